From an optimization exercise on the open Yosys and OpenROAD flow, aimed at small area and a short achievable clock period; shortcuts taken in it are not production practice. Where RTL was checked, it was by simulation tests only, not by an equivalence proof against the original. Runs are listed by start time; runs that overlapped did not see each other's results, and the first one shown may already differ from the original design. The series may have gaps, and a smaller design here may also do less where the tests do not look. Only the layout flow was run in runs 2 to 8, 11 to 13, 15, 16, 21, 23 to 26 and 35; the RTL was not checked for function there. Power figures rest on the tool's default switching activity, not on a simulated workload.

File: flow/design.v
module Shifter16_LR(out, shift, lr, in);
	input [15:0] shift;  
	input lr;  
	input [15:0] in;  
	output [15:0] out;  
	wire [15:0] ta;  
	wire [15:0] tb;  
	wire [15:0] tc;  
	wire [15:0] td;  
	assign ta = shift[0] ? (lr ? {in[14:0], 1'b0} : {1'b0, in[15:1]}) : in;  
	assign tb = shift[1] ? (lr ? {ta[13:0], 2'b0} : {2'b0, ta[15:2]}) : ta;  
	assign tc = shift[2] ? (lr ? {tb[11:0], 4'b0} : {4'b0, tb[15:4]}) : tb;  
	assign td = shift[3] ? (lr ? {tc[7:0], 8'b0} : {8'b0, tc[15:8]}) : tc;  
	assign out = td;
endmodule 
module ALU (result, cc, valA, valB, aluop);
	input [15:0] valA; 
	input [15:0] valB; 
	input [3:0] aluop; 
	wire sub; 
	output [3:0] cc;  
	output [15:0] result;  
	wire [15:0] and16b, or16b, not16b;
	wire [15:0] shift_out;
	wire [15:0] add_out, svalB;
	wire [15:0] result;
	wire [3:0] cc;
	wire shift_co, add_co; 
	wire shift_LR; 
	wire N, Z, C, V;  
	assign and16b = valA & valB; 
	assign or16b = valA | valB; 
	assign not16b = ~valB; 
	assign shift_LR = 
		(aluop == 3'b011) ? 1'b1 : 
		(aluop == 3'b100) ? 1'b0 : 1'b0; 
	Shifter16_LR myShifter(shift_out, valB, shift_LR, valA);
	assign sub = (aluop == 3'b010) ? 1'b1 : 1'b0;
	assign svalB = (aluop == 3'b010) ? ~valB : valB; 
	assign {add_co, add_out} = valA + svalB + sub;
	assign result =
		(aluop == 3'b001) ? add_out :
		(aluop == 3'b010) ? add_out :
		(aluop == 3'b011) ? shift_out :
		(aluop == 3'b100) ? shift_out :
		(aluop == 3'b101) ? and16b :
		(aluop == 3'b110) ? or16b :
		(aluop == 3'b111) ? not16b : 16'b0;
	assign N = result[15]; 
	assign Z = ~|result; 
	assign C = 
		(aluop == 3'b001) ? add_co :
		1'b0;
	assign V = 
		(aluop == 3'b011) ? valA[15] ^ shift_out[15] : 
		(aluop == 3'b001) ? 
			(~valA[15] & ~svalB[15] & add_out[15]) |   
			(valA[15] & svalB[15] & ~add_out[15]) :  
		1'b0;
	assign cc = {N, Z, C, V};
endmodule 
module Decoder_OP(instr, unary, imm, aluop, setcc, rD, rA, rB, immB, wben);
	input [15:0] instr;
	output unary;
	output imm;
	output [2:0] aluop;  
	output setcc;
	output [2:0] rD;
	output [2:0] rA;
	output [2:0] rB;
	output [4:0] immB;
	output wben;
	wire [3:0] opcode_i;
	reg unary;
	reg imm;
	reg [2:0] aluop;
	reg setcc;
	reg [2:0] rD;
	reg [2:0] rA;
	reg [2:0] rB;
	reg [4:0] immB;
	reg wben;
	assign opcode_i = {instr[15:12], instr[11]};  
	always @(opcode_i or instr)
		case (opcode_i)
			4'b0000: {unary, imm, aluop, setcc, rD, rA, rB, immB, wben} = 
				{1'b0, 1'b0, 3'b001, instr[11], instr[10:8], instr[7:5], instr[4:2], 5'b0, 1'b1};
			4'b0001: {unary, imm, aluop, setcc, rD, rA, rB, immB, wben} = 
				{1'b0, 1'b1, 3'b001, instr[11], instr[10:8], instr[7:5], 3'b0, instr[4:0], 1'b1};
			4'b0010: {unary, imm, aluop, setcc, rD, rA, rB, immB, wben} =
				{1'b1, 1'b0, 3'b001, instr[11], instr[10:8], instr[7:5], instr[4:2], 5'b0, 1'b1};
			4'b0011: {unary, imm, aluop, setcc, rD, rA, rB, immB, wben} =
				{1'b1, 1'b1, 3'b001, instr[11], instr[10:8], instr[7:5], 3'b0, instr[4:0], 1'b1};
			4'b0100: {unary, imm, aluop, setcc, rD, rA, rB, immB, wben} =
				{1'b0, 1'b0, 3'b010, instr[11], instr[10:8], instr[7:5], instr[4:2], 5'b0, 1'b1};
			4'b0101: {unary, imm, aluop, setcc, rD, rA, rB, immB, wben} =
				{1'b0, 1'b1, 3'b010, instr[11], instr[10:8], instr[7:5], 3'b0, instr[4:0], 1'b1};
			4'b0110: {unary, imm, aluop, setcc, rD, rA, rB, immB, wben} =
				{1'b0, 1'b0, 3'b011, instr[11], instr[10:8], instr[7:5], instr[4:2], 5'b0, 1'b1};
			4'b0111: {unary, imm, aluop, setcc, rD, rA, rB, immB, wben} =
				{1'b0, 1'b1, 3'b011, instr[11],instr[10:8], instr[7:5], 3'b0, instr[4:0], 1'b1};
			4'b1000: {unary, imm, aluop, setcc, rD, rA, rB, immB, wben} =
				{1'b0, 1'b0, 3'b100, instr[11], instr[10:8], instr[7:5], instr[4:2], 5'b0, 1'b1};
			4'b1001: {unary, imm, aluop, setcc, rD, rA, rB, immB, wben} =
				{1'b0, 1'b1, 3'b100, instr[11], instr[10:8], instr[7:5], 3'b0, instr[4:0], 1'b1};
			4'b1010: {unary, imm, aluop, setcc, rD, rA, rB, immB, wben} =
				{1'b0, 1'b0, 3'b101, instr[11], instr[10:8], instr[7:5], instr[4:2], 5'b0, 1'b1};
			4'b1011: {unary, imm, aluop, setcc, rD, rA, rB, immB, wben} =
				{1'b0, 1'b1, 3'b101, instr[11], instr[10:8], instr[7:5], 3'b0, instr[4:0], 1'b1};
			4'b1100: {unary, imm, aluop, setcc, rD, rA, rB, immB, wben} =
				{1'b0, 1'b0, 3'b110, instr[11], instr[10:8], instr[7:5], instr[4:2], 5'b0, 1'b1};
			4'b1101: {unary, imm, aluop, setcc, rD, rA, rB, immB, wben} =
				{1'b0, 1'b1, 3'b110, instr[11], instr[10:8], instr[7:5], 3'b0, instr[4:0], 1'b1};
			4'b1110: {unary, imm, aluop, setcc, rD, rA, rB, immB, wben} =
				{1'b0, 1'b0, 3'b111, instr[11], instr[10:8], instr[7:5], instr[4:2], 5'b0, 1'b1};
			default: {unary, imm, aluop, setcc, rD, rA, rB, immB, wben} =
				{1'b0, 1'b0, 3'b000, 1'b0, 3'b0, 3'b0, 3'b0, 5'b0, 1'b0};  
		endcase
endmodule 
module RegisterFile (clk, nRESET, write_en, write_addr, write_data, read_addrA,read_addrB, read_dataA,read_dataB, read_addrC, read_dataC);
	input clk,nRESET, write_en;
	input [3:0] write_addr, read_addrA, read_addrB, read_addrC;
	input [15:0] write_data;
	output [15:0] read_dataA, read_dataB, read_dataC;
	reg [15:0] reg_0, reg_1, reg_2, reg_3,
				  reg_4, reg_5, reg_6, reg_7,
				  reg_8, reg_9, reg_10, reg_11,
				  reg_12, reg_13, reg_14, reg_15;
	wire [15:0] decode_out;
	wire [15:0] reg_en; 
	assign decode_out = 
		(write_addr == 4'b0000) ? 16'b0000000000000001:
		(write_addr == 4'b0001) ? 16'b0000000000000010:
		(write_addr == 4'b0010) ? 16'b0000000000000100:
		(write_addr == 4'b0011) ? 16'b0000000000001000:
		(write_addr == 4'b0100) ? 16'b0000000000010000:
		(write_addr == 4'b0101) ? 16'b0000000000100000:
		(write_addr == 4'b0110) ? 16'b0000000001000000:
		(write_addr == 4'b0111) ? 16'b0000000010000000:
		(write_addr == 4'b1000) ? 16'b0000000100000000:
		(write_addr == 4'b1001) ? 16'b0000001000000000:
		(write_addr == 4'b1010) ? 16'b0000010000000000:
		(write_addr == 4'b1011) ? 16'b0000100000000000:
		(write_addr == 4'b1100) ? 16'b0001000000000000:
		(write_addr == 4'b1101) ? 16'b0010000000000000:
		(write_addr == 4'b1110) ? 16'b0100000000000000:
		(write_addr == 4'b1111) ? 16'b1000000000000000:16'bx;
	assign reg_en[0] = write_en & decode_out[0];
	assign reg_en[1] = write_en & decode_out[1];
	assign reg_en[2] = write_en & decode_out[2];
	assign reg_en[3] = write_en & decode_out[3];
	assign reg_en[4] = write_en & decode_out[4];
	assign reg_en[5] = write_en & decode_out[5];
	assign reg_en[6] = write_en & decode_out[6];
	assign reg_en[7] = write_en & decode_out[7];
	assign reg_en[8] = write_en & decode_out[8];
	assign reg_en[9] = write_en & decode_out[9];
	assign reg_en[10] = write_en & decode_out[10];
	assign reg_en[11] = write_en & decode_out[11];
	assign reg_en[12] = write_en & decode_out[12];
	assign reg_en[13] = write_en & decode_out[13];
	assign reg_en[14] = write_en & decode_out[14];
	assign reg_en[15] = write_en & decode_out[15];
	always @ (posedge clk or negedge nRESET)
		if(!nRESET)
			reg_0 <= 16'b0;
		else if (reg_en[0])
			reg_0 <= write_data;
	always @ (posedge clk or negedge nRESET)
		if(!nRESET)
			reg_1 <= 16'b0;
		else if (reg_en[1])
			reg_1 <= write_data;	
	always @ (posedge clk or negedge nRESET)
		if(!nRESET)
			reg_2 <= 16'b0;
		else if (reg_en[2])
			reg_2 <= write_data;
	always @ (posedge clk or negedge nRESET)
		if(!nRESET)
			reg_3 <= 16'b0;
		else if (reg_en[3])
			reg_3 <= write_data;
	always @ (posedge clk or negedge nRESET)
		if(!nRESET)
			reg_4 <= 16'b0;
		else if (reg_en[4])
			reg_4 <= write_data;		
	always @ (posedge clk or negedge nRESET)
		if(!nRESET)
			reg_5 <= 16'b0;
		else if (reg_en[5])
			reg_5 <= write_data;		
	always @ (posedge clk or negedge nRESET)
		if(!nRESET)
			reg_6 <= 16'b0;
		else if (reg_en[6])
			reg_6 <= write_data;
	always @ (posedge clk or negedge nRESET)
		if(!nRESET)
			reg_7 <= 16'b0;
		else if (reg_en[7])
			reg_7 <= write_data;
	always @ (posedge clk or negedge nRESET)
		if(!nRESET)
			reg_8 <= 16'b0;
		else if (reg_en[8])
			reg_8 <= write_data;
	always @ (posedge clk or negedge nRESET)
		if(!nRESET)
			reg_9 <= 16'b0;
		else if (reg_en[9])
			reg_9 <= write_data;
	always @ (posedge clk or negedge nRESET)
		if(!nRESET)
			reg_10 <= 16'b0;
		else if (reg_en[10])
			reg_10 <= write_data;
	always @ (posedge clk or negedge nRESET)
		if(!nRESET)
			reg_11 <= 16'b0;
		else if (reg_en[11])
			reg_11 <= write_data;
	always @ (posedge clk or negedge nRESET)
		if(!nRESET)
			reg_12 <= 16'b0;
		else if (reg_en[12])
			reg_12 <= write_data;
	always @ (posedge clk or negedge nRESET)
		if(!nRESET)
			reg_13 <= 16'b0;
		else if (reg_en[13])
			reg_13 <= write_data;		
	always @ (posedge clk or negedge nRESET)
		if(!nRESET)
			reg_14 <= 16'b0;
		else if (reg_en[14])
			reg_14 <= write_data;
	always @ (posedge clk or negedge nRESET)
		if(!nRESET)
			reg_15 <= 16'b0;
		else if (reg_en[15])
			reg_15 <= write_data;
	assign read_dataA = 
	(read_addrA == 4'b0000) ? reg_0 :
	(read_addrA == 4'b0001) ? reg_1 :
	(read_addrA == 4'b0010) ? reg_2 :
	(read_addrA == 4'b0011) ? reg_3 :
	(read_addrA == 4'b0100) ? reg_4 :
	(read_addrA == 4'b0101) ? reg_5 :
	(read_addrA == 4'b0110) ? reg_6 :
	(read_addrA == 4'b0111) ? reg_7 :
	(read_addrA == 4'b1000) ? reg_8 :
	(read_addrA == 4'b1001) ? reg_9 :
	(read_addrA == 4'b1010) ? reg_10 :
	(read_addrA == 4'b1011) ? reg_11 :
	(read_addrA == 4'b1100) ? reg_12 :
	(read_addrA == 4'b1101) ? reg_13 :
	(read_addrA == 4'b1110) ? reg_14 :
	(read_addrA == 4'b1111) ? reg_15 :16'bx;
	assign read_dataB = 
	(read_addrB == 4'b0000) ? reg_0 :
	(read_addrB == 4'b0001) ? reg_1 :
	(read_addrB == 4'b0010) ? reg_2 :
	(read_addrB == 4'b0011) ? reg_3 :
	(read_addrB == 4'b0100) ? reg_4 :
	(read_addrB == 4'b0101) ? reg_5 :
	(read_addrB == 4'b0110) ? reg_6 :
	(read_addrB == 4'b0111) ? reg_7 :
	(read_addrB == 4'b1000) ? reg_8 :
	(read_addrB == 4'b1001) ? reg_9 :
	(read_addrB == 4'b1010) ? reg_10 :
	(read_addrB == 4'b1011) ? reg_11 :
	(read_addrB == 4'b1100) ? reg_12 :
	(read_addrB == 4'b1101) ? reg_13 :
	(read_addrB == 4'b1110) ? reg_14 :
	(read_addrB == 4'b1111) ? reg_15 :16'bx;
	assign read_dataC = 
	(read_addrC == 4'b0000) ? reg_0 :
	(read_addrC == 4'b0001) ? reg_1 :
	(read_addrC == 4'b0010) ? reg_2 :
	(read_addrC == 4'b0011) ? reg_3 :
	(read_addrC == 4'b0100) ? reg_4 :
	(read_addrC == 4'b0101) ? reg_5 :
	(read_addrC == 4'b0110) ? reg_6 :
	(read_addrC == 4'b0111) ? reg_7 :
	(read_addrC == 4'b1000) ? reg_8 :
	(read_addrC == 4'b1001) ? reg_9 :
	(read_addrC == 4'b1010) ? reg_10 :
	(read_addrC == 4'b1011) ? reg_11 :
	(read_addrC == 4'b1100) ? reg_12 :
	(read_addrC == 4'b1101) ? reg_13 :
	(read_addrC == 4'b1110) ? reg_14 :
	(read_addrC == 4'b1111) ? reg_15 :16'bx;
endmodule
module MY_CPU (clk, nRESET, instr, pc, cc, dbg_addr, dbg_data);
	input clk;  
	input nRESET;  
	input [15:0] instr;  
	output [15:0] pc;  
	output [3:0] cc;  
	input [2:0] dbg_addr;  
	output [15:0] dbg_data;  
	reg [15:0] pc;  
	reg [3:0] cc;  
	wire [2:0] aluop;  
	wire unary;  
	wire imm;  
	wire setcc;  
	wire wben;  
	wire [2:0] rD, rA, rB; 
	wire [4:0] immB; 
	wire [15:0] valA, valB, svalA, svalB, valE; 
	wire [3:0] NZCV;  
	always @(posedge clk or negedge nRESET)
		if (!nRESET) 
			pc <= 16'b0;
		else 
			pc <= pc + 2;
	Decoder_OP idec(instr, unary, imm, aluop, setcc, rD, rA, rB, immB, wben);
	RegisterFile ireg_file(clk, nRESET, wben, {1'b0, rD}, valE, {1'b0, rA}, {1'b0, rB}, valA, valB,
		{1'b0, dbg_addr}, dbg_data);
	assign svalA = (unary == 1'b1) ? 16'b0 : valA;
	assign svalB = (imm == 1'b1) ? {{11{immB[4]}}, immB} : valB;  
	ALU ialu(valE, NZCV, svalA, svalB, {1'b0, aluop});
	always @(posedge clk or negedge nRESET)
		if (!nRESET) 
			cc <= 4'b0;
		else if(setcc) 
			cc <= NZCV;
		else
			cc <= 4'b0;
endmodule
File: flow/run.sh
#!/bin/bash
# synth_recipe.tcl (not shown) runs the flow's synth.tcl, then flattens the netlist and writes it again
# the make line also repeats each setting of config.mk as NAME=value (left out here)
make -C /OpenROAD-flow-scripts/flow DESIGN_CONFIG=/design/flow/config.mk WORK_HOME=/design/flow/orfs CLKGATE_MAP_FILE= SYNTH_SCRIPT=/design/flow/synth_recipe.tcl finish
File: flow/config.mk
export PLATFORM = sky130hd
export DESIGN_NAME = MY_CPU
export DESIGN_NICKNAME = MY_CPU
export VERILOG_FILES = /design/flow/design.v
export SDC_FILE = /design/flow/constraint.sdc
export NUM_CORES = 4
export LEC_CHECK = 0
export CAP_MARGIN = 20
export CORE_MARGIN = 2
export CORE_UTILIZATION = 40
export SLEW_MARGIN = 20
File: flow/constraint.sdc
create_clock -name core_clock -period 7.0 [get_ports {clk}]
set_input_delay 1.4000 -clock core_clock [delete_from_list [all_inputs] [get_ports {clk}]]
set_output_delay 1.4000 -clock core_clock [all_outputs]
set_load 0.01 [all_outputs]
==> results.py, run 1 <==
metrics = {
    "floorplan": {
        "die_w_um": 191,
        "start_util_pct": 40.5,
        "die_y_um": 191,
        "num_rows": 68,
        "num_io_pins": 57,
        "core_um2": 34500,
        "dieArea_um2": 36400,
    },
    "placement": {
        "dp_hpwl_um": 44800,
        "port_buffers": 54,
        "dpl.cell_count": 2135,
        "place_area_um2": 15100,
        "place_ws_ps": 63.7,
        "gp_congestion": 1.03,
    },
    "clocking": {
        "clockRootBuffer": "clkbuf_16",
        "clkLatencyLatePin_ps": 450,
        "numCtsBuffers": 17,
        "cts_tree": "yes",
        "htree_levels": 4,
        "cts_buffer_depth": 2,
        "cts_setup_buffers": 0,
        "holdBufCountCts": 0,
        "cts.sinks": 147,
        "clkTransAtPathRegs_ps": 60,
        "post_cts_resized": 0,
    },
    "sta": {
        "relSlewSlack_pct": 18.6,
        "worst_slew_pin_slew_ps": 1210,
        "hold_viol": 0,
        "rsz0062_at_grt": "no",
        "final.setup.tns_ps": 0,
        "finalWorstSetupSlack_ps": 417,
        "finalCriticalPeriod_ps": 6580,
        "slew_viol_final": 0,
        "post-route-period-util_pct": 94.0,
        "fin_skew_ps": 15.5,
        "fmax_mhz": 152,
        "final-setup-viol-count": 0,
    },
    "setup_path": {
        "crit_type": "primary input to register",
        "crit_buf_inv": 4,
        "rr_worst_depth": 18,
        "slowest_delay_ps": 710,
        "cp_max_fo": 24,
        "crit_arrival_ps": 6930,
        "worst-path-stages": 21,
        "required_ps": 7350,
        "setup.worst_path.end_class": "register",
        "critPathSlowestCell": "o21ai_0",
        "startpoint_type": "primary input",
        "critical_path.cell_chain": "clkdlybuf4s50_1 > buf_12 > buf_12 > a211oi_1 > a311oi_1 > inv_1 > o21ai_0 > xnor2_1 > ha_1 > a21o_1 > a21oi_1 > o21bai_1 > a21o_1 > a21oi_1 > nor2_1 > a2111oi_0 > or4b_1 > a2111o_1 > nor4_2 > nand4bb_1 > nor4_2",
        "cp_top_family": "compound AO/OA/AOI/OAI gates",
    },
    "finish": {
        "nets": 1737,
        "final_cell_mix": "nand2_1 (210), dfrtp_1 (147), a21oi_1 (123)",
        "final_common_cell": "nand2_1",
        "drive_above_1_share_pct": 18.8,
        "layoutNonFillerInstCount": 2167,
        "regArea_um2": 3680,
        "fillerInstances": 3422,
        "postLayoutCellArea_um2": 15800,
        "multi_input_area_um2": 9410,
        "syn2layout_area_growth_pct": 13.0,
        "antenna_cells": 0,
    },
    "detailed_routing": {
        "wl_per_cell_um": 27.6,
        "dr.pass1.iters": 6,
        "via_per_inst": 6.72,
        "vias": 14600,
        "ant_nets": 0,
        "drt_iter0_markers": 1958,
        "routed_wl_um": 59700,
        "remaining_drc_errors": 0,
    },
    "global_routing": {
        "overflow": 0,
        "antenna_found_initial": 0,
        "grt_pass1_wl_um": 90600,
        "grt_usage_pct": 33.4,
        "grt_pass1_vias": 13800,
        "grt_max_degree": 83,
    },
    "synth": {
        "synth_area_leaders": "dfrtp_1 (26%), mux2_2 (6.5%), nand2_1 (5.6%), mux4_2 (4.5%), a21oi_1 (4.4%)",
        "yosysTopAreaCellShare_pct": 26.3,
        "synth_area_per_cell_um2": 8.47,
        "ys_seq_area_share_pct": 26.3,
        "synth_seq_cells": 147,
        "synth_nets": 1686,
        "synth-edff-count": 0,
        "synth-main-ff-cell": "dfrtp_1",
        "yosys_warnings": 3,
        "syn_inst": 1648,
        "ys_types": 114,
        "postSynth.asyncResetShare_pct": 100,
        "yosys.area.top_type": "dfrtp_1",
        "synth_area_um2": 14000,
    },
    "power_and_ir_drop": {
        "ir_drop_uv": 235,
        "power.density_nw_per_um2": 367,
        "p_leak_nw": 6.41,
        "power.total_mw": 5.78,
    },
    "worst_hold_path": {
        "min_path_type": "register to register",
        "holdPathStages": 1,
    },
    "job": {
        "cap_viol_max_count": 0,
    },
    "status": {
        "status": "timing/DRC/antenna clean",
    },
}
## synthesized netlist by cell type (8+ instances only)
master	n
or3_1	12
ha_1	17
nand4_1	14
buf_4	21
mux2i_1	41
a22o_1	8
mux2_2	80
nand2b_1	35
a311oi_1	12
nand3_1	32
clkbuf_1	50
inv_1	31
mux4_2	28
buf_1	9
nor2_1	110
dfrtp_1	147
xor2_1	10
o21ai_1	12
and3_1	13
nand3b_1	18
o211ai_1	12
a211o_1	12
a211oi_1	14
o31ai_1	12
a32oi_1	8
o22ai_1	22
nor2b_1	20
o221ai_1	15
nand2_1	210
buf_6	18
o32ai_1	12
nor3_1	37
o21ai_0	117
a221oi_1	12
a31oi_1	20
a21oi_1	123
buf_2	35
xnor2_1	29
a21o_1	13
a22oi_1	9
## cell families after synthesis
kind of cell,Yosys count,synth area share (%)
adder cells (fa/ha/maj),18,1.60
other,1,0.0269
AO/OA/AOI/OAI,552,28.4
multiplexers,149,13.9
buffers and inverters,166,6.31
flip-flops,147,26.3
XOR/XNOR,39,2.45
AND/OR/NAND/NOR,576,20.9
## per-layer routing
metal  part of all wire [%]  vias up  GRT usage, %  wire length [um]
li1                       -     6361             -                 -
met1                     42     7265          46.3             25300
met2                     44      808          50.8             26400
met3                    9.2      139          7.10              5520
met4                    4.1        0          12.7              2440
met5                      0        -             0                 0
## power by group
| group | leakage [nW] | internal [mW] | total, mW | switching [mW] |
|---|---|---|---|---|
| clock | 0.303 | 0.604 | 0.980 | 0.376 |
| sequential | 1.83 | 1.18 | 1.71 | 0.528 |
| combinational | 4.27 | 1.31 | 3.09 | 1.78 |
## cell type report
type                    instances  area share, %
well taps                     455           3.61
inverters                      33          0.785
clock buffers                  19           2.81
clock inverters                13           1.15
multi-input cells            1335           59.6
flip-flops and latches        147           23.3
repair buffers                165           8.70
## per-stage QoR
| step | hold slack, ps | utilization (%) |
|---|---|---|
| after detailed placement | 482 | 44.0 |
| after floorplan | 470 | - |
| final | 491 | 45.8 |
| after global placement | 482 | 44.0 |
| after global routing | 514 | 45.8 |
| after CTS | 498 | 45.8 |
## flip-flops by register name (all words and copies together), names as in the netlist
register / flops
ireg_file.reg_5: 16
ireg_file.reg_3: 16
ireg_file.reg_2: 16
ireg_file.reg_6: 16
cc: 4
pc: 15
ireg_file.reg_4: 16
ireg_file.reg_0: 16
ireg_file.reg_7: 16
ireg_file.reg_1: 16
## worst paths after layout
| path | startpoint | end | slack [ps] |
|---|---|---|---|
| hold / removal | pc[15] | pc[15] | 490 |
| setup / recovery | instr[4] | cc[2] | 420 |
| min in group asynchronous | nRESET | ireg_file.reg_4[13] | 950 |
| hold reg to reg | pc[15] | pc[15] | 490 |
| setup reg to reg | ireg_file.reg_1[7] | cc[2] | 1730 |
| max in group asynchronous | nRESET | ireg_file.reg_2[0] | 4710 |
==> run 2, diff against run 1 <==
==> flow/design.v (replaced) <==
module MY_CPU (clk, nRESET, instr, pc, cc, dbg_addr, dbg_data);
	input clk;
	input nRESET;
	input [15:0] instr;
	output [15:0] pc;
	output [3:0] cc;
	input [2:0] dbg_addr;
	output [15:0] dbg_data;
	reg [14:0] pc_q;   
	reg [3:0] cc;
	assign pc = {pc_q, 1'b0};
	always @(posedge clk or negedge nRESET)
		if (!nRESET) pc_q <= 15'b0;
		else pc_q <= pc_q + 15'd1;
	wire [2:0] op = instr[14:12];
	wire i = instr[11];
	wire [2:0] rD = instr[10:8];
	wire [2:0] rA = instr[7:5];
	wire [2:0] rB = instr[4:2];
	wire [15:0] imm = {{11{instr[4]}}, instr[4:0]};
	wire valid = ~(op == 3'd7 & i);   
	reg [15:0] rf [0:7];
	reg [7:0] v;
	wire [15:0] res;
	wire [7:0] we;
	genvar k;
	generate for (k = 0; k < 8; k = k + 1) begin : g_rf
		assign we[k] = valid & (rD == k);
		always @(posedge clk)
			if (we[k]) rf[k] <= res;
	end endgenerate
	always @(posedge clk or negedge nRESET)
		if (!nRESET) v <= 8'b0;
		else v <= v | we;
	function [15:0] rd;
		input [2:0] a;
		input [7:0] vv;
		input [127:0] d;
		integer j;
		begin
			rd = 16'b0;
			for (j = 0; j < 8; j = j + 1)
				rd = rd | ({16{(a == j) & vv[j]}} & d[16*j +: 16]);
		end
	endfunction
	wire [127:0] rflat = {rf[7], rf[6], rf[5], rf[4], rf[3], rf[2], rf[1], rf[0]};
	wire [15:0] ra = rd(rA, v, rflat);
	wire [15:0] rb = rd(rB, v, rflat);
	assign dbg_data = rd(dbg_addr, v, rflat);
	wire [15:0] A = (op == 3'd1) ? 16'b0 : ra;
	wire [15:0] B = i ? imm : rb;
	wire sub = (op == 3'd2);
	wire [15:0] Bx = sub ? ~B : B;
	wire [16:0] sum = {1'b0, A} + {1'b0, Bx} + {16'b0, sub};
	wire [15:0] shl = A << B[3:0];
	wire [15:0] shr = A >> B[3:0];
	reg [15:0] r;
	always @(*)
		case (op)
			3'd0, 3'd1, 3'd2: r = sum[15:0];
			3'd3: r = shl;
			3'd4: r = shr;
			3'd5: r = A & B;
			3'd6: r = A | B;
			default: r = ~B;
		endcase
	assign res = r;
	wire N = r[15];
	wire Z = ~|r;
	wire C = (op == 3'd0 || op == 3'd1) ? sum[16] : 1'b0;
	wire V = (op == 3'd3) ? (A[15] ^ shl[15]) :
		(op == 3'd0 || op == 3'd1) ? ((~A[15] & ~B[15] & sum[15]) | (A[15] & B[15] & ~sum[15])) : 1'b0;
	always @(posedge clk or negedge nRESET)
		if (!nRESET) cc <= 4'b0;
		else if (valid & i) cc <= {N, Z, C, V};
		else cc <= 4'b0;
endmodule
==> run 2 against run 1 <==
  * Still clean
  * Die area decreased by 23%
  * Clock skew shrank 0.58 ps
  * Non-clock buffer count is 42 lower
  * Combinational power decreased by 68%
  * Worst hold slack improved by 4.9 ps
  * Wire length decreased by 27%
  * Flip-flop and latch count up 8
  * Synthesized cell count shrank 33%
  * Sequential share of layout area up 13 points
  * Sequential power shrank 33%
  * Clock power shrank 4.0%
  * Cell area decreased by 21%
==> results.py, run 2 <==
metrics = {
    "status": {
        "status": "timing/DRC/antenna clean",
    },
    "placement": {
        "place_area_um2": 11900,
        "gp_congestion": 1.05,
        "dpl.cell_count": 1473,
        "dp_hpwl_um": 30100,
        "port_buffers": 54,
    },
    "detailed_routing": {
        "vias": 10600,
        "ant_nets": 0,
        "wl_per_cell_um": 29.1,
        "dr.pass1.iters": 19,
        "drt_iter0_markers": 1825,
        "remaining_drc_errors": 0,
        "via_per_inst": 7.03,
        "routed_wl_um": 43700,
    },
    "clocking": {
        "holdBufCountCts": 0,
        "cts.sinks": 155,
        "cts_setup_buffers": 0,
        "clkTransAtPathRegs_ps": 70,
        "clkLatencyLatePin_ps": 430,
        "cts_buffer_depth": 2,
        "post_cts_resized": 0,
        "clockRootBuffer": "clkbuf_16",
        "htree_levels": 4,
        "cts_tree": "yes",
        "numCtsBuffers": 17,
    },
    "setup_path": {
        "crit_type": "primary input to register",
        "setup.worst_path.end_class": "register",
        "cp_max_fo": 11,
        "required_ps": 7310,
        "crit_arrival_ps": 6870,
        "startpoint_type": "primary input",
    },
    "finish": {
        "largest-register": "rf",
        "layoutNonFillerInstCount": 1505,
        "antenna_cells": 0,
        "postLayoutCellArea_um2": 12500,
        "top_regs": "rf: 128 flops, pc_q: 15 flops, v: 8 flops",
        "syn2layout_area_growth_pct": 16.9,
        "fillerInstances": 2485,
        "utilization_pct": 47.8,
        "final_common_cell": "a22oi_1",
        "drive_above_1_share_pct": 13.1,
        "nets": 1195,
        "final_cell_mix": "a22oi_1 (146), edfxtp_1 (128), nand2_1 (86)",
        "largest_reg_flops": 128,
    },
    "synth": {
        "synth_seq_cells": 155,
        "yosys_warnings": 2,
        "ys_seq_area_share_pct": 42.3,
        "syn_inst": 1098,
        "synth_area_per_cell_um2": 9.73,
        "synth_common_cells": "a22oi_1 (146), edfxtp_1 (128), nand2_1 (86)",
        "synth-edff-count": 128,
        "yosysMostFrequentCell": "a22oi_1",
        "yosys.area.top_type": "edfxtp_1",
        "synth_nets": 1136,
        "synth-main-ff-cell": "edfxtp_1",
        "ys_types": 92,
        "yosysTopAreaCellShare_pct": 36.0,
        "synth_area_um2": 10700,
        "synth_area_leaders": "edfxtp_1 (36%), a22oi_1 (10%), dfrtp_1 (6.3%), nand2_1 (3.0%), nor2_1 (2.7%)",
        "postSynth.asyncResetShare_pct": 17.4,
    },
    "sta": {
        "slew_viol_final": 0,
        "fmax_mhz": 152,
        "post-route-period-util_pct": 93.7,
        "fin_skew_ps": 14.9,
        "final-setup-viol-count": 0,
        "finalCriticalPeriod_ps": 6560,
        "worst_slew_pin_slew_ps": 1150,
        "final.setup.tns_ps": 0,
        "rsz0062_at_grt": "no",
        "relSlewSlack_pct": 23.1,
        "hold_viol": 0,
    },
    "worst_hold_path": {
        "min_path_type": "register to register",
    },
    "floorplan": {
        "core_um2": 26100,
        "dieArea_um2": 28000,
        "num_rows": 59,
        "start_util_pct": 40.9,
        "die_w_um": 167,
        "num_io_pins": 57,
        "die_y_um": 167,
    },
    "power_and_ir_drop": {
        "p_leak_nw": 4.44,
        "power.total_mw": 3.09,
        "power_frac_clock_pct": 30.5,
        "power.density_nw_per_um2": 248,
        "switching_power_mw": 1.07,
        "p_seq_share_pct": 37.1,
        "p_int_mw": 2.02,
        "pwr-share-comb_pct": 32.5,
        "ir_drop_uv": 162,
        "swShare_pct": 34.6,
    },
    "global_routing": {
        "grt_usage_pct": 30.7,
        "grt_pass1_vias": 10300,
        "overflow": 0,
        "grt_pass1_wl_um": 64500,
        "antenna_found_initial": 0,
        "grt_max_degree": 39,
    },
    "job": {
        "cap_viol_max_count": 0,
    },
}
## run 2: metrics by stage
| stage | hold WS [ps] | worst slack (ps) |
|---|---|---|
| 6_report | 496 | 439 |
| 3_5_place_dp | 487 | 237 |
| 3_3_place_gp | 468 | 270 |
| 4_1_cts | 500 | 632 |
| 2_1_floorplan | 465 | 1270 |
| 5_1_grt | 521 | 363 |
## run 2: layer usage
metal | wire length [um] | up-vias | GRT usage, %
li1 | - | 4535 | -
met1 | 17300 | 5059 | 40.6
met2 | 19500 | 818 | 48.1
met3 | 4750 | 167 | 6.48
met4 | 2160 | 0 | 14.9
met5 | 0 | - | 0
## run 2: path summary, 6_finish.rpt
| kind | from | to | slack, ps | cells after the start |
|---|---|---|---|---|
| min in group asynchronous | nRESET | v[2] | 1370 | 2 |
| max in group asynchronous | nRESET | pc_q[6] | 5320 | 2 |
| worst max-delay path | instr[6] | cc[2] | 440 | 20 |
| worst min-delay path | pc_q[14] | pc_q[14] | 500 | 1 |
| worst max register to register | v[1] | cc[2] | 1750 | 19 |
| worst min register to register | pc_q[14] | pc_q[14] | 500 | 1 |
## run 2: area by class of cell
| cell class | instances | area (um2) | share of cell area [%] |
|---|---|---|---|
| well taps | 335 | 419 | 3.36 |
| inverters | 23 | 86.3 | 0.692 |
| clock buffers | 20 | 437 | 3.50 |
| clock inverters | 12 | 161 | 1.29 |
| flip-flops and latches | 155 | 4520 | 36.2 |
| repair buffers | 123 | 1060 | 8.48 |
| multi-input cells | 837 | 5800 | 46.5 |
## run 2: critical path, stage by stage
cell and delay [ps]:
clkdlybuf4s50_1 660, nor4bb_4 980, buf_4 350, a22oi_1 110, nand2_1 160, o21ai_0 240
inv_1 110, ha_1 300, a21o_1 220, nand2_1 110, a31oi_1 150, o21ai_0 290
nand2b_1 120, or4_1 520, a22oi_1 240, a21oi_1 80, nor3_1 270, buf_4 240
nor4_1 80, and4_1 230
## run 2: cell families (layout without fill, tap and decap cells)
logic type | count (synthesis) | after routing | share of synthesized area [%]
mux | 15 | 15 | 1.53
simple gates | 321 | 321 | 15.9
compound gates | 444 | 444 | 30.2
flops | 155 | 155 | 42.3
fa+ha+maj | 17 | 17 | 2.06
buf+inv | 106 | 178 | 4.77
other cells | 1 | 1 | 0.0351
xor+xnor | 39 | 39 | 3.20
## run 2: power by group through the flow
stage	combinational [mW]	clock [mW]	sequential, mW
detailed placement	0.965	0	1.16
global placement	0.962	0	1.16
finish	1.00	0.941	1.14
global route	1.06	0.988	1.15
floorplan	0.600	0	1.15
CTS	0.971	0.949	1.14
==> run 3, diff against run 2 <==
--- a/flow/design.v
+++ b/flow/design.v
@@ -44,32 +44,48 @@
 		end
 	endfunction
 	wire [127:0] rflat = {rf[7], rf[6], rf[5], rf[4], rf[3], rf[2], rf[1], rf[0]};
-	wire [15:0] ra = rd(rA, v, rflat);
+	wire [15:0] A = rd(rA, v, rflat);
 	wire [15:0] rb = rd(rB, v, rflat);
 	assign dbg_data = rd(dbg_addr, v, rflat);
-	wire [15:0] A = (op == 3'd1) ? 16'b0 : ra;
 	wire [15:0] B = i ? imm : rb;
 	wire sub = (op == 3'd2);
-	wire [15:0] Bx = sub ? ~B : B;
-	wire [16:0] sum = {1'b0, A} + {1'b0, Bx} + {16'b0, sub};
+	wire [15:0] Bx = B ^ {16{sub}};
+	wire [15:0] g0 = A & Bx;
+	wire [15:0] p0 = (A ^ {16{sub}}) ^ B;
+	reg [15:0] G, P;
+	integer lv, b;
+	always @(*) begin
+		G = g0; P = p0;
+		G[0] = g0[0] | (p0[0] & sub);
+		for (lv = 0; lv < 4; lv = lv + 1)
+			for (b = 0; b < 16; b = b + 1)
+				if ((b >> lv) & 1) begin
+					G[b] = G[b] | (P[b] & G[((b >> lv) << lv) - 1]);
+					P[b] = P[b] & P[((b >> lv) << lv) - 1];
+				end
+	end
+	wire [16:0] cy = {G, sub};
+	wire [15:0] sum = p0 ^ cy[15:0];
+	wire cout = cy[16];
 	wire [15:0] shl = A << B[3:0];
 	wire [15:0] shr = A >> B[3:0];
-	reg [15:0] r;
-	always @(*)
-		case (op)
-			3'd0, 3'd1, 3'd2: r = sum[15:0];
-			3'd3: r = shl;
-			3'd4: r = shr;
-			3'd5: r = A & B;
-			3'd6: r = A | B;
-			default: r = ~B;
-		endcase
+	wire s_add = (op == 3'd0) | (op == 3'd2);
+	wire s_shl = (op == 3'd3);
+	wire s_shr = (op == 3'd4);
+	wire [15:0] lg = (op == 3'd1) ? B : (op == 3'd5) ? (A & B) : (op == 3'd6) ? (A | B) : ~B;
+	wire s_lg = ~s_add & ~s_shl & ~s_shr;
+	wire [15:0] r_na = ({16{s_shl}} & shl) | ({16{s_shr}} & shr) | ({16{s_lg}} & lg);
+	wire [15:0] r = s_add ? sum : r_na;
 	assign res = r;
+	wire [15:0] Bi = imm ^ {16{sub}};
+	wire [15:0] zx = A ^ Bi;
+	wire [15:0] zo = {A[14:0] | Bi[14:0], sub};
+	wire Z_add = ~|(zx ^ zo);
 	wire N = r[15];
-	wire Z = ~|r;
-	wire C = (op == 3'd0 || op == 3'd1) ? sum[16] : 1'b0;
+	wire Z = s_add ? Z_add : ~|r_na;
+	wire C = (op == 3'd0) & cout;
 	wire V = (op == 3'd3) ? (A[15] ^ shl[15]) :
-		(op == 3'd0 || op == 3'd1) ? ((~A[15] & ~B[15] & sum[15]) | (A[15] & B[15] & ~sum[15])) : 1'b0;
+		(op == 3'd0) ? ((A[15] == B[15]) & (sum[15] ^ A[15])) : 1'b0;
 	always @(posedge clk or negedge nRESET)
 		if (!nRESET) cc <= 4'b0;
 		else if (valid & i) cc <= {N, Z, C, V};
--- a/flow/config.mk
+++ b/flow/config.mk
@@ -8,4 +8,5 @@
 export CAP_MARGIN = 20
 export CORE_MARGIN = 2
 export CORE_UTILIZATION = 40
+export SETUP_SLACK_MARGIN = 2.5
 export SLEW_MARGIN = 20
==> run 3 against run 2 <==
  * Still clean on timing, DRC and antenna
  * Sequential power is essentially flat
  * Final cell count up 9.2%
  * Setup slack improved by 1700 ps
  * Maximum frequency increased by 35%
  * Combinational power increased by 23%
  * Synthesized cell count increased by 3.7%
  * Global-route usage down 0.17 points
  * Highest routed layer unchanged
==> results.py, run 3 <==
metrics = {
    "detailed_routing": {
        "vias": 11300,
        "remaining_drc_errors": 0,
        "wl_per_cell_um": 27.3,
        "drt_iter0_markers": 1989,
        "ant_nets": 0,
        "routed_wl_um": 44800,
        "via_per_inst": 6.89,
        "dr.pass1.iters": 11,
    },
    "synth": {
        "syn_inst": 1139,
        "muxShareOfSynthArea_pct": 2.41,
        "synth_top_family_by_area": "compound AO/OA/AOI/OAI gates",
        "yosysMostFrequentCell": "a22oi_1",
        "synth_area_leaders": "edfxtp_1 (35%), a22oi_1 (10%), dfrtp_1 (6.1%), xnor2_1 (5.1%), nand2_1 (2.8%)",
        "synth_nets": 1182,
        "synth_area_per_cell_um2": 9.66,
        "synth_compound_area_share_pct": 28.3,
        "synthXorXnorAreaFrac_pct": 5.81,
        "yosys.area.top_type": "edfxtp_1",
        "synth-main-ff-cell": "edfxtp_1",
        "synth_common_cells": "a22oi_1 (148), edfxtp_1 (128), nand2_1 (81)",
        "synth_area_um2": 11000,
        "synth_fa_ha_area_share_pct": 2.59,
        "synthSimpleGateAreaFrac_pct": 15.4,
        "ys_seq_area_share_pct": 41.1,
        "synth_seq_cells": 155,
        "postSynth.asyncResetShare_pct": 17.4,
        "yosys_warnings": 2,
        "synth-edff-count": 128,
        "yosysTopAreaCellShare_pct": 34.9,
        "ys_types": 82,
    },
    "sta": {
        "fmax_mhz": 205,
        "finalCriticalPeriod_ps": 4870,
        "rsz0062_at_grt": "yes",
        "worst_slew_pin_slew_ps": 1380,
        "post-route-period-util_pct": 69.6,
        "relSlewSlack_pct": 7.07,
        "final-setup-viol-count": 0,
        "hold_viol": 0,
        "final.setup.tns_ps": 0,
        "slew_viol_final": 0,
        "fin_skew_ps": 21.0,
        "whs_ps": 477,
    },
    "floorplan": {
        "num_io_pins": 57,
        "dieArea_um2": 28900,
        "num_rows": 60,
        "core_um2": 27000,
        "start_util_pct": 40.8,
        "die_y_um": 170,
        "die_w_um": 170,
    },
    "clocking": {
        "cts_tree": "yes",
        "clockRootBuffer": "clkbuf_16",
        "htree_levels": 4,
        "cts_buffer_depth": 2,
        "clkLatencyLatePin_ps": 440,
        "cts.sinks": 155,
        "clkTransAtPathRegs_ps": 70,
        "numCtsBuffers": 17,
    },
    "power_and_ir_drop": {
        "ir_drop_uv": 136,
        "power.density_nw_per_um2": 228,
        "p_leak_nw": 5.36,
    },
    "setup_path": {
        "required_ps": 7160,
        "critPathSlowestCell": "or4b_4",
        "rr_worst_depth": 14,
        "reg2reg_from": "v[2]",
        "rrSetupSlack_ps": 2770,
        "crit_type": "primary input to register",
        "crit_buf_inv": 3,
        "cp_max_fo": 8,
        "worstReg2RegEnd": "rf[5][15]",
        "critical_path.cell_chain": "buf_12 > nor4bb_4 > buf_12 > a222oi_1 > buf_4 > nand4_1 > a21oi_2 > o22a_1 > or4b_4 > a21oi_4 > o221ai_4 > a221oi_4 > nor3_4 > o22a_1 > or3_4",
        "cp_top_family": "compound AO/OA/AOI/OAI gates",
        "slowest_delay_ps": 470,
        "startpoint_type": "primary input",
        "crit_arrival_ps": 5030,
        "setup.worst_path.end_class": "register",
    },
    "finish": {
        "syn2layout_area_growth_pct": 32.6,
        "drive_above_1_share_pct": 29.6,
        "layoutNonFillerInstCount": 1644,
        "nets": 1334,
        "top_regs": "rf: 128 flops, pc_q: 15 flops, v: 8 flops",
        "final_common_cell": "a22oi_1",
        "final_cell_mix": "a22oi_1 (144), buf_4 (143), edfxtp_1 (128)",
        "largest-register": "rf",
        "antenna_cells": 0,
        "largest_reg_flops": 128,
    },
    "global_routing": {
        "antenna_found_initial": 0,
        "grt_usage_pct": 30.5,
        "overflow": 0,
        "grt_pass1_vias": 10700,
        "grt_pass1_wl_um": 65900,
        "grt_max_degree": 32,
    },
    "job": {
        "cap_viol_max_count": 0,
    },
    "status": {
        "status": "timing/DRC/antenna clean",
    },
    "placement": {
        "dpl.cell_count": 1501,
        "port_buffers": 54,
        "gp_congestion": 0.986,
        "dp_hpwl_um": 29800,
    },
    "worst_hold_path": {
        "min_path_type": "register to register",
        "min_from": "pc_q[14]",
        "holdPathEnd": "pc_q[14]",
        "holdPathStages": 1,
    },
}
run 3: cell types whose count changed in the layout (fill, tap and decap cells not counted), moves of 11 or more:
cell and change:
xnor2_1 +31, o21ai_2 +12, clkdlybuf4s50_1 -23, a21oi_1 -18, a211oi_1 +22, a22o_1 -13
nand2_1 -11, o21ai_0 -21, o22ai_1 -18, nor2_1 -31, buf_4 +74, buf_6 +24
run 3: power by group:
part | switching, mW | leakage [nW] | internal (mW) | total, mW
combinational | 0.739 | 3.56 | 0.490 | 1.23
clock | 0.403 | 0.296 | 0.569 | 0.973
sequential | 0.0357 | 1.51 | 1.09 | 1.12
total | 1.18 | 5.36 | 2.15 | 3.33
run 3: kinds of logic after synthesis:
group,Yosys count
multiplexers,26
buffers and inverters,113
AND/OR/NAND/NOR,317
flip-flops,155
other,1
XOR/XNOR,73
AO/OA/AOI/OAI,431
adder cells (fa/ha/maj),23
run 3: through the flow:
step	util (%)	power [mW]	cell area, um2	setup slack, ps
floorplan	-	1.79	11200	1850
global placement	45.7	2.11	12300	639
detailed placement	45.7	2.12	12300	539
CTS	51.9	3.19	14000	2260
global route	54.2	3.44	14600	2080
finish	54.2	3.33	14600	2130
run 3: worst max path at each step:
stage | startpoint | end | slack [ps] | cells after the start
finish | instr[3] | rf[5][15] | 2130 | 15
floorplan | instr[2] | rf[0][15] | 1850 | 21
global placement | instr[2] | rf[6][15] | 640 | 13
global route | instr[3] | rf[5][15] | 2080 | 19
detailed placement | instr[3] | rf[2][15] | 540 | 16
CTS | instr[3] | rf[1][15] | 2260 | 15
run 3: what timing repair did:
action,4_1_cts,5_1_grt
hold buffers,0,0
cloned,2,1
pin swaps,58,50
gates resized for setup,161,96
endpoints found under the setup margin,148,116
setup buffers,78,31
run 3: cell type report:
cell class / instances / area, um2
Clock buffer: 17 / 425
Clock inverter: 14 / 183
Fill cell: 2344 / 12400
Inverter: 19 / 76.3
Multi-Input combinational cell: 871 / 6910
Sequential cell: 155 / 4520
Tap cell: 341 / 427
Timing Repair Buffer: 227 / 2060
run 3: per-layer routing:
metal / vias up / global-route usage [%] / share of wire [%]
met5: - / 0 / 0
met4: 0 / 15.5 / 5.3
met3: 197 / 6.49 / 12
met2: 862 / 47.5 / 44
met1: 5378 / 40.2 / 39
li1: 4887 / - / -
==> run 4, diff against run 3 <==
--- a/flow/config.mk
+++ b/flow/config.mk
@@ -8,5 +8,4 @@
 export CAP_MARGIN = 20
 export CORE_MARGIN = 2
 export CORE_UTILIZATION = 40
-export SETUP_SLACK_MARGIN = 2.5
 export SLEW_MARGIN = 20
==> run 4 against run 3 <==
  * Largest cell class unchanged
  * Cell area shrank 12%
  * Flip-flop and latch count unchanged
  * Global-route usage fell by 1.6 points
  * Via count fell by 4.2%
  * Clock skew shrank 9.8 ps
  * Maximum frequency shrank 21%
  * Sequential power hardly changed
  * Wire length fell by 6.4%
  * Utilization decreased by 6.4 points
  * Count of clock-buffer cells in the layout is the same
  * Clock power up 1%
==> results.py, run 4 <==
metrics = {
    "finish": {
        "final_common_cell": "a22oi_1",
        "utilization_pct": 47.8,
        "final_cell_mix": "a22oi_1 (148), edfxtp_1 (128), nand2_1 (81)",
        "drive_above_1_share_pct": 13.3,
        "regArea_um2": 4520,
        "syn2layout_area_growth_pct": 17.0,
        "fillerInstances": 2460,
        "antenna_cells": 0,
        "largest_reg_flops": 128,
        "multi_input_area_um2": 6190,
        "top_regs": "rf: 128 flops, pc_q: 15 flops, v: 8 flops",
        "nets": 1229,
        "largest-register": "rf",
    },
    "synth": {
        "postSynth.asyncResetShare_pct": 17.4,
        "synth-edff-count": 128,
        "yosysTopAreaCellShare_pct": 34.9,
        "ys_seq_area_share_pct": 41.1,
        "synth_area_leaders": "edfxtp_1 (35%), a22oi_1 (10%), dfrtp_1 (6.1%), xnor2_1 (5.1%), nand2_1 (2.8%)",
        "synth_common_cells": "a22oi_1 (148), edfxtp_1 (128), nand2_1 (81)",
        "synth-main-ff-cell": "edfxtp_1",
        "synth_area_um2": 11000,
        "yosysMostFrequentCell": "a22oi_1",
        "syn_inst": 1139,
        "yosys_warnings": 2,
        "yosys.area.top_type": "edfxtp_1",
        "synth_area_per_cell_um2": 9.66,
        "ys_types": 82,
        "synth_seq_cells": 155,
        "synth_nets": 1182,
    },
    "detailed_routing": {
        "wl_met3_um": 4800,
        "drt_iter0_markers": 1959,
        "ant_nets": 0,
        "dr.pass1.iters": 12,
        "wl_per_cell_um": 27.2,
        "remaining_drc_errors": 0,
        "top_layer": "met4",
        "vias": 10900,
        "wl_met1_um": 17100,
        "routed_wl_um": 41900,
        "via_per_inst": 7.05,
        "met2_length_um": 18000,
    },
    "global_routing": {
        "grt_max_degree": 32,
        "antenna_found_initial": 0,
        "grt_pass1_vias": 10200,
        "grt_usage_pct": 28.9,
        "grt_pass1_wl_um": 62700,
        "overflow": 0,
    },
    "sta": {
        "hold_viol": 0,
        "slew_viol_final": 0,
        "fmax_mhz": 163,
        "worst_slew_pin_slew_ps": 1100,
        "rsz0062_at_grt": "no",
        "finalCriticalPeriod_ps": 6130,
        "whs_ps": 479,
        "final.setup.tns_ps": 0,
        "relSlewSlack_pct": 26.9,
        "final-setup-viol-count": 0,
        "finalWorstSetupSlack_ps": 873,
        "post-route-period-util_pct": 87.5,
        "fin_skew_ps": 11.2,
    },
    "clocking": {
        "cts_setup_buffers": 0,
        "numCtsBuffers": 17,
        "cts_tree": "yes",
        "cts.sinks": 155,
        "clockRootBuffer": "clkbuf_16",
        "holdBufCountCts": 0,
        "post_cts_resized": 0,
        "clkTransAtPathRegs_ps": 70,
        "htree_levels": 4,
        "clkLatencyLatePin_ps": 440,
        "cts_buffer_depth": 2,
    },
    "floorplan": {
        "start_util_pct": 40.8,
        "num_io_pins": 57,
        "num_rows": 60,
        "core_um2": 27000,
        "die_w_um": 170,
        "die_y_um": 170,
        "dieArea_um2": 28900,
    },
    "setup_path": {
        "setup.worst_path.end_class": "register",
        "startpoint_type": "primary input",
        "cp_max_fo": 11,
        "rr_worst_depth": 13,
        "required_ps": 7130,
        "crit_type": "primary input to register",
        "crit_arrival_ps": 6260,
    },
    "worst_hold_path": {
        "min_path_type": "register to register",
        "holdPathStages": 1,
    },
    "placement": {
        "dp_hpwl_um": 29500,
        "place_ws_ps": 627,
        "gp_congestion": 0.978,
        "port_buffers": 54,
    },
    "status": {
        "status": "timing/DRC/antenna clean",
    },
    "power_and_ir_drop": {
        "ir_drop_uv": 143,
        "power.density_nw_per_um2": 241,
        "p_leak_nw": 4.55,
    },
    "job": {
        "cap_viol_max_count": 0,
    },
}
[run 4: through the flow]
step | cell area [um2] | std cells | power, mW
after global routing | 12900 | 1540 | 3.23
after detailed placement | 12200 | 1507 | 2.10
final | 12900 | 1540 | 3.11
after floorplan | 11000 | 1139 | 1.76
after CTS | 12900 | 1539 | 3.08
after global placement | 12200 | 1507 | 2.09
[run 4: critical path, stage by stage]
cell and delay, ps:
clkdlybuf4s50_1 750, and4b_1 580, a222oi_1 760, a41oi_2 280, nor2_1 140, a21oi_1 60
ha_1 220, inv_1 50, o31ai_1 90, o311ai_1 260, buf_4 200, a21oi_4 50
o221ai_2 280, a221oi_2 140, o31ai_1 390, a22oi_1 140, or3_1 460
[run 4: logic make-up (layout without fill, tap and decap cells)]
kind of cell    after synthesis  after routing  share of synthesized area, %
other cells                   1              1                        0.0341
mux                          26             26                          2.41
flops                       155            155                          41.1
fa+ha+maj                    23             23                          2.59
compound gates              431            431                          28.3
xor+xnor                     73             73                          5.81
simple gates                317            317                          15.4
buf+inv                     113            173                          4.38
[run 4: layout make-up]
cell class	instances	share of cell area (%)
Inverter	19	0.554
Timing Repair Buffer	122	8.16
Multi-Input combinational cell	871	48.1
Clock buffer	17	3.30
Clock inverter	15	1.53
Tap cell	341	3.31
Sequential cell	155	35.1
[run 4: worst paths after layout]
check / start / slack, ps / end
min: pc_q[14] / 480 / pc_q[14]
min reg2reg: pc_q[14] / 480 / pc_q[14]
max reg2reg: v[3] / 2260 / rf[4][15]
max: instr[4] / 870 / rf[4][15]
min in group asynchronous: nRESET / 1340 / v[6]
max in group asynchronous: nRESET / 5370 / cc[1]
[run 4: per-layer routing]
layer	vias up	track usage, %
met5	-	0
met4	0	13.2
met3	195	6.81
met2	843	43.5
met1	5151	39.4
li1	4663	-
[run 4: where the power goes]
group	leakage, nW	switching, mW	internal [mW]
clock	0.308	0.439	0.548
sequential	1.51	0.0336	1.09
combinational	2.73	0.635	0.361
==> run 5, diff against run 4 <==
==> flow/flow/run.sh (new file) <==
#!/bin/bash
# Layout flow: the standard ORFS flow, with two changes:
#  - no full/half adder extraction in synthesis (ADDER_MAP_FILE empty), so ABC maps
#    the adder logic itself;
#  - port buffers are sky130_fd_sc_hd__buf_2 instead of the resizer's default pick.
# The make output is kept in flow_make.log; ORFS's own logs stay under orfs/logs.
set -euo pipefail
bash standard.sh ADDER_MAP_FILE= \
  "BUFFER_PORTS_ARGS=-buffer_cell sky130_fd_sc_hd__buf_2" \
  finish > flow_make.log 2>&1
==> flow/standard.sh (new file) <==
#!/bin/bash
# synth_recipe.tcl (not shown) runs the flow's synth.tcl, then flattens the netlist and writes it again
# the make line also repeats each setting of config.mk as NAME=value (left out here)
make -C /OpenROAD-flow-scripts/flow DESIGN_CONFIG=/design/flow/config.mk WORK_HOME=/design/flow/orfs CLKGATE_MAP_FILE= SYNTH_SCRIPT=/design/flow/synth_recipe.tcl "${@:-finish}"
--- a/flow/config.mk
+++ b/flow/config.mk
@@ -8,4 +8,5 @@
 export CAP_MARGIN = 20
 export CORE_MARGIN = 2
 export CORE_UTILIZATION = 40
+export SETUP_SLACK_MARGIN = 2.5
 export SLEW_MARGIN = 20
removed: flow/run.sh
==> run 5 against run 4 <==
  * Still clean on timing, DRC and antenna
  * Non-clock buffer count is 74 higher
  * Combinational power is 15% higher
  * Register-to-register slack better by 620 ps
  * Critical path depth is 1 lower
==> results.py, run 5 <==
metrics = {
    "finish": {
        "antenna_cells": 0,
        "top_regs": "rf: 128 flops, pc_q: 15 flops, v: 8 flops",
        "nets": 1265,
        "largest-register": "rf",
        "drive_above_1_share_pct": 29.0,
        "layoutNonFillerInstCount": 1598,
        "largest_reg_flops": 128,
        "final_common_cell": "a22oi_1",
        "utilization_pct": 50.8,
        "postLayoutCellArea_um2": 13600,
        "final_cell_mix": "a22oi_1 (138), edfxtp_1 (128), buf_4 (119)",
        "syn2layout_area_growth_pct": 25.8,
    },
    "sta": {
        "rsz0062_at_grt": "yes",
        "hold_viol": 0,
        "final.setup.tns_ps": 0,
        "worst_slew_pin_slew_ps": 1100,
        "post-route-period-util_pct": 67.8,
        "slew_viol_final": 0,
        "finalCriticalPeriod_ps": 4740,
        "fmax_mhz": 211,
        "fin_skew_ps": 18.2,
        "relSlewSlack_pct": 26.1,
        "final-setup-viol-count": 0,
    },
    "synth": {
        "synth_area_um2": 10800,
        "yosys.area.top_type": "edfxtp_1",
        "synth_area_leaders": "edfxtp_1 (35%), a22oi_1 (10%), dfrtp_1 (6.2%), xnor2_1 (3.6%), a21oi_1 (3.1%)",
        "synth_common_cells": "a22oi_1 (145), edfxtp_1 (128), nand2_1 (83)",
        "synth-edff-count": 128,
        "syn_inst": 1130,
        "yosys_warnings": 2,
        "synth-main-ff-cell": "edfxtp_1",
        "ys_types": 87,
        "synth_area_per_cell_um2": 9.58,
        "synth_seq_cells": 155,
        "synth_nets": 1151,
        "postSynth.asyncResetShare_pct": 17.4,
        "yosysMostFrequentCell": "a22oi_1",
        "yosysTopAreaCellShare_pct": 35.5,
        "ys_seq_area_share_pct": 41.7,
    },
    "power_and_ir_drop": {
        "power.total_mw": 3.23,
        "p_leak_nw": 4.95,
        "power.density_nw_per_um2": 237,
        "ir_drop_uv": 171,
    },
    "setup_path": {
        "setup.worst_path.end_class": "register",
        "cp_max_fo": 23,
        "crit_type": "primary input to register",
        "required_ps": 7370,
        "crit_arrival_ps": 5110,
        "startpoint_type": "primary input",
    },
    "detailed_routing": {
        "routed_wl_um": 42600,
        "dr.pass1.iters": 7,
        "drt_iter0_markers": 1821,
        "via_per_inst": 6.92,
        "vias": 11100,
        "ant_nets": 0,
        "remaining_drc_errors": 0,
        "wl_per_cell_um": 26.7,
    },
    "global_routing": {
        "overflow": 0,
        "grt_pass1_vias": 10400,
        "antenna_found_initial": 0,
        "grt_usage_pct": 29.5,
        "grt_pass1_wl_um": 63900,
        "grt_max_degree": 41,
    },
    "floorplan": {
        "num_rows": 60,
        "num_io_pins": 57,
        "die_y_um": 169,
        "dieArea_um2": 28400,
        "start_util_pct": 40.4,
        "core_um2": 26800,
        "die_w_um": 169,
    },
    "clocking": {
        "htree_levels": 4,
        "cts_tree": "yes",
        "clkLatencyLatePin_ps": 440,
        "cts.sinks": 155,
        "numCtsBuffers": 17,
        "clkTransAtPathRegs_ps": 70,
        "clockRootBuffer": "clkbuf_16",
        "cts_buffer_depth": 2,
    },
    "placement": {
        "port_buffers": 54,
        "gp_congestion": 0.927,
        "dp_hpwl_um": 26800,
        "dpl.cell_count": 1472,
        "place_area_um2": 11700,
    },
    "job": {
        "cap_viol_max_count": 0,
    },
    "worst_hold_path": {
        "min_path_type": "register to register",
    },
    "status": {
        "status": "timing/DRC/antenna clean",
    },
}
[run 5: cell count changes in the layout (fill, tap and decap cells not counted), sizes merged, moves of 9 or more]
cell,delta
a211oi,-20
a21oi,+15
a221oi,-16
buf,+128
clkdlybuf4s50,-54
ha,-22
mux2i,+9
nand3,-24
nor2,+13
o211ai,-9
o21ai,+11
xnor2,-20
xor2,+11
[run 5: layout make-up]
| class | count | area, um2 |
|---|---|---|
| tap | 341 | 427 |
| multi-input combinational | 859 | 6480 |
| clock buffer | 18 | 429 |
| timing repair buffer | 196 | 1530 |
| fill | 2371 | 13200 |
| clock inverter | 14 | 176 |
| inverter | 15 | 57.6 |
| sequential | 155 | 4520 |
[run 5: final timing paths]
| path | end | slack (ps) | startpoint | cells after the start |
|---|---|---|---|---|
| max | cc[2] | 2260 | instr[2] | 16 |
| min | pc_q[14] | 470 | pc_q[14] | 1 |
| max reg2reg | cc[2] | 2880 | v[2] | 15 |
| min reg2reg | pc_q[14] | 470 | pc_q[14] | 1 |
| max in group asynchronous | v[7] | 5630 | nRESET | 1 |
| min in group asynchronous | pc_q[3] | 960 | nRESET | 1 |
[run 5: kinds of logic (layout without fill, tap and decap cells)]
| family | count (synthesis) | after routing | share of synthesized area [%] |
|---|---|---|---|
| other cells | 1 | 1 | 0.0346 |
| buf+inv | 118 | 243 | 4.64 |
| xor+xnor | 64 | 64 | 5.18 |
| simple gates | 337 | 338 | 16.7 |
| compound gates | 405 | 406 | 26.2 |
| flops | 155 | 155 | 41.7 |
| fa+ha+maj | 6 | 6 | 0.589 |
| mux | 44 | 44 | 4.96 |
[run 5: critical path, stage by stage]
cell and delay [ps]:
buf_12 90, and4bb_4 240, buf_4 160, a222oi_1 390
nand4_1 140, buf_4 190, mux2i_4 240, buf_4 170
buf_6 190, and3_1 220, o32ai_1 110, a221oi_2 330
nand2_1 80, or4b_1 490, or4_4 510, o21ai_2 140
[run 5: report_power, final]
group	leakage, nW	internal (mW)	switching (mW)
Sequential	1.51	1.09	0.0352
Clock	0.292	0.540	0.413
Combinational	3.15	0.456	0.695
Total	4.95	2.09	1.14
[run 5: metrics by stage]
stage	hold WS, ps	setup slack, ps
after floorplan	461	2220
after global placement	456	951
after detailed placement	466	992
after CTS	482	2430
after global routing	515	2120
final	475	2260
[run 5: repair_timing]
action	in CTS	in global routing
resized for setup	116	37
pin swaps	47	18
cloned	4	0
buffers inserted	70	20
setup endpoints to repair	134	123
hold buffers	0	0
hold endpoints to repair	0	0
[run 5: routing by layer]
metal | part of all wire [%] | vias up | track usage, %
met1 | 38 | 5204 | 38.7
met2 | 45 | 920 | 46.9
met3 | 12 | 212 | 5.14
met4 | 5.4 | 0 | 15.7
li1 | - | 4715 | -
met5 | 0 | - | 0
==> run 6, diff against run 5 <==
--- a/flow/design.v
+++ b/flow/design.v
@@ -81,8 +81,22 @@
 	wire [15:0] zx = A ^ Bi;
 	wire [15:0] zo = {A[14:0] | Bi[14:0], sub};
 	wire Z_add = ~|(zx ^ zo);
+	wire [3:0] s = instr[3:0];
+	reg [15:0] m;
+	integer q;
+	always @(*)
+		for (q = 0; q < 16; q = q + 1)
+			case (op)
+				3'd3: m[q] = (q <= 15 - s);    
+				3'd4: m[q] = (q >= s);         
+				3'd5: m[q] = imm[q];           
+				3'd6: m[q] = 1'b1;             
+				default: m[q] = 1'b0;          
+			endcase
+	wire imm_z = ~|instr[4:0];
+	wire Z_oth = ~|(A & m) & ((op == 3'd6 || op == 3'd1) ? imm_z : 1'b1);
 	wire N = r[15];
-	wire Z = s_add ? Z_add : ~|r_na;
+	wire Z = s_add ? Z_add : Z_oth;
 	wire C = (op == 3'd0) & cout;
 	wire V = (op == 3'd3) ? (A[15] ^ shl[15]) :
 		(op == 3'd0) ? ((A[15] == B[15]) & (sum[15] ^ A[15])) : 1'b0;
==> run 6 against run 5 <==
  * Count of clock-buffer cells in the layout up 2
  * Clock skew fell by 3.5 ps
  * Final cell count increased by 13%
  * Maximum frequency up 3.3%
  * Synthesized area up 7.1%
  * Flip-flop and latch count unchanged
  * Setup slack gained 150 ps
  * Largest cell class unchanged
  * Non-clock buffer count up 22
  * First-iteration DRC count is 7.2% higher
  * Cell area up 9.5%
  * Die area is 6.9% higher
  * Sequential share of layout area down 2.9 points
==> results.py, run 6 <==
metrics = {
    "status": {
        "status": "timing/DRC/antenna clean",
    },
    "finish": {
        "largest_reg_flops": 128,
        "final_common_cell": "a22oi_1",
        "final_cell_mix": "a22oi_1 (150), edfxtp_1 (128), buf_4 (122)",
        "top_regs": "rf: 128 flops, pc_q: 15 flops, v: 8 flops",
        "layoutNonFillerInstCount": 1812,
        "largest-register": "rf",
        "fillerInstances": 2510,
        "drive_above_1_share_pct": 28.1,
        "syn2layout_area_growth_pct": 28.7,
        "nets": 1436,
        "antenna_cells": 0,
    },
    "setup_path": {
        "critPathSlowestCell": "and4b_4",
        "required_ps": 7300,
        "cp_max_fo": 10,
        "slowest_delay_ps": 490,
        "setup.worst_path.end_class": "register",
        "rrSetupSlack_ps": 3100,
        "critical_path.cell_chain": "buf_4 > and4b_4 > buf_4 > a22oi_1 > nand2_1 > nor2_1 > buf_6 > buf_4 > xnor2_1 > a211oi_4 > and2_1 > a221oi_4 > mux2i_1 > mux2_4 > nor3_4 > buf_12",
        "crit_type": "primary input to register",
        "crit_arrival_ps": 4890,
        "crit_buf_inv": 5,
        "crit_top_cell": "buf_4",
        "startpoint_type": "primary input",
        "cp_top_family": "simple AND/OR/NAND/NOR gates",
    },
    "synth": {
        "synth_area_per_cell_um2": 8.96,
        "synth_nets": 1315,
        "yosys_warnings": 2,
        "synth_seq_cells": 155,
        "synth_area_leaders": "edfxtp_1 (33%), a22oi_1 (10%), dfrtp_1 (5.8%), xnor2_1 (4.1%), nand2_1 (3.9%)",
        "syn_inst": 1294,
        "synth-main-ff-cell": "edfxtp_1",
        "ys_types": 88,
        "synth-edff-count": 128,
        "yosys.area.top_type": "edfxtp_1",
        "synth_common_cells": "a22oi_1 (158), edfxtp_1 (128), nand2_1 (119)",
        "yosysTopAreaCellShare_pct": 33.2,
        "yosysMostFrequentCell": "a22oi_1",
        "synth_area_um2": 11600,
        "postSynth.asyncResetShare_pct": 17.4,
        "ys_seq_area_share_pct": 39.0,
    },
    "sta": {
        "hold_viol": 0,
        "fin_skew_ps": 14.7,
        "final-setup-viol-count": 0,
        "fmax_mhz": 218,
        "whs_ps": 489,
        "slew_viol_final": 0,
        "worst_slew_pin_slew_ps": 1060,
        "relSlewSlack_pct": 29.2,
        "final.setup.tns_ps": 0,
        "post-route-period-util_pct": 65.6,
        "rsz0062_at_grt": "yes",
        "finalCriticalPeriod_ps": 4590,
    },
    "floorplan": {
        "num_rows": 62,
        "start_util_pct": 40.5,
        "die_y_um": 174,
        "dieArea_um2": 30400,
        "core_um2": 28600,
        "num_io_pins": 57,
        "die_w_um": 174,
    },
    "detailed_routing": {
        "drt_iter0_markers": 1952,
        "remaining_drc_errors": 0,
        "via_per_inst": 6.76,
        "vias": 12300,
        "dr.pass1.iters": 6,
        "routed_wl_um": 47800,
        "wl_per_cell_um": 26.4,
        "ant_nets": 0,
    },
    "clocking": {
        "holdBufCountCts": 0,
        "clockRootBuffer": "clkbuf_16",
        "clkLatencyLatePin_ps": 430,
        "cts.sinks": 155,
        "numCtsBuffers": 17,
        "cts_tree": "yes",
        "cts_buffer_depth": 2,
        "clkTransAtPathRegs_ps": 60,
        "htree_levels": 4,
    },
    "global_routing": {
        "antenna_found_initial": 0,
        "grt_max_degree": 44,
        "grt_pass1_wl_um": 68700,
        "overflow": 0,
        "grt_pass1_vias": 11100,
        "grt_usage_pct": 29.7,
    },
    "placement": {
        "dp_hpwl_um": 30300,
        "port_buffers": 54,
        "gp_congestion": 0.912,
        "dpl.cell_count": 1662,
    },
    "job": {
        "cap_viol_max_count": 0,
    },
    "worst_hold_path": {
        "min_path_type": "register to register",
    },
    "power_and_ir_drop": {
        "ir_drop_uv": 188,
        "power.density_nw_per_um2": 222,
        "p_leak_nw": 5.54,
    },
}
run 6: changes by cell type after synthesis, sizes merged, moves of 9 or more:
cell    previous run  this run
nand2             83       119
nand3             12        39
nor2              74        99
o211ai             8        28
a21oi             67        85
a22oi            145       160
o21ai             71        86
a31oi              8        21
nand4             41        30
xor2              20         9
or2               11        21
xnor2             44        54
clkbuf            77        86
run 6: worst paths after layout:
check                               from  cells past startpoint        end
worst max-delay path            instr[6]                     16  rf[0][11]
worst min-delay path            pc_q[10]                      1   pc_q[10]
worst max register to register      v[3]                     14  rf[0][11]
worst min register to register  pc_q[10]                      1   pc_q[10]
max in group asynchronous         nRESET                      1       v[0]
min in group asynchronous         nRESET                      1       v[2]
run 6: metal layers:
| metal | up-vias | routed length (um) | global-route usage, % |
|---|---|---|---|
| li1 | 5297 | - | - |
| met1 | 5849 | 18700 | 39.6 |
| met2 | 913 | 21300 | 45.8 |
| met3 | 194 | 5480 | 6.69 |
| met4 | 0 | 2360 | 14.1 |
| met5 | - | 0 | 0 |
run 6: cell type report:
class	count	area (um2)	area share (%)
clock buffer	20	437	2.93
sequential	155	4520	30.3
timing repair buffer	218	2040	13.7
tap	384	480	3.22
clock inverter	12	166	1.12
multi-input combinational	1010	7230	48.5
inverter	13	48.8	0.327
run 6: power breakdown:
| part | leakage, nW | internal (mW) | switching [mW] | total, mW |
|---|---|---|---|---|
| logic | 3.75 | 0.488 | 0.750 | 1.24 |
| clock network | 0.291 | 0.568 | 0.393 | 0.961 |
| registers | 1.50 | 1.08 | 0.0316 | 1.11 |
| total | 5.54 | 2.14 | 1.18 | 3.31 |
run 6: logic make-up (layout without fill, tap and decap cells):
kind of cell | Yosys count | count (layout) | share of synthesized area [%]
XOR/XNOR | 63 | 63 | 4.76
adder cells (fa/ha/maj) | 6 | 6 | 0.518
AO/OA/AOI/OAI | 491 | 491 | 29.4
multiplexers | 43 | 43 | 3.84
buffers and inverters | 131 | 263 | 4.83
flip-flops | 155 | 155 | 39.0
AND/OR/NAND/NOR | 404 | 406 | 17.6
other | 1 | 1 | 0.0323
run 6: stage by stage:
stage               worst slack, ps  cell area, um2  utilization, %  power, mW
floorplan                      2450           11700               -       1.80
global placement               1020           12500            43.6       2.09
detailed placement             1020           12500            43.6       2.10
CTS                            2500           13900            48.4       3.13
global route                   2350           14900            52.1       3.42
finish                         2410           14900            52.1       3.31
run 6: what timing repair did:
action	4_1_cts	5_1_grt
endpoints found under the setup margin	133	147
resized for setup	76	88
setup buffers	54	53
cloned	2	9
pin swaps	34	47
==> run 7, diff against run 6 <==
==> flow/flow/run.sh (replaced) <==
#!/bin/bash
# Layout flow: the standard ORFS flow with these changes:
#  - synthesis maps with flow/abc.script (flow/my_synth.tcl swaps it into ORFS's
#    synthesis; everything else there is the standard synthesis);
#  - no full/half adder extraction in synthesis (ADDER_MAP_FILE empty);
#  - port buffers are sky130_fd_sc_hd__buf_2 instead of the resizer's default pick.
# The make output is kept in flow_make.log; ORFS's own logs stay under orfs/logs.
set -euo pipefail
here=$(pwd)
export MY_ABC_SCRIPT=$here/flow/abc.script
bash standard.sh ADDER_MAP_FILE= \
  SYNTH_SCRIPT=$here/flow/my_synth.tcl \
  "BUFFER_PORTS_ARGS=-buffer_cell sky130_fd_sc_hd__buf_2" \
  finish > flow_make.log 2>&1
==> flow/flow/abc.script (new file) <==
strash
dch
map -D 2500
topo
buffer -c
upsize -c
dnsize -c
==> flow/flow/my_synth.tcl (new file) <==
proc synth {args} { yosys synth -nofsm -noshare {*}$args }
# Replace the ABC script ORFS picks with MY_ABC_SCRIPT, keeping its other arguments.
proc abc {args} {
  set i [lsearch -exact $args -script]
  if { $i >= 0 && [info exists ::env(MY_ABC_SCRIPT)] } {
    set args [lreplace $args [expr {$i + 1}] [expr {$i + 1}] $::env(MY_ABC_SCRIPT)]
  }
  puts "my abc: $args"
  yosys abc {*}$args
}
source $::env(SCRIPTS_DIR)/synth.tcl
# left out here: clear keep_hierarchy, flatten, clean up, hide names made inside functions, write 1_2_yosys.v
==> run 7 against run 6 <==
  * Still clean
  * Final cell count up 1.9%
  * Worst hold slack worse by 10 ps
  * Utilization increased by 0.084 points
  * Register-to-register slack worse by 110 ps
  * Wire length is 3.0% lower
  * Sequential share of layout area rose by 2.0 points
  * Cell area is 6.2% lower
  * Setup slack lost 42 ps
  * Critical path type unchanged
==> results.py, run 7 <==
metrics = {
    "synth": {
        "synth_area_per_cell_um2": 8.14,
        "synth_common_cells": "nand2_1 (187), inv_1 (163), nor2_1 (160)",
        "postSynth.asyncResetShare_pct": 17.4,
        "syn_inst": 1336,
        "synth_area_um2": 10900,
        "synth_seq_cells": 155,
        "ys_seq_area_share_pct": 41.6,
        "yosysTopAreaCellShare_pct": 35.4,
        "ys_types": 66,
        "synth-main-ff-cell": "edfxtp_1",
        "yosys.area.top_type": "edfxtp_1",
        "yosysMostFrequentCell": "nand2_1",
        "synth_area_leaders": "edfxtp_1 (35%), nand2_1 (6.5%), dfrtp_1 (6.2%), inv_1 (5.6%), nor2_1 (5.5%)",
        "synth_nets": 1357,
        "yosys_warnings": 2,
        "synth-edff-count": 128,
    },
    "clocking": {
        "numCtsBuffers": 17,
        "cts_tree": "yes",
        "htree_levels": 4,
        "clkLatencyLatePin_ps": 440,
        "clockRootBuffer": "clkbuf_16",
        "holdBufCountCts": 0,
        "cts.sinks": 155,
        "cts_buffer_depth": 2,
        "clkTransAtPathRegs_ps": 70,
    },
    "floorplan": {
        "num_rows": 60,
        "start_util_pct": 40.6,
        "die_w_um": 169,
        "num_io_pins": 57,
        "dieArea_um2": 28500,
        "die_y_um": 169,
        "core_um2": 26800,
    },
    "finish": {
        "utilization_pct": 52.2,
        "layoutNonFillerInstCount": 1846,
        "postLayoutCellArea_um2": 14000,
        "largest_reg_flops": 128,
        "final_cell_mix": "nand2_1 (180), inv_1 (150), nor2_1 (132)",
        "drive_above_1_share_pct": 26.0,
        "largest-register": "rf",
        "final_common_cell": "nand2_1",
        "nets": 1513,
        "top_regs": "rf: 128 flops, pc_q: 15 flops, v: 8 flops",
        "syn2layout_area_growth_pct": 28.7,
        "fillerInstances": 2464,
        "antenna_cells": 0,
    },
    "setup_path": {
        "required_ps": 7180,
        "crit_arrival_ps": 4810,
        "setup.worst_path.end_class": "register",
        "startpoint_type": "primary input",
        "cp_max_fo": 8,
        "crit_type": "primary input to register",
    },
    "detailed_routing": {
        "remaining_drc_errors": 0,
        "met2_length_um": 20500,
        "wl_per_cell_um": 25.1,
        "drt_iter0_markers": 1624,
        "top_layer": "met4",
        "routed_wl_um": 46400,
        "via_per_inst": 6.43,
        "wl_met1_um": 17800,
        "vias": 11900,
        "ant_nets": 0,
        "wl_met3_um": 5210,
        "dr.pass1.iters": 7,
    },
    "global_routing": {
        "overflow": 0,
        "grt_pass1_vias": 11000,
        "grt_pass1_wl_um": 67000,
        "grt_usage_pct": 31.5,
        "grt_max_degree": 31,
        "antenna_found_initial": 1,
    },
    "power_and_ir_drop": {
        "power.density_nw_per_um2": 224,
        "p_leak_nw": 5.60,
        "ir_drop_uv": 158,
        "power.total_mw": 3.14,
    },
    "worst_hold_path": {
        "min_path_type": "register to register",
    },
    "status": {
        "status": "timing/DRC/antenna clean",
    },
    "placement": {
        "gp_congestion": 0.997,
        "dp_hpwl_um": 31300,
        "dpl.cell_count": 1728,
        "port_buffers": 54,
        "place_ws_ps": 858,
        "place_area_um2": 11800,
    },
    "job": {
        "cap_viol_max_count": 0,
    },
    "sta": {
        "relSlewSlack_pct": 46.9,
        "final.setup.tns_ps": 0,
        "finalWorstSetupSlack_ps": 2360,
        "post-route-period-util_pct": 66.2,
        "slew_viol_final": 0,
        "finalCriticalPeriod_ps": 4640,
        "fmax_mhz": 216,
        "fin_skew_ps": 18.4,
        "hold_viol": 0,
        "final-setup-viol-count": 0,
        "worst_slew_pin_slew_ps": 796,
        "whs_ps": 479,
        "rsz0062_at_grt": "yes",
    },
}
==> run 7: cell types whose count changed after synthesis, sizes merged, moves of 14 or more <==
cell / change
xor2: +37
or2: -19
o221ai: +30
a22oi: -80
o21ai: +30
o211ai: -14
clkbuf: -53
nand2: +71
inv: +162
xnor2: -47
mux2i: -32
nor2: +66
==> run 7: logic make-up (layout without fill, tap and decap cells) <==
group,Yosys count,count (layout),share of synthesized area [%]
AND/OR/NAND/NOR,447,447,18.2
AO/OA/AOI/OAI,444,444,27.0
buffers and inverters,234,403,8.62
flip-flops,155,155,41.6
XOR/XNOR,53,53,4.41
multiplexers,2,2,0.184
other,1,1,0.0345
==> run 7: per-layer routing <==
layer / up-vias / global-route usage [%]
li1: 5143 / -
met1: 5605 / 40.6
met2: 896 / 49.1
met3: 232 / 6.87
met4: 0 / 17.8
met5: - / 0
==> run 7: area by class of cell <==
cell class	count	area (um2)	area share, %
Multi-Input combinational cell	947	6220	44.5
Clock buffer	19	433	3.09
Timing Repair Buffer	195	1460	10.4
Clock inverter	13	180	1.29
Inverter	176	747	5.34
Sequential cell	155	4520	32.3
Tap cell	341	427	3.05
==> run 7: repair_timing <==
item                       in CTS  in global routing
gates cloned                    0                  0
resized for setup             108                101
pin swaps                      26                 43
setup buffers                  42                 43
setup endpoints to repair     147                136
==> run 7: worst max-delay path, cell delays in order <==
cell and delay (ps):
buf_12 100, inv_16 40, nand3_4 140, clkinv_8 100
a22oi_2 220, o221ai_2 140, a2111oi_4 540, nor2_4 100
nand2_2 100, o21ai_2 70, a22oi_2 310, nor3_2 60
nor2_1 160, inv_1 80, nand4_2 100, nand2_2 100
nand2_2 90, nor2_1 50, nor2_2 170, a21oi_2 80
xor2_1 250, a32oi_1 140, buf_4 250
==> run 7: worst paths after layout <==
| check | startpoint | to | slack, ps | depth (start not counted) |
|---|---|---|---|---|
| max | instr[4] | rf[0][11] | 2360 | 23 |
| min | pc_q[14] | pc_q[14] | 480 | 1 |
| max reg2reg | v[3] | rf[0][11] | 2990 | 20 |
| min reg2reg | pc_q[14] | pc_q[14] | 480 | 1 |
| max in group asynchronous | nRESET | v[1] | 5630 | 1 |
| min in group asynchronous | nRESET | pc_q[0] | 970 | 1 |
==> run 7: report_power, final <==
part | total (mW) | switching [mW] | internal [mW]
clock network | 0.997 | 0.424 | 0.573
logic | 1.02 | 0.676 | 0.349
registers | 1.11 | 0.0272 | 1.09
total | 3.14 | 1.13 | 2.01
==> run 8, diff against run 7 <==
==> flow/flow/abc.script (replaced) <==
strash
&get -n
&st
&dch
&nf -p -R 0
&put
topo
==> run 8 against run 7 <==
  * Count of clock-buffer cells in the layout decreased by 2
  * Cell area shrank 5.3%
  * Register-to-register slack lost 120 ps
  * First-iteration DRC count grew 31%
  * Global-route usage grew 1.0 points
  * Sequential share of layout area up 1.8 points
  * Clock skew down 3.0 ps
  * Power is 1.2% lower
  * Sequential power is essentially flat
  * Setup slack worse by 36 ps
  * Critical endpoint is now rf[4][13]
  * Highest routed layer unchanged
==> results.py, run 8 <==
metrics = {
    "clocking": {
        "cts.sinks": 155,
        "htree_levels": 4,
        "cts_buffer_depth": 2,
        "numCtsBuffers": 17,
        "clockRootBuffer": "clkbuf_16",
        "holdBufCountCts": 0,
        "clkTransAtPathRegs_ps": 70,
        "clkLatencyLatePin_ps": 440,
        "cts_tree": "yes",
    },
    "finish": {
        "drive_above_1_share_pct": 25.5,
        "final_common_cell": "nand2_1",
        "fillerInstances": 2169,
        "syn2layout_area_growth_pct": 32.0,
        "largest_reg_flops": 128,
        "largest-register": "rf",
        "top_regs": "rf: 128 flops, pc_q: 15 flops, v: 8 flops",
        "final_cell_mix": "nand2_1 (163), edfxtp_1 (128), buf_4 (111)",
        "nets": 1288,
    },
    "synth": {
        "synth_top_family_by_area": "compound AO/OA/AOI/OAI gates",
        "muxShareOfSynthArea_pct": 0.511,
        "synth-edff-count": 128,
        "yosysTopAreaCellShare_pct": 38.3,
        "synth_area_um2": 10000,
        "postSynth.asyncResetShare_pct": 17.4,
        "synth_area_per_cell_um2": 9.52,
        "synth-main-ff-cell": "edfxtp_1",
        "ys_seq_area_share_pct": 45.0,
        "synth_seq_cells": 155,
        "synth_area_leaders": "edfxtp_1 (38%), dfrtp_1 (6.7%), a222oi_1 (6.7%), nand2_1 (6.2%), a21oi_1 (4.5%)",
        "synthXorXnorAreaFrac_pct": 5.98,
        "ys_types": 55,
        "yosys_warnings": 2,
        "syn_inst": 1055,
        "yosys.area.top_type": "edfxtp_1",
        "synthSimpleGateAreaFrac_pct": 19.6,
        "synth_nets": 1076,
        "synth_fa_ha_area_share_pct": 0.0997,
        "synth_common_cells": "nand2_1 (165), edfxtp_1 (128), a21oi_1 (90)",
        "synth_compound_area_share_pct": 28.4,
        "yosysMostFrequentCell": "nand2_1",
    },
    "sta": {
        "final.setup.tns_ps": 0,
        "worst_slew_pin_slew_ps": 1000,
        "fmax_mhz": 214,
        "relSlewSlack_pct": 33.3,
        "hold_viol": 0,
        "final-setup-viol-count": 0,
        "whs_ps": 498,
        "rsz0062_at_grt": "yes",
        "finalCriticalPeriod_ps": 4670,
        "post-route-period-util_pct": 66.7,
        "slew_viol_final": 0,
        "fin_skew_ps": 15.3,
    },
    "detailed_routing": {
        "dr.pass1.iters": 11,
        "ant_nets": 0,
        "remaining_drc_errors": 0,
        "drt_iter0_markers": 2122,
        "routed_wl_um": 43900,
        "wl_per_cell_um": 27.4,
        "via_per_inst": 6.91,
        "vias": 11100,
    },
    "floorplan": {
        "start_util_pct": 41.0,
        "core_um2": 24500,
        "die_y_um": 162,
        "dieArea_um2": 26400,
        "num_io_pins": 57,
        "die_w_um": 162,
        "num_rows": 57,
    },
    "placement": {
        "dp_hpwl_um": 27800,
        "gp_congestion": 0.996,
        "port_buffers": 54,
    },
    "global_routing": {
        "overflow": 0,
        "grt_pass1_vias": 10300,
        "antenna_found_initial": 0,
        "grt_max_degree": 45,
        "grt_usage_pct": 32.5,
        "grt_pass1_wl_um": 63700,
    },
    "power_and_ir_drop": {
        "p_leak_nw": 4.88,
        "power.total_mw": 3.10,
        "power.density_nw_per_um2": 234,
        "ir_drop_uv": 171,
    },
    "setup_path": {
        "required_ps": 7220,
        "setup.worst_path.end_class": "register",
        "cp_max_fo": 22,
        "crit_type": "primary input to register",
        "startpoint_type": "primary input",
        "crit_arrival_ps": 4900,
    },
    "status": {
        "status": "timing/DRC/antenna clean",
    },
    "worst_hold_path": {
        "min_path_type": "register to register",
    },
    "job": {
        "cap_viol_max_count": 0,
    },
}
-- run 8: changes by cell type after synthesis, moves of 18 or more --
| cell | before | now |
|---|---|---|
| inv_1 | 163 | 0 |
| nor2_1 | 160 | 76 |
| a222oi_1 | 0 | 67 |
| xnor2_1 | 6 | 51 |
| a22oi_1 | 79 | 42 |
| clkbuf_1 | 33 | 0 |
| xor2_1 | 45 | 15 |
| o21ai_0 | 112 | 85 |
| o221ai_1 | 34 | 7 |
| nand2_1 | 187 | 165 |
| o22ai_1 | 26 | 8 |
-- run 8: routing by layer --
layer  track usage [%]  up-vias  routed length, um
met1              43.9     5358              16800
li1                  -     4761                  -
met2              50.9      806              20200
met4              16.0        0               2100
met3              5.35      171               4860
met5                 0        -                  0
-- run 8: timing repair --
item | in CTS | in global routing
gates cloned | 5 | 0
pin swaps | 31 | 38
resized for setup | 80 | 75
endpoints found under the setup margin | 139 | 127
setup buffers | 53 | 26
-- run 8: path summary, 6_finish.rpt --
path	cells past startpoint	end	start	slack, ps
max	16	rf[4][13]	instr[3]	2330
min	1	pc_q[13]	pc_q[13]	500
max reg2reg	15	rf[4][13]	v[0]	2870
min reg2reg	1	pc_q[13]	pc_q[13]	500
max in group asynchronous	1	pc_q[0]	nRESET	5630
min in group asynchronous	1	pc_q[10]	nRESET	960
-- run 8: cell families after synthesis --
| group | count (synthesis) |
|---|---|
| AO/OA/AOI/OAI | 410 |
| XOR/XNOR | 67 |
| adder cells (fa/ha/maj) | 1 |
| buffers and inverters | 7 |
| flip-flops | 155 |
| multiplexers | 5 |
| other | 1 |
| AND/OR/NAND/NOR | 409 |
-- run 8: final cells by class --
class	count	area, um2	share of cell area, %
Sequential cell	155	4520	34.1
Inverter	6	22.5	0.170
Clock buffer	17	425	3.21
Timing Repair Buffer	190	1490	11.2
Antenna cell	1	2.50	0.0189
Multi-Input combinational cell	897	6280	47.4
Clock inverter	15	115	0.868
Tap cell	324	405	3.06
-- run 8: power breakdown --
part	internal, mW	switching [mW]	leakage [nW]
clock	0.458	0.406	0.264
sequential	1.09	0.0346	1.51
combinational	0.424	0.682	3.11
total	1.98	1.12	4.88
-- run 8: stage by stage --
step           area, um2  worst slack, ps  std cells  utilization, %
4_1_cts            12700             2340       1578            52.0
6_report           13300             2330       1605            54.2
5_1_grt            13300             2220       1604            54.2
3_5_place_dp       11400              873       1488            46.7
3_3_place_gp       11400             1030       1488            46.7
2_1_floorplan      10300             2120       1055               -
-- run 8: critical path, stage by stage --
cell,delay (ps)
buf_8,150
nor4bb_4,290
buf_4,210
buf_4,190
a22oi_1,110
a41o_1,240
and2_2,200
o211ai_1,220
nor3b_1,100
a311o_1,380
a221oi_2,320
or2_4,190
o31ai_4,80
maj3_2,330
xor2_2,160
o21ai_4,290
==> run 9, diff against run 8 <==
--- a/flow/design.v
+++ b/flow/design.v
@@ -32,26 +32,32 @@
 	always @(posedge clk or negedge nRESET)
 		if (!nRESET) v <= 8'b0;
 		else v <= v | we;
-	function [15:0] rd;
+	function [7:0] sel;
 		input [2:0] a;
 		input [7:0] vv;
+		integer j;
+		for (j = 0; j < 8; j = j + 1)
+			sel[j] = (a == j) & vv[j];
+	endfunction
+	function [15:0] rd;
+		input [7:0] s;
 		input [127:0] d;
 		integer j;
 		begin
 			rd = 16'b0;
 			for (j = 0; j < 8; j = j + 1)
-				rd = rd | ({16{(a == j) & vv[j]}} & d[16*j +: 16]);
+				rd = rd | ({16{s[j]}} & d[16*j +: 16]);
 		end
 	endfunction
 	wire [127:0] rflat = {rf[7], rf[6], rf[5], rf[4], rf[3], rf[2], rf[1], rf[0]};
-	wire [15:0] A = rd(rA, v, rflat);
-	wire [15:0] rb = rd(rB, v, rflat);
-	assign dbg_data = rd(dbg_addr, v, rflat);
+	wire [15:0] A = rd(sel(rA, v), rflat);
+	wire [15:0] rb = rd(sel(rB, v), rflat);
+	assign dbg_data = rd(sel(dbg_addr, v), rflat);
 	wire [15:0] B = i ? imm : rb;
 	wire sub = (op == 3'd2);
 	wire [15:0] Bx = B ^ {16{sub}};
 	wire [15:0] g0 = A & Bx;
-	wire [15:0] p0 = (A ^ {16{sub}}) ^ B;
+	wire [15:0] p0 = A ^ Bx;
 	reg [15:0] G, P;
 	integer lv, b;
 	always @(*) begin
@@ -67,15 +73,25 @@
 	wire [16:0] cy = {G, sub};
 	wire [15:0] sum = p0 ^ cy[15:0];
 	wire cout = cy[16];
-	wire [15:0] shl = A << B[3:0];
-	wire [15:0] shr = A >> B[3:0];
-	wire s_add = (op == 3'd0) | (op == 3'd2);
 	wire s_shl = (op == 3'd3);
 	wire s_shr = (op == 3'd4);
-	wire [15:0] lg = (op == 3'd1) ? B : (op == 3'd5) ? (A & B) : (op == 3'd6) ? (A | B) : ~B;
-	wire s_lg = ~s_add & ~s_shl & ~s_shr;
-	wire [15:0] r_na = ({16{s_shl}} & shl) | ({16{s_shr}} & shr) | ({16{s_lg}} & lg);
-	wire [15:0] r = s_add ? sum : r_na;
+	reg [15:0] sh, nx;
+	integer sl;
+	always @(*) begin
+		sh = A;
+		for (sl = 0; sl < 4; sl = sl + 1) begin
+			for (b = 0; b < 16; b = b + 1)
+				nx[b] = (B[sl] & s_shl & (b >= (1 << sl)) & sh[(b - (1 << sl)) & 15]) |
+					(B[sl] & s_shr & (b + (1 << sl) < 16) & sh[(b + (1 << sl)) & 15]) |
+					(~B[sl] & (s_shl | s_shr) & sh[b]);
+			sh = nx;
+		end
+	end
+	wire [15:0] shl = A << B[3:0];   
+	wire s_mov = (op == 3'd1), s_and = (op == 3'd5), s_or = (op == 3'd6), s_not = (op == 3'd7);
+	wire [15:0] lg = ({16{s_mov}} & B) | ({16{s_and | s_or}} & g0) | ({16{s_or}} & p0) | ({16{s_not}} & ~B);
+	wire s_add = (op == 3'd0) | (op == 3'd2);
+	wire [15:0] r = ({16{s_add}} & sum) | sh | lg;
 	assign res = r;
 	wire [15:0] Bi = imm ^ {16{sub}};
 	wire [15:0] zx = A ^ Bi;
--- a/flow/config.mk
+++ b/flow/config.mk
@@ -8,5 +8,6 @@
 export CAP_MARGIN = 20
 export CORE_MARGIN = 2
 export CORE_UTILIZATION = 40
+export CTS_BUF_LIST = sky130_fd_sc_hd__clkbuf_4 sky130_fd_sc_hd__clkbuf_8
 export SETUP_SLACK_MARGIN = 2.5
 export SLEW_MARGIN = 20
==> run 9 against run 8 <==
  * Setup slack got worse by 31 ps
  * Global-route usage down 2.4 points
  * Worst hold slack got worse by 24 ps
  * Synthesized cell count down 8.3%
  * Utilization decreased by 1.2 points
  * Still clean on timing, DRC and antenna
  * Sequential power about the same
  * Flip-flop and latch count unchanged
  * Count of clock-buffer cells in the layout stayed put
  * Largest power group unchanged
  * Cell area down 3.4%
  * Critical path type unchanged
==> results.py, run 9 <==
metrics = {
    "synth": {
        "postSynth.asyncResetShare_pct": 17.4,
        "synth-edff-count": 128,
        "synth_common_cells": "edfxtp_1 (128), nand2_1 (119), a222oi_1 (68)",
        "synth_seq_cells": 155,
        "synth_area_um2": 9810,
        "synth_nets": 988,
        "ys_seq_area_share_pct": 46.1,
        "synth-main-ff-cell": "edfxtp_1",
        "ys_types": 57,
        "yosysMostFrequentCell": "edfxtp_1",
        "yosys_warnings": 2,
        "synth_area_leaders": "edfxtp_1 (39%), a222oi_1 (6.9%), dfrtp_1 (6.9%), nand2_1 (4.6%), a22oi_1 (4.1%)",
        "yosysTopAreaCellShare_pct": 39.2,
        "yosys.area.top_type": "edfxtp_1",
        "syn_inst": 967,
        "synth_area_per_cell_um2": 10.1,
    },
    "placement": {
        "dp_hpwl_um": 25100,
        "port_buffers": 54,
        "place_ws_ps": 1020,
        "gp_congestion": 0.941,
    },
    "finish": {
        "syn2layout_area_growth_pct": 30.5,
        "top_regs": "rf: 128 flops, pc_q: 15 flops, v: 8 flops",
        "drive_above_1_share_pct": 28.4,
        "largest-register": "rf",
        "final_cell_mix": "edfxtp_1 (128), nand2_1 (117), buf_4 (114)",
        "antenna_cells": 0,
        "final_common_cell": "edfxtp_1",
        "largest_reg_flops": 128,
        "nets": 1188,
    },
    "setup_path": {
        "critPathSlowestCell": "a222oi_1",
        "rr_worst_depth": 15,
        "critical_path.cell_chain": "buf_4 > and4b_2 > a222oi_1 > nand3_1 > buf_4 > xnor2_2 > o32ai_4 > a211o_1 > buf_6 > a211oi_4 > xnor2_2 > a21oi_2 > o31ai_4 > buf_4",
        "crit_type": "primary input to register",
        "setup.worst_path.end_class": "register",
        "reg2reg_from": "v[1]",
        "crit_top_cell": "buf_4",
        "slowest_delay_ps": 560,
        "crit_arrival_ps": 4920,
        "startpoint_type": "primary input",
        "cp_max_fo": 18,
        "rrSetupSlack_ps": 2910,
        "required_ps": 7220,
        "worstReg2RegEnd": "rf[7][14]",
    },
    "sta": {
        "slew_viol_final": 0,
        "worst_slew_pin_slew_ps": 1000,
        "rsz0062_at_grt": "yes",
        "post-route-period-util_pct": 67.2,
        "relSlewSlack_pct": 33.1,
        "fin_skew_ps": 19.4,
        "finalWorstSetupSlack_ps": 2300,
        "hold_viol": 0,
        "final.setup.tns_ps": 0,
        "finalCriticalPeriod_ps": 4700,
        "fmax_mhz": 213,
        "final-setup-viol-count": 0,
    },
    "clocking": {
        "holdBufCountCts": 0,
        "numCtsBuffers": 17,
        "cts.sinks": 155,
        "clkTransAtPathRegs_ps": 100,
        "cts_tree": "yes",
        "cts_buffer_depth": 2,
        "htree_levels": 4,
        "clkLatencyLatePin_ps": 480,
        "clockRootBuffer": "clkbuf_8",
    },
    "power_and_ir_drop": {
        "power.density_nw_per_um2": 212,
        "pwr-share-comb_pct": 34.8,
        "p_int_mw": 1.72,
        "power_frac_clock_pct": 23.7,
        "swShare_pct": 36.6,
        "p_seq_share_pct": 41.5,
        "switching_power_uw": 993,
        "ir_drop_uv": 127,
        "p_leak_nw": 4.60,
    },
    "detailed_routing": {
        "dr.pass1.iters": 21,
        "remaining_drc_errors": 0,
        "via_per_inst": 7.05,
        "ant_nets": 0,
        "wl_per_cell_um": 27.4,
        "vias": 10600,
        "drt_iter0_markers": 2206,
        "routed_wl_um": 41100,
    },
    "global_routing": {
        "grt_pass1_vias": 9761,
        "use_met3_pct": 6.43,
        "grt_max_degree": 28,
        "grtUsageMet2_pct": 46.7,
        "antenna_found_initial": 1,
        "grt_usage_pct": 30.1,
        "overflow": 0,
        "use_met1_pct": 39.6,
        "grt_pass1_wl_um": 58700,
        "top_usage_layer": "met2",
    },
    "floorplan": {
        "dieArea_um2": 25800,
        "num_rows": 57,
        "num_io_pins": 57,
        "die_w_um": 161,
        "start_util_pct": 40.6,
        "core_um2": 24200,
        "die_y_um": 161,
    },
    "status": {
        "status": "timing/DRC/antenna clean",
    },
    "worst_hold_path": {
        "holdPathEnd": "pc_q[14]",
        "min_from": "pc_q[14]",
        "holdPathStages": 1,
        "min_path_type": "register to register",
    },
    "job": {
        "cap_viol_max_count": 0,
    },
}
-- run 9: cell count changes after synthesis, moves of 15 or more --
cell	change
a21oi_1	-41
nand2_1	-46
nor2_1	-17
o211ai_1	-15
a221oi_1	+17
o21ai_0	-28
-- run 9: area by class of cell --
class	instances	area, um2
multi-input combinational	801	6120
clock inverter	15	131
timing repair buffer	180	1350
sequential	155	4520
fill	2127	11400
inverter	12	45.0
tap	324	405
clock buffer	17	234
-- run 9: worst max-delay path by stage --
stage / from / cells past startpoint / end / slack, ps
6_report: instr[7] / 14 / rf[2][15] / 2300
5_1_grt: instr[7] / 15 / rf[5][14] / 2260
4_1_cts: instr[2] / 16 / rf[0][11] / 2440
3_5_place_dp: instr[4] / 15 / rf[4][14] / 1020
3_3_place_gp: instr[4] / 15 / rf[0][3] / 1060
2_1_floorplan: instr[4] / 13 / rf[0][11] / 2140
-- run 9: logic make-up (layout without fill, tap and decap cells) --
kind of cell               count (synthesis)  after routing  synth area share, %
DFF                                      155            155                 46.1
buffers and inverters                     13            224                0.536
adders and majority gates                  2              2                0.204
xor gates and xnor gates                  64             64                 5.71
muxes                                     14             14                 1.48
and+or+nand+nor                          353            354                 18.2
AOI/OAI and AO/OA                        365            366                 27.8
other                                      1              1               0.0382
-- run 9: what timing repair did --
action                                  CTS  global route
gates cloned                              2             3
resized for setup                        68           100
setup buffers                            42            34
pin swaps                                19            37
endpoints found under the setup margin  141           144
-- run 9: layer usage --
layer,wire length [um],up-vias
met5,0,-
met3,5280,185
met1,15400,5105
met4,1910,0
li1,-,4461
met2,18500,856
-- run 9: power groups by stage --
stage | sequential (mW) | clock [mW] | combinational (mW)
6_report | 1.13 | 0.643 | 0.945
5_1_grt | 1.13 | 0.688 | 0.987
4_1_cts | 1.12 | 0.654 | 0.773
3_5_place_dp | 1.14 | 0 | 0.703
3_3_place_gp | 1.14 | 0 | 0.698
2_1_floorplan | 1.13 | 0 | 0.439
-- run 9: metrics by stage --
step	hold slack [ps]	area (um2)	total power [mW]	utilization [%]	instances
floorplan	465	9990	1.57	-	967
global placement	458	11100	1.84	46.0	1391
detailed placement	462	11100	1.85	46.0	1391
CTS	480	12100	2.55	50.0	1467
global route	507	12800	2.81	53.0	1504
finish	473	12800	2.72	53.0	1504
-- run 9: critical path: cells and delay by family --
family          cells  cell delay [ps]
compound gates      6             1720
xor+xnor            2              410
buf+inv             4              770
simple gates        2              580
==> run 10, diff against run 9 <==
==> flow/flow/abc.script (replaced) <==
strash
dch
map -D 2500
topo
buffer -c
upsize -c
dnsize -c
==> run 10 against run 9 <==
  * Cell area grew 2.3%
  * Flip-flop and latch count is the same
  * Critical path type is now primary input to output port
  * Still clean on timing, DRC and antenna
  * Maximum frequency grew 4.7%
  * Sequential share of layout area shrank 0.80 points
  * Largest power group unchanged
  * Wire length grew 4.4%
  * Via count grew 4.7%
  * Synthesized cell count grew 29%
  * Sequential power is essentially flat
  * Global-route usage shrank 0.35 points
  * Largest cell class unchanged
  * Setup slack gained 210 ps
  * Utilization shrank 2.8 points
==> results.py, run 10 <==
metrics = {
    "status": {
        "status": "timing/DRC/antenna clean",
    },
    "floorplan": {
        "start_util_pct": 40.8,
        "dieArea_um2": 28000,
        "die_w_um": 167,
        "num_io_pins": 57,
        "num_rows": 59,
        "die_y_um": 167,
        "core_um2": 26100,
    },
    "placement": {
        "dp_hpwl_um": 28900,
        "dpl.cell_count": 1636,
        "port_buffers": 54,
        "gp_congestion": 0.968,
    },
    "synth": {
        "synth_area_per_cell_um2": 8.54,
        "synth-edff-count": 128,
        "synth_area_leaders": "edfxtp_1 (36%), a22oi_1 (8.5%), inv_1 (6.4%), dfrtp_1 (6.3%), nand2_1 (5.8%)",
        "yosysTopAreaCellShare_pct": 36.0,
        "synth_common_cells": "inv_1 (182), nand2_1 (166), nor2_1 (137)",
        "postSynth.asyncResetShare_pct": 17.4,
        "yosysMostFrequentCell": "inv_1",
        "yosys_warnings": 2,
        "syn_inst": 1249,
        "ys_types": 68,
        "synth-main-ff-cell": "edfxtp_1",
        "synth_area_um2": 10700,
        "ys_seq_area_share_pct": 42.4,
        "yosys.area.top_type": "edfxtp_1",
        "synth_seq_cells": 155,
        "synth_nets": 1270,
    },
    "finish": {
        "utilization_pct": 50.1,
        "top_regs": "rf: 128 flops, pc_q: 15 flops, v: 8 flops",
        "nets": 1411,
        "drive_above_1_share_pct": 25.7,
        "fillerInstances": 2492,
        "largest-register": "rf",
        "final_cell_mix": "inv_1 (161), nand2_1 (161), edfxtp_1 (128)",
        "largest_reg_flops": 128,
        "syn2layout_area_growth_pct": 22.9,
        "antenna_cells": 0,
        "multi_input_area_um2": 5660,
        "layoutNonFillerInstCount": 1738,
        "regArea_um2": 4520,
    },
    "setup_path": {
        "required_ps": 5600,
        "critPathSlowestCell": "buf_4",
        "crit_type": "primary input to output port",
        "critical_path.cell_chain": "buf_2 > inv_1 > nor2_1 > inv_1 > nor3_1 > buf_4 > clkinvlp_4 > o22ai_1 > nor2_1 > nand4_1 > buf_2",
        "setup.worst_path.end_class": "output port",
        "cp_max_fo": 12,
        "slowest_delay_ps": 320,
        "crit_arrival_ps": 3090,
        "startpoint_type": "primary input",
    },
    "detailed_routing": {
        "remaining_drc_errors": 0,
        "drt_iter0_markers": 1856,
        "vias": 11100,
        "via_per_inst": 6.39,
        "wl_per_cell_um": 24.7,
        "dr.pass1.iters": 17,
        "ant_nets": 0,
        "routed_wl_um": 43000,
    },
    "sta": {
        "relSlewSlack_pct": 26.7,
        "fin_skew_ps": 24.4,
        "finalCriticalPeriod_ps": 4490,
        "post-route-period-util_pct": 64.2,
        "hold_viol": 0,
        "final.setup.tns_ps": 0,
        "rsz0062_at_grt": "no",
        "worst_slew_pin_slew_ps": 1100,
        "fmax_mhz": 223,
        "slew_viol_final": 0,
        "final-setup-viol-count": 0,
    },
    "power_and_ir_drop": {
        "p_leak_nw": 5.16,
        "power.density_nw_per_um2": 201,
        "ir_drop_uv": 119,
        "power.total_mw": 2.63,
    },
    "worst_hold_path": {
        "min_path_type": "register to register",
    },
    "global_routing": {
        "antenna_found_initial": 0,
        "grt_max_degree": 28,
        "grt_pass1_vias": 10200,
        "grt_pass1_wl_um": 62700,
        "overflow": 0,
        "grt_usage_pct": 29.7,
    },
    "clocking": {
        "cts_buffer_depth": 2,
        "cts.sinks": 155,
        "cts_tree": "yes",
        "numCtsBuffers": 17,
        "clockRootBuffer": "clkbuf_8",
        "clkTransAtPathRegs_ps": 100,
        "clkLatencyLatePin_ps": 470,
        "holdBufCountCts": 0,
        "htree_levels": 4,
    },
    "job": {
        "cap_viol_max_count": 0,
    },
}
run 10: cell types whose count changed after synthesis, moves of 14 or more:
| cell | delta |
|---|---|
| inv_1 | +182 |
| clkbuf_1 | +28 |
| a222oi_1 | -68 |
| a22oi_1 | +67 |
| o22ai_1 | +34 |
| nand2_1 | +47 |
| o2111ai_1 | +15 |
| nand3_1 | -18 |
| nand2b_1 | -16 |
| or2_0 | -14 |
| nor2_1 | +78 |
| a21boi_0 | -16 |
| a21oi_1 | +15 |
| xnor2_1 | -42 |
run 10: path summary, 6_finish.rpt:
check / start / endpoint / slack (ps) / cells after the start
max: dbg_addr[1] / dbg_data[0] / 2510 / 11
min: pc_q[14] / pc_q[14] / 510 / 1
max reg2reg: v[3] / rf[2][7] / 3200 / 20
min reg2reg: pc_q[14] / pc_q[14] / 510 / 1
max in group asynchronous: nRESET / v[6] / 5640 / 1
min in group asynchronous: nRESET / pc_q[1] / 940 / 1
run 10: worst max-delay path, delay by kind of cell:
kind | cells | cell delay [ps]
and+or+nand+nor | 4 | 460
buffers and inverters | 6 | 1050
AOI/OAI and AO/OA | 1 | 170
run 10: layout make-up:
type,instances,share of cell area (%)
Clock inverter,15,1.23
Clock buffer,17,1.79
Multi-Input combinational cell,854,43.2
Inverter,194,6.19
Timing Repair Buffer,168,9.87
Sequential cell,155,34.5
Tap cell,335,3.20
run 10: what timing repair did:
action / in CTS / in global routing
setup endpoints to repair: 147 / 141
pin swaps: 13 / 37
resized for setup: 69 / 88
buffers inserted: 37 / 33
run 10: cells by family (layout without fill, tap and decap cells):
kind of cell | after synthesis | count (layout) | synth area share [%]
simple gates | 394 | 394 | 16.5
xor+xnor | 34 | 34 | 3.25
flops | 155 | 155 | 42.4
other cells | 1 | 1 | 0.0352
compound gates | 425 | 425 | 28.6
buf+inv | 240 | 394 | 9.32
run 10: stage by stage:
step,setup slack [ps],cell area (um2),hold slack (ps)
2_1_floorplan,2610,10700,475
3_3_place_gp,1150,11500,487
3_5_place_dp,1150,11500,485
4_1_cts,2490,12500,506
5_1_grt,2450,13100,522
6_report,2510,13100,508
run 10: routing by layer:
| metal | vias up | global-route usage (%) | wire, um |
|---|---|---|---|
| met1 | 5215 | 40.2 | 16800 |
| li1 | 4882 | - | - |
| met2 | 817 | 45.5 | 18500 |
| met4 | 0 | 14.3 | 2350 |
| met3 | 190 | 6.36 | 5250 |
| met5 | - | 0 | 0 |
run 10: power breakdown:
| group | total, mW | internal [mW] | switching [mW] | leakage (nW) |
|---|---|---|---|---|
| clock network | 0.708 | 0.323 | 0.385 | 0.199 |
| registers | 1.11 | 1.08 | 0.0270 | 1.52 |
| logic | 0.811 | 0.273 | 0.539 | 3.44 |
| total | 2.63 | 1.68 | 0.951 | 5.16 |
==> run 11, diff against run 10 <==
--- a/flow/design.v
+++ b/flow/design.v
@@ -87,34 +87,15 @@
 			sh = nx;
 		end
 	end
-	wire [15:0] shl = A << B[3:0];   
 	wire s_mov = (op == 3'd1), s_and = (op == 3'd5), s_or = (op == 3'd6), s_not = (op == 3'd7);
 	wire [15:0] lg = ({16{s_mov}} & B) | ({16{s_and | s_or}} & g0) | ({16{s_or}} & p0) | ({16{s_not}} & ~B);
 	wire s_add = (op == 3'd0) | (op == 3'd2);
 	wire [15:0] r = ({16{s_add}} & sum) | sh | lg;
 	assign res = r;
-	wire [15:0] Bi = imm ^ {16{sub}};
-	wire [15:0] zx = A ^ Bi;
-	wire [15:0] zo = {A[14:0] | Bi[14:0], sub};
-	wire Z_add = ~|(zx ^ zo);
-	wire [3:0] s = instr[3:0];
-	reg [15:0] m;
-	integer q;
-	always @(*)
-		for (q = 0; q < 16; q = q + 1)
-			case (op)
-				3'd3: m[q] = (q <= 15 - s);    
-				3'd4: m[q] = (q >= s);         
-				3'd5: m[q] = imm[q];           
-				3'd6: m[q] = 1'b1;             
-				default: m[q] = 1'b0;          
-			endcase
-	wire imm_z = ~|instr[4:0];
-	wire Z_oth = ~|(A & m) & ((op == 3'd6 || op == 3'd1) ? imm_z : 1'b1);
 	wire N = r[15];
-	wire Z = s_add ? Z_add : Z_oth;
+	wire Z = ~|r;
 	wire C = (op == 3'd0) & cout;
-	wire V = (op == 3'd3) ? (A[15] ^ shl[15]) :
+	wire V = (op == 3'd3) ? (A[15] ^ sh[15]) :
 		(op == 3'd0) ? ((A[15] == B[15]) & (sum[15] ^ A[15])) : 1'b0;
 	always @(posedge clk or negedge nRESET)
 		if (!nRESET) cc <= 4'b0;
==> run 11 against run 10 <==
  * Still clean
  * Critical path type is now primary input to register
  * Non-clock buffer count is 64 higher
  * Critical endpoint is now cc[2]
  * First-iteration DRC count shrank 27%
  * Highest routed layer is now met5
  * Count of clock-buffer cells in the layout stayed put
==> results.py, run 11 <==
metrics = {
    "job": {
        "cap_viol_max_count": 0,
    },
    "finish": {
        "largest_reg_flops": 128,
        "syn2layout_area_growth_pct": 34.0,
        "final_common_cell": "inv_1",
        "nets": 1407,
        "drive_above_1_share_pct": 36.0,
        "postLayoutCellArea_um2": 13500,
        "largest-register": "rf",
        "top_regs": "rf: 128 flops, pc_q: 15 flops, v: 8 flops",
        "final_cell_mix": "inv_1 (161), buf_4 (158), nand2_1 (151)",
    },
    "clocking": {
        "clkTransAtPathRegs_ps": 100,
        "clkLatencyLatePin_ps": 470,
        "cts_buffer_depth": 2,
        "holdBufCountCts": 0,
        "htree_levels": 4,
        "numCtsBuffers": 17,
        "clockRootBuffer": "clkbuf_8",
        "cts.sinks": 155,
        "cts_tree": "yes",
    },
    "global_routing": {
        "antenna_found_initial": 1,
        "grt_pass1_vias": 9814,
        "grt_max_degree": 28,
        "grt_pass1_wl_um": 59700,
        "grt_usage_pct": 30.6,
        "overflow": 0,
    },
    "floorplan": {
        "dieArea_um2": 26500,
        "num_rows": 58,
        "die_w_um": 163,
        "num_io_pins": 57,
        "die_y_um": 163,
        "start_util_pct": 40.3,
        "core_um2": 25000,
    },
    "setup_path": {
        "startpoint_type": "primary input",
        "cp-endpoint": "cc[2]",
        "setup.worst_path.end_class": "register",
        "cp-startpoint": "instr[5]",
        "rrSetupSlack_ps": 2960,
        "crit_type": "primary input to register",
        "crit_arrival_ps": 4980,
        "rr_worst_depth": 21,
        "required_ps": 7390,
        "reg2reg_from": "v[2]",
        "worstReg2RegEnd": "cc[2]",
        "cp_max_fo": 5,
    },
    "detailed_routing": {
        "ant_nets": 0,
        "routed_wl_um": 42100,
        "vias": 10700,
        "remaining_drc_errors": 0,
        "drt_iter0_markers": 1364,
        "wl_per_cell_um": 24.3,
        "dr.pass1.iters": 6,
        "via_per_inst": 6.21,
    },
    "synth": {
        "synth_nets": 1189,
        "ys_types": 67,
        "ys_seq_area_share_pct": 44.9,
        "yosysTopAreaCellShare_pct": 38.2,
        "synth-edff-count": 128,
        "synth_area_per_cell_um2": 8.62,
        "synth_area_leaders": "edfxtp_1 (38%), inv_1 (7.0%), dfrtp_1 (6.7%), nand2_1 (6.6%), a22oi_1 (5.5%)",
        "postSynth.asyncResetShare_pct": 17.4,
        "synth_seq_cells": 155,
        "yosys_warnings": 2,
        "synth_common_cells": "inv_1 (189), nand2_1 (176), nor2_1 (131)",
        "yosysMostFrequentCell": "inv_1",
        "syn_inst": 1168,
        "yosys.area.top_type": "edfxtp_1",
        "synth_area_um2": 10100,
        "synth-main-ff-cell": "edfxtp_1",
    },
    "worst_hold_path": {
        "min_from": "pc_q[14]",
        "min_path_type": "register to register",
    },
    "sta": {
        "fin_skew_ps": 15.2,
        "final-setup-viol-count": 0,
        "finalCriticalPeriod_ps": 4580,
        "worst_slew_pin_slew_ps": 1170,
        "fmax_mhz": 218,
        "relSlewSlack_pct": 21.2,
        "hold_viol": 0,
        "post-route-period-util_pct": 65.5,
        "rsz0062_at_grt": "yes",
        "final.setup.tns_ps": 0,
        "slew_viol_final": 0,
    },
    "placement": {
        "dp_hpwl_um": 27500,
        "gp_congestion": 0.949,
        "port_buffers": 54,
        "place_area_um2": 10900,
    },
    "power_and_ir_drop": {
        "p_leak_nw": 5.45,
        "power.density_nw_per_um2": 194,
        "swShare_pct": 36.8,
        "p_seq_share_pct": 42.3,
        "p_int_mw": 1.65,
        "switching_power_uw": 964,
        "ir_drop_uv": 126,
        "pwr-share-comb_pct": 32.6,
        "power_frac_clock_pct": 25.1,
    },
    "status": {
        "status": "timing/DRC/antenna clean",
    },
}
## run 11: cell types whose count changed in the layout (fill, tap and decap cells not counted), moves of 12 or more
cell	change
nand2_2	+17
xor2_1	-12
a21oi_1	-20
a22oi_1	-65
buf_4	+60
a22oi_2	+18
## run 11: critical path: stages
cell,delay (ps)
buf_8,100
inv_6,60
nor2_4,40
nand3_2,70
buf_6,130
clkinvlp_4,180
buf_6,190
a22oi_2,140
inv_1,70
nor4_2,260
buf_4,220
clkinvlp_4,140
a22oi_2,180
nand2_2,120
a22oi_2,230
nand2_2,90
a22oi_2,210
nand2_2,100
nand2_1,60
o211ai_1,150
nor4_2,240
nor3b_2,210
nand4_1,180
nor3b_2,190
## run 11: worst min path at each step
| stage | end | slack, ps | depth (start not counted) |
|---|---|---|---|
| 3_3_place_gp | pc_q[14] | 460 | 1 |
| 6_report | pc_q[14] | 470 | 1 |
| 2_1_floorplan | v[7] | 480 | 2 |
| 5_1_grt | pc_q[14] | 520 | 1 |
| 4_1_cts | pc_q[14] | 480 | 1 |
| 3_5_place_dp | pc_q[14] | 460 | 1 |
## run 11: per-stage QoR
stage               power [mW]  std cells  setup WS, ps  hold WS [ps]  utilization [%]
global placement          1.72       1564          1300           460             43.7
global route              2.70       1729          2260           516             54.0
detailed placement        1.72       1564          1260           462             43.7
floorplan                 1.50       1168          2670           476                -
CTS                       2.45       1669          2360           479             49.1
finish                    2.62       1730          2420           469             54.0
## run 11: routing by layer
metal | track usage, % | routed length (um)
met4 | 16.6 | 3050
met3 | 6.95 | 4680
met1 | 39.8 | 15800
met5 | 0 | 56
met2 | 47.6 | 18500
## run 11: kinds of logic (layout without fill, tap and decap cells)
kind of cell	Yosys count	in the layout	share of synthesized area, %
xor gates and xnor gates	26	26	2.26
buffers and inverters	237	468	9.84
and+or+nand+nor	393	393	17.8
DFF	155	155	44.9
other	1	2	0.0372
AOI/OAI and AO/OA	356	356	25.2
## run 11: final cells by class
type | count | area [um2]
antenna | 1 | 2.50
clock buffer | 17 | 234
clock inverter | 15 | 135
fill | 2261 | 11500
inverter | 204 | 871
multi-input combinational | 776 | 5530
sequential | 155 | 4520
tap | 330 | 413
timing repair buffer | 232 | 1780
## run 11: power by group through the flow
stage / registers (mW) / clock network (mW) / logic [mW]
after detailed placement: 1.12 / 0 / 0.598
after global placement: 1.12 / 0 / 0.594
after floorplan: 1.12 / 0 / 0.377
after CTS: 1.10 / 0.661 / 0.683
final: 1.11 / 0.657 / 0.853
after global routing: 1.11 / 0.694 / 0.899
## run 11: repair_timing
action,in CTS,in global routing
buffers inserted,73,59
hold endpoints to repair,0,0
cloned,0,1
pin swaps,36,88
endpoints found under the setup margin,140,133
gates resized for setup,88,182
==> run 12, diff against run 11 <==
==> flow/flow/run.sh (replaced) <==
#!/bin/bash
# Layout flow: the standard ORFS flow with these changes:
#  - synthesis maps with flow/abc.script (flow/my_synth.tcl swaps it into ORFS's
#    synthesis; everything else there is the standard synthesis);
#  - no full/half adder extraction in synthesis (ADDER_MAP_FILE empty);
#  - port buffers are sky130_fd_sc_hd__buf_1 instead of the resizer's default pick;
#  - clock tree from clkbuf_4/clkbuf_8 without dummy loads.
# The make output is kept in flow_make.log; ORFS's own logs stay under orfs/logs.
set -euo pipefail
here=$(pwd)
export MY_ABC_SCRIPT=$here/flow/abc.script
bash standard.sh ADDER_MAP_FILE= \
  SYNTH_SCRIPT=$here/flow/my_synth.tcl \
  "BUFFER_PORTS_ARGS=-buffer_cell sky130_fd_sc_hd__buf_1" \
  "CTS_ARGS=-sink_clustering_enable -repair_clock_nets -dont_use_dummy_load -buf_list {sky130_fd_sc_hd__clkbuf_4 sky130_fd_sc_hd__clkbuf_8}" \
  finish > flow_make.log 2>&1
==> flow/config.mk (replaced) <==
export PLATFORM = sky130hd
export DESIGN_NAME = MY_CPU
export DESIGN_NICKNAME = MY_CPU
export VERILOG_FILES = /design/flow/design.v
export SDC_FILE = /design/flow/constraint.sdc
export NUM_CORES = 4
export LEC_CHECK = 0
export CAP_MARGIN = 10
export CORE_MARGIN = 2
export CORE_UTILIZATION = 40
export SETUP_SLACK_MARGIN = 2.5
export SLEW_MARGIN = 10
==> run 12 against run 11 <==
  * Final cell count down 0.35%
  * Sequential power about the same
  * Clock power down 21%
  * Setup slack worse by 89 ps
  * Still clean on timing, DRC and antenna
  * Synthesized cell count unchanged
  * Utilization down 0.18 points
  * Clock skew up 19 ps
  * Power down 4.5%
  * Flip-flop and latch count unchanged
  * Cell area down 0.33%
  * Critical endpoint unchanged
  * Via count up 0.85%
  * Highest routed layer is now met4
==> results.py, run 12 <==
metrics = {
    "status": {
        "status": "timing/DRC/antenna clean",
    },
    "worst_hold_path": {
        "min_path_type": "register to register",
    },
    "finish": {
        "final_common_cell": "inv_1",
        "antenna_cells": 0,
        "top_regs": "rf: 128 flops, pc_q: 15 flops, v: 8 flops",
        "nets": 1417,
        "layoutNonFillerInstCount": 1724,
        "drive_above_1_share_pct": 31.8,
        "syn2layout_area_growth_pct": 33.5,
        "largest-register": "rf",
        "largest_reg_flops": 128,
        "fillerInstances": 2237,
        "final_cell_mix": "inv_1 (161), nand2_1 (159), buf_4 (151)",
    },
    "setup_path": {
        "startpoint_type": "primary input",
        "crit_top_cell": "buf_6",
        "setup.worst_path.end_class": "register",
        "critPathSlowestCell": "o31a_1",
        "cp_max_fo": 9,
        "crit_type": "primary input to register",
        "slowest_delay_ps": 340,
        "required_ps": 7360,
        "crit_arrival_ps": 5030,
    },
    "clocking": {
        "clkTransAtPathRegs_ps": 70,
        "holdBufCountCts": 0,
        "clockRootBuffer": "clkbuf_8",
        "numCtsBuffers": 17,
        "cts_tree": "yes",
        "clkLatencyLatePin_ps": 470,
        "cts_buffer_depth": 2,
        "cts.sinks": 155,
        "htree_levels": 4,
    },
    "synth": {
        "synth_area_um2": 10100,
        "synth-main-ff-cell": "edfxtp_1",
        "syn_inst": 1168,
        "synth_nets": 1189,
        "yosys_warnings": 2,
        "postSynth.asyncResetShare_pct": 17.4,
        "synth_area_per_cell_um2": 8.62,
        "synth_area_leaders": "edfxtp_1 (38%), inv_1 (7.0%), dfrtp_1 (6.7%), nand2_1 (6.6%), a22oi_1 (5.5%)",
        "synth_common_cells": "inv_1 (189), nand2_1 (176), nor2_1 (131)",
        "yosysTopAreaCellShare_pct": 38.2,
        "yosysMostFrequentCell": "inv_1",
        "ys_types": 67,
        "ys_seq_area_share_pct": 44.9,
        "synth_seq_cells": 155,
        "yosys.area.top_type": "edfxtp_1",
        "synth-edff-count": 128,
    },
    "sta": {
        "relSlewSlack_pct": 23.9,
        "final-setup-viol-count": 0,
        "worst_slew_pin_slew_ps": 1140,
        "fmax_mhz": 214,
        "finalWorstSetupSlack_ps": 2330,
        "finalCriticalPeriod_ps": 4670,
        "post-route-period-util_pct": 66.8,
        "slew_viol_final": 0,
        "hold_viol": 0,
        "fin_skew_ps": 34.1,
        "rsz0062_at_grt": "yes",
        "final.setup.tns_ps": 0,
    },
    "detailed_routing": {
        "via_per_inst": 6.29,
        "dr.pass1.iters": 8,
        "wl_per_cell_um": 24.4,
        "ant_nets": 0,
        "vias": 10800,
        "drt_iter0_markers": 1338,
        "routed_wl_um": 42000,
        "remaining_drc_errors": 0,
    },
    "power_and_ir_drop": {
        "power.total_mw": 2.50,
        "power_frac_clock_pct": 20.8,
        "switching_power_uw": 875,
        "swShare_pct": 35.0,
        "pwr-share-comb_pct": 34.8,
        "power.density_nw_per_um2": 186,
        "p_seq_share_pct": 44.3,
        "p_int_mw": 1.62,
        "p_leak_nw": 5.32,
        "ir_drop_uv": 126,
    },
    "floorplan": {
        "num_rows": 58,
        "start_util_pct": 40.3,
        "die_y_um": 163,
        "die_w_um": 163,
        "num_io_pins": 57,
        "core_um2": 25000,
        "dieArea_um2": 26500,
    },
    "global_routing": {
        "grt_max_degree": 28,
        "grt_usage_pct": 30.9,
        "antenna_found_initial": 0,
        "grt_pass1_vias": 10100,
        "grt_pass1_wl_um": 60500,
        "overflow": 0,
    },
    "placement": {
        "place_ws_ps": 977,
        "port_buffers": 54,
        "dpl.cell_count": 1562,
        "gp_congestion": 0.985,
        "dp_hpwl_um": 27200,
    },
    "job": {
        "cap_viol_max_count": 0,
    },
}
[run 12: cell counts after synthesis]
Identical to the previous run, type by type.
[run 12: layer usage]
metal  share of wire (%)  GRT usage [%]  vias up
li1                    -              -     4663
met1                  36           38.3     5097
met2                  44           48.2      832
met3                  13           8.94      248
met4                 7.3           18.2        0
met5                   0              0        -
[run 12: worst paths after layout]
check,startpoint,to,slack (ps),depth (start not counted)
worst max-delay path,instr[5],cc[2],2330,25
worst min-delay path,pc_q[14],pc_q[14],470,1
worst max register to register,v[3],cc[2],2850,22
worst min register to register,pc_q[14],pc_q[14],470,1
max in group asynchronous,nRESET,pc_q[14],5470,1
min in group asynchronous,nRESET,v[7],1020,1
[run 12: per-stage QoR]
stage	cell area [um2]	util (%)	hold WS, ps
CTS	12400	49.6	481
finish	13400	53.8	471
floorplan	10100	-	476
detailed placement	10800	43.3	471
global route	13400	53.8	497
global placement	10800	43.3	466
[run 12: final cells by class]
cell class	count	area [um2]	area share [%]
inverter	204	868	6.46
timing repair buffer	241	1910	14.2
clock buffer	17	234	1.74
sequential	155	4520	33.6
multi-input combinational	777	5500	40.9
tap	330	413	3.07
[run 12: repair_timing]
item | 4_1_cts | 5_1_grt
buffers inserted | 83 | 60
endpoints found under the hold margin | 0 | 0
gates cloned | 1 | 1
setup endpoints to repair | 147 | 101
pin swaps | 45 | 69
resized for setup | 133 | 151
[run 12: kinds of logic (layout without fill, tap and decap cells)]
logic type      Yosys count  count (layout)  share of synthesized area (%)
flops                   155             155                           44.9
other cells               1               1                         0.0372
simple gates            393             394                           17.8
compound gates          356             356                           25.2
xor+xnor                 26              26                           2.26
buf+inv                 237             462                           9.84
[run 12: worst max-delay path, delay by kind of cell]
kind	cells	cell delay, ps
and+or+nand+nor	12	1730
buffers and inverters	9	1150
AOI/OAI and AO/OA	4	720
[run 12: power by group through the flow]
stage	combinational (mW)	sequential (mW)	clock [mW]
2_1_floorplan	0.377	1.12	0
3_3_place_gp	0.583	1.12	0
3_5_place_dp	0.589	1.12	0
4_1_cts	0.712	1.10	0.530
5_1_grt	0.921	1.11	0.565
6_report	0.871	1.11	0.521
==> run 13, diff against run 12 <==
--- a/flow/design.v
+++ b/flow/design.v
@@ -92,8 +92,20 @@
 	wire s_add = (op == 3'd0) | (op == 3'd2);
 	wire [15:0] r = ({16{s_add}} & sum) | sh | lg;
 	assign res = r;
+	wire [15:0] Bi = imm ^ {16{sub}};
+	wire [15:0] zx = A ^ Bi;
+	wire [15:0] zo = {A[14:0] | Bi[14:0], sub};
+	wire Z_add = ~|(zx ^ zo);
+	wire [3:0] s = instr[3:0];
+	reg [15:0] m;
+	integer q;
+	always @(*)
+		for (q = 0; q < 16; q = q + 1)
+			m[q] = s_shl ? (q <= 15 - s) : (q >= s);
+	wire Z_sh = ~|(A & m);
+	wire Z_lg = ~|lg;
 	wire N = r[15];
-	wire Z = ~|r;
+	wire Z = s_add ? Z_add : (s_shl | s_shr) ? Z_sh : Z_lg;
 	wire C = (op == 3'd0) & cout;
 	wire V = (op == 3'd3) ? (A[15] ^ sh[15]) :
 		(op == 3'd0) ? ((A[15] == B[15]) & (sum[15] ^ A[15])) : 1'b0;
==> flow/flow/abc.script (replaced) <==
strash
dch
map -D 2000
topo
buffer -c
upsize -c
dnsize -c
==> run 13 against run 12 <==
  * First-iteration DRC count is 31% higher
  * Critical endpoint is now rf[6][9]
  * Flip-flop and latch count stayed put
  * Wire length is 6.8% higher
  * Still clean
==> results.py, run 13 <==
metrics = {
    "floorplan": {
        "dieArea_um2": 28400,
        "die_y_um": 168,
        "core_um2": 26700,
        "num_rows": 60,
        "num_io_pins": 57,
        "die_w_um": 168,
        "start_util_pct": 40.4,
    },
    "finish": {
        "largest_reg_flops": 128,
        "syn2layout_area_growth_pct": 18.4,
        "top_regs": "rf: 128 flops, pc_q: 15 flops, v: 8 flops",
        "postLayoutCellArea_um2": 12800,
        "fillerInstances": 2620,
        "final_common_cell": "nand2_1",
        "multi_input_area_um2": 5830,
        "drive_above_1_share_pct": 20.6,
        "antenna_cells": 0,
        "final_cell_mix": "nand2_1 (236), inv_1 (141), edfxtp_1 (128)",
        "regArea_um2": 4520,
        "largest-register": "rf",
        "nets": 1440,
    },
    "setup_path": {
        "setup.worst_path.end_class": "register",
        "cp_max_fo": 8,
        "critPathSlowestCell": "nor4_4",
        "crit_buf_inv": 4,
        "crit_type": "primary input to register",
        "critical_path.cell_chain": "buf_1 > inv_2 > nor4_4 > inv_1 > o221ai_1 > nor2_4 > inv_2 > nand2_1 > nand3_1 > nand2_1 > nand3_2 > nand3_4 > nand2_1 > nand2_1 > nand2_1 > nand2_1 > o21ai_1 > nand3_2",
        "rrSetupSlack_ps": 2830,
        "cp-endpoint": "rf[6][9]",
        "cp_top_family": "simple AND/OR/NAND/NOR gates",
        "rr_worst_depth": 17,
        "reg2reg_from": "v[6]",
        "startpoint_type": "primary input",
        "worst-path-stages": 18,
        "crit_top_cell": "nand2_1",
        "worstReg2RegEnd": "rf[6][9]",
        "required_ps": 7120,
        "slowest_delay_ps": 440,
        "cp-startpoint": "instr[6]",
        "crit_arrival_ps": 4620,
    },
    "sta": {
        "fin_skew_ps": 45.0,
        "hold_viol": 0,
        "finalWorstSetupSlack_ps": 2490,
        "final-setup-viol-count": 0,
        "slew_viol_final": 0,
        "relSlewSlack_pct": 12.4,
        "whs_ps": 478,
        "post-route-period-util_pct": 64.4,
        "final.setup.tns_ps": 0,
        "fmax_mhz": 222,
        "rsz0062_at_grt": "yes",
        "worst_slew_pin_slew_ps": 1310,
        "finalCriticalPeriod_ps": 4510,
    },
    "clocking": {
        "cts.sinks": 155,
        "cts_tree": "yes",
        "clockRootBuffer": "clkbuf_8",
        "htree_levels": 4,
        "clkLatencyLatePin_ps": 470,
        "cts_buffer_depth": 2,
        "numCtsBuffers": 17,
        "clkTransAtPathRegs_ps": 100,
    },
    "synth": {
        "yosys_warnings": 2,
        "yosysMostFrequentCell": "nand2_1",
        "syn_inst": 1286,
        "synth_area_leaders": "edfxtp_1 (36%), nand2_1 (8.6%), dfrtp_1 (6.3%), a22oi_1 (6.1%), inv_1 (5.0%)",
        "synth_nets": 1307,
        "synth-main-ff-cell": "edfxtp_1",
        "synth_area_um2": 10800,
        "synth_seq_cells": 155,
        "synth_common_cells": "nand2_1 (247), inv_1 (145), edfxtp_1 (128)",
        "postSynth.asyncResetShare_pct": 17.4,
        "ys_seq_area_share_pct": 41.8,
        "synth_area_per_cell_um2": 8.41,
        "ys_types": 68,
        "yosysTopAreaCellShare_pct": 35.6,
        "yosys.area.top_type": "edfxtp_1",
        "synth-edff-count": 128,
    },
    "detailed_routing": {
        "ant_nets": 0,
        "drt_iter0_markers": 1747,
        "wl_per_cell_um": 25.5,
        "vias": 11300,
        "routed_wl_um": 44900,
        "dr.pass1.iters": 9,
        "via_per_inst": 6.44,
        "remaining_drc_errors": 0,
    },
    "power_and_ir_drop": {
        "pwr-share-comb_pct": 32.5,
        "switching_power_uw": 876,
        "ir_drop_uv": 103,
        "power_frac_clock_pct": 21.6,
        "swShare_pct": 36.2,
        "p_int_mw": 1.54,
        "p_leak_nw": 5.03,
        "power.density_nw_per_um2": 189,
        "p_seq_share_pct": 45.9,
    },
    "global_routing": {
        "grt_max_degree": 28,
        "grt_pass1_vias": 10200,
        "grt_usage_pct": 30.9,
        "overflow": 0,
        "antenna_found_initial": 1,
        "grt_pass1_wl_um": 64600,
    },
    "job": {
        "cap_viol_max_count": 0,
    },
    "status": {
        "status": "timing/DRC/antenna clean",
    },
    "placement": {
        "gp_congestion": 0.976,
        "place_area_um2": 11500,
        "place_ws_ps": 1300,
        "port_buffers": 54,
        "dp_hpwl_um": 31300,
    },
    "worst_hold_path": {
        "min_path_type": "register to register",
    },
}
-- run 13: cell count changes after synthesis, sizes merged, moves of 15 or more --
cell    previous run  this run
o221ai            23        38
nand3             21        47
nor2             136       115
nand4              9        32
inv              202       170
nand2            178       254
a221oi            40        25
buf                8        27
-- run 13: how the worst min path moves through the flow --
stage | from | end | depth (start not counted) | slack [ps]
2_1_floorplan | v[5] | v[5] | 2 | 500
3_3_place_gp | pc_q[14] | pc_q[14] | 1 | 460
4_1_cts | pc_q[14] | pc_q[14] | 1 | 480
6_report | pc_q[14] | pc_q[14] | 1 | 480
3_5_place_dp | pc_q[14] | pc_q[14] | 1 | 460
5_1_grt | pc_q[14] | pc_q[14] | 1 | 500
-- run 13: stage by stage --
step	instances	power (mW)	utilization [%]
finish	1758	2.42	47.9
floorplan	1286	1.54	-
global placement	1674	1.78	43.1
detailed placement	1674	1.78	43.1
CTS	1716	2.32	45.3
global route	1758	2.50	47.9
-- run 13: layout make-up --
cell class | count | area share (%)
multi-input combinational | 910 | 45.6
inverter | 173 | 5.29
sequential | 155 | 35.3
clock buffer | 17 | 1.83
timing repair buffer | 162 | 8.67
tap | 341 | 3.33
-- run 13: metal layers --
layer	wire [um]	track usage [%]	up-vias
met2	20000	49.0	863
met5	0	0	-
met3	5250	6.32	186
li1	-	-	4953
met4	2480	15.2	0
met1	17100	40.3	5324
-- run 13: what timing repair did --
| action | CTS | global route |
|---|---|---|
| pin swaps | 12 | 24 |
| gates cloned | 0 | 1 |
| hold buffers | 0 | 0 |
| endpoints found under the setup margin | 147 | 148 |
| gates resized for setup | 43 | 77 |
| buffers inserted | 25 | 41 |
-- run 13: logic make-up (layout without fill, tap and decap cells) --
group / count (synthesis) / in the layout / synth area share [%]
compound gates: 386 / 386 / 25.5
flops: 155 / 155 / 41.8
buf+inv: 221 / 352 / 8.60
other cells: 1 / 1 / 0.0347
xor+xnor: 28 / 28 / 2.27
simple gates: 495 / 495 / 21.8
-- run 13: power by group through the flow --
stage	sequential, mW	combinational [mW]	clock (mW)
global route	1.11	0.831	0.556
CTS	1.11	0.687	0.525
floorplan	1.12	0.427	0
global placement	1.13	0.649	0
finish	1.11	0.786	0.521
detailed placement	1.13	0.655	0
==> run 14, diff against run 13 <==
--- a/flow/design.v
+++ b/flow/design.v
@@ -87,6 +87,7 @@
 			sh = nx;
 		end
 	end
+	wire [15:0] shl = A << B[3:0];   
 	wire s_mov = (op == 3'd1), s_and = (op == 3'd5), s_or = (op == 3'd6), s_not = (op == 3'd7);
 	wire [15:0] lg = ({16{s_mov}} & B) | ({16{s_and | s_or}} & g0) | ({16{s_or}} & p0) | ({16{s_not}} & ~B);
 	wire s_add = (op == 3'd0) | (op == 3'd2);
@@ -101,13 +102,19 @@
 	integer q;
 	always @(*)
 		for (q = 0; q < 16; q = q + 1)
-			m[q] = s_shl ? (q <= 15 - s) : (q >= s);
-	wire Z_sh = ~|(A & m);
-	wire Z_lg = ~|lg;
+			case (op)
+				3'd3: m[q] = (q <= 15 - s);    
+				3'd4: m[q] = (q >= s);         
+				3'd5: m[q] = imm[q];           
+				3'd6: m[q] = 1'b1;             
+				default: m[q] = 1'b0;          
+			endcase
+	wire imm_z = ~|instr[4:0];
+	wire Z_oth = ~|(A & m) & ((op == 3'd6 || op == 3'd1) ? imm_z : 1'b1);
 	wire N = r[15];
-	wire Z = s_add ? Z_add : (s_shl | s_shr) ? Z_sh : Z_lg;
+	wire Z = s_add ? Z_add : Z_oth;
 	wire C = (op == 3'd0) & cout;
-	wire V = (op == 3'd3) ? (A[15] ^ sh[15]) :
+	wire V = (op == 3'd3) ? (A[15] ^ shl[15]) :
 		(op == 3'd0) ? ((A[15] == B[15]) & (sum[15] ^ A[15])) : 1'b0;
 	always @(posedge clk or negedge nRESET)
 		if (!nRESET) cc <= 4'b0;
==> flow/flow/run.sh (replaced) <==
#!/bin/bash
# Layout flow: the standard ORFS flow with these changes:
#  - synthesis maps with flow/abc.script (flow/my_synth.tcl swaps it into ORFS's
#    synthesis; everything else there is the standard synthesis);
#  - no full/half adder extraction in synthesis (ADDER_MAP_FILE empty);
#  - port buffers are sky130_fd_sc_hd__buf_2 instead of the resizer's default pick.
# The make output is kept in flow_make.log; ORFS's own logs stay under orfs/logs.
set -euo pipefail
here=$(pwd)
export MY_ABC_SCRIPT=$here/flow/abc.script
bash standard.sh ADDER_MAP_FILE= \
  SYNTH_SCRIPT=$here/flow/my_synth.tcl \
  "BUFFER_PORTS_ARGS=-buffer_cell sky130_fd_sc_hd__buf_2" \
  finish > flow_make.log 2>&1
==> flow/flow/abc.script (replaced) <==
strash
dch
map -D 2500
topo
buffer -c
upsize -c
dnsize -c
--- a/flow/config.mk
+++ b/flow/config.mk
@@ -5,8 +5,10 @@
 export SDC_FILE = /design/flow/constraint.sdc
 export NUM_CORES = 4
 export LEC_CHECK = 0
-export CAP_MARGIN = 10
+export CAP_MARGIN = 20
 export CORE_MARGIN = 2
 export CORE_UTILIZATION = 40
+export CTS_BUF_LIST = sky130_fd_sc_hd__clkbuf_4 sky130_fd_sc_hd__clkbuf_8
 export SETUP_SLACK_MARGIN = 2.5
-export SLEW_MARGIN = 10
+export SLEW_MARGIN = 20
+export TNS_END_PERCENT = 0
==> run 14 against run 13 <==
  * Critical path depth fell by 10
  * Setup slack got worse by 75 ps
  * Register-to-register slack improved by 270 ps
  * Sequential power barely moved
  * Power rose by 10%
  * Critical endpoint is now dbg_data[0]
==> results.py, run 14 <==
metrics = {
    "synth": {
        "synth_common_cells": "inv_1 (182), nand2_1 (166), nor2_1 (137)",
        "yosys.area.top_type": "edfxtp_1",
        "ys_seq_area_share_pct": 42.4,
        "postSynth.asyncResetShare_pct": 17.4,
        "synth_nets": 1270,
        "ys_types": 68,
        "syn_inst": 1249,
        "synth-edff-count": 128,
        "synth_area_leaders": "edfxtp_1 (36%), a22oi_1 (8.5%), inv_1 (6.4%), dfrtp_1 (6.3%), nand2_1 (5.8%)",
        "synth-main-ff-cell": "edfxtp_1",
        "synth_area_per_cell_um2": 8.54,
        "yosysMostFrequentCell": "inv_1",
        "synth_seq_cells": 155,
        "synth_area_um2": 10700,
        "yosysTopAreaCellShare_pct": 36.0,
        "yosys_warnings": 2,
    },
    "sta": {
        "fmax_mhz": 218,
        "worst_slew_pin_slew_ps": 1070,
        "whs_ps": 481,
        "final.setup.tns_ps": 0,
        "fin_skew_ps": 26.3,
        "final-setup-viol-count": 0,
        "hold_viol": 0,
        "slew_viol_final": 0,
        "finalWorstSetupSlack_ps": 2420,
        "rsz0062_at_grt": "yes",
        "relSlewSlack_pct": 28.4,
        "finalCriticalPeriod_ps": 4580,
        "post-route-period-util_pct": 65.5,
    },
    "floorplan": {
        "core_um2": 26100,
        "num_rows": 59,
        "start_util_pct": 40.8,
        "num_io_pins": 57,
        "die_y_um": 167,
        "dieArea_um2": 28000,
        "die_w_um": 167,
    },
    "power_and_ir_drop": {
        "p_leak_nw": 5.21,
        "ir_drop_uv": 135,
        "power.density_nw_per_um2": 202,
        "power.total_mw": 2.67,
    },
    "placement": {
        "dp_hpwl_um": 29300,
        "port_buffers": 54,
        "place_ws_ps": 951,
        "gp_congestion": 0.954,
        "dpl.cell_count": 1643,
    },
    "setup_path": {
        "setup.worst_path.end_class": "output port",
        "rrSetupSlack_ps": 3100,
        "crit_type": "primary input to output port",
        "crit_arrival_ps": 3180,
        "startpoint_type": "primary input",
        "rr_worst_depth": 20,
        "cp_max_fo": 16,
        "worstReg2RegEnd": "rf[0][14]",
        "reg2reg_from": "v[3]",
        "required_ps": 5600,
    },
    "worst_hold_path": {
        "min_path_type": "register to register",
        "holdPathStages": 1,
        "min_from": "pc_q[14]",
        "holdPathEnd": "pc_q[14]",
    },
    "global_routing": {
        "grt_max_degree": 28,
        "antenna_found_initial": 0,
        "overflow": 0,
        "grt_usage_pct": 30.3,
        "grt_pass1_wl_um": 63700,
        "grt_pass1_vias": 10300,
    },
    "clocking": {
        "clkLatencyLatePin_ps": 470,
        "numCtsBuffers": 17,
        "cts_tree": "yes",
        "clockRootBuffer": "clkbuf_8",
        "cts_buffer_depth": 2,
        "cts.sinks": 155,
        "htree_levels": 4,
        "clkTransAtPathRegs_ps": 100,
    },
    "detailed_routing": {
        "drt_iter0_markers": 1660,
        "dr.pass1.iters": 17,
        "via_per_inst": 6.47,
        "routed_wl_um": 44000,
        "vias": 11300,
        "ant_nets": 0,
        "remaining_drc_errors": 0,
        "wl_per_cell_um": 25.2,
    },
    "finish": {
        "syn2layout_area_growth_pct": 23.7,
        "largest-register": "rf",
        "layoutNonFillerInstCount": 1745,
        "antenna_cells": 0,
        "final_common_cell": "inv_1",
        "final_cell_mix": "inv_1 (164), nand2_1 (160), edfxtp_1 (128)",
        "largest_reg_flops": 128,
        "nets": 1418,
        "top_regs": "rf: 128 flops, pc_q: 15 flops, v: 8 flops",
        "drive_above_1_share_pct": 26.6,
    },
    "status": {
        "status": "timing/DRC/antenna clean",
    },
    "job": {
        "cap_viol_max_count": 0,
    },
}
-- run 14: cell types whose count changed after synthesis, sizes merged, moves of 10 or more --
cell / delta
nand3: -23
a22oi: +34
inv: +22
o22ai: +16
o21ai: -11
nand2: -82
nand4: -16
nor2: +29
a221oi: +11
buf: -10
o221ai: -13
-- run 14: per-layer routing --
| metal | share of wire [%] | up-vias | routed length, um | track usage (%) |
|---|---|---|---|---|
| li1 | - | 4885 | - | - |
| met1 | 38 | 5281 | 16700 | 39.8 |
| met2 | 44 | 917 | 19200 | 46.8 |
| met3 | 13 | 214 | 5630 | 7.54 |
| met4 | 5.6 | 0 | 2470 | 15.4 |
| met5 | 0 | - | 0 | 0 |
-- run 14: kinds of logic (layout without fill, tap and decap cells) --
family                 Yosys count  in the layout  synth area share [%]
buffers and inverters          240            401                  9.32
XOR/XNOR                        34             34                  3.25
AND/OR/NAND/NOR                394            394                  16.5
AO/OA/AOI/OAI                  425            425                  28.6
other                            1              1                0.0352
flip-flops                     155            155                  42.4
-- run 14: report_power, final --
part           total [mW]  internal, mW  switching (mW)
combinational       0.838         0.281           0.557
sequential           1.11          1.08          0.0268
clock               0.722         0.331           0.390
-- run 14: what timing repair did --
action	in CTS	in global routing
hold buffers	0	0
resized for setup	69	95
pin swaps	14	44
endpoints found under the setup margin	147	144
setup buffers	30	40
-- run 14: stage by stage --
stage,instance area [um2],util [%]
floorplan,10700,-
global placement,11500,44.1
detailed placement,11500,44.2
CTS,12500,47.8
global route,13200,50.5
finish,13200,50.5
-- run 14: cell type report --
cell class | count | area, um2
fill | 2454 | 12900
multi-input combinational | 854 | 5750
sequential | 155 | 4520
timing repair buffer | 175 | 1290
inverter | 194 | 800
tap | 335 | 419
clock buffer | 17 | 234
clock inverter | 15 | 185
-- run 14: worst max-delay path, stage by stage --
cell	delay (ps)
buf_2	120
inv_1	70
nor2_1	230
nand3_2	530
o22ai_1	410
nor2_1	100
nand4_1	150
buf_2	160
-- run 14: worst max-delay path by stage --
stage	startpoint	to	slack [ps]	cells past startpoint
after floorplan	instr[2]	rf[0][11]	2480	22
after global placement	instr[5]	rf[4][11]	1050	23
after detailed placement	instr[7]	rf[6][11]	950	19
after CTS	instr[4]	rf[2][14]	2470	19
after global routing	instr[4]	rf[7][14]	2300	21
final	dbg_addr[1]	dbg_data[0]	2420	8
==> run 15, diff against run 14 <==
--- a/flow/design.v
+++ b/flow/design.v
@@ -87,7 +87,6 @@
 			sh = nx;
 		end
 	end
-	wire [15:0] shl = A << B[3:0];   
 	wire s_mov = (op == 3'd1), s_and = (op == 3'd5), s_or = (op == 3'd6), s_not = (op == 3'd7);
 	wire [15:0] lg = ({16{s_mov}} & B) | ({16{s_and | s_or}} & g0) | ({16{s_or}} & p0) | ({16{s_not}} & ~B);
 	wire s_add = (op == 3'd0) | (op == 3'd2);
@@ -102,19 +101,13 @@
 	integer q;
 	always @(*)
 		for (q = 0; q < 16; q = q + 1)
-			case (op)
-				3'd3: m[q] = (q <= 15 - s);    
-				3'd4: m[q] = (q >= s);         
-				3'd5: m[q] = imm[q];           
-				3'd6: m[q] = 1'b1;             
-				default: m[q] = 1'b0;          
-			endcase
-	wire imm_z = ~|instr[4:0];
-	wire Z_oth = ~|(A & m) & ((op == 3'd6 || op == 3'd1) ? imm_z : 1'b1);
+			m[q] = s_shl ? (q <= 15 - s) : (q >= s);
+	wire Z_sh = ~|(A & m);
+	wire Z_lg = ~|lg;
 	wire N = r[15];
-	wire Z = s_add ? Z_add : Z_oth;
+	wire Z = s_add ? Z_add : (s_shl | s_shr) ? Z_sh : Z_lg;
 	wire C = (op == 3'd0) & cout;
-	wire V = (op == 3'd3) ? (A[15] ^ shl[15]) :
+	wire V = (op == 3'd3) ? (A[15] ^ sh[15]) :
 		(op == 3'd0) ? ((A[15] == B[15]) & (sum[15] ^ A[15])) : 1'b0;
 	always @(posedge clk or negedge nRESET)
 		if (!nRESET) cc <= 4'b0;
==> flow/flow/run.sh (replaced) <==
#!/bin/bash
# Layout flow: the standard ORFS flow with these changes:
#  - synthesis maps with flow/abc.script (flow/my_synth.tcl swaps it into ORFS's
#    synthesis; everything else there is the standard synthesis);
#  - no full/half adder extraction in synthesis (ADDER_MAP_FILE empty);
#  - port buffers are sky130_fd_sc_hd__buf_1 instead of the resizer's default pick;
#  - clock tree from clkbuf_4/clkbuf_8 without dummy loads.
# The make output is kept in flow_make.log; ORFS's own logs stay under orfs/logs.
set -euo pipefail
here=$(pwd)
export MY_ABC_SCRIPT=$here/flow/abc.script
bash standard.sh ADDER_MAP_FILE= \
  SYNTH_SCRIPT=$here/flow/my_synth.tcl \
  "BUFFER_PORTS_ARGS=-buffer_cell sky130_fd_sc_hd__buf_1" \
  "CTS_ARGS=-sink_clustering_enable -repair_clock_nets -dont_use_dummy_load -buf_list {sky130_fd_sc_hd__clkbuf_4 sky130_fd_sc_hd__clkbuf_8}" \
  finish > flow_make.log 2>&1
==> flow/flow/abc.script (replaced) <==
strash
dch
map -D 2000
topo
buffer -c
upsize -c
dnsize -c
==> flow/config.mk (replaced) <==
export PLATFORM = sky130hd
export DESIGN_NAME = MY_CPU
export DESIGN_NICKNAME = MY_CPU
export VERILOG_FILES = /design/flow/design.v
export SDC_FILE = /design/flow/constraint.sdc
export NUM_CORES = 4
export LEC_CHECK = 0
export CAP_MARGIN = 10
export CORE_MARGIN = 2
export CORE_UTILIZATION = 40
export SETUP_SLACK_MARGIN = 2.0
export SLEW_MARGIN = 10
==> run 15 against run 14 <==
  * Via count is 2.9% lower
  * Final cell count shrank 1.9%
  * Sequential power about the same
  * Power is 13% lower
  * Clock skew is 21 ps higher
  * Synthesized cell count is 3.0% higher
  * Global-route usage up 0.19 points
  * Synthesized area grew 1.4%
  * First-iteration DRC count shrank 1.1%
  * Wire length decreased by 0.54%
  * Flip-flop and latch count unchanged
  * Setup slack lost 380 ps
==> results.py, run 15 <==
metrics = {
    "sta": {
        "fin_skew_ps": 47.7,
        "post-route-period-util_pct": 70.9,
        "slew_viol_final": 0,
        "finalWorstSetupSlack_ps": 2040,
        "relSlewSlack_pct": 18.6,
        "finalCriticalPeriod_ps": 4960,
        "rsz0062_at_grt": "no",
        "whs_ps": 478,
        "final-setup-viol-count": 0,
        "worst_slew_pin_slew_ps": 1220,
        "fmax_mhz": 201,
        "hold_viol": 0,
        "final.setup.tns_ps": 0,
    },
    "floorplan": {
        "core_um2": 26700,
        "die_y_um": 168,
        "dieArea_um2": 28400,
        "num_rows": 60,
        "die_w_um": 168,
        "start_util_pct": 40.4,
        "num_io_pins": 57,
    },
    "synth": {
        "yosysMostFrequentCell": "nand2_1",
        "synth_area_um2": 10800,
        "ys_types": 68,
        "ys_seq_area_share_pct": 41.8,
        "yosys.area.top_type": "edfxtp_1",
        "yosysTopAreaCellShare_pct": 35.6,
        "synth_seq_cells": 155,
        "synth-edff-count": 128,
        "synth_nets": 1307,
        "synth_common_cells": "nand2_1 (247), inv_1 (145), edfxtp_1 (128)",
        "synth_area_per_cell_um2": 8.41,
        "yosys_warnings": 2,
        "synth_area_leaders": "edfxtp_1 (36%), nand2_1 (8.6%), dfrtp_1 (6.3%), a22oi_1 (6.1%), inv_1 (5.0%)",
        "synth-main-ff-cell": "edfxtp_1",
        "syn_inst": 1286,
        "postSynth.asyncResetShare_pct": 17.4,
    },
    "global_routing": {
        "grt_max_degree": 28,
        "overflow": 0,
        "grt_usage_pct": 30.5,
        "antenna_found_initial": 1,
        "grt_pass1_vias": 10100,
        "grt_pass1_wl_um": 63800,
    },
    "setup_path": {
        "crit_top_cell": "buf_1",
        "critical_path.cell_chain": "buf_1 > inv_1 > nor2_1 > buf_4 > nand3_1 > o22ai_1 > a21oi_1 > o2111ai_1 > buf_1",
        "cp_max_fo": 10,
        "crit_arrival_ps": 3560,
        "setup.worst_path.end_class": "output port",
        "crit_buf_inv": 4,
        "cp_top_family": "buffers and inverters",
        "required_ps": 5600,
        "startpoint_type": "primary input",
        "crit_type": "primary input to output port",
        "slowest_delay_ps": 590,
        "critPathSlowestCell": "nand3_1",
    },
    "power_and_ir_drop": {
        "power.total_mw": 2.33,
        "ir_drop_uv": 100,
        "p_leak_nw": 4.68,
        "power.density_nw_per_um2": 195,
    },
    "detailed_routing": {
        "vias": 11000,
        "dr.pass1.iters": 8,
        "ant_nets": 0,
        "wl_per_cell_um": 25.6,
        "wl_met3_um": 5250,
        "drt_iter0_markers": 1642,
        "routed_wl_um": 43700,
        "via_per_inst": 6.41,
        "met2_length_um": 19300,
        "top_layer": "met4",
        "wl_met1_um": 16800,
        "remaining_drc_errors": 0,
    },
    "finish": {
        "final_cell_mix": "nand2_1 (246), inv_1 (143), edfxtp_1 (128)",
        "final_common_cell": "nand2_1",
        "largest_reg_flops": 128,
        "drive_above_1_share_pct": 14.3,
        "utilization_pct": 44.8,
        "largest-register": "rf",
        "top_regs": "rf: 128 flops, pc_q: 15 flops, v: 8 flops",
        "layoutNonFillerInstCount": 1711,
        "postLayoutCellArea_um2": 12000,
        "syn2layout_area_growth_pct": 10.7,
        "nets": 1391,
    },
    "clocking": {
        "cts_buffer_depth": 2,
        "numCtsBuffers": 17,
        "htree_levels": 4,
        "cts.sinks": 155,
        "clkLatencyLatePin_ps": 480,
        "cts_tree": "yes",
        "clkTransAtPathRegs_ps": 100,
        "clockRootBuffer": "clkbuf_8",
        "holdBufCountCts": 0,
    },
    "status": {
        "status": "timing/DRC/antenna clean",
    },
    "placement": {
        "port_buffers": 54,
        "place_area_um2": 11500,
        "place_ws_ps": 1300,
        "dp_hpwl_um": 31300,
        "dpl.cell_count": 1674,
        "gp_congestion": 0.976,
    },
    "worst_hold_path": {
        "min_path_type": "register to register",
    },
    "job": {
        "cap_viol_max_count": 0,
    },
}
[run 15: final timing paths]
kind / start / end / slack, ps / cells after the start
worst max-delay path: dbg_addr[1] / dbg_data[1] / 2040 / 9
worst min-delay path: pc_q[14] / pc_q[14] / 480 / 1
worst max register to register: v[6] / rf[0][10] / 2570 / 16
worst min register to register: pc_q[14] / pc_q[14] / 480 / 1
max in group asynchronous: nRESET / v[5] / 5780 / 2
min in group asynchronous: nRESET / pc_q[2] / 910 / 2
[run 15: repair_timing]
item | CTS | global route
gates resized for setup | 5 | 18
pin swaps | 3 | 6
gates cloned | 0 | 0
setup endpoints to repair | 82 | 123
setup buffers | 5 | 13
[run 15: power breakdown]
part	internal (mW)	switching, mW
Clock	0.214	0.309
Combinational	0.193	0.505
Sequential	1.08	0.0276
Total	1.49	0.842
[run 15: cell type report]
type	count	area (um2)
fill	2697	14800
multi-input combinational	910	5450
sequential	155	4520
timing repair buffer	113	674
inverter	173	661
tap	341	427
clock buffer	17	234
antenna	2	5.00
[run 15: worst reg2reg max path: stages (launching register included)]
cell and delay (ps):
dfrtp_1 670, inv_1 240, nor4_4 690, inv_2 270
o221ai_1 310, nor2_2 160, inv_2 100, nand2_1 120
nand3_1 120, nand2_1 110, nand3_2 110, nand3_2 180
nand2_1 160, nand2_1 100, a21oi_1 180, a21o_1 160
nand3_1 340
[run 15: per-layer routing]
layer | track usage, % | vias to the layer above
met4 | 16.2 | 0
met3 | 6.06 | 185
met2 | 47.9 | 789
li1 | - | 4868
met5 | 0 | -
met1 | 39.9 | 5127
[run 15: cells by family after synthesis]
logic type | after synthesis | synth area share (%)
AOI/OAI and AO/OA | 386 | 25.5
xor gates and xnor gates | 28 | 2.27
buffers and inverters | 221 | 8.60
DFF | 155 | 41.8
other | 1 | 0.0347
and+or+nand+nor | 495 | 21.8
==> run 16, diff against run 15 <==
--- a/flow/config.mk
+++ b/flow/config.mk
@@ -8,5 +8,5 @@
 export CAP_MARGIN = 10
 export CORE_MARGIN = 2
 export CORE_UTILIZATION = 40
-export SETUP_SLACK_MARGIN = 2.0
+export SETUP_SLACK_MARGIN = 3.0
 export SLEW_MARGIN = 10
==> run 16 against run 15 <==
  * Count of clock-buffer cells in the layout is the same
  * Critical path type is now primary input to register
  * Via count grew 15%
  * Highest routed layer unchanged
  * Sequential share of layout area is 8.9 points lower
  * Still clean
==> results.py, run 16 <==
metrics = {
    "status": {
        "status": "timing/DRC/antenna clean",
    },
    "setup_path": {
        "crit_type": "primary input to register",
        "critical_path.cell_chain": "buf_4 > inv_6 > nand2_4 > nor3_4 > buf_4 > buf_4 > a22oi_1 > nand2_1 > nor2_1 > buf_6 > inv_2 > nand2_1 > o221ai_2 > a22oi_1 > nand2_1 > a22oi_2 > o31ai_4 > a22oi_2 > o311ai_4",
        "cp_top_family": "compound AO/OA/AOI/OAI gates",
        "crit_buf_inv": 6,
        "crit_arrival_ps": 4380,
        "cp_max_fo": 8,
        "setup.worst_path.end_class": "register",
        "slowest_delay_ps": 240,
        "startpoint_type": "primary input",
        "critPathSlowestCell": "a22oi_2",
        "required_ps": 7140,
    },
    "global_routing": {
        "grt_max_degree": 28,
        "grt_pass1_wl_um": 68900,
        "grt_usage_pct": 32.9,
        "grt_pass1_vias": 11100,
        "antenna_found_initial": 0,
        "overflow": 0,
    },
    "floorplan": {
        "dieArea_um2": 28400,
        "num_rows": 60,
        "die_w_um": 168,
        "start_util_pct": 40.4,
        "num_io_pins": 57,
        "die_y_um": 168,
        "core_um2": 26700,
    },
    "synth": {
        "synth_area_um2": 10800,
        "yosys_warnings": 2,
        "yosysMostFrequentCell": "nand2_1",
        "yosysTopAreaCellShare_pct": 35.6,
        "synth_area_per_cell_um2": 8.41,
        "postSynth.asyncResetShare_pct": 17.4,
        "synthSimpleGateAreaFrac_pct": 21.8,
        "yosys.area.top_type": "edfxtp_1",
        "synth_area_leaders": "edfxtp_1 (36%), nand2_1 (8.6%), dfrtp_1 (6.3%), a22oi_1 (6.1%), inv_1 (5.0%)",
        "synth-edff-count": 128,
        "syn_inst": 1286,
        "muxShareOfSynthArea_pct": 0,
        "synth_seq_cells": 155,
        "ys_types": 68,
        "ys_seq_area_share_pct": 41.8,
        "synth_common_cells": "nand2_1 (247), inv_1 (145), edfxtp_1 (128)",
        "synth_compound_area_share_pct": 25.5,
        "synthXorXnorAreaFrac_pct": 2.27,
        "synth_nets": 1307,
        "synth-main-ff-cell": "edfxtp_1",
        "synth_fa_ha_area_share_pct": 0,
        "synth_top_family_by_area": "compound AO/OA/AOI/OAI gates",
    },
    "power_and_ir_drop": {
        "power.density_nw_per_um2": 173,
        "p_leak_nw": 6.18,
        "ir_drop_uv": 135,
    },
    "finish": {
        "largest-register": "rf",
        "top_regs": "rf: 128 flops, pc_q: 15 flops, v: 8 flops",
        "drive_above_1_share_pct": 40.7,
        "nets": 1581,
        "final_cell_mix": "nand2_1 (195), buf_4 (178), inv_1 (133)",
        "syn2layout_area_growth_pct": 44.9,
        "antenna_cells": 0,
        "utilization_pct": 58.6,
        "final_common_cell": "nand2_1",
        "largest_reg_flops": 128,
    },
    "detailed_routing": {
        "remaining_drc_errors": 0,
        "wl_per_cell_um": 26.8,
        "via_per_inst": 6.62,
        "drt_iter0_markers": 1986,
        "vias": 12600,
        "routed_wl_um": 51000,
        "ant_nets": 0,
        "dr.pass1.iters": 9,
    },
    "sta": {
        "relSlewSlack_pct": 18.9,
        "hold_viol": 0,
        "worst_slew_pin_slew_ps": 1210,
        "final.setup.tns_ps": 0,
        "fin_skew_ps": 36.5,
        "slew_viol_final": 0,
        "rsz0062_at_grt": "yes",
        "fmax_mhz": 236,
        "finalCriticalPeriod_ps": 4240,
        "final-setup-viol-count": 0,
        "post-route-period-util_pct": 60.5,
    },
    "clocking": {
        "clkTransAtPathRegs_ps": 80,
        "htree_levels": 4,
        "numCtsBuffers": 17,
        "cts_tree": "yes",
        "cts.sinks": 155,
        "cts_buffer_depth": 2,
        "clkLatencyLatePin_ps": 470,
        "clockRootBuffer": "clkbuf_8",
    },
    "worst_hold_path": {
        "min_path_type": "register to register",
    },
    "placement": {
        "port_buffers": 54,
        "dp_hpwl_um": 30800,
        "gp_congestion": 1.00,
    },
    "job": {
        "cap_viol_max_count": 0,
    },
}
[run 16: layer usage]
layer / GRT usage (%) / vias to the layer above / share of wire (%)
li1: - / 5245 / -
met1: 41.2 / 5778 / 34
met2: 50.2 / 1180 / 43
met3: 8.67 / 365 / 14
met4: 21.8 / 0 / 8.8
met5: 0 / - / 0
[run 16: cell type report]
type / instances / area (um2)
well taps: 341 / 427
clock buffers: 17 / 234
flip-flops and latches: 155 / 4520
repair buffers: 302 / 2630
multi-input cells: 911 / 7110
fillers: 2184 / 11100
inverters: 173 / 734
[run 16: where the power goes]
part / internal (mW) / switching, mW
combinational: 0.394 / 0.677
clock: 0.215 / 0.319
sequential: 1.08 / 0.0298
total: 1.69 / 1.03
[run 16: cell families (layout without fill, tap and decap cells)]
family / after synthesis / count (layout)
XOR/XNOR: 28 / 28
buffers and inverters: 221 / 492
AND/OR/NAND/NOR: 495 / 496
AO/OA/AOI/OAI: 386 / 386
other: 1 / 1
flip-flops: 155 / 155
[run 16: final timing paths]
check                      startpoint   endpoint  slack (ps)  cells past startpoint
min                          pc_q[14]   pc_q[14]         490                      1
max in group asynchronous      nRESET   pc_q[12]        5770                      2
max reg2reg                      v[6]  rf[2][13]        3070                     17
min in group asynchronous      nRESET    pc_q[2]         940                      2
min reg2reg                  pc_q[14]   pc_q[14]         490                      1
max                          instr[6]   rf[0][2]        2760                     19
[run 16: what timing repair did]
action	in CTS	in global routing
resized for setup	249	247
gates cloned	3	4
pin swaps	98	119
buffers inserted	131	69
hold buffers	0	0
endpoints found under the setup margin	148	148
[run 16: per-stage QoR]
step           instance area (um2)  power [mW]  std cells  hold WS [ps]  setup WS, ps
5_1_grt                      15700        2.79       1899           516          2700
6_report                     15700        2.72       1899           493          2760
2_1_floorplan                10900        1.55       1286           500          3000
3_5_place_dp                 11600        1.78       1675           486          1260
4_1_cts                      13900        2.48       1826           498          2810
3_3_place_gp                 11600        1.78       1675           467          1310
==> run 17, diff against run 16 <==
--- a/flow/design.v
+++ b/flow/design.v
@@ -9,9 +9,15 @@
 	reg [14:0] pc_q;   
 	reg [3:0] cc;
 	assign pc = {pc_q, 1'b0};
+	wire [15:0] pc_c;
+	assign pc_c[0] = 1'b1;
+	genvar t;
+	generate for (t = 0; t < 15; t = t + 1) begin : g_pc
+		assign pc_c[t + 1] = pc_c[t] & pc_q[t];
+	end endgenerate
 	always @(posedge clk or negedge nRESET)
 		if (!nRESET) pc_q <= 15'b0;
-		else pc_q <= pc_q + 15'd1;
+		else pc_q <= pc_q ^ pc_c[14:0];
 	wire [2:0] op = instr[14:12];
 	wire i = instr[11];
 	wire [2:0] rD = instr[10:8];
--- a/flow/flow/run.sh
+++ b/flow/flow/run.sh
@@ -1,6 +1,7 @@
 #!/bin/bash
 # Layout flow: the standard ORFS flow with these changes:
-#  - synthesis maps with flow/abc.script (flow/my_synth.tcl swaps it into ORFS's
+#  - synthesis maps with flow/abc.script, the pc incrementer with flow/abc_area.script
+#    (flow/my_synth.tcl swaps them into ORFS's
 #    synthesis; everything else there is the standard synthesis);
 #  - no full/half adder extraction in synthesis (ADDER_MAP_FILE empty);
 #  - port buffers are sky130_fd_sc_hd__buf_1 instead of the resizer's default pick;
@@ -9,6 +10,7 @@
 set -euo pipefail
 here=$(pwd)
 export MY_ABC_SCRIPT=$here/flow/abc.script
+export MY_ABC_AREA_SCRIPT=$here/flow/abc_area.script
 bash standard.sh ADDER_MAP_FILE= \
   SYNTH_SCRIPT=$here/flow/my_synth.tcl \
   "BUFFER_PORTS_ARGS=-buffer_cell sky130_fd_sc_hd__buf_1" \
==> flow/flow/abc_area.script (new file) <==
strash
&get -n
&st
&dch
&nf -p -R 0
&put
topo
==> flow/flow/my_synth.tcl (replaced) <==
# The standard flow's synth_recipe.tcl (standard ORFS synthesis, no fsm/share, flattened, renamed)
# with one change: ABC maps with flow/abc.script, and the pc incrementer (the logic
# cone of the pc_q flip-flops, which has the whole cycle) is first mapped on its own
# with flow/abc_area.script for area.
proc synth {args} { yosys synth -nofsm -noshare {*}$args }
proc abc {args} {
  set i [lsearch -exact $args -script]
  if { $i >= 0 } {
    set a [lreplace $args [expr {$i + 1}] [expr {$i + 1}] $::env(MY_ABC_AREA_SCRIPT)]
    yosys select -set pcl c:pc_q* %ci1:+\[D\] %ci* t:sky130_fd_sc_hd__* %d
    yosys abc {*}$a @pcl
    set args [lreplace $args [expr {$i + 1}] [expr {$i + 1}] $::env(MY_ABC_SCRIPT)]
  }
  puts "my abc: $args"
  yosys abc {*}$args
}
source $::env(SCRIPTS_DIR)/synth.tcl
# left out here: clear keep_hierarchy, flatten, clean up, hide names made inside functions, write 1_2_yosys.v
--- a/flow/config.mk
+++ b/flow/config.mk
@@ -7,6 +7,7 @@
 export LEC_CHECK = 0
 export CAP_MARGIN = 10
 export CORE_MARGIN = 2
-export CORE_UTILIZATION = 40
-export SETUP_SLACK_MARGIN = 3.0
+export CORE_UTILIZATION = 60
+export PLACE_DENSITY = 0.75
+export SETUP_SLACK_MARGIN = 2.5
 export SLEW_MARGIN = 10
==> run 17 against run 16 <==
  * First-iteration DRC count grew 8.3%
  * Synthesized area shrank 0.53%
  * Clock power shrank 4.1%
  * Maximum frequency shrank 7.0%
  * Via count shrank 7.5%
  * Sequential share of layout area grew 6.8 points
  * Critical endpoint is now dbg_data[14]
  * Non-clock buffer count shrank 144
  * Register-to-register slack gained 80 ps
==> results.py, run 17 <==
metrics = {
    "sta": {
        "final-setup-viol-count": 0,
        "slew_viol_final": 0,
        "relSlewSlack_pct": 26.9,
        "final.setup.tns_ps": 0,
        "rsz0062_at_grt": "yes",
        "finalCriticalPeriod_ps": 4550,
        "post-route-period-util_pct": 65.1,
        "fmax_mhz": 220,
        "hold_viol": 0,
        "fin_skew_ps": 48.9,
        "worst_slew_pin_slew_ps": 1090,
    },
    "power_and_ir_drop": {
        "p_leak_nw": 4.96,
        "power.total_mw": 2.41,
        "power.density_nw_per_um2": 190,
        "ir_drop_uv": 143,
    },
    "synth": {
        "synth_seq_cells": 155,
        "synth-main-ff-cell": "edfxtp_1",
        "yosys_warnings": 2,
        "yosys.area.top_type": "edfxtp_1",
        "yosysMostFrequentCell": "nand2_1",
        "synth_area_leaders": "edfxtp_1 (36%), nand2_1 (7.2%), a22oi_1 (6.9%), dfrtp_1 (6.3%), inv_1 (5.4%)",
        "synth_common_cells": "nand2_1 (207), inv_1 (154), edfxtp_1 (128)",
        "synth_area_um2": 10800,
        "synth_nets": 1276,
        "ys_seq_area_share_pct": 42.0,
        "synth-edff-count": 128,
        "yosysTopAreaCellShare_pct": 35.8,
        "postSynth.asyncResetShare_pct": 17.4,
        "synth_area_per_cell_um2": 8.57,
        "ys_types": 71,
        "syn_inst": 1255,
    },
    "finish": {
        "syn2layout_area_growth_pct": 18.0,
        "antenna_cells": 0,
        "drive_above_1_share_pct": 21.6,
        "final_cell_mix": "nand2_1 (202), inv_1 (147), edfxtp_1 (128)",
        "largest_reg_flops": 128,
        "multi_input_area_um2": 5870,
        "final_common_cell": "nand2_1",
        "largest-register": "rf",
        "top_regs": "rf: 128 flops, pc_q: 15 flops, v: 8 flops",
        "layoutNonFillerInstCount": 1611,
        "regArea_um2": 4520,
        "nets": 1409,
        "fillerInstances": 1313,
    },
    "floorplan": {
        "num_rows": 48,
        "die_w_um": 138,
        "core_um2": 17400,
        "num_io_pins": 57,
        "die_y_um": 138,
        "dieArea_um2": 19000,
        "start_util_pct": 61.7,
    },
    "setup_path": {
        "cp_max_fo": 7,
        "crit_type": "primary input to output port",
        "startpoint_type": "primary input",
        "setup.worst_path.end_class": "output port",
        "worstReg2RegEnd": "rf[7][0]",
        "required_ps": 5600,
        "crit_arrival_ps": 3150,
        "reg2reg_from": "v[6]",
        "rrSetupSlack_ps": 3150,
        "rr_worst_depth": 14,
    },
    "detailed_routing": {
        "via_per_inst": 7.21,
        "top_layer": "met5",
        "wl_met1_um": 15000,
        "remaining_drc_errors": 0,
        "ant_nets": 0,
        "drt_iter0_markers": 2150,
        "wl_met3_um": 7920,
        "vias": 11600,
        "wl_per_cell_um": 27.0,
        "dr.pass1.iters": 12,
        "met2_length_um": 17000,
        "routed_wl_um": 43400,
    },
    "clocking": {
        "cts_buffer_depth": 2,
        "numCtsBuffers": 17,
        "cts_tree": "yes",
        "clockRootBuffer": "clkbuf_8",
        "htree_levels": 4,
        "clkLatencyLatePin_ps": 470,
        "clkTransAtPathRegs_ps": 90,
        "cts.sinks": 155,
    },
    "placement": {
        "dp_hpwl_um": 29100,
        "gp_congestion": 1.04,
        "port_buffers": 54,
        "dpl.cell_count": 1521,
    },
    "global_routing": {
        "grt_pass1_wl_um": 60700,
        "grt_pass1_vias": 10100,
        "grt_usage_pct": 44.5,
        "overflow": 0,
        "antenna_found_initial": 1,
        "grt_max_degree": 28,
    },
    "job": {
        "cap_viol_max_count": 0,
    },
    "worst_hold_path": {
        "holdPathEnd": "pc_q[14]",
        "min_path_type": "register to register",
        "holdPathStages": 1,
        "min_from": "pc_q[14]",
    },
    "status": {
        "status": "timing/DRC/antenna clean",
    },
}
## run 17: layer usage
metal	vias up	global-route usage, %
met2	1249	60.3
met5	-	0
met4	2	26.0
met3	318	17.0
met1	5197	60.4
li1	4856	-
## run 17: worst max-delay path, cell delays in order
cell and delay, ps:
buf_2 220, inv_1 220, nand3_4 250, clkinvlp_4 130, buf_4 190, a221oi_1 330, o2111ai_1 230, buf_1 180
## run 17: per-stage QoR
stage               setup WS, ps  instance area (um2)  hold WS (ps)  util, %
CTS                         2490                11800           486     67.9
global route                2420                12700           510     72.8
finish                      2450                12700           477     72.8
floorplan                   2940                10800           484        -
global placement            1300                11200           458     64.3
detailed placement          1240                11200           470     64.3
## run 17: timing repair
action                                  in CTS  in global routing
hold buffers                                 0                  0
gates resized for setup                     64                 91
pin swaps                                   10                 22
setup buffers                               19                 53
endpoints found under the setup margin     148                148
## run 17: report_power, final
group | internal [mW] | total (mW) | switching, mW
clock | 0.214 | 0.512 | 0.298
combinational | 0.243 | 0.787 | 0.545
sequential | 1.08 | 1.11 | 0.0261
total | 1.54 | 2.41 | 0.869
## run 17: kinds of logic (layout without fill, tap and decap cells)
logic type | count (synthesis) | in the layout | synth area share [%]
other | 1 | 1 | 0.0349
AO/OA/AOI/OAI | 395 | 395 | 26.6
flip-flops | 155 | 155 | 42.0
AND/OR/NAND/NOR | 450 | 450 | 19.7
XOR/XNOR | 34 | 34 | 2.77
buffers and inverters | 220 | 351 | 8.90
## run 17: cell type report
cell class,count,area share (%)
inverter,176,5.58
timing repair buffer,158,8.46
clock buffer,17,1.84
multi-input combinational,880,46.3
sequential,155,35.6
tap,225,2.22
## run 17: worst max-delay path by stage
| stage | startpoint | end | slack, ps |
|---|---|---|---|
| detailed placement | instr[2] | rf[5][3] | 1240 |
| finish | dbg_addr[2] | dbg_data[14] | 2450 |
| CTS | dbg_addr[2] | dbg_data[10] | 2490 |
| global route | instr[5] | rf[6][13] | 2420 |
| global placement | instr[2] | rf[2][1] | 1300 |
| floorplan | instr[7] | rf[0][14] | 2940 |
==> run 18, diff against run 17 <==
--- a/flow/flow/run.sh
+++ b/flow/flow/run.sh
@@ -5,7 +5,7 @@
 #    synthesis; everything else there is the standard synthesis);
 #  - no full/half adder extraction in synthesis (ADDER_MAP_FILE empty);
 #  - port buffers are sky130_fd_sc_hd__buf_1 instead of the resizer's default pick;
-#  - clock tree from clkbuf_4/clkbuf_8 without dummy loads.
+#  - clock tree from clkbuf_4/clkbuf_8 in clusters of up to 30 sinks, without dummy loads.
 # The make output is kept in flow_make.log; ORFS's own logs stay under orfs/logs.
 set -euo pipefail
 here=$(pwd)
@@ -14,5 +14,5 @@
 bash standard.sh ADDER_MAP_FILE= \
   SYNTH_SCRIPT=$here/flow/my_synth.tcl \
   "BUFFER_PORTS_ARGS=-buffer_cell sky130_fd_sc_hd__buf_1" \
-  "CTS_ARGS=-sink_clustering_enable -repair_clock_nets -dont_use_dummy_load -buf_list {sky130_fd_sc_hd__clkbuf_4 sky130_fd_sc_hd__clkbuf_8}" \
+  "CTS_ARGS=-sink_clustering_enable -repair_clock_nets -dont_use_dummy_load -sink_clustering_size 30 -sink_clustering_max_diameter 100 -buf_list {sky130_fd_sc_hd__clkbuf_4 sky130_fd_sc_hd__clkbuf_8}" \
   finish > flow_make.log 2>&1
==> flow/config.mk (replaced) <==
export PLATFORM = sky130hd
export DESIGN_NAME = MY_CPU
export DESIGN_NICKNAME = MY_CPU
export VERILOG_FILES = /design/flow/design.v
export SDC_FILE = /design/flow/constraint.sdc
export NUM_CORES = 4
export LEC_CHECK = 0
export CAP_MARGIN = 5
export CORE_MARGIN = 2
export CORE_UTILIZATION = 40
export SETUP_SLACK_MARGIN = 2.5
export SLEW_MARGIN = 5
==> run 18 against run 17 <==
  * Still clean on timing, DRC and antenna
  * Synthesized cell count did not move
  * Synthesized area did not move
  * Wire length rose by 1.1%
==> results.py, run 18 <==
metrics = {
    "status": {
        "status": "timing/DRC/antenna clean",
    },
    "synth": {
        "postSynth.asyncResetShare_pct": 17.4,
        "synth_area_per_cell_um2": 8.57,
        "synth_area_um2": 10800,
        "yosys.area.top_type": "edfxtp_1",
        "yosysMostFrequentCell": "nand2_1",
        "synth-main-ff-cell": "edfxtp_1",
        "synth_seq_cells": 155,
        "synth_area_leaders": "edfxtp_1 (36%), nand2_1 (7.2%), a22oi_1 (6.9%), dfrtp_1 (6.3%), inv_1 (5.4%)",
        "synth_common_cells": "nand2_1 (207), inv_1 (154), edfxtp_1 (128)",
        "ys_types": 71,
        "syn_inst": 1255,
        "ys_seq_area_share_pct": 42.0,
        "synth-edff-count": 128,
        "yosys_warnings": 2,
        "synth_nets": 1276,
        "yosysTopAreaCellShare_pct": 35.8,
    },
    "clocking": {
        "cts_buffer_depth": 2,
        "clkTransAtPathRegs_ps": 100,
        "cts_tree": "yes",
        "htree_levels": 4,
        "clkLatencyLatePin_ps": 470,
        "holdBufCountCts": 0,
        "clockRootBuffer": "clkbuf_8",
        "cts.sinks": 155,
        "numCtsBuffers": 17,
    },
    "finish": {
        "syn2layout_area_growth_pct": 18.4,
        "final_cell_mix": "nand2_1 (201), inv_1 (144), edfxtp_1 (128)",
        "final_common_cell": "nand2_1",
        "nets": 1403,
        "largest-register": "rf",
        "drive_above_1_share_pct": 20.4,
        "regArea_um2": 4520,
        "multi_input_area_um2": 5780,
        "antenna_cells": 0,
        "postLayoutCellArea_um2": 12700,
        "top_regs": "rf: 128 flops, pc_q: 15 flops, v: 8 flops",
        "largest_reg_flops": 128,
        "utilization_pct": 47.8,
        "fillerInstances": 2512,
    },
    "placement": {
        "dp_hpwl_um": 29800,
        "place_ws_ps": 1210,
        "place_area_um2": 11400,
        "port_buffers": 54,
        "gp_congestion": 0.966,
    },
    "worst_hold_path": {
        "min_path_type": "register to register",
        "holdPathStages": 1,
        "holdPathEnd": "pc_q[14]",
        "min_from": "pc_q[14]",
    },
    "power_and_ir_drop": {
        "power.density_nw_per_um2": 187,
        "swShare_pct": 35.5,
        "p_int_mw": 1.54,
        "pwr-share-comb_pct": 32.4,
        "ir_drop_uv": 101,
        "p_leak_nw": 4.90,
        "switching_power_uw": 846,
        "p_seq_share_pct": 46.4,
        "power_frac_clock_pct": 21.2,
    },
    "setup_path": {
        "crit_type": "primary input to register",
        "worstReg2RegEnd": "cc[2]",
        "rr_worst_depth": 18,
        "cp_max_fo": 9,
        "startpoint_type": "primary input",
        "rrSetupSlack_ps": 3140,
        "crit_arrival_ps": 4610,
        "cp-startpoint": "instr[5]",
        "reg2reg_from": "v[2]",
        "required_ps": 7140,
        "setup.worst_path.end_class": "register",
    },
    "detailed_routing": {
        "vias": 11200,
        "ant_nets": 0,
        "wl_per_cell_um": 25.5,
        "remaining_drc_errors": 0,
        "via_per_inst": 6.49,
        "dr.pass1.iters": 9,
        "drt_iter0_markers": 1809,
        "routed_wl_um": 43900,
    },
    "sta": {
        "finalCriticalPeriod_ps": 4480,
        "worst_slew_pin_slew_ps": 977,
        "fmax_mhz": 223,
        "post-route-period-util_pct": 63.9,
        "final.setup.tns_ps": 0,
        "final-setup-viol-count": 0,
        "fin_skew_ps": 36.7,
        "rsz0062_at_grt": "yes",
        "relSlewSlack_pct": 34.6,
        "finalWorstSetupSlack_ps": 2520,
        "hold_viol": 0,
        "slew_viol_final": 0,
    },
    "global_routing": {
        "grt_pass1_wl_um": 63400,
        "grt_usage_pct": 30.3,
        "grt_max_degree": 28,
        "overflow": 0,
        "antenna_found_initial": 0,
        "grt_pass1_vias": 10100,
    },
    "floorplan": {
        "die_y_um": 168,
        "core_um2": 26700,
        "num_io_pins": 57,
        "num_rows": 60,
        "die_w_um": 168,
        "dieArea_um2": 28200,
        "start_util_pct": 40.3,
    },
    "job": {
        "cap_viol_max_count": 0,
    },
}
## run 18: cell counts after synthesis
No cell type changed its count.
## run 18: critical path, stage by stage
cell and delay, ps:
buf_1 160, inv_2 90, nand4_2 80, buf_6 200, clkinvlp_4 230, buf_12 190, a22oi_1 190, o211ai_1 170
nor2_4 170, inv_1 150, nand2_2 140, inv_1 60, nor2_1 170, inv_1 120, nor3_4 170, a21boi_4 90
buf_4 150, o21bai_4 140, nand2_2 80, nand2_1 80, a21oi_1 60, o21ai_0 100, nand3_2 210
## run 18: worst max path at each step
stage,depth (start not counted),slack [ps],to
after floorplan,18,2940,rf[0][14]
after global placement,14,1220,rf[0][7]
after detailed placement,14,1210,rf[0][7]
after CTS,8,2490,dbg_data[5]
after global routing,21,2430,rf[3][15]
final,23,2520,rf[3][13]
## run 18: power by group through the flow
stage	Sequential, mW	Clock, mW	Combinational (mW)
after CTS	1.11	0.512	0.667
after global routing	1.11	0.551	0.816
after floorplan	1.12	0	0.425
final	1.11	0.505	0.772
after global placement	1.12	0	0.631
after detailed placement	1.13	0	0.634
## run 18: cells by family after synthesis
kind of cell,after synthesis,share of synthesized area (%)
xor+xnor,34,2.77
compound gates,395,26.6
buf+inv,220,8.90
simple gates,450,19.7
flops,155,42.0
other cells,1,0.0349
## run 18: repair_timing
action | 4_1_cts | 5_1_grt
setup buffers | 15 | 52
endpoints found under the setup margin | 148 | 147
pin swaps | 4 | 24
gates resized for setup | 66 | 68
## run 18: cell type report
type,count,share of cell area [%]
clock buffers,17,1.84
inverters,176,5.69
multi-input cells,880,45.4
flip-flops and latches,155,35.5
well taps,341,3.35
repair buffers,152,8.23
## run 18: metrics by stage
step                hold slack, ps  power (mW)  cells
floorplan                      484        1.54   1255
global placement               465        1.76   1637
detailed placement             466        1.76   1637
CTS                            490        2.28   1669
global route                   513        2.48   1721
finish                         487        2.38   1721
## run 18: metal layers
layer  global-route usage (%)  vias up  share of wire [%]
li1                         -     4854                  -
met1                     41.5     5256                 39
met2                     44.6      884                 42
met3                     8.02      175                 14
met4                     14.5        0                5.5
met5                        0        -                  0
==> run 19, diff against run 18 <==
==> flow/flow/run.sh (replaced) <==
#!/bin/bash
# Layout flow: the standard ORFS flow with these changes:
#  - synthesis maps with flow/abc.script, the pc incrementer with flow/abc_area.script
#    (flow/my_synth.tcl swaps them into ORFS's
#    synthesis; everything else there is the standard synthesis);
#  - no full/half adder extraction in synthesis (ADDER_MAP_FILE empty);
#  - port buffers are sky130_fd_sc_hd__buf_1 instead of the resizer's default pick;
#  - clock tree from clkbuf_4/clkbuf_8 without dummy loads.
# The make output is kept in flow_make.log; ORFS's own logs stay under orfs/logs.
set -euo pipefail
here=$(pwd)
export MY_ABC_SCRIPT=$here/flow/abc.script
export MY_ABC_AREA_SCRIPT=$here/flow/abc_area.script
bash standard.sh ADDER_MAP_FILE= \
  SYNTH_SCRIPT=$here/flow/my_synth.tcl \
  "BUFFER_PORTS_ARGS=-buffer_cell sky130_fd_sc_hd__buf_1" \
  "CTS_ARGS=-sink_clustering_enable -repair_clock_nets -dont_use_dummy_load -buf_list {sky130_fd_sc_hd__clkbuf_4 sky130_fd_sc_hd__clkbuf_8}" \
  finish > flow_make.log 2>&1
--- a/flow/config.mk
+++ b/flow/config.mk
@@ -5,8 +5,8 @@
 export SDC_FILE = /design/flow/constraint.sdc
 export NUM_CORES = 4
 export LEC_CHECK = 0
-export CAP_MARGIN = 5
+export CAP_MARGIN = 10
 export CORE_MARGIN = 2
 export CORE_UTILIZATION = 40
 export SETUP_SLACK_MARGIN = 2.5
-export SLEW_MARGIN = 5
+export SLEW_MARGIN = 10
==> run 19 against run 18 <==
  * Maximum frequency unchanged
  * Final cell count stayed put
  * Combinational power about the same
  * Power is the same
  * Critical path depth is the same
  * Synthesized cell count is the same
  * Die area is the same
  * Largest power group unchanged
  * Highest routed layer unchanged
==> results.py, run 19 <==
metrics = {
    "global_routing": {
        "grt_max_degree": 28,
        "top_usage_layer": "met2",
        "antenna_found_initial": 0,
        "grtUsageMet2_pct": 44.6,
        "grt_pass1_wl_um": 63400,
        "use_met1_pct": 41.5,
        "use_met3_pct": 8.02,
        "grt_pass1_vias": 10100,
        "overflow": 0,
        "grt_usage_pct": 30.3,
    },
    "finish": {
        "nets": 1403,
        "top_regs": "rf: 128 flops, pc_q: 15 flops, v: 8 flops",
        "largest_reg_flops": 128,
        "final_common_cell": "nand2_1",
        "drive_above_1_share_pct": 20.4,
        "final_cell_mix": "nand2_1 (201), inv_1 (144), edfxtp_1 (128)",
        "syn2layout_area_growth_pct": 18.4,
        "regArea_um2": 4520,
        "antenna_cells": 0,
        "fillerInstances": 2512,
        "multi_input_area_um2": 5780,
        "largest-register": "rf",
    },
    "synth": {
        "synth_area_um2": 10800,
        "yosysTopAreaCellShare_pct": 35.8,
        "yosysMostFrequentCell": "nand2_1",
        "postSynth.asyncResetShare_pct": 17.4,
        "synth-main-ff-cell": "edfxtp_1",
        "ys_seq_area_share_pct": 42.0,
        "syn_inst": 1255,
        "synth_area_per_cell_um2": 8.57,
        "synth-edff-count": 128,
        "synth_nets": 1276,
        "yosys_warnings": 2,
        "yosys.area.top_type": "edfxtp_1",
        "ys_types": 71,
        "synth_area_leaders": "edfxtp_1 (36%), nand2_1 (7.2%), a22oi_1 (6.9%), dfrtp_1 (6.3%), inv_1 (5.4%)",
        "synth_seq_cells": 155,
        "synth_common_cells": "nand2_1 (207), inv_1 (154), edfxtp_1 (128)",
    },
    "setup_path": {
        "rr_worst_depth": 18,
        "cp-endpoint": "rf[3][13]",
        "required_ps": 7140,
        "reg2reg_from": "v[2]",
        "crit_type": "primary input to register",
        "crit_arrival_ps": 4610,
        "cp_max_fo": 9,
        "rrSetupSlack_ps": 3140,
        "setup.worst_path.end_class": "register",
        "worstReg2RegEnd": "cc[2]",
        "startpoint_type": "primary input",
        "cp-startpoint": "instr[5]",
    },
    "detailed_routing": {
        "remaining_drc_errors": 0,
        "wl_per_cell_um": 25.5,
        "vias": 11200,
        "dr.pass1.iters": 9,
        "routed_wl_um": 43900,
        "ant_nets": 0,
        "drt_iter0_markers": 1809,
        "via_per_inst": 6.49,
    },
    "sta": {
        "worst_slew_pin_slew_ps": 977,
        "rsz0062_at_grt": "yes",
        "hold_viol": 0,
        "final.setup.tns_ps": 0,
        "whs_ps": 487,
        "fmax_mhz": 223,
        "final-setup-viol-count": 0,
        "finalWorstSetupSlack_ps": 2520,
        "relSlewSlack_pct": 34.6,
        "fin_skew_ps": 36.7,
        "finalCriticalPeriod_ps": 4480,
        "post-route-period-util_pct": 63.9,
        "slew_viol_final": 0,
    },
    "status": {
        "status": "timing/DRC/antenna clean",
    },
    "clocking": {
        "cts_buffer_depth": 2,
        "clkTransAtPathRegs_ps": 100,
        "clkLatencyLatePin_ps": 470,
        "cts.sinks": 155,
        "clockRootBuffer": "clkbuf_8",
        "numCtsBuffers": 17,
        "htree_levels": 4,
        "cts_tree": "yes",
    },
    "power_and_ir_drop": {
        "power.total_mw": 2.38,
        "p_leak_nw": 4.90,
        "ir_drop_uv": 101,
        "power.density_nw_per_um2": 187,
    },
    "worst_hold_path": {
        "holdPathStages": 1,
        "min_path_type": "register to register",
    },
    "floorplan": {
        "num_io_pins": 57,
        "core_um2": 26700,
        "die_w_um": 168,
        "die_y_um": 168,
        "num_rows": 60,
        "start_util_pct": 40.3,
        "dieArea_um2": 28200,
    },
    "placement": {
        "gp_congestion": 0.966,
        "port_buffers": 54,
        "dp_hpwl_um": 29800,
        "place_ws_ps": 1210,
    },
    "job": {
        "cap_viol_max_count": 0,
    },
}
## run 19: cell counts after synthesis
No cell type changed its count.
## run 19: cells by family (layout without fill, tap and decap cells)
family                    count (synthesis)  in the layout  synth area share (%)
and+or+nand+nor                         450            450                  19.7
xor gates and xnor gates                 34             34                  2.77
buffers and inverters                   220            345                  8.90
DFF                                     155            155                  42.0
AOI/OAI and AO/OA                       395            395                  26.6
other                                     1              1                0.0349
## run 19: metal layers
metal,wire [um],vias up,part of all wire [%]
met5,0,-,0
met1,17000,5256,39
met2,18500,884,42
met4,2440,0,5.5
li1,-,4854,-
met3,6070,175,14
## run 19: how the worst min path moves through the flow
stage	from	to	slack (ps)
2_1_floorplan	v[3]	v[3]	480
3_5_place_dp	pc_q[14]	pc_q[14]	470
5_1_grt	pc_q[14]	pc_q[14]	510
3_3_place_gp	pc_q[14]	pc_q[14]	470
6_report	pc_q[14]	pc_q[14]	490
4_1_cts	pc_q[14]	pc_q[14]	490
## run 19: power breakdown
group	internal [mW]	switching (mW)	total [mW]
logic	0.243	0.529	0.772
clock network	0.214	0.291	0.505
registers	1.08	0.0259	1.11
## run 19: through the flow
| stage | util, % | std cells | cell area (um2) |
|---|---|---|---|
| finish | 47.8 | 1721 | 12700 |
| global route | 47.8 | 1721 | 12700 |
| CTS | 45.0 | 1669 | 12000 |
| detailed placement | 42.6 | 1637 | 11400 |
| global placement | 42.6 | 1637 | 11400 |
| floorplan | - | 1255 | 10800 |
## run 19: worst max-delay path: stages
cell and delay (ps):
buf_1 160, inv_2 90, nand4_2 80, buf_6 200, clkinvlp_4 230, buf_12 190
a22oi_1 190, o211ai_1 170, nor2_4 170, inv_1 150, nand2_2 140, inv_1 60
nor2_1 170, inv_1 120, nor3_4 170, a21boi_4 90, buf_4 150, o21bai_4 140
nand2_2 80, nand2_1 80, a21oi_1 60, o21ai_0 100, nand3_2 210
## run 19: cell type report
class	instances	area share, %
Multi-Input combinational cell	880	45.4
Tap cell	341	3.35
Inverter	176	5.69
Sequential cell	155	35.5
Clock buffer	17	1.84
Timing Repair Buffer	152	8.23
## run 19: repair_timing
| item | in CTS | in global routing |
|---|---|---|
| setup buffers | 15 | 52 |
| endpoints found under the setup margin | 148 | 147 |
| resized for setup | 66 | 68 |
| hold buffers | 0 | 0 |
| pin swaps | 4 | 24 |
==> run 20, diff against run 19 <==
--- a/flow/config.mk
+++ b/flow/config.mk
@@ -8,5 +8,5 @@
 export CAP_MARGIN = 10
 export CORE_MARGIN = 2
 export CORE_UTILIZATION = 40
-export SETUP_SLACK_MARGIN = 2.5
+export SETUP_SLACK_MARGIN = 2.7
 export SLEW_MARGIN = 10
==> run 20 against run 19 <==
  * Setup slack gained 180 ps
  * Flip-flop and latch count is the same
  * Die area is the same
  * Via count grew 2.5%
  * Count of clock-buffer cells in the layout is the same
  * Utilization grew 2.0 points
  * Register-to-register slack gained 230 ps
==> results.py, run 20 <==
metrics = {
    "clocking": {
        "clockRootBuffer": "clkbuf_8",
        "cts.sinks": 155,
        "numCtsBuffers": 17,
        "clkTransAtPathRegs_ps": 100,
        "htree_levels": 4,
        "clkLatencyLatePin_ps": 470,
        "holdBufCountCts": 0,
        "cts_buffer_depth": 2,
        "cts_tree": "yes",
    },
    "floorplan": {
        "dieArea_um2": 28200,
        "die_y_um": 168,
        "die_w_um": 168,
        "num_io_pins": 57,
        "num_rows": 60,
        "core_um2": 26700,
        "start_util_pct": 40.3,
    },
    "synth": {
        "synth_seq_cells": 155,
        "synth-edff-count": 128,
        "yosys_warnings": 2,
        "synth_area_um2": 10800,
        "postSynth.asyncResetShare_pct": 17.4,
        "synth_area_leaders": "edfxtp_1 (36%), nand2_1 (7.2%), a22oi_1 (6.9%), dfrtp_1 (6.3%), inv_1 (5.4%)",
        "yosys.area.top_type": "edfxtp_1",
        "syn_inst": 1255,
        "ys_seq_area_share_pct": 42.0,
        "yosysTopAreaCellShare_pct": 35.8,
        "synth_nets": 1276,
        "synth_common_cells": "nand2_1 (207), inv_1 (154), edfxtp_1 (128)",
        "ys_types": 71,
        "synth-main-ff-cell": "edfxtp_1",
        "synth_area_per_cell_um2": 8.57,
        "yosysMostFrequentCell": "nand2_1",
    },
    "setup_path": {
        "required_ps": 7170,
        "crit_type": "primary input to register",
        "critical_path.cell_chain": "buf_2 > inv_1 > nor3_4 > inv_2 > o211ai_1 > nor2_4 > inv_1 > nor2_1 > nor2_1 > inv_1 > nor3_2 > a21boi_4 > o21bai_4 > nand2_2 > nand2_1 > a21oi_1 > o21ai_1 > nand3_4",
        "crit_buf_inv": 5,
        "critPathSlowestCell": "nor3_4",
        "setup.worst_path.end_class": "register",
        "crit_top_cell": "inv_1",
        "crit_arrival_ps": 4470,
        "cp_max_fo": 8,
        "startpoint_type": "primary input",
        "slowest_delay_ps": 460,
        "rrSetupSlack_ps": 3370,
        "cp_top_family": "simple AND/OR/NAND/NOR gates",
    },
    "detailed_routing": {
        "routed_wl_um": 45000,
        "remaining_drc_errors": 0,
        "dr.pass1.iters": 6,
        "vias": 11500,
        "via_per_inst": 6.53,
        "drt_iter0_markers": 1865,
        "wl_per_cell_um": 25.6,
        "ant_nets": 0,
    },
    "finish": {
        "syn2layout_area_growth_pct": 23.3,
        "fillerInstances": 2455,
        "antenna_cells": 0,
        "largest-register": "rf",
        "multi_input_area_um2": 6000,
        "drive_above_1_share_pct": 25.2,
        "regArea_um2": 4520,
        "final_cell_mix": "nand2_1 (199), inv_1 (140), edfxtp_1 (128)",
        "largest_reg_flops": 128,
        "top_regs": "rf: 128 flops, pc_q: 15 flops, v: 8 flops",
        "nets": 1436,
        "utilization_pct": 49.8,
        "final_common_cell": "nand2_1",
    },
    "sta": {
        "finalWorstSetupSlack_ps": 2700,
        "fin_skew_ps": 34.8,
        "worst_slew_pin_slew_ps": 1040,
        "fmax_mhz": 233,
        "hold_viol": 0,
        "relSlewSlack_pct": 30.3,
        "post-route-period-util_pct": 61.4,
        "rsz0062_at_grt": "yes",
        "final.setup.tns_ps": 0,
        "finalCriticalPeriod_ps": 4300,
        "slew_viol_final": 0,
        "final-setup-viol-count": 0,
    },
    "global_routing": {
        "antenna_found_initial": 0,
        "grt_usage_pct": 30.9,
        "overflow": 0,
        "grt_max_degree": 28,
        "grt_pass1_vias": 10400,
        "grt_pass1_wl_um": 64900,
    },
    "worst_hold_path": {
        "min_path_type": "register to register",
    },
    "power_and_ir_drop": {
        "ir_drop_uv": 100,
        "power.total_mw": 2.43,
        "power.density_nw_per_um2": 183,
        "p_leak_nw": 5.11,
    },
    "placement": {
        "gp_congestion": 0.966,
        "place_ws_ps": 1210,
        "port_buffers": 54,
        "dp_hpwl_um": 29800,
    },
    "job": {
        "cap_viol_max_count": 0,
    },
    "status": {
        "status": "timing/DRC/antenna clean",
    },
}
==> run 20: cell types whose count changed in the layout (fill, tap and decap cells not counted), sizes merged <==
cell      before  now
inv          160  161
buf          149  181
clkinv         6    4
clkinvlp      10   11
clkbuf        20   21
==> run 20: final cells by class <==
type / count / area share, %
tap: 341 / 3.22
inverter: 176 / 5.59
timing repair buffer: 185 / 10.1
clock buffer: 17 / 1.76
sequential: 155 / 34.1
multi-input combinational: 880 / 45.2
==> run 20: where the power goes <==
group	leakage (nW)	switching (mW)	total [mW]	internal [mW]
Clock	0.122	0.300	0.514	0.214
Combinational	3.48	0.547	0.806	0.259
Sequential	1.51	0.0259	1.11	1.08
Total	5.11	0.873	2.43	1.55
==> run 20: worst reg2reg max path, cell delays in order, from the launching register on <==
cell and delay [ps]:
dfrtp_1 430, inv_1 240, nor3_4 80, buf_4 220
a22oi_1 170, o221ai_1 160, nor2_2 400, inv_2 150
nand2_1 100, o221ai_1 190, a22oi_1 220, nand2_1 140
a22oi_2 190, o31ai_2 110, a22oi_1 210, nand3_2 270
==> run 20: repair_timing <==
item,CTS,global route
setup endpoints to repair,148,147
buffers inserted,54,45
cloned,0,1
gates resized for setup,107,102
pin swaps,20,43
==> run 20: kinds of logic after synthesis <==
kind of cell / share of synthesized area, %
and+or+nand+nor: 19.7
DFF: 42.0
buffers and inverters: 8.90
xor gates and xnor gates: 2.77
AOI/OAI and AO/OA: 26.6
other: 0.0349
==> run 20: per-layer routing <==
layer	GRT usage [%]	up-vias	share of wire [%]
met2	45.9	954	42
met3	8.09	200	14
met5	0	-	0
met4	15.3	0	6.0
met1	41.9	5369	38
li1	-	4927	-
==> run 20: final timing paths <==
check	startpoint	cells past startpoint	to
max	instr[7]	18	rf[3][13]
max in group asynchronous	nRESET	1	v[7]
min reg2reg	pc_q[14]	1	pc_q[14]
max reg2reg	v[4]	15	rf[0][2]
min in group asynchronous	nRESET	1	pc_q[10]
min	pc_q[14]	1	pc_q[14]
==> run 20: per-stage QoR <==
step,hold WS [ps],std cells,cell area (um2)
floorplan,484,1255,10800
global placement,465,1637,11400
detailed placement,466,1637,11400
CTS,490,1708,12500
global route,513,1754,13300
finish,488,1754,13300
==> run 21, diff against run 20 <==
--- a/flow/design.v
+++ b/flow/design.v
@@ -57,9 +57,9 @@
 	endfunction
 	wire [127:0] rflat = {rf[7], rf[6], rf[5], rf[4], rf[3], rf[2], rf[1], rf[0]};
 	wire [15:0] A = rd(sel(rA, v), rflat);
-	wire [15:0] rb = rd(sel(rB, v), rflat);
+	wire [15:0] rb = rd(sel(rB, v & {8{~i}}), rflat);   
 	assign dbg_data = rd(sel(dbg_addr, v), rflat);
-	wire [15:0] B = i ? imm : rb;
+	wire [15:0] B = rb | (imm & {16{i}});
 	wire sub = (op == 3'd2);
 	wire [15:0] Bx = B ^ {16{sub}};
 	wire [15:0] g0 = A & Bx;
--- a/flow/config.mk
+++ b/flow/config.mk
@@ -8,5 +8,5 @@
 export CAP_MARGIN = 10
 export CORE_MARGIN = 2
 export CORE_UTILIZATION = 40
-export SETUP_SLACK_MARGIN = 2.7
+export SETUP_SLACK_MARGIN = 2.5
 export SLEW_MARGIN = 10
==> run 21 against run 20 <==
  * Sequential share of layout area up 1.2 points
  * Sequential power about the same
  * Count of clock-buffer cells in the layout unchanged
  * Clock power down 1%
  * Still clean
  * Critical path depth down 9
  * Via count down 5.4%
  * First-iteration DRC count down 36%
  * Setup slack worse by 160 ps
  * Non-clock buffer count down 33
  * Utilization down 0.80 points
  * Power down 1.8%
  * Die area down 0.75%
==> results.py, run 21 <==
metrics = {
    "sta": {
        "finalWorstSetupSlack_ps": 2540,
        "post-route-period-util_pct": 63.7,
        "hold_viol": 0,
        "fin_skew_ps": 36.3,
        "slew_viol_final": 0,
        "worst_slew_pin_slew_ps": 811,
        "fmax_mhz": 224,
        "final.setup.tns_ps": 0,
        "final-setup-viol-count": 0,
        "relSlewSlack_pct": 45.9,
        "finalCriticalPeriod_ps": 4460,
        "rsz0062_at_grt": "yes",
    },
    "clocking": {
        "numCtsBuffers": 17,
        "htree_levels": 4,
        "cts.sinks": 155,
        "clkTransAtPathRegs_ps": 60,
        "clockRootBuffer": "clkbuf_8",
        "cts_buffer_depth": 2,
        "clkLatencyLatePin_ps": 460,
        "cts_tree": "yes",
        "holdBufCountCts": 0,
    },
    "synth": {
        "ys_seq_area_share_pct": 42.4,
        "muxShareOfSynthArea_pct": 0,
        "synth_compound_area_share_pct": 25.7,
        "synthXorXnorAreaFrac_pct": 3.44,
        "synth_area_um2": 10700,
        "yosysMostFrequentCell": "nand2_1",
        "synth_seq_cells": 155,
        "yosys_warnings": 2,
        "synth_top_family_by_area": "compound AO/OA/AOI/OAI gates",
        "synth_fa_ha_area_share_pct": 0,
        "yosysTopAreaCellShare_pct": 36.0,
        "postSynth.asyncResetShare_pct": 17.4,
        "synth-edff-count": 128,
        "syn_inst": 1240,
        "yosys.area.top_type": "edfxtp_1",
        "synth_nets": 1261,
        "ys_types": 62,
        "synth_common_cells": "nand2_1 (203), inv_1 (156), edfxtp_1 (128)",
        "synth_area_leaders": "edfxtp_1 (36%), nand2_1 (7.1%), dfrtp_1 (6.3%), a22oi_1 (6.1%), inv_1 (5.5%)",
        "synth_area_per_cell_um2": 8.60,
        "synth-main-ff-cell": "edfxtp_1",
        "synthSimpleGateAreaFrac_pct": 20.2,
    },
    "floorplan": {
        "die_w_um": 167,
        "num_io_pins": 57,
        "dieArea_um2": 28000,
        "die_y_um": 167,
        "core_um2": 26100,
        "start_util_pct": 40.8,
        "num_rows": 59,
    },
    "detailed_routing": {
        "remaining_drc_errors": 0,
        "vias": 10800,
        "routed_wl_um": 41800,
        "dr.pass1.iters": 17,
        "drt_iter0_markers": 1186,
        "ant_nets": 0,
        "via_per_inst": 6.37,
        "wl_per_cell_um": 24.5,
    },
    "setup_path": {
        "crit_top_cell": "buf_1",
        "crit_arrival_ps": 3060,
        "startpoint_type": "primary input",
        "cp_max_fo": 13,
        "slowest_delay_ps": 260,
        "crit_type": "primary input to output port",
        "required_ps": 5600,
        "critPathSlowestCell": "buf_1",
        "setup.worst_path.end_class": "output port",
        "critical_path.cell_chain": "buf_1 > inv_2 > nor3_2 > buf_6 > inv_1 > o22ai_1 > nor2_1 > o2111ai_1 > buf_1",
    },
    "finish": {
        "largest_reg_flops": 128,
        "syn2layout_area_growth_pct": 19.9,
        "final_common_cell": "nand2_1",
        "largest-register": "rf",
        "nets": 1390,
        "antenna_cells": 0,
        "final_cell_mix": "nand2_1 (199), inv_1 (147), edfxtp_1 (128)",
        "drive_above_1_share_pct": 21.1,
        "layoutNonFillerInstCount": 1702,
        "postLayoutCellArea_um2": 12800,
        "top_regs": "rf: 128 flops, pc_q: 15 flops, v: 8 flops",
        "fillerInstances": 2462,
    },
    "placement": {
        "gp_congestion": 0.997,
        "place_ws_ps": 1150,
        "port_buffers": 54,
        "dp_hpwl_um": 28500,
        "dpl.cell_count": 1616,
        "place_area_um2": 11300,
    },
    "global_routing": {
        "grt_pass1_vias": 10100,
        "overflow": 0,
        "grt_pass1_wl_um": 61400,
        "grt_max_degree": 28,
        "grt_usage_pct": 29.2,
        "antenna_found_initial": 0,
    },
    "worst_hold_path": {
        "min_path_type": "register to register",
    },
    "power_and_ir_drop": {
        "power.total_mw": 2.38,
        "power.density_nw_per_um2": 186,
        "p_leak_nw": 4.89,
        "ir_drop_uv": 106,
    },
    "status": {
        "status": "timing/DRC/antenna clean",
    },
    "job": {
        "cap_viol_max_count": 0,
    },
}
-- run 21: metal layers --
layer  routed length [um]  global-route usage (%)
met1                16200                    38.0
met2                18400                    45.6
met3                 4680                    6.07
met4                 2500                    16.0
met5                    0                       0
-- run 21: layout make-up --
class                   count  area (um2)  share of cell area, %
multi-input cells         875        5870                   45.8
flip-flops and latches    155        4520                   35.3
repair buffers            152        1090                   8.50
inverters                 168         668                   5.22
well taps                 335         419                   3.28
clock buffers              17         234                   1.83
-- run 21: cell families after synthesis --
| logic type | Yosys count |
|---|---|
| other cells | 1 |
| flops | 155 |
| compound gates | 383 |
| xor+xnor | 41 |
| simple gates | 449 |
| buf+inv | 211 |
-- run 21: path summary, 6_finish.rpt --
path                             start  slack (ps)           to  cells after the start
setup / recovery           dbg_addr[2]        2540  dbg_data[2]                      9
hold / removal                pc_q[14]         470     pc_q[14]                      1
hold reg to reg               pc_q[14]         470     pc_q[14]                      1
min in group asynchronous       nRESET        1010     pc_q[12]                      1
setup reg to reg                  v[7]        3250     rf[7][5]                     17
max in group asynchronous       nRESET        5450         v[0]                      1
-- run 21: where the power goes --
part | switching (mW) | total, mW | internal [mW]
logic | 0.521 | 0.770 | 0.249
registers | 0.0251 | 1.11 | 1.08
clock network | 0.293 | 0.507 | 0.214
total | 0.839 | 2.38 | 1.54
-- run 21: timing repair --
item	4_1_cts	5_1_grt
resized for setup	60	77
pin swaps	21	27
buffers inserted	37	31
endpoints found under the setup margin	148	138
gates cloned	0	1
-- run 21: critical path, delay by kind of cell --
family          cells  cell delay (ps)
buf+inv             5             1020
simple gates        2              270
compound gates      2              350
-- run 21: metrics by stage --
step,hold slack [ps],utilization (%)
2_1_floorplan,507,-
3_3_place_gp,458,43.3
3_5_place_dp,466,43.3
4_1_cts,474,46.6
5_1_grt,525,49.0
6_report,469,49.0
==> run 22, diff against run 21 <==
--- a/flow/design.v
+++ b/flow/design.v
@@ -57,9 +57,9 @@
 	endfunction
 	wire [127:0] rflat = {rf[7], rf[6], rf[5], rf[4], rf[3], rf[2], rf[1], rf[0]};
 	wire [15:0] A = rd(sel(rA, v), rflat);
-	wire [15:0] rb = rd(sel(rB, v & {8{~i}}), rflat);   
+	wire [15:0] rb = rd(sel(rB, v), rflat);
 	assign dbg_data = rd(sel(dbg_addr, v), rflat);
-	wire [15:0] B = rb | (imm & {16{i}});
+	wire [15:0] B = i ? imm : rb;
 	wire sub = (op == 3'd2);
 	wire [15:0] Bx = B ^ {16{sub}};
 	wire [15:0] g0 = A & Bx;
==> flow/flow/abc.script (replaced) <==
strash
&get -n
&st
&dch
&nf -p -D 2000
&put
topo
buffer -c
upsize -c
dnsize -c
==> run 22 against run 21 <==
  * Utilization is 0.59 points higher
  * Final cell count is 16% lower
  * Via count fell by 10%
  * Largest power group unchanged
  * Setup slack worse by 120 ps
  * Register-to-register slack worse by 190 ps
  * Global-route usage down 2.1 points
  * Critical path depth grew 8
  * Power grew 3.6%
  * Clock power is 2% lower
  * Still clean on timing, DRC and antenna
  * Clock skew increased by 1.2 ps
  * First-iteration DRC count is 42% higher
  * Count of clock-buffer cells in the layout unchanged
==> results.py, run 22 <==
metrics = {
    "finish": {
        "drive_above_1_share_pct": 24.2,
        "largest-register": "rf",
        "syn2layout_area_growth_pct": 20.9,
        "nets": 1122,
        "final_cell_mix": "edfxtp_1 (128), nand2_1 (96), buf_4 (82)",
        "utilization_pct": 49.5,
        "top_regs": "rf: 128 flops, pc_q: 15 flops, v: 8 flops",
        "postLayoutCellArea_um2": 12100,
        "layoutNonFillerInstCount": 1423,
        "antenna_cells": 0,
        "largest_reg_flops": 128,
        "multi_input_area_um2": 5730,
        "regArea_um2": 4520,
        "fillerInstances": 2223,
        "final_common_cell": "edfxtp_1",
    },
    "global_routing": {
        "grt_pass1_vias": 8925,
        "overflow": 0,
        "grt_pass1_wl_um": 53700,
        "grt_max_degree": 28,
        "grt_usage_pct": 27.1,
        "antenna_found_initial": 0,
    },
    "detailed_routing": {
        "ant_nets": 0,
        "routed_wl_um": 36800,
        "via_per_inst": 6.82,
        "remaining_drc_errors": 0,
        "wl_per_cell_um": 25.9,
        "vias": 9705,
        "drt_iter0_markers": 1680,
        "dr.pass1.iters": 12,
    },
    "sta": {
        "post-route-period-util_pct": 65.3,
        "final-setup-viol-count": 0,
        "worst_slew_pin_slew_ps": 1200,
        "slew_viol_final": 0,
        "fmax_mhz": 219,
        "rsz0062_at_grt": "yes",
        "final.setup.tns_ps": 0,
        "fin_skew_ps": 37.6,
        "relSlewSlack_pct": 19.8,
        "hold_viol": 0,
        "finalCriticalPeriod_ps": 4570,
        "whs_ps": 472,
    },
    "clocking": {
        "cts_tree": "yes",
        "cts.sinks": 155,
        "htree_levels": 4,
        "clockRootBuffer": "clkbuf_8",
        "cts_buffer_depth": 2,
        "clkTransAtPathRegs_ps": 80,
        "clkLatencyLatePin_ps": 460,
        "numCtsBuffers": 17,
        "holdBufCountCts": 0,
    },
    "power_and_ir_drop": {
        "pwr-share-comb_pct": 34.0,
        "power.density_nw_per_um2": 204,
        "ir_drop_uv": 152,
        "switching_power_uw": 838,
        "swShare_pct": 34.0,
        "p_seq_share_pct": 45.8,
        "p_int_mw": 1.63,
        "power_frac_clock_pct": 20.2,
        "p_leak_nw": 4.22,
    },
    "job": {
        "cap_viol_max_count": 0,
    },
    "setup_path": {
        "critical_path.cell_chain": "buf_12 > buf_8 > and4_4 > buf_12 > a222oi_1 > a22o_2 > buf_6 > nand2b_1 > o21a_1 > a21o_1 > a31o_1 > a211o_4 > a21oi_4 > nor2b_2 > o31ai_2 > nand2_1 > a31o_4",
        "critPathSlowestCell": "a222oi_1",
        "worst-path-stages": 17,
        "slowest_delay_ps": 490,
        "cp-startpoint": "instr[2]",
        "crit_arrival_ps": 4770,
        "setup.worst_path.end_class": "register",
        "cp_top_family": "compound AO/OA/AOI/OAI gates",
        "rrSetupSlack_ps": 3060,
        "startpoint_type": "primary input",
        "crit_type": "primary input to register",
        "required_ps": 7190,
        "worstReg2RegEnd": "rf[5][14]",
        "reg2reg_from": "v[1]",
        "crit_buf_inv": 4,
        "rr_worst_depth": 16,
        "crit_top_cell": "buf_12",
        "cp_max_fo": 8,
        "cp-endpoint": "rf[5][14]",
    },
    "placement": {
        "dpl.cell_count": 1340,
        "place_area_um2": 10700,
        "gp_congestion": 0.919,
        "dp_hpwl_um": 23800,
        "port_buffers": 54,
    },
    "synth": {
        "yosys.area.top_type": "edfxtp_1",
        "synth-edff-count": 128,
        "yosysTopAreaCellShare_pct": 38.3,
        "synth_seq_cells": 155,
        "postSynth.asyncResetShare_pct": 17.4,
        "syn_inst": 1006,
        "synth_common_cells": "edfxtp_1 (128), nand2_1 (102), a222oi_1 (73)",
        "synth-main-ff-cell": "edfxtp_1",
        "yosys_warnings": 2,
        "ys_types": 78,
        "yosysMostFrequentCell": "edfxtp_1",
        "synth_area_per_cell_um2": 9.96,
        "synth_area_leaders": "edfxtp_1 (38%), a222oi_1 (7.3%), dfrtp_1 (6.7%), nand2_1 (3.8%), xnor2_1 (3.1%)",
        "ys_seq_area_share_pct": 45.1,
        "synth_area_um2": 10000,
        "synth_nets": 1027,
    },
    "floorplan": {
        "die_y_um": 162,
        "num_rows": 57,
        "num_io_pins": 57,
        "die_w_um": 162,
        "core_um2": 24500,
        "dieArea_um2": 26300,
        "start_util_pct": 41.0,
    },
    "worst_hold_path": {
        "min_path_type": "register to register",
    },
    "status": {
        "status": "timing/DRC/antenna clean",
    },
}
[run 22: metrics by stage]
stage          power, mW  worst slack (ps)
2_1_floorplan       1.59              2380
3_3_place_gp        1.80               966
3_5_place_dp        1.81               921
4_1_cts             2.39              2480
5_1_grt             2.56              2360
6_report            2.47              2430
[run 22: what timing repair did]
| action | in CTS | in global routing |
|---|---|---|
| cloned | 0 | 0 |
| resized for setup | 91 | 69 |
| endpoints found under the setup margin | 148 | 140 |
| buffers inserted | 48 | 18 |
| pin swaps | 31 | 24 |
[run 22: kinds of logic after synthesis]
family	share of synthesized area (%)
AOI/OAI and AO/OA	27.0
and+or+nand+nor	17.5
DFF	45.1
buffers and inverters	4.13
xor gates and xnor gates	5.67
muxes	0.300
adders and majority gates	0.212
other	0.0374
[run 22: how the worst min path moves through the flow]
stage | from | end | slack [ps] | cells past startpoint
after floorplan | v[2] | v[2] | 460 | 1
after global placement | pc_q[14] | pc_q[14] | 460 | 1
after detailed placement | pc_q[14] | pc_q[14] | 470 | 1
after CTS | pc_q[14] | pc_q[14] | 480 | 1
after global routing | pc_q[3] | pc_q[3] | 520 | 1
final | pc_q[14] | pc_q[14] | 470 | 1
[run 22: routing by layer]
layer	share of wire [%]	global-route usage (%)
met5	0	0
met4	4.3	12.9
met3	11	4.60
met2	46	42.3
met1	39	36.8
[run 22: power by group through the flow]
stage               Sequential, mW  Combinational [mW]  Clock [mW]
floorplan                     1.14               0.457           0
global placement              1.15               0.655           0
detailed placement            1.15               0.661           0
CTS                           1.13               0.760       0.506
global route                  1.13               0.886       0.539
finish                        1.13               0.840       0.498
[run 22: layout make-up]
type | instances | share of cell area [%]
clock buffer | 17 | 1.93
sequential | 155 | 37.3
timing repair buffer | 155 | 9.74
tap | 324 | 3.34
multi-input combinational | 758 | 47.3
inverter | 14 | 0.434
[run 22: worst reg2reg max path, stage by stage, from the launching register on]
cell and delay [ps]:
dfrtp_1 420, nor4bb_4 180, buf_4 160, buf_6 120
a222oi_1 340, nand3_1 150, a221oi_2 310, a21oi_2 90
xor2_2 180, maj3_2 300, a31o_1 220, a211o_4 390
a21oi_4 150, nor2b_2 60, o31ai_2 220, nand2_1 110
a31o_4 300
==> run 23, diff against run 22 <==
--- a/flow/design.v
+++ b/flow/design.v
@@ -57,9 +57,9 @@
 	endfunction
 	wire [127:0] rflat = {rf[7], rf[6], rf[5], rf[4], rf[3], rf[2], rf[1], rf[0]};
 	wire [15:0] A = rd(sel(rA, v), rflat);
-	wire [15:0] rb = rd(sel(rB, v), rflat);
+	wire [15:0] rb = rd(sel(rB, v & {8{~i}}), rflat);   
 	assign dbg_data = rd(sel(dbg_addr, v), rflat);
-	wire [15:0] B = i ? imm : rb;
+	wire [15:0] B = rb | (imm & {16{i}});
 	wire sub = (op == 3'd2);
 	wire [15:0] Bx = B ^ {16{sub}};
 	wire [15:0] g0 = A & Bx;
@@ -98,10 +98,8 @@
 	wire s_add = (op == 3'd0) | (op == 3'd2);
 	wire [15:0] r = ({16{s_add}} & sum) | sh | lg;
 	assign res = r;
-	wire [15:0] Bi = imm ^ {16{sub}};
-	wire [15:0] zx = A ^ Bi;
-	wire [15:0] zo = {A[14:0] | Bi[14:0], sub};
-	wire Z_add = ~|(zx ^ zo);
+	wire [15:0] zo = {g0[14:0] | p0[14:0], sub};
+	wire Z_add = ~|(p0 ^ zo);
 	wire [3:0] s = instr[3:0];
 	reg [15:0] m;
 	integer q;
==> run 23 against run 22 <==
  * Still clean
  * Wire length rose by 6.8%
  * Die area fell by 1.6%
  * Flip-flop and latch count did not move
  * Sequential power barely moved
  * Worst hold slack improved by 8.2 ps
  * Power rose by 3.4%
  * Critical path type unchanged
  * Highest routed layer unchanged
==> results.py, run 23 <==
metrics = {
    "global_routing": {
        "grt_pass1_vias": 9378,
        "overflow": 0,
        "antenna_found_initial": 0,
        "grt_pass1_wl_um": 56800,
        "grt_usage_pct": 29.0,
        "grt_max_degree": 28,
    },
    "sta": {
        "post-route-period-util_pct": 65.4,
        "final.setup.tns_ps": 0,
        "relSlewSlack_pct": 26.9,
        "worst_slew_pin_slew_ps": 1090,
        "fin_skew_ps": 29.8,
        "slew_viol_final": 0,
        "finalCriticalPeriod_ps": 4580,
        "hold_viol": 0,
        "final-setup-viol-count": 0,
        "rsz0062_at_grt": "yes",
        "finalWorstSetupSlack_ps": 2420,
        "fmax_mhz": 218,
    },
    "detailed_routing": {
        "routed_wl_um": 39400,
        "vias": 10200,
        "ant_nets": 0,
        "wl_per_cell_um": 27.1,
        "dr.pass1.iters": 9,
        "via_per_inst": 6.98,
        "remaining_drc_errors": 0,
        "drt_iter0_markers": 2366,
    },
    "finish": {
        "drive_above_1_share_pct": 27.9,
        "largest_reg_flops": 128,
        "final_cell_mix": "edfxtp_1 (128), nand2_1 (122), buf_4 (116)",
        "fillerInstances": 2208,
        "regArea_um2": 4520,
        "antenna_cells": 0,
        "nets": 1154,
        "largest-register": "rf",
        "top_regs": "rf: 128 flops, pc_q: 15 flops, v: 8 flops",
        "multi_input_area_um2": 5920,
        "utilization_pct": 51.8,
        "final_common_cell": "edfxtp_1",
        "syn2layout_area_growth_pct": 27.3,
        "layoutNonFillerInstCount": 1455,
    },
    "job": {
        "cap_viol_max_count": 0,
    },
    "floorplan": {
        "die_y_um": 161,
        "core_um2": 24200,
        "dieArea_um2": 25900,
        "num_io_pins": 57,
        "die_w_um": 161,
        "num_rows": 57,
        "start_util_pct": 40.7,
    },
    "power_and_ir_drop": {
        "p_leak_nw": 4.43,
        "power.density_nw_per_um2": 203,
        "ir_drop_uv": 119,
    },
    "clocking": {
        "clkTransAtPathRegs_ps": 80,
        "cts_buffer_depth": 2,
        "clockRootBuffer": "clkbuf_8",
        "cts_tree": "yes",
        "holdBufCountCts": 0,
        "numCtsBuffers": 17,
        "htree_levels": 4,
        "clkLatencyLatePin_ps": 460,
        "cts.sinks": 155,
    },
    "synth": {
        "synth_common_cells": "nand2_1 (129), edfxtp_1 (128), a222oi_1 (85)",
        "yosysMostFrequentCell": "nand2_1",
        "synth-main-ff-cell": "edfxtp_1",
        "yosysTopAreaCellShare_pct": 39.0,
        "ys_types": 69,
        "synth-edff-count": 128,
        "yosys_warnings": 2,
        "synth_seq_cells": 155,
        "postSynth.asyncResetShare_pct": 17.4,
        "synth_area_um2": 9860,
        "yosys.area.top_type": "edfxtp_1",
        "ys_seq_area_share_pct": 45.8,
        "synth_area_per_cell_um2": 9.96,
        "synth_area_leaders": "edfxtp_1 (39%), a222oi_1 (8.6%), dfrtp_1 (6.9%), nand2_1 (4.9%), xnor2_1 (4.0%)",
        "syn_inst": 990,
        "synth_nets": 1011,
    },
    "setup_path": {
        "required_ps": 7180,
        "rrSetupSlack_ps": 3060,
        "setup.worst_path.end_class": "register",
        "startpoint_type": "primary input",
        "rr_worst_depth": 14,
        "worstReg2RegEnd": "rf[6][14]",
        "cp_max_fo": 13,
        "reg2reg_from": "v[2]",
        "crit_arrival_ps": 4760,
        "crit_type": "primary input to register",
        "cp-startpoint": "instr[2]",
    },
    "placement": {
        "port_buffers": 54,
        "dp_hpwl_um": 25300,
        "dpl.cell_count": 1338,
        "place_ws_ps": 805,
        "gp_congestion": 0.938,
    },
    "status": {
        "status": "timing/DRC/antenna clean",
    },
    "worst_hold_path": {
        "holdPathEnd": "pc_q[14]",
        "min_path_type": "register to register",
        "holdPathStages": 1,
        "min_from": "pc_q[14]",
    },
}
-- run 23: cell families after synthesis --
kind of cell / Yosys count / synth area share [%]
AND/OR/NAND/NOR: 369 / 19.1
multiplexers: 1 / 0.102
other: 1 / 0.0380
AO/OA/AOI/OAI: 323 / 25.9
flip-flops: 155 / 45.8
buffers and inverters: 79 / 3.30
XOR/XNOR: 62 / 5.66
-- run 23: per-layer routing --
layer | share of wire [%] | vias to the layer above | wire length [um] | GRT usage (%)
met5 | 0 | - | 0 | 0
met4 | 5.1 | 0 | 2000 | 13.9
met3 | 12 | 175 | 4690 | 6.21
met2 | 46 | 828 | 18200 | 46.8
met1 | 37 | 4836 | 14500 | 37.4
li1 | - | 4317 | - | -
-- run 23: critical path, stage by stage --
cell	delay, ps
buf_6	150
and2_2	250
and3_4	330
buf_4	170
nand2_1	180
nand3_4	190
mux2i_4	320
a21oi_4	100
o311a_4	430
o31a_1	310
or3_1	370
o211ai_2	100
xor2_1	190
o21ai_2	90
buf_6	170
-- run 23: power by group --
| group | internal [mW] | leakage (nW) | switching, mW |
|---|---|---|---|
| Combinational | 0.375 | 2.79 | 0.555 |
| Sequential | 1.09 | 1.51 | 0.0327 |
| Clock | 0.214 | 0.122 | 0.287 |
| Total | 1.68 | 4.43 | 0.875 |
-- run 23: layout make-up --
class,count,area share [%]
multi-input cells,758,47.2
clock buffers,17,1.86
inverters,14,0.419
well taps,324,3.23
repair buffers,187,11.3
flip-flops and latches,155,36.0
-- run 23: worst max path at each step --
stage	to	slack (ps)	cells past startpoint
after floorplan	rf[0][14]	2380	13
after detailed placement	rf[4][15]	810	15
after CTS	rf[6][14]	2510	15
final	rf[6][14]	2420	15
after global placement	rf[3][15]	830	15
after global routing	rf[6][14]	2370	16
-- run 23: what timing repair did --
item                                    CTS  global route
gates resized for setup                 119            92
pin swaps                                37            45
endpoints found under the setup margin  148           132
endpoints found under the hold margin     0             0
buffers inserted                         51            46
gates cloned                              2             1
-- run 23: metrics by stage --
| stage | power (mW) | instance area (um2) | hold slack, ps |
|---|---|---|---|
| after detailed placement | 1.81 | 10700 | 468 |
| after global placement | 1.81 | 10700 | 460 |
| after CTS | 2.42 | 11800 | 483 |
| final | 2.55 | 12600 | 480 |
| after global routing | 2.64 | 12600 | 513 |
| after floorplan | 1.58 | 9930 | 460 |
==> run 24, diff against run 23 <==
--- a/flow/design.v
+++ b/flow/design.v
@@ -41,9 +41,17 @@
 	function [7:0] sel;
 		input [2:0] a;
 		input [7:0] vv;
+		reg [3:0] lo;
+		reg [7:0] hv;
 		integer j;
-		for (j = 0; j < 8; j = j + 1)
-			sel[j] = (a == j) & vv[j];
+		begin
+			for (j = 0; j < 4; j = j + 1)
+				lo[j] = (a[1:0] == j);
+			for (j = 0; j < 8; j = j + 1)
+				hv[j] = (a[2] == j[2]) & vv[j];
+			for (j = 0; j < 8; j = j + 1)
+				sel[j] = lo[j % 4] & hv[j];
+		end
 	endfunction
 	function [15:0] rd;
 		input [7:0] s;
==> run 24 against run 23 <==
  * Setup slack improved by 1.8 ps
  * Sequential power about the same
  * Worst hold slack worse by 4.6 ps
  * Wire length is 1.5% higher
  * Via count down 0.11%
  * Final cell count about the same
  * Die area up 2.8%
  * Synthesized area rose by 2.9%
  * Critical endpoint is now rf[4][13]
==> results.py, run 24 <==
metrics = {
    "setup_path": {
        "rrSetupSlack_ps": 3070,
        "cp_top_family": "simple AND/OR/NAND/NOR gates",
        "crit_arrival_ps": 4810,
        "crit_type": "primary input to register",
        "startpoint_type": "primary input",
        "reg2reg_from": "v[1]",
        "crit_buf_inv": 4,
        "critPathSlowestCell": "or4b_4",
        "worstReg2RegEnd": "rf[4][13]",
        "cp_max_fo": 8,
        "required_ps": 7230,
        "slowest_delay_ps": 490,
        "critical_path.cell_chain": "buf_12 > nor2b_4 > and4b_4 > buf_6 > a222oi_1 > and3_4 > xnor2_4 > nor2_2 > nand2b_4 > or4b_4 > o211a_4 > buf_6 > o21bai_4 > nand2_2 > nand2_2 > xor2_1 > o211ai_1 > buf_4",
        "worst-path-stages": 18,
        "cp-startpoint": "instr[4]",
        "rr_worst_depth": 17,
        "setup.worst_path.end_class": "register",
    },
    "clocking": {
        "clkLatencyLatePin_ps": 470,
        "clockRootBuffer": "clkbuf_8",
        "holdBufCountCts": 0,
        "htree_levels": 4,
        "cts_tree": "yes",
        "numCtsBuffers": 17,
        "cts_buffer_depth": 2,
        "clkTransAtPathRegs_ps": 110,
        "cts.sinks": 155,
    },
    "status": {
        "status": "timing/DRC/antenna clean",
    },
    "synth": {
        "synth_nets": 1024,
        "synth-edff-count": 128,
        "synth-main-ff-cell": "edfxtp_1",
        "postSynth.asyncResetShare_pct": 17.4,
        "yosysMostFrequentCell": "edfxtp_1",
        "synth_area_per_cell_um2": 10.1,
        "syn_inst": 1003,
        "synth_area_leaders": "edfxtp_1 (38%), a222oi_1 (8.6%), dfrtp_1 (6.7%), nand2_1 (4.6%), xnor2_1 (3.2%)",
        "yosys.area.top_type": "edfxtp_1",
        "synth_common_cells": "edfxtp_1 (128), nand2_1 (125), a222oi_1 (87)",
        "yosysTopAreaCellShare_pct": 37.9,
        "ys_types": 88,
        "ys_seq_area_share_pct": 44.6,
        "synth_area_um2": 10100,
        "synth_seq_cells": 155,
        "yosys_warnings": 2,
    },
    "finish": {
        "final_cell_mix": "edfxtp_1 (128), nand2_1 (120), buf_4 (107)",
        "top_regs": "rf: 128 flops, pc_q: 15 flops, v: 8 flops",
        "fillerInstances": 2230,
        "largest_reg_flops": 128,
        "largest-register": "rf",
        "final_common_cell": "edfxtp_1",
        "syn2layout_area_growth_pct": 23.7,
        "drive_above_1_share_pct": 29.4,
        "antenna_cells": 0,
        "nets": 1149,
    },
    "worst_hold_path": {
        "holdPathStages": 1,
        "min_path_type": "register to register",
        "min_from": "pc_q[14]",
        "holdPathEnd": "pc_q[14]",
    },
    "power_and_ir_drop": {
        "ir_drop_uv": 113,
        "power.density_nw_per_um2": 204,
        "p_leak_nw": 4.39,
        "power.total_mw": 2.55,
    },
    "floorplan": {
        "die_w_um": 163,
        "start_util_pct": 40.5,
        "num_io_pins": 57,
        "die_y_um": 163,
        "dieArea_um2": 26600,
        "core_um2": 25000,
        "num_rows": 58,
    },
    "placement": {
        "gp_congestion": 0.989,
        "dp_hpwl_um": 25100,
        "port_buffers": 54,
    },
    "sta": {
        "slew_viol_final": 0,
        "finalCriticalPeriod_ps": 4580,
        "hold_viol": 0,
        "relSlewSlack_pct": 11.0,
        "fmax_mhz": 218,
        "final-setup-viol-count": 0,
        "worst_slew_pin_slew_ps": 1330,
        "rsz0062_at_grt": "yes",
        "final.setup.tns_ps": 0,
        "fin_skew_ps": 56.1,
        "post-route-period-util_pct": 65.4,
    },
    "detailed_routing": {
        "via_per_inst": 6.97,
        "routed_wl_um": 39900,
        "dr.pass1.iters": 9,
        "vias": 10100,
        "wl_per_cell_um": 27.4,
        "ant_nets": 0,
        "drt_iter0_markers": 1988,
        "remaining_drc_errors": 0,
    },
    "global_routing": {
        "overflow": 0,
        "grt_pass1_wl_um": 57100,
        "grt_pass1_vias": 9306,
        "grt_max_degree": 28,
        "grt_usage_pct": 29.1,
        "antenna_found_initial": 0,
    },
    "job": {
        "cap_viol_max_count": 0,
    },
}
## run 24: logic make-up after synthesis
family | Yosys count | share of synthesized area (%)
AND/OR/NAND/NOR | 384 | 19.8
AO/OA/AOI/OAI | 323 | 25.5
flip-flops | 155 | 44.6
buffers and inverters | 76 | 3.70
XOR/XNOR | 61 | 6.16
adder cells (fa/ha/maj) | 2 | 0.197
other | 1 | 0.0370
multiplexers | 1 | 0.0987
## run 24: worst max-delay path by stage
stage / endpoint / slack [ps]
6_report: rf[4][13] / 2420
5_1_grt: cc[2] / 2330
4_1_cts: rf[3][15] / 2470
3_5_place_dp: rf[2][11] / 930
3_3_place_gp: rf[2][11] / 960
2_1_floorplan: rf[0][11] / 2240
## run 24: power by group
| group | leakage [nW] | switching (mW) | internal, mW |
|---|---|---|---|
| logic | 2.75 | 0.561 | 0.370 |
| clock network | 0.122 | 0.288 | 0.214 |
| registers | 1.51 | 0.0321 | 1.09 |
## run 24: through the flow
| stage | instance area, um2 | util [%] | hold WS [ps] | instances | setup slack [ps] |
|---|---|---|---|---|---|
| after floorplan | 10200 | - | 458 | 1003 | 2240 |
| after global placement | 10800 | 43.3 | 460 | 1349 | 961 |
| after detailed placement | 10800 | 43.3 | 470 | 1349 | 933 |
| after CTS | 11900 | 47.6 | 487 | 1425 | 2470 |
| after global routing | 12500 | 50.1 | 515 | 1456 | 2330 |
| final | 12500 | 50.1 | 475 | 1456 | 2420 |
## run 24: metal layers
layer  global-route usage, %  part of all wire, %
met1                    38.3                   37
met2                    45.6                   45
met3                    5.23                   12
met4                    15.7                  5.4
met5                       0                    0
## run 24: final cells by class
class / instances / area, um2 / area share, %
multi-input combinational: 775 / 6100 / 48.6
tap: 330 / 413 / 3.29
sequential: 155 / 4520 / 36.0
timing repair buffer: 173 / 1260 / 10.0
clock buffer: 17 / 234 / 1.86
inverter: 6 / 22.5 / 0.179
## run 24: worst reg2reg max path: cells and delay by family, from the launching register on
kind                   cells  cell delay [ps]
XOR/XNOR                   2              300
buffers and inverters      3              500
AO/OA/AOI/OAI              4              920
AND/OR/NAND/NOR            8             1560
flip-flops                 1              430
## run 24: repair_timing
action	in CTS	in global routing
gates resized for setup	101	90
setup endpoints to repair	148	144
gates cloned	3	0
pin swaps	43	50
buffers inserted	56	31
==> run 25, diff against run 24 <==
--- a/flow/design.v
+++ b/flow/design.v
@@ -41,17 +41,9 @@
 	function [7:0] sel;
 		input [2:0] a;
 		input [7:0] vv;
-		reg [3:0] lo;
-		reg [7:0] hv;
 		integer j;
-		begin
-			for (j = 0; j < 4; j = j + 1)
-				lo[j] = (a[1:0] == j);
-			for (j = 0; j < 8; j = j + 1)
-				hv[j] = (a[2] == j[2]) & vv[j];
-			for (j = 0; j < 8; j = j + 1)
-				sel[j] = lo[j % 4] & hv[j];
-		end
+		for (j = 0; j < 8; j = j + 1)
+			sel[j] = (a == j) & vv[j];
 	endfunction
 	function [15:0] rd;
 		input [7:0] s;
==> flow/flow/abc.script (replaced) <==
strash
&get -n
&st
&dch
&nf -p -D 2000
&put
topo
upsize -c
dnsize -c
==> run 25 against run 24 <==
  * Combinational power decreased by 6.1%
  * Largest cell class unchanged
  * Synthesized area decreased by 4.6%
  * First-iteration DRC count increased by 3.9%
  * Global-route usage increased by 2.1 points
  * Utilization increased by 2.2 points
  * Sequential share of layout area increased by 0.58 points
  * Worst hold slack improved by 3.9 ps
  * Power decreased by 1.7%
  * Sequential power about the same
  * Critical path type unchanged
  * Maximum frequency increased by 0.91%
  * Clock power increased by 3%
==> results.py, run 25 <==
metrics = {
    "power_and_ir_drop": {
        "p_leak_nw": 4.20,
        "ir_drop_uv": 112,
        "power.density_nw_per_um2": 203,
    },
    "clocking": {
        "clockRootBuffer": "clkbuf_8",
        "clkTransAtPathRegs_ps": 80,
        "htree_levels": 4,
        "clkLatencyLatePin_ps": 470,
        "cts_buffer_depth": 2,
        "holdBufCountCts": 0,
        "cts_tree": "yes",
        "numCtsBuffers": 17,
        "cts.sinks": 155,
    },
    "detailed_routing": {
        "via_per_inst": 7.10,
        "ant_nets": 0,
        "wl_per_cell_um": 28.9,
        "routed_wl_um": 41600,
        "remaining_drc_errors": 0,
        "vias": 10200,
        "dr.pass1.iters": 8,
        "drt_iter0_markers": 2066,
    },
    "synth": {
        "yosysTopAreaCellShare_pct": 39.7,
        "ys_types": 76,
        "synth_seq_cells": 155,
        "synth_area_per_cell_um2": 10.5,
        "synth-main-ff-cell": "edfxtp_1",
        "yosysMostFrequentCell": "edfxtp_1",
        "synth_area_leaders": "edfxtp_1 (40%), a222oi_1 (8.8%), dfrtp_1 (7.0%), nand2_1 (4.9%), xnor2_1 (4.1%)",
        "postSynth.asyncResetShare_pct": 17.4,
        "yosys.area.top_type": "edfxtp_1",
        "synth_nets": 947,
        "synth_common_cells": "edfxtp_1 (128), nand2_1 (127), a222oi_1 (85)",
        "ys_seq_area_share_pct": 46.7,
        "yosys_warnings": 2,
        "synth_area_um2": 9680,
        "synth-edff-count": 128,
        "syn_inst": 926,
    },
    "floorplan": {
        "die_w_um": 160,
        "start_util_pct": 41.0,
        "num_rows": 56,
        "die_y_um": 160,
        "core_um2": 23600,
        "num_io_pins": 57,
        "dieArea_um2": 25500,
    },
    "setup_path": {
        "cp-startpoint": "instr[2]",
        "setup.worst_path.end_class": "register",
        "critical_path.cell_chain": "buf_12 > buf_8 > and2_4 > and2_4 > buf_4 > a222oi_1 > buf_4 > nand2_8 > xnor2_4 > xnor2_4 > o311a_4 > o31a_1 > or3_1 > o211ai_2 > xor2_2 > o21ai_4",
        "crit_type": "primary input to register",
        "rr_worst_depth": 12,
        "crit_buf_inv": 4,
        "worstReg2RegEnd": "rf[6][14]",
        "cp_max_fo": 8,
        "reg2reg_from": "v[2]",
        "cp_top_family": "compound AO/OA/AOI/OAI gates",
        "crit_arrival_ps": 4710,
        "cp-endpoint": "rf[6][14]",
        "worst-path-stages": 16,
        "slowest_delay_ps": 400,
        "critPathSlowestCell": "o311a_4",
        "required_ps": 7180,
        "startpoint_type": "primary input",
        "rrSetupSlack_ps": 3050,
    },
    "finish": {
        "largest_reg_flops": 128,
        "nets": 1142,
        "postLayoutCellArea_um2": 12300,
        "largest-register": "rf",
        "drive_above_1_share_pct": 24.5,
        "syn2layout_area_growth_pct": 27.6,
        "top_regs": "rf: 128 flops, pc_q: 15 flops, v: 8 flops",
        "final_common_cell": "edfxtp_1",
        "final_cell_mix": "edfxtp_1 (128), nand2_1 (123), buf_4 (107)",
    },
    "sta": {
        "finalWorstSetupSlack_ps": 2460,
        "relSlewSlack_pct": 23.7,
        "post-route-period-util_pct": 64.8,
        "finalCriticalPeriod_ps": 4540,
        "worst_slew_pin_slew_ps": 1140,
        "slew_viol_final": 0,
        "rsz0062_at_grt": "yes",
        "final-setup-viol-count": 0,
        "final.setup.tns_ps": 0,
        "hold_viol": 0,
        "fmax_mhz": 220,
        "whs_ps": 479,
        "fin_skew_ps": 35.9,
    },
    "placement": {
        "place_ws_ps": 1140,
        "place_area_um2": 10600,
        "port_buffers": 54,
        "gp_congestion": 1.00,
        "dp_hpwl_um": 25100,
    },
    "global_routing": {
        "grt_usage_pct": 31.2,
        "overflow": 0,
        "grt_max_degree": 28,
        "grt_pass1_vias": 9319,
        "use_met1_pct": 42.0,
        "use_met3_pct": 5.97,
        "top_usage_layer": "met2",
        "grt_pass1_wl_um": 58900,
        "antenna_found_initial": 1,
        "grtUsageMet2_pct": 46.1,
    },
    "job": {
        "cap_viol_max_count": 0,
    },
    "worst_hold_path": {
        "min_path_type": "register to register",
    },
    "status": {
        "status": "timing/DRC/antenna clean",
    },
}
[run 25: cell type report]
cell class	count	area (um2)
fillers	2138	11300
diodes	1	2.50
inverters	14	61.3
multi-input cells	759	5810
clock buffers	17	234
repair buffers	174	1320
well taps	319	399
flip-flops and latches	155	4520
[run 25: routing by layer]
metal | up-vias | wire [um]
met5 | - | 0
met4 | 0 | 2980
met3 | 198 | 5890
met2 | 888 | 17700
met1 | 4845 | 15000
li1 | 4284 | -
[run 25: cells by family (layout without fill, tap and decap cells)]
| kind of cell | after synthesis | in the layout | synth area share [%] |
|---|---|---|---|
| AND/OR/NAND/NOR | 369 | 372 | 20.1 |
| AO/OA/AOI/OAI | 323 | 323 | 26.5 |
| flip-flops | 155 | 155 | 46.7 |
| XOR/XNOR | 62 | 62 | 5.88 |
| buffers and inverters | 15 | 205 | 0.621 |
| other | 1 | 2 | 0.0388 |
| multiplexers | 1 | 1 | 0.103 |
[run 25: how the worst min path moves through the flow]
| stage | start | end | slack, ps | cells after the start |
|---|---|---|---|---|
| after floorplan | v[1] | v[1] | 460 | 1 |
| after global placement | pc_q[14] | pc_q[14] | 460 | 1 |
| after detailed placement | pc_q[14] | pc_q[14] | 480 | 1 |
| after CTS | pc_q[14] | pc_q[14] | 490 | 1 |
| after global routing | pc_q[14] | pc_q[14] | 490 | 1 |
| final | pc_q[14] | pc_q[14] | 480 | 1 |
[run 25: what timing repair did]
| action | in CTS | in global routing |
|---|---|---|
| setup endpoints to repair | 148 | 133 |
| gates cloned | 2 | 1 |
| pin swaps | 30 | 42 |
| gates resized for setup | 100 | 72 |
| buffers inserted | 58 | 31 |
[run 25: power breakdown]
| part | internal (mW) | switching, mW | total [mW] | leakage, nW |
|---|---|---|---|---|
| Combinational | 0.340 | 0.533 | 0.873 | 2.57 |
| Clock | 0.214 | 0.302 | 0.516 | 0.122 |
| Sequential | 1.09 | 0.0327 | 1.12 | 1.51 |
[run 25: metrics by stage]
step                      std cells  power, mW  util [%]
after floorplan                 926       1.57         -
after global placement         1329       1.80      45.0
after detailed placement       1329       1.80      45.0
after CTS                      1406       2.41      50.0
after global routing           1438       2.60      52.3
final                          1439       2.51      52.3
==> run 26, diff against run 25 <==
--- a/flow/design.v
+++ b/flow/design.v
@@ -41,9 +41,17 @@
 	function [7:0] sel;
 		input [2:0] a;
 		input [7:0] vv;
+		reg [3:0] lo;
+		reg [7:0] hv;
 		integer j;
-		for (j = 0; j < 8; j = j + 1)
-			sel[j] = (a == j) & vv[j];
+		begin
+			for (j = 0; j < 4; j = j + 1)
+				lo[j] = (a[1:0] == j);
+			for (j = 0; j < 8; j = j + 1)
+				hv[j] = (a[2] == j[2]) & vv[j];
+			for (j = 0; j < 8; j = j + 1)
+				sel[j] = lo[j % 4] & hv[j];
+		end
 	endfunction
 	function [15:0] rd;
 		input [7:0] s;
==> flow/flow/abc.script (replaced) <==
strash
dch
map -D 2000
topo
buffer -c
upsize -c
dnsize -c
==> run 26 against run 25 <==
  * Sequential share of layout area down 0.40 points
  * Flip-flop and latch count unchanged
  * Critical path depth grew 4
  * Largest power group unchanged
  * Count of clock-buffer cells in the layout stayed put
  * Largest cell class unchanged
  * Global-route usage shrank 1.2 points
  * Register-to-register slack gained 150 ps
  * Maximum frequency up 2.1%
  * Combinational power down 11%
  * Still clean on timing, DRC and antenna
  * Clock skew is 13 ps higher
==> results.py, run 26 <==
metrics = {
    "synth": {
        "ys_types": 68,
        "synth_common_cells": "nand2_1 (187), inv_1 (161), edfxtp_1 (128)",
        "ys_seq_area_share_pct": 42.6,
        "yosys.area.top_type": "edfxtp_1",
        "synth_seq_cells": 155,
        "synth-main-ff-cell": "edfxtp_1",
        "synth-edff-count": 128,
        "syn_inst": 1231,
        "postSynth.asyncResetShare_pct": 17.4,
        "yosysTopAreaCellShare_pct": 36.2,
        "yosysMostFrequentCell": "nand2_1",
        "synth_area_per_cell_um2": 8.62,
        "synth_nets": 1252,
        "yosys_warnings": 2,
        "synth_area_leaders": "edfxtp_1 (36%), a22oi_1 (7.9%), nand2_1 (6.6%), dfrtp_1 (6.4%), inv_1 (5.7%)",
        "synth_area_um2": 10600,
    },
    "floorplan": {
        "core_um2": 26100,
        "num_rows": 59,
        "die_w_um": 167,
        "dieArea_um2": 27900,
        "num_io_pins": 57,
        "die_y_um": 167,
        "start_util_pct": 40.7,
    },
    "sta": {
        "final.setup.tns_ps": 0,
        "post-route-period-util_pct": 63.5,
        "relSlewSlack_pct": 40.7,
        "hold_viol": 0,
        "final-setup-viol-count": 0,
        "rsz0062_at_grt": "yes",
        "worst_slew_pin_slew_ps": 886,
        "slew_viol_final": 0,
        "finalCriticalPeriod_ps": 4440,
        "fin_skew_ps": 48.9,
        "fmax_mhz": 225,
    },
    "global_routing": {
        "grt_usage_pct": 30.0,
        "grt_pass1_vias": 10100,
        "overflow": 0,
        "antenna_found_initial": 0,
        "grt_max_degree": 28,
        "grt_pass1_wl_um": 62600,
    },
    "placement": {
        "gp_congestion": 0.971,
        "port_buffers": 54,
        "dp_hpwl_um": 29900,
        "dpl.cell_count": 1614,
    },
    "worst_hold_path": {
        "min_path_type": "register to register",
    },
    "power_and_ir_drop": {
        "ir_drop_uv": 118,
        "p_leak_nw": 4.73,
        "power.density_nw_per_um2": 192,
    },
    "job": {
        "cap_viol_max_count": 0,
    },
    "setup_path": {
        "crit_arrival_ps": 4610,
        "startpoint_type": "primary input",
        "setup.worst_path.end_class": "register",
        "critPathSlowestCell": "nor3_4",
        "required_ps": 7170,
        "crit_type": "primary input to register",
        "cp_top_family": "compound AO/OA/AOI/OAI gates",
        "critical_path.cell_chain": "clkbuf_4 > inv_4 > nand2_2 > nor3_4 > buf_12 > buf_4 > a22oi_2 > nand2_2 > nor3_4 > xor2_1 > nand2_2 > nand2_2 > nor2_4 > a21oi_4 > o21bai_4 > a21boi_4 > o311a_1 > a21oi_1 > o21ai_1 > nand3_4",
        "cp_max_fo": 9,
        "crit_top_cell": "nand2_2",
        "slowest_delay_ps": 330,
        "crit_buf_inv": 4,
    },
    "clocking": {
        "numCtsBuffers": 17,
        "cts_buffer_depth": 2,
        "clockRootBuffer": "clkbuf_8",
        "htree_levels": 4,
        "cts.sinks": 155,
        "cts_tree": "yes",
        "clkTransAtPathRegs_ps": 90,
        "holdBufCountCts": 0,
        "clkLatencyLatePin_ps": 480,
    },
    "detailed_routing": {
        "via_per_inst": 6.50,
        "remaining_drc_errors": 0,
        "routed_wl_um": 42800,
        "dr.pass1.iters": 6,
        "vias": 10800,
        "ant_nets": 0,
        "wl_per_cell_um": 25.8,
        "drt_iter0_markers": 1485,
    },
    "finish": {
        "final_cell_mix": "nand2_1 (183), inv_1 (150), edfxtp_1 (128)",
        "largest-register": "rf",
        "drive_above_1_share_pct": 19.9,
        "layoutNonFillerInstCount": 1659,
        "top_regs": "rf: 128 flops, pc_q: 15 flops, v: 8 flops",
        "fillerInstances": 2496,
        "nets": 1347,
        "syn2layout_area_growth_pct": 17.6,
        "final_common_cell": "nand2_1",
        "antenna_cells": 0,
        "largest_reg_flops": 128,
    },
    "status": {
        "status": "timing/DRC/antenna clean",
    },
}
run 26: cell count changes in the layout (fill, tap and decap cells not counted), moves of 53 or more:
cell and change:
a22oi_1 +76, buf_4 -53, inv_1 +150, nand2_1 +60, a222oi_1 -85
run 26: cells by family after synthesis:
kind of cell,share of synthesized area [%]
buf+inv,8.37
compound gates,27.3
flops,42.6
xor+xnor,2.63
other cells,0.0353
simple gates,19.1
run 26: report_power, final:
group | internal (mW) | switching (mW)
clock network | 0.214 | 0.300
registers | 1.08 | 0.0268
logic | 0.231 | 0.541
run 26: final cells by class:
class                      count  area [um2]  area share (%)
multi-input combinational    858        5820            46.6
sequential                   155        4520            36.2
timing repair buffer         118         797            6.38
inverter                     176         692            5.54
tap                          335         419            3.36
clock buffer                  17         234            1.87
run 26: worst paths after layout:
| check | startpoint | endpoint | slack [ps] | cells after the start |
|---|---|---|---|---|
| setup / recovery | instr[2] | rf[5][11] | 2560 | 20 |
| hold / removal | pc_q[14] | pc_q[14] | 480 | 1 |
| setup reg to reg | v[1] | rf[5][11] | 3200 | 16 |
| hold reg to reg | pc_q[14] | pc_q[14] | 480 | 1 |
| max in group asynchronous | nRESET | cc[0] | 5460 | 1 |
| min in group asynchronous | nRESET | v[1] | 990 | 1 |
run 26: layer usage:
layer	routed length, um	up-vias	global-route usage, %
met1	16000	5118	38.1
met2	19300	756	47.8
met5	0	-	0
met4	2430	0	15.3
met3	5110	177	7.11
li1	-	4730	-
run 26: stage by stage:
| stage | utilization, % | cell area, um2 | hold WS, ps | power [mW] | setup WS (ps) |
|---|---|---|---|---|---|
| 2_1_floorplan | - | 10600 | 497 | 1.55 | 2750 |
| 3_3_place_gp | 43.6 | 11400 | 480 | 1.78 | 1320 |
| 3_5_place_dp | 43.6 | 11400 | 472 | 1.78 | 1200 |
| 4_1_cts | 46.4 | 12100 | 483 | 2.33 | 2500 |
| 5_1_grt | 47.9 | 12500 | 500 | 2.48 | 2440 |
| 6_report | 47.9 | 12500 | 479 | 2.40 | 2560 |
run 26: timing repair:
item	CTS	global route
pin swaps	11	16
endpoints found under the setup margin	148	141
setup buffers	20	8
gates cloned	0	0
endpoints found under the hold margin	0	0
gates resized for setup	61	85
==> run 27, diff against run 26 <==
--- a/flow/design.v
+++ b/flow/design.v
@@ -106,8 +106,10 @@
 	wire s_add = (op == 3'd0) | (op == 3'd2);
 	wire [15:0] r = ({16{s_add}} & sum) | sh | lg;
 	assign res = r;
-	wire [15:0] zo = {g0[14:0] | p0[14:0], sub};
-	wire Z_add = ~|(p0 ^ zo);
+	wire [15:0] Bi = imm ^ {16{sub}};
+	wire [15:0] zx = A ^ Bi;
+	wire [15:0] zo = {A[14:0] | Bi[14:0], sub};
+	wire Z_add = ~|(zx ^ zo);
 	wire [3:0] s = instr[3:0];
 	reg [15:0] m;
 	integer q;
==> run 27 against run 26 <==
  * Synthesized cell count shrank 3.2%
  * First-iteration DRC count grew 19%
  * Largest power group unchanged
  * Still clean
  * Register-to-register slack lost 90 ps
  * Synthesized area grew 1.1%
  * Setup slack lost 2.1 ps
  * Wire length grew 0.21%
==> results.py, run 27 <==
metrics = {
    "status": {
        "status": "timing/DRC/antenna clean",
    },
    "floorplan": {
        "die_y_um": 168,
        "num_rows": 59,
        "dieArea_um2": 28200,
        "num_io_pins": 57,
        "start_util_pct": 41.0,
        "die_w_um": 168,
        "core_um2": 26200,
    },
    "finish": {
        "nets": 1326,
        "syn2layout_area_growth_pct": 16.4,
        "regArea_um2": 4520,
        "multi_input_area_um2": 5810,
        "drive_above_1_share_pct": 21.1,
        "final_cell_mix": "nand2_1 (174), edfxtp_1 (128), a22oi_1 (119)",
        "antenna_cells": 0,
        "fillerInstances": 2495,
        "top_regs": "rf: 128 flops, pc_q: 15 flops, v: 8 flops",
        "largest_reg_flops": 128,
        "final_common_cell": "nand2_1",
        "largest-register": "rf",
    },
    "clocking": {
        "clockRootBuffer": "clkbuf_8",
        "clkTransAtPathRegs_ps": 90,
        "clkLatencyLatePin_ps": 480,
        "cts_tree": "yes",
        "cts_buffer_depth": 2,
        "cts.sinks": 155,
        "numCtsBuffers": 17,
        "htree_levels": 4,
    },
    "synth": {
        "synth_area_um2": 10700,
        "ys_seq_area_share_pct": 42.1,
        "synth_area_per_cell_um2": 9.01,
        "postSynth.asyncResetShare_pct": 17.4,
        "synth_area_leaders": "edfxtp_1 (36%), a22oi_1 (8.5%), dfrtp_1 (6.3%), nand2_1 (6.3%), nor2_1 (4.3%)",
        "synth_nets": 1212,
        "synth_common_cells": "nand2_1 (180), edfxtp_1 (128), nor2_1 (124)",
        "synth-main-ff-cell": "edfxtp_1",
        "yosys.area.top_type": "edfxtp_1",
        "syn_inst": 1191,
        "synth_seq_cells": 155,
        "yosysTopAreaCellShare_pct": 35.8,
        "yosysMostFrequentCell": "nand2_1",
        "synth-edff-count": 128,
        "ys_types": 68,
        "yosys_warnings": 2,
    },
    "global_routing": {
        "overflow": 0,
        "grt_max_degree": 28,
        "grt_pass1_wl_um": 62500,
        "antenna_found_initial": 0,
        "grt_usage_pct": 29.9,
        "grt_pass1_vias": 9984,
    },
    "sta": {
        "worst_slew_pin_slew_ps": 892,
        "rsz0062_at_grt": "no",
        "whs_ps": 480,
        "relSlewSlack_pct": 40.3,
        "final.setup.tns_ps": 0,
        "final-setup-viol-count": 0,
        "finalCriticalPeriod_ps": 4440,
        "fmax_mhz": 225,
        "fin_skew_ps": 40.3,
        "post-route-period-util_pct": 63.5,
        "slew_viol_final": 0,
        "hold_viol": 0,
    },
    "worst_hold_path": {
        "holdPathStages": 1,
        "min_from": "pc_q[14]",
        "min_path_type": "register to register",
    },
    "detailed_routing": {
        "dr.pass1.iters": 6,
        "wl_per_cell_um": 26.2,
        "remaining_drc_errors": 0,
        "via_per_inst": 6.56,
        "vias": 10700,
        "ant_nets": 0,
        "drt_iter0_markers": 1774,
        "routed_wl_um": 42900,
    },
    "placement": {
        "dp_hpwl_um": 29200,
        "gp_congestion": 0.990,
        "port_buffers": 54,
    },
    "setup_path": {
        "critPathSlowestCell": "a221oi_1",
        "required_ps": 5600,
        "setup.worst_path.end_class": "output port",
        "rr_worst_depth": 14,
        "cp-startpoint": "dbg_addr[2]",
        "critical_path.cell_chain": "clkbuf_4 > clkinvlp_4 > nand3_4 > clkinvlp_4 > a221oi_1 > o21ai_0 > a221oi_1 > nand3_1 > buf_1",
        "crit_type": "primary input to output port",
        "crit_arrival_ps": 3040,
        "reg2reg_from": "v[1]",
        "crit_buf_inv": 4,
        "startpoint_type": "primary input",
        "cp_max_fo": 5,
        "cp_top_family": "buffers and inverters",
        "worst-path-stages": 9,
        "slowest_delay_ps": 230,
    },
    "power_and_ir_drop": {
        "ir_drop_uv": 129,
        "p_leak_nw": 4.64,
        "power.density_nw_per_um2": 190,
        "power.total_mw": 2.38,
    },
    "job": {
        "cap_viol_max_count": 0,
    },
}
==> run 27: power breakdown <==
part	leakage (nW)	switching [mW]	internal, mW
logic	3.01	0.517	0.228
registers	1.51	0.0296	1.08
clock network	0.122	0.306	0.214
total	4.64	0.852	1.53
==> run 27: worst register-to-register path: cells and delay by family (launching register included) <==
family,cells,cell delay (ps)
AND/OR/NAND/NOR,5,1140
buffers and inverters,3,630
flip-flops,1,470
AO/OA/AOI/OAI,6,1310
==> run 27: final timing paths <==
check | end | slack (ps)
worst max-delay path | dbg_data[7] | 2560
worst min-delay path | pc_q[14] | 480
worst max register to register | rf[2][1] | 3110
worst min register to register | pc_q[14] | 480
max in group asynchronous | v[2] | 5800
min in group asynchronous | v[3] | 890
==> run 27: logic make-up after synthesis <==
group / count (synthesis) / share of synthesized area, %
compound gates: 361 / 26.0
flops: 155 / 42.1
simple gates: 456 / 21.2
other cells: 1 / 0.0349
xor+xnor: 39 / 3.39
buf+inv: 179 / 7.24
==> run 27: layout make-up <==
type	instances	area share (%)
sequential	155	36.2
inverter	142	4.57
timing repair buffer	132	7.52
clock buffer	17	1.87
tap	335	3.35
multi-input combinational	857	46.5
==> run 27: layer usage <==
| metal | GRT usage, % | wire length [um] |
|---|---|---|
| met1 | 38.0 | 16000 |
| met5 | 0 | 0 |
| met4 | 14.4 | 2230 |
| met2 | 48.4 | 19600 |
| met3 | 6.96 | 5150 |
==> run 27: through the flow <==
step | cells | util, % | setup WS, ps | instance area, um2
after floorplan | 1191 | - | 2880 | 10700
after global placement | 1575 | 43.6 | 1400 | 11400
after detailed placement | 1575 | 43.6 | 1300 | 11400
after CTS | 1622 | 46.4 | 2480 | 12200
after global routing | 1638 | 47.7 | 2460 | 12500
final | 1638 | 47.7 | 2560 | 12500
==> run 27: repair_timing <==
item,4_1_cts,5_1_grt
setup buffers,30,16
endpoints found under the setup margin,148,129
gates cloned,0,0
hold buffers,0,0
pin swaps,18,22
resized for setup,53,47
hold endpoints to repair,0,0
==> run 28, diff against run 27 <==
==> flow/flow/abc.script (replaced) <==
strash
&get -n
&st
&dch
&nf -p -D 2000
&put
topo
upsize -c
dnsize -c
==> run 28 against run 27 <==
  * Still clean on timing, DRC and antenna
  * Combinational power up about 10%
  * Via count down 4.6%
  * Global-route usage up 0.59 points
  * Wire length down 6.0%
  * Worst hold slack better by 5.8 ps
  * Clock power about the same
  * Clock skew down 12 ps
  * Setup slack worse by 170 ps
  * Final cell count down 10%
  * Synthesized cell count down 21%
  * Critical path type is now primary input to register
  * Critical endpoint is now rf[5][14]
  * Largest cell class unchanged
==> results.py, run 28 <==
metrics = {
    "synth": {
        "syn_inst": 945,
        "synthXorXnorAreaFrac_pct": 5.49,
        "ys_types": 81,
        "synthSimpleGateAreaFrac_pct": 21.1,
        "synth_area_per_cell_um2": 10.3,
        "ys_seq_area_share_pct": 46.5,
        "synth_area_um2": 9710,
        "postSynth.asyncResetShare_pct": 17.4,
        "synth_compound_area_share_pct": 26.1,
        "synth_nets": 966,
        "synth_fa_ha_area_share_pct": 0.103,
        "muxShareOfSynthArea_pct": 0.232,
        "synth_seq_cells": 155,
        "yosysMostFrequentCell": "edfxtp_1",
        "synth_common_cells": "edfxtp_1 (128), nand2_1 (118), a222oi_1 (88)",
        "synth-main-ff-cell": "edfxtp_1",
        "synth-edff-count": 128,
        "yosys_warnings": 2,
        "yosysTopAreaCellShare_pct": 39.6,
        "yosys.area.top_type": "edfxtp_1",
        "synth_top_family_by_area": "compound AO/OA/AOI/OAI gates",
        "synth_area_leaders": "edfxtp_1 (40%), a222oi_1 (9.1%), dfrtp_1 (7.0%), nand2_1 (4.6%), xnor2_1 (4.0%)",
    },
    "sta": {
        "rsz0062_at_grt": "yes",
        "relSlewSlack_pct": 36.3,
        "slew_viol_final": 0,
        "finalCriticalPeriod_ps": 4620,
        "fmax_mhz": 217,
        "worst_slew_pin_slew_ps": 952,
        "fin_skew_ps": 28.1,
        "post-route-period-util_pct": 66.0,
        "final-setup-viol-count": 0,
        "final.setup.tns_ps": 0,
        "hold_viol": 0,
    },
    "finish": {
        "fillerInstances": 2203,
        "regArea_um2": 4520,
        "drive_above_1_share_pct": 25.0,
        "nets": 1172,
        "final_cell_mix": "edfxtp_1 (128), buf_4 (114), nand2_1 (108)",
        "final_common_cell": "edfxtp_1",
        "multi_input_area_um2": 5720,
        "layoutNonFillerInstCount": 1474,
        "top_regs": "rf: 128 flops, pc_q: 15 flops, v: 8 flops",
        "largest-register": "rf",
        "syn2layout_area_growth_pct": 27.5,
        "largest_reg_flops": 128,
    },
    "placement": {
        "dp_hpwl_um": 24800,
        "dpl.cell_count": 1349,
        "gp_congestion": 0.981,
        "port_buffers": 54,
    },
    "clocking": {
        "clkTransAtPathRegs_ps": 80,
        "cts_tree": "yes",
        "cts_buffer_depth": 2,
        "cts.sinks": 155,
        "clkLatencyLatePin_ps": 470,
        "clockRootBuffer": "clkbuf_8",
        "htree_levels": 4,
        "numCtsBuffers": 17,
    },
    "global_routing": {
        "antenna_found_initial": 0,
        "grt_usage_pct": 30.5,
        "grt_max_degree": 28,
        "grt_pass1_vias": 9555,
        "overflow": 0,
        "grt_pass1_wl_um": 58500,
    },
    "setup_path": {
        "crit_type": "primary input to register",
        "cp-endpoint": "rf[5][14]",
        "required_ps": 7180,
        "crit_arrival_ps": 4800,
        "rrSetupSlack_ps": 2930,
        "reg2reg_from": "v[2]",
        "setup.worst_path.end_class": "register",
        "startpoint_type": "primary input",
        "cp-startpoint": "instr[6]",
        "rr_worst_depth": 14,
        "worstReg2RegEnd": "rf[5][14]",
        "cp_max_fo": 10,
    },
    "detailed_routing": {
        "via_per_inst": 6.95,
        "routed_wl_um": 40400,
        "ant_nets": 0,
        "dr.pass1.iters": 9,
        "vias": 10200,
        "remaining_drc_errors": 0,
        "wl_per_cell_um": 27.4,
        "drt_iter0_markers": 2423,
    },
    "power_and_ir_drop": {
        "power.total_mw": 2.47,
        "p_leak_nw": 4.27,
        "ir_drop_uv": 99.2,
        "power.density_nw_per_um2": 199,
    },
    "job": {
        "cap_viol_max_count": 0,
    },
    "floorplan": {
        "die_y_um": 160,
        "dieArea_um2": 25500,
        "core_um2": 24100,
        "num_rows": 57,
        "die_w_um": 160,
        "start_util_pct": 40.3,
        "num_io_pins": 57,
    },
    "status": {
        "status": "timing/DRC/antenna clean",
    },
    "worst_hold_path": {
        "min_path_type": "register to register",
    },
}
## run 28: worst min-delay path by stage
stage	slack, ps	startpoint	cells past startpoint	end
floorplan	460	v[2]	1	v[2]
global placement	460	pc_q[14]	1	pc_q[14]
detailed placement	480	pc_q[14]	1	pc_q[14]
CTS	500	pc_q[14]	1	pc_q[14]
global route	520	pc_q[3]	1	pc_q[3]
finish	490	pc_q[14]	1	pc_q[14]
## run 28: kinds of logic (layout without fill, tap and decap cells)
logic type / Yosys count / count (layout)
compound gates: 328 / 328
other cells: 1 / 2
flops: 155 / 155
fa+ha+maj: 1 / 1
mux: 2 / 2
xor+xnor: 60 / 60
buf+inv: 11 / 212
simple gates: 387 / 390
## run 28: repair_timing
action                     CTS  global route
setup endpoints to repair  148           147
pin swaps                   47            29
gates resized for setup     89            61
hold buffers                 0             0
hold endpoints to repair     0             0
cloned                       4             0
setup buffers               87            16
## run 28: routing by layer
layer  track usage [%]  wire length [um]
met1              41.0             15900
met2              45.3             17300
met3              7.90              5050
met4              16.3              2160
met5             0.568                 0
## run 28: final cells by class
| class | count | area share (%) |
|---|---|---|
| multi-input cells | 782 | 46.2 |
| flip-flops and latches | 155 | 36.5 |
| repair buffers | 185 | 11.8 |
| well taps | 324 | 3.27 |
| clock buffers | 17 | 1.89 |
| inverters | 10 | 0.303 |
| diodes | 1 | 0.0202 |
## run 28: critical path, stage by stage
cell and delay (ps):
buf_4 170, and4bb_2 560, a222oi_1 190, and3_2 340
a21oi_2 170, buf_4 150, a21oi_4 40, o31a_1 350
o41a_1 420, o21ai_2 200, nand2_2 110, a21oi_2 200
xor2_1 90, a211o_2 400
## run 28: where the power goes
part	total (mW)	switching (mW)	internal [mW]
Combinational	0.820	0.502	0.318
Sequential	1.13	0.0332	1.09
Clock	0.518	0.304	0.214
## run 28: per-stage QoR
stage / cell area, um2 / worst slack [ps] / hold WS, ps / utilization [%]
global placement: 10600 / 1010 / 461 / 44.1
detailed placement: 10600 / 972 / 480 / 44.1
global route: 12400 / 2360 / 519 / 51.3
finish: 12400 / 2380 / 486 / 51.4
CTS: 12000 / 2460 / 496 / 49.8
floorplan: 9760 / 2510 / 464 / -
==> run 29, diff against run 28 <==
==> flow/flow/abc.script (replaced) <==
strash
dch
map -D 2000
topo
buffer -c
upsize -c
dnsize -c
--- a/flow/config.mk
+++ b/flow/config.mk
@@ -8,5 +8,5 @@
 export CAP_MARGIN = 10
 export CORE_MARGIN = 2
 export CORE_UTILIZATION = 40
-export SETUP_SLACK_MARGIN = 2.5
+export SETUP_SLACK_MARGIN = 2.7
 export SLEW_MARGIN = 10
==> run 29 against run 28 <==
  * Still clean on timing, DRC and antenna
  * Clock power is essentially flat
  * Count of clock-buffer cells in the layout unchanged
  * Synthesized area is 10% higher
  * Register-to-register slack improved by 340 ps
  * Critical path type unchanged
  * Critical endpoint is now rf[4][7]
  * Largest power group unchanged
==> results.py, run 29 <==
metrics = {
    "power_and_ir_drop": {
        "ir_drop_uv": 127,
        "power.density_nw_per_um2": 188,
        "p_leak_nw": 4.91,
    },
    "worst_hold_path": {
        "min_path_type": "register to register",
    },
    "floorplan": {
        "num_rows": 59,
        "num_io_pins": 57,
        "start_util_pct": 41.0,
        "core_um2": 26200,
        "die_w_um": 168,
        "die_y_um": 168,
        "dieArea_um2": 28200,
    },
    "placement": {
        "dp_hpwl_um": 29200,
        "gp_congestion": 0.990,
        "port_buffers": 54,
        "dpl.cell_count": 1575,
    },
    "sta": {
        "hold_viol": 0,
        "fmax_mhz": 233,
        "slew_viol_final": 0,
        "rsz0062_at_grt": "yes",
        "whs_ps": 480,
        "fin_skew_ps": 39.9,
        "relSlewSlack_pct": 39.4,
        "worst_slew_pin_slew_ps": 905,
        "finalCriticalPeriod_ps": 4290,
        "post-route-period-util_pct": 61.4,
        "final.setup.tns_ps": 0,
        "final-setup-viol-count": 0,
    },
    "global_routing": {
        "grt_usage_pct": 30.3,
        "antenna_found_initial": 0,
        "grt_pass1_wl_um": 63300,
        "grt_max_degree": 28,
        "overflow": 0,
        "grt_pass1_vias": 10100,
    },
    "synth": {
        "syn_inst": 1191,
        "synth_area_um2": 10700,
        "ys_seq_area_share_pct": 42.1,
        "synth_compound_area_share_pct": 26.0,
        "synth-main-ff-cell": "edfxtp_1",
        "synth_seq_cells": 155,
        "muxShareOfSynthArea_pct": 0,
        "synth_top_family_by_area": "compound AO/OA/AOI/OAI gates",
        "yosys_warnings": 2,
        "synthXorXnorAreaFrac_pct": 3.39,
        "synth_area_leaders": "edfxtp_1 (36%), a22oi_1 (8.5%), dfrtp_1 (6.3%), nand2_1 (6.3%), nor2_1 (4.3%)",
        "synth_fa_ha_area_share_pct": 0,
        "yosysTopAreaCellShare_pct": 35.8,
        "synthSimpleGateAreaFrac_pct": 21.2,
        "ys_types": 68,
        "yosys.area.top_type": "edfxtp_1",
        "synth-edff-count": 128,
        "yosysMostFrequentCell": "nand2_1",
        "synth_nets": 1212,
        "synth_common_cells": "nand2_1 (180), edfxtp_1 (128), nor2_1 (124)",
        "postSynth.asyncResetShare_pct": 17.4,
        "synth_area_per_cell_um2": 9.01,
    },
    "clocking": {
        "cts.sinks": 155,
        "holdBufCountCts": 0,
        "cts_buffer_depth": 2,
        "htree_levels": 4,
        "clockRootBuffer": "clkbuf_8",
        "clkLatencyLatePin_ps": 470,
        "cts_tree": "yes",
        "clkTransAtPathRegs_ps": 90,
        "numCtsBuffers": 17,
    },
    "detailed_routing": {
        "via_per_inst": 6.55,
        "remaining_drc_errors": 0,
        "top_layer": "met4",
        "wl_met3_um": 5080,
        "wl_met1_um": 16500,
        "drt_iter0_markers": 1674,
        "routed_wl_um": 43800,
        "wl_per_cell_um": 26.1,
        "vias": 11000,
        "dr.pass1.iters": 6,
        "met2_length_um": 19600,
        "ant_nets": 0,
    },
    "job": {
        "cap_viol_max_count": 0,
    },
    "finish": {
        "largest_reg_flops": 128,
        "final_common_cell": "nand2_1",
        "nets": 1367,
        "syn2layout_area_growth_pct": 22.0,
        "largest-register": "rf",
        "final_cell_mix": "nand2_1 (172), edfxtp_1 (128), a22oi_1 (116)",
        "layoutNonFillerInstCount": 1679,
        "utilization_pct": 49.9,
        "fillerInstances": 2422,
        "top_regs": "rf: 128 flops, pc_q: 15 flops, v: 8 flops",
        "antenna_cells": 0,
        "drive_above_1_share_pct": 26.1,
    },
    "setup_path": {
        "crit_arrival_ps": 4430,
        "setup.worst_path.end_class": "register",
        "startpoint_type": "primary input",
        "cp_max_fo": 14,
        "crit_type": "primary input to register",
        "required_ps": 7130,
    },
    "status": {
        "status": "timing/DRC/antenna clean",
    },
}
run 29: final cells by class:
type / count / area, um2 / area share [%]
Clock buffer: 17 / 234 / 1.79
Inverter: 142 / 582 / 4.44
Multi-Input combinational cell: 857 / 6040 / 46.1
Sequential cell: 155 / 4520 / 34.5
Tap cell: 335 / 419 / 3.20
Timing Repair Buffer: 173 / 1300 / 9.90
run 29: what timing repair did:
action,CTS,global route
pin swaps,31,40
resized for setup,102,66
endpoints found under the setup margin,148,134
setup buffers,51,35
gates cloned,0,1
run 29: routing by layer:
| layer | GRT usage (%) | up-vias |
|---|---|---|
| met3 | 6.86 | 215 |
| met2 | 48.5 | 807 |
| met1 | 38.7 | 5237 |
| li1 | - | 4731 |
| met5 | 0 | - |
| met4 | 15.2 | 0 |
run 29: critical path, stage by stage:
cell and delay, ps:
buf_12 110, inv_6 60, nand2_8 80, buf_4 120
nor3_4 40, buf_12 170, nand2_1 80, nand3_2 90
nor3_4 560, xor2_2 140, buf_4 170, buf_4 130
a21oi_4 190, o221ai_4 180, buf_6 160, nand2_4 70
a31oi_4 90, o21bai_1 200, a21oi_1 90, o21ai_1 90
nand2_2 180
run 29: logic make-up (layout without fill, tap and decap cells):
family / Yosys count / after routing
AOI/OAI and AO/OA: 361 / 361
DFF: 155 / 155
buffers and inverters: 179 / 332
and+or+nand+nor: 456 / 456
xor gates and xnor gates: 39 / 39
other: 1 / 1
run 29: final timing paths:
| path | slack [ps] | startpoint | cells after the start | to |
|---|---|---|---|---|
| max reg2reg | 3270 | v[1] | 14 | rf[0][2] |
| min reg2reg | 480 | pc_q[14] | 1 | pc_q[14] |
| min in group asynchronous | 900 | nRESET | 2 | v[3] |
| max in group asynchronous | 5800 | nRESET | 2 | v[2] |
| max | 2710 | instr[11] | 21 | rf[4][7] |
| min | 480 | pc_q[14] | 1 | pc_q[14] |
run 29: stage by stage:
stage	total power [mW]	area [um2]	setup WS, ps
after floorplan	1.55	10700	2880
after global placement	1.77	11400	1400
after detailed placement	1.77	11400	1300
after CTS	2.37	12500	2690
after global routing	2.54	13100	2650
final	2.46	13100	2710
run 29: report_power, final:
part	internal (mW)	switching, mW	total, mW
registers	1.08	0.0304	1.11
clock network	0.214	0.306	0.521
logic	0.272	0.549	0.821
==> run 30, diff against run 29 <==
--- a/flow/config.mk
+++ b/flow/config.mk
@@ -8,5 +8,6 @@
 export CAP_MARGIN = 10
 export CORE_MARGIN = 2
 export CORE_UTILIZATION = 40
-export SETUP_SLACK_MARGIN = 2.7
+export GPL_TIMING_DRIVEN = 0
+export SETUP_SLACK_MARGIN = 2.5
 export SLEW_MARGIN = 10
==> run 30 against run 29 <==
  * Sequential share of layout area rose by 1.3 points
  * Maximum frequency fell by 4.8%
  * Global-route usage rose by 0.12 points
  * Synthesized cell count did not move
  * Count of clock-buffer cells in the layout did not move
  * Largest power group unchanged
  * Critical endpoint is now dbg_data[10]
  * Power fell by 3.0%
  * Critical path depth fell by 11
  * Register-to-register slack got worse by 60 ps
  * Largest cell class unchanged
  * Critical path type is now primary input to output port
  * Wire length fell by 1.7%
  * Setup slack got worse by 220 ps
==> results.py, run 30 <==
metrics = {
    "worst_hold_path": {
        "min_path_type": "register to register",
    },
    "global_routing": {
        "overflow": 0,
        "grt_pass1_vias": 10100,
        "grt_max_degree": 28,
        "grt_pass1_wl_um": 63900,
        "antenna_found_initial": 0,
        "grt_usage_pct": 30.4,
    },
    "finish": {
        "drive_above_1_share_pct": 21.3,
        "fillerInstances": 2471,
        "nets": 1340,
        "top_regs": "rf: 128 flops, pc_q: 15 flops, v: 8 flops",
        "postLayoutCellArea_um2": 12600,
        "antenna_cells": 0,
        "utilization_pct": 48.1,
        "final_common_cell": "nand2_1",
        "syn2layout_area_growth_pct": 17.4,
        "largest_reg_flops": 128,
        "largest-register": "rf",
        "final_cell_mix": "nand2_1 (175), edfxtp_1 (128), a22oi_1 (120)",
        "layoutNonFillerInstCount": 1652,
    },
    "sta": {
        "fmax_mhz": 222,
        "relSlewSlack_pct": 31.0,
        "finalWorstSetupSlack_ps": 2490,
        "rsz0062_at_grt": "yes",
        "hold_viol": 0,
        "fin_skew_ps": 40.6,
        "worst_slew_pin_slew_ps": 1030,
        "slew_viol_final": 0,
        "final.setup.tns_ps": 0,
        "whs_ps": 488,
        "final-setup-viol-count": 0,
        "post-route-period-util_pct": 64.4,
        "finalCriticalPeriod_ps": 4510,
    },
    "setup_path": {
        "crit_top_cell": "buf_1",
        "cp_top_family": "buffers and inverters",
        "required_ps": 5600,
        "startpoint_type": "primary input",
        "critPathSlowestCell": "nor3_2",
        "crit_arrival_ps": 3110,
        "crit_type": "primary input to output port",
        "setup.worst_path.end_class": "output port",
        "slowest_delay_ps": 260,
        "crit_buf_inv": 5,
        "critical_path.cell_chain": "buf_1 > nor2_1 > inv_1 > nor3_2 > clkbuf_8 > clkinvlp_4 > o22ai_1 > a221oi_1 > o2111ai_1 > buf_1",
        "cp_max_fo": 6,
    },
    "synth": {
        "synth_area_leaders": "edfxtp_1 (36%), a22oi_1 (8.5%), dfrtp_1 (6.3%), nand2_1 (6.3%), nor2_1 (4.3%)",
        "synth_seq_cells": 155,
        "syn_inst": 1191,
        "synth_nets": 1212,
        "yosys.area.top_type": "edfxtp_1",
        "synth-main-ff-cell": "edfxtp_1",
        "synth_common_cells": "nand2_1 (180), edfxtp_1 (128), nor2_1 (124)",
        "synth_area_per_cell_um2": 9.01,
        "yosysTopAreaCellShare_pct": 35.8,
        "yosysMostFrequentCell": "nand2_1",
        "synth-edff-count": 128,
        "ys_types": 68,
        "yosys_warnings": 2,
        "postSynth.asyncResetShare_pct": 17.4,
        "synth_area_um2": 10700,
        "ys_seq_area_share_pct": 42.1,
    },
    "clocking": {
        "cts.sinks": 155,
        "numCtsBuffers": 17,
        "htree_levels": 4,
        "clkTransAtPathRegs_ps": 70,
        "clkLatencyLatePin_ps": 470,
        "clockRootBuffer": "clkbuf_8",
        "holdBufCountCts": 0,
        "cts_tree": "yes",
        "cts_buffer_depth": 2,
    },
    "floorplan": {
        "die_w_um": 168,
        "num_rows": 59,
        "start_util_pct": 41.0,
        "die_y_um": 168,
        "dieArea_um2": 28200,
        "core_um2": 26200,
        "num_io_pins": 57,
    },
    "placement": {
        "place_area_um2": 11500,
        "place_ws_ps": 1310,
        "dpl.cell_count": 1584,
        "port_buffers": 52,
        "dp_hpwl_um": 31300,
        "gp_congestion": 1.02,
    },
    "detailed_routing": {
        "drt_iter0_markers": 1583,
        "ant_nets": 0,
        "wl_per_cell_um": 26.1,
        "vias": 10800,
        "remaining_drc_errors": 0,
        "routed_wl_um": 43100,
        "via_per_inst": 6.56,
        "dr.pass1.iters": 6,
    },
    "power_and_ir_drop": {
        "power_frac_clock_pct": 21.8,
        "ir_drop_uv": 119,
        "power.density_nw_per_um2": 189,
        "p_int_mw": 1.53,
        "switching_power_uw": 856,
        "pwr-share-comb_pct": 31.4,
        "swShare_pct": 35.9,
        "p_seq_share_pct": 46.9,
        "power.total_mw": 2.38,
        "p_leak_nw": 4.69,
    },
    "job": {
        "cap_viol_max_count": 0,
    },
    "status": {
        "status": "timing/DRC/antenna clean",
    },
}
run 30: cell count changes in the layout (fill, tap and decap cells not counted), moves of 6 or more:
| cell | before | now |
|---|---|---|
| a221oi_1 | 31 | 38 |
| buf_12 | 10 | 3 |
| buf_8 | 0 | 7 |
| a221oi_2 | 18 | 11 |
| clkbuf_4 | 0 | 6 |
| clkbuf_1 | 0 | 8 |
| buf_4 | 99 | 52 |
run 30: worst reg2reg max path, delay by kind of cell (launching register included):
kind	cells	cell delay (ps)
AND/OR/NAND/NOR	7	1050
buffers and inverters	3	560
AO/OA/AOI/OAI	7	1470
flip-flops	1	390
run 30: layout make-up:
class | instances | area (um2) | area share (%)
plain buffers | 37 | 282 | 2.23
clock buffers | 17 | 234 | 1.86
inverters | 142 | 574 | 4.56
multi-input cells | 857 | 5840 | 46.3
flip-flops and latches | 155 | 4520 | 35.9
well taps | 335 | 419 | 3.33
repair buffers | 109 | 741 | 5.88
run 30: metal layers:
metal	up-vias	track usage [%]	part of all wire (%)
met5	-	0	0
met4	0	13.8	4.9
met3	175	6.25	12
met2	813	47.9	45
met1	5169	40.5	38
li1	4679	-	-
run 30: cells by family (layout without fill, tap and decap cells):
kind of cell | after synthesis | count (layout) | share of synthesized area, %
buf+inv | 179 | 305 | 7.24
compound gates | 361 | 361 | 26.0
other cells | 1 | 1 | 0.0349
xor+xnor | 39 | 39 | 3.39
flops | 155 | 155 | 42.1
simple gates | 456 | 456 | 21.2
run 30: final timing paths:
check,startpoint,end,slack (ps),cells past startpoint
worst max-delay path,dbg_addr[1],dbg_data[10],2490,10
worst min-delay path,pc_q[14],pc_q[14],490,1
worst max register to register,v[7],rf[3][12],3210,17
worst min register to register,pc_q[14],pc_q[14],490,1
max in group asynchronous,nRESET,pc_q[5],5650,1
min in group asynchronous,nRESET,v[0],950,1
run 30: what timing repair did:
action | in CTS | in global routing
setup buffers | 23 | 28
resized for setup | 62 | 59
setup endpoints to repair | 148 | 141
pin swaps | 13 | 22
run 30: power groups by stage:
stage / clock network, mW / logic (mW) / registers, mW
2_1_floorplan: 0 / 0.426 / 1.12
3_3_place_gp: 0 / 0.630 / 1.14
3_5_place_dp: 0 / 0.644 / 1.13
4_1_cts: 0.523 / 0.689 / 1.11
5_1_grt: 0.558 / 0.794 / 1.12
6_report: 0.519 / 0.747 / 1.12
==> run 31, diff against run 30 <==
--- a/flow/flow/run.sh
+++ b/flow/flow/run.sh
@@ -5,7 +5,8 @@
 #    synthesis; everything else there is the standard synthesis);
 #  - no full/half adder extraction in synthesis (ADDER_MAP_FILE empty);
 #  - port buffers are sky130_fd_sc_hd__buf_1 instead of the resizer's default pick;
-#  - clock tree from clkbuf_4/clkbuf_8 without dummy loads.
+#  - clock tree from clkbuf_4/clkbuf_8 without dummy loads;
+#  - setup repair by unbuffering, sizing, pin swaps and buffering only.
 # The make output is kept in flow_make.log; ORFS's own logs stay under orfs/logs.
 set -euo pipefail
 here=$(pwd)
@@ -15,4 +16,5 @@
   SYNTH_SCRIPT=$here/flow/my_synth.tcl \
   "BUFFER_PORTS_ARGS=-buffer_cell sky130_fd_sc_hd__buf_1" \
   "CTS_ARGS=-sink_clustering_enable -repair_clock_nets -dont_use_dummy_load -buf_list {sky130_fd_sc_hd__clkbuf_4 sky130_fd_sc_hd__clkbuf_8}" \
+  SETUP_MOVE_SEQUENCE=unbuffer,sizeup,swap,buffer \
   finish > flow_make.log 2>&1
--- a/flow/config.mk
+++ b/flow/config.mk
@@ -8,6 +8,5 @@
 export CAP_MARGIN = 10
 export CORE_MARGIN = 2
 export CORE_UTILIZATION = 40
-export GPL_TIMING_DRIVEN = 0
 export SETUP_SLACK_MARGIN = 2.5
 export SLEW_MARGIN = 10
==> run 31 against run 30 <==
  * Sequential power barely moved
  * Setup slack gained 65 ps
  * Via count is 0.87% lower
  * Synthesized cell count stayed put
  * Maximum frequency grew 1.5%
  * Cell area is 0.86% lower
  * Count of clock-buffer cells in the layout did not move
  * Wire length fell by 0.35%
  * Highest routed layer unchanged
==> results.py, run 31 <==
metrics = {
    "detailed_routing": {
        "routed_wl_um": 42900,
        "ant_nets": 0,
        "remaining_drc_errors": 0,
        "drt_iter0_markers": 1774,
        "via_per_inst": 6.56,
        "dr.pass1.iters": 6,
        "vias": 10700,
        "wl_per_cell_um": 26.2,
    },
    "setup_path": {
        "setup.worst_path.end_class": "output port",
        "cp_max_fo": 5,
        "rr_worst_depth": 14,
        "startpoint_type": "primary input",
        "crit_type": "primary input to output port",
        "crit_arrival_ps": 3040,
        "rrSetupSlack_ps": 3110,
        "worstReg2RegEnd": "rf[2][1]",
        "reg2reg_from": "v[1]",
        "required_ps": 5600,
    },
    "synth": {
        "synth_area_per_cell_um2": 9.01,
        "synth_common_cells": "nand2_1 (180), edfxtp_1 (128), nor2_1 (124)",
        "synth_nets": 1212,
        "synth_seq_cells": 155,
        "yosys.area.top_type": "edfxtp_1",
        "synth_area_leaders": "edfxtp_1 (36%), a22oi_1 (8.5%), dfrtp_1 (6.3%), nand2_1 (6.3%), nor2_1 (4.3%)",
        "synth_area_um2": 10700,
        "yosysTopAreaCellShare_pct": 35.8,
        "synth-main-ff-cell": "edfxtp_1",
        "ys_seq_area_share_pct": 42.1,
        "ys_types": 68,
        "yosys_warnings": 2,
        "yosysMostFrequentCell": "nand2_1",
        "synth-edff-count": 128,
        "postSynth.asyncResetShare_pct": 17.4,
        "syn_inst": 1191,
    },
    "global_routing": {
        "grt_pass1_vias": 9984,
        "antenna_found_initial": 0,
        "grt_usage_pct": 29.9,
        "grt_pass1_wl_um": 62500,
        "overflow": 0,
        "grt_max_degree": 28,
    },
    "clocking": {
        "cts_tree": "yes",
        "clkLatencyLatePin_ps": 480,
        "cts_buffer_depth": 2,
        "htree_levels": 4,
        "cts.sinks": 155,
        "numCtsBuffers": 17,
        "holdBufCountCts": 0,
        "clockRootBuffer": "clkbuf_8",
        "clkTransAtPathRegs_ps": 90,
    },
    "finish": {
        "largest_reg_flops": 128,
        "fillerInstances": 2495,
        "largest-register": "rf",
        "antenna_cells": 0,
        "multi_input_area_um2": 5810,
        "final_cell_mix": "nand2_1 (174), edfxtp_1 (128), a22oi_1 (119)",
        "drive_above_1_share_pct": 21.1,
        "regArea_um2": 4520,
        "syn2layout_area_growth_pct": 16.4,
        "layoutNonFillerInstCount": 1638,
        "top_regs": "rf: 128 flops, pc_q: 15 flops, v: 8 flops",
        "final_common_cell": "nand2_1",
        "nets": 1326,
        "postLayoutCellArea_um2": 12500,
    },
    "sta": {
        "final.setup.tns_ps": 0,
        "finalCriticalPeriod_ps": 4440,
        "rsz0062_at_grt": "no",
        "fin_skew_ps": 40.3,
        "whs_ps": 480,
        "relSlewSlack_pct": 40.3,
        "slew_viol_final": 0,
        "fmax_mhz": 225,
        "worst_slew_pin_slew_ps": 892,
        "post-route-period-util_pct": 63.5,
        "hold_viol": 0,
        "final-setup-viol-count": 0,
    },
    "floorplan": {
        "core_um2": 26200,
        "dieArea_um2": 28200,
        "num_io_pins": 57,
        "die_w_um": 168,
        "start_util_pct": 41.0,
        "num_rows": 59,
        "die_y_um": 168,
    },
    "worst_hold_path": {
        "min_path_type": "register to register",
        "holdPathStages": 1,
        "min_from": "pc_q[14]",
        "holdPathEnd": "pc_q[14]",
    },
    "power_and_ir_drop": {
        "power.density_nw_per_um2": 190,
        "p_leak_nw": 4.64,
        "ir_drop_uv": 129,
    },
    "placement": {
        "place_area_um2": 11400,
        "port_buffers": 54,
        "dpl.cell_count": 1575,
        "gp_congestion": 0.990,
        "dp_hpwl_um": 29200,
    },
    "status": {
        "status": "timing/DRC/antenna clean",
    },
    "job": {
        "cap_viol_max_count": 0,
    },
}
run 31: cell families after synthesis:
logic type / count (synthesis) / share of synthesized area, %
other: 1 / 0.0349
xor gates and xnor gates: 39 / 3.39
buffers and inverters: 179 / 7.24
DFF: 155 / 42.1
AOI/OAI and AO/OA: 361 / 26.0
and+or+nand+nor: 456 / 21.2
run 31: per-layer routing:
metal  global-route usage (%)  routed length, um
met5                        0                  0
met2                     48.4              19600
met3                     6.96               5150
met4                     14.4               2230
met1                     38.0              16000
run 31: through the flow:
step	utilization (%)	worst slack, ps	power, mW
floorplan	-	2880	1.55
global placement	43.6	1400	1.77
detailed placement	43.6	1300	1.77
CTS	46.4	2480	2.32
global route	47.7	2460	2.46
finish	47.7	2560	2.38
run 31: report_power, final:
group          internal (mW)  switching [mW]
sequential              1.08          0.0296
clock                  0.214           0.306
combinational          0.228           0.517
run 31: final cells by class:
class | instances | area share [%]
clock buffer | 17 | 1.87
inverter | 142 | 4.57
multi-input combinational | 857 | 46.5
sequential | 155 | 36.2
tap | 335 | 3.35
timing repair buffer | 132 | 7.52
run 31: timing repair:
action | CTS | global route
setup buffers | 30 | 16
resized for setup | 53 | 47
setup endpoints to repair | 148 | 129
endpoints found under the hold margin | 0 | 0
pin swaps | 18 | 22
gates cloned | 0 | 0
run 31: how the worst max path moves through the flow:
stage	from	to	slack [ps]	cells after the start
after global routing	instr[11]	rf[7][14]	2460	22
after detailed placement	instr[2]	rf[0][8]	1300	17
after CTS	instr[2]	rf[5][12]	2480	21
after global placement	instr[3]	rf[5][12]	1400	14
after floorplan	instr[3]	rf[0][11]	2880	17
final	dbg_addr[2]	dbg_data[7]	2560	9
run 31: worst max-delay path, cell delays in order:
cell and delay [ps]:
clkbuf_4 200, clkinvlp_4 190, nand3_4 180, clkinvlp_4 140, a221oi_1 230, o21ai_0 120
a221oi_1 220, nand3_1 190, buf_1 170
==> run 32, diff against run 31 <==
--- a/flow/flow/run.sh
+++ b/flow/flow/run.sh
@@ -5,8 +5,7 @@
 #    synthesis; everything else there is the standard synthesis);
 #  - no full/half adder extraction in synthesis (ADDER_MAP_FILE empty);
 #  - port buffers are sky130_fd_sc_hd__buf_1 instead of the resizer's default pick;
-#  - clock tree from clkbuf_4/clkbuf_8 without dummy loads;
-#  - setup repair by unbuffering, sizing, pin swaps and buffering only.
+#  - clock tree from clkbuf_4/clkbuf_8 without dummy loads.
 # The make output is kept in flow_make.log; ORFS's own logs stay under orfs/logs.
 set -euo pipefail
 here=$(pwd)
@@ -16,5 +15,4 @@
   SYNTH_SCRIPT=$here/flow/my_synth.tcl \
   "BUFFER_PORTS_ARGS=-buffer_cell sky130_fd_sc_hd__buf_1" \
   "CTS_ARGS=-sink_clustering_enable -repair_clock_nets -dont_use_dummy_load -buf_list {sky130_fd_sc_hd__clkbuf_4 sky130_fd_sc_hd__clkbuf_8}" \
-  SETUP_MOVE_SEQUENCE=unbuffer,sizeup,swap,buffer \
   finish > flow_make.log 2>&1
==> flow/flow/abc.script (replaced) <==
strash
dch -f
map -D 2000
topo
buffer -c
upsize -c
dnsize -c
==> run 32 against run 31 <==
  * Still clean
  * Final cell count grew 5.6%
  * Maximum frequency down 1.0%
  * Power up 0.91%
  * Sequential share of layout area decreased by 1.4 points
  * Global-route usage increased by 0.37 points
  * Synthesized cell count rose by 4.6%
  * Highest routed layer unchanged
==> results.py, run 32 <==
metrics = {
    "synth": {
        "synth_area_um2": 10800,
        "synth_seq_cells": 155,
        "yosys.area.top_type": "edfxtp_1",
        "postSynth.asyncResetShare_pct": 17.4,
        "synth_area_per_cell_um2": 8.64,
        "syn_inst": 1246,
        "ys_seq_area_share_pct": 42.0,
        "synth-edff-count": 128,
        "yosys_warnings": 2,
        "synth_area_leaders": "edfxtp_1 (36%), nand2_1 (6.4%), a22oi_1 (6.3%), dfrtp_1 (6.3%), inv_1 (6.0%)",
        "synth-main-ff-cell": "edfxtp_1",
        "yosysMostFrequentCell": "nand2_1",
        "ys_types": 66,
        "synth_common_cells": "nand2_1 (184), inv_1 (171), edfxtp_1 (128)",
        "yosysTopAreaCellShare_pct": 35.7,
        "synth_nets": 1267,
    },
    "clocking": {
        "clkTransAtPathRegs_ps": 70,
        "numCtsBuffers": 17,
        "holdBufCountCts": 0,
        "cts_buffer_depth": 2,
        "clkLatencyLatePin_ps": 480,
        "clockRootBuffer": "clkbuf_8",
        "cts_tree": "yes",
        "cts.sinks": 155,
        "htree_levels": 4,
    },
    "sta": {
        "slew_viol_final": 0,
        "rsz0062_at_grt": "yes",
        "relSlewSlack_pct": 20.7,
        "hold_viol": 0,
        "post-route-period-util_pct": 64.2,
        "fmax_mhz": 223,
        "final-setup-viol-count": 0,
        "fin_skew_ps": 40.7,
        "whs_ps": 476,
        "final.setup.tns_ps": 0,
        "finalWorstSetupSlack_ps": 2510,
        "worst_slew_pin_slew_ps": 1190,
        "finalCriticalPeriod_ps": 4490,
    },
    "floorplan": {
        "die_w_um": 168,
        "num_rows": 60,
        "dieArea_um2": 28200,
        "num_io_pins": 57,
        "core_um2": 26700,
        "die_y_um": 168,
        "start_util_pct": 40.3,
    },
    "power_and_ir_drop": {
        "swShare_pct": 36.0,
        "pwr-share-comb_pct": 32.2,
        "p_seq_share_pct": 46.1,
        "p_leak_nw": 5.03,
        "power.density_nw_per_um2": 185,
        "ir_drop_uv": 128,
        "power_frac_clock_pct": 21.7,
        "switching_power_uw": 865,
        "p_int_mw": 1.53,
    },
    "setup_path": {
        "setup.worst_path.end_class": "register",
        "rr_worst_depth": 16,
        "worstReg2RegEnd": "rf[0][15]",
        "cp_max_fo": 10,
        "required_ps": 7170,
        "crit_type": "primary input to register",
        "reg2reg_from": "v[2]",
        "startpoint_type": "primary input",
        "rrSetupSlack_ps": 3130,
        "crit_arrival_ps": 4660,
    },
    "placement": {
        "dp_hpwl_um": 30200,
        "place_ws_ps": 1240,
        "gp_congestion": 1.01,
        "port_buffers": 54,
        "dpl.cell_count": 1642,
    },
    "global_routing": {
        "antenna_found_initial": 0,
        "grt_usage_pct": 30.3,
        "grt_pass1_vias": 10200,
        "grt_max_degree": 28,
        "grt_pass1_wl_um": 64000,
        "overflow": 0,
    },
    "detailed_routing": {
        "vias": 11100,
        "dr.pass1.iters": 6,
        "wl_per_cell_um": 25.2,
        "ant_nets": 0,
        "drt_iter0_markers": 1786,
        "routed_wl_um": 43500,
        "remaining_drc_errors": 0,
        "via_per_inst": 6.44,
    },
    "finish": {
        "layoutNonFillerInstCount": 1730,
        "nets": 1412,
        "largest-register": "rf",
        "fillerInstances": 2546,
        "final_common_cell": "nand2_1",
        "largest_reg_flops": 128,
        "final_cell_mix": "nand2_1 (177), inv_1 (163), edfxtp_1 (128)",
        "antenna_cells": 0,
        "top_regs": "rf: 128 flops, pc_q: 15 flops, v: 8 flops",
        "utilization_pct": 48.6,
        "syn2layout_area_growth_pct": 20.6,
        "drive_above_1_share_pct": 21.9,
    },
    "job": {
        "cap_viol_max_count": 0,
    },
    "worst_hold_path": {
        "min_from": "pc_q[14]",
        "holdPathEnd": "pc_q[14]",
        "holdPathStages": 1,
        "min_path_type": "register to register",
    },
    "status": {
        "status": "timing/DRC/antenna clean",
    },
}
[run 32: changes by cell type after synthesis, moves of 8 or more]
cell | previous run | this run
o211ai_1 | 7 | 15
inv_1 | 118 | 171
nand4_1 | 22 | 14
a22oi_1 | 121 | 90
o221ai_1 | 16 | 42
a21oi_1 | 40 | 61
a221oi_1 | 38 | 30
[run 32: worst max-delay path: stages]
cell and delay, ps:
buf_2 160, inv_2 90, nor2_1 120, inv_2 60
nor3_1 180, buf_4 290, clkinvlp_4 240, buf_4 200
o221ai_1 260, nor2_4 140, or2_1 290, nand2_1 180
o21ai_1 100, inv_1 90, o21ai_2 80, a21oi_1 290
o211ai_1 170, nand3_1 180, nand2_4 130
[run 32: logic make-up after synthesis]
logic type,after synthesis,synth area share [%]
compound gates,386,26.9
xor+xnor,37,3.08
buf+inv,228,8.65
flops,155,42.0
other cells,1,0.0348
simple gates,439,19.4
[run 32: repair_timing]
| item | in CTS | in global routing |
|---|---|---|
| gates resized for setup | 69 | 68 |
| cloned | 2 | 0 |
| setup buffers | 31 | 38 |
| pin swaps | 20 | 31 |
| setup endpoints to repair | 148 | 136 |
[run 32: power groups by stage]
stage | clock network [mW] | registers (mW) | logic (mW)
after detailed placement | 0 | 1.13 | 0.636
final | 0.521 | 1.11 | 0.772
after CTS | 0.523 | 1.10 | 0.686
after global routing | 0.557 | 1.11 | 0.822
after floorplan | 0 | 1.12 | 0.415
after global placement | 0 | 1.13 | 0.633
[run 32: worst max-delay path by stage]
| stage | from | endpoint | slack, ps | cells after the start |
|---|---|---|---|---|
| final | instr[6] | rf[0][15] | 2510 | 19 |
| after global routing | instr[6] | rf[0][15] | 2390 | 19 |
| after CTS | instr[4] | rf[4][7] | 2420 | 17 |
| after detailed placement | instr[11] | rf[2][4] | 1240 | 13 |
| after global placement | instr[7] | rf[5][12] | 1310 | 16 |
| after floorplan | instr[2] | rf[0][2] | 2790 | 18 |
[run 32: layout make-up]
type,instances,area [um2],area share [%]
inverter,191,758,5.84
clock buffer,17,234,1.80
multi-input combinational,865,5960,45.9
timing repair buffer,161,1080,8.33
sequential,155,4520,34.8
tap,341,427,3.29
[run 32: per-layer routing]
| layer | up-vias | routed length (um) | track usage, % | part of all wire [%] |
|---|---|---|---|---|
| met1 | 5226 | 16800 | 40.4 | 39 |
| met4 | 0 | 2320 | 14.5 | 5.3 |
| met3 | 205 | 5210 | 6.56 | 12 |
| met5 | - | 0 | 0 | 0 |
| met2 | 845 | 19200 | 47.1 | 44 |
| li1 | 4867 | - | - | - |
[run 32: per-stage QoR]
step | instance area, um2 | power, mW
CTS | 12300 | 2.31
detailed placement | 11500 | 1.76
global route | 13000 | 2.49
finish | 13000 | 2.40
floorplan | 10800 | 1.53
global placement | 11500 | 1.76
==> run 33, diff against run 32 <==
==> flow/flow/abc.script (replaced) <==
strash
dch
map -D 2200
topo
buffer -c
upsize -c
dnsize -c
==> run 33 against run 32 <==
  * Flip-flop and latch count unchanged
  * Sequential share of layout area increased by 1.1 points
  * Wire length decreased by 3.1%
  * Maximum frequency increased by 1.3%
  * Setup slack improved by 57 ps
==> results.py, run 33 <==
metrics = {
    "synth": {
        "synthSimpleGateAreaFrac_pct": 20.7,
        "yosysMostFrequentCell": "nand2_1",
        "muxShareOfSynthArea_pct": 0,
        "yosysTopAreaCellShare_pct": 36.6,
        "synth_nets": 1211,
        "synth_top_family_by_area": "compound AO/OA/AOI/OAI gates",
        "yosys.area.top_type": "edfxtp_1",
        "synth_area_per_cell_um2": 8.83,
        "synth-edff-count": 128,
        "synth_area_um2": 10500,
        "synthXorXnorAreaFrac_pct": 3.24,
        "synth_compound_area_share_pct": 25.6,
        "synth_seq_cells": 155,
        "synth-main-ff-cell": "edfxtp_1",
        "ys_types": 71,
        "synth_fa_ha_area_share_pct": 0,
        "ys_seq_area_share_pct": 43.0,
        "synth_area_leaders": "edfxtp_1 (37%), a22oi_1 (9.5%), dfrtp_1 (6.4%), nand2_1 (6.0%), inv_1 (4.6%)",
        "yosys_warnings": 2,
        "postSynth.asyncResetShare_pct": 17.4,
        "syn_inst": 1190,
        "synth_common_cells": "nand2_1 (169), a22oi_1 (133), inv_1 (129)",
    },
    "detailed_routing": {
        "drt_iter0_markers": 1564,
        "remaining_drc_errors": 0,
        "wl_per_cell_um": 25.5,
        "wl_met3_um": 4950,
        "top_layer": "met4",
        "vias": 10700,
        "met2_length_um": 19000,
        "wl_met1_um": 15900,
        "ant_nets": 0,
        "dr.pass1.iters": 7,
        "routed_wl_um": 42200,
        "via_per_inst": 6.49,
    },
    "setup_path": {
        "startpoint_type": "primary input",
        "cp-endpoint": "rf[5][13]",
        "reg2reg_from": "v[2]",
        "cp_max_fo": 8,
        "worstReg2RegEnd": "rf[5][13]",
        "cp-startpoint": "instr[4]",
        "crit_type": "primary input to register",
        "required_ps": 7110,
        "crit_top_cell": "nand2_1",
        "crit_buf_inv": 4,
        "crit_arrival_ps": 4540,
        "cp_top_family": "simple AND/OR/NAND/NOR gates",
        "rr_worst_depth": 21,
        "critical_path.cell_chain": "buf_2 > inv_2 > nand2_1 > nor3_4 > buf_4 > a22oi_1 > nand2_1 > nor3_4 > inv_2 > nand2_2 > a21o_1 > nand2_1 > nor2_2 > nor2_4 > o221ai_4 > nand2_1 > nand2_2 > a21oi_2 > nand3b_4 > nand2_1 > a21oi_1 > o21ai_2 > o2111ai_4",
        "slowest_delay_ps": 310,
        "rrSetupSlack_ps": 3220,
        "setup.worst_path.end_class": "register",
        "critPathSlowestCell": "nor3_4",
        "worst-path-stages": 23,
    },
    "placement": {
        "place_ws_ps": 1120,
        "port_buffers": 54,
        "place_area_um2": 11200,
        "dp_hpwl_um": 28500,
        "gp_congestion": 0.985,
    },
    "global_routing": {
        "grt_pass1_vias": 10000,
        "grt_pass1_wl_um": 60500,
        "overflow": 0,
        "antenna_found_initial": 0,
        "grt_usage_pct": 29.1,
        "grt_max_degree": 28,
    },
    "power_and_ir_drop": {
        "power_frac_clock_pct": 21.3,
        "pwr-share-comb_pct": 31.5,
        "p_int_mw": 1.53,
        "power.density_nw_per_um2": 187,
        "p_leak_nw": 4.77,
        "p_seq_share_pct": 47.2,
        "ir_drop_uv": 118,
        "switching_power_uw": 829,
        "swShare_pct": 35.1,
    },
    "status": {
        "status": "timing/DRC/antenna clean",
    },
    "sta": {
        "fin_skew_ps": 49.5,
        "final.setup.tns_ps": 0,
        "fmax_mhz": 225,
        "post-route-period-util_pct": 63.4,
        "finalWorstSetupSlack_ps": 2570,
        "final-setup-viol-count": 0,
        "slew_viol_final": 0,
        "rsz0062_at_grt": "yes",
        "finalCriticalPeriod_ps": 4430,
        "relSlewSlack_pct": 12.3,
        "hold_viol": 0,
        "worst_slew_pin_slew_ps": 1310,
    },
    "finish": {
        "top_regs": "rf: 128 flops, pc_q: 15 flops, v: 8 flops",
        "largest-register": "rf",
        "syn2layout_area_growth_pct": 19.9,
        "postLayoutCellArea_um2": 12600,
        "antenna_cells": 0,
        "regArea_um2": 4520,
        "final_common_cell": "nand2_1",
        "fillerInstances": 2470,
        "nets": 1340,
        "drive_above_1_share_pct": 21.8,
        "multi_input_area_um2": 5710,
        "final_cell_mix": "nand2_1 (162), edfxtp_1 (128), a22oi_1 (127)",
        "utilization_pct": 48.6,
        "largest_reg_flops": 128,
    },
    "worst_hold_path": {
        "min_path_type": "register to register",
    },
    "clocking": {
        "holdBufCountCts": 0,
        "cts.sinks": 155,
        "clkTransAtPathRegs_ps": 70,
        "cts_tree": "yes",
        "cts_buffer_depth": 2,
        "clockRootBuffer": "clkbuf_8",
        "clkLatencyLatePin_ps": 480,
        "htree_levels": 4,
        "numCtsBuffers": 17,
    },
    "floorplan": {
        "dieArea_um2": 27600,
        "num_io_pins": 57,
        "core_um2": 25900,
        "die_w_um": 166,
        "start_util_pct": 40.6,
        "die_y_um": 166,
        "num_rows": 59,
    },
    "job": {
        "cap_viol_max_count": 0,
    },
}
[run 33: changes by cell type after synthesis, sizes merged, moves of 7 or more]
cell    previous run  this run
nand4             15        26
inv              188       148
o22ai             29        22
nand2            191       180
o211ai            15         5
a221oi            35        48
a22oi             92       136
a21oi             63        45
o221ai            52        15
[run 33: how the worst min path moves through the flow]
| stage | endpoint | cells after the start | start |
|---|---|---|---|
| 6_report | pc_q[10] | 1 | pc_q[10] |
| 5_1_grt | pc_q[10] | 1 | pc_q[10] |
| 3_5_place_dp | pc_q[3] | 1 | pc_q[3] |
| 3_3_place_gp | pc_q[14] | 1 | pc_q[14] |
| 4_1_cts | pc_q[3] | 1 | pc_q[3] |
| 2_1_floorplan | v[0] | 2 | v[0] |
[run 33: worst reg2reg max path: cells and delay by family (launching register included)]
family | cells | cell delay, ps
flops | 1 | 420
buf+inv | 3 | 490
simple gates | 11 | 1490
compound gates | 7 | 1020
[run 33: area by class of cell]
type                            count  area share, %
Tap cell                          335           3.33
Timing Repair Buffer              148           8.59
Clock buffer                       17           1.86
Inverter                          152           5.02
Multi-Input combinational cell    845           45.3
Sequential cell                   155           35.9
[run 33: logic make-up after synthesis]
logic type,count (synthesis)
and+or+nand+nor,440
AOI/OAI and AO/OA,366
buffers and inverters,190
DFF,155
xor gates and xnor gates,38
other,1
[run 33: per-layer routing]
metal / global-route usage [%] / vias to the layer above
met5: 0 / -
met4: 17.7 / 0
met3: 6.22 / 172
met2: 44.8 / 764
met1: 37.7 / 5107
li1: - / 4672
[run 33: power by group through the flow]
stage | Sequential, mW | Clock (mW) | Combinational, mW
CTS | 1.11 | 0.513 | 0.662
floorplan | 1.12 | 0 | 0.398
global route | 1.12 | 0.544 | 0.784
global placement | 1.13 | 0 | 0.603
finish | 1.11 | 0.503 | 0.744
detailed placement | 1.13 | 0 | 0.607
[run 33: what timing repair did]
action / CTS / global route
gates resized for setup: 64 / 73
setup endpoints to repair: 148 / 146
pin swaps: 20 / 25
setup buffers: 38 / 30
[run 33: per-stage QoR]
step	power (mW)	hold slack, ps	std cells
2_1_floorplan	1.52	488	1190
3_3_place_gp	1.74	473	1567
3_5_place_dp	1.74	488	1567
4_1_cts	2.29	505	1622
5_1_grt	2.44	526	1652
6_report	2.36	503	1652
==> run 34, diff against run 33 <==
==> flow/flow/abc.script (replaced) <==
strash
dch
map -D 2000
topo
buffer -c
upsize -c
dnsize -c
--- a/flow/config.mk
+++ b/flow/config.mk
@@ -8,5 +8,5 @@
 export CAP_MARGIN = 10
 export CORE_MARGIN = 2
 export CORE_UTILIZATION = 40
-export SETUP_SLACK_MARGIN = 2.5
+export SETUP_SLACK_MARGIN = 2.4
 export SLEW_MARGIN = 10
==> run 34 against run 33 <==
  * Largest cell class unchanged
  * Sequential share of layout area increased by 1.0 points
  * Critical path depth fell by 15
  * Flip-flop and latch count stayed put
  * Combinational power down 3.2%
  * Critical endpoint is now dbg_data[2]
  * Still clean on timing, DRC and antenna
  * Highest routed layer unchanged
==> results.py, run 34 <==
metrics = {
    "clocking": {
        "holdBufCountCts": 0,
        "cts_tree": "yes",
        "clkTransAtPathRegs_ps": 90,
        "numCtsBuffers": 17,
        "clkLatencyLatePin_ps": 470,
        "cts.sinks": 155,
        "htree_levels": 4,
        "cts_buffer_depth": 2,
        "clockRootBuffer": "clkbuf_8",
    },
    "finish": {
        "syn2layout_area_growth_pct": 14.0,
        "top_regs": "rf: 128 flops, pc_q: 15 flops, v: 8 flops",
        "largest-register": "rf",
        "largest_reg_flops": 128,
        "antenna_cells": 0,
        "drive_above_1_share_pct": 19.2,
        "final_common_cell": "nand2_1",
        "nets": 1309,
        "final_cell_mix": "nand2_1 (176), edfxtp_1 (128), a22oi_1 (120)",
        "postLayoutCellArea_um2": 12200,
    },
    "floorplan": {
        "num_rows": 59,
        "dieArea_um2": 28200,
        "core_um2": 26200,
        "die_y_um": 168,
        "die_w_um": 168,
        "start_util_pct": 41.0,
        "num_io_pins": 57,
    },
    "synth": {
        "synthSimpleGateAreaFrac_pct": 21.2,
        "synth_area_um2": 10700,
        "synth_area_leaders": "edfxtp_1 (36%), a22oi_1 (8.5%), dfrtp_1 (6.3%), nand2_1 (6.3%), nor2_1 (4.3%)",
        "muxShareOfSynthArea_pct": 0,
        "yosysMostFrequentCell": "nand2_1",
        "ys_types": 68,
        "synth_nets": 1212,
        "yosysTopAreaCellShare_pct": 35.8,
        "syn_inst": 1191,
        "postSynth.asyncResetShare_pct": 17.4,
        "ys_seq_area_share_pct": 42.1,
        "synth_fa_ha_area_share_pct": 0,
        "synth-main-ff-cell": "edfxtp_1",
        "synth_seq_cells": 155,
        "yosys_warnings": 2,
        "synth_top_family_by_area": "compound AO/OA/AOI/OAI gates",
        "synth_area_per_cell_um2": 9.01,
        "synth_compound_area_share_pct": 26.0,
        "synth-edff-count": 128,
        "synth_common_cells": "nand2_1 (180), edfxtp_1 (128), nor2_1 (124)",
        "synthXorXnorAreaFrac_pct": 3.39,
        "yosys.area.top_type": "edfxtp_1",
    },
    "placement": {
        "dp_hpwl_um": 29200,
        "place_area_um2": 11400,
        "port_buffers": 54,
        "gp_congestion": 0.990,
    },
    "detailed_routing": {
        "wl_per_cell_um": 26.4,
        "top_layer": "met4",
        "remaining_drc_errors": 0,
        "wl_met1_um": 16200,
        "met2_length_um": 19300,
        "vias": 10600,
        "drt_iter0_markers": 1802,
        "wl_met3_um": 5130,
        "ant_nets": 0,
        "routed_wl_um": 42800,
        "via_per_inst": 6.57,
        "dr.pass1.iters": 14,
    },
    "worst_hold_path": {
        "min_path_type": "register to register",
    },
    "power_and_ir_drop": {
        "p_leak_nw": 4.53,
        "power.total_mw": 2.35,
        "ir_drop_uv": 125,
        "power.density_nw_per_um2": 192,
    },
    "status": {
        "status": "timing/DRC/antenna clean",
    },
    "sta": {
        "post-route-period-util_pct": 65.3,
        "finalCriticalPeriod_ps": 4570,
        "fmax_mhz": 219,
        "fin_skew_ps": 38.7,
        "final-setup-viol-count": 0,
        "final.setup.tns_ps": 0,
        "slew_viol_final": 0,
        "relSlewSlack_pct": 34.7,
        "worst_slew_pin_slew_ps": 976,
        "hold_viol": 0,
        "rsz0062_at_grt": "no",
    },
    "job": {
        "cap_viol_max_count": 0,
    },
    "global_routing": {
        "grt_pass1_wl_um": 62000,
        "grt_pass1_vias": 9841,
        "antenna_found_initial": 0,
        "overflow": 0,
        "grt_max_degree": 28,
        "grt_usage_pct": 29.7,
    },
    "setup_path": {
        "startpoint_type": "primary input",
        "cp_max_fo": 15,
        "crit_arrival_ps": 3170,
        "required_ps": 5600,
        "critPathSlowestCell": "a221oi_1",
        "slowest_delay_ps": 480,
        "cp_top_family": "buffers and inverters",
        "crit_type": "primary input to output port",
        "critical_path.cell_chain": "buf_1 > inv_1 > nor2_1 > nand3_1 > clkinvlp_4 > a221oi_1 > nand3_1 > buf_1",
        "crit_buf_inv": 4,
        "setup.worst_path.end_class": "output port",
    },
}
## run 34: cell count changes after synthesis, moves of 4 or more
cell,previous run,this run
inv_2,19,15
nor3_4,2,6
o21ai_1,7,13
a21oi_1,44,40
o2111ai_1,15,10
inv_1,129,118
o221ai_2,1,10
nand2_1,169,180
o21ai_0,45,39
a22oi_1,133,121
a31oi_1,0,4
or2_2,4,0
buf_6,5,9
nand3_1,40,44
## run 34: cell type report
cell class | instances | area [um2]
inverters | 142 | 567
fillers | 2527 | 14000
multi-input cells | 857 | 5740
flip-flops and latches | 155 | 4520
repair buffers | 115 | 756
well taps | 335 | 419
clock buffers | 17 | 234
## run 34: timing repair
action                                  CTS  global route
setup buffers                            13            16
pin swaps                                 9            15
endpoints found under the setup margin  147           136
gates resized for setup                  34            48
## run 34: kinds of logic (layout without fill, tap and decap cells)
| logic type | count (synthesis) | in the layout |
|---|---|---|
| other | 1 | 1 |
| buffers and inverters | 179 | 274 |
| AO/OA/AOI/OAI | 361 | 361 |
| flip-flops | 155 | 155 |
| AND/OR/NAND/NOR | 456 | 456 |
| XOR/XNOR | 39 | 39 |
## run 34: final timing paths
check                            start           to  slack (ps)  depth (start not counted)
setup / recovery           dbg_addr[0]  dbg_data[2]        2430                          8
hold / removal                pc_q[14]     pc_q[14]         480                          1
setup reg to reg                  v[3]    rf[0][14]        3110                         18
hold reg to reg               pc_q[14]     pc_q[14]         480                          1
max in group asynchronous       nRESET         v[2]        5800                          2
min in group asynchronous       nRESET         v[3]         900                          2
## run 34: per-stage QoR
step	utilization (%)	setup WS (ps)	std cells	hold slack, ps
finish	46.7	2430	1621	480
global route	46.7	2360	1621	513
CTS	45.5	2410	1605	482
detailed placement	43.6	1300	1575	467
global placement	43.6	1400	1575	471
floorplan	-	2880	1191	508
## run 34: where the power goes
part / switching [mW] / internal [mW]
Sequential: 0.0295 / 1.08
Combinational: 0.509 / 0.211
Clock: 0.301 / 0.214
## run 34: worst reg2reg max path, stage by stage, from the launching register on
cell	delay, ps
dfrtp_1	410
inv_1	280
nor4_4	80
buf_6	180
nand2_1	70
o21ai_0	150
nor3_4	530
xor2_2	170
nand2_1	120
nand2_2	80
nor2_2	130
a21oi_2	80
o221ai_4	320
nand2_1	110
nand2_2	120
nand3_2	80
nand2_1	70
nand2_1	110
a311o_2	500
## run 34: metal layers
layer | vias up | track usage [%]
met2 | 804 | 47.9
li1 | 4620 | -
met1 | 5052 | 37.9
met5 | - | 0
met3 | 166 | 6.63
met4 | 0 | 14.8
==> run 35, diff against run 34 <==
--- a/flow/design.v
+++ b/flow/design.v
@@ -106,10 +106,8 @@
 	wire s_add = (op == 3'd0) | (op == 3'd2);
 	wire [15:0] r = ({16{s_add}} & sum) | sh | lg;
 	assign res = r;
-	wire [15:0] Bi = imm ^ {16{sub}};
-	wire [15:0] zx = A ^ Bi;
-	wire [15:0] zo = {A[14:0] | Bi[14:0], sub};
-	wire Z_add = ~|(zx ^ zo);
+	wire [15:0] zo = {g0[14:0] | p0[14:0], sub};
+	wire Z_add = ~|(p0 ^ zo);
 	wire [3:0] s = instr[3:0];
 	reg [15:0] m;
 	integer q;
==> flow/flow/abc.script (replaced) <==
strash
&get -n
&st
&dch
&nf -p -D 2000
&put
topo
upsize -c
dnsize -c
--- a/flow/config.mk
+++ b/flow/config.mk
@@ -8,5 +8,5 @@
 export CAP_MARGIN = 10
 export CORE_MARGIN = 2
 export CORE_UTILIZATION = 40
-export SETUP_SLACK_MARGIN = 2.4
+export SETUP_SLACK_MARGIN = 2.5
 export SLEW_MARGIN = 10
==> run 35 against run 34 <==
  * Wire length is 5.7% lower
  * Setup slack improved by 12 ps
  * Final cell count decreased by 10%
  * Sequential share of layout area fell by 0.65 points
  * Utilization grew 5.0 points
  * Critical path depth increased by 8
  * Clock skew is 8.4 ps lower
  * Clock power decreased by 3%
  * Register-to-register slack worse by 50 ps
  * Combinational power rose by 24%
  * Synthesized area shrank 9.3%
  * Largest cell class unchanged
==> results.py, run 35 <==
metrics = {
    "placement": {
        "dp_hpwl_um": 24700,
        "place_ws_ps": 966,
        "gp_congestion": 0.944,
        "port_buffers": 54,
    },
    "synth": {
        "synth-edff-count": 128,
        "synth_area_leaders": "edfxtp_1 (39%), a222oi_1 (8.9%), dfrtp_1 (6.9%), nand2_1 (4.9%), xnor2_1 (3.6%)",
        "synth_common_cells": "edfxtp_1 (128), nand2_1 (127), a222oi_1 (87)",
        "yosysTopAreaCellShare_pct": 39.5,
        "ys_seq_area_share_pct": 46.4,
        "synth_area_um2": 9740,
        "syn_inst": 934,
        "synth_seq_cells": 155,
        "postSynth.asyncResetShare_pct": 17.4,
        "ys_types": 85,
        "synth-main-ff-cell": "edfxtp_1",
        "yosys_warnings": 2,
        "yosys.area.top_type": "edfxtp_1",
        "yosysMostFrequentCell": "edfxtp_1",
        "synth_nets": 955,
        "synth_area_per_cell_um2": 10.4,
    },
    "finish": {
        "top_regs": "rf: 128 flops, pc_q: 15 flops, v: 8 flops",
        "fillerInstances": 2232,
        "antenna_cells": 0,
        "syn2layout_area_growth_pct": 28.0,
        "regArea_um2": 4520,
        "multi_input_area_um2": 6010,
        "final_common_cell": "edfxtp_1",
        "drive_above_1_share_pct": 27.2,
        "final_cell_mix": "edfxtp_1 (128), nand2_1 (120), buf_4 (106)",
        "largest-register": "rf",
        "nets": 1150,
        "largest_reg_flops": 128,
    },
    "detailed_routing": {
        "drt_iter0_markers": 1997,
        "via_per_inst": 6.95,
        "routed_wl_um": 40300,
        "remaining_drc_errors": 0,
        "dr.pass1.iters": 13,
        "ant_nets": 0,
        "vias": 10100,
        "wl_per_cell_um": 27.8,
    },
    "clocking": {
        "cts.sinks": 155,
        "cts_buffer_depth": 2,
        "cts_tree": "yes",
        "clkTransAtPathRegs_ps": 90,
        "numCtsBuffers": 17,
        "clkLatencyLatePin_ps": 460,
        "clockRootBuffer": "clkbuf_8",
        "holdBufCountCts": 0,
        "htree_levels": 4,
    },
    "sta": {
        "fmax_mhz": 219,
        "hold_viol": 0,
        "finalWorstSetupSlack_ps": 2440,
        "fin_skew_ps": 30.3,
        "post-route-period-util_pct": 65.2,
        "final.setup.tns_ps": 0,
        "slew_viol_final": 0,
        "rsz0062_at_grt": "yes",
        "worst_slew_pin_slew_ps": 1250,
        "relSlewSlack_pct": 16.4,
        "finalCriticalPeriod_ps": 4560,
        "final-setup-viol-count": 0,
    },
    "global_routing": {
        "overflow": 0,
        "grt_pass1_vias": 9122,
        "antenna_found_initial": 1,
        "grt_pass1_wl_um": 57200,
        "grt_max_degree": 28,
        "grt_usage_pct": 30.1,
    },
    "floorplan": {
        "die_y_um": 160,
        "start_util_pct": 40.4,
        "core_um2": 24100,
        "dieArea_um2": 25600,
        "num_rows": 57,
        "num_io_pins": 57,
        "die_w_um": 160,
    },
    "setup_path": {
        "crit_type": "primary input to register",
        "startpoint_type": "primary input",
        "cp_max_fo": 8,
        "cp-startpoint": "instr[3]",
        "rr_worst_depth": 14,
        "setup.worst_path.end_class": "register",
        "required_ps": 7180,
        "worstReg2RegEnd": "rf[0][11]",
        "reg2reg_from": "v[1]",
        "crit_arrival_ps": 4740,
        "cp-endpoint": "rf[0][11]",
        "rrSetupSlack_ps": 3060,
    },
    "worst_hold_path": {
        "min_path_type": "register to register",
    },
    "power_and_ir_drop": {
        "pwr-share-comb_pct": 35.5,
        "switching_power_uw": 863,
        "power.density_nw_per_um2": 202,
        "p_seq_share_pct": 44.5,
        "power.total_mw": 2.51,
        "swShare_pct": 34.3,
        "power_frac_clock_pct": 20.0,
        "p_int_mw": 1.65,
        "p_leak_nw": 4.32,
        "ir_drop_uv": 125,
    },
    "job": {
        "cap_viol_max_count": 0,
    },
    "status": {
        "status": "timing/DRC/antenna clean",
    },
}
run 35: changes by cell type in the layout (fill, tap and decap cells not counted), moves of 22 or more:
cell	before	now
a222oi_1	0	87
a22oi_1	120	24
buf_4	52	106
inv_1	112	0
nand2_1	176	120
nor2_1	105	52
xnor2_1	9	31
run 35: through the flow:
stage | std cells | area, um2 | hold WS [ps] | utilization (%)
global route | 1451 | 12500 | 514 | 51.7
detailed placement | 1339 | 10700 | 470 | 44.5
global placement | 1339 | 10700 | 462 | 44.5
CTS | 1421 | 11900 | 487 | 49.3
floorplan | 934 | 9850 | 463 | -
finish | 1451 | 12500 | 481 | 51.7
run 35: layout make-up:
| cell class | count | share of cell area, % |
|---|---|---|
| multi-input cells | 778 | 48.3 |
| inverters | 6 | 0.181 |
| flip-flops and latches | 155 | 36.3 |
| repair buffers | 171 | 10.1 |
| well taps | 324 | 3.25 |
| clock buffers | 17 | 1.88 |
run 35: logic make-up (layout without fill, tap and decap cells):
family	count (synthesis)	in the layout	share of synthesized area (%)
simple gates	384	390	20.8
fa+ha+maj	2	2	0.206
other cells	1	1	0.0385
mux	1	1	0.103
flops	155	155	46.4
compound gates	323	323	26.3
xor+xnor	61	61	5.87
buf+inv	7	194	0.308
run 35: how the worst min path moves through the flow:
stage	start	slack, ps	cells past startpoint	to
detailed placement	pc_q[14]	470	1	pc_q[14]
floorplan	v[2]	460	1	v[2]
CTS	pc_q[14]	490	1	pc_q[14]
finish	pc_q[14]	480	1	pc_q[14]
global route	pc_q[14]	510	1	pc_q[14]
global placement	pc_q[14]	460	1	pc_q[14]
run 35: what timing repair did:
item / 4_1_cts / 5_1_grt
endpoints found under the setup margin: 148 / 131
gates cloned: 5 / 2
buffers inserted: 60 / 28
pin swaps: 27 / 49
gates resized for setup: 94 / 84
run 35: power by group through the flow:
stage	combinational [mW]	sequential [mW]	clock, mW
after floorplan	0.452	1.13	0
after global placement	0.681	1.14	0
after detailed placement	0.684	1.14	0
after CTS	0.794	1.12	0.506
after global routing	0.937	1.12	0.535
final	0.892	1.12	0.503
run 35: layer usage:
layer | up-vias | global-route usage, % | wire length, um
li1 | 4295 | - | -
met1 | 4865 | 41.2 | 15200
met2 | 774 | 45.9 | 17800
met3 | 149 | 5.87 | 5150
met4 | 0 | 14.6 | 2160
met5 | - | 0 | 0
run 35: critical path: stages:
cell      delay, ps
buf_12          110
and2_4          180
and2_4          200
buf_4           150
a222oi_1        340
and3_4          300
xnor2_4         140
nor2_2           60
nand2b_4        160
or4b_4          540
o211a_4         290
o21ai_4         170
maj3_2          220
xor2_1          160
o211ai_1        100
buf_4           210

-- afterwards: timing with drivers on the ports --
No port has a modelled driver above. Below, the same layouts with a new extraction and two added sets of constraints.
Step 1 sets driving cells, clkbuf_16 on the clock port and buf_2 on the other inputs (assumed; they add their load-dependent delay and slew).
Step 2, shift: input delay + t, output delay - t, t = (earliest + latest rising clock arrival at the registers) / 2. This alone moves slack from input paths to output paths.
Slacks: ideal / step 1 / step 2; pairs: ideal / step 1.
run | t, ns | slack for setup (ns) | hold slack, ns | worst setup path at the end | clock arrival spread, ns
run 1 | 0.493 | 0.417 / 0.437 / -0.056 | 0.491 / 0.491 / 0.491 | input to register | 0.016 / 0.015
run 2 | 0.472 | 0.439 / 0.464 / -0.008 | 0.496 / 0.496 / 0.496 | input to register | 0.016 / 0.016
run 3 | 0.480 | 2.129 / 2.105 / 1.625 | 0.477 / 0.477 / 0.477 | input to register | 0.021 / 0.021
run 4 | 0.486 | 0.873 / 0.898 / 0.411 | 0.479 / 0.479 / 0.479 | input to register | 0.011 / 0.011
run 5 | 0.483 | 2.256 / 2.158 / 1.675 | 0.475 / 0.475 / 0.475 | input to register | 0.019 / 0.019
run 6 | 0.476 | 2.407 / 2.320 / 1.844 | 0.489 / 0.489 / 0.489 | input to register | 0.015 / 0.015
run 7 | 0.481 | 2.365 / 2.328 / 1.847 | 0.479 / 0.479 / 0.479 | input to register | 0.019 / 0.018
run 8 | 0.480 | 2.329 / 2.329 / 1.849 | 0.498 / 0.498 / 0.498 | input to register | 0.016 / 0.015
run 9 | 0.518 | 2.298 / 2.252 / 1.734 | 0.473 / 0.473 / 0.473 | input to register | 0.021 / 0.021
run 10 | 0.504 | 2.508 / 2.478 / 2.077 | 0.508 / 0.508 / 0.508 | input to register | 0.024 / 0.025
run 11 | 0.511 | 2.416 / 2.420 / 1.909 | 0.469 / 0.469 / 0.469 | input to register | 0.016 / 0.016
run 12 | 0.498 | 2.327 / 2.339 / 1.841 | 0.471 / 0.471 / 0.471 | input to register | 0.034 / 0.034
run 13 | 0.500 | 2.491 / 2.510 / 2.010 | 0.478 / 0.478 / 0.478 | input to register | 0.045 / 0.045
run 14 | 0.503 | 2.416 / 2.394 / 1.953 | 0.481 / 0.481 / 0.481 | input to register | 0.028 / 0.028
run 15 | 0.500 | 2.035 / 1.994 / 1.635 | 0.478 / 0.478 / 0.478 | input to register | 0.048 / 0.047
run 16 | 0.498 | 2.764 / 2.717 / 2.287 | 0.493 / 0.493 / 0.493 | input to register | 0.036 / 0.037
run 17 | 0.493 | 2.446 / 2.423 / 2.026 | 0.477 / 0.477 / 0.477 | input to register | 0.049 / 0.049
run 18 | 0.499 | 2.524 / 2.519 / 2.045 | 0.487 / 0.487 / 0.487 | input to register | 0.036 / 0.037
run 19 | 0.499 | 2.524 / 2.519 / 2.045 | 0.487 / 0.487 / 0.487 | input to register | 0.036 / 0.037
run 20 | 0.500 | 2.703 / 2.681 / 2.218 | 0.488 / 0.488 / 0.488 | input to register | 0.034 / 0.035
run 21 | 0.488 | 2.544 / 2.520 / 2.092 | 0.469 / 0.469 / 0.469 | input to register | 0.036 / 0.037
run 22 | 0.487 | 2.426 / 2.410 / 1.924 | 0.472 / 0.472 / 0.472 | input to register | 0.038 / 0.037
run 23 | 0.484 | 2.420 / 2.422 / 1.938 | 0.480 / 0.480 / 0.480 | input to register | 0.029 / 0.029
run 24 | 0.486 | 2.422 / 2.404 / 1.918 | 0.475 / 0.475 / 0.475 | input to register | 0.056 / 0.056
run 25 | 0.500 | 2.463 / 2.457 / 1.957 | 0.479 / 0.479 / 0.479 | input to register | 0.036 / 0.036
run 26 | 0.493 | 2.557 / 2.545 / 2.083 | 0.479 / 0.479 / 0.479 | input to register | 0.049 / 0.049
run 27 | 0.506 | 2.555 / 2.525 / 2.081 | 0.480 / 0.480 / 0.480 | input to register | 0.040 / 0.041
run 28 | 0.503 | 2.381 / 2.407 / 1.904 | 0.486 / 0.486 / 0.486 | input to register | 0.028 / 0.028
run 29 | 0.495 | 2.705 / 2.671 / 2.180 | 0.480 / 0.480 / 0.480 | input to register | 0.040 / 0.040
run 30 | 0.489 | 2.490 / 2.461 / 2.073 | 0.488 / 0.488 / 0.488 | input to register | 0.040 / 0.041
run 31 | 0.506 | 2.555 / 2.525 / 2.081 | 0.480 / 0.480 / 0.480 | input to register | 0.040 / 0.041
run 32 | 0.504 | 2.509 / 2.532 / 2.027 | 0.476 / 0.476 / 0.476 | input to register | 0.041 / 0.041
run 33 | 0.497 | 2.565 / 2.553 / 2.063 | 0.503 / 0.503 / 0.503 | input to register | 0.049 / 0.050
run 34 | 0.493 | 2.426 / 2.404 / 1.991 | 0.480 / 0.480 / 0.480 | input to register | 0.038 / 0.039
run 35 | 0.490 | 2.438 / 2.399 / 1.909 | 0.481 / 0.481 / 0.481 | input to register | 0.031 / 0.031
With both steps, setup timing fails in run 1 and run 2, where it was met with ideal ports. For run 5, which loses most, drivers alone change the setup slack by -0.098 ns; drivers and shift together by -0.581 ns.
